Background: an optimization exercise with open tools, aiming at small area and a short achievable clock period. Do not read the settings as production practice. At most, simulation tests tie the RTL to the original design; equivalence was not proved. Runs are listed by start time; runs that overlapped did not see each other's results, and the first one shown may already differ from the original design. Some runs may be left out. An edit can pass the tests and still lose a function that they never use. Only the layout flow was run in runs 2 to 7 and 20; the RTL was not checked for function there. Power figures rest on the tool's default switching activity, not on a simulated workload.

`flow/config.mk`:
```
export PLATFORM = sky130hd
export DESIGN_NAME = conv2d
export DESIGN_NICKNAME = conv2d
export VERILOG_FILES = /design/flow/design.v
export SDC_FILE = /design/flow/constraint.sdc
export NUM_CORES = 8
export LEC_CHECK = 0
export CAP_MARGIN = 20
export CORE_MARGIN = 2
export CORE_UTILIZATION = 35
export PLACE_DENSITY = 0.45
export SLEW_MARGIN = 20
```
`flow/constraint.sdc`:
```
create_clock -name core_clock -period 11.0 [get_ports {clk}]
set_input_delay 2.2000 -clock core_clock [delete_from_list [all_inputs] [get_ports {clk}]]
set_output_delay 2.2000 -clock core_clock [all_outputs]
set_load 0.01 [all_outputs]
```
`flow/design.v`:
```
module dff_define (Q, clk, D, rstn, en);
  parameter WIDTH=32;
   output reg [WIDTH-1:0] Q;
   input  clk;
   input [WIDTH-1:0]  D;
	input rstn;
	input en;
	always @(posedge clk) begin
	if(~rstn ==1'b1) begin
		Q<=0;
		end
	else if (en) Q<=D;
end
endmodule
module line	#(parameter size_buffer = 32)(clk,reset,en,datain,dataout);
input clk,reset,en;
input [31:0]datain;
output [31:0]dataout;
wire [31:0] Q1 [size_buffer-1:0];
dff_define d0(.Q(Q1[0]), .clk(clk), .D(datain),.rstn(reset),.en(en));
genvar g;
generate
	for (g = 1; g < size_buffer; g = g + 1) begin : stage
		dff_define d(.Q(Q1[g]), .clk(clk), .D(Q1[g-1]),.rstn(reset),.en(en));
	end
endgenerate
assign dataout = Q1[size_buffer-1];
endmodule
module counter #(parameter time_counter =10'd67)
						(clk,reset, lf_done,enable,fire);
input clk, enable, reset;
output reg lf_done;
output reg fire;
reg [9:0] i;
always @(posedge clk) begin
		if(~reset) begin
			i<=10'd0;
			lf_done<=0;
			fire<=0;
		end
		else begin
			fire <= enable & (i == (time_counter-1));
			if (i < (time_counter-1)& enable) begin
				i<=i+10'd1;
				lf_done<=0;
				end
			else if (i==(time_counter-1) & enable) begin
				lf_done<=1;
			end
		end
end
endmodule
module double_linebuffer (clk,enable, reset,in, w1,w2,w3,w4,w5,w6,w7,w8,w9,lf_done,win_valid);
parameter DATA_WIDTH = 32;
input clk, enable,reset;
input [DATA_WIDTH-1:0] in;
output [DATA_WIDTH-1:0] w1,w2,w3,w4,w5,w6,w7,w8,w9;
output lf_done;
output win_valid;
counter counter1(.clk(clk),.reset(reset), .lf_done(lf_done), .enable(enable), .fire(win_valid));
dff_define dff9(.Q(w9),
					 .clk(clk),
					 .D(in),
					 .rstn(reset),
					 .en(enable));
line lf1(	.clk(clk),
				.reset(reset),
				.en(enable),
				.datain(w9),
				.dataout(w6));
line lf2(	.clk(clk),
				.reset(reset),
				.en(enable),
				.datain(w6),
				.dataout(w3));
dff_define dff1(.Q(w8),
					 .clk(clk),
					 .D(w9),
					 .rstn(reset),
					 .en(enable)
					 );
dff_define dff2(.Q(w7),
					 .clk(clk),
					 .D(w8),
					 .rstn(reset),
					 .en(enable));
dff_define dff3(.Q(w5),
					 .clk(clk),
					 .D(w6),
					 .rstn(reset),
					 .en(enable));
dff_define dff4(.Q(w4),
					 .clk(clk),
					 .D(w5),
					 .rstn(reset),
					 .en(enable));
dff_define dff5(.Q(w2),
					 .clk(clk),
					 .D(w3),
					 .rstn(reset),
					 .en(enable));
dff_define dff6(.Q(w1),
					 .clk(clk),
					 .D(w2),
					 .rstn(reset),
					 .en(enable));
endmodule
module kernel (clk, kernel_in, load_kernel_done, reset,k1,k2,k3,k4,k5,k6,k7,k8,k9);
input clk, reset;
input [31:0] kernel_in;
output reg load_kernel_done;
output [31:0] k1,k2,k3,k4,k5,k6,k7,k8,k9;
reg [31:0] in [8:0];
reg [3:0] i;
always @(posedge clk) begin
	if(~reset) begin
		i<=0;
		load_kernel_done<=0;
	end
	else if (i<4'd9) begin
		in[i]<=kernel_in;
		load_kernel_done<=(i==4'd8);
		i<=i+4'd1;
	end
end
		assign k1=in[0];
		assign k2=in[1];
		assign k3=in[2];
		assign k4=in[3];
		assign k5=in[4];
		assign k6=in[5];
		assign k7=in[6];
		assign k8=in[7];
		assign k9=in[8];
endmodule
module fp_mul (A,B,C,enable,clk);
input [31:0] A,B;
input enable,clk;
output reg [31:0] C;
 reg [47:0] C1;
 reg [23:0] manA,manB;
 reg [31:0] R;
always @* begin
		R = 32'd0;
		C1 = 48'd0;
		manA = 24'd0;
		manB = 24'd0;
		if(A[30:0]==31'd0 || B[30:0]==31'd0) begin
		R=32'd0;
		end
		else begin
		R[31] = (A[31]-B[31]==0)?1'b0:1'b1;   
		R[30:23] = A[30:23] + B[30:23] - 8'd127;  
		manA= {1'd1,A[22:0]};				 
		manB={1'd1,B[22:0]};
		C1 = manA * manB;
					if (C1[47]==1'b1)begin		 
						R[30:23]=R[30:23]+8'd1;
						R[22:0] =C1[46:24];
						end
					else begin
					R[22:0] = C1[45:23];
						end
			end
end
always @(posedge clk) begin
	if (enable) C <= R;
end
endmodule
module fp_add (A,B,C,enable, clk);
input clk;
input [31:0] A,B;
input enable;
output reg [31:0] C;
reg [23:0] ManA, ManB;
reg[7:0] expTemp;
reg [24:0] ManC;
reg [7:0] ea, eb;
reg [31:0] R;
always @* begin
	R = 32'b0;
	ManA = 24'b0;
	ManB = 24'b0;
	ManC = 25'b0;
	ea = 8'b0;
	eb = 8'b0;
	expTemp = 8'b0;
if (A==32'b0 && B==32'b0) begin
	R=32'b0;
end
else begin
			ManA = {1'd1,A[22:0]};
			ManB= {1'd1,B[22:0]};
			ea= A[30:23];
			eb=B[30:23];
if (ea< eb) begin     		 
		expTemp = eb - ea;
		ea = eb;
		ManA = ManA >> expTemp;
end
else begin 											 
		expTemp= ea - eb;
		eb = ea;
		ManB = ManB >> expTemp;
end
if (A[31]==B[31]) begin
	ManC=ManB + ManA;
   R[31] = A[31];
end
else 	if(ManA > ManB) begin 			    
				ManC= ManA-ManB;
				R[31]=A[31];
			end
else if (ManA < ManB) begin			 
				ManC=ManB - ManA;
				R[31]=B[31];
				end
else begin			 
					ManC = ManA-ManB;
					R[31] = 1'd0;
				end
if (ManC[24]==1) begin
				R[22:0]=ManC[23:1];
				R[30:23]=ea+8'd1;
		end
		else if(ManC[23]==1) begin
				R[22:0]=ManC[22:0];
				R[30:23]=ea;
		end
		else if (ManC[22]==1) begin
					R[22:0]={ManC[21:0],1'd0};
					R[30:23]=ea-8'd1;
				end
		else if (ManC[21]==1) begin
					R[22:0]={ManC[20:0],2'd0};
					R[30:23]=ea-8'd2;
				end
		else if (ManC[20]==1) begin
					R[22:0]={ManC[19:0],3'd0};
					R[30:23]=ea-8'd3;
				end
		else if (ManC[19]==1) begin
					R[22:0]={ManC[18:0],4'd0};
					R[30:23]=ea-8'd4;
				end
		else if (ManC[18]==1) begin
					R[22:0]={ManC[17:0],5'd0};
					R[30:23]=ea-8'd5;
				end
		else if (ManC[17]==1) begin
					R[22:0]={ManC[16:0],6'd0};
					R[30:23]=ea-8'd6;
				end
		else if (ManC[16]==1) begin
					R[22:0]={ManC[15:0],7'd0};
					R[30:23]=ea-8'd7;
				end
		else if (ManC[15]==1) begin
					R[22:0]={ManC[14:0],8'd0};
					R[30:23]=ea-8'd8;
				end
		else if (ManC[14]==1) begin
					R[22:0]={ManC[13:0],9'd0};
					R[30:23]=ea-8'd9;
				end
		else if (ManC[13]==1) begin
					R[22:0]={ManC[12:0],10'd0};
					R[30:23]=ea-8'd10;
				end
		else if (ManC[12]==1) begin
					R[22:0]={ManC[11:0],11'd0};
					R[30:23]=ea-8'd11;
				end
		else if (ManC[11]==1) begin
					R[22:0]={ManC[10:0],12'd0};
					R[30:23]=ea-8'd12;
				end
		else if (ManC[10]==1) begin
					R[22:0]={ManC[9:0],13'd0};
					R[30:23]=ea-8'd13;
				end
		else if (ManC[9]==1) begin
					R[22:0]={ManC[8:0],14'd0};
					R[30:23]=ea-8'd14;
				end
		else if (ManC[8]==1) begin
					R[22:0]={ManC[7:0],15'd0};
					R[30:23]=ea-8'd15;
				end
		else if (ManC[7]==1) begin
					R[22:0]={ManC[6:0],16'd0};
					R[30:23]=ea-8'd16;
				end
		else if (ManC[6]==1) begin
					R[22:0]={ManC[5:0],17'd0};
					R[30:23]=ea-8'd17;
				end
		else if (ManC[5]==1) begin
					R[22:0]={ManC[4:0],18'd0};
					R[30:23]=ea-8'd18;
				end
		else if (ManC[4]==1) begin
					R[22:0]={ManC[3:0],19'd0};
					R[30:23]=ea-8'd19;
				end
		else if (ManC[3]==1) begin
					R[22:0]={ManC[2:0],20'd0};
					R[30:23]=ea-8'd20;
				end
		else if (ManC[2]==1) begin
					R[22:0]={ManC[1:0],21'd0};
					R[30:23]=ea-8'd21;
				end
		else if (ManC[1]==1) begin
					R[22:0]={ManC[0],22'd0};
					R[30:23]=ea-8'd22;
				end
		else if (ManC[0]==1) begin
					R[22:0]={23'd0};
					R[30:23]=ea-8'd23;
				end
		else R[30:0]=31'b0;
end
end
always @(posedge clk) begin
	if (!enable) C <= 32'b0;
	else C <= R;
end
endmodule
module alu (clk,reset,enable,w1,w2,w3,w4,w5,w6,w7,w8,w9,k1,k2,k3,k4,k5,k6,k7,k8,k9,out,valid_out);
input [31:0] w1,w2,w3,w4,w5,w6,w7,w8,w9,k1,k2,k3,k4,k5,k6,k7,k8,k9;
input clk, enable,reset;
output [31:0] out;
output valid_out;
wire [31:0] p1,p2,p3,p4,p5,p6,p7,p8,p9;
wire [31:0] a1,a2,a3,a4,a5,x1,x2,x3,x4,x5;
reg [4:0] v;
always @(posedge clk) begin
	if (~reset) v <= 5'b0;
	else v <= {v[3:0], enable};
end
assign valid_out = v[4];
fp_mul mul1(.A(k1),
				.B(w1),
				.C(p1),
				.enable(enable),
				.clk(clk)
				);
fp_mul mul2(.A(k2),
				.B(w2),
				.C(p2),
				.enable(enable),
				.clk(clk)
				);
fp_mul mul3(.A(k3),
				.B(w3),
				.C(p3),
				.enable(enable),
				.clk(clk)
				);
fp_mul mul4(.A(k4),
				.B(w4),
				.C(p4),
				.enable(enable),
				.clk(clk)
				);
fp_mul mul5(.A(k5),
				.B(w5),
				.C(p5),
				.enable(enable),
				.clk(clk)
				);
fp_mul mul6(.A(k6),
				.B(w6),
				.C(p6),
				.enable(enable),
				.clk(clk)
				);
fp_mul mul7(.A(k7),
				.B(w7),
				.C(p7),
				.enable(enable),
				.clk(clk)
				);
fp_mul mul8(.A(k8),
				.B(w8),
				.C(p8),
				.enable(enable),
				.clk(clk)
				);
fp_mul mul9(.A(k9),
				.B(w9),
				.C(p9),
				.enable(enable),
				.clk(clk)
				);
fp_add add1(.A(p1),.B(p2),.C(a1),.enable(v[0]), .clk(clk));
fp_add add2(.A(p3),.B(p4),.C(a2),.enable(v[0]), .clk(clk));
fp_add add3(.A(p5),.B(p6),.C(a3),.enable(v[0]), .clk(clk));
fp_add add4(.A(p7),.B(p8),.C(a4),.enable(v[0]), .clk(clk));
fp_add add5(.A(p9),.B(32'b0),.C(a5),.enable(v[0]), .clk(clk));
fp_add add6(.A(a1),.B(a2),.C(x1),.enable(v[1]), .clk(clk));
fp_add add7(.A(a3),.B(a4),.C(x2),.enable(v[1]), .clk(clk));
fp_add add8(.A(a5),.B(32'b0),.C(x3),.enable(v[1]), .clk(clk));
fp_add add9(.A(x1),.B(x2),.C(x4),.enable(v[2]), .clk(clk));
fp_add add10(.A(x3),.B(32'b0),.C(x5),.enable(v[2]), .clk(clk));
fp_add add11(.A(x4),.B(x5),.C(out),.enable(v[3]), .clk(clk));
endmodule
module relu (in, out );
input [31:0] in;
output reg [31:0] out;
always @* begin
	if(in[31]) out=32'b0;
	else out=in;
end
endmodule
module conv2d (clk,reset,valid_in,data_in,kernel_in,load_kernel_done,data_out,valid_out,lf_done);
input clk, reset, valid_in;
input [31:0] data_in,kernel_in;
output load_kernel_done,valid_out;
output [31:0] data_out;
output lf_done;
wire [31:0] w1,w2,w3,w4,w5,w6,w7,w8,w9,k1,k2,k3,k4,k5,k6,k7,k8,k9;
wire [31:0] alu_out;
wire win_valid;
double_linebuffer dblb(.clk(clk),
						 .enable(valid_in),
						 .reset(reset),
						 .in(data_in),
						 .w1(w1),
						 .w2(w2),
						 .w3(w3),
						 .w4(w4),
						 .w5(w5),
						 .w6(w6),
						 .w7(w7),
						 .w8(w8),
						 .w9(w9),
						 .lf_done(lf_done),
						 .win_valid(win_valid)
						 );
kernel ker1(.clk(clk),
				.kernel_in(kernel_in),
		  .load_kernel_done(load_kernel_done),
		  .reset(reset),
		  .k1(k1),
		  .k2(k2),
		  .k3(k3),
		  .k4(k4),
		  .k5(k5),
		  .k6(k6),
		  .k7(k7),
		  .k8(k8),
		  .k9(k9)
		  );
alu alu1(.clk(clk),
	  .reset(reset),
	  .enable(win_valid),
	  .w1(w1),
	  .w2(w2),
	  .w3(w3),
	  .w4(w4),
	  .w5(w5),
	  .w6(w6),
	  .w7(w7),
	  .w8(w8),
	  .w9(w9),
	  .k1(k1),
	  .k2(k2),
	  .k3(k3),
	  .k4(k4),
	  .k5(k5),
	  .k6(k6),
	  .k7(k7),
	  .k8(k8),
	  .k9(k9),
	  .out(alu_out),
	  .valid_out(valid_out)
	  );
relu rl(.in(alu_out), .out(data_out));
	  endmodule
```
`flow/run.sh`:
```
#!/bin/bash
# synth_recipe.tcl (not shown) runs the flow's synth.tcl, then flattens the netlist and writes it again
# the make line also repeats each setting of config.mk as NAME=value (left out here)
make -C /OpenROAD-flow-scripts/flow DESIGN_CONFIG=/design/flow/config.mk WORK_HOME=/design/flow/orfs CLKGATE_MAP_FILE= SYNTH_SCRIPT=/design/flow/synth_recipe.tcl finish
```
==> qor_table.md, run 1 <==
| Group | Parameter | Value |
| --- | --- | --- |
| global routing | Largest net degree at the start of global routing | 296 |
| detailed routing | Number of vias after detailed routing | 371k |
| cells and area | Register Area | 67700 um^2 |
| cells and area | Fillers | 121k |
| worst setup path | Worst path top cell family by delay | compound AO/OA/AOI/OAI gates |
| logic synthesis | Number of distinct standard cells referenced by the synthesized netlist | 122 |
| clock network | Post-cts sizing count | 0 |
| cells and area | Layout net count | 56.4k |
| clock network | CTS tree | built |
| timing | Final count of negative-setup-slack endpoints | 0 |
| pwr | Leak pwr | 198 nW |
| logic synthesis | Total standard cell area after synthesis | 414000 um^2 |
| cells and area | Count of placed standard cells in the final layout, fillers left out | 65.2k |
| placed design | Minimum setup slack after placement | 0.428 ns |
| run | Max-capacitance violation count | 0 |
| worst setup path | CP most frequent cell | fa_1 |
| global routing | Antenna violations before repair | 91 |
| hold path | Class of the tightest hold or removal check | reg2reg |
| placed design | Routability-driven placement congestion ratio | 0.949 |
| clock network | Total CTS buffers | 402 |
| pwr | Maximum vdd drop | 158 uV |
| cells and area | Top Registers | dblb.lf1.stage.d.Q (992), dblb.lf2.stage.d.Q (992), ker1.in (288) |
| logic synthesis | Async S/R FF share, synth | 0% |
| pwr | Power density of the placed cells | 68.7 nW/um^2 |
| worst setup path | Category of the most critical setup path | reg2reg |
| placed design | Half-perimeter wire length of the detailed placement result | 1280000 um |
| logic synthesis | Number of flip-flops and latches in the synthesized netlist | 3094 |
| cells and area | Multi-input logic area | 313000 um^2 |
| worst setup path | Data arrival time of the worst path | 11.47 ns |
| detailed routing | Initial drt markers | 35.6k |
| logic synthesis | Cell count after synthesis | 50.3k |
| logic synthesis | EDFF count, synth | 576 |
| pwr | Total Power | 0.0312 W |
| clock network | Count of H-tree levels built during CTS | 5 |
| cells and area | Share of cells above drive strength 1 | 7.37% |
| timing | RSZ-0062 raised after global routing | no |
| logic synthesis | Synth Flop Type | dfxtp_1 |
| floorplanning | Horiz. Die Dim | 1090 um |
| detailed routing | Residual antenna-violating net count after detailed routing | 0 |
| timing | Pins over their slew limit | 0 |
| floorplanning | Die ar. | 1190000 um^2 |
| timing | Setup TNS | 0 ns |
| cells and area | Final design instance area without fill | 454000 um^2 |
| timing | Transition at the pin with the smallest max-transition slack | 1.30 ns |
| hold path | Start point of the worst min-delay path | dblb.lf1.stage[17].d.Q[6] |
| worst setup path | Worst R2R Start | dblb.dff6.Q[2] |
| timing | Fin. Hold Viols | 0 |
| timing | Final Cycle Share | 95.2% |
| global routing | All-layer global routing usage | 27.5% |
| timing | Skew final | 0.149 ns |
| detailed routing | Routed wire length | 1700000 um |
| logic synthesis | Yosys warnings | 8 |
| global routing | Wire length of the first global-routing pass | 2520000 um |
| worst setup path | Type of element launching the critical path | flip-flop |
| timing | Relative slew slack | 13.3% |
| logic synthesis | Post-Syn Area per Cell | 8.24 um^2 |
| detailed routing | Number of iterations in the first detailed-routing pass | 9 |
| clock network | Number of clock sinks | 3094 |
| floorplanning | Overall die height | 1090 um |
| detailed routing | Remaining DRCs | 0 |
| clock network | Post-CTS Hold Buffers | 0 |
| worst setup path | Sum of buffers and inverters on the critical path | 5 |
| worst setup path | CP Max Fanout | 18 |
| timing | Post-layout minimum cycle time | 10.48 ns |
| run status | Status | no timing/DRC/antenna violations |
| floorplanning | Top-level I/O count | 102 |
| clock network | Maximum number of buffers from clock root to sink | 5 |
| clock network | Clk pin slew, worst setup/hold paths | 0.07 ns |
| worst setup path | Biggest cell delay along the critical path | 0.83 ns |
| logic synthesis | Share of synthesized area occupied by flip-flops and latches | 16.3% |
| global routing | Total gr overflow | 0 |
| clock network | CTS root buf | clkbuf_16 |
| global routing | Number of global-route vias before repair | 373k |
| placed design | Quantity of I/O buffers inserted on ports | 100 |
| timing | FMAX | 95.5 MHz |
| worst setup path | R2R Setup Slk | 0.52 ns |
| floorplanning | Area inside the core boundary | 1180000 um^2 |
| logic synthesis | Number of nets in the synthesized netlist | 57.6k |
| clock network | Setup bufs post-CTS | 0 |
| floorplanning | Initial standard-cell utilization of the core | 35.1% |
| clock network | Clock latency on the worst-skew pair | 1.20 ns |
| placed design | Placement Cell Area | 440000 um^2 |
| placed design | Number of cells in the design after placement | 64.3k |
| timing | Setup WS post-layout | 0.524 ns |
| cells and area | Area grow syn2layout | 9.62% |
| worst setup path | Critical Path Slowest Stage Cell | dfxtp_1 |
| worst setup path | Type of destination of the critical path | flip-flop |
| worst setup path | Worst endpoint required time | 12.00 ns |
| detailed routing | Vias/cell | 5.69 |
| floorplanning | Floorplan row count | 399 |
| worst setup path | Crit. Startpoint | dblb.dff6.Q[2] |
| detailed routing | Wirelength per Cell | 26.0 um |
[placed cells by master (no fill, tap or decap), types with 422 or more instances in the layout]
cell / synthesis / final
dfxtp_1: 2518 / 2504
ha_1: 2816 / 2808
and2_1: 2061 / 2061
nand2_1: 5501 / 5501
mux2i_1: 2617 / 2596
fa_1: 4387 / 4387
nor2_1: 2425 / 2410
xnor2_1: 939 / 811
o211ai_1: 469 / 469
a21oi_1: 2739 / 2711
nand3_1: 737 / 733
buf_4: 9 / 1989
nor2b_1: 2471 / 2470
a31oi_1: 487 / 484
nor4_1: 442 / 431
a211oi_1: 693 / 687
a21o_1: 422 / 422
inv_1: 5992 / 5992
edfxtp_1: 576 / 576
o21ai_0: 1976 / 1967
nor3_1: 885 / 853
[metal layers]
layer  GRT usage [%]  routed length [um]  up-vias
li1                -                   -   166949
met1            38.3              754000   185596
met2            43.5              759000    15600
met3            4.02              120000     3018
met4            9.52               61800       12
met5               0                  75        -
[cells in the mapped netlist, drive strengths merged, types with 281 or more instances]
cell type | n | area, um^2
dfxtp | 2518 | 50400
buf | 581 | 2500
xnor2 | 948 | 8370
o21ai | 2006 | 10000
a211oi | 697 | 5250
o22ai | 298 | 1870
nand3 | 738 | 3700
clkbuf | 3175 | 11900
mux2i | 2617 | 26200
nor4 | 447 | 2830
edfxtp | 576 | 17300
nor3 | 892 | 4500
a31oi | 487 | 3050
nor2b | 2471 | 15500
nand2 | 5501 | 20600
a21oi | 2750 | 13800
and2 | 2066 | 12900
ha | 2816 | 35200
nor2 | 2431 | 9150
o221ai | 306 | 2690
a21o | 422 | 3170
xor2 | 281 | 2480
o211ai | 472 | 3560
inv | 6002 | 22500
fa | 4387 | 87800
[worst register-to-register path: cells and delay by family (launching register included)]
family                   cells  cell delay, ns
AO/OA/AOI/OAI               12            4.24
adder cells (fa/ha/maj)      8            3.82
flip-flops                   1            0.83
buffers and inverters        5            0.79
AND/OR/NAND/NOR              2            0.40
XOR/XNOR                     1            0.25
[path summary, 6_finish.rpt]
| check | depth (start not counted) | endpoint |
|---|---|---|
| max | 28 | alu1.mul1.C[12] |
| min | 2 | dblb.lf1.stage[18].d.Q[6] |
| max reg2reg | 28 | alu1.mul1.C[12] |
| min reg2reg | 2 | dblb.lf1.stage[18].d.Q[6] |
[stage by stage]
step           utilization [%]  hold WS [ns]
3_3_place_gp              37.3         0.442
6_report                  38.5         0.437
3_5_place_dp              37.3         0.451
2_1_floorplan                -         0.431
5_1_grt                   38.5         0.456
4_1_cts                   38.4         0.426
[power by group]
part	leakage [nW]	switching [W]	internal, W
Sequential	25.4	0.000125	0.0117
Combinational	165	0.00321	0.00221
Clock	6.77	0.00591	0.00803
Total	198	0.00925	0.0219
[area by class of cell]
type / count / area share [%]
inverter: 6034 / 4.99
tap: 15639 / 4.31
antenna: 148 / 0.0816
timing repair buffer: 2163 / 3.81
clock buffer: 514 / 2.48
multi-input combinational: 37411 / 68.9
sequential: 3094 / 14.9
clock inverter: 225 / 0.566
[cells by family (layout without fill, tap and decap cells)]
group / after synthesis / after routing / share of synthesized area [%]
and+or+nand+nor: 15815 / 15815 / 18.7
AOI/OAI and AO/OA: 10347 / 10347 / 16.6
buffers and inverters: 9790 / 8936 / 8.95
adders and majority gates: 7203 / 7203 / 29.7
DFF: 3094 / 3094 / 16.3
muxes: 2816 / 2816 / 7.11
xor gates and xnor gates: 1229 / 1229 / 2.62
other: 1 / 149 / 0.000905
==> run 2, diff against run 1 <==
==> flow/design.v (replaced) <==
module dff_define (Q, clk, D, en);
parameter WIDTH = 32;
output reg [WIDTH-1:0] Q;
input clk;
input [WIDTH-1:0] D;
input en;
always @(posedge clk)
	if (en) Q <= D;
endmodule
module line #(parameter size_buffer = 32) (clk, en, datain, q);
input clk, en;
input [31:0] datain;
output [32*size_buffer-1:0] q;
dff_define d0(.Q(q[31:0]), .clk(clk), .D(datain), .en(en));
genvar g;
generate
	for (g = 1; g < size_buffer; g = g + 1) begin : stage
		dff_define d(.Q(q[32*g+31:32*g]), .clk(clk), .D(q[32*g-1:32*(g-1)]), .en(en));
	end
endgenerate
endmodule
module counter (clk, reset, acc, lf_done, win);
input clk, reset, acc;
output reg lf_done;
output win;
reg [6:0] i;
wire full = (i == 7'd66);
assign win = acc & full;
always @(posedge clk) begin
	if (~reset) begin
		i <= 7'd0;
		lf_done <= 1'b0;
	end else if (acc) begin
		if (!full) i <= i + 7'd1;
		if (full) lf_done <= 1'b1;
	end
end
endmodule
module double_linebuffer (clk, reset, valid_in, in, w1, w2, w3, w4, w5, w6, w7, w8, w9);
input clk, reset, valid_in;
input [31:0] in;
output [31:0] w1, w2, w3, w4, w5, w6, w7, w8, w9;
reg [31:0] in_q;
reg in_v;
always @(posedge clk) begin
	in_q <= in;
	in_v <= reset & valid_in;
end
wire [32*66-1:0] q;
line #(.size_buffer(66)) lb(.clk(clk), .en(in_v), .datain(in_q), .q(q));
assign w9 = in_q;              
assign w8 = q[32*0+31:32*0];   
assign w7 = q[32*1+31:32*1];   
assign w6 = q[32*31+31:32*31];   
assign w5 = q[32*32+31:32*32];   
assign w4 = q[32*33+31:32*33];   
assign w3 = q[32*63+31:32*63];   
assign w2 = q[32*64+31:32*64];   
assign w1 = q[32*65+31:32*65];   
endmodule
module kernel (clk, reset, kernel_in, load_kernel_done, k);
input clk, reset;
input [31:0] kernel_in;
output reg load_kernel_done;
output [32*9-1:0] k;
reg [3:0] i;
reg [31:0] kin;
reg kld;
always @(posedge clk) begin
	kin <= kernel_in;
	kld <= reset & (i != 4'd9);
	if (~reset) begin
		i <= 4'd0;
		load_kernel_done <= 1'b0;
	end else if (i != 4'd9) begin
		i <= i + 4'd1;
		load_kernel_done <= (i == 4'd8);
	end
end
dff_define kw8(.Q(k[32*8+31:32*8]), .clk(clk), .D(kin), .en(kld));
genvar g;
generate
	for (g = 0; g < 8; g = g + 1) begin : kw
		dff_define d(.Q(k[32*g+31:32*g]), .clk(clk), .D(k[32*g+63:32*g+32]), .en(kld));
	end
endgenerate
endmodule
module fp_mul (clk, k, w, p);
input clk;
input [31:0] k, w;
output reg [31:0] p;
wire z = ~|k[30:0] | ~|w[30:0];
wire sg = k[31] ^ w[31];
wire [7:0] e0 = k[30:23] + w[30:23] - 8'd127;
wire [25:0] y = {3'b001, k[22:0]};
wire [24:0] x = {2'b01, w[22:0]};
wire one0 = y[0] ^ 1'b0;
wire two0 = (y[1] & ~y[0] & ~1'b0) | (~y[1] & y[0] & 1'b0);
wire neg0 = y[1] & ~(y[0] & 1'b0);
wire pp0_0 = ((one0 & x[0]) | (two0 & 1'b0)) ^ neg0;
wire pp0_1 = ((one0 & x[1]) | (two0 & x[0])) ^ neg0;
wire pp0_2 = ((one0 & x[2]) | (two0 & x[1])) ^ neg0;
wire pp0_3 = ((one0 & x[3]) | (two0 & x[2])) ^ neg0;
wire pp0_4 = ((one0 & x[4]) | (two0 & x[3])) ^ neg0;
wire pp0_5 = ((one0 & x[5]) | (two0 & x[4])) ^ neg0;
wire pp0_6 = ((one0 & x[6]) | (two0 & x[5])) ^ neg0;
wire pp0_7 = ((one0 & x[7]) | (two0 & x[6])) ^ neg0;
wire pp0_8 = ((one0 & x[8]) | (two0 & x[7])) ^ neg0;
wire pp0_9 = ((one0 & x[9]) | (two0 & x[8])) ^ neg0;
wire pp0_10 = ((one0 & x[10]) | (two0 & x[9])) ^ neg0;
wire pp0_11 = ((one0 & x[11]) | (two0 & x[10])) ^ neg0;
wire pp0_12 = ((one0 & x[12]) | (two0 & x[11])) ^ neg0;
wire pp0_13 = ((one0 & x[13]) | (two0 & x[12])) ^ neg0;
wire pp0_14 = ((one0 & x[14]) | (two0 & x[13])) ^ neg0;
wire pp0_15 = ((one0 & x[15]) | (two0 & x[14])) ^ neg0;
wire pp0_16 = ((one0 & x[16]) | (two0 & x[15])) ^ neg0;
wire pp0_17 = ((one0 & x[17]) | (two0 & x[16])) ^ neg0;
wire pp0_18 = ((one0 & x[18]) | (two0 & x[17])) ^ neg0;
wire pp0_19 = ((one0 & x[19]) | (two0 & x[18])) ^ neg0;
wire pp0_20 = ((one0 & x[20]) | (two0 & x[19])) ^ neg0;
wire pp0_21 = ((one0 & x[21]) | (two0 & x[20])) ^ neg0;
wire pp0_22 = ((one0 & x[22]) | (two0 & x[21])) ^ neg0;
wire pp0_23 = ((one0 & x[23]) | (two0 & x[22])) ^ neg0;
wire pp0_24 = ((one0 & x[24]) | (two0 & x[23])) ^ neg0;
wire nn0 = ~neg0;
wire one1 = y[2] ^ y[1];
wire two1 = (y[3] & ~y[2] & ~y[1]) | (~y[3] & y[2] & y[1]);
wire neg1 = y[3] & ~(y[2] & y[1]);
wire pp1_0 = ((one1 & x[0]) | (two1 & 1'b0)) ^ neg1;
wire pp1_1 = ((one1 & x[1]) | (two1 & x[0])) ^ neg1;
wire pp1_2 = ((one1 & x[2]) | (two1 & x[1])) ^ neg1;
wire pp1_3 = ((one1 & x[3]) | (two1 & x[2])) ^ neg1;
wire pp1_4 = ((one1 & x[4]) | (two1 & x[3])) ^ neg1;
wire pp1_5 = ((one1 & x[5]) | (two1 & x[4])) ^ neg1;
wire pp1_6 = ((one1 & x[6]) | (two1 & x[5])) ^ neg1;
wire pp1_7 = ((one1 & x[7]) | (two1 & x[6])) ^ neg1;
wire pp1_8 = ((one1 & x[8]) | (two1 & x[7])) ^ neg1;
wire pp1_9 = ((one1 & x[9]) | (two1 & x[8])) ^ neg1;
wire pp1_10 = ((one1 & x[10]) | (two1 & x[9])) ^ neg1;
wire pp1_11 = ((one1 & x[11]) | (two1 & x[10])) ^ neg1;
wire pp1_12 = ((one1 & x[12]) | (two1 & x[11])) ^ neg1;
wire pp1_13 = ((one1 & x[13]) | (two1 & x[12])) ^ neg1;
wire pp1_14 = ((one1 & x[14]) | (two1 & x[13])) ^ neg1;
wire pp1_15 = ((one1 & x[15]) | (two1 & x[14])) ^ neg1;
wire pp1_16 = ((one1 & x[16]) | (two1 & x[15])) ^ neg1;
wire pp1_17 = ((one1 & x[17]) | (two1 & x[16])) ^ neg1;
wire pp1_18 = ((one1 & x[18]) | (two1 & x[17])) ^ neg1;
wire pp1_19 = ((one1 & x[19]) | (two1 & x[18])) ^ neg1;
wire pp1_20 = ((one1 & x[20]) | (two1 & x[19])) ^ neg1;
wire pp1_21 = ((one1 & x[21]) | (two1 & x[20])) ^ neg1;
wire pp1_22 = ((one1 & x[22]) | (two1 & x[21])) ^ neg1;
wire pp1_23 = ((one1 & x[23]) | (two1 & x[22])) ^ neg1;
wire pp1_24 = ((one1 & x[24]) | (two1 & x[23])) ^ neg1;
wire nn1 = ~neg1;
wire one2 = y[4] ^ y[3];
wire two2 = (y[5] & ~y[4] & ~y[3]) | (~y[5] & y[4] & y[3]);
wire neg2 = y[5] & ~(y[4] & y[3]);
wire pp2_0 = ((one2 & x[0]) | (two2 & 1'b0)) ^ neg2;
wire pp2_1 = ((one2 & x[1]) | (two2 & x[0])) ^ neg2;
wire pp2_2 = ((one2 & x[2]) | (two2 & x[1])) ^ neg2;
wire pp2_3 = ((one2 & x[3]) | (two2 & x[2])) ^ neg2;
wire pp2_4 = ((one2 & x[4]) | (two2 & x[3])) ^ neg2;
wire pp2_5 = ((one2 & x[5]) | (two2 & x[4])) ^ neg2;
wire pp2_6 = ((one2 & x[6]) | (two2 & x[5])) ^ neg2;
wire pp2_7 = ((one2 & x[7]) | (two2 & x[6])) ^ neg2;
wire pp2_8 = ((one2 & x[8]) | (two2 & x[7])) ^ neg2;
wire pp2_9 = ((one2 & x[9]) | (two2 & x[8])) ^ neg2;
wire pp2_10 = ((one2 & x[10]) | (two2 & x[9])) ^ neg2;
wire pp2_11 = ((one2 & x[11]) | (two2 & x[10])) ^ neg2;
wire pp2_12 = ((one2 & x[12]) | (two2 & x[11])) ^ neg2;
wire pp2_13 = ((one2 & x[13]) | (two2 & x[12])) ^ neg2;
wire pp2_14 = ((one2 & x[14]) | (two2 & x[13])) ^ neg2;
wire pp2_15 = ((one2 & x[15]) | (two2 & x[14])) ^ neg2;
wire pp2_16 = ((one2 & x[16]) | (two2 & x[15])) ^ neg2;
wire pp2_17 = ((one2 & x[17]) | (two2 & x[16])) ^ neg2;
wire pp2_18 = ((one2 & x[18]) | (two2 & x[17])) ^ neg2;
wire pp2_19 = ((one2 & x[19]) | (two2 & x[18])) ^ neg2;
wire pp2_20 = ((one2 & x[20]) | (two2 & x[19])) ^ neg2;
wire pp2_21 = ((one2 & x[21]) | (two2 & x[20])) ^ neg2;
wire pp2_22 = ((one2 & x[22]) | (two2 & x[21])) ^ neg2;
wire pp2_23 = ((one2 & x[23]) | (two2 & x[22])) ^ neg2;
wire pp2_24 = ((one2 & x[24]) | (two2 & x[23])) ^ neg2;
wire nn2 = ~neg2;
wire one3 = y[6] ^ y[5];
wire two3 = (y[7] & ~y[6] & ~y[5]) | (~y[7] & y[6] & y[5]);
wire neg3 = y[7] & ~(y[6] & y[5]);
wire pp3_0 = ((one3 & x[0]) | (two3 & 1'b0)) ^ neg3;
wire pp3_1 = ((one3 & x[1]) | (two3 & x[0])) ^ neg3;
wire pp3_2 = ((one3 & x[2]) | (two3 & x[1])) ^ neg3;
wire pp3_3 = ((one3 & x[3]) | (two3 & x[2])) ^ neg3;
wire pp3_4 = ((one3 & x[4]) | (two3 & x[3])) ^ neg3;
wire pp3_5 = ((one3 & x[5]) | (two3 & x[4])) ^ neg3;
wire pp3_6 = ((one3 & x[6]) | (two3 & x[5])) ^ neg3;
wire pp3_7 = ((one3 & x[7]) | (two3 & x[6])) ^ neg3;
wire pp3_8 = ((one3 & x[8]) | (two3 & x[7])) ^ neg3;
wire pp3_9 = ((one3 & x[9]) | (two3 & x[8])) ^ neg3;
wire pp3_10 = ((one3 & x[10]) | (two3 & x[9])) ^ neg3;
wire pp3_11 = ((one3 & x[11]) | (two3 & x[10])) ^ neg3;
wire pp3_12 = ((one3 & x[12]) | (two3 & x[11])) ^ neg3;
wire pp3_13 = ((one3 & x[13]) | (two3 & x[12])) ^ neg3;
wire pp3_14 = ((one3 & x[14]) | (two3 & x[13])) ^ neg3;
wire pp3_15 = ((one3 & x[15]) | (two3 & x[14])) ^ neg3;
wire pp3_16 = ((one3 & x[16]) | (two3 & x[15])) ^ neg3;
wire pp3_17 = ((one3 & x[17]) | (two3 & x[16])) ^ neg3;
wire pp3_18 = ((one3 & x[18]) | (two3 & x[17])) ^ neg3;
wire pp3_19 = ((one3 & x[19]) | (two3 & x[18])) ^ neg3;
wire pp3_20 = ((one3 & x[20]) | (two3 & x[19])) ^ neg3;
wire pp3_21 = ((one3 & x[21]) | (two3 & x[20])) ^ neg3;
wire pp3_22 = ((one3 & x[22]) | (two3 & x[21])) ^ neg3;
wire pp3_23 = ((one3 & x[23]) | (two3 & x[22])) ^ neg3;
wire pp3_24 = ((one3 & x[24]) | (two3 & x[23])) ^ neg3;
wire nn3 = ~neg3;
wire one4 = y[8] ^ y[7];
wire two4 = (y[9] & ~y[8] & ~y[7]) | (~y[9] & y[8] & y[7]);
wire neg4 = y[9] & ~(y[8] & y[7]);
wire pp4_0 = ((one4 & x[0]) | (two4 & 1'b0)) ^ neg4;
wire pp4_1 = ((one4 & x[1]) | (two4 & x[0])) ^ neg4;
wire pp4_2 = ((one4 & x[2]) | (two4 & x[1])) ^ neg4;
wire pp4_3 = ((one4 & x[3]) | (two4 & x[2])) ^ neg4;
wire pp4_4 = ((one4 & x[4]) | (two4 & x[3])) ^ neg4;
wire pp4_5 = ((one4 & x[5]) | (two4 & x[4])) ^ neg4;
wire pp4_6 = ((one4 & x[6]) | (two4 & x[5])) ^ neg4;
wire pp4_7 = ((one4 & x[7]) | (two4 & x[6])) ^ neg4;
wire pp4_8 = ((one4 & x[8]) | (two4 & x[7])) ^ neg4;
wire pp4_9 = ((one4 & x[9]) | (two4 & x[8])) ^ neg4;
wire pp4_10 = ((one4 & x[10]) | (two4 & x[9])) ^ neg4;
wire pp4_11 = ((one4 & x[11]) | (two4 & x[10])) ^ neg4;
wire pp4_12 = ((one4 & x[12]) | (two4 & x[11])) ^ neg4;
wire pp4_13 = ((one4 & x[13]) | (two4 & x[12])) ^ neg4;
wire pp4_14 = ((one4 & x[14]) | (two4 & x[13])) ^ neg4;
wire pp4_15 = ((one4 & x[15]) | (two4 & x[14])) ^ neg4;
wire pp4_16 = ((one4 & x[16]) | (two4 & x[15])) ^ neg4;
wire pp4_17 = ((one4 & x[17]) | (two4 & x[16])) ^ neg4;
wire pp4_18 = ((one4 & x[18]) | (two4 & x[17])) ^ neg4;
wire pp4_19 = ((one4 & x[19]) | (two4 & x[18])) ^ neg4;
wire pp4_20 = ((one4 & x[20]) | (two4 & x[19])) ^ neg4;
wire pp4_21 = ((one4 & x[21]) | (two4 & x[20])) ^ neg4;
wire pp4_22 = ((one4 & x[22]) | (two4 & x[21])) ^ neg4;
wire pp4_23 = ((one4 & x[23]) | (two4 & x[22])) ^ neg4;
wire pp4_24 = ((one4 & x[24]) | (two4 & x[23])) ^ neg4;
wire nn4 = ~neg4;
wire one5 = y[10] ^ y[9];
wire two5 = (y[11] & ~y[10] & ~y[9]) | (~y[11] & y[10] & y[9]);
wire neg5 = y[11] & ~(y[10] & y[9]);
wire pp5_0 = ((one5 & x[0]) | (two5 & 1'b0)) ^ neg5;
wire pp5_1 = ((one5 & x[1]) | (two5 & x[0])) ^ neg5;
wire pp5_2 = ((one5 & x[2]) | (two5 & x[1])) ^ neg5;
wire pp5_3 = ((one5 & x[3]) | (two5 & x[2])) ^ neg5;
wire pp5_4 = ((one5 & x[4]) | (two5 & x[3])) ^ neg5;
wire pp5_5 = ((one5 & x[5]) | (two5 & x[4])) ^ neg5;
wire pp5_6 = ((one5 & x[6]) | (two5 & x[5])) ^ neg5;
wire pp5_7 = ((one5 & x[7]) | (two5 & x[6])) ^ neg5;
wire pp5_8 = ((one5 & x[8]) | (two5 & x[7])) ^ neg5;
wire pp5_9 = ((one5 & x[9]) | (two5 & x[8])) ^ neg5;
wire pp5_10 = ((one5 & x[10]) | (two5 & x[9])) ^ neg5;
wire pp5_11 = ((one5 & x[11]) | (two5 & x[10])) ^ neg5;
wire pp5_12 = ((one5 & x[12]) | (two5 & x[11])) ^ neg5;
wire pp5_13 = ((one5 & x[13]) | (two5 & x[12])) ^ neg5;
wire pp5_14 = ((one5 & x[14]) | (two5 & x[13])) ^ neg5;
wire pp5_15 = ((one5 & x[15]) | (two5 & x[14])) ^ neg5;
wire pp5_16 = ((one5 & x[16]) | (two5 & x[15])) ^ neg5;
wire pp5_17 = ((one5 & x[17]) | (two5 & x[16])) ^ neg5;
wire pp5_18 = ((one5 & x[18]) | (two5 & x[17])) ^ neg5;
wire pp5_19 = ((one5 & x[19]) | (two5 & x[18])) ^ neg5;
wire pp5_20 = ((one5 & x[20]) | (two5 & x[19])) ^ neg5;
wire pp5_21 = ((one5 & x[21]) | (two5 & x[20])) ^ neg5;
wire pp5_22 = ((one5 & x[22]) | (two5 & x[21])) ^ neg5;
wire pp5_23 = ((one5 & x[23]) | (two5 & x[22])) ^ neg5;
wire pp5_24 = ((one5 & x[24]) | (two5 & x[23])) ^ neg5;
wire nn5 = ~neg5;
wire one6 = y[12] ^ y[11];
wire two6 = (y[13] & ~y[12] & ~y[11]) | (~y[13] & y[12] & y[11]);
wire neg6 = y[13] & ~(y[12] & y[11]);
wire pp6_0 = ((one6 & x[0]) | (two6 & 1'b0)) ^ neg6;
wire pp6_1 = ((one6 & x[1]) | (two6 & x[0])) ^ neg6;
wire pp6_2 = ((one6 & x[2]) | (two6 & x[1])) ^ neg6;
wire pp6_3 = ((one6 & x[3]) | (two6 & x[2])) ^ neg6;
wire pp6_4 = ((one6 & x[4]) | (two6 & x[3])) ^ neg6;
wire pp6_5 = ((one6 & x[5]) | (two6 & x[4])) ^ neg6;
wire pp6_6 = ((one6 & x[6]) | (two6 & x[5])) ^ neg6;
wire pp6_7 = ((one6 & x[7]) | (two6 & x[6])) ^ neg6;
wire pp6_8 = ((one6 & x[8]) | (two6 & x[7])) ^ neg6;
wire pp6_9 = ((one6 & x[9]) | (two6 & x[8])) ^ neg6;
wire pp6_10 = ((one6 & x[10]) | (two6 & x[9])) ^ neg6;
wire pp6_11 = ((one6 & x[11]) | (two6 & x[10])) ^ neg6;
wire pp6_12 = ((one6 & x[12]) | (two6 & x[11])) ^ neg6;
wire pp6_13 = ((one6 & x[13]) | (two6 & x[12])) ^ neg6;
wire pp6_14 = ((one6 & x[14]) | (two6 & x[13])) ^ neg6;
wire pp6_15 = ((one6 & x[15]) | (two6 & x[14])) ^ neg6;
wire pp6_16 = ((one6 & x[16]) | (two6 & x[15])) ^ neg6;
wire pp6_17 = ((one6 & x[17]) | (two6 & x[16])) ^ neg6;
wire pp6_18 = ((one6 & x[18]) | (two6 & x[17])) ^ neg6;
wire pp6_19 = ((one6 & x[19]) | (two6 & x[18])) ^ neg6;
wire pp6_20 = ((one6 & x[20]) | (two6 & x[19])) ^ neg6;
wire pp6_21 = ((one6 & x[21]) | (two6 & x[20])) ^ neg6;
wire pp6_22 = ((one6 & x[22]) | (two6 & x[21])) ^ neg6;
wire pp6_23 = ((one6 & x[23]) | (two6 & x[22])) ^ neg6;
wire pp6_24 = ((one6 & x[24]) | (two6 & x[23])) ^ neg6;
wire nn6 = ~neg6;
wire one7 = y[14] ^ y[13];
wire two7 = (y[15] & ~y[14] & ~y[13]) | (~y[15] & y[14] & y[13]);
wire neg7 = y[15] & ~(y[14] & y[13]);
wire pp7_0 = ((one7 & x[0]) | (two7 & 1'b0)) ^ neg7;
wire pp7_1 = ((one7 & x[1]) | (two7 & x[0])) ^ neg7;
wire pp7_2 = ((one7 & x[2]) | (two7 & x[1])) ^ neg7;
wire pp7_3 = ((one7 & x[3]) | (two7 & x[2])) ^ neg7;
wire pp7_4 = ((one7 & x[4]) | (two7 & x[3])) ^ neg7;
wire pp7_5 = ((one7 & x[5]) | (two7 & x[4])) ^ neg7;
wire pp7_6 = ((one7 & x[6]) | (two7 & x[5])) ^ neg7;
wire pp7_7 = ((one7 & x[7]) | (two7 & x[6])) ^ neg7;
wire pp7_8 = ((one7 & x[8]) | (two7 & x[7])) ^ neg7;
wire pp7_9 = ((one7 & x[9]) | (two7 & x[8])) ^ neg7;
wire pp7_10 = ((one7 & x[10]) | (two7 & x[9])) ^ neg7;
wire pp7_11 = ((one7 & x[11]) | (two7 & x[10])) ^ neg7;
wire pp7_12 = ((one7 & x[12]) | (two7 & x[11])) ^ neg7;
wire pp7_13 = ((one7 & x[13]) | (two7 & x[12])) ^ neg7;
wire pp7_14 = ((one7 & x[14]) | (two7 & x[13])) ^ neg7;
wire pp7_15 = ((one7 & x[15]) | (two7 & x[14])) ^ neg7;
wire pp7_16 = ((one7 & x[16]) | (two7 & x[15])) ^ neg7;
wire pp7_17 = ((one7 & x[17]) | (two7 & x[16])) ^ neg7;
wire pp7_18 = ((one7 & x[18]) | (two7 & x[17])) ^ neg7;
wire pp7_19 = ((one7 & x[19]) | (two7 & x[18])) ^ neg7;
wire pp7_20 = ((one7 & x[20]) | (two7 & x[19])) ^ neg7;
wire pp7_21 = ((one7 & x[21]) | (two7 & x[20])) ^ neg7;
wire pp7_22 = ((one7 & x[22]) | (two7 & x[21])) ^ neg7;
wire pp7_23 = ((one7 & x[23]) | (two7 & x[22])) ^ neg7;
wire pp7_24 = ((one7 & x[24]) | (two7 & x[23])) ^ neg7;
wire nn7 = ~neg7;
wire one8 = y[16] ^ y[15];
wire two8 = (y[17] & ~y[16] & ~y[15]) | (~y[17] & y[16] & y[15]);
wire neg8 = y[17] & ~(y[16] & y[15]);
wire pp8_0 = ((one8 & x[0]) | (two8 & 1'b0)) ^ neg8;
wire pp8_1 = ((one8 & x[1]) | (two8 & x[0])) ^ neg8;
wire pp8_2 = ((one8 & x[2]) | (two8 & x[1])) ^ neg8;
wire pp8_3 = ((one8 & x[3]) | (two8 & x[2])) ^ neg8;
wire pp8_4 = ((one8 & x[4]) | (two8 & x[3])) ^ neg8;
wire pp8_5 = ((one8 & x[5]) | (two8 & x[4])) ^ neg8;
wire pp8_6 = ((one8 & x[6]) | (two8 & x[5])) ^ neg8;
wire pp8_7 = ((one8 & x[7]) | (two8 & x[6])) ^ neg8;
wire pp8_8 = ((one8 & x[8]) | (two8 & x[7])) ^ neg8;
wire pp8_9 = ((one8 & x[9]) | (two8 & x[8])) ^ neg8;
wire pp8_10 = ((one8 & x[10]) | (two8 & x[9])) ^ neg8;
wire pp8_11 = ((one8 & x[11]) | (two8 & x[10])) ^ neg8;
wire pp8_12 = ((one8 & x[12]) | (two8 & x[11])) ^ neg8;
wire pp8_13 = ((one8 & x[13]) | (two8 & x[12])) ^ neg8;
wire pp8_14 = ((one8 & x[14]) | (two8 & x[13])) ^ neg8;
wire pp8_15 = ((one8 & x[15]) | (two8 & x[14])) ^ neg8;
wire pp8_16 = ((one8 & x[16]) | (two8 & x[15])) ^ neg8;
wire pp8_17 = ((one8 & x[17]) | (two8 & x[16])) ^ neg8;
wire pp8_18 = ((one8 & x[18]) | (two8 & x[17])) ^ neg8;
wire pp8_19 = ((one8 & x[19]) | (two8 & x[18])) ^ neg8;
wire pp8_20 = ((one8 & x[20]) | (two8 & x[19])) ^ neg8;
wire pp8_21 = ((one8 & x[21]) | (two8 & x[20])) ^ neg8;
wire pp8_22 = ((one8 & x[22]) | (two8 & x[21])) ^ neg8;
wire pp8_23 = ((one8 & x[23]) | (two8 & x[22])) ^ neg8;
wire pp8_24 = ((one8 & x[24]) | (two8 & x[23])) ^ neg8;
wire nn8 = ~neg8;
wire one9 = y[18] ^ y[17];
wire two9 = (y[19] & ~y[18] & ~y[17]) | (~y[19] & y[18] & y[17]);
wire neg9 = y[19] & ~(y[18] & y[17]);
wire pp9_0 = ((one9 & x[0]) | (two9 & 1'b0)) ^ neg9;
wire pp9_1 = ((one9 & x[1]) | (two9 & x[0])) ^ neg9;
wire pp9_2 = ((one9 & x[2]) | (two9 & x[1])) ^ neg9;
wire pp9_3 = ((one9 & x[3]) | (two9 & x[2])) ^ neg9;
wire pp9_4 = ((one9 & x[4]) | (two9 & x[3])) ^ neg9;
wire pp9_5 = ((one9 & x[5]) | (two9 & x[4])) ^ neg9;
wire pp9_6 = ((one9 & x[6]) | (two9 & x[5])) ^ neg9;
wire pp9_7 = ((one9 & x[7]) | (two9 & x[6])) ^ neg9;
wire pp9_8 = ((one9 & x[8]) | (two9 & x[7])) ^ neg9;
wire pp9_9 = ((one9 & x[9]) | (two9 & x[8])) ^ neg9;
wire pp9_10 = ((one9 & x[10]) | (two9 & x[9])) ^ neg9;
wire pp9_11 = ((one9 & x[11]) | (two9 & x[10])) ^ neg9;
wire pp9_12 = ((one9 & x[12]) | (two9 & x[11])) ^ neg9;
wire pp9_13 = ((one9 & x[13]) | (two9 & x[12])) ^ neg9;
wire pp9_14 = ((one9 & x[14]) | (two9 & x[13])) ^ neg9;
wire pp9_15 = ((one9 & x[15]) | (two9 & x[14])) ^ neg9;
wire pp9_16 = ((one9 & x[16]) | (two9 & x[15])) ^ neg9;
wire pp9_17 = ((one9 & x[17]) | (two9 & x[16])) ^ neg9;
wire pp9_18 = ((one9 & x[18]) | (two9 & x[17])) ^ neg9;
wire pp9_19 = ((one9 & x[19]) | (two9 & x[18])) ^ neg9;
wire pp9_20 = ((one9 & x[20]) | (two9 & x[19])) ^ neg9;
wire pp9_21 = ((one9 & x[21]) | (two9 & x[20])) ^ neg9;
wire pp9_22 = ((one9 & x[22]) | (two9 & x[21])) ^ neg9;
wire pp9_23 = ((one9 & x[23]) | (two9 & x[22])) ^ neg9;
wire pp9_24 = ((one9 & x[24]) | (two9 & x[23])) ^ neg9;
wire nn9 = ~neg9;
wire one10 = y[20] ^ y[19];
wire two10 = (y[21] & ~y[20] & ~y[19]) | (~y[21] & y[20] & y[19]);
wire neg10 = y[21] & ~(y[20] & y[19]);
wire pp10_0 = ((one10 & x[0]) | (two10 & 1'b0)) ^ neg10;
wire pp10_1 = ((one10 & x[1]) | (two10 & x[0])) ^ neg10;
wire pp10_2 = ((one10 & x[2]) | (two10 & x[1])) ^ neg10;
wire pp10_3 = ((one10 & x[3]) | (two10 & x[2])) ^ neg10;
wire pp10_4 = ((one10 & x[4]) | (two10 & x[3])) ^ neg10;
wire pp10_5 = ((one10 & x[5]) | (two10 & x[4])) ^ neg10;
wire pp10_6 = ((one10 & x[6]) | (two10 & x[5])) ^ neg10;
wire pp10_7 = ((one10 & x[7]) | (two10 & x[6])) ^ neg10;
wire pp10_8 = ((one10 & x[8]) | (two10 & x[7])) ^ neg10;
wire pp10_9 = ((one10 & x[9]) | (two10 & x[8])) ^ neg10;
wire pp10_10 = ((one10 & x[10]) | (two10 & x[9])) ^ neg10;
wire pp10_11 = ((one10 & x[11]) | (two10 & x[10])) ^ neg10;
wire pp10_12 = ((one10 & x[12]) | (two10 & x[11])) ^ neg10;
wire pp10_13 = ((one10 & x[13]) | (two10 & x[12])) ^ neg10;
wire pp10_14 = ((one10 & x[14]) | (two10 & x[13])) ^ neg10;
wire pp10_15 = ((one10 & x[15]) | (two10 & x[14])) ^ neg10;
wire pp10_16 = ((one10 & x[16]) | (two10 & x[15])) ^ neg10;
wire pp10_17 = ((one10 & x[17]) | (two10 & x[16])) ^ neg10;
wire pp10_18 = ((one10 & x[18]) | (two10 & x[17])) ^ neg10;
wire pp10_19 = ((one10 & x[19]) | (two10 & x[18])) ^ neg10;
wire pp10_20 = ((one10 & x[20]) | (two10 & x[19])) ^ neg10;
wire pp10_21 = ((one10 & x[21]) | (two10 & x[20])) ^ neg10;
wire pp10_22 = ((one10 & x[22]) | (two10 & x[21])) ^ neg10;
wire pp10_23 = ((one10 & x[23]) | (two10 & x[22])) ^ neg10;
wire pp10_24 = ((one10 & x[24]) | (two10 & x[23])) ^ neg10;
wire nn10 = ~neg10;
wire one11 = y[22] ^ y[21];
wire two11 = (y[23] & ~y[22] & ~y[21]) | (~y[23] & y[22] & y[21]);
wire neg11 = y[23] & ~(y[22] & y[21]);
wire pp11_0 = ((one11 & x[0]) | (two11 & 1'b0)) ^ neg11;
wire pp11_1 = ((one11 & x[1]) | (two11 & x[0])) ^ neg11;
wire pp11_2 = ((one11 & x[2]) | (two11 & x[1])) ^ neg11;
wire pp11_3 = ((one11 & x[3]) | (two11 & x[2])) ^ neg11;
wire pp11_4 = ((one11 & x[4]) | (two11 & x[3])) ^ neg11;
wire pp11_5 = ((one11 & x[5]) | (two11 & x[4])) ^ neg11;
wire pp11_6 = ((one11 & x[6]) | (two11 & x[5])) ^ neg11;
wire pp11_7 = ((one11 & x[7]) | (two11 & x[6])) ^ neg11;
wire pp11_8 = ((one11 & x[8]) | (two11 & x[7])) ^ neg11;
wire pp11_9 = ((one11 & x[9]) | (two11 & x[8])) ^ neg11;
wire pp11_10 = ((one11 & x[10]) | (two11 & x[9])) ^ neg11;
wire pp11_11 = ((one11 & x[11]) | (two11 & x[10])) ^ neg11;
wire pp11_12 = ((one11 & x[12]) | (two11 & x[11])) ^ neg11;
wire pp11_13 = ((one11 & x[13]) | (two11 & x[12])) ^ neg11;
wire pp11_14 = ((one11 & x[14]) | (two11 & x[13])) ^ neg11;
wire pp11_15 = ((one11 & x[15]) | (two11 & x[14])) ^ neg11;
wire pp11_16 = ((one11 & x[16]) | (two11 & x[15])) ^ neg11;
wire pp11_17 = ((one11 & x[17]) | (two11 & x[16])) ^ neg11;
wire pp11_18 = ((one11 & x[18]) | (two11 & x[17])) ^ neg11;
wire pp11_19 = ((one11 & x[19]) | (two11 & x[18])) ^ neg11;
wire pp11_20 = ((one11 & x[20]) | (two11 & x[19])) ^ neg11;
wire pp11_21 = ((one11 & x[21]) | (two11 & x[20])) ^ neg11;
wire pp11_22 = ((one11 & x[22]) | (two11 & x[21])) ^ neg11;
wire pp11_23 = ((one11 & x[23]) | (two11 & x[22])) ^ neg11;
wire pp11_24 = ((one11 & x[24]) | (two11 & x[23])) ^ neg11;
wire nn11 = ~neg11;
wire t_t1 = 1'b1 ^ x[1];
wire t_t2 = 1'b1 & x[1];
wire t_t3 = 1'b1 ^ x[2];
wire t_t4 = 1'b1 & x[2];
wire t_t5 = neg8 ^ pp0_16;
wire t_t6 = neg8 & pp0_16;
wire t_t7 = pp0_17 ^ pp1_15;
wire t_t8 = pp0_17 & pp1_15;
wire t_t9 = neg9 ^ pp0_18 ^ pp1_16;
wire t_t10 = (neg9 & pp0_18) | (neg9 & pp1_16) | (pp0_18 & pp1_16);
wire t_t11 = pp2_14 ^ pp3_12;
wire t_t12 = pp2_14 & pp3_12;
wire t_t13 = pp0_19 ^ pp1_17 ^ pp2_15;
wire t_t14 = (pp0_19 & pp1_17) | (pp0_19 & pp2_15) | (pp1_17 & pp2_15);
wire t_t15 = pp3_13 ^ pp4_11;
wire t_t16 = pp3_13 & pp4_11;
wire t_t17 = neg10 ^ pp0_20 ^ pp10_0;
wire t_t18 = (neg10 & pp0_20) | (neg10 & pp10_0) | (pp0_20 & pp10_0);
wire t_t19 = pp1_18 ^ pp2_16 ^ pp3_14;
wire t_t20 = (pp1_18 & pp2_16) | (pp1_18 & pp3_14) | (pp2_16 & pp3_14);
wire t_t21 = pp4_12 ^ pp5_10;
wire t_t22 = pp4_12 & pp5_10;
wire t_t23 = pp0_21 ^ pp10_1 ^ pp1_19;
wire t_t24 = (pp0_21 & pp10_1) | (pp0_21 & pp1_19) | (pp10_1 & pp1_19);
wire t_t25 = pp2_17 ^ pp3_15 ^ pp4_13;
wire t_t26 = (pp2_17 & pp3_15) | (pp2_17 & pp4_13) | (pp3_15 & pp4_13);
wire t_t27 = pp5_11 ^ pp6_9;
wire t_t28 = pp5_11 & pp6_9;
wire t_t29 = neg11 ^ pp0_22 ^ pp10_2;
wire t_t30 = (neg11 & pp0_22) | (neg11 & pp10_2) | (pp0_22 & pp10_2);
wire t_t31 = pp11_0 ^ pp1_20 ^ pp2_18;
wire t_t32 = (pp11_0 & pp1_20) | (pp11_0 & pp2_18) | (pp1_20 & pp2_18);
wire t_t33 = pp3_16 ^ pp4_14 ^ pp5_12;
wire t_t34 = (pp3_16 & pp4_14) | (pp3_16 & pp5_12) | (pp4_14 & pp5_12);
wire t_t35 = pp6_10 ^ pp7_8;
wire t_t36 = pp6_10 & pp7_8;
wire t_t37 = pp0_23 ^ pp10_3 ^ pp11_1;
wire t_t38 = (pp0_23 & pp10_3) | (pp0_23 & pp11_1) | (pp10_3 & pp11_1);
wire t_t39 = pp1_21 ^ pp2_19 ^ pp3_17;
wire t_t40 = (pp1_21 & pp2_19) | (pp1_21 & pp3_17) | (pp2_19 & pp3_17);
wire t_t41 = pp4_15 ^ pp5_13 ^ pp6_11;
wire t_t42 = (pp4_15 & pp5_13) | (pp4_15 & pp6_11) | (pp5_13 & pp6_11);
wire t_t43 = pp7_9 ^ pp8_7;
wire t_t44 = pp7_9 & pp8_7;
wire t_t45 = x[0] ^ pp0_24 ^ pp10_4;
wire t_t46 = (x[0] & pp0_24) | (x[0] & pp10_4) | (pp0_24 & pp10_4);
wire t_t47 = pp11_2 ^ pp1_22 ^ pp2_20;
wire t_t48 = (pp11_2 & pp1_22) | (pp11_2 & pp2_20) | (pp1_22 & pp2_20);
wire t_t49 = pp3_18 ^ pp4_16 ^ pp5_14;
wire t_t50 = (pp3_18 & pp4_16) | (pp3_18 & pp5_14) | (pp4_16 & pp5_14);
wire t_t51 = pp6_12 ^ pp7_10 ^ pp8_8;
wire t_t52 = (pp6_12 & pp7_10) | (pp6_12 & pp8_8) | (pp7_10 & pp8_8);
wire t_t53 = nn0 ^ pp10_5 ^ pp11_3;
wire t_t54 = (nn0 & pp10_5) | (nn0 & pp11_3) | (pp10_5 & pp11_3);
wire t_t55 = pp1_23 ^ pp2_21 ^ pp3_19;
wire t_t56 = (pp1_23 & pp2_21) | (pp1_23 & pp3_19) | (pp2_21 & pp3_19);
wire t_t57 = pp4_17 ^ pp5_15 ^ pp6_13;
wire t_t58 = (pp4_17 & pp5_15) | (pp4_17 & pp6_13) | (pp5_15 & pp6_13);
wire t_t59 = pp7_11 ^ pp8_9 ^ pp9_7;
wire t_t60 = (pp7_11 & pp8_9) | (pp7_11 & pp9_7) | (pp8_9 & pp9_7);
wire t_t61 = t_t2 ^ pp10_6 ^ pp11_4;
wire t_t62 = (t_t2 & pp10_6) | (t_t2 & pp11_4) | (pp10_6 & pp11_4);
wire t_t63 = pp1_24 ^ pp2_22 ^ pp3_20;
wire t_t64 = (pp1_24 & pp2_22) | (pp1_24 & pp3_20) | (pp2_22 & pp3_20);
wire t_t65 = pp4_18 ^ pp5_16 ^ pp6_14;
wire t_t66 = (pp4_18 & pp5_16) | (pp4_18 & pp6_14) | (pp5_16 & pp6_14);
wire t_t67 = pp7_12 ^ pp8_10 ^ pp9_8;
wire t_t68 = (pp7_12 & pp8_10) | (pp7_12 & pp9_8) | (pp8_10 & pp9_8);
wire t_t69 = x[3] ^ nn1 ^ t_t4;
wire t_t70 = (x[3] & nn1) | (x[3] & t_t4) | (nn1 & t_t4);
wire t_t71 = pp10_7 ^ pp11_5 ^ pp2_23;
wire t_t72 = (pp10_7 & pp11_5) | (pp10_7 & pp2_23) | (pp11_5 & pp2_23);
wire t_t73 = pp3_21 ^ pp4_19 ^ pp5_17;
wire t_t74 = (pp3_21 & pp4_19) | (pp3_21 & pp5_17) | (pp4_19 & pp5_17);
wire t_t75 = pp6_15 ^ pp7_13 ^ pp8_11;
wire t_t76 = (pp6_15 & pp7_13) | (pp6_15 & pp8_11) | (pp7_13 & pp8_11);
wire t_t77 = 1'b1 ^ x[4] ^ pp10_8;
wire t_t78 = (1'b1 & x[4]) | (1'b1 & pp10_8) | (x[4] & pp10_8);
wire t_t79 = pp11_6 ^ pp2_24 ^ pp3_22;
wire t_t80 = (pp11_6 & pp2_24) | (pp11_6 & pp3_22) | (pp2_24 & pp3_22);
wire t_t81 = pp4_20 ^ pp5_18 ^ pp6_16;
wire t_t82 = (pp4_20 & pp5_18) | (pp4_20 & pp6_16) | (pp5_18 & pp6_16);
wire t_t83 = pp7_14 ^ pp8_12;
wire t_t84 = pp7_14 & pp8_12;
wire t_t85 = x[5] ^ nn2 ^ pp10_9;
wire t_t86 = (x[5] & nn2) | (x[5] & pp10_9) | (nn2 & pp10_9);
wire t_t87 = pp11_7 ^ pp3_23 ^ pp4_21;
wire t_t88 = (pp11_7 & pp3_23) | (pp11_7 & pp4_21) | (pp3_23 & pp4_21);
wire t_t89 = pp5_19 ^ pp6_17 ^ pp7_15;
wire t_t90 = (pp5_19 & pp6_17) | (pp5_19 & pp7_15) | (pp6_17 & pp7_15);
wire t_t91 = 1'b1 ^ x[6] ^ pp10_10;
wire t_t92 = (1'b1 & x[6]) | (1'b1 & pp10_10) | (x[6] & pp10_10);
wire t_t93 = pp11_8 ^ pp3_24 ^ pp4_22;
wire t_t94 = (pp11_8 & pp3_24) | (pp11_8 & pp4_22) | (pp3_24 & pp4_22);
wire t_t95 = pp5_20 ^ pp6_18;
wire t_t96 = pp5_20 & pp6_18;
wire t_t97 = x[7] ^ nn3 ^ pp10_11;
wire t_t98 = (x[7] & nn3) | (x[7] & pp10_11) | (nn3 & pp10_11);
wire t_t99 = pp11_9 ^ pp4_23 ^ pp5_21;
wire t_t100 = (pp11_9 & pp4_23) | (pp11_9 & pp5_21) | (pp4_23 & pp5_21);
wire t_t101 = 1'b1 ^ x[8] ^ pp10_12;
wire t_t102 = (1'b1 & x[8]) | (1'b1 & pp10_12) | (x[8] & pp10_12);
wire t_t103 = pp11_10 ^ pp4_24;
wire t_t104 = pp11_10 & pp4_24;
wire t_t105 = x[9] ^ nn4 ^ pp10_13;
wire t_t106 = (x[9] & nn4) | (x[9] & pp10_13) | (nn4 & pp10_13);
wire t_t107 = 1'b1 ^ x[10];
wire t_t108 = 1'b1 & x[10];
wire t_t109 = neg5 ^ pp0_10;
wire t_t110 = neg5 & pp0_10;
wire t_t111 = pp0_11 ^ pp1_9;
wire t_t112 = pp0_11 & pp1_9;
wire t_t113 = neg6 ^ pp0_12 ^ pp1_10;
wire t_t114 = (neg6 & pp0_12) | (neg6 & pp1_10) | (pp0_12 & pp1_10);
wire t_t115 = pp2_8 ^ pp3_6;
wire t_t116 = pp2_8 & pp3_6;
wire t_t117 = pp0_13 ^ pp1_11 ^ pp2_9;
wire t_t118 = (pp0_13 & pp1_11) | (pp0_13 & pp2_9) | (pp1_11 & pp2_9);
wire t_t119 = pp3_7 ^ pp4_5;
wire t_t120 = pp3_7 & pp4_5;
wire t_t121 = neg7 ^ pp0_14 ^ pp1_12;
wire t_t122 = (neg7 & pp0_14) | (neg7 & pp1_12) | (pp0_14 & pp1_12);
wire t_t123 = pp2_10 ^ pp3_8 ^ pp4_6;
wire t_t124 = (pp2_10 & pp3_8) | (pp2_10 & pp4_6) | (pp3_8 & pp4_6);
wire t_t125 = pp5_4 ^ pp6_2;
wire t_t126 = pp5_4 & pp6_2;
wire t_t127 = pp0_15 ^ pp1_13 ^ pp2_11;
wire t_t128 = (pp0_15 & pp1_13) | (pp0_15 & pp2_11) | (pp1_13 & pp2_11);
wire t_t129 = pp3_9 ^ pp4_7 ^ pp5_5;
wire t_t130 = (pp3_9 & pp4_7) | (pp3_9 & pp5_5) | (pp4_7 & pp5_5);
wire t_t131 = pp6_3 ^ pp7_1;
wire t_t132 = pp6_3 & pp7_1;
wire t_t133 = pp1_14 ^ pp2_12 ^ pp3_10;
wire t_t134 = (pp1_14 & pp2_12) | (pp1_14 & pp3_10) | (pp2_12 & pp3_10);
wire t_t135 = pp4_8 ^ pp5_6 ^ pp6_4;
wire t_t136 = (pp4_8 & pp5_6) | (pp4_8 & pp6_4) | (pp5_6 & pp6_4);
wire t_t137 = pp7_2 ^ pp8_0 ^ t_t5;
wire t_t138 = (pp7_2 & pp8_0) | (pp7_2 & t_t5) | (pp8_0 & t_t5);
wire t_t139 = pp2_13 ^ pp3_11 ^ pp4_9;
wire t_t140 = (pp2_13 & pp3_11) | (pp2_13 & pp4_9) | (pp3_11 & pp4_9);
wire t_t141 = pp5_7 ^ pp6_5 ^ pp7_3;
wire t_t142 = (pp5_7 & pp6_5) | (pp5_7 & pp7_3) | (pp6_5 & pp7_3);
wire t_t143 = pp8_1 ^ t_t6 ^ t_t7;
wire t_t144 = (pp8_1 & t_t6) | (pp8_1 & t_t7) | (t_t6 & t_t7);
wire t_t145 = pp4_10 ^ pp5_8 ^ pp6_6;
wire t_t146 = (pp4_10 & pp5_8) | (pp4_10 & pp6_6) | (pp5_8 & pp6_6);
wire t_t147 = pp7_4 ^ pp8_2 ^ pp9_0;
wire t_t148 = (pp7_4 & pp8_2) | (pp7_4 & pp9_0) | (pp8_2 & pp9_0);
wire t_t149 = t_t8 ^ t_t11 ^ t_t9;
wire t_t150 = (t_t8 & t_t11) | (t_t8 & t_t9) | (t_t11 & t_t9);
wire t_t151 = pp5_9 ^ pp6_7 ^ pp7_5;
wire t_t152 = (pp5_9 & pp6_7) | (pp5_9 & pp7_5) | (pp6_7 & pp7_5);
wire t_t153 = pp8_3 ^ pp9_1 ^ t_t12;
wire t_t154 = (pp8_3 & pp9_1) | (pp8_3 & t_t12) | (pp9_1 & t_t12);
wire t_t155 = t_t15 ^ t_t10 ^ t_t13;
wire t_t156 = (t_t15 & t_t10) | (t_t15 & t_t13) | (t_t10 & t_t13);
wire t_t157 = pp6_8 ^ pp7_6 ^ pp8_4;
wire t_t158 = (pp6_8 & pp7_6) | (pp6_8 & pp8_4) | (pp7_6 & pp8_4);
wire t_t159 = pp9_2 ^ t_t16 ^ t_t21;
wire t_t160 = (pp9_2 & t_t16) | (pp9_2 & t_t21) | (t_t16 & t_t21);
wire t_t161 = t_t14 ^ t_t17 ^ t_t19;
wire t_t162 = (t_t14 & t_t17) | (t_t14 & t_t19) | (t_t17 & t_t19);
wire t_t163 = pp7_7 ^ pp8_5 ^ pp9_3;
wire t_t164 = (pp7_7 & pp8_5) | (pp7_7 & pp9_3) | (pp8_5 & pp9_3);
wire t_t165 = t_t22 ^ t_t27 ^ t_t18;
wire t_t166 = (t_t22 & t_t27) | (t_t22 & t_t18) | (t_t27 & t_t18);
wire t_t167 = t_t20 ^ t_t23 ^ t_t25;
wire t_t168 = (t_t20 & t_t23) | (t_t20 & t_t25) | (t_t23 & t_t25);
wire t_t169 = pp8_6 ^ pp9_4 ^ t_t28;
wire t_t170 = (pp8_6 & pp9_4) | (pp8_6 & t_t28) | (pp9_4 & t_t28);
wire t_t171 = t_t35 ^ t_t24 ^ t_t26;
wire t_t172 = (t_t35 & t_t24) | (t_t35 & t_t26) | (t_t24 & t_t26);
wire t_t173 = t_t29 ^ t_t31 ^ t_t33;
wire t_t174 = (t_t29 & t_t31) | (t_t29 & t_t33) | (t_t31 & t_t33);
wire t_t175 = pp9_5 ^ t_t36 ^ t_t43;
wire t_t176 = (pp9_5 & t_t36) | (pp9_5 & t_t43) | (t_t36 & t_t43);
wire t_t177 = t_t30 ^ t_t32 ^ t_t34;
wire t_t178 = (t_t30 & t_t32) | (t_t30 & t_t34) | (t_t32 & t_t34);
wire t_t179 = t_t37 ^ t_t39 ^ t_t41;
wire t_t180 = (t_t37 & t_t39) | (t_t37 & t_t41) | (t_t39 & t_t41);
wire t_t181 = pp9_6 ^ t_t44 ^ t_t38;
wire t_t182 = (pp9_6 & t_t44) | (pp9_6 & t_t38) | (t_t44 & t_t38);
wire t_t183 = t_t40 ^ t_t42 ^ t_t45;
wire t_t184 = (t_t40 & t_t42) | (t_t40 & t_t45) | (t_t42 & t_t45);
wire t_t185 = t_t47 ^ t_t49 ^ t_t51;
wire t_t186 = (t_t47 & t_t49) | (t_t47 & t_t51) | (t_t49 & t_t51);
wire t_t187 = t_t1 ^ t_t46 ^ t_t48;
wire t_t188 = (t_t1 & t_t46) | (t_t1 & t_t48) | (t_t46 & t_t48);
wire t_t189 = t_t50 ^ t_t52 ^ t_t53;
wire t_t190 = (t_t50 & t_t52) | (t_t50 & t_t53) | (t_t52 & t_t53);
wire t_t191 = t_t55 ^ t_t57 ^ t_t59;
wire t_t192 = (t_t55 & t_t57) | (t_t55 & t_t59) | (t_t57 & t_t59);
wire t_t193 = t_t3 ^ t_t54 ^ t_t56;
wire t_t194 = (t_t3 & t_t54) | (t_t3 & t_t56) | (t_t54 & t_t56);
wire t_t195 = t_t58 ^ t_t60 ^ t_t61;
wire t_t196 = (t_t58 & t_t60) | (t_t58 & t_t61) | (t_t60 & t_t61);
wire t_t197 = t_t63 ^ t_t65 ^ t_t67;
wire t_t198 = (t_t63 & t_t65) | (t_t63 & t_t67) | (t_t65 & t_t67);
wire t_t199 = pp9_9 ^ t_t62 ^ t_t64;
wire t_t200 = (pp9_9 & t_t62) | (pp9_9 & t_t64) | (t_t62 & t_t64);
wire t_t201 = t_t66 ^ t_t68 ^ t_t69;
wire t_t202 = (t_t66 & t_t68) | (t_t66 & t_t69) | (t_t68 & t_t69);
wire t_t203 = t_t71 ^ t_t73 ^ t_t75;
wire t_t204 = (t_t71 & t_t73) | (t_t71 & t_t75) | (t_t73 & t_t75);
wire t_t205 = pp9_10 ^ t_t83 ^ t_t70;
wire t_t206 = (pp9_10 & t_t83) | (pp9_10 & t_t70) | (t_t83 & t_t70);
wire t_t207 = t_t72 ^ t_t74 ^ t_t76;
wire t_t208 = (t_t72 & t_t74) | (t_t72 & t_t76) | (t_t74 & t_t76);
wire t_t209 = t_t77 ^ t_t79 ^ t_t81;
wire t_t210 = (t_t77 & t_t79) | (t_t77 & t_t81) | (t_t79 & t_t81);
wire t_t211 = pp8_13 ^ pp9_11 ^ t_t84;
wire t_t212 = (pp8_13 & pp9_11) | (pp8_13 & t_t84) | (pp9_11 & t_t84);
wire t_t213 = t_t78 ^ t_t80 ^ t_t82;
wire t_t214 = (t_t78 & t_t80) | (t_t78 & t_t82) | (t_t80 & t_t82);
wire t_t215 = t_t85 ^ t_t87 ^ t_t89;
wire t_t216 = (t_t85 & t_t87) | (t_t85 & t_t89) | (t_t87 & t_t89);
wire t_t217 = pp7_16 ^ pp8_14 ^ pp9_12;
wire t_t218 = (pp7_16 & pp8_14) | (pp7_16 & pp9_12) | (pp8_14 & pp9_12);
wire t_t219 = t_t95 ^ t_t86 ^ t_t88;
wire t_t220 = (t_t95 & t_t86) | (t_t95 & t_t88) | (t_t86 & t_t88);
wire t_t221 = t_t90 ^ t_t91 ^ t_t93;
wire t_t222 = (t_t90 & t_t91) | (t_t90 & t_t93) | (t_t91 & t_t93);
wire t_t223 = pp6_19 ^ pp7_17 ^ pp8_15;
wire t_t224 = (pp6_19 & pp7_17) | (pp6_19 & pp8_15) | (pp7_17 & pp8_15);
wire t_t225 = pp9_13 ^ t_t96 ^ t_t92;
wire t_t226 = (pp9_13 & t_t96) | (pp9_13 & t_t92) | (t_t96 & t_t92);
wire t_t227 = t_t94 ^ t_t97 ^ t_t99;
wire t_t228 = (t_t94 & t_t97) | (t_t94 & t_t99) | (t_t97 & t_t99);
wire t_t229 = pp5_22 ^ pp6_20 ^ pp7_18;
wire t_t230 = (pp5_22 & pp6_20) | (pp5_22 & pp7_18) | (pp6_20 & pp7_18);
wire t_t231 = pp8_16 ^ pp9_14 ^ t_t103;
wire t_t232 = (pp8_16 & pp9_14) | (pp8_16 & t_t103) | (pp9_14 & t_t103);
wire t_t233 = t_t100 ^ t_t98 ^ t_t101;
wire t_t234 = (t_t100 & t_t98) | (t_t100 & t_t101) | (t_t98 & t_t101);
wire t_t235 = pp11_11 ^ pp5_23 ^ pp6_21;
wire t_t236 = (pp11_11 & pp5_23) | (pp11_11 & pp6_21) | (pp5_23 & pp6_21);
wire t_t237 = pp7_19 ^ pp8_17 ^ pp9_15;
wire t_t238 = (pp7_19 & pp8_17) | (pp7_19 & pp9_15) | (pp8_17 & pp9_15);
wire t_t239 = t_t104 ^ t_t102 ^ t_t105;
wire t_t240 = (t_t104 & t_t102) | (t_t104 & t_t105) | (t_t102 & t_t105);
wire t_t241 = pp10_14 ^ pp11_12 ^ pp5_24;
wire t_t242 = (pp10_14 & pp11_12) | (pp10_14 & pp5_24) | (pp11_12 & pp5_24);
wire t_t243 = pp6_22 ^ pp7_20 ^ pp8_18;
wire t_t244 = (pp6_22 & pp7_20) | (pp6_22 & pp8_18) | (pp7_20 & pp8_18);
wire t_t245 = pp9_16 ^ t_t107 ^ t_t106;
wire t_t246 = (pp9_16 & t_t107) | (pp9_16 & t_t106) | (t_t107 & t_t106);
wire t_t247 = x[11] ^ nn5 ^ t_t108;
wire t_t248 = (x[11] & nn5) | (x[11] & t_t108) | (nn5 & t_t108);
wire t_t249 = pp10_15 ^ pp11_13 ^ pp6_23;
wire t_t250 = (pp10_15 & pp11_13) | (pp10_15 & pp6_23) | (pp11_13 & pp6_23);
wire t_t251 = pp7_21 ^ pp8_19 ^ pp9_17;
wire t_t252 = (pp7_21 & pp8_19) | (pp7_21 & pp9_17) | (pp8_19 & pp9_17);
wire t_t253 = 1'b1 ^ x[12] ^ pp10_16;
wire t_t254 = (1'b1 & x[12]) | (1'b1 & pp10_16) | (x[12] & pp10_16);
wire t_t255 = pp11_14 ^ pp6_24 ^ pp7_22;
wire t_t256 = (pp11_14 & pp6_24) | (pp11_14 & pp7_22) | (pp6_24 & pp7_22);
wire t_t257 = pp8_20 ^ pp9_18;
wire t_t258 = pp8_20 & pp9_18;
wire t_t259 = x[13] ^ nn6 ^ pp10_17;
wire t_t260 = (x[13] & nn6) | (x[13] & pp10_17) | (nn6 & pp10_17);
wire t_t261 = pp11_15 ^ pp7_23 ^ pp8_21;
wire t_t262 = (pp11_15 & pp7_23) | (pp11_15 & pp8_21) | (pp7_23 & pp8_21);
wire t_t263 = 1'b1 ^ x[14] ^ pp10_18;
wire t_t264 = (1'b1 & x[14]) | (1'b1 & pp10_18) | (x[14] & pp10_18);
wire t_t265 = pp11_16 ^ pp7_24;
wire t_t266 = pp11_16 & pp7_24;
wire t_t267 = x[15] ^ nn7 ^ pp10_19;
wire t_t268 = (x[15] & nn7) | (x[15] & pp10_19) | (nn7 & pp10_19);
wire t_t269 = 1'b1 ^ x[16];
wire t_t270 = 1'b1 & x[16];
wire t_t271 = neg3 ^ pp0_6;
wire t_t272 = neg3 & pp0_6;
wire t_t273 = pp0_7 ^ pp1_5;
wire t_t274 = pp0_7 & pp1_5;
wire t_t275 = neg4 ^ pp0_8 ^ pp1_6;
wire t_t276 = (neg4 & pp0_8) | (neg4 & pp1_6) | (pp0_8 & pp1_6);
wire t_t277 = pp2_4 ^ pp3_2;
wire t_t278 = pp2_4 & pp3_2;
wire t_t279 = pp0_9 ^ pp1_7 ^ pp2_5;
wire t_t280 = (pp0_9 & pp1_7) | (pp0_9 & pp2_5) | (pp1_7 & pp2_5);
wire t_t281 = pp3_3 ^ pp4_1;
wire t_t282 = pp3_3 & pp4_1;
wire t_t283 = pp1_8 ^ pp2_6 ^ pp3_4;
wire t_t284 = (pp1_8 & pp2_6) | (pp1_8 & pp3_4) | (pp2_6 & pp3_4);
wire t_t285 = pp4_2 ^ pp5_0 ^ t_t109;
wire t_t286 = (pp4_2 & pp5_0) | (pp4_2 & t_t109) | (pp5_0 & t_t109);
wire t_t287 = pp2_7 ^ pp3_5 ^ pp4_3;
wire t_t288 = (pp2_7 & pp3_5) | (pp2_7 & pp4_3) | (pp3_5 & pp4_3);
wire t_t289 = pp5_1 ^ t_t110 ^ t_t111;
wire t_t290 = (pp5_1 & t_t110) | (pp5_1 & t_t111) | (t_t110 & t_t111);
wire t_t291 = pp4_4 ^ pp5_2 ^ pp6_0;
wire t_t292 = (pp4_4 & pp5_2) | (pp4_4 & pp6_0) | (pp5_2 & pp6_0);
wire t_t293 = t_t112 ^ t_t115 ^ t_t113;
wire t_t294 = (t_t112 & t_t115) | (t_t112 & t_t113) | (t_t115 & t_t113);
wire t_t295 = pp5_3 ^ pp6_1 ^ t_t116;
wire t_t296 = (pp5_3 & pp6_1) | (pp5_3 & t_t116) | (pp6_1 & t_t116);
wire t_t297 = t_t119 ^ t_t114 ^ t_t117;
wire t_t298 = (t_t119 & t_t114) | (t_t119 & t_t117) | (t_t114 & t_t117);
wire t_t299 = pp7_0 ^ t_t120 ^ t_t125;
wire t_t300 = (pp7_0 & t_t120) | (pp7_0 & t_t125) | (t_t120 & t_t125);
wire t_t301 = t_t118 ^ t_t121 ^ t_t123;
wire t_t302 = (t_t118 & t_t121) | (t_t118 & t_t123) | (t_t121 & t_t123);
wire t_t303 = t_t126 ^ t_t131 ^ t_t122;
wire t_t304 = (t_t126 & t_t131) | (t_t126 & t_t122) | (t_t131 & t_t122);
wire t_t305 = t_t124 ^ t_t127 ^ t_t129;
wire t_t306 = (t_t124 & t_t127) | (t_t124 & t_t129) | (t_t127 & t_t129);
wire t_t307 = t_t132 ^ t_t128 ^ t_t130;
wire t_t308 = (t_t132 & t_t128) | (t_t132 & t_t130) | (t_t128 & t_t130);
wire t_t309 = t_t133 ^ t_t135 ^ t_t137;
wire t_t310 = (t_t133 & t_t135) | (t_t133 & t_t137) | (t_t135 & t_t137);
wire t_t311 = t_t134 ^ t_t136 ^ t_t139;
wire t_t312 = (t_t134 & t_t136) | (t_t134 & t_t139) | (t_t136 & t_t139);
wire t_t313 = t_t141 ^ t_t138 ^ t_t143;
wire t_t314 = (t_t141 & t_t138) | (t_t141 & t_t143) | (t_t138 & t_t143);
wire t_t315 = t_t140 ^ t_t142 ^ t_t145;
wire t_t316 = (t_t140 & t_t142) | (t_t140 & t_t145) | (t_t142 & t_t145);
wire t_t317 = t_t147 ^ t_t144 ^ t_t149;
wire t_t318 = (t_t147 & t_t144) | (t_t147 & t_t149) | (t_t144 & t_t149);
wire t_t319 = t_t146 ^ t_t148 ^ t_t151;
wire t_t320 = (t_t146 & t_t148) | (t_t146 & t_t151) | (t_t148 & t_t151);
wire t_t321 = t_t153 ^ t_t150 ^ t_t155;
wire t_t322 = (t_t153 & t_t150) | (t_t153 & t_t155) | (t_t150 & t_t155);
wire t_t323 = t_t152 ^ t_t157 ^ t_t154;
wire t_t324 = (t_t152 & t_t157) | (t_t152 & t_t154) | (t_t157 & t_t154);
wire t_t325 = t_t159 ^ t_t156 ^ t_t161;
wire t_t326 = (t_t159 & t_t156) | (t_t159 & t_t161) | (t_t156 & t_t161);
wire t_t327 = t_t158 ^ t_t163 ^ t_t160;
wire t_t328 = (t_t158 & t_t163) | (t_t158 & t_t160) | (t_t163 & t_t160);
wire t_t329 = t_t162 ^ t_t165 ^ t_t167;
wire t_t330 = (t_t162 & t_t165) | (t_t162 & t_t167) | (t_t165 & t_t167);
wire t_t331 = t_t164 ^ t_t169 ^ t_t166;
wire t_t332 = (t_t164 & t_t169) | (t_t164 & t_t166) | (t_t169 & t_t166);
wire t_t333 = t_t168 ^ t_t171 ^ t_t173;
wire t_t334 = (t_t168 & t_t171) | (t_t168 & t_t173) | (t_t171 & t_t173);
wire t_t335 = t_t170 ^ t_t175 ^ t_t172;
wire t_t336 = (t_t170 & t_t175) | (t_t170 & t_t172) | (t_t175 & t_t172);
wire t_t337 = t_t174 ^ t_t177 ^ t_t179;
wire t_t338 = (t_t174 & t_t177) | (t_t174 & t_t179) | (t_t177 & t_t179);
wire t_t339 = t_t176 ^ t_t178 ^ t_t180;
wire t_t340 = (t_t176 & t_t178) | (t_t176 & t_t180) | (t_t178 & t_t180);
wire t_t341 = t_t181 ^ t_t183 ^ t_t185;
wire t_t342 = (t_t181 & t_t183) | (t_t181 & t_t185) | (t_t183 & t_t185);
wire t_t343 = t_t182 ^ t_t184 ^ t_t186;
wire t_t344 = (t_t182 & t_t184) | (t_t182 & t_t186) | (t_t184 & t_t186);
wire t_t345 = t_t187 ^ t_t189 ^ t_t191;
wire t_t346 = (t_t187 & t_t189) | (t_t187 & t_t191) | (t_t189 & t_t191);
wire t_t347 = t_t188 ^ t_t190 ^ t_t192;
wire t_t348 = (t_t188 & t_t190) | (t_t188 & t_t192) | (t_t190 & t_t192);
wire t_t349 = t_t193 ^ t_t195 ^ t_t197;
wire t_t350 = (t_t193 & t_t195) | (t_t193 & t_t197) | (t_t195 & t_t197);
wire t_t351 = t_t194 ^ t_t196 ^ t_t198;
wire t_t352 = (t_t194 & t_t196) | (t_t194 & t_t198) | (t_t196 & t_t198);
wire t_t353 = t_t199 ^ t_t201 ^ t_t203;
wire t_t354 = (t_t199 & t_t201) | (t_t199 & t_t203) | (t_t201 & t_t203);
wire t_t355 = t_t200 ^ t_t202 ^ t_t205;
wire t_t356 = (t_t200 & t_t202) | (t_t200 & t_t205) | (t_t202 & t_t205);
wire t_t357 = t_t204 ^ t_t207 ^ t_t209;
wire t_t358 = (t_t204 & t_t207) | (t_t204 & t_t209) | (t_t207 & t_t209);
wire t_t359 = t_t211 ^ t_t206 ^ t_t208;
wire t_t360 = (t_t211 & t_t206) | (t_t211 & t_t208) | (t_t206 & t_t208);
wire t_t361 = t_t210 ^ t_t213 ^ t_t215;
wire t_t362 = (t_t210 & t_t213) | (t_t210 & t_t215) | (t_t213 & t_t215);
wire t_t363 = t_t217 ^ t_t212 ^ t_t214;
wire t_t364 = (t_t217 & t_t212) | (t_t217 & t_t214) | (t_t212 & t_t214);
wire t_t365 = t_t216 ^ t_t219 ^ t_t221;
wire t_t366 = (t_t216 & t_t219) | (t_t216 & t_t221) | (t_t219 & t_t221);
wire t_t367 = t_t218 ^ t_t223 ^ t_t220;
wire t_t368 = (t_t218 & t_t223) | (t_t218 & t_t220) | (t_t223 & t_t220);
wire t_t369 = t_t222 ^ t_t225 ^ t_t227;
wire t_t370 = (t_t222 & t_t225) | (t_t222 & t_t227) | (t_t225 & t_t227);
wire t_t371 = t_t224 ^ t_t229 ^ t_t231;
wire t_t372 = (t_t224 & t_t229) | (t_t224 & t_t231) | (t_t229 & t_t231);
wire t_t373 = t_t226 ^ t_t228 ^ t_t233;
wire t_t374 = (t_t226 & t_t228) | (t_t226 & t_t233) | (t_t228 & t_t233);
wire t_t375 = t_t230 ^ t_t235 ^ t_t237;
wire t_t376 = (t_t230 & t_t235) | (t_t230 & t_t237) | (t_t235 & t_t237);
wire t_t377 = t_t232 ^ t_t234 ^ t_t239;
wire t_t378 = (t_t232 & t_t234) | (t_t232 & t_t239) | (t_t234 & t_t239);
wire t_t379 = t_t236 ^ t_t238 ^ t_t241;
wire t_t380 = (t_t236 & t_t238) | (t_t236 & t_t241) | (t_t238 & t_t241);
wire t_t381 = t_t243 ^ t_t240 ^ t_t245;
wire t_t382 = (t_t243 & t_t240) | (t_t243 & t_t245) | (t_t240 & t_t245);
wire t_t383 = t_t242 ^ t_t244 ^ t_t247;
wire t_t384 = (t_t242 & t_t244) | (t_t242 & t_t247) | (t_t244 & t_t247);
wire t_t385 = t_t249 ^ t_t251 ^ t_t246;
wire t_t386 = (t_t249 & t_t251) | (t_t249 & t_t246) | (t_t251 & t_t246);
wire t_t387 = t_t257 ^ t_t248 ^ t_t250;
wire t_t388 = (t_t257 & t_t248) | (t_t257 & t_t250) | (t_t248 & t_t250);
wire t_t389 = t_t252 ^ t_t253 ^ t_t255;
wire t_t390 = (t_t252 & t_t253) | (t_t252 & t_t255) | (t_t253 & t_t255);
wire t_t391 = pp9_19 ^ t_t258 ^ t_t254;
wire t_t392 = (pp9_19 & t_t258) | (pp9_19 & t_t254) | (t_t258 & t_t254);
wire t_t393 = t_t256 ^ t_t259 ^ t_t261;
wire t_t394 = (t_t256 & t_t259) | (t_t256 & t_t261) | (t_t259 & t_t261);
wire t_t395 = pp8_22 ^ pp9_20 ^ t_t265;
wire t_t396 = (pp8_22 & pp9_20) | (pp8_22 & t_t265) | (pp9_20 & t_t265);
wire t_t397 = t_t260 ^ t_t262 ^ t_t263;
wire t_t398 = (t_t260 & t_t262) | (t_t260 & t_t263) | (t_t262 & t_t263);
wire t_t399 = pp11_17 ^ pp8_23 ^ pp9_21;
wire t_t400 = (pp11_17 & pp8_23) | (pp11_17 & pp9_21) | (pp8_23 & pp9_21);
wire t_t401 = t_t266 ^ t_t264 ^ t_t267;
wire t_t402 = (t_t266 & t_t264) | (t_t266 & t_t267) | (t_t264 & t_t267);
wire t_t403 = pp10_20 ^ pp11_18 ^ pp8_24;
wire t_t404 = (pp10_20 & pp11_18) | (pp10_20 & pp8_24) | (pp11_18 & pp8_24);
wire t_t405 = pp9_22 ^ t_t269 ^ t_t268;
wire t_t406 = (pp9_22 & t_t269) | (pp9_22 & t_t268) | (t_t269 & t_t268);
wire t_t407 = x[17] ^ nn8 ^ t_t270;
wire t_t408 = (x[17] & nn8) | (x[17] & t_t270) | (nn8 & t_t270);
wire t_t409 = pp10_21 ^ pp11_19 ^ pp9_23;
wire t_t410 = (pp10_21 & pp11_19) | (pp10_21 & pp9_23) | (pp11_19 & pp9_23);
wire t_t411 = 1'b1 ^ x[18] ^ pp10_22;
wire t_t412 = (1'b1 & x[18]) | (1'b1 & pp10_22) | (x[18] & pp10_22);
wire t_t413 = pp11_20 ^ pp9_24;
wire t_t414 = pp11_20 & pp9_24;
wire t_t415 = x[19] ^ nn9 ^ pp10_23;
wire t_t416 = (x[19] & nn9) | (x[19] & pp10_23) | (nn9 & pp10_23);
wire t_t417 = 1'b1 ^ x[20];
wire t_t418 = 1'b1 & x[20];
reg r_z, r_s;
reg [7:0] r_e0, r_e1;
reg c0_0;
reg c0_1;
reg c1_2;
reg c2_3;
reg c2_4;
reg c2_5;
reg c3_6;
reg c3_7;
reg c4_8;
reg c4_9;
reg c4_10;
reg c4_11;
reg c5_12;
reg c5_13;
reg c5_14;
reg c6_15;
reg c6_16;
reg c6_17;
reg c6_18;
reg c7_19;
reg c7_20;
reg c7_21;
reg c7_22;
reg c8_23;
reg c8_24;
reg c8_25;
reg c8_26;
reg c9_27;
reg c9_28;
reg c9_29;
reg c9_30;
reg c10_31;
reg c10_32;
reg c10_33;
reg c10_34;
reg c11_35;
reg c11_36;
reg c11_37;
reg c11_38;
reg c12_39;
reg c12_40;
reg c12_41;
reg c12_42;
reg c13_43;
reg c13_44;
reg c13_45;
reg c13_46;
reg c14_47;
reg c14_48;
reg c14_49;
reg c14_50;
reg c15_51;
reg c15_52;
reg c15_53;
reg c15_54;
reg c16_55;
reg c16_56;
reg c16_57;
reg c16_58;
reg c17_59;
reg c17_60;
reg c17_61;
reg c17_62;
reg c18_63;
reg c18_64;
reg c18_65;
reg c18_66;
reg c19_67;
reg c19_68;
reg c19_69;
reg c19_70;
reg c20_71;
reg c20_72;
reg c20_73;
reg c20_74;
reg c21_75;
reg c21_76;
reg c21_77;
reg c21_78;
reg c22_79;
reg c22_80;
reg c22_81;
reg c22_82;
reg c23_83;
reg c23_84;
reg c23_85;
reg c23_86;
reg c24_87;
reg c24_88;
reg c24_89;
reg c24_90;
reg c25_91;
reg c25_92;
reg c25_93;
reg c25_94;
reg c26_95;
reg c26_96;
reg c26_97;
reg c26_98;
reg c27_99;
reg c27_100;
reg c27_101;
reg c27_102;
reg c28_103;
reg c28_104;
reg c28_105;
reg c28_106;
reg c29_107;
reg c29_108;
reg c29_109;
reg c29_110;
reg c30_111;
reg c30_112;
reg c30_113;
reg c30_114;
reg c31_115;
reg c31_116;
reg c31_117;
reg c31_118;
reg c32_119;
reg c32_120;
reg c32_121;
reg c32_122;
reg c33_123;
reg c33_124;
reg c33_125;
reg c33_126;
reg c34_127;
reg c34_128;
reg c34_129;
reg c34_130;
reg c35_131;
reg c35_132;
reg c35_133;
reg c35_134;
reg c36_135;
reg c36_136;
reg c36_137;
reg c36_138;
reg c37_139;
reg c37_140;
reg c37_141;
reg c37_142;
reg c38_143;
reg c38_144;
reg c38_145;
reg c38_146;
reg c39_147;
reg c39_148;
reg c39_149;
reg c39_150;
reg c40_151;
reg c40_152;
reg c40_153;
reg c40_154;
reg c41_155;
reg c41_156;
reg c41_157;
reg c41_158;
reg c42_159;
reg c42_160;
reg c42_161;
reg c42_162;
reg c43_163;
reg c43_164;
reg c43_165;
reg c43_166;
reg c44_167;
reg c44_168;
reg c44_169;
reg c44_170;
reg c45_171;
reg c45_172;
reg c45_173;
reg c45_174;
reg c46_175;
reg c46_176;
reg c47_177;
always @(posedge clk) begin
	r_z <= z;
	r_s <= sg;
	r_e0 <= e0;
	r_e1 <= e0 + 8'd1;
	c0_0 <= neg0;
	c0_1 <= pp0_0;
	c1_2 <= pp0_1;
	c2_3 <= neg1;
	c2_4 <= pp0_2;
	c2_5 <= pp1_0;
	c3_6 <= pp0_3;
	c3_7 <= pp1_1;
	c4_8 <= neg2;
	c4_9 <= pp0_4;
	c4_10 <= pp1_2;
	c4_11 <= pp2_0;
	c5_12 <= pp0_5;
	c5_13 <= pp1_3;
	c5_14 <= pp2_1;
	c6_15 <= t_t271;
	c6_16 <= pp1_4;
	c6_17 <= pp2_2;
	c6_18 <= pp3_0;
	c7_19 <= t_t273;
	c7_20 <= pp2_3;
	c7_21 <= pp3_1;
	c7_22 <= t_t272;
	c8_23 <= t_t275;
	c8_24 <= t_t277;
	c8_25 <= pp4_0;
	c8_26 <= t_t274;
	c9_27 <= t_t279;
	c9_28 <= t_t281;
	c9_29 <= t_t276;
	c9_30 <= t_t278;
	c10_31 <= t_t283;
	c10_32 <= t_t285;
	c10_33 <= t_t280;
	c10_34 <= t_t282;
	c11_35 <= t_t287;
	c11_36 <= t_t289;
	c11_37 <= t_t284;
	c11_38 <= t_t286;
	c12_39 <= t_t291;
	c12_40 <= t_t293;
	c12_41 <= t_t288;
	c12_42 <= t_t290;
	c13_43 <= t_t295;
	c13_44 <= t_t297;
	c13_45 <= t_t292;
	c13_46 <= t_t294;
	c14_47 <= t_t299;
	c14_48 <= t_t301;
	c14_49 <= t_t296;
	c14_50 <= t_t298;
	c15_51 <= t_t303;
	c15_52 <= t_t305;
	c15_53 <= t_t300;
	c15_54 <= t_t302;
	c16_55 <= t_t307;
	c16_56 <= t_t309;
	c16_57 <= t_t304;
	c16_58 <= t_t306;
	c17_59 <= t_t311;
	c17_60 <= t_t313;
	c17_61 <= t_t308;
	c17_62 <= t_t310;
	c18_63 <= t_t315;
	c18_64 <= t_t317;
	c18_65 <= t_t312;
	c18_66 <= t_t314;
	c19_67 <= t_t319;
	c19_68 <= t_t321;
	c19_69 <= t_t316;
	c19_70 <= t_t318;
	c20_71 <= t_t323;
	c20_72 <= t_t325;
	c20_73 <= t_t320;
	c20_74 <= t_t322;
	c21_75 <= t_t327;
	c21_76 <= t_t329;
	c21_77 <= t_t324;
	c21_78 <= t_t326;
	c22_79 <= t_t331;
	c22_80 <= t_t333;
	c22_81 <= t_t328;
	c22_82 <= t_t330;
	c23_83 <= t_t335;
	c23_84 <= t_t337;
	c23_85 <= t_t332;
	c23_86 <= t_t334;
	c24_87 <= t_t339;
	c24_88 <= t_t341;
	c24_89 <= t_t336;
	c24_90 <= t_t338;
	c25_91 <= t_t343;
	c25_92 <= t_t345;
	c25_93 <= t_t340;
	c25_94 <= t_t342;
	c26_95 <= t_t347;
	c26_96 <= t_t349;
	c26_97 <= t_t344;
	c26_98 <= t_t346;
	c27_99 <= t_t351;
	c27_100 <= t_t353;
	c27_101 <= t_t348;
	c27_102 <= t_t350;
	c28_103 <= t_t355;
	c28_104 <= t_t357;
	c28_105 <= t_t352;
	c28_106 <= t_t354;
	c29_107 <= t_t359;
	c29_108 <= t_t361;
	c29_109 <= t_t356;
	c29_110 <= t_t358;
	c30_111 <= t_t363;
	c30_112 <= t_t365;
	c30_113 <= t_t360;
	c30_114 <= t_t362;
	c31_115 <= t_t367;
	c31_116 <= t_t369;
	c31_117 <= t_t364;
	c31_118 <= t_t366;
	c32_119 <= t_t371;
	c32_120 <= t_t373;
	c32_121 <= t_t368;
	c32_122 <= t_t370;
	c33_123 <= t_t375;
	c33_124 <= t_t377;
	c33_125 <= t_t372;
	c33_126 <= t_t374;
	c34_127 <= t_t379;
	c34_128 <= t_t381;
	c34_129 <= t_t376;
	c34_130 <= t_t378;
	c35_131 <= t_t383;
	c35_132 <= t_t385;
	c35_133 <= t_t380;
	c35_134 <= t_t382;
	c36_135 <= t_t387;
	c36_136 <= t_t389;
	c36_137 <= t_t384;
	c36_138 <= t_t386;
	c37_139 <= t_t391;
	c37_140 <= t_t393;
	c37_141 <= t_t388;
	c37_142 <= t_t390;
	c38_143 <= t_t395;
	c38_144 <= t_t397;
	c38_145 <= t_t392;
	c38_146 <= t_t394;
	c39_147 <= t_t399;
	c39_148 <= t_t401;
	c39_149 <= t_t396;
	c39_150 <= t_t398;
	c40_151 <= t_t403;
	c40_152 <= t_t405;
	c40_153 <= t_t400;
	c40_154 <= t_t402;
	c41_155 <= t_t407;
	c41_156 <= t_t409;
	c41_157 <= t_t404;
	c41_158 <= t_t406;
	c42_159 <= t_t411;
	c42_160 <= t_t413;
	c42_161 <= t_t408;
	c42_162 <= t_t410;
	c43_163 <= t_t415;
	c43_164 <= pp11_21;
	c43_165 <= t_t412;
	c43_166 <= t_t414;
	c44_167 <= t_t417;
	c44_168 <= pp10_24;
	c44_169 <= pp11_22;
	c44_170 <= t_t416;
	c45_171 <= x[21];
	c45_172 <= nn10;
	c45_173 <= pp11_23;
	c45_174 <= t_t418;
	c46_175 <= x[22];
	c46_176 <= pp11_24;
	c47_177 <= nn11;
end
wire u_t1 = c4_10 ^ c4_11;
wire u_t2 = c4_10 & c4_11;
wire u_t3 = c5_12 ^ c5_13;
wire u_t4 = c5_12 & c5_13;
wire u_t5 = c6_15 ^ c6_16 ^ c6_17;
wire u_t6 = (c6_15 & c6_16) | (c6_15 & c6_17) | (c6_16 & c6_17);
wire u_t7 = c7_19 ^ c7_20 ^ c7_21;
wire u_t8 = (c7_19 & c7_20) | (c7_19 & c7_21) | (c7_20 & c7_21);
wire u_t9 = c8_23 ^ c8_24 ^ c8_25;
wire u_t10 = (c8_23 & c8_24) | (c8_23 & c8_25) | (c8_24 & c8_25);
wire u_t11 = c9_27 ^ c9_28 ^ c9_29;
wire u_t12 = (c9_27 & c9_28) | (c9_27 & c9_29) | (c9_28 & c9_29);
wire u_t13 = c10_31 ^ c10_32 ^ c10_33;
wire u_t14 = (c10_31 & c10_32) | (c10_31 & c10_33) | (c10_32 & c10_33);
wire u_t15 = c11_35 ^ c11_36 ^ c11_37;
wire u_t16 = (c11_35 & c11_36) | (c11_35 & c11_37) | (c11_36 & c11_37);
wire u_t17 = c12_39 ^ c12_40 ^ c12_41;
wire u_t18 = (c12_39 & c12_40) | (c12_39 & c12_41) | (c12_40 & c12_41);
wire u_t19 = c13_43 ^ c13_44 ^ c13_45;
wire u_t20 = (c13_43 & c13_44) | (c13_43 & c13_45) | (c13_44 & c13_45);
wire u_t21 = c14_47 ^ c14_48 ^ c14_49;
wire u_t22 = (c14_47 & c14_48) | (c14_47 & c14_49) | (c14_48 & c14_49);
wire u_t23 = c15_51 ^ c15_52 ^ c15_53;
wire u_t24 = (c15_51 & c15_52) | (c15_51 & c15_53) | (c15_52 & c15_53);
wire u_t25 = c16_55 ^ c16_56 ^ c16_57;
wire u_t26 = (c16_55 & c16_56) | (c16_55 & c16_57) | (c16_56 & c16_57);
wire u_t27 = c17_59 ^ c17_60 ^ c17_61;
wire u_t28 = (c17_59 & c17_60) | (c17_59 & c17_61) | (c17_60 & c17_61);
wire u_t29 = c18_63 ^ c18_64 ^ c18_65;
wire u_t30 = (c18_63 & c18_64) | (c18_63 & c18_65) | (c18_64 & c18_65);
wire u_t31 = c19_67 ^ c19_68 ^ c19_69;
wire u_t32 = (c19_67 & c19_68) | (c19_67 & c19_69) | (c19_68 & c19_69);
wire u_t33 = c20_71 ^ c20_72 ^ c20_73;
wire u_t34 = (c20_71 & c20_72) | (c20_71 & c20_73) | (c20_72 & c20_73);
wire u_t35 = c21_75 ^ c21_76 ^ c21_77;
wire u_t36 = (c21_75 & c21_76) | (c21_75 & c21_77) | (c21_76 & c21_77);
wire u_t37 = c22_79 ^ c22_80 ^ c22_81;
wire u_t38 = (c22_79 & c22_80) | (c22_79 & c22_81) | (c22_80 & c22_81);
wire u_t39 = c23_83 ^ c23_84 ^ c23_85;
wire u_t40 = (c23_83 & c23_84) | (c23_83 & c23_85) | (c23_84 & c23_85);
wire u_t41 = c24_87 ^ c24_88 ^ c24_89;
wire u_t42 = (c24_87 & c24_88) | (c24_87 & c24_89) | (c24_88 & c24_89);
wire u_t43 = c25_91 ^ c25_92 ^ c25_93;
wire u_t44 = (c25_91 & c25_92) | (c25_91 & c25_93) | (c25_92 & c25_93);
wire u_t45 = c26_95 ^ c26_96 ^ c26_97;
wire u_t46 = (c26_95 & c26_96) | (c26_95 & c26_97) | (c26_96 & c26_97);
wire u_t47 = c27_100 ^ c27_101 ^ c27_102;
wire u_t48 = (c27_100 & c27_101) | (c27_100 & c27_102) | (c27_101 & c27_102);
wire u_t49 = c28_103 ^ c28_104 ^ c28_105;
wire u_t50 = (c28_103 & c28_104) | (c28_103 & c28_105) | (c28_104 & c28_105);
wire u_t51 = c29_107 ^ c29_108 ^ c29_109;
wire u_t52 = (c29_107 & c29_108) | (c29_107 & c29_109) | (c29_108 & c29_109);
wire u_t53 = c30_111 ^ c30_112 ^ c30_113;
wire u_t54 = (c30_111 & c30_112) | (c30_111 & c30_113) | (c30_112 & c30_113);
wire u_t55 = c31_115 ^ c31_116 ^ c31_117;
wire u_t56 = (c31_115 & c31_116) | (c31_115 & c31_117) | (c31_116 & c31_117);
wire u_t57 = c32_119 ^ c32_120 ^ c32_121;
wire u_t58 = (c32_119 & c32_120) | (c32_119 & c32_121) | (c32_120 & c32_121);
wire u_t59 = c33_123 ^ c33_124 ^ c33_125;
wire u_t60 = (c33_123 & c33_124) | (c33_123 & c33_125) | (c33_124 & c33_125);
wire u_t61 = c34_127 ^ c34_128 ^ c34_129;
wire u_t62 = (c34_127 & c34_128) | (c34_127 & c34_129) | (c34_128 & c34_129);
wire u_t63 = c35_131 ^ c35_132 ^ c35_133;
wire u_t64 = (c35_131 & c35_132) | (c35_131 & c35_133) | (c35_132 & c35_133);
wire u_t65 = c36_135 ^ c36_136 ^ c36_137;
wire u_t66 = (c36_135 & c36_136) | (c36_135 & c36_137) | (c36_136 & c36_137);
wire u_t67 = c37_139 ^ c37_140 ^ c37_141;
wire u_t68 = (c37_139 & c37_140) | (c37_139 & c37_141) | (c37_140 & c37_141);
wire u_t69 = c38_143 ^ c38_144 ^ c38_145;
wire u_t70 = (c38_143 & c38_144) | (c38_143 & c38_145) | (c38_144 & c38_145);
wire u_t71 = c39_147 ^ c39_148 ^ c39_149;
wire u_t72 = (c39_147 & c39_148) | (c39_147 & c39_149) | (c39_148 & c39_149);
wire u_t73 = c40_151 ^ c40_152 ^ c40_153;
wire u_t74 = (c40_151 & c40_152) | (c40_151 & c40_153) | (c40_152 & c40_153);
wire u_t75 = c41_155 ^ c41_156 ^ c41_157;
wire u_t76 = (c41_155 & c41_156) | (c41_155 & c41_157) | (c41_156 & c41_157);
wire u_t77 = c42_159 ^ c42_160 ^ c42_161;
wire u_t78 = (c42_159 & c42_160) | (c42_159 & c42_161) | (c42_160 & c42_161);
wire u_t79 = c43_163 ^ c43_164 ^ c43_165;
wire u_t80 = (c43_163 & c43_164) | (c43_163 & c43_165) | (c43_164 & c43_165);
wire u_t81 = c44_167 ^ c44_168 ^ c44_169;
wire u_t82 = (c44_167 & c44_168) | (c44_167 & c44_169) | (c44_168 & c44_169);
wire u_t83 = c45_171 ^ c45_172 ^ c45_173;
wire u_t84 = (c45_171 & c45_172) | (c45_171 & c45_173) | (c45_172 & c45_173);
wire u_t85 = 1'b1 ^ c46_175;
wire u_t86 = 1'b1 & c46_175;
wire u_t87 = c2_3 ^ c2_4;
wire u_t88 = c2_3 & c2_4;
wire u_t89 = c3_6 ^ c3_7;
wire u_t90 = c3_6 & c3_7;
wire u_t91 = c4_8 ^ c4_9 ^ u_t1;
wire u_t92 = (c4_8 & c4_9) | (c4_8 & u_t1) | (c4_9 & u_t1);
wire u_t93 = c5_14 ^ u_t2 ^ u_t3;
wire u_t94 = (c5_14 & u_t2) | (c5_14 & u_t3) | (u_t2 & u_t3);
wire u_t95 = c6_18 ^ u_t4 ^ u_t5;
wire u_t96 = (c6_18 & u_t4) | (c6_18 & u_t5) | (u_t4 & u_t5);
wire u_t97 = c7_22 ^ u_t6 ^ u_t7;
wire u_t98 = (c7_22 & u_t6) | (c7_22 & u_t7) | (u_t6 & u_t7);
wire u_t99 = c8_26 ^ u_t8 ^ u_t9;
wire u_t100 = (c8_26 & u_t8) | (c8_26 & u_t9) | (u_t8 & u_t9);
wire u_t101 = c9_30 ^ u_t10 ^ u_t11;
wire u_t102 = (c9_30 & u_t10) | (c9_30 & u_t11) | (u_t10 & u_t11);
wire u_t103 = c10_34 ^ u_t12 ^ u_t13;
wire u_t104 = (c10_34 & u_t12) | (c10_34 & u_t13) | (u_t12 & u_t13);
wire u_t105 = c11_38 ^ u_t14 ^ u_t15;
wire u_t106 = (c11_38 & u_t14) | (c11_38 & u_t15) | (u_t14 & u_t15);
wire u_t107 = c12_42 ^ u_t16 ^ u_t17;
wire u_t108 = (c12_42 & u_t16) | (c12_42 & u_t17) | (u_t16 & u_t17);
wire u_t109 = c13_46 ^ u_t18 ^ u_t19;
wire u_t110 = (c13_46 & u_t18) | (c13_46 & u_t19) | (u_t18 & u_t19);
wire u_t111 = c14_50 ^ u_t20 ^ u_t21;
wire u_t112 = (c14_50 & u_t20) | (c14_50 & u_t21) | (u_t20 & u_t21);
wire u_t113 = c15_54 ^ u_t22 ^ u_t23;
wire u_t114 = (c15_54 & u_t22) | (c15_54 & u_t23) | (u_t22 & u_t23);
wire u_t115 = c16_58 ^ u_t24 ^ u_t25;
wire u_t116 = (c16_58 & u_t24) | (c16_58 & u_t25) | (u_t24 & u_t25);
wire u_t117 = c17_62 ^ u_t26 ^ u_t27;
wire u_t118 = (c17_62 & u_t26) | (c17_62 & u_t27) | (u_t26 & u_t27);
wire u_t119 = c18_66 ^ u_t28 ^ u_t29;
wire u_t120 = (c18_66 & u_t28) | (c18_66 & u_t29) | (u_t28 & u_t29);
wire u_t121 = c19_70 ^ u_t30 ^ u_t31;
wire u_t122 = (c19_70 & u_t30) | (c19_70 & u_t31) | (u_t30 & u_t31);
wire u_t123 = c20_74 ^ u_t32 ^ u_t33;
wire u_t124 = (c20_74 & u_t32) | (c20_74 & u_t33) | (u_t32 & u_t33);
wire u_t125 = c21_78 ^ u_t34 ^ u_t35;
wire u_t126 = (c21_78 & u_t34) | (c21_78 & u_t35) | (u_t34 & u_t35);
wire u_t127 = c22_82 ^ u_t36 ^ u_t37;
wire u_t128 = (c22_82 & u_t36) | (c22_82 & u_t37) | (u_t36 & u_t37);
wire u_t129 = c23_86 ^ u_t38 ^ u_t39;
wire u_t130 = (c23_86 & u_t38) | (c23_86 & u_t39) | (u_t38 & u_t39);
wire u_t131 = c24_90 ^ u_t40 ^ u_t41;
wire u_t132 = (c24_90 & u_t40) | (c24_90 & u_t41) | (u_t40 & u_t41);
wire u_t133 = c25_94 ^ u_t42 ^ u_t43;
wire u_t134 = (c25_94 & u_t42) | (c25_94 & u_t43) | (u_t42 & u_t43);
wire u_t135 = c26_98 ^ u_t44 ^ u_t45;
wire u_t136 = (c26_98 & u_t44) | (c26_98 & u_t45) | (u_t44 & u_t45);
wire u_t137 = c27_99 ^ u_t46 ^ u_t47;
wire u_t138 = (c27_99 & u_t46) | (c27_99 & u_t47) | (u_t46 & u_t47);
wire u_t139 = c28_106 ^ u_t48 ^ u_t49;
wire u_t140 = (c28_106 & u_t48) | (c28_106 & u_t49) | (u_t48 & u_t49);
wire u_t141 = c29_110 ^ u_t50 ^ u_t51;
wire u_t142 = (c29_110 & u_t50) | (c29_110 & u_t51) | (u_t50 & u_t51);
wire u_t143 = c30_114 ^ u_t52 ^ u_t53;
wire u_t144 = (c30_114 & u_t52) | (c30_114 & u_t53) | (u_t52 & u_t53);
wire u_t145 = c31_118 ^ u_t54 ^ u_t55;
wire u_t146 = (c31_118 & u_t54) | (c31_118 & u_t55) | (u_t54 & u_t55);
wire u_t147 = c32_122 ^ u_t56 ^ u_t57;
wire u_t148 = (c32_122 & u_t56) | (c32_122 & u_t57) | (u_t56 & u_t57);
wire u_t149 = c33_126 ^ u_t58 ^ u_t59;
wire u_t150 = (c33_126 & u_t58) | (c33_126 & u_t59) | (u_t58 & u_t59);
wire u_t151 = c34_130 ^ u_t60 ^ u_t61;
wire u_t152 = (c34_130 & u_t60) | (c34_130 & u_t61) | (u_t60 & u_t61);
wire u_t153 = c35_134 ^ u_t62 ^ u_t63;
wire u_t154 = (c35_134 & u_t62) | (c35_134 & u_t63) | (u_t62 & u_t63);
wire u_t155 = c36_138 ^ u_t64 ^ u_t65;
wire u_t156 = (c36_138 & u_t64) | (c36_138 & u_t65) | (u_t64 & u_t65);
wire u_t157 = c37_142 ^ u_t66 ^ u_t67;
wire u_t158 = (c37_142 & u_t66) | (c37_142 & u_t67) | (u_t66 & u_t67);
wire u_t159 = c38_146 ^ u_t68 ^ u_t69;
wire u_t160 = (c38_146 & u_t68) | (c38_146 & u_t69) | (u_t68 & u_t69);
wire u_t161 = c39_150 ^ u_t70 ^ u_t71;
wire u_t162 = (c39_150 & u_t70) | (c39_150 & u_t71) | (u_t70 & u_t71);
wire u_t163 = c40_154 ^ u_t72 ^ u_t73;
wire u_t164 = (c40_154 & u_t72) | (c40_154 & u_t73) | (u_t72 & u_t73);
wire u_t165 = c41_158 ^ u_t74 ^ u_t75;
wire u_t166 = (c41_158 & u_t74) | (c41_158 & u_t75) | (u_t74 & u_t75);
wire u_t167 = c42_162 ^ u_t76 ^ u_t77;
wire u_t168 = (c42_162 & u_t76) | (c42_162 & u_t77) | (u_t76 & u_t77);
wire u_t169 = c43_166 ^ u_t78 ^ u_t79;
wire u_t170 = (c43_166 & u_t78) | (c43_166 & u_t79) | (u_t78 & u_t79);
wire u_t171 = c44_170 ^ u_t80 ^ u_t81;
wire u_t172 = (c44_170 & u_t80) | (c44_170 & u_t81) | (u_t80 & u_t81);
wire u_t173 = c45_174 ^ u_t82 ^ u_t83;
wire u_t174 = (c45_174 & u_t82) | (c45_174 & u_t83) | (u_t82 & u_t83);
wire u_t175 = c46_176 ^ u_t85 ^ u_t84;
wire u_t176 = (c46_176 & u_t85) | (c46_176 & u_t84) | (u_t85 & u_t84);
wire u_t177 = 1'b1 ^ c47_177 ^ u_t86;
wire u_t178 = (1'b1 & c47_177) | (1'b1 & u_t86) | (c47_177 & u_t86);
wire [47:0] ra = {u_t177, u_t175, u_t173, u_t171, u_t169, u_t167, u_t165, u_t163, u_t161, u_t159, u_t157, u_t155, u_t153, u_t151, u_t149, u_t147, u_t145, u_t143, u_t141, u_t139, u_t137, u_t135, u_t133, u_t131, u_t129, u_t127, u_t125, u_t123, u_t121, u_t119, u_t117, u_t115, u_t113, u_t111, u_t109, u_t107, u_t105, u_t103, u_t101, u_t99, u_t97, u_t95, u_t93, u_t91, u_t89, u_t87, c1_2, c0_0};
wire [47:0] rb = {u_t176, u_t174, u_t172, u_t170, u_t168, u_t166, u_t164, u_t162, u_t160, u_t158, u_t156, u_t154, u_t152, u_t150, u_t148, u_t146, u_t144, u_t142, u_t140, u_t138, u_t136, u_t134, u_t132, u_t130, u_t128, u_t126, u_t124, u_t122, u_t120, u_t118, u_t116, u_t114, u_t112, u_t110, u_t108, u_t106, u_t104, u_t102, u_t100, u_t98, u_t96, u_t94, u_t92, u_t90, u_t88, c2_5, 1'b0, c0_1};
wire [47:0] m = ra + rb;
always @(posedge clk)
	p <= r_z ? 32'd0 : {r_s, m[47] ? r_e1 : r_e0, m[47] ? m[46:24] : m[45:23]};
endmodule
module fp_add (clk, A, B, C);
input clk;
input [31:0] A, B;
output reg [31:0] C;
wire bz = ~|A & ~|B;
wire [7:0] ea = A[30:23], eb = B[30:23];
wire ege = ea >= eb;
wire eeq = ea == eb;
wire mge = A[22:0] >= B[22:0];
wire agb = eeq ? mge : ege;             
wire [7:0] dab = ea - eb;
wire [7:0] dba = eb - ea;
wire [7:0] d = ege ? dab : dba;
wire [22:0] mL = agb ? A[22:0] : B[22:0];
wire [22:0] mS = agb ? B[22:0] : A[22:0];
wire [7:0] eL = ege ? ea : eb;
wire sL = agb ? A[31] : B[31];
wire [23:0] al = (d > 8'd23) ? 24'd0 : ({1'b1, mS} >> d[4:0]);
reg [22:0] r_mL;
reg [23:0] r_al;
reg [7:0] r_e;
reg r_s, r_sub, r_bz;
always @(posedge clk) begin
	r_mL <= mL;
	r_al <= al;
	r_e <= eL;
	r_s <= sL;
	r_sub <= A[31] ^ B[31];
	r_bz <= bz;
end
wire [24:0] m = r_sub ? ({2'b01, r_mL} - {1'b0, r_al}) : ({2'b01, r_mL} + {1'b0, r_al});
reg [4:0] lz;
integer i;
always @* begin
	lz = 5'd0;
	for (i = 0; i < 24; i = i + 1)
		if (m[i]) lz = 5'd23 - i[4:0];
end
wire [23:0] ms = m[23:0] << lz;
wire [31:0] R = (r_bz || m == 25'd0) ? 32'd0 :
                m[24] ? {r_s, r_e + 8'd1, m[23:1]} :
                {r_s, r_e - {3'd0, lz}, ms[22:0]};
always @(posedge clk) C <= R;
endmodule
module alu (clk, reset, enable, w1, w2, w3, w4, w5, w6, w7, w8, w9, k, out, valid_out);
input clk, reset, enable;
input [31:0] w1, w2, w3, w4, w5, w6, w7, w8, w9;
input [32*9-1:0] k;
output [31:0] out;
output valid_out;
localparam LAT = 10;
reg [LAT-1:0] v;
always @(posedge clk) begin
	if (~reset) v <= {LAT{1'b0}};
	else v <= {v[LAT-2:0], enable};
end
assign valid_out = v[LAT-1];
wire [31:0] p1, p2, p3, p4, p5, p6, p7, p8, p9;
wire [31:0] a1, a2, a3, a4, a5, x1, x2, x3, x4, x5;
fp_mul mul1(.clk(clk), .k(k[32*0+31:32*0]), .w(w1), .p(p1));
fp_mul mul2(.clk(clk), .k(k[32*1+31:32*1]), .w(w2), .p(p2));
fp_mul mul3(.clk(clk), .k(k[32*2+31:32*2]), .w(w3), .p(p3));
fp_mul mul4(.clk(clk), .k(k[32*3+31:32*3]), .w(w4), .p(p4));
fp_mul mul5(.clk(clk), .k(k[32*4+31:32*4]), .w(w5), .p(p5));
fp_mul mul6(.clk(clk), .k(k[32*5+31:32*5]), .w(w6), .p(p6));
fp_mul mul7(.clk(clk), .k(k[32*6+31:32*6]), .w(w7), .p(p7));
fp_mul mul8(.clk(clk), .k(k[32*7+31:32*7]), .w(w8), .p(p8));
fp_mul mul9(.clk(clk), .k(k[32*8+31:32*8]), .w(w9), .p(p9));
fp_add add1(.clk(clk), .A(p1), .B(p2), .C(a1));
fp_add add2(.clk(clk), .A(p3), .B(p4), .C(a2));
fp_add add3(.clk(clk), .A(p5), .B(p6), .C(a3));
fp_add add4(.clk(clk), .A(p7), .B(p8), .C(a4));
fp_add add5(.clk(clk), .A(p9), .B(32'd0), .C(a5));
fp_add add6(.clk(clk), .A(a1), .B(a2), .C(x1));
fp_add add7(.clk(clk), .A(a3), .B(a4), .C(x2));
fp_add add8(.clk(clk), .A(a5), .B(32'd0), .C(x3));
fp_add add9(.clk(clk), .A(x1), .B(x2), .C(x4));
fp_add add10(.clk(clk), .A(x3), .B(32'd0), .C(x5));
fp_add add11(.clk(clk), .A(x4), .B(x5), .C(out));
endmodule
module relu (in, out);
input [31:0] in;
output [31:0] out;
assign out = in[31] ? 32'd0 : in;
endmodule
module conv2d (clk, reset, valid_in, data_in, kernel_in, load_kernel_done, data_out, valid_out, lf_done);
input clk, reset, valid_in;
input [31:0] data_in, kernel_in;
output load_kernel_done, valid_out;
output [31:0] data_out;
output lf_done;
wire [31:0] w1, w2, w3, w4, w5, w6, w7, w8, w9;
wire [32*9-1:0] k;
wire [31:0] alu_out, relu_out;
wire win;
reg win_q;
reg [31:0] out_q;
reg vout_q;
counter cnt(.clk(clk), .reset(reset), .acc(valid_in), .lf_done(lf_done), .win(win));
always @(posedge clk) win_q <= reset & win;
double_linebuffer dblb(.clk(clk), .reset(reset), .valid_in(valid_in), .in(data_in),
	.w1(w1), .w2(w2), .w3(w3), .w4(w4), .w5(w5), .w6(w6), .w7(w7), .w8(w8), .w9(w9));
kernel ker1(.clk(clk), .reset(reset), .kernel_in(kernel_in), .load_kernel_done(load_kernel_done), .k(k));
wire alu_valid;
alu alu1(.clk(clk), .reset(reset), .enable(win_q), .w1(w1), .w2(w2), .w3(w3), .w4(w4), .w5(w5),
	.w6(w6), .w7(w7), .w8(w8), .w9(w9), .k(k), .out(alu_out), .valid_out(alu_valid));
relu rl(.in(alu_out), .out(relu_out));
always @(posedge clk) begin
	out_q <= relu_out;
	vout_q <= reset & alu_valid;
end
assign data_out = out_q;
assign valid_out = vout_q;
endmodule
==> qor_table.md, run 2 <==
| Group | Parameter | Value | Change |
| --- | --- | --- | --- |
| clock network | Clock latency on the worst-skew pair | 1.11 ns | -0.09 ns |
| timing | Post-layout minimum cycle time | 8.41 ns | -2.06 ns |
| floorplanning | Top-level I/O count | 102 | unchanged |
| logic synthesis | Share of the synthesized area in the top cell type | 21.3% | +0.14 points |
| clock network | CTS tree | built |  |
| detailed routing | Vias/cell | 5.42 | -4.7% |
| worst setup path | Type of destination of the critical path | flip-flop |  |
| logic synthesis | Number of nets in the synthesized netlist | 35.2k | -39% |
| logic synthesis | Cell count after synthesis | 31.2k | -38% |
| detailed routing | Routed wire length | 1100000 um | -35% |
| timing | Setup TNS | 0 ns | unchanged |
| placed design | Minimum setup slack after placement | 2.58 ns | +2.16 ns |
| timing | RSZ-0062 raised after global routing | no |  |
| cells and area | Share of cells above drive strength 1 | 8.11% | +0.74 points |
| clock network | Post-CTS Hold Buffers | 0 | unchanged |
| cells and area | Most frequent cells in the layout | dfxtp_1 (3153), xnor2_1 (2986), edfxtp_1 (2400), fa_1 (2351), a22oi_1 (2298) |  |
| logic synthesis | Number of flip-flops and latches in the synthesized netlist | 5561 | +80% |
| worst setup path | Worst endpoint required time | 11.91 ns | -0.09 ns |
| floorplanning | Die ar. | 973000 um^2 | -18% |
| cells and area | Multi-input logic area | 187000 um^2 | -40% |
| logic synthesis | Top cells by area in the synthesized netlist | edfxtp_1 (21%), dfxtp_1 (19%), fa_1 (14%) |  |
| detailed routing | Number of iterations in the first detailed-routing pass | 9 | unchanged |
| logic synthesis | Number of distinct standard cells referenced by the synthesized netlist | 131 | +7.4% |
| clock network | Maximum number of buffers from clock root to sink | 5 | unchanged |
| timing | Relative slew slack | 20.6% | +7.4 points |
| floorplanning | Horiz. Die Dim | 986 um | -9.7% |
| placed design | Half-perimeter wire length of the detailed placement result | 755000 um | -41% |
| cells and area | Register Area | 135000 um^2 | +100% |
| logic synthesis | Async S/R FF share, synth | 0% | unchanged |
| cells and area | Max reg flops | 2080 |  |
| cells and area | Largest register by flop count | dblb.lb.stage.d.Q |  |
| timing | Fin. Hold Viols | 0 | unchanged |
| cells and area | Final design instance area without fill | 376000 um^2 | -17% |
| global routing | Largest net degree at the start of global routing | 202 | -32% |
| logic synthesis | Most numerous cell types in the synthesized netlist | dfxtp_1 (3161), xnor2_1 (3004), edfxtp_1 (2400) |  |
| placed design | Routability-driven placement congestion ratio | 0.867 | -8.6% |
| clock network | Post-cts sizing count | 0 | unchanged |
| detailed routing | Residual antenna-violating net count after detailed routing | 0 | unchanged |
| clock network | CTS root buf | clkbuf_16 |  |
| timing | Pins over their slew limit | 0 | unchanged |
| timing | Skew final | 0.102 ns | -0.0475 ns |
| logic synthesis | Post-Syn Area per Cell | 10.8 um^2 | +31% |
| cells and area | Top Registers | dblb.lb.stage.d.Q (2080), ker1.kw.d.Q (256) |  |
| clock network | Count of H-tree levels built during CTS | 6 | +1 |
| placed design | Quantity of I/O buffers inserted on ports | 100 | unchanged |
| logic synthesis | Library cell with the highest instance count after synthesis | dfxtp_1 |  |
| cells and area | Area grow syn2layout | 11.4% |  |
| worst setup path | Data arrival time of the worst path | 9.32 ns | -2.15 ns |
| global routing | Antenna violations before repair | 55 | -40% |
| hold path | Hold-critical path depth | 0 | -2 |
| clock network | Total CTS buffers | 655 | +63% |
| floorplanning | Initial standard-cell utilization of the core | 35.1% | about the same |
| detailed routing | Number of vias after detailed routing | 239k | -36% |
| hold path | Class of the tightest hold or removal check | reg2reg |  |
| worst setup path | Type of element launching the critical path | flip-flop |  |
| worst setup path | Category of the most critical setup path | reg2reg |  |
| run status | Status | no timing/DRC/antenna violations |  |
| detailed routing | Initial drt markers | 20.9k | -41% |
| cells and area | Share of the core filled with cells in the final layout | 39.1% | +0.64 points |
| cells and area | Fillers | 93.2k | -23% |
| global routing | Total gr overflow | 0 | unchanged |
| placed design | Placement Cell Area | 354000 um^2 | -20% |
| floorplanning | Area inside the core boundary | 962000 um^2 | -19% |
| floorplanning | Overall die height | 986 um | -9.7% |
| clock network | Setup bufs post-CTS | 0 | unchanged |
| logic synthesis | Cell taking the most area after synthesis | edfxtp_1 |  |
| worst setup path | FF-to-FF path depth | 27 | -3.6% |
| logic synthesis | Share of synthesized area occupied by flip-flops and latches | 40.1% | +24 points |
| timing | Setup WS post-layout | 2.59 ns | +2.06 ns |
| global routing | Wire length of the first global-routing pass | 1630000 um | -35% |
| logic synthesis | Synth Flop Type | dfxtp_1 |  |
| detailed routing | Wirelength per Cell | 24.8 um | -4.4% |
| clock network | Number of clock sinks | 5561 | +80% |
| cells and area | Layout net count | 34.7k | -38% |
| timing | Transition at the pin with the smallest max-transition slack | 1.19 ns | -0.106 ns |
| logic synthesis | EDFF count, synth | 2400 | +320% |
| detailed routing | Remaining DRCs | 0 | unchanged |
| logic synthesis | Total standard cell area after synthesis | 338000 um^2 | -18% |
| clock network | Clk pin slew, worst setup/hold paths | 0.06 ns | about the same |
| timing | FMAX | 119 MHz | +25% |
| global routing | All-layer global routing usage | 22.0% | -5.5 points |
| logic synthesis | Yosys warnings | 8 | unchanged |
| worst setup path | CP Max Fanout | 28 | +10 |
| timing | Final Cycle Share | 76.5% | -19 points |
| timing | Final count of negative-setup-slack endpoints | 0 | unchanged |
| floorplanning | Floorplan row count | 360 | -9.8% |
| worst setup path | R2R Setup Slk | 2.59 ns | +2.06 ns |
| global routing | Number of global-route vias before repair | 244k | -35% |
| cells and area | Commonest non-fill, non-tap cell in the layout | dfxtp_1 |  |
| run | Max-capacitance violation count | 0 | unchanged |
-- run 2: cells by family after synthesis --
family	synth area share, %
adder cells (fa/ha/maj)	19.9
buffers and inverters	4.82
other	0.00111
AO/OA/AOI/OAI	14.0
multiplexers	3.83
flip-flops	40.1
AND/OR/NAND/NOR	8.47
XOR/XNOR	8.89
-- run 2: routing by layer --
layer	global-route usage [%]	wire (um)	share of wire [%]	up-vias
li1	-	-	-	108860
met2	35.1	494000	45	8372
met5	0	55	0.0050	-
met3	3.34	70000	6.4	1907
met4	7.44	39600	3.6	8
met1	30.6	492000	45	119794
-- run 2: worst paths after layout --
path                                   startpoint                 end
worst max-delay path            alu1.add4.r_al[3]     alu1.add4.C[30]
worst min register to register     alu1.add8.C[0]  alu1.add10.r_mL[0]
worst max register to register  alu1.add4.r_al[3]     alu1.add4.C[30]
worst min-delay path               alu1.add8.C[0]  alu1.add10.r_mL[0]
-- run 2: worst max-delay path, stage by stage (launching register included) --
cell,delay (ns)
dfxtp_1,0.35
or4_1,0.66
or3_1,0.42
nor4_1,0.75
nor2_1,0.11
xnor2_1,0.17
ha_1,0.40
o21a_1,0.17
o21a_1,0.19
o21ai_1,0.27
o2bb2ai_1,0.32
nor2_1,0.15
xnor2_1,0.55
o311ai_0,0.43
a21boi_1,0.45
nand2_2,0.47
ha_1,0.44
and2_1,0.17
ha_1,0.30
a21o_1,0.18
a21o_1,0.21
a21o_1,0.19
a21oi_1,0.24
o21bai_1,0.09
a21oi_1,0.19
xnor2_1,0.15
xnor2_1,0.14
nor2_1,0.06
-- run 2: final cells by class --
cell class / instances / share of cell area, %
multi-input cells: 21342 / 49.8
flip-flops and latches: 5561 / 36.0
clock buffers: 844 / 4.78
well taps: 12851 / 4.27
inverters: 2304 / 2.30
repair buffers: 820 / 1.75
clock inverters: 331 / 1.07
diodes: 26 / 0.0173
-- run 2: metrics by stage --
stage	hold WS (ns)	instances
after floorplan	0.323	31189
final	0.343	44079
after CTS	0.347	44047
after global placement	0.336	42872
after detailed placement	0.343	42872
after global routing	0.349	44068
Power of run 2 is not shown: default switching activity piles up to over one toggle a cycle in this logic, so the estimate is an artifact.
==> run 3, diff against run 2 <==
--- a/flow/design.v
+++ b/flow/design.v
@@ -1415,9 +1415,7 @@
 wire bz = ~|A & ~|B;
 wire [7:0] ea = A[30:23], eb = B[30:23];
 wire ege = ea >= eb;
-wire eeq = ea == eb;
-wire mge = A[22:0] >= B[22:0];
-wire agb = eeq ? mge : ege;             
+wire agb = A[30:0] >= B[30:0];
 wire [7:0] dab = ea - eb;
 wire [7:0] dba = eb - ea;
 wire [7:0] d = ege ? dab : dba;
@@ -1425,31 +1423,312 @@
 wire [22:0] mS = agb ? B[22:0] : A[22:0];
 wire [7:0] eL = ege ? ea : eb;
 wire sL = agb ? A[31] : B[31];
-wire [23:0] al = (d > 8'd23) ? 24'd0 : ({1'b1, mS} >> d[4:0]);
+wire sub = A[31] ^ B[31];
+wire [23:0] al = ({1'b1, mS} >> d[4:0]) & {24{~(d[7] | d[6] | d[5] | (d[4] & d[3]))}};
 reg [22:0] r_mL;
-reg [23:0] r_al;
-reg [7:0] r_e;
+reg [24:0] r_al;
+reg [7:0] r_e1;
+reg [2:0] r_e1h;
 reg r_s, r_sub, r_bz;
 always @(posedge clk) begin
 	r_mL <= mL;
-	r_al <= al;
-	r_e <= eL;
+	r_al <= {1'b0, al} ^ {25{sub}};
+	r_e1 <= eL + 8'd1;
+	r_e1h <= eL[7:5] + {2'd0, eL[4:0] == 5'd31} - 3'd1;
 	r_s <= sL;
-	r_sub <= A[31] ^ B[31];
+	r_sub <= sub;
 	r_bz <= bz;
 end
-wire [24:0] m = r_sub ? ({2'b01, r_mL} - {1'b0, r_al}) : ({2'b01, r_mL} + {1'b0, r_al});
-reg [4:0] lz;
-integer i;
-always @* begin
-	lz = 5'd0;
-	for (i = 0; i < 24; i = i + 1)
-		if (m[i]) lz = 5'd23 - i[4:0];
+wire [25:0] mc = {2'b01, r_mL, 1'b1} + {r_al, r_sub};
+wire [24:0] m = mc[25:1];
+wire [7:0] e1 = r_e1;
+wire [2:0] e1h = r_e1h;
+wire s = r_s;
+wire z = r_bz;
+wire [31:0] n_lz_x = {m, 7'b1111111};
+wire n_lz_v0_0 = n_lz_x[31] | n_lz_x[30];
+wire n_lz_c0_0 = ~n_lz_x[31];
+wire n_lz_v0_1 = n_lz_x[29] | n_lz_x[28];
+wire n_lz_c0_1 = ~n_lz_x[29];
+wire n_lz_v0_2 = n_lz_x[27] | n_lz_x[26];
+wire n_lz_c0_2 = ~n_lz_x[27];
+wire n_lz_v0_3 = n_lz_x[25] | n_lz_x[24];
+wire n_lz_c0_3 = ~n_lz_x[25];
+wire n_lz_v0_4 = n_lz_x[23] | n_lz_x[22];
+wire n_lz_c0_4 = ~n_lz_x[23];
+wire n_lz_v0_5 = n_lz_x[21] | n_lz_x[20];
+wire n_lz_c0_5 = ~n_lz_x[21];
+wire n_lz_v0_6 = n_lz_x[19] | n_lz_x[18];
+wire n_lz_c0_6 = ~n_lz_x[19];
+wire n_lz_v0_7 = n_lz_x[17] | n_lz_x[16];
+wire n_lz_c0_7 = ~n_lz_x[17];
+wire n_lz_v0_8 = n_lz_x[15] | n_lz_x[14];
+wire n_lz_c0_8 = ~n_lz_x[15];
+wire n_lz_v0_9 = n_lz_x[13] | n_lz_x[12];
+wire n_lz_c0_9 = ~n_lz_x[13];
+wire n_lz_v0_10 = n_lz_x[11] | n_lz_x[10];
+wire n_lz_c0_10 = ~n_lz_x[11];
+wire n_lz_v0_11 = n_lz_x[9] | n_lz_x[8];
+wire n_lz_c0_11 = ~n_lz_x[9];
+wire n_lz_v0_12 = n_lz_x[7] | n_lz_x[6];
+wire n_lz_c0_12 = ~n_lz_x[7];
+wire n_lz_v0_13 = n_lz_x[5] | n_lz_x[4];
+wire n_lz_c0_13 = ~n_lz_x[5];
+wire n_lz_v0_14 = n_lz_x[3] | n_lz_x[2];
+wire n_lz_c0_14 = ~n_lz_x[3];
+wire n_lz_v0_15 = n_lz_x[1] | n_lz_x[0];
+wire n_lz_c0_15 = ~n_lz_x[1];
+wire n_lz_v1_0 = n_lz_v0_0 | n_lz_v0_1;
+wire [1:0] n_lz_c1_0 = n_lz_v0_0 ? {1'b0, n_lz_c0_0} : {1'b1, n_lz_c0_1};
+wire n_lz_v1_1 = n_lz_v0_2 | n_lz_v0_3;
+wire [1:0] n_lz_c1_1 = n_lz_v0_2 ? {1'b0, n_lz_c0_2} : {1'b1, n_lz_c0_3};
+wire n_lz_v1_2 = n_lz_v0_4 | n_lz_v0_5;
+wire [1:0] n_lz_c1_2 = n_lz_v0_4 ? {1'b0, n_lz_c0_4} : {1'b1, n_lz_c0_5};
+wire n_lz_v1_3 = n_lz_v0_6 | n_lz_v0_7;
+wire [1:0] n_lz_c1_3 = n_lz_v0_6 ? {1'b0, n_lz_c0_6} : {1'b1, n_lz_c0_7};
+wire n_lz_v1_4 = n_lz_v0_8 | n_lz_v0_9;
+wire [1:0] n_lz_c1_4 = n_lz_v0_8 ? {1'b0, n_lz_c0_8} : {1'b1, n_lz_c0_9};
+wire n_lz_v1_5 = n_lz_v0_10 | n_lz_v0_11;
+wire [1:0] n_lz_c1_5 = n_lz_v0_10 ? {1'b0, n_lz_c0_10} : {1'b1, n_lz_c0_11};
+wire n_lz_v1_6 = n_lz_v0_12 | n_lz_v0_13;
+wire [1:0] n_lz_c1_6 = n_lz_v0_12 ? {1'b0, n_lz_c0_12} : {1'b1, n_lz_c0_13};
+wire n_lz_v1_7 = n_lz_v0_14 | n_lz_v0_15;
+wire [1:0] n_lz_c1_7 = n_lz_v0_14 ? {1'b0, n_lz_c0_14} : {1'b1, n_lz_c0_15};
+wire n_lz_v2_0 = n_lz_v1_0 | n_lz_v1_1;
+wire [2:0] n_lz_c2_0 = n_lz_v1_0 ? {1'b0, n_lz_c1_0} : {1'b1, n_lz_c1_1};
+wire n_lz_v2_1 = n_lz_v1_2 | n_lz_v1_3;
+wire [2:0] n_lz_c2_1 = n_lz_v1_2 ? {1'b0, n_lz_c1_2} : {1'b1, n_lz_c1_3};
+wire n_lz_v2_2 = n_lz_v1_4 | n_lz_v1_5;
+wire [2:0] n_lz_c2_2 = n_lz_v1_4 ? {1'b0, n_lz_c1_4} : {1'b1, n_lz_c1_5};
+wire n_lz_v2_3 = n_lz_v1_6 | n_lz_v1_7;
+wire [2:0] n_lz_c2_3 = n_lz_v1_6 ? {1'b0, n_lz_c1_6} : {1'b1, n_lz_c1_7};
+wire n_lz_v3_0 = n_lz_v2_0 | n_lz_v2_1;
+wire [3:0] n_lz_c3_0 = n_lz_v2_0 ? {1'b0, n_lz_c2_0} : {1'b1, n_lz_c2_1};
+wire n_lz_v3_1 = n_lz_v2_2 | n_lz_v2_3;
+wire [3:0] n_lz_c3_1 = n_lz_v2_2 ? {1'b0, n_lz_c2_2} : {1'b1, n_lz_c2_3};
+wire n_lz_v4_0 = n_lz_v3_0 | n_lz_v3_1;
+wire [4:0] n_lz_c4_0 = n_lz_v3_0 ? {1'b0, n_lz_c3_0} : {1'b1, n_lz_c3_1};
+wire [4:0] n_lz = n_lz_c4_0;
+wire [24:0] n_sh4 = n_lz[4] ? {m[8:0], 16'd0} : m;
+wire [24:0] n_sh3 = n_lz[3] ? {n_sh4[16:0], 8'd0} : n_sh4;
+wire [24:0] n_sh2 = n_lz[2] ? {n_sh3[20:0], 4'd0} : n_sh3;
+wire [24:0] n_sh1 = n_lz[1] ? {n_sh2[22:0], 2'd0} : n_sh2;
+wire [24:0] n_sh0 = n_lz[0] ? {n_sh1[23:0], 1'd0} : n_sh1;
+wire [5:0] n_El = {1'b0, e1[4:0]} - {1'b0, n_lz};
+wire [7:0] n_E = {n_El[5] ? e1h : e1[7:5], n_El[4:0]};
+wire n_mz = ~|m;
+wire [31:0] R = (z | n_mz) ? 32'd0 : {s, n_E, n_sh0[23:1]};
+always @(posedge clk) C <= R;
+endmodule
+module fp_add_relu (clk, A, B, C);
+input clk;
+input [31:0] A, B;
+output reg [31:0] C;
+wire bz = ~|A & ~|B;
+wire [7:0] ea = A[30:23], eb = B[30:23];
+wire ege = ea >= eb;
+wire agb = A[30:0] >= B[30:0];
+wire [7:0] dab = ea - eb;
+wire [7:0] dba = eb - ea;
+wire [7:0] d = ege ? dab : dba;
+wire [22:0] mL = agb ? A[22:0] : B[22:0];
+wire [22:0] mS = agb ? B[22:0] : A[22:0];
+wire [7:0] eL = ege ? ea : eb;
+wire sL = agb ? A[31] : B[31];
+wire sub = A[31] ^ B[31];
+wire [23:0] al = ({1'b1, mS} >> d[4:0]) & {24{~(d[7] | d[6] | d[5] | (d[4] & d[3]))}};
+reg [22:0] r_mL;
+reg [24:0] r_al;
+reg [7:0] r_e1;
+reg [2:0] r_e1h;
+reg r_s, r_sub, r_bz;
+always @(posedge clk) begin
+	r_mL <= mL;
+	r_al <= {1'b0, al} ^ {25{sub}};
+	r_e1 <= eL + 8'd1;
+	r_e1h <= eL[7:5] + {2'd0, eL[4:0] == 5'd31} - 3'd1;
+	r_s <= sL;
+	r_sub <= sub;
+	r_bz <= bz;
+end
+wire [25:0] mc = {2'b01, r_mL, 1'b1} + {r_al, r_sub};
+wire [24:0] m = mc[25:1];
+wire [7:0] e1 = r_e1;
+wire [2:0] e1h = r_e1h;
+wire s = r_s;
+wire z = r_bz;
+wire [31:0] n_lz_x = {m, 7'b1111111};
+wire n_lz_v0_0 = n_lz_x[31] | n_lz_x[30];
+wire n_lz_c0_0 = ~n_lz_x[31];
+wire n_lz_v0_1 = n_lz_x[29] | n_lz_x[28];
+wire n_lz_c0_1 = ~n_lz_x[29];
+wire n_lz_v0_2 = n_lz_x[27] | n_lz_x[26];
+wire n_lz_c0_2 = ~n_lz_x[27];
+wire n_lz_v0_3 = n_lz_x[25] | n_lz_x[24];
+wire n_lz_c0_3 = ~n_lz_x[25];
+wire n_lz_v0_4 = n_lz_x[23] | n_lz_x[22];
+wire n_lz_c0_4 = ~n_lz_x[23];
+wire n_lz_v0_5 = n_lz_x[21] | n_lz_x[20];
+wire n_lz_c0_5 = ~n_lz_x[21];
+wire n_lz_v0_6 = n_lz_x[19] | n_lz_x[18];
+wire n_lz_c0_6 = ~n_lz_x[19];
+wire n_lz_v0_7 = n_lz_x[17] | n_lz_x[16];
+wire n_lz_c0_7 = ~n_lz_x[17];
+wire n_lz_v0_8 = n_lz_x[15] | n_lz_x[14];
+wire n_lz_c0_8 = ~n_lz_x[15];
+wire n_lz_v0_9 = n_lz_x[13] | n_lz_x[12];
+wire n_lz_c0_9 = ~n_lz_x[13];
+wire n_lz_v0_10 = n_lz_x[11] | n_lz_x[10];
+wire n_lz_c0_10 = ~n_lz_x[11];
+wire n_lz_v0_11 = n_lz_x[9] | n_lz_x[8];
+wire n_lz_c0_11 = ~n_lz_x[9];
+wire n_lz_v0_12 = n_lz_x[7] | n_lz_x[6];
+wire n_lz_c0_12 = ~n_lz_x[7];
+wire n_lz_v0_13 = n_lz_x[5] | n_lz_x[4];
+wire n_lz_c0_13 = ~n_lz_x[5];
+wire n_lz_v0_14 = n_lz_x[3] | n_lz_x[2];
+wire n_lz_c0_14 = ~n_lz_x[3];
+wire n_lz_v0_15 = n_lz_x[1] | n_lz_x[0];
+wire n_lz_c0_15 = ~n_lz_x[1];
+wire n_lz_v1_0 = n_lz_v0_0 | n_lz_v0_1;
+wire [1:0] n_lz_c1_0 = n_lz_v0_0 ? {1'b0, n_lz_c0_0} : {1'b1, n_lz_c0_1};
+wire n_lz_v1_1 = n_lz_v0_2 | n_lz_v0_3;
+wire [1:0] n_lz_c1_1 = n_lz_v0_2 ? {1'b0, n_lz_c0_2} : {1'b1, n_lz_c0_3};
+wire n_lz_v1_2 = n_lz_v0_4 | n_lz_v0_5;
+wire [1:0] n_lz_c1_2 = n_lz_v0_4 ? {1'b0, n_lz_c0_4} : {1'b1, n_lz_c0_5};
+wire n_lz_v1_3 = n_lz_v0_6 | n_lz_v0_7;
+wire [1:0] n_lz_c1_3 = n_lz_v0_6 ? {1'b0, n_lz_c0_6} : {1'b1, n_lz_c0_7};
+wire n_lz_v1_4 = n_lz_v0_8 | n_lz_v0_9;
+wire [1:0] n_lz_c1_4 = n_lz_v0_8 ? {1'b0, n_lz_c0_8} : {1'b1, n_lz_c0_9};
+wire n_lz_v1_5 = n_lz_v0_10 | n_lz_v0_11;
+wire [1:0] n_lz_c1_5 = n_lz_v0_10 ? {1'b0, n_lz_c0_10} : {1'b1, n_lz_c0_11};
+wire n_lz_v1_6 = n_lz_v0_12 | n_lz_v0_13;
+wire [1:0] n_lz_c1_6 = n_lz_v0_12 ? {1'b0, n_lz_c0_12} : {1'b1, n_lz_c0_13};
+wire n_lz_v1_7 = n_lz_v0_14 | n_lz_v0_15;
+wire [1:0] n_lz_c1_7 = n_lz_v0_14 ? {1'b0, n_lz_c0_14} : {1'b1, n_lz_c0_15};
+wire n_lz_v2_0 = n_lz_v1_0 | n_lz_v1_1;
+wire [2:0] n_lz_c2_0 = n_lz_v1_0 ? {1'b0, n_lz_c1_0} : {1'b1, n_lz_c1_1};
+wire n_lz_v2_1 = n_lz_v1_2 | n_lz_v1_3;
+wire [2:0] n_lz_c2_1 = n_lz_v1_2 ? {1'b0, n_lz_c1_2} : {1'b1, n_lz_c1_3};
+wire n_lz_v2_2 = n_lz_v1_4 | n_lz_v1_5;
+wire [2:0] n_lz_c2_2 = n_lz_v1_4 ? {1'b0, n_lz_c1_4} : {1'b1, n_lz_c1_5};
+wire n_lz_v2_3 = n_lz_v1_6 | n_lz_v1_7;
+wire [2:0] n_lz_c2_3 = n_lz_v1_6 ? {1'b0, n_lz_c1_6} : {1'b1, n_lz_c1_7};
+wire n_lz_v3_0 = n_lz_v2_0 | n_lz_v2_1;
+wire [3:0] n_lz_c3_0 = n_lz_v2_0 ? {1'b0, n_lz_c2_0} : {1'b1, n_lz_c2_1};
+wire n_lz_v3_1 = n_lz_v2_2 | n_lz_v2_3;
+wire [3:0] n_lz_c3_1 = n_lz_v2_2 ? {1'b0, n_lz_c2_2} : {1'b1, n_lz_c2_3};
+wire n_lz_v4_0 = n_lz_v3_0 | n_lz_v3_1;
+wire [4:0] n_lz_c4_0 = n_lz_v3_0 ? {1'b0, n_lz_c3_0} : {1'b1, n_lz_c3_1};
+wire [4:0] n_lz = n_lz_c4_0;
+wire [24:0] n_sh4 = n_lz[4] ? {m[8:0], 16'd0} : m;
+wire [24:0] n_sh3 = n_lz[3] ? {n_sh4[16:0], 8'd0} : n_sh4;
+wire [24:0] n_sh2 = n_lz[2] ? {n_sh3[20:0], 4'd0} : n_sh3;
+wire [24:0] n_sh1 = n_lz[1] ? {n_sh2[22:0], 2'd0} : n_sh2;
+wire [24:0] n_sh0 = n_lz[0] ? {n_sh1[23:0], 1'd0} : n_sh1;
+wire [5:0] n_El = {1'b0, e1[4:0]} - {1'b0, n_lz};
+wire [7:0] n_E = {n_El[5] ? e1h : e1[7:5], n_El[4:0]};
+wire n_mz = ~|m;
+wire [31:0] R = (z | n_mz) ? 32'd0 : {s, n_E, n_sh0[23:1]};
+always @(posedge clk) C <= R[31] ? 32'd0 : R;
+endmodule
+module fp_add0 (clk, A, C);
+input clk;
+input [31:0] A;
+output reg [31:0] C;
+wire [7:0] ea = A[30:23];
+wire [23:0] mb = (ea < 8'd24) ? (24'h800000 >> ea[4:0]) : 24'd0;
+wire [25:0] mmc = {2'b01, A[22:0], 1'b1} + {{1'b0, mb} ^ {25{A[31]}}, A[31]};
+wire [24:0] mm = mmc[25:1];
+reg [24:0] r_m;
+reg [7:0] r_e1;
+reg [2:0] r_e1h;
+reg r_s, r_z;
+always @(posedge clk) begin
+	r_m <= mm;
+	r_e1 <= ea + 8'd1;
+	r_e1h <= ea[7:5] + {2'd0, ea[4:0] == 5'd31} - 3'd1;
+	r_s <= A[31];
+	r_z <= ~|A;
 end
-wire [23:0] ms = m[23:0] << lz;
-wire [31:0] R = (r_bz || m == 25'd0) ? 32'd0 :
-                m[24] ? {r_s, r_e + 8'd1, m[23:1]} :
-                {r_s, r_e - {3'd0, lz}, ms[22:0]};
+wire [24:0] m = r_m;
+wire [7:0] e1 = r_e1;
+wire [2:0] e1h = r_e1h;
+wire s = r_s;
+wire z = r_z;
+wire [31:0] n_lz_x = {m, 7'b1111111};
+wire n_lz_v0_0 = n_lz_x[31] | n_lz_x[30];
+wire n_lz_c0_0 = ~n_lz_x[31];
+wire n_lz_v0_1 = n_lz_x[29] | n_lz_x[28];
+wire n_lz_c0_1 = ~n_lz_x[29];
+wire n_lz_v0_2 = n_lz_x[27] | n_lz_x[26];
+wire n_lz_c0_2 = ~n_lz_x[27];
+wire n_lz_v0_3 = n_lz_x[25] | n_lz_x[24];
+wire n_lz_c0_3 = ~n_lz_x[25];
+wire n_lz_v0_4 = n_lz_x[23] | n_lz_x[22];
+wire n_lz_c0_4 = ~n_lz_x[23];
+wire n_lz_v0_5 = n_lz_x[21] | n_lz_x[20];
+wire n_lz_c0_5 = ~n_lz_x[21];
+wire n_lz_v0_6 = n_lz_x[19] | n_lz_x[18];
+wire n_lz_c0_6 = ~n_lz_x[19];
+wire n_lz_v0_7 = n_lz_x[17] | n_lz_x[16];
+wire n_lz_c0_7 = ~n_lz_x[17];
+wire n_lz_v0_8 = n_lz_x[15] | n_lz_x[14];
+wire n_lz_c0_8 = ~n_lz_x[15];
+wire n_lz_v0_9 = n_lz_x[13] | n_lz_x[12];
+wire n_lz_c0_9 = ~n_lz_x[13];
+wire n_lz_v0_10 = n_lz_x[11] | n_lz_x[10];
+wire n_lz_c0_10 = ~n_lz_x[11];
+wire n_lz_v0_11 = n_lz_x[9] | n_lz_x[8];
+wire n_lz_c0_11 = ~n_lz_x[9];
+wire n_lz_v0_12 = n_lz_x[7] | n_lz_x[6];
+wire n_lz_c0_12 = ~n_lz_x[7];
+wire n_lz_v0_13 = n_lz_x[5] | n_lz_x[4];
+wire n_lz_c0_13 = ~n_lz_x[5];
+wire n_lz_v0_14 = n_lz_x[3] | n_lz_x[2];
+wire n_lz_c0_14 = ~n_lz_x[3];
+wire n_lz_v0_15 = n_lz_x[1] | n_lz_x[0];
+wire n_lz_c0_15 = ~n_lz_x[1];
+wire n_lz_v1_0 = n_lz_v0_0 | n_lz_v0_1;
+wire [1:0] n_lz_c1_0 = n_lz_v0_0 ? {1'b0, n_lz_c0_0} : {1'b1, n_lz_c0_1};
+wire n_lz_v1_1 = n_lz_v0_2 | n_lz_v0_3;
+wire [1:0] n_lz_c1_1 = n_lz_v0_2 ? {1'b0, n_lz_c0_2} : {1'b1, n_lz_c0_3};
+wire n_lz_v1_2 = n_lz_v0_4 | n_lz_v0_5;
+wire [1:0] n_lz_c1_2 = n_lz_v0_4 ? {1'b0, n_lz_c0_4} : {1'b1, n_lz_c0_5};
+wire n_lz_v1_3 = n_lz_v0_6 | n_lz_v0_7;
+wire [1:0] n_lz_c1_3 = n_lz_v0_6 ? {1'b0, n_lz_c0_6} : {1'b1, n_lz_c0_7};
+wire n_lz_v1_4 = n_lz_v0_8 | n_lz_v0_9;
+wire [1:0] n_lz_c1_4 = n_lz_v0_8 ? {1'b0, n_lz_c0_8} : {1'b1, n_lz_c0_9};
+wire n_lz_v1_5 = n_lz_v0_10 | n_lz_v0_11;
+wire [1:0] n_lz_c1_5 = n_lz_v0_10 ? {1'b0, n_lz_c0_10} : {1'b1, n_lz_c0_11};
+wire n_lz_v1_6 = n_lz_v0_12 | n_lz_v0_13;
+wire [1:0] n_lz_c1_6 = n_lz_v0_12 ? {1'b0, n_lz_c0_12} : {1'b1, n_lz_c0_13};
+wire n_lz_v1_7 = n_lz_v0_14 | n_lz_v0_15;
+wire [1:0] n_lz_c1_7 = n_lz_v0_14 ? {1'b0, n_lz_c0_14} : {1'b1, n_lz_c0_15};
+wire n_lz_v2_0 = n_lz_v1_0 | n_lz_v1_1;
+wire [2:0] n_lz_c2_0 = n_lz_v1_0 ? {1'b0, n_lz_c1_0} : {1'b1, n_lz_c1_1};
+wire n_lz_v2_1 = n_lz_v1_2 | n_lz_v1_3;
+wire [2:0] n_lz_c2_1 = n_lz_v1_2 ? {1'b0, n_lz_c1_2} : {1'b1, n_lz_c1_3};
+wire n_lz_v2_2 = n_lz_v1_4 | n_lz_v1_5;
+wire [2:0] n_lz_c2_2 = n_lz_v1_4 ? {1'b0, n_lz_c1_4} : {1'b1, n_lz_c1_5};
+wire n_lz_v2_3 = n_lz_v1_6 | n_lz_v1_7;
+wire [2:0] n_lz_c2_3 = n_lz_v1_6 ? {1'b0, n_lz_c1_6} : {1'b1, n_lz_c1_7};
+wire n_lz_v3_0 = n_lz_v2_0 | n_lz_v2_1;
+wire [3:0] n_lz_c3_0 = n_lz_v2_0 ? {1'b0, n_lz_c2_0} : {1'b1, n_lz_c2_1};
+wire n_lz_v3_1 = n_lz_v2_2 | n_lz_v2_3;
+wire [3:0] n_lz_c3_1 = n_lz_v2_2 ? {1'b0, n_lz_c2_2} : {1'b1, n_lz_c2_3};
+wire n_lz_v4_0 = n_lz_v3_0 | n_lz_v3_1;
+wire [4:0] n_lz_c4_0 = n_lz_v3_0 ? {1'b0, n_lz_c3_0} : {1'b1, n_lz_c3_1};
+wire [4:0] n_lz = n_lz_c4_0;
+wire [24:0] n_sh4 = n_lz[4] ? {m[8:0], 16'd0} : m;
+wire [24:0] n_sh3 = n_lz[3] ? {n_sh4[16:0], 8'd0} : n_sh4;
+wire [24:0] n_sh2 = n_lz[2] ? {n_sh3[20:0], 4'd0} : n_sh3;
+wire [24:0] n_sh1 = n_lz[1] ? {n_sh2[22:0], 2'd0} : n_sh2;
+wire [24:0] n_sh0 = n_lz[0] ? {n_sh1[23:0], 1'd0} : n_sh1;
+wire [5:0] n_El = {1'b0, e1[4:0]} - {1'b0, n_lz};
+wire [7:0] n_E = {n_El[5] ? e1h : e1[7:5], n_El[4:0]};
+wire n_mz = ~|m;
+wire [31:0] R = (z | n_mz) ? 32'd0 : {s, n_E, n_sh0[23:1]};
 always @(posedge clk) C <= R;
 endmodule
 module alu (clk, reset, enable, w1, w2, w3, w4, w5, w6, w7, w8, w9, k, out, valid_out);
@@ -1480,18 +1759,13 @@
 fp_add add2(.clk(clk), .A(p3), .B(p4), .C(a2));
 fp_add add3(.clk(clk), .A(p5), .B(p6), .C(a3));
 fp_add add4(.clk(clk), .A(p7), .B(p8), .C(a4));
-fp_add add5(.clk(clk), .A(p9), .B(32'd0), .C(a5));
+fp_add0 add5(.clk(clk), .A(p9), .C(a5));
 fp_add add6(.clk(clk), .A(a1), .B(a2), .C(x1));
 fp_add add7(.clk(clk), .A(a3), .B(a4), .C(x2));
-fp_add add8(.clk(clk), .A(a5), .B(32'd0), .C(x3));
+fp_add0 add8(.clk(clk), .A(a5), .C(x3));
 fp_add add9(.clk(clk), .A(x1), .B(x2), .C(x4));
-fp_add add10(.clk(clk), .A(x3), .B(32'd0), .C(x5));
-fp_add add11(.clk(clk), .A(x4), .B(x5), .C(out));
-endmodule
-module relu (in, out);
-input [31:0] in;
-output [31:0] out;
-assign out = in[31] ? 32'd0 : in;
+fp_add0 add10(.clk(clk), .A(x3), .C(x5));
+fp_add_relu add11(.clk(clk), .A(x4), .B(x5), .C(out));
 endmodule
 module conv2d (clk, reset, valid_in, data_in, kernel_in, load_kernel_done, data_out, valid_out, lf_done);
 input clk, reset, valid_in;
@@ -1501,24 +1775,14 @@
 output lf_done;
 wire [31:0] w1, w2, w3, w4, w5, w6, w7, w8, w9;
 wire [32*9-1:0] k;
-wire [31:0] alu_out, relu_out;
+wire [31:0] alu_out;
 wire win;
 reg win_q;
-reg [31:0] out_q;
-reg vout_q;
 counter cnt(.clk(clk), .reset(reset), .acc(valid_in), .lf_done(lf_done), .win(win));
 always @(posedge clk) win_q <= reset & win;
 double_linebuffer dblb(.clk(clk), .reset(reset), .valid_in(valid_in), .in(data_in),
 	.w1(w1), .w2(w2), .w3(w3), .w4(w4), .w5(w5), .w6(w6), .w7(w7), .w8(w8), .w9(w9));
 kernel ker1(.clk(clk), .reset(reset), .kernel_in(kernel_in), .load_kernel_done(load_kernel_done), .k(k));
-wire alu_valid;
 alu alu1(.clk(clk), .reset(reset), .enable(win_q), .w1(w1), .w2(w2), .w3(w3), .w4(w4), .w5(w5),
-	.w6(w6), .w7(w7), .w8(w8), .w9(w9), .k(k), .out(alu_out), .valid_out(alu_valid));
-relu rl(.in(alu_out), .out(relu_out));
-always @(posedge clk) begin
-	out_q <= relu_out;
-	vout_q <= reset & alu_valid;
-end
-assign data_out = out_q;
-assign valid_out = vout_q;
+	.w6(w6), .w7(w7), .w8(w8), .w9(w9), .k(k), .out(data_out), .valid_out(valid_out));
 endmodule
--- a/flow/config.mk
+++ b/flow/config.mk
@@ -5,8 +5,10 @@
 export SDC_FILE = /design/flow/constraint.sdc
 export NUM_CORES = 8
 export LEC_CHECK = 0
+export ABC_CLOCK_PERIOD_IN_PS = 3500
 export CAP_MARGIN = 20
 export CORE_MARGIN = 2
-export CORE_UTILIZATION = 35
-export PLACE_DENSITY = 0.45
+export CORE_UTILIZATION = 50
+export PLACE_DENSITY = 0.62
+export SETUP_SLACK_MARGIN = 5
 export SLEW_MARGIN = 20
==> qor_table.md, run 3 <==
| Group | Parameter | Value | Change |
| --- | --- | --- | --- |
| global routing | Met1 layer usage reported by global route | 38.9% | +8.3 points |
| floorplanning | Overall die height | 814 um | -17% |
| detailed routing | Residual antenna-violating net count after detailed routing | 0 | unchanged |
| logic synthesis | Post-Syn Area per Cell | 10.9 um^2 | +1.1% |
| logic synthesis | Library cell with the highest instance count after synthesis | dfxtp_1 |  |
| logic synthesis | Share of synthesized area occupied by flip-flops and latches | 40.8% | +0.78 points |
| detailed routing | Wirelength per Cell | 24.8 um | -0.36% |
| placed design | Routability-driven placement congestion ratio | 0.933 | +7.6% |
| timing | Fin. Hold Viols | 0 | unchanged |
| logic synthesis | Async S/R FF share, synth | 0% | unchanged |
| timing | FMAX | 173 MHz | +45% |
| timing | Post-layout minimum cycle time | 5.79 ns | -2.62 ns |
| run status | Status | no timing/DRC/antenna violations |  |
| global routing | All-layer global routing usage | 28.3% | +6.3 points |
| cells and area | Largest register by flop count | dblb.lb.stage.d.Q |  |
| worst setup path | R2R Setup Slk | 5.21 ns | +2.62 ns |
| floorplanning | Die ar. | 663000 um^2 | -32% |
| global routing | Wire length of the first global-routing pass | 1450000 um | -11% |
| floorplanning | Initial standard-cell utilization of the core | 50.2% | +15 points |
| run | Max-capacitance violation count | 0 | unchanged |
| timing | Final count of negative-setup-slack endpoints | 0 | unchanged |
| timing | Pins over their slew limit | 0 | unchanged |
| cells and area | Share of cells above drive strength 1 | 7.73% | -0.38 points |
| clock network | Total CTS buffers | 602 | -8.1% |
| logic synthesis | Number of nets in the synthesized netlist | 34.0k | -3.5% |
| detailed routing | Initial drt markers | 24.7k | +18% |
| clock network | Maximum number of buffers from clock root to sink | 4 | -1 |
| worst setup path | Type of element launching the critical path | flip-flop |  |
| worst setup path | Data arrival time of the worst path | 6.77 ns | -2.55 ns |
| cells and area | Area grow syn2layout | 9.63% |  |
| detailed routing | Remaining DRCs | 0 | unchanged |
| worst setup path | Category of the most critical setup path | reg2reg |  |
| floorplanning | Area inside the core boundary | 654000 um^2 | -32% |
| worst setup path | Worst endpoint required time | 11.98 ns | +0.07 ns |
| cells and area | Top Registers | dblb.lb.stage.d.Q (2080), ker1.kw.d.Q (256) |  |
| worst setup path | CP Max Fanout | 39 | +39% |
| logic synthesis | EDFF count, synth | 2400 | unchanged |
| floorplanning | Horiz. Die Dim | 814 um | -17% |
| timing | Final Cycle Share | 52.7% | -24 points |
| timing | Fin Hold WS | 0.379 ns | +0.0356 ns |
| clock network | Post-CTS Hold Buffers | 0 | unchanged |
| hold path | Class of the tightest hold or removal check | reg2reg |  |
| floorplanning | Top-level I/O count | 102 | unchanged |
| logic synthesis | Total standard cell area after synthesis | 328000 um^2 | -2.9% |
| placed design | Quantity of I/O buffers inserted on ports | 100 | unchanged |
| clock network | Count of H-tree levels built during CTS | 6 | unchanged |
| worst setup path | FF-to-FF path depth | 22 | -19% |
| logic synthesis | Multiplexer area fraction after synthesis | 3.41% | -0.42 points |
| detailed routing | Routed wire length | 957000 um | -13% |
| logic synthesis | Simple-Gate Fraction of Synth Area | 7.49% | -0.99 points |
| worst setup path | Capture instance of the worst register-to-register path | alu1.mul7.p[13] |  |
| clock network | Clock latency on the worst-skew pair | 1.15 ns | +0.04 ns |
| cells and area | Most frequent cells in the layout | dfxtp_1 (3087), xnor2_1 (3000), inv_1 (2659), edfxtp_1 (2400), fa_1 (2347) |  |
| detailed routing | Number of iterations in the first detailed-routing pass | 7 | -2 |
| logic synthesis | Number of distinct standard cells referenced by the synthesized netlist | 144 | +9.9% |
| logic synthesis | Top cells by area in the synthesized netlist | edfxtp_1 (22%), dfxtp_1 (19%), fa_1 (14%) |  |
| timing | RSZ-0062 raised after global routing | yes |  |
| logic synthesis | Cell count after synthesis | 30.0k | -3.9% |
| logic synthesis | Synth Area in Compound Gates | 13.0% | -1.0 points |
| global routing | GR Layer Usage met3 | 6.32% | +3.0 points |
| floorplanning | Floorplan row count | 297 | -18% |
| logic synthesis | Yosys warnings | 10 | +2 |
| logic synthesis | Synth Flop Type | dfxtp_1 |  |
| global routing | Largest net degree at the start of global routing | 206 | +2.0% |
| timing | Skew final | 0.0747 ns | -0.0269 ns |
| worst setup path | Critical Path Sink | alu1.mul7.p[13] |  |
| global routing | Met2 layer usage reported by global route | 43.3% | +8.2 points |
| clock network | Clk pin slew, worst setup/hold paths | 0.06 ns | about the same |
| cells and area | Commonest non-fill, non-tap cell in the layout | dfxtp_1 |  |
| logic synthesis | Cell taking the most area after synthesis | edfxtp_1 |  |
| cells and area | Max reg flops | 2080 | unchanged |
| clock network | CTS root buf | clkbuf_16 |  |
| placed design | Half-perimeter wire length of the detailed placement result | 651000 um | -14% |
| logic synthesis | Number of flip-flops and latches in the synthesized netlist | 5495 | -1.2% |
| clock network | Number of clock sinks | 5495 | -1.2% |
| cells and area | Layout net count | 33.5k | -3.5% |
| clock network | CTS tree | built |  |
| global routing | Total gr overflow | 0 | unchanged |
| worst setup path | Worst R2R Start | alu1.mul7.c14_47 |  |
| logic synthesis | Share of the synthesized netlist area taken by xor and xnor gates | 9.31% | +0.42 points |
| logic synthesis | Post-synthesis adder-cell area fraction | 20.5% | +0.64 points |
| logic synthesis | Share of the synthesized area in the top cell type | 22.0% | +0.63 points |
| worst setup path | Crit. Startpoint | alu1.mul7.c14_47 |  |
| logic synthesis | Dominant combinational cell family by area after synthesis | adder cells |  |
| logic synthesis | Most numerous cell types in the synthesized netlist | dfxtp_1 (3095), xnor2_1 (3018), inv_1 (2660) |  |
| timing | Relative slew slack | 14.0% | -6.6 points |
| worst setup path | Type of destination of the critical path | flip-flop |  |
| timing | Transition at the pin with the smallest max-transition slack | 1.28 ns | +0.0900 ns |
| detailed routing | Vias/cell | 5.95 | +9.8% |
| global routing | Antenna violations before repair | 27 | -51% |
| global routing | Most Crowded Layer GR | met2 |  |
| global routing | Number of global-route vias before repair | 232k | -4.9% |
| detailed routing | Number of vias after detailed routing | 230k | -3.7% |
[run 3: layer usage]
metal	vias to the layer above	part of all wire [%]
met1	112993	42
met3	2571	9.7
met5	-	0.011
li1	103042	-
met4	16	4.9
met2	11372	44
[run 3: metrics by stage]
stage	util (%)	instances	setup slack, ns	area [um^2]	TNS (ns)
2_1_floorplan	-	29965	-4.25	328000	-8967.95
3_3_place_gp	51.7	37495	4.53	338000	0
3_5_place_dp	51.7	37495	4.35	338000	0
4_1_cts	54.9	38595	4.81	359000	0
5_1_grt	55.0	38630	5.00	360000	0
6_report	55.0	38647	5.21	360000	0
[run 3: area by class of cell]
class / instances / area, um^2
fillers: 55921 / 294000
multi-input cells: 19810 / 177000
flip-flops and latches: 5495 / 134000
clock buffers: 804 / 16900
well taps: 8671 / 10800
inverters: 2771 / 10400
repair buffers: 781 / 6350
clock inverters: 295 / 3580
diodes: 20 / 50.0
[run 3: timing repair]
item                                    in CTS  in global routing
endpoints found under the setup margin     144                261
pin swaps                                    0                 13
gates resized for setup                     18                 85
setup buffers                                0                 28
cloned                                       1                  1
[run 3: worst max-delay path, cell delays in order (launching register included)]
cell and delay [ns]:
dfxtp_1 0.32, inv_1 0.05, fa_1 0.53, inv_1 0.06
fa_1 0.47, ha_1 0.32, a21o_1 0.19, a21o_1 0.18
a211o_1 0.34, a22o_1 0.23, nor3_1 0.27, buf_4 0.23
a211o_1 0.20, nand3_1 0.11, a31oi_1 0.29, o21ai_1 0.17
a21o_1 0.23, nand3_1 0.14, a21oi_4 0.08, xnor2_2 0.19
buf_6 0.28, o21a_1 0.21, a2111oi_1 0.50
[run 3: cell families after synthesis]
| kind of cell | after synthesis |
|---|---|
| compound gates | 6310 |
| xor+xnor | 3481 |
| fa+ha+maj | 3975 |
| buf+inv | 4662 |
| flops | 5495 |
| mux | 988 |
| other cells | 1 |
| simple gates | 5053 |
[run 3: worst min-delay path by stage]
stage | start | end | cells after the start
detailed placement | ker1.kin[17] | ker1.kw8.Q[17] | 0
global placement | ker1.kin[17] | ker1.kw8.Q[17] | 0
global route | dblb.lb.stage[39].d.Q[1] | dblb.lb.stage[40].d.Q[1] | 0
finish | dblb.lb.stage[9].d.Q[24] | dblb.lb.stage[10].d.Q[24] | 0
floorplan | dblb.in_q[21] | alu1.mul9.c45_171 | 0
CTS | dblb.lb.stage[40].d.Q[11] | dblb.lb.stage[41].d.Q[11] | 0
Power of run 3 is left out for the same reason.
==> run 4, diff against run 3 <==
==> flow/flow/run.sh (new file) <==
#!/bin/bash
# Own layout flow: the standard flow (standard.sh) on all steps, with timing
# repair allowed to resize cells across footprints and aimed at a tighter setup
# target than the 11 ns clock needs, so the achieved period is optimised.
# Each step's full log stays in orfs/logs/; make's own output goes to make.log.
set -euo pipefail
bash standard.sh MATCH_CELL_FOOTPRINT=0 SETUP_SLACK_MARGIN=7.4 finish > make.log 2>&1
==> flow/standard.sh (new file) <==
#!/bin/bash
# synth_recipe.tcl (not shown) runs the flow's synth.tcl, then flattens the netlist and writes it again
# the make line also repeats each setting of config.mk as NAME=value (left out here)
make -C /OpenROAD-flow-scripts/flow DESIGN_CONFIG=/design/flow/config.mk WORK_HOME=/design/flow/orfs CLKGATE_MAP_FILE= SYNTH_SCRIPT=/design/flow/synth_recipe.tcl "${@:-finish}"
removed: flow/run.sh
==> qor_table.md, run 4 <==
| Group | Parameter | Value | Change |
| --- | --- | --- | --- |
| cells and area | Share of cells above drive strength 1 | 21.8% | +14 points |
| logic synthesis | Synth Flop Type | dfxtp_1 |  |
| clock network | Number of clock sinks | 5495 | unchanged |
| floorplanning | Top-level I/O count | 102 | unchanged |
| clock network | Post-CTS Hold Buffers | 0 | unchanged |
| global routing | Number of global-route vias before repair | 244k | +5.2% |
| floorplanning | Die ar. | 663000 um^2 | unchanged |
| detailed routing | Routed wire length | 1020000 um | +7.0% |
| detailed routing | Vias/cell | 6.02 | +1.1% |
| detailed routing | Residual antenna-violating net count after detailed routing | 0 | unchanged |
| logic synthesis | Share of the synthesized area in the top cell type | 22.0% | unchanged |
| cells and area | Share of the core filled with cells in the final layout | 60.5% | +5.5 points |
| logic synthesis | Number of flip-flops and latches in the synthesized netlist | 5495 | unchanged |
| logic synthesis | Total standard cell area after synthesis | 328000 um^2 | unchanged |
| timing | Pins over their slew limit | 0 | unchanged |
| detailed routing | Uppermost layer routed | met5 |  |
| worst setup path | Crit-path cells | inv_2, fa_1, inv_2, fa_1, ha_4, nand4_1, nor2_2, o21ai_1, o31ai_2, buf_4, a31o_4, a41o_4, a221oi_4, o31ai_4, o2111ai_2, a311o_2, o2111a_2, buf_6, xor2_4, buf_6, nor2_2, o221ai_2, nor2_1 |  |
| logic synthesis | Post-Syn Area per Cell | 10.9 um^2 | unchanged |
| timing | Relative slew slack | 12.8% | -1.2 points |
| cells and area | Area grow syn2layout | 20.7% |  |
| detailed routing | Metal1 wirelength | 413000 um | +3.2% |
| timing | Final count of negative-setup-slack endpoints | 0 | unchanged |
| logic synthesis | Most numerous cell types in the synthesized netlist | dfxtp_1 (3095), xnor2_1 (3018), inv_1 (2660) |  |
| cells and area | Top Registers | dblb.lb.stage.d.Q (2080), ker1.kw.d.Q (256) |  |
| logic synthesis | Yosys warnings | 10 | unchanged |
| worst setup path | CP Max Fanout | 5 | -87% |
| run status | Status | no timing/DRC/antenna violations |  |
| detailed routing | Number of vias after detailed routing | 243k | +5.6% |
| timing | FMAX | 190 MHz | +9.9% |
| detailed routing | Remaining DRCs | 0 | unchanged |
| cells and area | Layout net count | 35.2k | +5.1% |
| global routing | Total gr overflow | 0 | unchanged |
| clock network | Total CTS buffers | 602 | unchanged |
| hold path | Class of the tightest hold or removal check | reg2reg |  |
| worst setup path | Data arrival time of the worst path | 6.27 ns | -0.50 ns |
| global routing | Antenna violations before repair | 31 | +15% |
| timing | Post-layout minimum cycle time | 5.27 ns | -0.523 ns |
| timing | Skew final | 0.0636 ns | -0.0111 ns |
| worst setup path | Critical Path Slowest Stage Cell | fa_1 |  |
| detailed routing | Wirelength per Cell | 25.4 um | +2.4% |
| logic synthesis | Number of nets in the synthesized netlist | 34.0k | unchanged |
| global routing | All-layer global routing usage | 29.8% | +1.5 points |
| worst setup path | R2R Setup Slk | 5.73 ns | +0.52 ns |
| clock network | Clock latency on the worst-skew pair | 1.16 ns | about the same |
| clock network | Clk pin slew, worst setup/hold paths | 0.06 ns | about the same |
| logic synthesis | Async S/R FF share, synth | 0% | unchanged |
| timing | Final Cycle Share | 47.9% | -4.8 points |
| worst setup path | Biggest cell delay along the critical path | 0.55 ns | +0.02 ns |
| worst setup path | Worst endpoint required time | 12.00 ns | +0.02 ns |
| detailed routing | Initial drt markers | 26.4k | +6.9% |
| logic synthesis | Cell count after synthesis | 30.0k | unchanged |
| cells and area | Most frequent cells in the layout | xnor2_1 (2883), dfxtp_1 (2788), inv_1 (2545), edfxtp_1 (2400), fa_1 (2308) |  |
| floorplanning | Floorplan row count | 297 | unchanged |
| detailed routing | Routed length on met3 | 104000 um | +12% |
| global routing | Largest net degree at the start of global routing | 206 | unchanged |
| detailed routing | Number of iterations in the first detailed-routing pass | 7 | unchanged |
| timing | Fin. Hold Viols | 0 | unchanged |
| logic synthesis | Share of synthesized area occupied by flip-flops and latches | 40.8% | unchanged |
| placed design | Routability-driven placement congestion ratio | 0.933 | unchanged |
| logic synthesis | Number of distinct standard cells referenced by the synthesized netlist | 144 | unchanged |
| logic synthesis | Top cells by area in the synthesized netlist | edfxtp_1 (22%), dfxtp_1 (19%), fa_1 (14%) |  |
| worst setup path | Category of the most critical setup path | reg2reg |  |
| run | Max-capacitance violation count | 0 | unchanged |
| detailed routing | Met2 wire len | 451000 um | +8.1% |
| clock network | CTS tree | built |  |
| logic synthesis | Library cell with the highest instance count after synthesis | dfxtp_1 |  |
| timing | Transition at the pin with the smallest max-transition slack | 1.30 ns | +0.0177 ns |
| clock network | Count of H-tree levels built during CTS | 6 | unchanged |
| floorplanning | Overall die height | 814 um | unchanged |
| cells and area | Largest register by flop count | dblb.lb.stage.d.Q |  |
| timing | RSZ-0062 raised after global routing | yes |  |
| placed design | Half-perimeter wire length of the detailed placement result | 651000 um | unchanged |
| cells and area | Fillers | 52.0k | -7.0% |
| cells and area | Commonest non-fill, non-tap cell in the layout | xnor2_1 |  |
| worst setup path | Type of destination of the critical path | flip-flop |  |
| worst setup path | Type of element launching the critical path | flip-flop |  |
| placed design | Quantity of I/O buffers inserted on ports | 100 | unchanged |
| floorplanning | Horiz. Die Dim | 814 um | unchanged |
| logic synthesis | EDFF count, synth | 2400 | unchanged |
| global routing | Wire length of the first global-routing pass | 1520000 um | +5.2% |
| placed design | Number of cells in the design after placement | 37.5k | unchanged |
| clock network | CTS root buf | clkbuf_16 |  |
| floorplanning | Area inside the core boundary | 654000 um^2 | unchanged |
| floorplanning | Initial standard-cell utilization of the core | 50.2% | unchanged |
| clock network | Maximum number of buffers from clock root to sink | 4 | unchanged |
| logic synthesis | Cell taking the most area after synthesis | edfxtp_1 |  |
| cells and area | Max reg flops | 2080 | unchanged |
| cells and area | Count of placed standard cells in the final layout, fillers left out | 40.4k | +4.4% |
## run 4: cell types whose count changed in the layout (fill, tap and decap cells not counted), sizes merged, moves of 5 or more
cell	previous run	this run
clkinv	193	181
clkbuf	804	889
clkinvlp	32	62
buf	681	2315
diode	20	13
o21ai	916	921
inv	2790	2772
clkdlybuf4s50	100	66
## run 4: final timing paths
path	start	end	cells past startpoint
setup reg to reg	alu1.mul8.c14_49	alu1.mul8.p[5]	23
hold reg to reg	dblb.lb.stage[47].d.Q[4]	dblb.lb.stage[48].d.Q[4]	0
hold / removal	dblb.lb.stage[47].d.Q[4]	dblb.lb.stage[48].d.Q[4]	0
setup / recovery	alu1.mul8.c14_49	alu1.mul8.p[5]	23
## run 4: timing repair
| action | 4_1_cts | 5_1_grt |
|---|---|---|
| gates cloned | 131 | 21 |
| pin swaps | 1330 | 1038 |
| hold endpoints to repair | 0 | 0 |
| endpoints found under the setup margin | 1831 | 1197 |
| setup buffers | 1026 | 572 |
| gates resized for setup | 3558 | 1741 |
## run 4: kinds of logic after synthesis
group | count (synthesis) | synth area share (%)
simple gates | 5053 | 7.49
fa+ha+maj | 3975 | 20.5
flops | 5495 | 40.8
compound gates | 6310 | 13.0
other cells | 1 | 0.00114
mux | 988 | 3.41
buf+inv | 4662 | 5.41
xor+xnor | 3481 | 9.31
## run 4: area by class of cell
class                           instances  area [um^2]  share of cell area, %
Antenna cell                           13         32.5                0.00822
Clock buffer                          804        16900                   4.28
Clock inverter                        295         3580                  0.903
Inverter                             2771        10800                   2.74
Multi-Input combinational cell      19846       195000                   49.3
Sequential cell                      5495       135000                   34.0
Tap cell                             8671        10800                   2.74
Timing Repair Buffer                 2466        23800                   6.00
## run 4: per-layer routing
metal | track usage, % | up-vias
met5 | 0 | -
met3 | 6.86 | 3218
met2 | 45.8 | 13037
met4 | 13.4 | 18
li1 | - | 106652
met1 | 40.3 | 119947
## run 4: critical path: cells and delay by family, from the launching register on
kind | cells | cell delay (ns)
DFF | 1 | 0.32
and+or+nand+nor | 4 | 0.44
adders and majority gates | 3 | 1.34
xor gates and xnor gates | 1 | 0.27
AOI/OAI and AO/OA | 10 | 2.16
buffers and inverters | 5 | 0.57
## run 4: through the flow
stage          TNS (ns)  hold WS, ns  setup WS [ns]  cell area [um^2]
6_report              0        0.379           5.73            396000
5_1_grt               0        0.389           5.59            396000
4_1_cts               0        0.375           5.79            383000
3_5_place_dp          0        0.389           4.35            338000
3_3_place_gp          0        0.389           4.53            338000
2_1_floorplan  -8967.95        0.345          -4.25            328000
Power of run 4 is left out for the same reason.
==> run 5, diff against run 4 <==
--- a/flow/design.v
+++ b/flow/design.v
@@ -88,7 +88,7 @@
 module fp_mul (clk, k, w, p);
 input clk;
 input [31:0] k, w;
-output reg [31:0] p;
+output reg [33:0] p;
 wire z = ~|k[30:0] | ~|w[30:0];
 wire sg = k[31] ^ w[31];
 wire [7:0] e0 = k[30:23] + w[30:23] - 8'd127;
@@ -861,7 +861,7 @@
 wire t_t417 = 1'b1 ^ x[20];
 wire t_t418 = 1'b1 & x[20];
 reg r_z, r_s;
-reg [7:0] r_e0, r_e1;
+reg [7:0] r_e0;
 reg c0_0;
 reg c0_1;
 reg c1_2;
@@ -1044,7 +1044,6 @@
 	r_z <= z;
 	r_s <= sg;
 	r_e0 <= e0;
-	r_e1 <= e0 + 8'd1;
 	c0_0 <= neg0;
 	c0_1 <= pp0_0;
 	c1_2 <= pp0_1;
@@ -1406,46 +1405,179 @@
 wire [47:0] rb = {u_t176, u_t174, u_t172, u_t170, u_t168, u_t166, u_t164, u_t162, u_t160, u_t158, u_t156, u_t154, u_t152, u_t150, u_t148, u_t146, u_t144, u_t142, u_t140, u_t138, u_t136, u_t134, u_t132, u_t130, u_t128, u_t126, u_t124, u_t122, u_t120, u_t118, u_t116, u_t114, u_t112, u_t110, u_t108, u_t106, u_t104, u_t102, u_t100, u_t98, u_t96, u_t94, u_t92, u_t90, u_t88, c2_5, 1'b0, c0_1};
 wire [47:0] m = ra + rb;
 always @(posedge clk)
-	p <= r_z ? 32'd0 : {r_s, m[47] ? r_e1 : r_e0, m[47] ? m[46:24] : m[45:23]};
+	p <= r_z ? 34'd0 : {r_s, r_e0, m[47:23]};
+endmodule
+module fp_add_p (clk, A, B, C);
+input clk;
+input [33:0] A, B;
+output reg [31:0] C;
+wire [7:0] a_e0 = A[32:25];
+wire [7:0] a_e1 = a_e0 + 8'd1;
+wire [31:0] a = {A[33], A[24] ? a_e1 : a_e0, A[24] ? A[23:1] : A[22:0]};
+wire [7:0] b_e0 = B[32:25];
+wire [7:0] b_e1 = b_e0 + 8'd1;
+wire [31:0] b = {B[33], B[24] ? b_e1 : b_e0, B[24] ? B[23:1] : B[22:0]};
+wire bz = ~|a & ~|b;
+wire [7:0] ea = a[30:23], eb = b[30:23];
+wire ege = ea >= eb;
+wire agb = a[30:0] >= b[30:0];
+wire [7:0] dab = ea - eb;
+wire [7:0] dba = eb - ea;
+wire [7:0] d = ege ? dab : dba;
+wire [22:0] mL = agb ? a[22:0] : b[22:0];
+wire [22:0] mS = agb ? b[22:0] : a[22:0];
+wire [7:0] eL = ege ? ea : eb;
+wire sL = agb ? a[31] : b[31];
+wire big = d[7] | d[6] | d[5] | (d[4] & d[3]);
+wire [23:0] s16 = d[4] ? {16'd0, 1'b1, mS[22:16]} : {1'b1, mS};
+wire [23:0] s8 = big ? 24'd0 : d[3] ? {8'd0, s16[23:8]} : s16;
+reg [22:0] r_mL;
+reg [23:0] r_s8;
+reg [2:0] r_d;
+reg [7:0] r_e;
+reg r_s, r_sub, r_bz;
+always @(posedge clk) begin
+	r_mL <= mL;
+	r_s8 <= s8;
+	r_d <= d[2:0];
+	r_e <= eL;
+	r_s <= sL;
+	r_sub <= a[31] ^ b[31];
+	r_bz <= bz;
+end
+wire [23:0] al = r_s8 >> r_d;
+wire [25:0] mc = {2'b01, r_mL, 1'b1} + {{1'b0, al} ^ {25{r_sub}}, r_sub};
+reg [24:0] r_m;
+reg [7:0] r_e1;
+reg r_s2, r_z2;
+always @(posedge clk) begin
+	r_m <= mc[25:1];
+	r_e1 <= r_e + 8'd1;
+	r_s2 <= r_s;
+	r_z2 <= r_bz;
+end
+wire [31:0] n_lz_x = {r_m, 7'b1111111};
+wire n_lz_v0_0 = n_lz_x[31] | n_lz_x[30];
+wire n_lz_c0_0 = ~n_lz_x[31];
+wire n_lz_v0_1 = n_lz_x[29] | n_lz_x[28];
+wire n_lz_c0_1 = ~n_lz_x[29];
+wire n_lz_v0_2 = n_lz_x[27] | n_lz_x[26];
+wire n_lz_c0_2 = ~n_lz_x[27];
+wire n_lz_v0_3 = n_lz_x[25] | n_lz_x[24];
+wire n_lz_c0_3 = ~n_lz_x[25];
+wire n_lz_v0_4 = n_lz_x[23] | n_lz_x[22];
+wire n_lz_c0_4 = ~n_lz_x[23];
+wire n_lz_v0_5 = n_lz_x[21] | n_lz_x[20];
+wire n_lz_c0_5 = ~n_lz_x[21];
+wire n_lz_v0_6 = n_lz_x[19] | n_lz_x[18];
+wire n_lz_c0_6 = ~n_lz_x[19];
+wire n_lz_v0_7 = n_lz_x[17] | n_lz_x[16];
+wire n_lz_c0_7 = ~n_lz_x[17];
+wire n_lz_v0_8 = n_lz_x[15] | n_lz_x[14];
+wire n_lz_c0_8 = ~n_lz_x[15];
+wire n_lz_v0_9 = n_lz_x[13] | n_lz_x[12];
+wire n_lz_c0_9 = ~n_lz_x[13];
+wire n_lz_v0_10 = n_lz_x[11] | n_lz_x[10];
+wire n_lz_c0_10 = ~n_lz_x[11];
+wire n_lz_v0_11 = n_lz_x[9] | n_lz_x[8];
+wire n_lz_c0_11 = ~n_lz_x[9];
+wire n_lz_v0_12 = n_lz_x[7] | n_lz_x[6];
+wire n_lz_c0_12 = ~n_lz_x[7];
+wire n_lz_v0_13 = n_lz_x[5] | n_lz_x[4];
+wire n_lz_c0_13 = ~n_lz_x[5];
+wire n_lz_v0_14 = n_lz_x[3] | n_lz_x[2];
+wire n_lz_c0_14 = ~n_lz_x[3];
+wire n_lz_v0_15 = n_lz_x[1] | n_lz_x[0];
+wire n_lz_c0_15 = ~n_lz_x[1];
+wire n_lz_v1_0 = n_lz_v0_0 | n_lz_v0_1;
+wire [1:0] n_lz_c1_0 = n_lz_v0_0 ? {1'b0, n_lz_c0_0} : {1'b1, n_lz_c0_1};
+wire n_lz_v1_1 = n_lz_v0_2 | n_lz_v0_3;
+wire [1:0] n_lz_c1_1 = n_lz_v0_2 ? {1'b0, n_lz_c0_2} : {1'b1, n_lz_c0_3};
+wire n_lz_v1_2 = n_lz_v0_4 | n_lz_v0_5;
+wire [1:0] n_lz_c1_2 = n_lz_v0_4 ? {1'b0, n_lz_c0_4} : {1'b1, n_lz_c0_5};
+wire n_lz_v1_3 = n_lz_v0_6 | n_lz_v0_7;
+wire [1:0] n_lz_c1_3 = n_lz_v0_6 ? {1'b0, n_lz_c0_6} : {1'b1, n_lz_c0_7};
+wire n_lz_v1_4 = n_lz_v0_8 | n_lz_v0_9;
+wire [1:0] n_lz_c1_4 = n_lz_v0_8 ? {1'b0, n_lz_c0_8} : {1'b1, n_lz_c0_9};
+wire n_lz_v1_5 = n_lz_v0_10 | n_lz_v0_11;
+wire [1:0] n_lz_c1_5 = n_lz_v0_10 ? {1'b0, n_lz_c0_10} : {1'b1, n_lz_c0_11};
+wire n_lz_v1_6 = n_lz_v0_12 | n_lz_v0_13;
+wire [1:0] n_lz_c1_6 = n_lz_v0_12 ? {1'b0, n_lz_c0_12} : {1'b1, n_lz_c0_13};
+wire n_lz_v1_7 = n_lz_v0_14 | n_lz_v0_15;
+wire [1:0] n_lz_c1_7 = n_lz_v0_14 ? {1'b0, n_lz_c0_14} : {1'b1, n_lz_c0_15};
+wire n_lz_v2_0 = n_lz_v1_0 | n_lz_v1_1;
+wire [2:0] n_lz_c2_0 = n_lz_v1_0 ? {1'b0, n_lz_c1_0} : {1'b1, n_lz_c1_1};
+wire n_lz_v2_1 = n_lz_v1_2 | n_lz_v1_3;
+wire [2:0] n_lz_c2_1 = n_lz_v1_2 ? {1'b0, n_lz_c1_2} : {1'b1, n_lz_c1_3};
+wire n_lz_v2_2 = n_lz_v1_4 | n_lz_v1_5;
+wire [2:0] n_lz_c2_2 = n_lz_v1_4 ? {1'b0, n_lz_c1_4} : {1'b1, n_lz_c1_5};
+wire n_lz_v2_3 = n_lz_v1_6 | n_lz_v1_7;
+wire [2:0] n_lz_c2_3 = n_lz_v1_6 ? {1'b0, n_lz_c1_6} : {1'b1, n_lz_c1_7};
+wire n_lz_v3_0 = n_lz_v2_0 | n_lz_v2_1;
+wire [3:0] n_lz_c3_0 = n_lz_v2_0 ? {1'b0, n_lz_c2_0} : {1'b1, n_lz_c2_1};
+wire n_lz_v3_1 = n_lz_v2_2 | n_lz_v2_3;
+wire [3:0] n_lz_c3_1 = n_lz_v2_2 ? {1'b0, n_lz_c2_2} : {1'b1, n_lz_c2_3};
+wire n_lz_v4_0 = n_lz_v3_0 | n_lz_v3_1;
+wire [4:0] n_lz_c4_0 = n_lz_v3_0 ? {1'b0, n_lz_c3_0} : {1'b1, n_lz_c3_1};
+wire [4:0] n_lz = n_lz_c4_0;
+wire [24:0] n_sh4 = n_lz[4] ? {r_m[8:0], 16'd0} : r_m;
+wire [24:0] n_sh3 = n_lz[3] ? {n_sh4[16:0], 8'd0} : n_sh4;
+wire [24:0] n_sh2 = n_lz[2] ? {n_sh3[20:0], 4'd0} : n_sh3;
+wire [24:0] n_sh1 = n_lz[1] ? {n_sh2[22:0], 2'd0} : n_sh2;
+wire [24:0] n_sh0 = n_lz[0] ? {n_sh1[23:0], 1'd0} : n_sh1;
+wire [5:0] n_El = {1'b0, r_e1[4:0]} - {1'b0, n_lz};
+wire [2:0] n_Eh = r_e1[7:5] - 3'd1;
+wire [7:0] n_E = {n_El[5] ? n_Eh : r_e1[7:5], n_El[4:0]};
+wire n_mz = ~|r_m;
+wire [31:0] R = (r_z2 | n_mz) ? 32'd0 : {r_s2, n_E, n_sh0[23:1]};
+always @(posedge clk) C <= R;
 endmodule
 module fp_add (clk, A, B, C);
 input clk;
 input [31:0] A, B;
 output reg [31:0] C;
-wire bz = ~|A & ~|B;
-wire [7:0] ea = A[30:23], eb = B[30:23];
+wire [31:0] a = A;
+wire [31:0] b = B;
+wire bz = ~|a & ~|b;
+wire [7:0] ea = a[30:23], eb = b[30:23];
 wire ege = ea >= eb;
-wire agb = A[30:0] >= B[30:0];
+wire agb = a[30:0] >= b[30:0];
 wire [7:0] dab = ea - eb;
 wire [7:0] dba = eb - ea;
 wire [7:0] d = ege ? dab : dba;
-wire [22:0] mL = agb ? A[22:0] : B[22:0];
-wire [22:0] mS = agb ? B[22:0] : A[22:0];
+wire [22:0] mL = agb ? a[22:0] : b[22:0];
+wire [22:0] mS = agb ? b[22:0] : a[22:0];
 wire [7:0] eL = ege ? ea : eb;
-wire sL = agb ? A[31] : B[31];
-wire sub = A[31] ^ B[31];
-wire [23:0] al = ({1'b1, mS} >> d[4:0]) & {24{~(d[7] | d[6] | d[5] | (d[4] & d[3]))}};
+wire sL = agb ? a[31] : b[31];
+wire big = d[7] | d[6] | d[5] | (d[4] & d[3]);
+wire [23:0] s16 = d[4] ? {16'd0, 1'b1, mS[22:16]} : {1'b1, mS};
+wire [23:0] s8 = big ? 24'd0 : d[3] ? {8'd0, s16[23:8]} : s16;
 reg [22:0] r_mL;
-reg [24:0] r_al;
-reg [7:0] r_e1;
-reg [2:0] r_e1h;
+reg [23:0] r_s8;
+reg [2:0] r_d;
+reg [7:0] r_e;
 reg r_s, r_sub, r_bz;
 always @(posedge clk) begin
 	r_mL <= mL;
-	r_al <= {1'b0, al} ^ {25{sub}};
-	r_e1 <= eL + 8'd1;
-	r_e1h <= eL[7:5] + {2'd0, eL[4:0] == 5'd31} - 3'd1;
+	r_s8 <= s8;
+	r_d <= d[2:0];
+	r_e <= eL;
 	r_s <= sL;
-	r_sub <= sub;
+	r_sub <= a[31] ^ b[31];
 	r_bz <= bz;
 end
-wire [25:0] mc = {2'b01, r_mL, 1'b1} + {r_al, r_sub};
-wire [24:0] m = mc[25:1];
-wire [7:0] e1 = r_e1;
-wire [2:0] e1h = r_e1h;
-wire s = r_s;
-wire z = r_bz;
-wire [31:0] n_lz_x = {m, 7'b1111111};
+wire [23:0] al = r_s8 >> r_d;
+wire [25:0] mc = {2'b01, r_mL, 1'b1} + {{1'b0, al} ^ {25{r_sub}}, r_sub};
+reg [24:0] r_m;
+reg [7:0] r_e1;
+reg r_s2, r_z2;
+always @(posedge clk) begin
+	r_m <= mc[25:1];
+	r_e1 <= r_e + 8'd1;
+	r_s2 <= r_s;
+	r_z2 <= r_bz;
+end
+wire [31:0] n_lz_x = {r_m, 7'b1111111};
 wire n_lz_v0_0 = n_lz_x[31] | n_lz_x[30];
 wire n_lz_c0_0 = ~n_lz_x[31];
 wire n_lz_v0_1 = n_lz_x[29] | n_lz_x[28];
@@ -1509,55 +1641,64 @@
 wire n_lz_v4_0 = n_lz_v3_0 | n_lz_v3_1;
 wire [4:0] n_lz_c4_0 = n_lz_v3_0 ? {1'b0, n_lz_c3_0} : {1'b1, n_lz_c3_1};
 wire [4:0] n_lz = n_lz_c4_0;
-wire [24:0] n_sh4 = n_lz[4] ? {m[8:0], 16'd0} : m;
+wire [24:0] n_sh4 = n_lz[4] ? {r_m[8:0], 16'd0} : r_m;
 wire [24:0] n_sh3 = n_lz[3] ? {n_sh4[16:0], 8'd0} : n_sh4;
 wire [24:0] n_sh2 = n_lz[2] ? {n_sh3[20:0], 4'd0} : n_sh3;
 wire [24:0] n_sh1 = n_lz[1] ? {n_sh2[22:0], 2'd0} : n_sh2;
 wire [24:0] n_sh0 = n_lz[0] ? {n_sh1[23:0], 1'd0} : n_sh1;
-wire [5:0] n_El = {1'b0, e1[4:0]} - {1'b0, n_lz};
-wire [7:0] n_E = {n_El[5] ? e1h : e1[7:5], n_El[4:0]};
-wire n_mz = ~|m;
-wire [31:0] R = (z | n_mz) ? 32'd0 : {s, n_E, n_sh0[23:1]};
+wire [5:0] n_El = {1'b0, r_e1[4:0]} - {1'b0, n_lz};
+wire [2:0] n_Eh = r_e1[7:5] - 3'd1;
+wire [7:0] n_E = {n_El[5] ? n_Eh : r_e1[7:5], n_El[4:0]};
+wire n_mz = ~|r_m;
+wire [31:0] R = (r_z2 | n_mz) ? 32'd0 : {r_s2, n_E, n_sh0[23:1]};
 always @(posedge clk) C <= R;
 endmodule
 module fp_add_relu (clk, A, B, C);
 input clk;
 input [31:0] A, B;
 output reg [31:0] C;
-wire bz = ~|A & ~|B;
-wire [7:0] ea = A[30:23], eb = B[30:23];
+wire [31:0] a = A;
+wire [31:0] b = B;
+wire bz = ~|a & ~|b;
+wire [7:0] ea = a[30:23], eb = b[30:23];
 wire ege = ea >= eb;
-wire agb = A[30:0] >= B[30:0];
+wire agb = a[30:0] >= b[30:0];
 wire [7:0] dab = ea - eb;
 wire [7:0] dba = eb - ea;
 wire [7:0] d = ege ? dab : dba;
-wire [22:0] mL = agb ? A[22:0] : B[22:0];
-wire [22:0] mS = agb ? B[22:0] : A[22:0];
+wire [22:0] mL = agb ? a[22:0] : b[22:0];
+wire [22:0] mS = agb ? b[22:0] : a[22:0];
 wire [7:0] eL = ege ? ea : eb;
-wire sL = agb ? A[31] : B[31];
-wire sub = A[31] ^ B[31];
-wire [23:0] al = ({1'b1, mS} >> d[4:0]) & {24{~(d[7] | d[6] | d[5] | (d[4] & d[3]))}};
+wire sL = agb ? a[31] : b[31];
+wire big = d[7] | d[6] | d[5] | (d[4] & d[3]);
+wire [23:0] s16 = d[4] ? {16'd0, 1'b1, mS[22:16]} : {1'b1, mS};
+wire [23:0] s8 = big ? 24'd0 : d[3] ? {8'd0, s16[23:8]} : s16;
 reg [22:0] r_mL;
-reg [24:0] r_al;
-reg [7:0] r_e1;
-reg [2:0] r_e1h;
+reg [23:0] r_s8;
+reg [2:0] r_d;
+reg [7:0] r_e;
 reg r_s, r_sub, r_bz;
 always @(posedge clk) begin
 	r_mL <= mL;
-	r_al <= {1'b0, al} ^ {25{sub}};
-	r_e1 <= eL + 8'd1;
-	r_e1h <= eL[7:5] + {2'd0, eL[4:0] == 5'd31} - 3'd1;
+	r_s8 <= s8;
+	r_d <= d[2:0];
+	r_e <= eL;
 	r_s <= sL;
-	r_sub <= sub;
+	r_sub <= a[31] ^ b[31];
 	r_bz <= bz;
 end
-wire [25:0] mc = {2'b01, r_mL, 1'b1} + {r_al, r_sub};
-wire [24:0] m = mc[25:1];
-wire [7:0] e1 = r_e1;
-wire [2:0] e1h = r_e1h;
-wire s = r_s;
-wire z = r_bz;
-wire [31:0] n_lz_x = {m, 7'b1111111};
+wire [23:0] al = r_s8 >> r_d;
+wire [25:0] mc = {2'b01, r_mL, 1'b1} + {{1'b0, al} ^ {25{r_sub}}, r_sub};
+reg [24:0] r_m;
+reg [7:0] r_e1;
+reg r_s2, r_z2;
+always @(posedge clk) begin
+	r_m <= mc[25:1];
+	r_e1 <= r_e + 8'd1;
+	r_s2 <= r_s;
+	r_z2 <= r_bz;
+end
+wire [31:0] n_lz_x = {r_m, 7'b1111111};
 wire n_lz_v0_0 = n_lz_x[31] | n_lz_x[30];
 wire n_lz_c0_0 = ~n_lz_x[31];
 wire n_lz_v0_1 = n_lz_x[29] | n_lz_x[28];
@@ -1621,42 +1762,133 @@
 wire n_lz_v4_0 = n_lz_v3_0 | n_lz_v3_1;
 wire [4:0] n_lz_c4_0 = n_lz_v3_0 ? {1'b0, n_lz_c3_0} : {1'b1, n_lz_c3_1};
 wire [4:0] n_lz = n_lz_c4_0;
-wire [24:0] n_sh4 = n_lz[4] ? {m[8:0], 16'd0} : m;
+wire [24:0] n_sh4 = n_lz[4] ? {r_m[8:0], 16'd0} : r_m;
 wire [24:0] n_sh3 = n_lz[3] ? {n_sh4[16:0], 8'd0} : n_sh4;
 wire [24:0] n_sh2 = n_lz[2] ? {n_sh3[20:0], 4'd0} : n_sh3;
 wire [24:0] n_sh1 = n_lz[1] ? {n_sh2[22:0], 2'd0} : n_sh2;
 wire [24:0] n_sh0 = n_lz[0] ? {n_sh1[23:0], 1'd0} : n_sh1;
-wire [5:0] n_El = {1'b0, e1[4:0]} - {1'b0, n_lz};
-wire [7:0] n_E = {n_El[5] ? e1h : e1[7:5], n_El[4:0]};
-wire n_mz = ~|m;
-wire [31:0] R = (z | n_mz) ? 32'd0 : {s, n_E, n_sh0[23:1]};
+wire [5:0] n_El = {1'b0, r_e1[4:0]} - {1'b0, n_lz};
+wire [2:0] n_Eh = r_e1[7:5] - 3'd1;
+wire [7:0] n_E = {n_El[5] ? n_Eh : r_e1[7:5], n_El[4:0]};
+wire n_mz = ~|r_m;
+wire [31:0] R = (r_z2 | n_mz) ? 32'd0 : {r_s2, n_E, n_sh0[23:1]};
 always @(posedge clk) C <= R[31] ? 32'd0 : R;
 endmodule
+module fp_add0_p (clk, A, C);
+input clk;
+input [33:0] A;
+output reg [31:0] C;
+wire [7:0] a_e0 = A[32:25];
+wire [7:0] a_e1 = a_e0 + 8'd1;
+wire [31:0] a = {A[33], A[24] ? a_e1 : a_e0, A[24] ? A[23:1] : A[22:0]};
+wire [7:0] ea = a[30:23];
+wire [23:0] mb = (ea < 8'd24) ? (24'h800000 >> ea[4:0]) : 24'd0;
+wire [25:0] mc = {2'b01, a[22:0], 1'b1} + {{1'b0, mb} ^ {25{a[31]}}, a[31]};
+reg [24:0] r_m;
+reg [7:0] r_e1;
+reg r_s, r_z;
+always @(posedge clk) begin
+	r_m <= mc[25:1];
+	r_e1 <= ea + 8'd1;
+	r_s <= a[31];
+	r_z <= ~|a;
+end
+wire [31:0] n_lz_x = {r_m, 7'b1111111};
+wire n_lz_v0_0 = n_lz_x[31] | n_lz_x[30];
+wire n_lz_c0_0 = ~n_lz_x[31];
+wire n_lz_v0_1 = n_lz_x[29] | n_lz_x[28];
+wire n_lz_c0_1 = ~n_lz_x[29];
+wire n_lz_v0_2 = n_lz_x[27] | n_lz_x[26];
+wire n_lz_c0_2 = ~n_lz_x[27];
+wire n_lz_v0_3 = n_lz_x[25] | n_lz_x[24];
+wire n_lz_c0_3 = ~n_lz_x[25];
+wire n_lz_v0_4 = n_lz_x[23] | n_lz_x[22];
+wire n_lz_c0_4 = ~n_lz_x[23];
+wire n_lz_v0_5 = n_lz_x[21] | n_lz_x[20];
+wire n_lz_c0_5 = ~n_lz_x[21];
+wire n_lz_v0_6 = n_lz_x[19] | n_lz_x[18];
+wire n_lz_c0_6 = ~n_lz_x[19];
+wire n_lz_v0_7 = n_lz_x[17] | n_lz_x[16];
+wire n_lz_c0_7 = ~n_lz_x[17];
+wire n_lz_v0_8 = n_lz_x[15] | n_lz_x[14];
+wire n_lz_c0_8 = ~n_lz_x[15];
+wire n_lz_v0_9 = n_lz_x[13] | n_lz_x[12];
+wire n_lz_c0_9 = ~n_lz_x[13];
+wire n_lz_v0_10 = n_lz_x[11] | n_lz_x[10];
+wire n_lz_c0_10 = ~n_lz_x[11];
+wire n_lz_v0_11 = n_lz_x[9] | n_lz_x[8];
+wire n_lz_c0_11 = ~n_lz_x[9];
+wire n_lz_v0_12 = n_lz_x[7] | n_lz_x[6];
+wire n_lz_c0_12 = ~n_lz_x[7];
+wire n_lz_v0_13 = n_lz_x[5] | n_lz_x[4];
+wire n_lz_c0_13 = ~n_lz_x[5];
+wire n_lz_v0_14 = n_lz_x[3] | n_lz_x[2];
+wire n_lz_c0_14 = ~n_lz_x[3];
+wire n_lz_v0_15 = n_lz_x[1] | n_lz_x[0];
+wire n_lz_c0_15 = ~n_lz_x[1];
+wire n_lz_v1_0 = n_lz_v0_0 | n_lz_v0_1;
+wire [1:0] n_lz_c1_0 = n_lz_v0_0 ? {1'b0, n_lz_c0_0} : {1'b1, n_lz_c0_1};
+wire n_lz_v1_1 = n_lz_v0_2 | n_lz_v0_3;
+wire [1:0] n_lz_c1_1 = n_lz_v0_2 ? {1'b0, n_lz_c0_2} : {1'b1, n_lz_c0_3};
+wire n_lz_v1_2 = n_lz_v0_4 | n_lz_v0_5;
+wire [1:0] n_lz_c1_2 = n_lz_v0_4 ? {1'b0, n_lz_c0_4} : {1'b1, n_lz_c0_5};
+wire n_lz_v1_3 = n_lz_v0_6 | n_lz_v0_7;
+wire [1:0] n_lz_c1_3 = n_lz_v0_6 ? {1'b0, n_lz_c0_6} : {1'b1, n_lz_c0_7};
+wire n_lz_v1_4 = n_lz_v0_8 | n_lz_v0_9;
+wire [1:0] n_lz_c1_4 = n_lz_v0_8 ? {1'b0, n_lz_c0_8} : {1'b1, n_lz_c0_9};
+wire n_lz_v1_5 = n_lz_v0_10 | n_lz_v0_11;
+wire [1:0] n_lz_c1_5 = n_lz_v0_10 ? {1'b0, n_lz_c0_10} : {1'b1, n_lz_c0_11};
+wire n_lz_v1_6 = n_lz_v0_12 | n_lz_v0_13;
+wire [1:0] n_lz_c1_6 = n_lz_v0_12 ? {1'b0, n_lz_c0_12} : {1'b1, n_lz_c0_13};
+wire n_lz_v1_7 = n_lz_v0_14 | n_lz_v0_15;
+wire [1:0] n_lz_c1_7 = n_lz_v0_14 ? {1'b0, n_lz_c0_14} : {1'b1, n_lz_c0_15};
+wire n_lz_v2_0 = n_lz_v1_0 | n_lz_v1_1;
+wire [2:0] n_lz_c2_0 = n_lz_v1_0 ? {1'b0, n_lz_c1_0} : {1'b1, n_lz_c1_1};
+wire n_lz_v2_1 = n_lz_v1_2 | n_lz_v1_3;
+wire [2:0] n_lz_c2_1 = n_lz_v1_2 ? {1'b0, n_lz_c1_2} : {1'b1, n_lz_c1_3};
+wire n_lz_v2_2 = n_lz_v1_4 | n_lz_v1_5;
+wire [2:0] n_lz_c2_2 = n_lz_v1_4 ? {1'b0, n_lz_c1_4} : {1'b1, n_lz_c1_5};
+wire n_lz_v2_3 = n_lz_v1_6 | n_lz_v1_7;
+wire [2:0] n_lz_c2_3 = n_lz_v1_6 ? {1'b0, n_lz_c1_6} : {1'b1, n_lz_c1_7};
+wire n_lz_v3_0 = n_lz_v2_0 | n_lz_v2_1;
+wire [3:0] n_lz_c3_0 = n_lz_v2_0 ? {1'b0, n_lz_c2_0} : {1'b1, n_lz_c2_1};
+wire n_lz_v3_1 = n_lz_v2_2 | n_lz_v2_3;
+wire [3:0] n_lz_c3_1 = n_lz_v2_2 ? {1'b0, n_lz_c2_2} : {1'b1, n_lz_c2_3};
+wire n_lz_v4_0 = n_lz_v3_0 | n_lz_v3_1;
+wire [4:0] n_lz_c4_0 = n_lz_v3_0 ? {1'b0, n_lz_c3_0} : {1'b1, n_lz_c3_1};
+wire [4:0] n_lz = n_lz_c4_0;
+wire [24:0] n_sh4 = n_lz[4] ? {r_m[8:0], 16'd0} : r_m;
+wire [24:0] n_sh3 = n_lz[3] ? {n_sh4[16:0], 8'd0} : n_sh4;
+wire [24:0] n_sh2 = n_lz[2] ? {n_sh3[20:0], 4'd0} : n_sh3;
+wire [24:0] n_sh1 = n_lz[1] ? {n_sh2[22:0], 2'd0} : n_sh2;
+wire [24:0] n_sh0 = n_lz[0] ? {n_sh1[23:0], 1'd0} : n_sh1;
+wire [5:0] n_El = {1'b0, r_e1[4:0]} - {1'b0, n_lz};
+wire [2:0] n_Eh = r_e1[7:5] - 3'd1;
+wire [7:0] n_E = {n_El[5] ? n_Eh : r_e1[7:5], n_El[4:0]};
+wire n_mz = ~|r_m;
+wire [31:0] R = (r_z | n_mz) ? 32'd0 : {r_s, n_E, n_sh0[23:1]};
+reg [31:0] r_c;
+always @(posedge clk) r_c <= R;
+always @(posedge clk) C <= r_c;
+endmodule
 module fp_add0 (clk, A, C);
 input clk;
 input [31:0] A;
 output reg [31:0] C;
-wire [7:0] ea = A[30:23];
+wire [31:0] a = A;
+wire [7:0] ea = a[30:23];
 wire [23:0] mb = (ea < 8'd24) ? (24'h800000 >> ea[4:0]) : 24'd0;
-wire [25:0] mmc = {2'b01, A[22:0], 1'b1} + {{1'b0, mb} ^ {25{A[31]}}, A[31]};
-wire [24:0] mm = mmc[25:1];
+wire [25:0] mc = {2'b01, a[22:0], 1'b1} + {{1'b0, mb} ^ {25{a[31]}}, a[31]};
 reg [24:0] r_m;
 reg [7:0] r_e1;
-reg [2:0] r_e1h;
 reg r_s, r_z;
 always @(posedge clk) begin
-	r_m <= mm;
+	r_m <= mc[25:1];
 	r_e1 <= ea + 8'd1;
-	r_e1h <= ea[7:5] + {2'd0, ea[4:0] == 5'd31} - 3'd1;
-	r_s <= A[31];
-	r_z <= ~|A;
+	r_s <= a[31];
+	r_z <= ~|a;
 end
-wire [24:0] m = r_m;
-wire [7:0] e1 = r_e1;
-wire [2:0] e1h = r_e1h;
-wire s = r_s;
-wire z = r_z;
-wire [31:0] n_lz_x = {m, 7'b1111111};
+wire [31:0] n_lz_x = {r_m, 7'b1111111};
 wire n_lz_v0_0 = n_lz_x[31] | n_lz_x[30];
 wire n_lz_c0_0 = ~n_lz_x[31];
 wire n_lz_v0_1 = n_lz_x[29] | n_lz_x[28];
@@ -1720,16 +1952,19 @@
 wire n_lz_v4_0 = n_lz_v3_0 | n_lz_v3_1;
 wire [4:0] n_lz_c4_0 = n_lz_v3_0 ? {1'b0, n_lz_c3_0} : {1'b1, n_lz_c3_1};
 wire [4:0] n_lz = n_lz_c4_0;
-wire [24:0] n_sh4 = n_lz[4] ? {m[8:0], 16'd0} : m;
+wire [24:0] n_sh4 = n_lz[4] ? {r_m[8:0], 16'd0} : r_m;
 wire [24:0] n_sh3 = n_lz[3] ? {n_sh4[16:0], 8'd0} : n_sh4;
 wire [24:0] n_sh2 = n_lz[2] ? {n_sh3[20:0], 4'd0} : n_sh3;
 wire [24:0] n_sh1 = n_lz[1] ? {n_sh2[22:0], 2'd0} : n_sh2;
 wire [24:0] n_sh0 = n_lz[0] ? {n_sh1[23:0], 1'd0} : n_sh1;
-wire [5:0] n_El = {1'b0, e1[4:0]} - {1'b0, n_lz};
-wire [7:0] n_E = {n_El[5] ? e1h : e1[7:5], n_El[4:0]};
-wire n_mz = ~|m;
-wire [31:0] R = (z | n_mz) ? 32'd0 : {s, n_E, n_sh0[23:1]};
-always @(posedge clk) C <= R;
+wire [5:0] n_El = {1'b0, r_e1[4:0]} - {1'b0, n_lz};
+wire [2:0] n_Eh = r_e1[7:5] - 3'd1;
+wire [7:0] n_E = {n_El[5] ? n_Eh : r_e1[7:5], n_El[4:0]};
+wire n_mz = ~|r_m;
+wire [31:0] R = (r_z | n_mz) ? 32'd0 : {r_s, n_E, n_sh0[23:1]};
+reg [31:0] r_c;
+always @(posedge clk) r_c <= R;
+always @(posedge clk) C <= r_c;
 endmodule
 module alu (clk, reset, enable, w1, w2, w3, w4, w5, w6, w7, w8, w9, k, out, valid_out);
 input clk, reset, enable;
@@ -1737,14 +1972,14 @@
 input [32*9-1:0] k;
 output [31:0] out;
 output valid_out;
-localparam LAT = 10;
+localparam LAT = 14;
 reg [LAT-1:0] v;
 always @(posedge clk) begin
 	if (~reset) v <= {LAT{1'b0}};
 	else v <= {v[LAT-2:0], enable};
 end
 assign valid_out = v[LAT-1];
-wire [31:0] p1, p2, p3, p4, p5, p6, p7, p8, p9;
+wire [33:0] p1, p2, p3, p4, p5, p6, p7, p8, p9;
 wire [31:0] a1, a2, a3, a4, a5, x1, x2, x3, x4, x5;
 fp_mul mul1(.clk(clk), .k(k[32*0+31:32*0]), .w(w1), .p(p1));
 fp_mul mul2(.clk(clk), .k(k[32*1+31:32*1]), .w(w2), .p(p2));
@@ -1755,11 +1990,11 @@
 fp_mul mul7(.clk(clk), .k(k[32*6+31:32*6]), .w(w7), .p(p7));
 fp_mul mul8(.clk(clk), .k(k[32*7+31:32*7]), .w(w8), .p(p8));
 fp_mul mul9(.clk(clk), .k(k[32*8+31:32*8]), .w(w9), .p(p9));
-fp_add add1(.clk(clk), .A(p1), .B(p2), .C(a1));
-fp_add add2(.clk(clk), .A(p3), .B(p4), .C(a2));
-fp_add add3(.clk(clk), .A(p5), .B(p6), .C(a3));
-fp_add add4(.clk(clk), .A(p7), .B(p8), .C(a4));
-fp_add0 add5(.clk(clk), .A(p9), .C(a5));
+fp_add_p add1(.clk(clk), .A(p1), .B(p2), .C(a1));
+fp_add_p add2(.clk(clk), .A(p3), .B(p4), .C(a2));
+fp_add_p add3(.clk(clk), .A(p5), .B(p6), .C(a3));
+fp_add_p add4(.clk(clk), .A(p7), .B(p8), .C(a4));
+fp_add0_p add5(.clk(clk), .A(p9), .C(a5));
 fp_add add6(.clk(clk), .A(a1), .B(a2), .C(x1));
 fp_add add7(.clk(clk), .A(a3), .B(a4), .C(x2));
 fp_add0 add8(.clk(clk), .A(a5), .C(x3));
==> flow/run.sh (new file) <==
#!/bin/bash
# synth_recipe.tcl (not shown) runs the flow's synth.tcl, then flattens the netlist and writes it again
# the make line also repeats each setting of config.mk as NAME=value (left out here)
make -C /OpenROAD-flow-scripts/flow DESIGN_CONFIG=/design/flow/config.mk WORK_HOME=/design/flow/orfs CLKGATE_MAP_FILE= SYNTH_SCRIPT=/design/flow/synth_recipe.tcl finish
--- a/flow/config.mk
+++ b/flow/config.mk
@@ -5,7 +5,7 @@
 export SDC_FILE = /design/flow/constraint.sdc
 export NUM_CORES = 8
 export LEC_CHECK = 0
-export ABC_CLOCK_PERIOD_IN_PS = 3500
+export ABC_AREA = 1
 export CAP_MARGIN = 20
 export CORE_MARGIN = 2
 export CORE_UTILIZATION = 50
removed: flow/flow/run.sh
removed: flow/standard.sh
==> qor_table.md, run 5 <==
| Group | Parameter | Value | Change |
| --- | --- | --- | --- |
| cells and area | Most frequent cells in the layout | nand2_1 (5275), inv_1 (4344), dfxtp_1 (3410), xor2_1 (3252), o22ai_1 (2460) |  |
| worst setup path | Worst path top cell family by delay | simple AND/OR/NAND/NOR gates |  |
| logic synthesis | Share of synthesized area occupied by flip-flops and latches | 41.0% | +0.12 points |
| worst setup path | CP Max Fanout | 51 | +46 |
| global routing | Wire length of the first global-routing pass | 1630000 um | +7.3% |
| run | Max-capacitance violation count | 0 | unchanged |
| placed design | Routability-driven placement congestion ratio | 0.967 | +3.6% |
| worst setup path | Type of element launching the critical path | flip-flop |  |
| placed design | Quantity of I/O buffers inserted on ports | 100 | unchanged |
| timing | Skew final | 0.111 ns | +0.0475 ns |
| clock network | Clock latency on the worst-skew pair | 1.18 ns | +0.02 ns |
| detailed routing | Residual antenna-violating net count after detailed routing | 0 | unchanged |
| placed design | Half-perimeter wire length of the detailed placement result | 797000 um | +22% |
| timing | Fin Hold WS | 0.319 ns | -0.0593 ns |
| detailed routing | Number of vias after detailed routing | 260k | +7.2% |
| run status | Status | no timing/DRC/antenna violations |  |
| timing | Final Cycle Share | 46.2% | -1.7 points |
| global routing | All-layer global routing usage | 30.8% | +0.98 points |
| cells and area | Max reg flops | 2080 | unchanged |
| clock network | Total CTS buffers | 637 | +5.8% |
| worst setup path | Data arrival time of the worst path | 6.08 ns | -0.19 ns |
| worst setup path | Biggest cell delay along the critical path | 0.74 ns | +0.19 ns |
| logic synthesis | Share of the synthesized area in the top cell type | 21.0% | -0.93 points |
| cells and area | Layout net count | 39.8k | +13% |
| cells and area | Largest register by flop count | dblb.lb.stage.d.Q |  |
| worst setup path | Worst R2R Start | alu1.mul6.p[24] |  |
| clock network | CTS root buf | clkbuf_16 |  |
| timing | Pins over their slew limit | 0 | unchanged |
| worst setup path | CP most frequent cell | nand2_1 |  |
| clock network | Count of H-tree levels built during CTS | 6 | unchanged |
| logic synthesis | Number of flip-flops and latches in the synthesized netlist | 5812 | +5.8% |
| clock network | CTS tree | built |  |
| detailed routing | Wirelength per Cell | 24.0 um | -5.4% |
| logic synthesis | Async S/R FF share, synth | 0% | unchanged |
| logic synthesis | Post-Syn Area per Cell | 9.50 um^2 | -13% |
| timing | RSZ-0062 raised after global routing | no |  |
| worst setup path | Sum of buffers and inverters on the critical path | 5 | unchanged |
| global routing | Total gr overflow | 0 | unchanged |
| worst setup path | Type of destination of the critical path | flip-flop |  |
| hold path | Class of the tightest hold or removal check | reg2reg |  |
| floorplanning | Overall die height | 832 um | +2.2% |
| clock network | Number of clock sinks | 5812 | +5.8% |
| timing | Fin. Hold Viols | 0 | unchanged |
| worst setup path | Critical Path Slowest Stage Cell | nand2_1 |  |
| worst setup path | Category of the most critical setup path | reg2reg |  |
| logic synthesis | Number of distinct standard cells referenced by the synthesized netlist | 74 | -49% |
| hold path | Start point of the worst min-delay path | alu1.add8.r_c[15] |  |
| detailed routing | Initial drt markers | 25.8k | -2.2% |
| global routing | Antenna violations before repair | 59 | +90% |
| logic synthesis | Cell taking the most area after synthesis | edfxtp_1 |  |
| detailed routing | Number of iterations in the first detailed-routing pass | 9 | +2 |
| clock network | Maximum number of buffers from clock root to sink | 4 | unchanged |
| floorplanning | Initial standard-cell utilization of the core | 50.1% | -0.065 points |
| worst setup path | Crit-path cells | buf_4, nand2_1, nor3_1, nand3_1, xor2_1, inv_1, ha_1, nand2_2, nor2_2, inv_1, nor2_1, nor2_1, nand2_2, nand2_1, nand2_1, inv_2, nand2_2, nand3_4, inv_2, nand2_1, nor2_1 |  |
| floorplanning | Horiz. Die Dim | 832 um | +2.2% |
| logic synthesis | Cell count after synthesis | 36.1k | +20% |
| clock network | Clk pin slew, worst setup/hold paths | 0.06 ns | about the same |
| worst setup path | Crit. Startpoint | alu1.mul6.p[24] |  |
| logic synthesis | EDFF count, synth | 2400 | unchanged |
| logic synthesis | Total standard cell area after synthesis | 343000 um^2 | +4.4% |
| cells and area | Area grow syn2layout | 9.39% |  |
| clock network | Post-cts sizing count | 0 | -100% |
| logic synthesis | Number of nets in the synthesized netlist | 40.1k | +18% |
| detailed routing | Remaining DRCs | 0 | unchanged |
| timing | Transition at the pin with the smallest max-transition slack | 1.25 ns | -0.0503 ns |
| logic synthesis | Yosys warnings | 12 | +2 |
| clock network | Post-CTS Hold Buffers | 0 | unchanged |
| floorplanning | Floorplan row count | 304 | +2.4% |
| cells and area | Commonest non-fill, non-tap cell in the layout | nand2_1 |  |
| global routing | Largest net degree at the start of global routing | 210 | +1.9% |
| global routing | Number of global-route vias before repair | 262k | +7.5% |
| timing | Post-layout minimum cycle time | 5.08 ns | -0.190 ns |
| worst setup path | Worst endpoint required time | 12.00 ns | about the same |
| logic synthesis | Top cells by area in the synthesized netlist | edfxtp_1 (21%), dfxtp_1 (20%), fa_1 (14%) |  |
| detailed routing | Vias/cell | 5.74 | -4.6% |
| floorplanning | Die ar. | 692000 um^2 | +4.4% |
| timing | FMAX | 197 MHz | +3.7% |
| cells and area | Top Registers | dblb.lb.stage.d.Q (2080), ker1.kw.d.Q (256) |  |
| detailed routing | Routed wire length | 1090000 um | +6.4% |
| timing | Relative slew slack | 16.0% | +3.2 points |
| timing | Final count of negative-setup-slack endpoints | 0 | unchanged |
| cells and area | Share of cells above drive strength 1 | 5.83% | -16 points |
| clock network | Setup bufs post-CTS | 0 | -100% |
| logic synthesis | Library cell with the highest instance count after synthesis | nand2_1 |  |
| logic synthesis | Synth Flop Type | dfxtp_1 |  |
| logic synthesis | Most numerous cell types in the synthesized netlist | nand2_1 (5279), inv_1 (4350), dfxtp_1 (3412) |  |
| floorplanning | Area inside the core boundary | 684000 um^2 | +4.6% |
| floorplanning | Top-level I/O count | 102 | unchanged |
==> run 5: changes by cell type after synthesis, sizes merged, moves of 649 or more <==
cell / delta
o21ai: +1257
o22ai: +2269
xnor2: -2806
inv: +1839
mux2i: -649
xor2: +2792
nor2: +1026
a22oi: -2239
nand3: +800
nand2: +3860
==> run 5: metal layers <==
| layer | track usage [%] | routed length (um) | up-vias |
|---|---|---|---|
| li1 | - | - | 119400 |
| met1 | 40.1 | 441000 | 125170 |
| met3 | 6.91 | 99900 | 3278 |
| met2 | 48.7 | 485000 | 12537 |
| met5 | 0 | 180 | - |
| met4 | 14.6 | 62600 | 28 |
==> run 5: through the flow <==
step	area (um^2)	cells	setup TNS (ns)	worst slack [ns]	utilization, %
after floorplan	343000	36058	-8967.95	-4.25	-
after global placement	353000	44138	0	5.99	51.6
after detailed placement	353000	44141	0	6.10	51.6
after CTS	375000	45311	0	5.95	54.8
after global routing	375000	45343	0	5.46	54.8
final	375000	45372	0	5.92	54.8
==> run 5: cell families after synthesis <==
family,after synthesis,share of synthesized area (%)
AO/OA/AOI/OAI,6787,11.4
XOR/XNOR,3467,8.86
adder cells (fa/ha/maj),3939,19.5
buffers and inverters,6131,6.86
flip-flops,5812,41.0
multiplexers,98,0.286
other,1,0.00109
AND/OR/NAND/NOR,9823,12.1
==> run 5: final timing paths <==
kind	to	slack, ns	depth (start not counted)
worst min register to register	alu1.add8.C[15]	0.32	0
worst max-delay path	alu1.add3.r_s8[0]	5.92	21
worst max register to register	alu1.add3.r_s8[0]	5.92	21
worst min-delay path	alu1.add8.C[15]	0.32	0
==> run 5: cell type report <==
cell class | instances | area [um^2]
timing repair buffer | 571 | 4670
clock inverter | 352 | 4240
multi-input combinational | 24115 | 179000
antenna | 60 | 150
fill | 61052 | 309000
clock buffer | 818 | 17600
sequential | 5812 | 140000
tap | 9027 | 11300
inverter | 4617 | 17300
Power of run 5 is left out for the same reason.
==> run 6, diff against run 5 <==
--- a/flow/config.mk
+++ b/flow/config.mk
@@ -6,9 +6,9 @@
 export NUM_CORES = 8
 export LEC_CHECK = 0
 export ABC_AREA = 1
-export CAP_MARGIN = 20
+export CAP_MARGIN = 50
 export CORE_MARGIN = 2
 export CORE_UTILIZATION = 50
 export PLACE_DENSITY = 0.62
 export SETUP_SLACK_MARGIN = 5
-export SLEW_MARGIN = 20
+export SLEW_MARGIN = 65
==> qor_table.md, run 6 <==
| Group | Parameter | Value | Change |
| --- | --- | --- | --- |
| floorplanning | Horiz. Die Dim | 832 um | unchanged |
| global routing | Wire length of the first global-routing pass | 1630000 um | about the same |
| clock network | Maximum number of buffers from clock root to sink | 4 | unchanged |
| timing | Pins over their slew limit | 0 | unchanged |
| clock network | Post-cts sizing count | 0 | unchanged |
| hold path | Start point of the worst min-delay path | alu1.add8.r_c[31] |  |
| timing | RSZ-0062 raised after global routing | no |  |
| worst setup path | Worst R2R Start | alu1.mul3.p[24] |  |
| hold path | Class of the tightest hold or removal check | reg2reg |  |
| clock network | Count of H-tree levels built during CTS | 6 | unchanged |
| floorplanning | Initial standard-cell utilization of the core | 50.1% | unchanged |
| detailed routing | Wirelength per Cell | 24.0 um | -0.11% |
| logic synthesis | Number of distinct standard cells referenced by the synthesized netlist | 74 | unchanged |
| logic synthesis | Share of the synthesized area in the top cell type | 21.0% | unchanged |
| timing | Skew final | 0.110 ns | -0.000732 ns |
| clock network | Clock latency on the worst-skew pair | 1.18 ns | about the same |
| logic synthesis | Cell count after synthesis | 36.1k | unchanged |
| detailed routing | Remaining DRCs | 0 | unchanged |
| placed design | Half-perimeter wire length of the detailed placement result | 805000 um | +0.97% |
| global routing | Largest net degree at the start of global routing | 84 | -60% |
| hold path | Hold endpoint | alu1.add8.C[31] |  |
| cells and area | Layout net count | 39.9k | +0.46% |
| worst setup path | CP Max Fanout | 40 | -22% |
| logic synthesis | Most numerous cell types in the synthesized netlist | nand2_1 (5279), inv_1 (4350), dfxtp_1 (3412) |  |
| logic synthesis | Number of flip-flops and latches in the synthesized netlist | 5812 | unchanged |
| cells and area | Most frequent cells in the layout | nand2_1 (5257), inv_1 (4167), dfxtp_1 (3378), xor2_1 (3242), o22ai_1 (2457) |  |
| timing | Fin Hold WS | 0.311 ns | -0.00781 ns |
| timing | Fin. Hold Viols | 0 | unchanged |
| worst setup path | Biggest cell delay along the critical path | 0.44 ns | -0.30 ns |
| cells and area | Share of cells above drive strength 1 | 7.40% | +1.6 points |
| worst setup path | Crit-path cells | buf_4, nand2_1, nor3_1, nand3_1, nor3_1, xor2_1, ha_1, nand4_1, inv_1, nand2_1, nor4_2, nand2_1, nand3_4, buf_4, inv_2, o21ai_0, nand3_1, nand2_1 |  |
| cells and area | Max reg flops | 2080 | unchanged |
| worst setup path | Type of element launching the critical path | flip-flop |  |
| worst setup path | Category of the most critical setup path | reg2reg |  |
| timing | Final count of negative-setup-slack endpoints | 0 | unchanged |
| cells and area | Fillers | 60.4k | -1.0% |
| cells and area | Area grow syn2layout | 10.5% |  |
| detailed routing | Initial drt markers | 26.0k | +0.58% |
| detailed routing | Number of vias after detailed routing | 261k | +0.31% |
| global routing | Total gr overflow | 0 | unchanged |
| clock network | CTS root buf | clkbuf_16 |  |
| logic synthesis | Number of nets in the synthesized netlist | 40.1k | unchanged |
| logic synthesis | Synth Flop Type | dfxtp_1 |  |
| detailed routing | Routed wire length | 1090000 um | +0.23% |
| placed design | Quantity of I/O buffers inserted on ports | 100 | unchanged |
| placed design | Routability-driven placement congestion ratio | 0.967 | unchanged |
| timing | Relative slew slack | 60.4% | +44 points |
| cells and area | Largest register by flop count | dblb.lb.stage.d.Q |  |
| logic synthesis | Total standard cell area after synthesis | 343000 um^2 | unchanged |
| timing | Transition at the pin with the smallest max-transition slack | 0.594 ns | -0.654 ns |
| detailed routing | Residual antenna-violating net count after detailed routing | 0 | unchanged |
| logic synthesis | Post-Syn Area per Cell | 9.50 um^2 | unchanged |
| clock network | Number of clock sinks | 5812 | unchanged |
| timing | Post-layout minimum cycle time | 4.76 ns | -0.324 ns |
| floorplanning | Floorplan row count | 304 | unchanged |
| worst setup path | CP most frequent cell | nand2_1 |  |
| logic synthesis | Library cell with the highest instance count after synthesis | nand2_1 |  |
| worst setup path | R2R Setup Slk | 6.24 ns | +0.32 ns |
| timing | FMAX | 210 MHz | +6.8% |
| placed design | Minimum setup slack after placement | 6.32 ns | +0.221 ns |
| clock network | Post-CTS Hold Buffers | 0 | unchanged |
| floorplanning | Area inside the core boundary | 684000 um^2 | unchanged |
| logic synthesis | Yosys warnings | 12 | unchanged |
| cells and area | Top Registers | dblb.lb.stage.d.Q (2080), ker1.kw.d.Q (256) |  |
| worst setup path | FF-to-FF path depth | 18 | -14% |
| clock network | Clk pin slew, worst setup/hold paths | 0.06 ns | about the same |
| floorplanning | Die ar. | 692000 um^2 | unchanged |
| floorplanning | Overall die height | 832 um | unchanged |
| placed design | Placement Cell Area | 356000 um^2 | +0.94% |
| global routing | Antenna violations before repair | 46 | -22% |
| logic synthesis | Cell taking the most area after synthesis | edfxtp_1 |  |
| global routing | Number of global-route vias before repair | 263k | +0.22% |
| detailed routing | Number of iterations in the first detailed-routing pass | 9 | unchanged |
| cells and area | Share of the core filled with cells in the final layout | 55.3% | +0.54 points |
| global routing | All-layer global routing usage | 30.8% | about the same |
| cells and area | Multi-input logic area | 180000 um^2 | +0.61% |
| detailed routing | Vias/cell | 5.74 | about the same |
| worst setup path | Number of stages on the worst setup path | 18 | -14% |
| run status | Status | no timing/DRC/antenna violations |  |
| cells and area | Register Area | 140000 um^2 | about the same |
| timing | Final Cycle Share | 43.2% | -2.9 points |
| worst setup path | Type of destination of the critical path | flip-flop |  |
| cells and area | Commonest non-fill, non-tap cell in the layout | nand2_1 |  |
| worst setup path | Capture instance of the worst register-to-register path | alu1.add2.r_s8[7] |  |
| worst setup path | Worst endpoint required time | 12.05 ns | +0.05 ns |
| cells and area | Final design instance area without fill | 379000 um^2 | +0.98% |
| clock network | Total CTS buffers | 633 | -0.63% |
| hold path | Hold-critical path depth | 0 | unchanged |
| clock network | Setup bufs post-CTS | 0 | unchanged |
| logic synthesis | Top cells by area in the synthesized netlist | edfxtp_1 (21%), dfxtp_1 (20%), fa_1 (14%) |  |
| floorplanning | Top-level I/O count | 102 | unchanged |
| logic synthesis | Async S/R FF share, synth | 0% | unchanged |
| worst setup path | Data arrival time of the worst path | 5.81 ns | -0.27 ns |
| worst setup path | Sum of buffers and inverters on the critical path | 4 | -1 |
| timing | Setup WS post-layout | 6.24 ns | +0.324 ns |
| worst setup path | Worst path top cell family by delay | simple AND/OR/NAND/NOR gates |  |
| logic synthesis | EDFF count, synth | 2400 | unchanged |
| run | Max-capacitance violation count | 0 | unchanged |
| worst setup path | Critical Path Slowest Stage Cell | buf_4 |  |
| logic synthesis | Share of synthesized area occupied by flip-flops and latches | 41.0% | unchanged |
| clock network | CTS tree | built |  |
run 6: cell counts after synthesis:
Identical to the previous run, type by type.
run 6: routing by layer:
layer	up-vias	share of wire, %	global-route usage [%]
met1	125726	41	40.2
met3	3246	9.1	6.90
met4	34	5.7	14.7
met5	-	0.030	0.158
met2	12471	45	48.7
li1	119737	-	-
run 6: worst max path at each step:
stage	from	to	slack (ns)
floorplan	dblb.in_v	dblb.lb.d0.Q[0]	-4.25
global placement	alu1.mul6.p[24]	alu1.add3.r_s8[0]	5.99
detailed placement	alu1.mul4.p[24]	alu1.add2.r_s8[7]	6.32
CTS	alu1.mul3.p[24]	alu1.add2.r_s8[7]	6.28
global route	alu1.mul1.p[24]	alu1.add1.r_s8[4]	5.82
finish	alu1.mul3.p[24]	alu1.add2.r_s8[7]	6.24
run 6: per-stage QoR:
step | instances | setup TNS, ns
floorplan | 36058 | -8967.95
global placement | 44138 | 0
detailed placement | 44301 | 0
CTS | 45467 | 0
global route | 45517 | 0
finish | 45526 | 0
run 6: final cells by class:
cell class,instances,share of cell area [%]
well taps,9027,2.98
clock buffers,802,4.58
diodes,33,0.0218
clock inverters,364,1.17
multi-input cells,24115,47.6
repair buffers,756,1.82
flip-flops and latches,5812,37.1
inverters,4617,4.70
run 6: logic make-up after synthesis:
family	synth area share, %
muxes	0.286
buffers and inverters	6.86
AOI/OAI and AO/OA	11.4
DFF	41.0
other	0.00109
and+or+nand+nor	12.1
xor gates and xnor gates	8.86
adders and majority gates	19.5
run 6: worst register-to-register path: stages, from the launching register on:
cell and delay [ns]:
dfxtp_1 0.30, buf_4 0.35, nand2_1 0.12, nor3_1 0.26, nand3_1 0.17, nor3_1 0.20, xor2_1 0.30, ha_1 0.34
nand4_1 0.14, inv_1 0.12, nand2_1 0.14, nor4_2 0.33, nand2_1 0.28, nand3_4 0.39, buf_4 0.45, inv_2 0.27
o21ai_0 0.33, nand3_1 0.12, nand2_1 0.09
Power of run 6 is left out for the same reason.
==> run 7, diff against run 6 <==
==> flow/flow/run.sh (new file) <==
#!/bin/bash
# Own layout flow: the standard flow (standard.sh) on all steps, with
# - port buffers of type buf_4 (the default picks a slow delay cell),
# - timing repair allowed to resize cells across footprints, aimed at a setup
#   target tighter than the 11 ns clock needs, so the achieved period improves.
# Each step's full log stays in orfs/logs/; make's own output goes to make.log.
set -euo pipefail
bash standard.sh MATCH_CELL_FOOTPRINT=0 SETUP_SLACK_MARGIN=6.6 \
  "BUFFER_PORTS_ARGS=-buffer_cell sky130_fd_sc_hd__buf_4" finish > make.log 2>&1
==> flow/standard.sh (new file) <==
#!/bin/bash
# synth_recipe.tcl (not shown) runs the flow's synth.tcl, then flattens the netlist and writes it again
# the make line also repeats each setting of config.mk as NAME=value (left out here)
make -C /OpenROAD-flow-scripts/flow DESIGN_CONFIG=/design/flow/config.mk WORK_HOME=/design/flow/orfs CLKGATE_MAP_FILE= SYNTH_SCRIPT=/design/flow/synth_recipe.tcl "${@:-finish}"
removed: flow/run.sh
==> qor_table.md, run 7 <==
| Group | Parameter | Value | Change |
| --- | --- | --- | --- |
| floorplanning | Initial standard-cell utilization of the core | 50.1% | unchanged |
| timing | Skew final | 0.111 ns | +0.000796 ns |
| floorplanning | Overall die height | 832 um | unchanged |
| timing | Pins over their slew limit | 0 | unchanged |
| worst setup path | CP Max Fanout | 28 | -30% |
| timing | Post-layout minimum cycle time | 4.17 ns | -0.587 ns |
| global routing | Antenna violations before repair | 45 | -2.2% |
| logic synthesis | Most numerous cell types in the synthesized netlist | nand2_1 (5279), inv_1 (4350), dfxtp_1 (3412) |  |
| logic synthesis | EDFF count, synth | 2400 | unchanged |
| logic synthesis | Number of nets in the synthesized netlist | 40.1k | unchanged |
| logic synthesis | Share of the synthesized area in the top cell type | 21.0% | unchanged |
| cells and area | Most frequent cells in the layout | nand2_1 (5252), inv_1 (4170), dfxtp_1 (3382), xor2_1 (3237), o22ai_1 (2457) |  |
| global routing | Number of global-route vias before repair | 263k | -0.013% |
| global routing | Largest net degree at the start of global routing | 84 | unchanged |
| detailed routing | Number of vias after detailed routing | 260k | -0.29% |
| clock network | Total CTS buffers | 628 | -0.79% |
| logic synthesis | Cell taking the most area after synthesis | edfxtp_1 |  |
| floorplanning | Die ar. | 692000 um^2 | unchanged |
| cells and area | Count of placed standard cells in the final layout, fillers left out | 45.5k | -0.053% |
| placed design | Quantity of I/O buffers inserted on ports | 100 | unchanged |
| placed design | Placement Cell Area | 356000 um^2 | about the same |
| cells and area | Share of cells above drive strength 1 | 7.81% | +0.40 points |
| clock network | Clock latency on the worst-skew pair | 1.16 ns | -0.02 ns |
| run | Max-capacitance violation count | 0 | unchanged |
| clock network | CTS tree | built |  |
| hold path | Start point of the worst min-delay path | alu1.add10.r_c[28] |  |
| timing | Setup TNS | 0 ns | unchanged |
| cells and area | Commonest non-fill, non-tap cell in the layout | nand2_1 |  |
| timing | FMAX | 240 MHz | +14% |
| detailed routing | Residual antenna-violating net count after detailed routing | 0 | unchanged |
| detailed routing | Number of iterations in the first detailed-routing pass | 10 | +1 |
| timing | Final Cycle Share | 37.9% | -5.3 points |
| logic synthesis | Synth Flop Type | dfxtp_1 |  |
| detailed routing | Routed wire length | 1100000 um | +0.32% |
| floorplanning | Top-level I/O count | 102 | unchanged |
| logic synthesis | Number of flip-flops and latches in the synthesized netlist | 5812 | unchanged |
| clock network | Maximum number of buffers from clock root to sink | 4 | unchanged |
| worst setup path | Category of the most critical setup path | reg2reg |  |
| worst setup path | Data arrival time of the worst path | 5.15 ns | -0.66 ns |
| timing | Final count of negative-setup-slack endpoints | 0 | unchanged |
| logic synthesis | Post-Syn Area per Cell | 9.50 um^2 | unchanged |
| global routing | Wire length of the first global-routing pass | 1640000 um | +0.45% |
| cells and area | Max reg flops | 2080 | unchanged |
| clock network | Number of clock sinks | 5812 | unchanged |
| run status | Status | no timing/DRC/antenna violations |  |
| global routing | Total gr overflow | 0 | unchanged |
| placed design | Half-perimeter wire length of the detailed placement result | 806000 um | +0.22% |
| placed design | Number of cells in the design after placement | 44.3k | +0.0023% |
| worst setup path | Worst endpoint required time | 11.98 ns | -0.07 ns |
| cells and area | Final design instance area without fill | 378000 um^2 | about the same |
| cells and area | Layout net count | 39.9k | +0.013% |
| detailed routing | Wirelength per Cell | 24.1 um | +0.37% |
| worst setup path | Type of element launching the critical path | flip-flop |  |
| hold path | Class of the tightest hold or removal check | reg2reg |  |
| floorplanning | Area inside the core boundary | 684000 um^2 | unchanged |
| logic synthesis | Share of synthesized area occupied by flip-flops and latches | 41.0% | unchanged |
| floorplanning | Horiz. Die Dim | 832 um | unchanged |
| logic synthesis | Cell count after synthesis | 36.1k | unchanged |
| logic synthesis | Number of distinct standard cells referenced by the synthesized netlist | 74 | unchanged |
| floorplanning | Floorplan row count | 304 | unchanged |
| worst setup path | Crit. Startpoint | ker1.kw[7].d.Q[1] |  |
| timing | Transition at the pin with the smallest max-transition slack | 0.581 ns | -0.0131 ns |
| detailed routing | Remaining DRCs | 0 | unchanged |
| detailed routing | Initial drt markers | 26.5k | +2.1% |
| clock network | CTS root buf | clkbuf_16 |  |
| logic synthesis | Async S/R FF share, synth | 0% | unchanged |
| worst setup path | Type of destination of the critical path | flip-flop |  |
| cells and area | Area grow syn2layout | 10.4% | about the same |
| logic synthesis | Top cells by area in the synthesized netlist | edfxtp_1 (21%), dfxtp_1 (20%), fa_1 (14%) |  |
| placed design | Routability-driven placement congestion ratio | 0.966 | about the same |
| detailed routing | Vias/cell | 5.72 | -0.23% |
| clock network | Post-CTS Hold Buffers | 0 | unchanged |
| timing | Fin Hold WS | 0.310 ns | -0.00136 ns |
| timing | Fin. Hold Viols | 0 | unchanged |
| cells and area | Largest register by flop count | dblb.lb.stage.d.Q |  |
| logic synthesis | Yosys warnings | 12 | unchanged |
| clock network | Clk pin slew, worst setup/hold paths | 0.06 ns | about the same |
| cells and area | Top Registers | dblb.lb.stage.d.Q (2080), ker1.kw.d.Q (256) |  |
| timing | RSZ-0062 raised after global routing | no |  |
| global routing | All-layer global routing usage | 30.9% | +0.17 points |
| clock network | Count of H-tree levels built during CTS | 6 | unchanged |
| logic synthesis | Total standard cell area after synthesis | 343000 um^2 | unchanged |
| logic synthesis | Library cell with the highest instance count after synthesis | nand2_1 |  |
| worst setup path | Worst R2R Start | ker1.kw[7].d.Q[1] |  |
| timing | Relative slew slack | 61.1% | +0.73 points |
-- run 7: cell counts after synthesis --
Identical to the previous run, type by type.
-- run 7: worst max-delay path, stage by stage (launching register included) --
cell,delay (ns)
edfxtp_1,0.35
buf_6,0.34
clkinv_1,0.56
o21ai_0,0.32
o21ai_1,0.10
buf_4,0.28
o21ai_0,0.24
xor2_1,0.24
fa_1,0.51
fa_1,0.56
inv_1,0.05
fa_1,0.44
-- run 7: routing by layer --
metal / global-route usage [%] / up-vias / part of all wire (%)
met1: 41.0 / 125345 / 41
met2: 48.3 / 12215 / 44
met4: 14.5 / 14 / 5.7
li1: - / 119743 / -
met5: 0 / - / 0.0098
met3: 7.13 / 3148 / 9.0
-- run 7: worst paths after layout --
path	to	depth (start not counted)	slack, ns
max	alu1.mul8.c25_92	11	6.83
min	alu1.add10.C[28]	0	0.31
max reg2reg	alu1.mul8.c25_92	11	6.83
min reg2reg	alu1.add10.C[28]	0	0.31
-- run 7: through the flow --
step | util [%] | setup slack (ns)
4_1_cts | 55.2 | 6.61
6_report | 55.3 | 6.83
5_1_grt | 55.3 | 6.59
3_3_place_gp | 51.5 | 5.85
3_5_place_dp | 52.0 | 6.28
2_1_floorplan | - | -4.25
-- run 7: kinds of logic after synthesis --
family / count (synthesis) / synth area share [%]
compound gates: 6787 / 11.4
xor+xnor: 3467 / 8.86
fa+ha+maj: 3939 / 19.5
buf+inv: 6131 / 6.86
flops: 5812 / 41.0
mux: 98 / 0.286
other cells: 1 / 0.00109
simple gates: 9823 / 12.1
-- run 7: final cells by class --
cell class | instances | area, um^2
multi-input combinational | 24120 | 181000
clock buffer | 808 | 17400
clock inverter | 344 | 3870
antenna | 13 | 32.5
tap | 9027 | 11300
sequential | 5812 | 140000
inverter | 4617 | 17700
fill | 60895 | 306000
timing repair buffer | 761 | 6760
-- run 7: timing repair --
item	in CTS	in global routing
gates resized for setup	14	53
buffers inserted	1	14
pin swaps	3	8
endpoints found under the setup margin	58	124
gates cloned	2	3
Power of run 7 is left out for the same reason.
==> run 8, diff against run 7 <==
--- a/flow/design.v
+++ b/flow/design.v
@@ -91,7 +91,8 @@
 output reg [33:0] p;
 wire z = ~|k[30:0] | ~|w[30:0];
 wire sg = k[31] ^ w[31];
-wire [7:0] e0 = k[30:23] + w[30:23] - 8'd127;
+wire [7:0] e0 = k[30:23] + w[30:23] + 8'd129;   
+wire [7:0] e1 = k[30:23] + w[30:23] + 8'd130;   
 wire [25:0] y = {3'b001, k[22:0]};
 wire [24:0] x = {2'b01, w[22:0]};
 wire one0 = y[0] ^ 1'b0;
@@ -861,7 +862,7 @@
 wire t_t417 = 1'b1 ^ x[20];
 wire t_t418 = 1'b1 & x[20];
 reg r_z, r_s;
-reg [7:0] r_e0;
+reg [7:0] r_e0, r_e1;
 reg c0_0;
 reg c0_1;
 reg c1_2;
@@ -1044,6 +1045,7 @@
 	r_z <= z;
 	r_s <= sg;
 	r_e0 <= e0;
+	r_e1 <= e1;
 	c0_0 <= neg0;
 	c0_1 <= pp0_0;
 	c1_2 <= pp0_1;
@@ -1405,48 +1407,50 @@
 wire [47:0] rb = {u_t176, u_t174, u_t172, u_t170, u_t168, u_t166, u_t164, u_t162, u_t160, u_t158, u_t156, u_t154, u_t152, u_t150, u_t148, u_t146, u_t144, u_t142, u_t140, u_t138, u_t136, u_t134, u_t132, u_t130, u_t128, u_t126, u_t124, u_t122, u_t120, u_t118, u_t116, u_t114, u_t112, u_t110, u_t108, u_t106, u_t104, u_t102, u_t100, u_t98, u_t96, u_t94, u_t92, u_t90, u_t88, c2_5, 1'b0, c0_1};
 wire [47:0] m = ra + rb;
 always @(posedge clk)
-	p <= r_z ? 34'd0 : {r_s, r_e0, m[47:23]};
+	p <= r_z ? 34'd0 : {r_s, m[47] ? r_e1 : r_e0, m[47:23]};
 endmodule
 module fp_add_p (clk, A, B, C);
 input clk;
 input [33:0] A, B;
 output reg [31:0] C;
-wire [7:0] a_e0 = A[32:25];
-wire [7:0] a_e1 = a_e0 + 8'd1;
-wire [31:0] a = {A[33], A[24] ? a_e1 : a_e0, A[24] ? A[23:1] : A[22:0]};
-wire [7:0] b_e0 = B[32:25];
-wire [7:0] b_e1 = b_e0 + 8'd1;
-wire [31:0] b = {B[33], B[24] ? b_e1 : b_e0, B[24] ? B[23:1] : B[22:0]};
+wire [31:0] a = {A[33:25], A[24] ? A[23:1] : A[22:0]};
+wire [31:0] b = {B[33:25], B[24] ? B[23:1] : B[22:0]};
 wire bz = ~|a & ~|b;
 wire [7:0] ea = a[30:23], eb = b[30:23];
 wire ege = ea >= eb;
-wire agb = a[30:0] >= b[30:0];
+wire eeq = ea == eb;
+wire mlt = a[22:0] < b[22:0];
+wire sub = a[31] ^ b[31];
+wire swp = sub & eeq & mlt;
 wire [7:0] dab = ea - eb;
 wire [7:0] dba = eb - ea;
 wire [7:0] d = ege ? dab : dba;
-wire [22:0] mL = agb ? a[22:0] : b[22:0];
-wire [22:0] mS = agb ? b[22:0] : a[22:0];
-wire [7:0] eL = ege ? ea : eb;
-wire sL = agb ? a[31] : b[31];
+wire [22:0] mX = ege ? a[22:0] : b[22:0];
+wire [22:0] mY = ege ? b[22:0] : a[22:0];
+wire [7:0] eX = ege ? ea : eb;
+wire sL = swp ? b[31] : ege ? a[31] : b[31];
 wire big = d[7] | d[6] | d[5] | (d[4] & d[3]);
-wire [23:0] s16 = d[4] ? {16'd0, 1'b1, mS[22:16]} : {1'b1, mS};
+wire [23:0] s16 = d[4] ? {16'd0, 1'b1, mY[22:16]} : {1'b1, mY};
 wire [23:0] s8 = big ? 24'd0 : d[3] ? {8'd0, s16[23:8]} : s16;
-reg [22:0] r_mL;
+reg [22:0] r_mX;
 reg [23:0] r_s8;
 reg [2:0] r_d;
 reg [7:0] r_e;
-reg r_s, r_sub, r_bz;
+reg r_s, r_sub, r_swp, r_bz;
 always @(posedge clk) begin
-	r_mL <= mL;
+	r_mX <= mX;
 	r_s8 <= s8;
 	r_d <= d[2:0];
-	r_e <= eL;
+	r_e <= eX;
 	r_s <= sL;
-	r_sub <= a[31] ^ b[31];
+	r_sub <= sub;
+	r_swp <= swp;
 	r_bz <= bz;
 end
 wire [23:0] al = r_s8 >> r_d;
-wire [25:0] mc = {2'b01, r_mL, 1'b1} + {{1'b0, al} ^ {25{r_sub}}, r_sub};
+wire [24:0] P = {2'b01, r_mX} ^ {25{r_swp}};
+wire [24:0] Q = {1'b0, al} ^ {25{r_sub & ~r_swp}};
+wire [25:0] mc = {P, 1'b1} + {Q, r_sub};
 reg [24:0] r_m;
 reg [7:0] r_e1;
 reg r_s2, r_z2;
@@ -1541,33 +1545,39 @@
 wire bz = ~|a & ~|b;
 wire [7:0] ea = a[30:23], eb = b[30:23];
 wire ege = ea >= eb;
-wire agb = a[30:0] >= b[30:0];
+wire eeq = ea == eb;
+wire mlt = a[22:0] < b[22:0];
+wire sub = a[31] ^ b[31];
+wire swp = sub & eeq & mlt;
 wire [7:0] dab = ea - eb;
 wire [7:0] dba = eb - ea;
 wire [7:0] d = ege ? dab : dba;
-wire [22:0] mL = agb ? a[22:0] : b[22:0];
-wire [22:0] mS = agb ? b[22:0] : a[22:0];
-wire [7:0] eL = ege ? ea : eb;
-wire sL = agb ? a[31] : b[31];
+wire [22:0] mX = ege ? a[22:0] : b[22:0];
+wire [22:0] mY = ege ? b[22:0] : a[22:0];
+wire [7:0] eX = ege ? ea : eb;
+wire sL = swp ? b[31] : ege ? a[31] : b[31];
 wire big = d[7] | d[6] | d[5] | (d[4] & d[3]);
-wire [23:0] s16 = d[4] ? {16'd0, 1'b1, mS[22:16]} : {1'b1, mS};
+wire [23:0] s16 = d[4] ? {16'd0, 1'b1, mY[22:16]} : {1'b1, mY};
 wire [23:0] s8 = big ? 24'd0 : d[3] ? {8'd0, s16[23:8]} : s16;
-reg [22:0] r_mL;
+reg [22:0] r_mX;
 reg [23:0] r_s8;
 reg [2:0] r_d;
 reg [7:0] r_e;
-reg r_s, r_sub, r_bz;
+reg r_s, r_sub, r_swp, r_bz;
 always @(posedge clk) begin
-	r_mL <= mL;
+	r_mX <= mX;
 	r_s8 <= s8;
 	r_d <= d[2:0];
-	r_e <= eL;
+	r_e <= eX;
 	r_s <= sL;
-	r_sub <= a[31] ^ b[31];
+	r_sub <= sub;
+	r_swp <= swp;
 	r_bz <= bz;
 end
 wire [23:0] al = r_s8 >> r_d;
-wire [25:0] mc = {2'b01, r_mL, 1'b1} + {{1'b0, al} ^ {25{r_sub}}, r_sub};
+wire [24:0] P = {2'b01, r_mX} ^ {25{r_swp}};
+wire [24:0] Q = {1'b0, al} ^ {25{r_sub & ~r_swp}};
+wire [25:0] mc = {P, 1'b1} + {Q, r_sub};
 reg [24:0] r_m;
 reg [7:0] r_e1;
 reg r_s2, r_z2;
@@ -1662,33 +1672,39 @@
 wire bz = ~|a & ~|b;
 wire [7:0] ea = a[30:23], eb = b[30:23];
 wire ege = ea >= eb;
-wire agb = a[30:0] >= b[30:0];
+wire eeq = ea == eb;
+wire mlt = a[22:0] < b[22:0];
+wire sub = a[31] ^ b[31];
+wire swp = sub & eeq & mlt;
 wire [7:0] dab = ea - eb;
 wire [7:0] dba = eb - ea;
 wire [7:0] d = ege ? dab : dba;
-wire [22:0] mL = agb ? a[22:0] : b[22:0];
-wire [22:0] mS = agb ? b[22:0] : a[22:0];
-wire [7:0] eL = ege ? ea : eb;
-wire sL = agb ? a[31] : b[31];
+wire [22:0] mX = ege ? a[22:0] : b[22:0];
+wire [22:0] mY = ege ? b[22:0] : a[22:0];
+wire [7:0] eX = ege ? ea : eb;
+wire sL = swp ? b[31] : ege ? a[31] : b[31];
 wire big = d[7] | d[6] | d[5] | (d[4] & d[3]);
-wire [23:0] s16 = d[4] ? {16'd0, 1'b1, mS[22:16]} : {1'b1, mS};
+wire [23:0] s16 = d[4] ? {16'd0, 1'b1, mY[22:16]} : {1'b1, mY};
 wire [23:0] s8 = big ? 24'd0 : d[3] ? {8'd0, s16[23:8]} : s16;
-reg [22:0] r_mL;
+reg [22:0] r_mX;
 reg [23:0] r_s8;
 reg [2:0] r_d;
 reg [7:0] r_e;
-reg r_s, r_sub, r_bz;
+reg r_s, r_sub, r_swp, r_bz;
 always @(posedge clk) begin
-	r_mL <= mL;
+	r_mX <= mX;
 	r_s8 <= s8;
 	r_d <= d[2:0];
-	r_e <= eL;
+	r_e <= eX;
 	r_s <= sL;
-	r_sub <= a[31] ^ b[31];
+	r_sub <= sub;
+	r_swp <= swp;
 	r_bz <= bz;
 end
 wire [23:0] al = r_s8 >> r_d;
-wire [25:0] mc = {2'b01, r_mL, 1'b1} + {{1'b0, al} ^ {25{r_sub}}, r_sub};
+wire [24:0] P = {2'b01, r_mX} ^ {25{r_swp}};
+wire [24:0] Q = {1'b0, al} ^ {25{r_sub & ~r_swp}};
+wire [25:0] mc = {P, 1'b1} + {Q, r_sub};
 reg [24:0] r_m;
 reg [7:0] r_e1;
 reg r_s2, r_z2;
@@ -1778,9 +1794,7 @@
 input clk;
 input [33:0] A;
 output reg [31:0] C;
-wire [7:0] a_e0 = A[32:25];
-wire [7:0] a_e1 = a_e0 + 8'd1;
-wire [31:0] a = {A[33], A[24] ? a_e1 : a_e0, A[24] ? A[23:1] : A[22:0]};
+wire [31:0] a = {A[33:25], A[24] ? A[23:1] : A[22:0]};
 wire [7:0] ea = a[30:23];
 wire [23:0] mb = (ea < 8'd24) ? (24'h800000 >> ea[4:0]) : 24'd0;
 wire [25:0] mc = {2'b01, a[22:0], 1'b1} + {{1'b0, mb} ^ {25{a[31]}}, a[31]};
--- a/flow/flow/run.sh
+++ b/flow/flow/run.sh
@@ -5,5 +5,5 @@
 #   target tighter than the 11 ns clock needs, so the achieved period improves.
 # Each step's full log stays in orfs/logs/; make's own output goes to make.log.
 set -euo pipefail
-bash standard.sh MATCH_CELL_FOOTPRINT=0 SETUP_SLACK_MARGIN=6.6 \
+bash standard.sh MATCH_CELL_FOOTPRINT=0 SETUP_SLACK_MARGIN=7.0 \
   "BUFFER_PORTS_ARGS=-buffer_cell sky130_fd_sc_hd__buf_4" finish > make.log 2>&1
==> qor_table.md, run 8 <==
| Group | Parameter | Value | Change |
| --- | --- | --- | --- |
| logic synthesis | Total standard cell area after synthesis | 357000 um^2 | +4.1% |
| logic synthesis | Dominant combinational cell family by area after synthesis | adder cells |  |
| logic synthesis | Async S/R FF share, synth | 0% | unchanged |
| logic synthesis | Post-synthesis adder-cell area fraction | 18.6% | -0.89 points |
| timing | Post-layout minimum cycle time | 3.92 ns | -0.247 ns |
| placed design | Routability-driven placement congestion ratio | 0.957 | -0.98% |
| run | Max-capacitance violation count | 0 | unchanged |
| logic synthesis | Most numerous cell types in the synthesized netlist | nand2_1 (6609), inv_1 (6039), dfxtp_1 (3492) |  |
| logic synthesis | Cell taking the most area after synthesis | edfxtp_1 |  |
| worst setup path | Data arrival time of the worst path | 4.91 ns | -0.24 ns |
| global routing | Most Crowded Layer GR | met2 |  |
| timing | Relative slew slack | 60.8% | -0.30 points |
| floorplanning | Initial standard-cell utilization of the core | 50.1% | about the same |
| detailed routing | Number of vias after detailed routing | 276k | +5.9% |
| logic synthesis | Top cells by area in the synthesized netlist | edfxtp_1 (20%), dfxtp_1 (20%), fa_1 (13%) |  |
| worst setup path | CP Max Fanout | 15 | -46% |
| cells and area | Top Registers | dblb.lb.stage.d.Q (2080), ker1.kw.d.Q (256) |  |
| cells and area | Multi-input logic area | 187000 um^2 | +3.4% |
| clock network | Number of clock sinks | 5892 | +1.4% |
| worst setup path | Type of destination of the critical path | flip-flop |  |
| worst setup path | Category of the most critical setup path | reg2reg |  |
| placed design | Half-perimeter wire length of the detailed placement result | 853000 um | +5.8% |
| run status | Status | no timing/DRC/antenna violations |  |
| timing | RSZ-0062 raised after global routing | yes |  |
| worst setup path | Worst path top cell family by delay | adder cells |  |
| cells and area | Largest register by flop count | dblb.lb.stage.d.Q |  |
| cells and area | Count of placed standard cells in the final layout, fillers left out | 49.5k | +8.7% |
| timing | Pins over their slew limit | 0 | unchanged |
| clock network | Clk pin slew, worst setup/hold paths | 0.07 ns | about the same |
| logic synthesis | Synth Area in Compound Gates | 10.3% | -1.1 points |
| floorplanning | Horiz. Die Dim | 849 um | +2.0% |
| clock network | Clock latency on the worst-skew pair | 1.19 ns | +0.03 ns |
| timing | FMAX | 255 MHz | +6.3% |
| cells and area | Share of cells above drive strength 1 | 7.26% | -0.54 points |
| logic synthesis | Simple-Gate Fraction of Synth Area | 13.7% | +1.6 points |
| timing | Transition at the pin with the smallest max-transition slack | 0.588 ns | +0.00672 ns |
| detailed routing | Initial drt markers | 28.4k | +7.1% |
| worst setup path | Biggest cell delay along the critical path | 0.59 ns | +0.03 ns |
| clock network | Post-CTS Hold Buffers | 0 | unchanged |
| cells and area | Most frequent cells in the layout | nand2_1 (6580), inv_1 (5863), dfxtp_1 (3457), xor2_1 (3393) |  |
| timing | Fin. Hold Viols | 0 | unchanged |
| timing | Skew final | 0.0949 ns | -0.0163 ns |
| logic synthesis | Share of the synthesized netlist area taken by xor and xnor gates | 8.93% | +0.068 points |
| global routing | All-layer global routing usage | 31.0% | about the same |
| logic synthesis | Share of the synthesized area in the top cell type | 20.2% | -0.83 points |
| detailed routing | Wirelength per Cell | 23.1 um | -4.2% |
| cells and area | Area grow syn2layout | 10.5% |  |
| worst setup path | Sum of buffers and inverters on the critical path | 5 | +1 |
| detailed routing | Number of iterations in the first detailed-routing pass | 11 | +1 |
| placed design | Number of cells in the design after placement | 48.2k | +8.9% |
| global routing | Met1 layer usage reported by global route | 42.1% | +1.1 points |
| cells and area | Fillers | 64.4k | +5.7% |
| logic synthesis | Multiplexer area fraction after synthesis | 0.227% | -0.059 points |
| timing | Fin Hold WS | 0.318 ns | +0.00771 ns |
| logic synthesis | Library cell with the highest instance count after synthesis | nand2_1 |  |
| global routing | Largest net degree at the start of global routing | 105 | +25% |
| cells and area | Commonest non-fill, non-tap cell in the layout | nand2_1 |  |
| logic synthesis | Number of nets in the synthesized netlist | 43.5k | +8.5% |
| clock network | Count of H-tree levels built during CTS | 6 | unchanged |
| clock network | Total CTS buffers | 641 | +2.1% |
| clock network | Maximum number of buffers from clock root to sink | 4 | unchanged |
| global routing | Antenna violations before repair | 59 | +31% |
| worst setup path | Type of element launching the critical path | flip-flop |  |
| floorplanning | Die ar. | 720000 um^2 | +4.1% |
| logic synthesis | Post-Syn Area per Cell | 9.03 um^2 | -4.9% |
| logic synthesis | Share of synthesized area occupied by flip-flops and latches | 39.8% | -1.2 points |
| detailed routing | Vias/cell | 5.57 | -2.6% |
| floorplanning | Top-level I/O count | 102 | unchanged |
| floorplanning | Floorplan row count | 310 | +2.0% |
| logic synthesis | Cell count after synthesis | 39.5k | +9.6% |
| worst setup path | Worst endpoint required time | 11.99 ns | about the same |
| cells and area | Register Area | 142000 um^2 | +1.2% |
| global routing | Total gr overflow | 0 | unchanged |
| global routing | Wire length of the first global-routing pass | 1720000 um | +4.7% |
| cells and area | Layout net count | 43.4k | +8.6% |
| timing | Final count of negative-setup-slack endpoints | 0 | unchanged |
| global routing | GR Layer Usage met3 | 7.09% | -0.044 points |
| floorplanning | Area inside the core boundary | 712000 um^2 | +4.1% |
| worst setup path | Crit-path cells | inv_1, nor2_1, buf_4, clkinvlp_4, buf_4, xor2_1, fa_1, inv_1, fa_1, fa_1 |  |
| floorplanning | Overall die height | 849 um | +2.0% |
| logic synthesis | Number of flip-flops and latches in the synthesized netlist | 5892 | +1.4% |
| logic synthesis | Number of distinct standard cells referenced by the synthesized netlist | 65 | -12% |
| placed design | Quantity of I/O buffers inserted on ports | 100 | unchanged |
| timing | Final Cycle Share | 35.7% | -2.2 points |
| logic synthesis | Synth Flop Type | dfxtp_1 |  |
| cells and area | Max reg flops | 2080 | unchanged |
| detailed routing | Residual antenna-violating net count after detailed routing | 0 | unchanged |
| detailed routing | Remaining DRCs | 0 | unchanged |
| logic synthesis | EDFF count, synth | 2400 | unchanged |
| worst setup path | Critical Path Slowest Stage Cell | edfxtp_1 |  |
| worst setup path | CP most frequent cell | fa_1 |  |
| global routing | Met2 layer usage reported by global route | 47.9% | -0.39 points |
| hold path | Class of the tightest hold or removal check | reg2reg |  |
| detailed routing | Routed wire length | 1140000 um | +4.2% |
| clock network | CTS tree | built |  |
| clock network | CTS root buf | clkbuf_16 |  |
| global routing | Number of global-route vias before repair | 276k | +4.8% |
| logic synthesis | Yosys warnings | 12 | unchanged |
-- run 8: cell count changes after synthesis, moves of 73 or more --
cell      delta
o21ai_0    -153
nand3_1    +449
nand4_1    +125
nor2_1     +277
dfxtp_1     +80
xor2_1     +161
inv_1     +1689
nand2_1   +1330
nand3b_1    -73
o21ai_1     -74
-- run 8: kinds of logic after synthesis --
| kind of cell | Yosys count |
|---|---|
| xor gates and xnor gates | 3639 |
| adders and majority gates | 3902 |
| and+or+nand+nor | 11748 |
| other | 1 |
| AOI/OAI and AO/OA | 6416 |
| buffers and inverters | 7823 |
| DFF | 5892 |
| muxes | 81 |
-- run 8: layout make-up --
class | count | area share [%]
antenna | 16 | 0.0102
clock buffer | 795 | 4.47
clock inverter | 387 | 1.15
inverter | 6270 | 6.06
multi-input combinational | 25787 | 47.4
sequential | 5892 | 36.0
tap | 9516 | 3.02
timing repair buffer | 809 | 1.88
timing repair inverter | 1 | 0.00127
-- run 8: metal layers --
layer | up-vias | routed length, um
li1 | 128196 | -
met1 | 132132 | 483000
met2 | 12479 | 496000
met3 | 2922 | 105000
met4 | 46 | 56500
met5 | - | 413
-- run 8: path summary, 6_finish.rpt --
path,startpoint,end,slack (ns),cells after the start
setup / recovery,ker1.kw8.Q[21],alu1.mul9.c22_80,7.08,10
hold / removal,alu1.add10.r_c[20],alu1.add10.C[20],0.32,0
setup reg to reg,ker1.kw8.Q[21],alu1.mul9.c22_80,7.08,10
hold reg to reg,alu1.add10.r_c[20],alu1.add10.C[20],0.32,0
-- run 8: per-stage QoR --
stage	TNS [ns]	setup WS, ns	util, %	area [um^2]
after CTS	0	7.01	55.2	393000
after detailed placement	0	6.93	52.1	371000
after floorplan	-8967.95	-4.25	-	357000
after global placement	0	6.52	51.6	367000
after global routing	0	6.97	55.4	394000
final	0	7.08	55.4	394000
-- run 8: timing repair --
item,in CTS,in global routing
pin swaps,0,1
resized for setup,1,54
buffers inserted,0,5
gates cloned,0,1
setup endpoints to repair,1,83
Power of run 8 is left out for the same reason.
==> run 9, diff against run 8 <==
--- a/flow/design.v
+++ b/flow/design.v
@@ -62,7 +62,7 @@
 input clk, reset;
 input [31:0] kernel_in;
 output reg load_kernel_done;
-output [32*9-1:0] k;
+output [46*9-1:0] k;
 reg [3:0] i;
 reg [31:0] kin;
 reg kld;
@@ -77,27 +77,39 @@
 		load_kernel_done <= (i == 4'd8);
 	end
 end
-dff_define kw8(.Q(k[32*8+31:32*8]), .clk(clk), .D(kin), .en(kld));
+wire [24:0] y = {1'b1, kin[22:0], 1'b0};    
+reg [11:0] one, two, neg;
+integer j;
+always @* begin
+	for (j = 0; j < 12; j = j + 1) begin
+		one[j] = y[2*j+1] ^ y[2*j];
+		two[j] = (y[2*j+2] & ~y[2*j+1] & ~y[2*j]) | (~y[2*j+2] & y[2*j+1] & y[2*j]);
+		neg[j] = y[2*j+2] & ~(y[2*j+1] & y[2*j]);
+	end
+end
+wire [45:0] enc = {kin[31], kin[30:23], ~|kin[30:0], neg, two, one};
+dff_define #(.WIDTH(46)) kw8(.Q(k[46*8+45:46*8]), .clk(clk), .D(enc), .en(kld));
 genvar g;
 generate
 	for (g = 0; g < 8; g = g + 1) begin : kw
-		dff_define d(.Q(k[32*g+31:32*g]), .clk(clk), .D(k[32*g+63:32*g+32]), .en(kld));
+		dff_define #(.WIDTH(46)) d(.Q(k[46*g+45:46*g]), .clk(clk), .D(k[46*g+91:46*g+46]), .en(kld));
 	end
 endgenerate
 endmodule
 module fp_mul (clk, k, w, p);
 input clk;
-input [31:0] k, w;
+input [45:0] k;    
+input [31:0] w;
 output reg [33:0] p;
-wire z = ~|k[30:0] | ~|w[30:0];
-wire sg = k[31] ^ w[31];
-wire [7:0] e0 = k[30:23] + w[30:23] + 8'd129;   
-wire [7:0] e1 = k[30:23] + w[30:23] + 8'd130;   
-wire [25:0] y = {3'b001, k[22:0]};
+wire z = k[36] | ~|w[30:0];
+wire sg = k[45] ^ w[31];
+wire [7:0] ke = k[44:37];
+wire [7:0] e0 = ke + w[30:23] + 8'd129;   
+wire [7:0] e1 = ke + w[30:23] + 8'd130;   
 wire [24:0] x = {2'b01, w[22:0]};
-wire one0 = y[0] ^ 1'b0;
-wire two0 = (y[1] & ~y[0] & ~1'b0) | (~y[1] & y[0] & 1'b0);
-wire neg0 = y[1] & ~(y[0] & 1'b0);
+wire one0 = k[0];
+wire two0 = k[12];
+wire neg0 = k[24];
 wire pp0_0 = ((one0 & x[0]) | (two0 & 1'b0)) ^ neg0;
 wire pp0_1 = ((one0 & x[1]) | (two0 & x[0])) ^ neg0;
 wire pp0_2 = ((one0 & x[2]) | (two0 & x[1])) ^ neg0;
@@ -124,9 +136,9 @@
 wire pp0_23 = ((one0 & x[23]) | (two0 & x[22])) ^ neg0;
 wire pp0_24 = ((one0 & x[24]) | (two0 & x[23])) ^ neg0;
 wire nn0 = ~neg0;
-wire one1 = y[2] ^ y[1];
-wire two1 = (y[3] & ~y[2] & ~y[1]) | (~y[3] & y[2] & y[1]);
-wire neg1 = y[3] & ~(y[2] & y[1]);
+wire one1 = k[1];
+wire two1 = k[13];
+wire neg1 = k[25];
 wire pp1_0 = ((one1 & x[0]) | (two1 & 1'b0)) ^ neg1;
 wire pp1_1 = ((one1 & x[1]) | (two1 & x[0])) ^ neg1;
 wire pp1_2 = ((one1 & x[2]) | (two1 & x[1])) ^ neg1;
@@ -153,9 +165,9 @@
 wire pp1_23 = ((one1 & x[23]) | (two1 & x[22])) ^ neg1;
 wire pp1_24 = ((one1 & x[24]) | (two1 & x[23])) ^ neg1;
 wire nn1 = ~neg1;
-wire one2 = y[4] ^ y[3];
-wire two2 = (y[5] & ~y[4] & ~y[3]) | (~y[5] & y[4] & y[3]);
-wire neg2 = y[5] & ~(y[4] & y[3]);
+wire one2 = k[2];
+wire two2 = k[14];
+wire neg2 = k[26];
 wire pp2_0 = ((one2 & x[0]) | (two2 & 1'b0)) ^ neg2;
 wire pp2_1 = ((one2 & x[1]) | (two2 & x[0])) ^ neg2;
 wire pp2_2 = ((one2 & x[2]) | (two2 & x[1])) ^ neg2;
@@ -182,9 +194,9 @@
 wire pp2_23 = ((one2 & x[23]) | (two2 & x[22])) ^ neg2;
 wire pp2_24 = ((one2 & x[24]) | (two2 & x[23])) ^ neg2;
 wire nn2 = ~neg2;
-wire one3 = y[6] ^ y[5];
-wire two3 = (y[7] & ~y[6] & ~y[5]) | (~y[7] & y[6] & y[5]);
-wire neg3 = y[7] & ~(y[6] & y[5]);
+wire one3 = k[3];
+wire two3 = k[15];
+wire neg3 = k[27];
 wire pp3_0 = ((one3 & x[0]) | (two3 & 1'b0)) ^ neg3;
 wire pp3_1 = ((one3 & x[1]) | (two3 & x[0])) ^ neg3;
 wire pp3_2 = ((one3 & x[2]) | (two3 & x[1])) ^ neg3;
@@ -211,9 +223,9 @@
 wire pp3_23 = ((one3 & x[23]) | (two3 & x[22])) ^ neg3;
 wire pp3_24 = ((one3 & x[24]) | (two3 & x[23])) ^ neg3;
 wire nn3 = ~neg3;
-wire one4 = y[8] ^ y[7];
-wire two4 = (y[9] & ~y[8] & ~y[7]) | (~y[9] & y[8] & y[7]);
-wire neg4 = y[9] & ~(y[8] & y[7]);
+wire one4 = k[4];
+wire two4 = k[16];
+wire neg4 = k[28];
 wire pp4_0 = ((one4 & x[0]) | (two4 & 1'b0)) ^ neg4;
 wire pp4_1 = ((one4 & x[1]) | (two4 & x[0])) ^ neg4;
 wire pp4_2 = ((one4 & x[2]) | (two4 & x[1])) ^ neg4;
@@ -240,9 +252,9 @@
 wire pp4_23 = ((one4 & x[23]) | (two4 & x[22])) ^ neg4;
 wire pp4_24 = ((one4 & x[24]) | (two4 & x[23])) ^ neg4;
 wire nn4 = ~neg4;
-wire one5 = y[10] ^ y[9];
-wire two5 = (y[11] & ~y[10] & ~y[9]) | (~y[11] & y[10] & y[9]);
-wire neg5 = y[11] & ~(y[10] & y[9]);
+wire one5 = k[5];
+wire two5 = k[17];
+wire neg5 = k[29];
 wire pp5_0 = ((one5 & x[0]) | (two5 & 1'b0)) ^ neg5;
 wire pp5_1 = ((one5 & x[1]) | (two5 & x[0])) ^ neg5;
 wire pp5_2 = ((one5 & x[2]) | (two5 & x[1])) ^ neg5;
@@ -269,9 +281,9 @@
 wire pp5_23 = ((one5 & x[23]) | (two5 & x[22])) ^ neg5;
 wire pp5_24 = ((one5 & x[24]) | (two5 & x[23])) ^ neg5;
 wire nn5 = ~neg5;
-wire one6 = y[12] ^ y[11];
-wire two6 = (y[13] & ~y[12] & ~y[11]) | (~y[13] & y[12] & y[11]);
-wire neg6 = y[13] & ~(y[12] & y[11]);
+wire one6 = k[6];
+wire two6 = k[18];
+wire neg6 = k[30];
 wire pp6_0 = ((one6 & x[0]) | (two6 & 1'b0)) ^ neg6;
 wire pp6_1 = ((one6 & x[1]) | (two6 & x[0])) ^ neg6;
 wire pp6_2 = ((one6 & x[2]) | (two6 & x[1])) ^ neg6;
@@ -298,9 +310,9 @@
 wire pp6_23 = ((one6 & x[23]) | (two6 & x[22])) ^ neg6;
 wire pp6_24 = ((one6 & x[24]) | (two6 & x[23])) ^ neg6;
 wire nn6 = ~neg6;
-wire one7 = y[14] ^ y[13];
-wire two7 = (y[15] & ~y[14] & ~y[13]) | (~y[15] & y[14] & y[13]);
-wire neg7 = y[15] & ~(y[14] & y[13]);
+wire one7 = k[7];
+wire two7 = k[19];
+wire neg7 = k[31];
 wire pp7_0 = ((one7 & x[0]) | (two7 & 1'b0)) ^ neg7;
 wire pp7_1 = ((one7 & x[1]) | (two7 & x[0])) ^ neg7;
 wire pp7_2 = ((one7 & x[2]) | (two7 & x[1])) ^ neg7;
@@ -327,9 +339,9 @@
 wire pp7_23 = ((one7 & x[23]) | (two7 & x[22])) ^ neg7;
 wire pp7_24 = ((one7 & x[24]) | (two7 & x[23])) ^ neg7;
 wire nn7 = ~neg7;
-wire one8 = y[16] ^ y[15];
-wire two8 = (y[17] & ~y[16] & ~y[15]) | (~y[17] & y[16] & y[15]);
-wire neg8 = y[17] & ~(y[16] & y[15]);
+wire one8 = k[8];
+wire two8 = k[20];
+wire neg8 = k[32];
 wire pp8_0 = ((one8 & x[0]) | (two8 & 1'b0)) ^ neg8;
 wire pp8_1 = ((one8 & x[1]) | (two8 & x[0])) ^ neg8;
 wire pp8_2 = ((one8 & x[2]) | (two8 & x[1])) ^ neg8;
@@ -356,9 +368,9 @@
 wire pp8_23 = ((one8 & x[23]) | (two8 & x[22])) ^ neg8;
 wire pp8_24 = ((one8 & x[24]) | (two8 & x[23])) ^ neg8;
 wire nn8 = ~neg8;
-wire one9 = y[18] ^ y[17];
-wire two9 = (y[19] & ~y[18] & ~y[17]) | (~y[19] & y[18] & y[17]);
-wire neg9 = y[19] & ~(y[18] & y[17]);
+wire one9 = k[9];
+wire two9 = k[21];
+wire neg9 = k[33];
 wire pp9_0 = ((one9 & x[0]) | (two9 & 1'b0)) ^ neg9;
 wire pp9_1 = ((one9 & x[1]) | (two9 & x[0])) ^ neg9;
 wire pp9_2 = ((one9 & x[2]) | (two9 & x[1])) ^ neg9;
@@ -385,9 +397,9 @@
 wire pp9_23 = ((one9 & x[23]) | (two9 & x[22])) ^ neg9;
 wire pp9_24 = ((one9 & x[24]) | (two9 & x[23])) ^ neg9;
 wire nn9 = ~neg9;
-wire one10 = y[20] ^ y[19];
-wire two10 = (y[21] & ~y[20] & ~y[19]) | (~y[21] & y[20] & y[19]);
-wire neg10 = y[21] & ~(y[20] & y[19]);
+wire one10 = k[10];
+wire two10 = k[22];
+wire neg10 = k[34];
 wire pp10_0 = ((one10 & x[0]) | (two10 & 1'b0)) ^ neg10;
 wire pp10_1 = ((one10 & x[1]) | (two10 & x[0])) ^ neg10;
 wire pp10_2 = ((one10 & x[2]) | (two10 & x[1])) ^ neg10;
@@ -414,9 +426,9 @@
 wire pp10_23 = ((one10 & x[23]) | (two10 & x[22])) ^ neg10;
 wire pp10_24 = ((one10 & x[24]) | (two10 & x[23])) ^ neg10;
 wire nn10 = ~neg10;
-wire one11 = y[22] ^ y[21];
-wire two11 = (y[23] & ~y[22] & ~y[21]) | (~y[23] & y[22] & y[21]);
-wire neg11 = y[23] & ~(y[22] & y[21]);
+wire one11 = k[11];
+wire two11 = k[23];
+wire neg11 = k[35];
 wire pp11_0 = ((one11 & x[0]) | (two11 & 1'b0)) ^ neg11;
 wire pp11_1 = ((one11 & x[1]) | (two11 & x[0])) ^ neg11;
 wire pp11_2 = ((one11 & x[2]) | (two11 & x[1])) ^ neg11;
@@ -861,6 +873,92 @@
 wire t_t416 = (x[19] & nn9) | (x[19] & pp10_23) | (nn9 & pp10_23);
 wire t_t417 = 1'b1 ^ x[20];
 wire t_t418 = 1'b1 & x[20];
+wire t_t419 = neg2 ^ pp0_4;
+wire t_t420 = neg2 & pp0_4;
+wire t_t421 = pp0_5 ^ pp1_3;
+wire t_t422 = pp0_5 & pp1_3;
+wire t_t423 = pp1_4 ^ pp2_2 ^ pp3_0;
+wire t_t424 = (pp1_4 & pp2_2) | (pp1_4 & pp3_0) | (pp2_2 & pp3_0);
+wire t_t425 = pp2_3 ^ pp3_1 ^ t_t272;
+wire t_t426 = (pp2_3 & pp3_1) | (pp2_3 & t_t272) | (pp3_1 & t_t272);
+wire t_t427 = pp4_0 ^ t_t274 ^ t_t277;
+wire t_t428 = (pp4_0 & t_t274) | (pp4_0 & t_t277) | (t_t274 & t_t277);
+wire t_t429 = t_t278 ^ t_t281 ^ t_t276;
+wire t_t430 = (t_t278 & t_t281) | (t_t278 & t_t276) | (t_t281 & t_t276);
+wire t_t431 = t_t282 ^ t_t280 ^ t_t283;
+wire t_t432 = (t_t282 & t_t280) | (t_t282 & t_t283) | (t_t280 & t_t283);
+wire t_t433 = t_t284 ^ t_t287 ^ t_t286;
+wire t_t434 = (t_t284 & t_t287) | (t_t284 & t_t286) | (t_t287 & t_t286);
+wire t_t435 = t_t288 ^ t_t291 ^ t_t290;
+wire t_t436 = (t_t288 & t_t291) | (t_t288 & t_t290) | (t_t291 & t_t290);
+wire t_t437 = t_t292 ^ t_t295 ^ t_t294;
+wire t_t438 = (t_t292 & t_t295) | (t_t292 & t_t294) | (t_t295 & t_t294);
+wire t_t439 = t_t296 ^ t_t299 ^ t_t298;
+wire t_t440 = (t_t296 & t_t299) | (t_t296 & t_t298) | (t_t299 & t_t298);
+wire t_t441 = t_t300 ^ t_t302 ^ t_t303;
+wire t_t442 = (t_t300 & t_t302) | (t_t300 & t_t303) | (t_t302 & t_t303);
+wire t_t443 = t_t304 ^ t_t306 ^ t_t307;
+wire t_t444 = (t_t304 & t_t306) | (t_t304 & t_t307) | (t_t306 & t_t307);
+wire t_t445 = t_t308 ^ t_t311 ^ t_t310;
+wire t_t446 = (t_t308 & t_t311) | (t_t308 & t_t310) | (t_t311 & t_t310);
+wire t_t447 = t_t312 ^ t_t315 ^ t_t314;
+wire t_t448 = (t_t312 & t_t315) | (t_t312 & t_t314) | (t_t315 & t_t314);
+wire t_t449 = t_t316 ^ t_t319 ^ t_t318;
+wire t_t450 = (t_t316 & t_t319) | (t_t316 & t_t318) | (t_t319 & t_t318);
+wire t_t451 = t_t320 ^ t_t323 ^ t_t322;
+wire t_t452 = (t_t320 & t_t323) | (t_t320 & t_t322) | (t_t323 & t_t322);
+wire t_t453 = t_t324 ^ t_t327 ^ t_t326;
+wire t_t454 = (t_t324 & t_t327) | (t_t324 & t_t326) | (t_t327 & t_t326);
+wire t_t455 = t_t328 ^ t_t331 ^ t_t330;
+wire t_t456 = (t_t328 & t_t331) | (t_t328 & t_t330) | (t_t331 & t_t330);
+wire t_t457 = t_t332 ^ t_t335 ^ t_t334;
+wire t_t458 = (t_t332 & t_t335) | (t_t332 & t_t334) | (t_t335 & t_t334);
+wire t_t459 = t_t336 ^ t_t338 ^ t_t339;
+wire t_t460 = (t_t336 & t_t338) | (t_t336 & t_t339) | (t_t338 & t_t339);
+wire t_t461 = t_t340 ^ t_t342 ^ t_t343;
+wire t_t462 = (t_t340 & t_t342) | (t_t340 & t_t343) | (t_t342 & t_t343);
+wire t_t463 = t_t344 ^ t_t346 ^ t_t347;
+wire t_t464 = (t_t344 & t_t346) | (t_t344 & t_t347) | (t_t346 & t_t347);
+wire t_t465 = t_t348 ^ t_t350 ^ t_t351;
+wire t_t466 = (t_t348 & t_t350) | (t_t348 & t_t351) | (t_t350 & t_t351);
+wire t_t467 = t_t352 ^ t_t355 ^ t_t354;
+wire t_t468 = (t_t352 & t_t355) | (t_t352 & t_t354) | (t_t355 & t_t354);
+wire t_t469 = t_t356 ^ t_t359 ^ t_t358;
+wire t_t470 = (t_t356 & t_t359) | (t_t356 & t_t358) | (t_t359 & t_t358);
+wire t_t471 = t_t360 ^ t_t363 ^ t_t362;
+wire t_t472 = (t_t360 & t_t363) | (t_t360 & t_t362) | (t_t363 & t_t362);
+wire t_t473 = t_t364 ^ t_t367 ^ t_t366;
+wire t_t474 = (t_t364 & t_t367) | (t_t364 & t_t366) | (t_t367 & t_t366);
+wire t_t475 = t_t368 ^ t_t371 ^ t_t370;
+wire t_t476 = (t_t368 & t_t371) | (t_t368 & t_t370) | (t_t371 & t_t370);
+wire t_t477 = t_t375 ^ t_t372 ^ t_t374;
+wire t_t478 = (t_t375 & t_t372) | (t_t375 & t_t374) | (t_t372 & t_t374);
+wire t_t479 = t_t376 ^ t_t379 ^ t_t378;
+wire t_t480 = (t_t376 & t_t379) | (t_t376 & t_t378) | (t_t379 & t_t378);
+wire t_t481 = t_t380 ^ t_t383 ^ t_t382;
+wire t_t482 = (t_t380 & t_t383) | (t_t380 & t_t382) | (t_t383 & t_t382);
+wire t_t483 = t_t384 ^ t_t387 ^ t_t389;
+wire t_t484 = (t_t384 & t_t387) | (t_t384 & t_t389) | (t_t387 & t_t389);
+wire t_t485 = t_t388 ^ t_t390 ^ t_t391;
+wire t_t486 = (t_t388 & t_t390) | (t_t388 & t_t391) | (t_t390 & t_t391);
+wire t_t487 = t_t395 ^ t_t392 ^ t_t394;
+wire t_t488 = (t_t395 & t_t392) | (t_t395 & t_t394) | (t_t392 & t_t394);
+wire t_t489 = t_t399 ^ t_t396 ^ t_t398;
+wire t_t490 = (t_t399 & t_t396) | (t_t399 & t_t398) | (t_t396 & t_t398);
+wire t_t491 = t_t400 ^ t_t403 ^ t_t402;
+wire t_t492 = (t_t400 & t_t403) | (t_t400 & t_t402) | (t_t403 & t_t402);
+wire t_t493 = t_t404 ^ t_t407 ^ t_t409;
+wire t_t494 = (t_t404 & t_t407) | (t_t404 & t_t409) | (t_t407 & t_t409);
+wire t_t495 = t_t413 ^ t_t408 ^ t_t410;
+wire t_t496 = (t_t413 & t_t408) | (t_t413 & t_t410) | (t_t408 & t_t410);
+wire t_t497 = pp11_21 ^ t_t414 ^ t_t412;
+wire t_t498 = (pp11_21 & t_t414) | (pp11_21 & t_t412) | (t_t414 & t_t412);
+wire t_t499 = pp10_24 ^ pp11_22 ^ t_t417;
+wire t_t500 = (pp10_24 & pp11_22) | (pp10_24 & t_t417) | (pp11_22 & t_t417);
+wire t_t501 = x[21] ^ nn10 ^ t_t418;
+wire t_t502 = (x[21] & nn10) | (x[21] & t_t418) | (nn10 & t_t418);
+wire t_t503 = 1'b1 ^ x[22];
+wire t_t504 = 1'b1 & x[22];
 reg r_z, r_s;
 reg [7:0] r_e0, r_e1;
 reg c0_0;
@@ -874,173 +972,134 @@
 reg c4_8;
 reg c4_9;
 reg c4_10;
-reg c4_11;
+reg c5_11;
 reg c5_12;
 reg c5_13;
-reg c5_14;
+reg c6_14;
 reg c6_15;
 reg c6_16;
-reg c6_17;
-reg c6_18;
+reg c7_17;
+reg c7_18;
 reg c7_19;
-reg c7_20;
-reg c7_21;
-reg c7_22;
-reg c8_23;
-reg c8_24;
-reg c8_25;
-reg c8_26;
-reg c9_27;
-reg c9_28;
-reg c9_29;
-reg c9_30;
-reg c10_31;
-reg c10_32;
-reg c10_33;
-reg c10_34;
-reg c11_35;
-reg c11_36;
-reg c11_37;
-reg c11_38;
-reg c12_39;
-reg c12_40;
-reg c12_41;
-reg c12_42;
-reg c13_43;
-reg c13_44;
-reg c13_45;
-reg c13_46;
-reg c14_47;
-reg c14_48;
-reg c14_49;
-reg c14_50;
-reg c15_51;
-reg c15_52;
-reg c15_53;
-reg c15_54;
-reg c16_55;
-reg c16_56;
-reg c16_57;
-reg c16_58;
-reg c17_59;
-reg c17_60;
-reg c17_61;
-reg c17_62;
-reg c18_63;
-reg c18_64;
-reg c18_65;
-reg c18_66;
-reg c19_67;
-reg c19_68;
-reg c19_69;
-reg c19_70;
-reg c20_71;
-reg c20_72;
-reg c20_73;
-reg c20_74;
-reg c21_75;
-reg c21_76;
-reg c21_77;
-reg c21_78;
-reg c22_79;
-reg c22_80;
-reg c22_81;
-reg c22_82;
-reg c23_83;
-reg c23_84;
-reg c23_85;
-reg c23_86;
-reg c24_87;
-reg c24_88;
-reg c24_89;
-reg c24_90;
-reg c25_91;
-reg c25_92;
-reg c25_93;
-reg c25_94;
-reg c26_95;
-reg c26_96;
-reg c26_97;
-reg c26_98;
-reg c27_99;
-reg c27_100;
-reg c27_101;
-reg c27_102;
-reg c28_103;
-reg c28_104;
-reg c28_105;
-reg c28_106;
-reg c29_107;
-reg c29_108;
-reg c29_109;
-reg c29_110;
-reg c30_111;
-reg c30_112;
-reg c30_113;
-reg c30_114;
-reg c31_115;
-reg c31_116;
-reg c31_117;
-reg c31_118;
-reg c32_119;
-reg c32_120;
-reg c32_121;
-reg c32_122;
-reg c33_123;
-reg c33_124;
-reg c33_125;
-reg c33_126;
-reg c34_127;
-reg c34_128;
-reg c34_129;
-reg c34_130;
-reg c35_131;
-reg c35_132;
-reg c35_133;
-reg c35_134;
-reg c36_135;
-reg c36_136;
-reg c36_137;
-reg c36_138;
-reg c37_139;
-reg c37_140;
-reg c37_141;
-reg c37_142;
-reg c38_143;
-reg c38_144;
-reg c38_145;
-reg c38_146;
-reg c39_147;
-reg c39_148;
-reg c39_149;
-reg c39_150;
-reg c40_151;
-reg c40_152;
-reg c40_153;
-reg c40_154;
-reg c41_155;
-reg c41_156;
-reg c41_157;
-reg c41_158;
-reg c42_159;
-reg c42_160;
-reg c42_161;
-reg c42_162;
-reg c43_163;
-reg c43_164;
-reg c43_165;
-reg c43_166;
-reg c44_167;
-reg c44_168;
-reg c44_169;
-reg c44_170;
-reg c45_171;
-reg c45_172;
-reg c45_173;
-reg c45_174;
-reg c46_175;
-reg c46_176;
-reg c47_177;
+reg c8_20;
+reg c8_21;
+reg c8_22;
+reg c9_23;
+reg c9_24;
+reg c9_25;
+reg c10_26;
+reg c10_27;
+reg c10_28;
+reg c11_29;
+reg c11_30;
+reg c11_31;
+reg c12_32;
+reg c12_33;
+reg c12_34;
+reg c13_35;
+reg c13_36;
+reg c13_37;
+reg c14_38;
+reg c14_39;
+reg c14_40;
+reg c15_41;
+reg c15_42;
+reg c15_43;
+reg c16_44;
+reg c16_45;
+reg c16_46;
+reg c17_47;
+reg c17_48;
+reg c17_49;
+reg c18_50;
+reg c18_51;
+reg c18_52;
+reg c19_53;
+reg c19_54;
+reg c19_55;
+reg c20_56;
+reg c20_57;
+reg c20_58;
+reg c21_59;
+reg c21_60;
+reg c21_61;
+reg c22_62;
+reg c22_63;
+reg c22_64;
+reg c23_65;
+reg c23_66;
+reg c23_67;
+reg c24_68;
+reg c24_69;
+reg c24_70;
+reg c25_71;
+reg c25_72;
+reg c25_73;
+reg c26_74;
+reg c26_75;
+reg c26_76;
+reg c27_77;
+reg c27_78;
+reg c27_79;
+reg c28_80;
+reg c28_81;
+reg c28_82;
+reg c29_83;
+reg c29_84;
+reg c29_85;
+reg c30_86;
+reg c30_87;
+reg c30_88;
+reg c31_89;
+reg c31_90;
+reg c31_91;
+reg c32_92;
+reg c32_93;
+reg c32_94;
+reg c33_95;
+reg c33_96;
+reg c33_97;
+reg c34_98;
+reg c34_99;
+reg c34_100;
+reg c35_101;
+reg c35_102;
+reg c35_103;
+reg c36_104;
+reg c36_105;
+reg c36_106;
+reg c37_107;
+reg c37_108;
+reg c37_109;
+reg c38_110;
+reg c38_111;
+reg c38_112;
+reg c39_113;
+reg c39_114;
+reg c39_115;
+reg c40_116;
+reg c40_117;
+reg c40_118;
+reg c41_119;
+reg c41_120;
+reg c41_121;
+reg c42_122;
+reg c42_123;
+reg c42_124;
+reg c43_125;
+reg c43_126;
+reg c43_127;
+reg c44_128;
+reg c44_129;
+reg c44_130;
+reg c45_131;
+reg c45_132;
+reg c45_133;
+reg c46_134;
+reg c46_135;
+reg c46_136;
+reg c47_137;
+reg c47_138;
 always @(posedge clk) begin
 	r_z <= z;
 	r_s <= sg;
@@ -1054,357 +1113,232 @@
 	c2_5 <= pp1_0;
 	c3_6 <= pp0_3;
 	c3_7 <= pp1_1;
-	c4_8 <= neg2;
-	c4_9 <= pp0_4;
-	c4_10 <= pp1_2;
-	c4_11 <= pp2_0;
-	c5_12 <= pp0_5;
-	c5_13 <= pp1_3;
-	c5_14 <= pp2_1;
+	c4_8 <= t_t419;
+	c4_9 <= pp1_2;
+	c4_10 <= pp2_0;
+	c5_11 <= t_t421;
+	c5_12 <= pp2_1;
+	c5_13 <= t_t420;
+	c6_14 <= t_t423;
 	c6_15 <= t_t271;
-	c6_16 <= pp1_4;
-	c6_17 <= pp2_2;
-	c6_18 <= pp3_0;
-	c7_19 <= t_t273;
-	c7_20 <= pp2_3;
-	c7_21 <= pp3_1;
-	c7_22 <= t_t272;
-	c8_23 <= t_t275;
-	c8_24 <= t_t277;
-	c8_25 <= pp4_0;
-	c8_26 <= t_t274;
-	c9_27 <= t_t279;
-	c9_28 <= t_t281;
-	c9_29 <= t_t276;
-	c9_30 <= t_t278;
-	c10_31 <= t_t283;
-	c10_32 <= t_t285;
-	c10_33 <= t_t280;
-	c10_34 <= t_t282;
-	c11_35 <= t_t287;
-	c11_36 <= t_t289;
-	c11_37 <= t_t284;
-	c11_38 <= t_t286;
-	c12_39 <= t_t291;
-	c12_40 <= t_t293;
-	c12_41 <= t_t288;
-	c12_42 <= t_t290;
-	c13_43 <= t_t295;
-	c13_44 <= t_t297;
-	c13_45 <= t_t292;
-	c13_46 <= t_t294;
-	c14_47 <= t_t299;
-	c14_48 <= t_t301;
-	c14_49 <= t_t296;
-	c14_50 <= t_t298;
-	c15_51 <= t_t303;
-	c15_52 <= t_t305;
-	c15_53 <= t_t300;
-	c15_54 <= t_t302;
-	c16_55 <= t_t307;
-	c16_56 <= t_t309;
-	c16_57 <= t_t304;
-	c16_58 <= t_t306;
-	c17_59 <= t_t311;
-	c17_60 <= t_t313;
-	c17_61 <= t_t308;
-	c17_62 <= t_t310;
-	c18_63 <= t_t315;
-	c18_64 <= t_t317;
-	c18_65 <= t_t312;
-	c18_66 <= t_t314;
-	c19_67 <= t_t319;
-	c19_68 <= t_t321;
-	c19_69 <= t_t316;
-	c19_70 <= t_t318;
-	c20_71 <= t_t323;
-	c20_72 <= t_t325;
-	c20_73 <= t_t320;
-	c20_74 <= t_t322;
-	c21_75 <= t_t327;
-	c21_76 <= t_t329;
-	c21_77 <= t_t324;
-	c21_78 <= t_t326;
-	c22_79 <= t_t331;
-	c22_80 <= t_t333;
-	c22_81 <= t_t328;
-	c22_82 <= t_t330;
-	c23_83 <= t_t335;
-	c23_84 <= t_t337;
-	c23_85 <= t_t332;
-	c23_86 <= t_t334;
-	c24_87 <= t_t339;
-	c24_88 <= t_t341;
-	c24_89 <= t_t336;
-	c24_90 <= t_t338;
-	c25_91 <= t_t343;
-	c25_92 <= t_t345;
-	c25_93 <= t_t340;
-	c25_94 <= t_t342;
-	c26_95 <= t_t347;
-	c26_96 <= t_t349;
-	c26_97 <= t_t344;
-	c26_98 <= t_t346;
-	c27_99 <= t_t351;
-	c27_100 <= t_t353;
-	c27_101 <= t_t348;
-	c27_102 <= t_t350;
-	c28_103 <= t_t355;
-	c28_104 <= t_t357;
-	c28_105 <= t_t352;
-	c28_106 <= t_t354;
-	c29_107 <= t_t359;
-	c29_108 <= t_t361;
-	c29_109 <= t_t356;
-	c29_110 <= t_t358;
-	c30_111 <= t_t363;
-	c30_112 <= t_t365;
-	c30_113 <= t_t360;
-	c30_114 <= t_t362;
-	c31_115 <= t_t367;
-	c31_116 <= t_t369;
-	c31_117 <= t_t364;
-	c31_118 <= t_t366;
-	c32_119 <= t_t371;
-	c32_120 <= t_t373;
-	c32_121 <= t_t368;
-	c32_122 <= t_t370;
-	c33_123 <= t_t375;
-	c33_124 <= t_t377;
-	c33_125 <= t_t372;
-	c33_126 <= t_t374;
-	c34_127 <= t_t379;
-	c34_128 <= t_t381;
-	c34_129 <= t_t376;
-	c34_130 <= t_t378;
-	c35_131 <= t_t383;
-	c35_132 <= t_t385;
-	c35_133 <= t_t380;
-	c35_134 <= t_t382;
-	c36_135 <= t_t387;
-	c36_136 <= t_t389;
-	c36_137 <= t_t384;
-	c36_138 <= t_t386;
-	c37_139 <= t_t391;
-	c37_140 <= t_t393;
-	c37_141 <= t_t388;
-	c37_142 <= t_t390;
-	c38_143 <= t_t395;
-	c38_144 <= t_t397;
-	c38_145 <= t_t392;
-	c38_146 <= t_t394;
-	c39_147 <= t_t399;
-	c39_148 <= t_t401;
-	c39_149 <= t_t396;
-	c39_150 <= t_t398;
-	c40_151 <= t_t403;
-	c40_152 <= t_t405;
-	c40_153 <= t_t400;
-	c40_154 <= t_t402;
-	c41_155 <= t_t407;
-	c41_156 <= t_t409;
-	c41_157 <= t_t404;
-	c41_158 <= t_t406;
-	c42_159 <= t_t411;
-	c42_160 <= t_t413;
-	c42_161 <= t_t408;
-	c42_162 <= t_t410;
-	c43_163 <= t_t415;
-	c43_164 <= pp11_21;
-	c43_165 <= t_t412;
-	c43_166 <= t_t414;
-	c44_167 <= t_t417;
-	c44_168 <= pp10_24;
-	c44_169 <= pp11_22;
-	c44_170 <= t_t416;
-	c45_171 <= x[21];
-	c45_172 <= nn10;
-	c45_173 <= pp11_23;
-	c45_174 <= t_t418;
-	c46_175 <= x[22];
-	c46_176 <= pp11_24;
-	c47_177 <= nn11;
+	c6_16 <= t_t422;
+	c7_17 <= t_t425;
+	c7_18 <= t_t273;
+	c7_19 <= t_t424;
+	c8_20 <= t_t427;
+	c8_21 <= t_t275;
+	c8_22 <= t_t426;
+	c9_23 <= t_t429;
+	c9_24 <= t_t279;
+	c9_25 <= t_t428;
+	c10_26 <= t_t431;
+	c10_27 <= t_t285;
+	c10_28 <= t_t430;
+	c11_29 <= t_t433;
+	c11_30 <= t_t289;
+	c11_31 <= t_t432;
+	c12_32 <= t_t435;
+	c12_33 <= t_t293;
+	c12_34 <= t_t434;
+	c13_35 <= t_t437;
+	c13_36 <= t_t297;
+	c13_37 <= t_t436;
+	c14_38 <= t_t439;
+	c14_39 <= t_t301;
+	c14_40 <= t_t438;
+	c15_41 <= t_t441;
+	c15_42 <= t_t305;
+	c15_43 <= t_t440;
+	c16_44 <= t_t443;
+	c16_45 <= t_t309;
+	c16_46 <= t_t442;
+	c17_47 <= t_t445;
+	c17_48 <= t_t313;
+	c17_49 <= t_t444;
+	c18_50 <= t_t447;
+	c18_51 <= t_t317;
+	c18_52 <= t_t446;
+	c19_53 <= t_t449;
+	c19_54 <= t_t321;
+	c19_55 <= t_t448;
+	c20_56 <= t_t451;
+	c20_57 <= t_t325;
+	c20_58 <= t_t450;
+	c21_59 <= t_t453;
+	c21_60 <= t_t329;
+	c21_61 <= t_t452;
+	c22_62 <= t_t455;
+	c22_63 <= t_t333;
+	c22_64 <= t_t454;
+	c23_65 <= t_t457;
+	c23_66 <= t_t337;
+	c23_67 <= t_t456;
+	c24_68 <= t_t459;
+	c24_69 <= t_t341;
+	c24_70 <= t_t458;
+	c25_71 <= t_t461;
+	c25_72 <= t_t345;
+	c25_73 <= t_t460;
+	c26_74 <= t_t463;
+	c26_75 <= t_t349;
+	c26_76 <= t_t462;
+	c27_77 <= t_t465;
+	c27_78 <= t_t353;
+	c27_79 <= t_t464;
+	c28_80 <= t_t467;
+	c28_81 <= t_t357;
+	c28_82 <= t_t466;
+	c29_83 <= t_t469;
+	c29_84 <= t_t361;
+	c29_85 <= t_t468;
+	c30_86 <= t_t471;
+	c30_87 <= t_t365;
+	c30_88 <= t_t470;
+	c31_89 <= t_t473;
+	c31_90 <= t_t369;
+	c31_91 <= t_t472;
+	c32_92 <= t_t475;
+	c32_93 <= t_t373;
+	c32_94 <= t_t474;
+	c33_95 <= t_t477;
+	c33_96 <= t_t377;
+	c33_97 <= t_t476;
+	c34_98 <= t_t479;
+	c34_99 <= t_t381;
+	c34_100 <= t_t478;
+	c35_101 <= t_t481;
+	c35_102 <= t_t385;
+	c35_103 <= t_t480;
+	c36_104 <= t_t483;
+	c36_105 <= t_t386;
+	c36_106 <= t_t482;
+	c37_107 <= t_t485;
+	c37_108 <= t_t393;
+	c37_109 <= t_t484;
+	c38_110 <= t_t487;
+	c38_111 <= t_t397;
+	c38_112 <= t_t486;
+	c39_113 <= t_t489;
+	c39_114 <= t_t401;
+	c39_115 <= t_t488;
+	c40_116 <= t_t491;
+	c40_117 <= t_t405;
+	c40_118 <= t_t490;
+	c41_119 <= t_t493;
+	c41_120 <= t_t406;
+	c41_121 <= t_t492;
+	c42_122 <= t_t495;
+	c42_123 <= t_t411;
+	c42_124 <= t_t494;
+	c43_125 <= t_t497;
+	c43_126 <= t_t415;
+	c43_127 <= t_t496;
+	c44_128 <= t_t499;
+	c44_129 <= t_t416;
+	c44_130 <= t_t498;
+	c45_131 <= t_t501;
+	c45_132 <= pp11_23;
+	c45_133 <= t_t500;
+	c46_134 <= t_t503;
+	c46_135 <= pp11_24;
+	c46_136 <= t_t502;
+	c47_137 <= nn11;
+	c47_138 <= t_t504;
 end
-wire u_t1 = c4_10 ^ c4_11;
-wire u_t2 = c4_10 & c4_11;
-wire u_t3 = c5_12 ^ c5_13;
-wire u_t4 = c5_12 & c5_13;
-wire u_t5 = c6_15 ^ c6_16 ^ c6_17;
-wire u_t6 = (c6_15 & c6_16) | (c6_15 & c6_17) | (c6_16 & c6_17);
-wire u_t7 = c7_19 ^ c7_20 ^ c7_21;
-wire u_t8 = (c7_19 & c7_20) | (c7_19 & c7_21) | (c7_20 & c7_21);
-wire u_t9 = c8_23 ^ c8_24 ^ c8_25;
-wire u_t10 = (c8_23 & c8_24) | (c8_23 & c8_25) | (c8_24 & c8_25);
-wire u_t11 = c9_27 ^ c9_28 ^ c9_29;
-wire u_t12 = (c9_27 & c9_28) | (c9_27 & c9_29) | (c9_28 & c9_29);
-wire u_t13 = c10_31 ^ c10_32 ^ c10_33;
-wire u_t14 = (c10_31 & c10_32) | (c10_31 & c10_33) | (c10_32 & c10_33);
-wire u_t15 = c11_35 ^ c11_36 ^ c11_37;
-wire u_t16 = (c11_35 & c11_36) | (c11_35 & c11_37) | (c11_36 & c11_37);
-wire u_t17 = c12_39 ^ c12_40 ^ c12_41;
-wire u_t18 = (c12_39 & c12_40) | (c12_39 & c12_41) | (c12_40 & c12_41);
-wire u_t19 = c13_43 ^ c13_44 ^ c13_45;
-wire u_t20 = (c13_43 & c13_44) | (c13_43 & c13_45) | (c13_44 & c13_45);
-wire u_t21 = c14_47 ^ c14_48 ^ c14_49;
-wire u_t22 = (c14_47 & c14_48) | (c14_47 & c14_49) | (c14_48 & c14_49);
-wire u_t23 = c15_51 ^ c15_52 ^ c15_53;
-wire u_t24 = (c15_51 & c15_52) | (c15_51 & c15_53) | (c15_52 & c15_53);
-wire u_t25 = c16_55 ^ c16_56 ^ c16_57;
-wire u_t26 = (c16_55 & c16_56) | (c16_55 & c16_57) | (c16_56 & c16_57);
-wire u_t27 = c17_59 ^ c17_60 ^ c17_61;
-wire u_t28 = (c17_59 & c17_60) | (c17_59 & c17_61) | (c17_60 & c17_61);
-wire u_t29 = c18_63 ^ c18_64 ^ c18_65;
-wire u_t30 = (c18_63 & c18_64) | (c18_63 & c18_65) | (c18_64 & c18_65);
-wire u_t31 = c19_67 ^ c19_68 ^ c19_69;
-wire u_t32 = (c19_67 & c19_68) | (c19_67 & c19_69) | (c19_68 & c19_69);
-wire u_t33 = c20_71 ^ c20_72 ^ c20_73;
-wire u_t34 = (c20_71 & c20_72) | (c20_71 & c20_73) | (c20_72 & c20_73);
-wire u_t35 = c21_75 ^ c21_76 ^ c21_77;
-wire u_t36 = (c21_75 & c21_76) | (c21_75 & c21_77) | (c21_76 & c21_77);
-wire u_t37 = c22_79 ^ c22_80 ^ c22_81;
-wire u_t38 = (c22_79 & c22_80) | (c22_79 & c22_81) | (c22_80 & c22_81);
-wire u_t39 = c23_83 ^ c23_84 ^ c23_85;
-wire u_t40 = (c23_83 & c23_84) | (c23_83 & c23_85) | (c23_84 & c23_85);
-wire u_t41 = c24_87 ^ c24_88 ^ c24_89;
-wire u_t42 = (c24_87 & c24_88) | (c24_87 & c24_89) | (c24_88 & c24_89);
-wire u_t43 = c25_91 ^ c25_92 ^ c25_93;
-wire u_t44 = (c25_91 & c25_92) | (c25_91 & c25_93) | (c25_92 & c25_93);
-wire u_t45 = c26_95 ^ c26_96 ^ c26_97;
-wire u_t46 = (c26_95 & c26_96) | (c26_95 & c26_97) | (c26_96 & c26_97);
-wire u_t47 = c27_100 ^ c27_101 ^ c27_102;
-wire u_t48 = (c27_100 & c27_101) | (c27_100 & c27_102) | (c27_101 & c27_102);
-wire u_t49 = c28_103 ^ c28_104 ^ c28_105;
-wire u_t50 = (c28_103 & c28_104) | (c28_103 & c28_105) | (c28_104 & c28_105);
-wire u_t51 = c29_107 ^ c29_108 ^ c29_109;
-wire u_t52 = (c29_107 & c29_108) | (c29_107 & c29_109) | (c29_108 & c29_109);
-wire u_t53 = c30_111 ^ c30_112 ^ c30_113;
-wire u_t54 = (c30_111 & c30_112) | (c30_111 & c30_113) | (c30_112 & c30_113);
-wire u_t55 = c31_115 ^ c31_116 ^ c31_117;
-wire u_t56 = (c31_115 & c31_116) | (c31_115 & c31_117) | (c31_116 & c31_117);
-wire u_t57 = c32_119 ^ c32_120 ^ c32_121;
-wire u_t58 = (c32_119 & c32_120) | (c32_119 & c32_121) | (c32_120 & c32_121);
-wire u_t59 = c33_123 ^ c33_124 ^ c33_125;
-wire u_t60 = (c33_123 & c33_124) | (c33_123 & c33_125) | (c33_124 & c33_125);
-wire u_t61 = c34_127 ^ c34_128 ^ c34_129;
-wire u_t62 = (c34_127 & c34_128) | (c34_127 & c34_129) | (c34_128 & c34_129);
-wire u_t63 = c35_131 ^ c35_132 ^ c35_133;
-wire u_t64 = (c35_131 & c35_132) | (c35_131 & c35_133) | (c35_132 & c35_133);
-wire u_t65 = c36_135 ^ c36_136 ^ c36_137;
-wire u_t66 = (c36_135 & c36_136) | (c36_135 & c36_137) | (c36_136 & c36_137);
-wire u_t67 = c37_139 ^ c37_140 ^ c37_141;
-wire u_t68 = (c37_139 & c37_140) | (c37_139 & c37_141) | (c37_140 & c37_141);
-wire u_t69 = c38_143 ^ c38_144 ^ c38_145;
-wire u_t70 = (c38_143 & c38_144) | (c38_143 & c38_145) | (c38_144 & c38_145);
-wire u_t71 = c39_147 ^ c39_148 ^ c39_149;
-wire u_t72 = (c39_147 & c39_148) | (c39_147 & c39_149) | (c39_148 & c39_149);
-wire u_t73 = c40_151 ^ c40_152 ^ c40_153;
-wire u_t74 = (c40_151 & c40_152) | (c40_151 & c40_153) | (c40_152 & c40_153);
-wire u_t75 = c41_155 ^ c41_156 ^ c41_157;
-wire u_t76 = (c41_155 & c41_156) | (c41_155 & c41_157) | (c41_156 & c41_157);
-wire u_t77 = c42_159 ^ c42_160 ^ c42_161;
-wire u_t78 = (c42_159 & c42_160) | (c42_159 & c42_161) | (c42_160 & c42_161);
-wire u_t79 = c43_163 ^ c43_164 ^ c43_165;
-wire u_t80 = (c43_163 & c43_164) | (c43_163 & c43_165) | (c43_164 & c43_165);
-wire u_t81 = c44_167 ^ c44_168 ^ c44_169;
-wire u_t82 = (c44_167 & c44_168) | (c44_167 & c44_169) | (c44_168 & c44_169);
-wire u_t83 = c45_171 ^ c45_172 ^ c45_173;
-wire u_t84 = (c45_171 & c45_172) | (c45_171 & c45_173) | (c45_172 & c45_173);
-wire u_t85 = 1'b1 ^ c46_175;
-wire u_t86 = 1'b1 & c46_175;
-wire u_t87 = c2_3 ^ c2_4;
-wire u_t88 = c2_3 & c2_4;
-wire u_t89 = c3_6 ^ c3_7;
-wire u_t90 = c3_6 & c3_7;
-wire u_t91 = c4_8 ^ c4_9 ^ u_t1;
-wire u_t92 = (c4_8 & c4_9) | (c4_8 & u_t1) | (c4_9 & u_t1);
-wire u_t93 = c5_14 ^ u_t2 ^ u_t3;
-wire u_t94 = (c5_14 & u_t2) | (c5_14 & u_t3) | (u_t2 & u_t3);
-wire u_t95 = c6_18 ^ u_t4 ^ u_t5;
-wire u_t96 = (c6_18 & u_t4) | (c6_18 & u_t5) | (u_t4 & u_t5);
-wire u_t97 = c7_22 ^ u_t6 ^ u_t7;
-wire u_t98 = (c7_22 & u_t6) | (c7_22 & u_t7) | (u_t6 & u_t7);
-wire u_t99 = c8_26 ^ u_t8 ^ u_t9;
-wire u_t100 = (c8_26 & u_t8) | (c8_26 & u_t9) | (u_t8 & u_t9);
-wire u_t101 = c9_30 ^ u_t10 ^ u_t11;
-wire u_t102 = (c9_30 & u_t10) | (c9_30 & u_t11) | (u_t10 & u_t11);
-wire u_t103 = c10_34 ^ u_t12 ^ u_t13;
-wire u_t104 = (c10_34 & u_t12) | (c10_34 & u_t13) | (u_t12 & u_t13);
-wire u_t105 = c11_38 ^ u_t14 ^ u_t15;
-wire u_t106 = (c11_38 & u_t14) | (c11_38 & u_t15) | (u_t14 & u_t15);
-wire u_t107 = c12_42 ^ u_t16 ^ u_t17;
-wire u_t108 = (c12_42 & u_t16) | (c12_42 & u_t17) | (u_t16 & u_t17);
-wire u_t109 = c13_46 ^ u_t18 ^ u_t19;
-wire u_t110 = (c13_46 & u_t18) | (c13_46 & u_t19) | (u_t18 & u_t19);
-wire u_t111 = c14_50 ^ u_t20 ^ u_t21;
-wire u_t112 = (c14_50 & u_t20) | (c14_50 & u_t21) | (u_t20 & u_t21);
-wire u_t113 = c15_54 ^ u_t22 ^ u_t23;
-wire u_t114 = (c15_54 & u_t22) | (c15_54 & u_t23) | (u_t22 & u_t23);
-wire u_t115 = c16_58 ^ u_t24 ^ u_t25;
-wire u_t116 = (c16_58 & u_t24) | (c16_58 & u_t25) | (u_t24 & u_t25);
-wire u_t117 = c17_62 ^ u_t26 ^ u_t27;
-wire u_t118 = (c17_62 & u_t26) | (c17_62 & u_t27) | (u_t26 & u_t27);
-wire u_t119 = c18_66 ^ u_t28 ^ u_t29;
-wire u_t120 = (c18_66 & u_t28) | (c18_66 & u_t29) | (u_t28 & u_t29);
-wire u_t121 = c19_70 ^ u_t30 ^ u_t31;
-wire u_t122 = (c19_70 & u_t30) | (c19_70 & u_t31) | (u_t30 & u_t31);
-wire u_t123 = c20_74 ^ u_t32 ^ u_t33;
-wire u_t124 = (c20_74 & u_t32) | (c20_74 & u_t33) | (u_t32 & u_t33);
-wire u_t125 = c21_78 ^ u_t34 ^ u_t35;
-wire u_t126 = (c21_78 & u_t34) | (c21_78 & u_t35) | (u_t34 & u_t35);
-wire u_t127 = c22_82 ^ u_t36 ^ u_t37;
-wire u_t128 = (c22_82 & u_t36) | (c22_82 & u_t37) | (u_t36 & u_t37);
-wire u_t129 = c23_86 ^ u_t38 ^ u_t39;
-wire u_t130 = (c23_86 & u_t38) | (c23_86 & u_t39) | (u_t38 & u_t39);
-wire u_t131 = c24_90 ^ u_t40 ^ u_t41;
-wire u_t132 = (c24_90 & u_t40) | (c24_90 & u_t41) | (u_t40 & u_t41);
-wire u_t133 = c25_94 ^ u_t42 ^ u_t43;
-wire u_t134 = (c25_94 & u_t42) | (c25_94 & u_t43) | (u_t42 & u_t43);
-wire u_t135 = c26_98 ^ u_t44 ^ u_t45;
-wire u_t136 = (c26_98 & u_t44) | (c26_98 & u_t45) | (u_t44 & u_t45);
-wire u_t137 = c27_99 ^ u_t46 ^ u_t47;
-wire u_t138 = (c27_99 & u_t46) | (c27_99 & u_t47) | (u_t46 & u_t47);
-wire u_t139 = c28_106 ^ u_t48 ^ u_t49;
-wire u_t140 = (c28_106 & u_t48) | (c28_106 & u_t49) | (u_t48 & u_t49);
-wire u_t141 = c29_110 ^ u_t50 ^ u_t51;
-wire u_t142 = (c29_110 & u_t50) | (c29_110 & u_t51) | (u_t50 & u_t51);
-wire u_t143 = c30_114 ^ u_t52 ^ u_t53;
-wire u_t144 = (c30_114 & u_t52) | (c30_114 & u_t53) | (u_t52 & u_t53);
-wire u_t145 = c31_118 ^ u_t54 ^ u_t55;
-wire u_t146 = (c31_118 & u_t54) | (c31_118 & u_t55) | (u_t54 & u_t55);
-wire u_t147 = c32_122 ^ u_t56 ^ u_t57;
-wire u_t148 = (c32_122 & u_t56) | (c32_122 & u_t57) | (u_t56 & u_t57);
-wire u_t149 = c33_126 ^ u_t58 ^ u_t59;
-wire u_t150 = (c33_126 & u_t58) | (c33_126 & u_t59) | (u_t58 & u_t59);
-wire u_t151 = c34_130 ^ u_t60 ^ u_t61;
-wire u_t152 = (c34_130 & u_t60) | (c34_130 & u_t61) | (u_t60 & u_t61);
-wire u_t153 = c35_134 ^ u_t62 ^ u_t63;
-wire u_t154 = (c35_134 & u_t62) | (c35_134 & u_t63) | (u_t62 & u_t63);
-wire u_t155 = c36_138 ^ u_t64 ^ u_t65;
-wire u_t156 = (c36_138 & u_t64) | (c36_138 & u_t65) | (u_t64 & u_t65);
-wire u_t157 = c37_142 ^ u_t66 ^ u_t67;
-wire u_t158 = (c37_142 & u_t66) | (c37_142 & u_t67) | (u_t66 & u_t67);
-wire u_t159 = c38_146 ^ u_t68 ^ u_t69;
-wire u_t160 = (c38_146 & u_t68) | (c38_146 & u_t69) | (u_t68 & u_t69);
-wire u_t161 = c39_150 ^ u_t70 ^ u_t71;
-wire u_t162 = (c39_150 & u_t70) | (c39_150 & u_t71) | (u_t70 & u_t71);
-wire u_t163 = c40_154 ^ u_t72 ^ u_t73;
-wire u_t164 = (c40_154 & u_t72) | (c40_154 & u_t73) | (u_t72 & u_t73);
-wire u_t165 = c41_158 ^ u_t74 ^ u_t75;
-wire u_t166 = (c41_158 & u_t74) | (c41_158 & u_t75) | (u_t74 & u_t75);
-wire u_t167 = c42_162 ^ u_t76 ^ u_t77;
-wire u_t168 = (c42_162 & u_t76) | (c42_162 & u_t77) | (u_t76 & u_t77);
-wire u_t169 = c43_166 ^ u_t78 ^ u_t79;
-wire u_t170 = (c43_166 & u_t78) | (c43_166 & u_t79) | (u_t78 & u_t79);
-wire u_t171 = c44_170 ^ u_t80 ^ u_t81;
-wire u_t172 = (c44_170 & u_t80) | (c44_170 & u_t81) | (u_t80 & u_t81);
-wire u_t173 = c45_174 ^ u_t82 ^ u_t83;
-wire u_t174 = (c45_174 & u_t82) | (c45_174 & u_t83) | (u_t82 & u_t83);
-wire u_t175 = c46_176 ^ u_t85 ^ u_t84;
-wire u_t176 = (c46_176 & u_t85) | (c46_176 & u_t84) | (u_t85 & u_t84);
-wire u_t177 = 1'b1 ^ c47_177 ^ u_t86;
-wire u_t178 = (1'b1 & c47_177) | (1'b1 & u_t86) | (c47_177 & u_t86);
-wire [47:0] ra = {u_t177, u_t175, u_t173, u_t171, u_t169, u_t167, u_t165, u_t163, u_t161, u_t159, u_t157, u_t155, u_t153, u_t151, u_t149, u_t147, u_t145, u_t143, u_t141, u_t139, u_t137, u_t135, u_t133, u_t131, u_t129, u_t127, u_t125, u_t123, u_t121, u_t119, u_t117, u_t115, u_t113, u_t111, u_t109, u_t107, u_t105, u_t103, u_t101, u_t99, u_t97, u_t95, u_t93, u_t91, u_t89, u_t87, c1_2, c0_0};
-wire [47:0] rb = {u_t176, u_t174, u_t172, u_t170, u_t168, u_t166, u_t164, u_t162, u_t160, u_t158, u_t156, u_t154, u_t152, u_t150, u_t148, u_t146, u_t144, u_t142, u_t140, u_t138, u_t136, u_t134, u_t132, u_t130, u_t128, u_t126, u_t124, u_t122, u_t120, u_t118, u_t116, u_t114, u_t112, u_t110, u_t108, u_t106, u_t104, u_t102, u_t100, u_t98, u_t96, u_t94, u_t92, u_t90, u_t88, c2_5, 1'b0, c0_1};
+wire u_t1 = c2_3 ^ c2_4;
+wire u_t2 = c2_3 & c2_4;
+wire u_t3 = c3_6 ^ c3_7;
+wire u_t4 = c3_6 & c3_7;
+wire u_t5 = c4_10 ^ c4_8 ^ c4_9;
+wire u_t6 = (c4_10 & c4_8) | (c4_10 & c4_9) | (c4_8 & c4_9);
+wire u_t7 = c5_11 ^ c5_12 ^ c5_13;
+wire u_t8 = (c5_11 & c5_12) | (c5_11 & c5_13) | (c5_12 & c5_13);
+wire u_t9 = c6_14 ^ c6_15 ^ c6_16;
+wire u_t10 = (c6_14 & c6_15) | (c6_14 & c6_16) | (c6_15 & c6_16);
+wire u_t11 = c7_17 ^ c7_18 ^ c7_19;
+wire u_t12 = (c7_17 & c7_18) | (c7_17 & c7_19) | (c7_18 & c7_19);
+wire u_t13 = c8_20 ^ c8_21 ^ c8_22;
+wire u_t14 = (c8_20 & c8_21) | (c8_20 & c8_22) | (c8_21 & c8_22);
+wire u_t15 = c9_23 ^ c9_24 ^ c9_25;
+wire u_t16 = (c9_23 & c9_24) | (c9_23 & c9_25) | (c9_24 & c9_25);
+wire u_t17 = c10_26 ^ c10_27 ^ c10_28;
+wire u_t18 = (c10_26 & c10_27) | (c10_26 & c10_28) | (c10_27 & c10_28);
+wire u_t19 = c11_29 ^ c11_30 ^ c11_31;
+wire u_t20 = (c11_29 & c11_30) | (c11_29 & c11_31) | (c11_30 & c11_31);
+wire u_t21 = c12_32 ^ c12_33 ^ c12_34;
+wire u_t22 = (c12_32 & c12_33) | (c12_32 & c12_34) | (c12_33 & c12_34);
+wire u_t23 = c13_35 ^ c13_36 ^ c13_37;
+wire u_t24 = (c13_35 & c13_36) | (c13_35 & c13_37) | (c13_36 & c13_37);
+wire u_t25 = c14_38 ^ c14_39 ^ c14_40;
+wire u_t26 = (c14_38 & c14_39) | (c14_38 & c14_40) | (c14_39 & c14_40);
+wire u_t27 = c15_41 ^ c15_42 ^ c15_43;
+wire u_t28 = (c15_41 & c15_42) | (c15_41 & c15_43) | (c15_42 & c15_43);
+wire u_t29 = c16_44 ^ c16_45 ^ c16_46;
+wire u_t30 = (c16_44 & c16_45) | (c16_44 & c16_46) | (c16_45 & c16_46);
+wire u_t31 = c17_47 ^ c17_48 ^ c17_49;
+wire u_t32 = (c17_47 & c17_48) | (c17_47 & c17_49) | (c17_48 & c17_49);
+wire u_t33 = c18_50 ^ c18_51 ^ c18_52;
+wire u_t34 = (c18_50 & c18_51) | (c18_50 & c18_52) | (c18_51 & c18_52);
+wire u_t35 = c19_53 ^ c19_54 ^ c19_55;
+wire u_t36 = (c19_53 & c19_54) | (c19_53 & c19_55) | (c19_54 & c19_55);
+wire u_t37 = c20_56 ^ c20_57 ^ c20_58;
+wire u_t38 = (c20_56 & c20_57) | (c20_56 & c20_58) | (c20_57 & c20_58);
+wire u_t39 = c21_59 ^ c21_60 ^ c21_61;
+wire u_t40 = (c21_59 & c21_60) | (c21_59 & c21_61) | (c21_60 & c21_61);
+wire u_t41 = c22_62 ^ c22_63 ^ c22_64;
+wire u_t42 = (c22_62 & c22_63) | (c22_62 & c22_64) | (c22_63 & c22_64);
+wire u_t43 = c23_65 ^ c23_66 ^ c23_67;
+wire u_t44 = (c23_65 & c23_66) | (c23_65 & c23_67) | (c23_66 & c23_67);
+wire u_t45 = c24_68 ^ c24_69 ^ c24_70;
+wire u_t46 = (c24_68 & c24_69) | (c24_68 & c24_70) | (c24_69 & c24_70);
+wire u_t47 = c25_71 ^ c25_72 ^ c25_73;
+wire u_t48 = (c25_71 & c25_72) | (c25_71 & c25_73) | (c25_72 & c25_73);
+wire u_t49 = c26_74 ^ c26_75 ^ c26_76;
+wire u_t50 = (c26_74 & c26_75) | (c26_74 & c26_76) | (c26_75 & c26_76);
+wire u_t51 = c27_77 ^ c27_78 ^ c27_79;
+wire u_t52 = (c27_77 & c27_78) | (c27_77 & c27_79) | (c27_78 & c27_79);
+wire u_t53 = c28_80 ^ c28_81 ^ c28_82;
+wire u_t54 = (c28_80 & c28_81) | (c28_80 & c28_82) | (c28_81 & c28_82);
+wire u_t55 = c29_83 ^ c29_84 ^ c29_85;
+wire u_t56 = (c29_83 & c29_84) | (c29_83 & c29_85) | (c29_84 & c29_85);
+wire u_t57 = c30_86 ^ c30_87 ^ c30_88;
+wire u_t58 = (c30_86 & c30_87) | (c30_86 & c30_88) | (c30_87 & c30_88);
+wire u_t59 = c31_89 ^ c31_90 ^ c31_91;
+wire u_t60 = (c31_89 & c31_90) | (c31_89 & c31_91) | (c31_90 & c31_91);
+wire u_t61 = c32_92 ^ c32_93 ^ c32_94;
+wire u_t62 = (c32_92 & c32_93) | (c32_92 & c32_94) | (c32_93 & c32_94);
+wire u_t63 = c33_95 ^ c33_96 ^ c33_97;
+wire u_t64 = (c33_95 & c33_96) | (c33_95 & c33_97) | (c33_96 & c33_97);
+wire u_t65 = c34_100 ^ c34_98 ^ c34_99;
+wire u_t66 = (c34_100 & c34_98) | (c34_100 & c34_99) | (c34_98 & c34_99);
+wire u_t67 = c35_101 ^ c35_102 ^ c35_103;
+wire u_t68 = (c35_101 & c35_102) | (c35_101 & c35_103) | (c35_102 & c35_103);
+wire u_t69 = c36_104 ^ c36_105 ^ c36_106;
+wire u_t70 = (c36_104 & c36_105) | (c36_104 & c36_106) | (c36_105 & c36_106);
+wire u_t71 = c37_107 ^ c37_108 ^ c37_109;
+wire u_t72 = (c37_107 & c37_108) | (c37_107 & c37_109) | (c37_108 & c37_109);
+wire u_t73 = c38_110 ^ c38_111 ^ c38_112;
+wire u_t74 = (c38_110 & c38_111) | (c38_110 & c38_112) | (c38_111 & c38_112);
+wire u_t75 = c39_113 ^ c39_114 ^ c39_115;
+wire u_t76 = (c39_113 & c39_114) | (c39_113 & c39_115) | (c39_114 & c39_115);
+wire u_t77 = c40_116 ^ c40_117 ^ c40_118;
+wire u_t78 = (c40_116 & c40_117) | (c40_116 & c40_118) | (c40_117 & c40_118);
+wire u_t79 = c41_119 ^ c41_120 ^ c41_121;
+wire u_t80 = (c41_119 & c41_120) | (c41_119 & c41_121) | (c41_120 & c41_121);
+wire u_t81 = c42_122 ^ c42_123 ^ c42_124;
+wire u_t82 = (c42_122 & c42_123) | (c42_122 & c42_124) | (c42_123 & c42_124);
+wire u_t83 = c43_125 ^ c43_126 ^ c43_127;
+wire u_t84 = (c43_125 & c43_126) | (c43_125 & c43_127) | (c43_126 & c43_127);
+wire u_t85 = c44_128 ^ c44_129 ^ c44_130;
+wire u_t86 = (c44_128 & c44_129) | (c44_128 & c44_130) | (c44_129 & c44_130);
+wire u_t87 = c45_131 ^ c45_132 ^ c45_133;
+wire u_t88 = (c45_131 & c45_132) | (c45_131 & c45_133) | (c45_132 & c45_133);
+wire u_t89 = c46_134 ^ c46_135 ^ c46_136;
+wire u_t90 = (c46_134 & c46_135) | (c46_134 & c46_136) | (c46_135 & c46_136);
+wire u_t91 = 1'b1 ^ c47_137 ^ c47_138;
+wire u_t92 = (1'b1 & c47_137) | (1'b1 & c47_138) | (c47_137 & c47_138);
+wire [47:0] ra = {u_t91, u_t89, u_t87, u_t85, u_t83, u_t81, u_t79, u_t77, u_t75, u_t73, u_t71, u_t69, u_t67, u_t65, u_t63, u_t61, u_t59, u_t57, u_t55, u_t53, u_t51, u_t49, u_t47, u_t45, u_t43, u_t41, u_t39, u_t37, u_t35, u_t33, u_t31, u_t29, u_t27, u_t25, u_t23, u_t21, u_t19, u_t17, u_t15, u_t13, u_t11, u_t9, u_t7, u_t5, u_t3, u_t1, c1_2, c0_0};
+wire [47:0] rb = {u_t90, u_t88, u_t86, u_t84, u_t82, u_t80, u_t78, u_t76, u_t74, u_t72, u_t70, u_t68, u_t66, u_t64, u_t62, u_t60, u_t58, u_t56, u_t54, u_t52, u_t50, u_t48, u_t46, u_t44, u_t42, u_t40, u_t38, u_t36, u_t34, u_t32, u_t30, u_t28, u_t26, u_t24, u_t22, u_t20, u_t18, u_t16, u_t14, u_t12, u_t10, u_t8, u_t6, u_t4, u_t2, c2_5, 1'b0, c0_1};
 wire [47:0] m = ra + rb;
 always @(posedge clk)
 	p <= r_z ? 34'd0 : {r_s, m[47] ? r_e1 : r_e0, m[47:23]};
@@ -1983,7 +1917,7 @@
 module alu (clk, reset, enable, w1, w2, w3, w4, w5, w6, w7, w8, w9, k, out, valid_out);
 input clk, reset, enable;
 input [31:0] w1, w2, w3, w4, w5, w6, w7, w8, w9;
-input [32*9-1:0] k;
+input [46*9-1:0] k;
 output [31:0] out;
 output valid_out;
 localparam LAT = 14;
@@ -1995,15 +1929,15 @@
 assign valid_out = v[LAT-1];
 wire [33:0] p1, p2, p3, p4, p5, p6, p7, p8, p9;
 wire [31:0] a1, a2, a3, a4, a5, x1, x2, x3, x4, x5;
-fp_mul mul1(.clk(clk), .k(k[32*0+31:32*0]), .w(w1), .p(p1));
-fp_mul mul2(.clk(clk), .k(k[32*1+31:32*1]), .w(w2), .p(p2));
-fp_mul mul3(.clk(clk), .k(k[32*2+31:32*2]), .w(w3), .p(p3));
-fp_mul mul4(.clk(clk), .k(k[32*3+31:32*3]), .w(w4), .p(p4));
-fp_mul mul5(.clk(clk), .k(k[32*4+31:32*4]), .w(w5), .p(p5));
-fp_mul mul6(.clk(clk), .k(k[32*5+31:32*5]), .w(w6), .p(p6));
-fp_mul mul7(.clk(clk), .k(k[32*6+31:32*6]), .w(w7), .p(p7));
-fp_mul mul8(.clk(clk), .k(k[32*7+31:32*7]), .w(w8), .p(p8));
-fp_mul mul9(.clk(clk), .k(k[32*8+31:32*8]), .w(w9), .p(p9));
+fp_mul mul1(.clk(clk), .k(k[46*0+45:46*0]), .w(w1), .p(p1));
+fp_mul mul2(.clk(clk), .k(k[46*1+45:46*1]), .w(w2), .p(p2));
+fp_mul mul3(.clk(clk), .k(k[46*2+45:46*2]), .w(w3), .p(p3));
+fp_mul mul4(.clk(clk), .k(k[46*3+45:46*3]), .w(w4), .p(p4));
+fp_mul mul5(.clk(clk), .k(k[46*4+45:46*4]), .w(w5), .p(p5));
+fp_mul mul6(.clk(clk), .k(k[46*5+45:46*5]), .w(w6), .p(p6));
+fp_mul mul7(.clk(clk), .k(k[46*6+45:46*6]), .w(w7), .p(p7));
+fp_mul mul8(.clk(clk), .k(k[46*7+45:46*7]), .w(w8), .p(p8));
+fp_mul mul9(.clk(clk), .k(k[46*8+45:46*8]), .w(w9), .p(p9));
 fp_add_p add1(.clk(clk), .A(p1), .B(p2), .C(a1));
 fp_add_p add2(.clk(clk), .A(p3), .B(p4), .C(a2));
 fp_add_p add3(.clk(clk), .A(p5), .B(p6), .C(a3));
@@ -2023,7 +1957,7 @@
 output [31:0] data_out;
 output lf_done;
 wire [31:0] w1, w2, w3, w4, w5, w6, w7, w8, w9;
-wire [32*9-1:0] k;
+wire [46*9-1:0] k;
 wire [31:0] alu_out;
 wire win;
 reg win_q;
==> flow/flow/run.sh (replaced) <==
#!/bin/bash
# Own layout flow: the standard flow (standard.sh) on all steps, with
# - a full-adder polarity pass at the start of floorplan (flow/pol.tcl) that
#   removes inverters Yosys's full-adder extraction leaves between adder cells,
# - port buffers of type buf_4 (the default picks a slow delay cell),
# - timing repair allowed to resize cells across footprints, aimed at a setup
#   target tighter than the 11 ns clock needs, so the achieved period improves.
# Each step's full log stays in orfs/logs/; make's own output goes to make.log.
set -euo pipefail
bash standard.sh MATCH_CELL_FOOTPRINT=0 SETUP_SLACK_MARGIN=7.0 \
  "PRE_FLOORPLAN_TCL=$PWD/flow/pol.tcl" \
  "BUFFER_PORTS_ARGS=-buffer_cell sky130_fd_sc_hd__buf_4" finish > make.log 2>&1
==> flow/flow/pol.tcl (new file) <==
# Full-adder polarity optimisation.
# Yosys's extract_fa leaves many inverters between full-adder cells. Since
# FA(~a, ~b, ~c) = (~sum, ~cout), a full adder can take the complements of its
# inputs and give the complements of its outputs. This pass flips full adders
# (greedily, while it saves inverters): inputs that came through an inverter are
# connected to the inverter's input instead; outputs that fed only inverters drive
# those inverters' loads directly. The logic function is unchanged.

proc pol_is_inv {inst} {
  set m [[$inst getMaster] getName]
  return [expr {[string match "sky130_fd_sc_hd__inv_*" $m] || [string match "sky130_fd_sc_hd__clkinv_*" $m]}]
}

proc pol_is_fa {inst} {
  return [string match "sky130_fd_sc_hd__fa_*" [[$inst getMaster] getName]]
}

# driver iterm of a net (or "")
proc pol_driver {net} {
  foreach it [$net getITerms] {
    if {[$it isOutputSignal]} { return $it }
  }
  return ""
}

# input (load) iterms of a net
proc pol_loads {net} {
  set l {}
  foreach it [$net getITerms] {
    if {[$it isInputSignal]} { lappend l $it }
  }
  return $l
}

proc pol_inv_in {inv} { return [[$inv findITerm A] getNet] }
proc pol_inv_out {inv} { return [[$inv findITerm Y] getNet] }

# a net that carries ~net: the input of the inverter driving net, or the output
# of an inverter loading net; "" if none
proc pol_complement {net} {
  set d [pol_driver $net]
  if {$d ne "" && [pol_is_inv [$d getInst]]} {
    set n [pol_inv_in [$d getInst]]
    if {$n ne "NULL"} { return $n }
  }
  foreach it [pol_loads $net] {
    set i [$it getInst]
    if {[pol_is_inv $i]} {
      set o [pol_inv_out $i]
      if {$o ne "NULL"} { return $o }
    }
  }
  return ""
}

proc pol_gain {fa} {
  set g 0
  foreach p {A B CIN} {
    set n [[$fa findITerm $p] getNet]
    set d [pol_driver $n]
    if {$d ne "" && [pol_is_inv [$d getInst]]} {
      # connect to the inverter's input; the inverter goes if this was its only load
      set others 0
      foreach it [pol_loads $n] { if {[$it getInst] ne $fa} { incr others } }
      if {$others == 0 && [llength [$n getBTerms]] == 0} { incr g }
    } elseif {[pol_complement $n] eq ""} {
      incr g -1
    }
  }
  foreach p {SUM COUT} {
    set s [[$fa findITerm $p] getNet]
    if {$s eq "NULL"} { continue }
    set rest 0
    foreach it [pol_loads $s] {
      set i [$it getInst]
      if {[pol_is_inv $i] && [llength [[pol_inv_out $i] getBTerms]] == 0} {
        incr g
      } else {
        set rest 1
      }
    }
    if {[llength [$s getBTerms]] > 0} { set rest 1 }
    if {$rest} { incr g -1 }
  }
  return $g
}

proc pol_new_inv {block master from to} {
  global pol_n
  incr pol_n
  set inv [odb::dbInst_create $block $master "pol_inv_$pol_n"]
  [$inv findITerm A] connect $from
  [$inv findITerm Y] connect $to
  return $inv
}

proc pol_new_net {block} {
  global pol_n
  incr pol_n
  return [odb::dbNet_create $block "pol_net_$pol_n"]
}

proc pol_flip {block master fa} {
  # inputs
  foreach p {A B CIN} {
    set it [$fa findITerm $p]
    set n [$it getNet]
    set c [pol_complement $n]
    if {$c eq ""} {
      set c [pol_new_net $block]
      pol_new_inv $block $master $n $c
    }
    $it disconnect
    $it connect $c
  }
  # outputs
  foreach p {SUM COUT} {
    set it [$fa findITerm $p]
    set s [$it getNet]
    if {$s eq "NULL"} { continue }
    set ns [pol_new_net $block]
    $it disconnect
    $it connect $ns
    set rest 0
    foreach lit [pol_loads $s] {
      set i [$lit getInst]
      if {[pol_is_inv $i] && [llength [[pol_inv_out $i] getBTerms]] == 0} {
        set t [pol_inv_out $i]
        foreach l2 [pol_loads $t] {
          $l2 disconnect
          $l2 connect $ns
        }
        odb::dbInst_destroy $i
        odb::dbNet_destroy $t
      } else {
        set rest 1
      }
    }
    if {[llength [$s getBTerms]] > 0} { set rest 1 }
    if {$rest} {
      pol_new_inv $block $master $ns $s
    } else {
      odb::dbNet_destroy $s
    }
  }
}

# remove inverters with no loads
proc pol_sweep {block} {
  set k 0
  set again 1
  while {$again} {
    set again 0
    foreach inst [$block getInsts] {
      if {![pol_is_inv $inst]} { continue }
      set o [pol_inv_out $inst]
      if {$o eq "NULL" || ([llength [pol_loads $o]] == 0 && [llength [$o getBTerms]] == 0)} {
        set a [pol_inv_in $inst]
        odb::dbInst_destroy $inst
        if {$o ne "NULL"} { odb::dbNet_destroy $o }
        incr k
        set again 1
      }
    }
  }
  return $k
}

proc pol_count_inv {block} {
  set k 0
  foreach inst [$block getInsts] { if {[pol_is_inv $inst]} { incr k } }
  return $k
}

proc pol_run {} {
  global pol_n
  set pol_n 0
  set block [ord::get_db_block]
  set master [[ord::get_db] findMaster sky130_fd_sc_hd__inv_1]
  set before [pol_count_inv $block]
  set fas {}
  foreach inst [$block getInsts] { if {[pol_is_fa $inst]} { lappend fas $inst } }
  set flips 0
  for {set pass 0} {$pass < 6} {incr pass} {
    set f 0
    foreach fa $fas {
      if {[pol_gain $fa] > 0} {
        pol_flip $block $master $fa
        incr f
      }
    }
    set swept [pol_sweep $block]
    puts "pol: pass $pass flipped $f full adders, swept $swept inverters, [pol_count_inv $block] inverters"
    incr flips $f
    if {$f == 0} { break }
  }
  puts "pol: inverters $before -> [pol_count_inv $block], $flips flips"
}

pol_run
--- a/flow/config.mk
+++ b/flow/config.mk
@@ -9,6 +9,8 @@
 export CAP_MARGIN = 50
 export CORE_MARGIN = 2
 export CORE_UTILIZATION = 50
+export CTS_CLUSTER_DIAMETER = 80
+export CTS_CLUSTER_SIZE = 20
 export PLACE_DENSITY = 0.62
 export SETUP_SLACK_MARGIN = 5
 export SLEW_MARGIN = 65
==> qor_table.md, run 9 <==
| Group | Parameter | Value | Change |
| --- | --- | --- | --- |
| run status | Status | no timing/DRC/antenna violations |  |
| clock network | Number of clock sinks | 5667 | -3.8% |
| cells and area | Max reg flops | 2080 | unchanged |
| clock network | Total CTS buffers | 403 | -37% |
| worst setup path | Category of the most critical setup path | reg2reg |  |
| global routing | All-layer global routing usage | 31.5% | +0.54 points |
| worst setup path | Crit. Startpoint | ker1.kw[3].d.Q[3] |  |
| detailed routing | Initial drt markers | 26.8k | -5.4% |
| detailed routing | Vias/cell | 5.75 | +3.2% |
| placed design | Half-perimeter wire length of the detailed placement result | 834000 um | -2.3% |
| cells and area | Area grow syn2layout | 7.58% |  |
| placed design | Quantity of I/O buffers inserted on ports | 100 | unchanged |
| timing | Fin. Hold Viols | 0 | unchanged |
| worst setup path | Critical Path Sink | alu1.mul4.c28_80 |  |
| floorplanning | Floorplan row count | 304 | -1.9% |
| worst setup path | Data arrival time of the worst path | 4.91 ns | about the same |
| cells and area | Final design instance area without fill | 369000 um^2 | -6.5% |
| timing | Pins over their slew limit | 0 | unchanged |
| clock network | CTS tree | built |  |
| worst setup path | Type of destination of the critical path | flip-flop |  |
| worst setup path | Worst R2R Start | ker1.kw[3].d.Q[3] |  |
| run | Max-capacitance violation count | 0 | unchanged |
| global routing | Largest net degree at the start of global routing | 102 | -2.9% |
| cells and area | Top Registers | dblb.lb.stage.d.Q (2080), ker1.kw.d.Q (368), ker1.kw8.Q (46) |  |
| clock network | CTS root buf | clkbuf_16 |  |
| floorplanning | Overall die height | 832 um | -2.0% |
| cells and area | Layout net count | 40.0k | -7.8% |
| timing | Post-layout minimum cycle time | 3.90 ns | -0.0191 ns |
| cells and area | Commonest non-fill, non-tap cell in the layout | nand2_1 |  |
| floorplanning | Area inside the core boundary | 684000 um^2 | -3.9% |
| cells and area | Share of cells above drive strength 1 | 6.05% | -1.2 points |
| logic synthesis | Yosys warnings | 13 | +1 |
| timing | RSZ-0062 raised after global routing | yes |  |
| timing | Skew final | 0.102 ns | +0.00661 ns |
| detailed routing | Wirelength per Cell | 24.6 um | +6.5% |
| timing | FMAX | 256 MHz | +0.49% |
| detailed routing | Routed wire length | 1120000 um | -2.1% |
| cells and area | Largest register by flop count | dblb.lb.stage.d.Q |  |
| timing | Relative slew slack | 61.0% | +0.17 points |
| clock network | Post-CTS Hold Buffers | 0 | unchanged |
| clock network | Clock latency on the worst-skew pair | 1.11 ns | -0.08 ns |
| hold path | Hold-critical path depth | 0 | unchanged |
| logic synthesis | Total standard cell area after synthesis | 343000 um^2 | -3.9% |
| detailed routing | Residual antenna-violating net count after detailed routing | 0 | unchanged |
| global routing | Number of global-route vias before repair | 259k | -5.9% |
| worst setup path | FF-to-FF path depth | 8 | -2 |
| detailed routing | Number of vias after detailed routing | 262k | -5.1% |
| logic synthesis | Cell count after synthesis | 36.7k | -7.1% |
| global routing | Wire length of the first global-routing pass | 1660000 um | -3.2% |
| floorplanning | Initial standard-cell utilization of the core | 50.1% | about the same |
| timing | Transition at the pin with the smallest max-transition slack | 0.582 ns | -0.00578 ns |
| placed design | Routability-driven placement congestion ratio | 0.980 | +2.4% |
| timing | Final count of negative-setup-slack endpoints | 0 | unchanged |
| timing | Final Cycle Share | 35.5% | -0.17 points |
| clock network | Clk pin slew, worst setup/hold paths | 0.10 ns | +0.03 ns |
| logic synthesis | Number of nets in the synthesized netlist | 40.6k | -6.7% |
| clock network | Maximum number of buffers from clock root to sink | 4 | unchanged |
| floorplanning | Die ar. | 692000 um^2 | -3.9% |
| detailed routing | Remaining DRCs | 0 | unchanged |
| floorplanning | Top-level I/O count | 102 | unchanged |
| floorplanning | Horiz. Die Dim | 832 um | -2.0% |
| cells and area | Most frequent cells in the layout | nand2_1 (6573), inv_1 (3468), xor2_1 (3452), dfxtp_1 (3109), edfxtp_1 (2526) |  |
| worst setup path | CP Max Fanout | 22 | +7 |
| logic synthesis | Post-Syn Area per Cell | 9.34 um^2 | +3.4% |
| placed design | Placement Cell Area | 354000 um^2 | -4.6% |
| worst setup path | Type of element launching the critical path | flip-flop |  |
| hold path | Class of the tightest hold or removal check | reg2reg |  |
| worst setup path | Worst endpoint required time | 12.00 ns | about the same |
| clock network | Setup bufs post-CTS | 0 | unchanged |
| global routing | Antenna violations before repair | 54 | -8.5% |
| worst setup path | R2R Setup Slk | 7.10 ns | +0.02 ns |
| detailed routing | Number of iterations in the first detailed-routing pass | 7 | -4 |
| worst setup path | Capture instance of the worst register-to-register path | alu1.mul4.c28_80 |  |
| global routing | Total gr overflow | 0 | unchanged |
| clock network | Count of H-tree levels built during CTS | 5 | -1 |
run 9: layer usage:
metal | vias up | global-route usage, % | share of wire [%]
li1 | 120430 | - | -
met1 | 126762 | 43.7 | 43
met2 | 11921 | 48.3 | 43
met3 | 2535 | 6.76 | 8.9
met4 | 20 | 12.5 | 4.8
met5 | - | 0 | 0.012
run 9: cell type report:
type                       instances  area (um^2)
fill                           61899       316000
multi-input combinational      25353       183000
sequential                      5667       139000
inverter                        4006        15400
tap                             9027        11300
clock buffer                     538        10900
timing repair buffer             674         6170
clock inverter                   192         2710
antenna                           15         37.5
run 9: worst max-delay path: stages (launching register included):
cell and delay (ns):
edfxtp_1 0.69, clkinv_2 0.57, o22ai_1 0.40, xor2_1 0.14, fa_1 0.57, inv_1 0.06, fa_1 0.50, fa_1 0.40
fa_1 0.44
run 9: timing repair:
| action | CTS | global route |
|---|---|---|
| resized for setup | 0 | 12 |
| endpoints found under the hold margin | 0 | 0 |
| endpoints found under the setup margin | 0 | 35 |
run 9: worst min path at each step:
stage	start	endpoint	slack, ns
6_report	alu1.add7.r_s	alu1.add7.r_s2	0.30
5_1_grt	alu1.add7.r_s	alu1.add7.r_s2	0.32
4_1_cts	alu1.add7.r_s	alu1.add7.r_s2	0.31
3_5_place_dp	alu1.add10.r_c[21]	alu1.add10.C[21]	0.31
3_3_place_gp	alu1.add5.r_c[11]	alu1.add5.C[11]	0.31
2_1_floorplan	alu1.add1.r_s	alu1.add1.r_s2	0.31
run 9: metrics by stage:
| step | std cells | hold WS [ns] | util [%] | worst slack (ns) | TNS (ns) |
|---|---|---|---|---|---|
| 3_3_place_gp | 44561 | 0.310 | 51.3 | 6.68 | 0 |
| 4_1_cts | 45420 | 0.305 | 53.7 | 7.09 | 0 |
| 5_1_grt | 45463 | 0.325 | 53.9 | 6.96 | 0 |
| 2_1_floorplan | 36689 | 0.310 | - | -4.25 | -8967.95 |
| 3_5_place_dp | 44690 | 0.312 | 51.8 | 7.17 | 0 |
| 6_report | 45472 | 0.304 | 53.9 | 7.10 | 0 |
Power of run 9 is not shown: the default activity estimate is doubtful for this run.
==> run 10, diff against run 9 <==
--- a/flow/config.mk
+++ b/flow/config.mk
@@ -8,9 +8,9 @@
 export ABC_AREA = 1
 export CAP_MARGIN = 50
 export CORE_MARGIN = 2
-export CORE_UTILIZATION = 50
+export CORE_UTILIZATION = 62
 export CTS_CLUSTER_DIAMETER = 80
 export CTS_CLUSTER_SIZE = 20
-export PLACE_DENSITY = 0.62
+export PLACE_DENSITY = 0.72
 export SETUP_SLACK_MARGIN = 5
 export SLEW_MARGIN = 65
==> qor_table.md, run 10 <==
| Group | Parameter | Value | Change |
| --- | --- | --- | --- |
| worst setup path | Crit. Startpoint | ker1.kw[5].d.Q[15] |  |
| floorplanning | Area inside the core boundary | 552000 um^2 | -19% |
| cells and area | Area grow syn2layout | 6.29% |  |
| worst setup path | Worst endpoint required time | 11.98 ns | -0.02 ns |
| worst setup path | Crit-path cells | clkinv_2, o22ai_1, xor2_1, fa_1, fa_1, inv_1, fa_1, fa_1 |  |
| timing | Relative slew slack | 60.8% | -0.15 points |
| detailed routing | Number of vias after detailed routing | 268k | +2.5% |
| worst setup path | Worst R2R Start | ker1.kw[5].d.Q[15] |  |
| timing | Final Cycle Share | 37.1% | +1.6 points |
| detailed routing | Wirelength per Cell | 24.8 um | +1.1% |
| worst setup path | Type of element launching the critical path | flip-flop |  |
| run status | Status | no timing/DRC/antenna violations |  |
| clock network | Total CTS buffers | 378 | -6.2% |
| global routing | Wire length of the first global-routing pass | 1620000 um | -2.7% |
| clock network | CTS tree | built |  |
| timing | Final count of negative-setup-slack endpoints | 0 | unchanged |
| placed design | Half-perimeter wire length of the detailed placement result | 788000 um | -5.6% |
| logic synthesis | Total standard cell area after synthesis | 343000 um^2 | unchanged |
| logic synthesis | Yosys warnings | 13 | unchanged |
| worst setup path | Data arrival time of the worst path | 5.07 ns | +0.16 ns |
| detailed routing | Number of iterations in the first detailed-routing pass | 19 | +12 |
| floorplanning | Horiz. Die Dim | 747 um | -10% |
| clock network | Clk pin slew, worst setup/hold paths | 0.08 ns | -0.02 ns |
| clock network | Number of clock sinks | 5667 | unchanged |
| global routing | Largest net degree at the start of global routing | 102 | unchanged |
| worst setup path | CP Max Fanout | 22 | unchanged |
| clock network | CTS root buf | clkbuf_16 |  |
| cells and area | Max reg flops | 2080 | unchanged |
| placed design | Routability-driven placement congestion ratio | 1.02 | +4.5% |
| floorplanning | Top-level I/O count | 102 | unchanged |
| timing | Fin. Hold Viols | 0 | unchanged |
| clock network | Maximum number of buffers from clock root to sink | 4 | unchanged |
| cells and area | Commonest non-fill, non-tap cell in the layout | nand2_1 |  |
| cells and area | Fillers | 44.5k | -28% |
| floorplanning | Floorplan row count | 273 | -10% |
| timing | Transition at the pin with the smallest max-transition slack | 0.581 ns | -0.000700 ns |
| floorplanning | Initial standard-cell utilization of the core | 62.1% | +12 points |
| run | Max-capacitance violation count | 0 | unchanged |
| cells and area | Share of cells above drive strength 1 | 5.69% | -0.36 points |
| global routing | Total gr overflow | 0 | unchanged |
| logic synthesis | Number of nets in the synthesized netlist | 40.6k | unchanged |
| clock network | Clock latency on the worst-skew pair | 1.12 ns | about the same |
| detailed routing | Residual antenna-violating net count after detailed routing | 0 | unchanged |
| floorplanning | Overall die height | 747 um | -10% |
| clock network | Count of H-tree levels built during CTS | 5 | unchanged |
| global routing | Number of global-route vias before repair | 264k | +1.8% |
| detailed routing | Routed wire length | 1080000 um | -3.1% |
| timing | Post-layout minimum cycle time | 4.08 ns | +0.179 ns |
| worst setup path | Critical Path Slowest Stage Cell | edfxtp_1 |  |
| worst setup path | Type of destination of the critical path | flip-flop |  |
| hold path | Start point of the worst min-delay path | alu1.add10.r_c[28] |  |
| detailed routing | Remaining DRCs | 0 | unchanged |
| floorplanning | Die ar. | 559000 um^2 | -19% |
| timing | RSZ-0062 raised after global routing | no |  |
| detailed routing | Initial drt markers | 32.9k | +23% |
| logic synthesis | Cell count after synthesis | 36.7k | unchanged |
| logic synthesis | Post-Syn Area per Cell | 9.34 um^2 | unchanged |
| worst setup path | CP most frequent cell | fa_1 |  |
| worst setup path | Category of the most critical setup path | reg2reg |  |
| cells and area | Layout net count | 39.9k | -0.30% |
| cells and area | Top Registers | dblb.lb.stage.d.Q (2080), ker1.kw.d.Q (368), ker1.kw8.Q (46) |  |
| global routing | Antenna violations before repair | 55 | +1.9% |
| hold path | Class of the tightest hold or removal check | reg2reg |  |
| global routing | All-layer global routing usage | 37.8% | +6.2 points |
| detailed routing | Vias/cell | 6.15 | +6.9% |
| timing | FMAX | 245 MHz | -4.4% |
| cells and area | Largest register by flop count | dblb.lb.stage.d.Q |  |
| placed design | Quantity of I/O buffers inserted on ports | 100 | unchanged |
| worst setup path | Biggest cell delay along the critical path | 0.68 ns | about the same |
| timing | Skew final | 0.0989 ns | -0.00261 ns |
| timing | Setup TNS | 0 ns | unchanged |
| timing | Pins over their slew limit | 0 | unchanged |
| cells and area | Most frequent cells in the layout | nand2_1 (6574), xor2_1 (3460), inv_1 (3425), dfxtp_1 (3104), edfxtp_1 (2526) |  |
run 10: what timing repair did:
action,in CTS,in global routing
cloned,0,1
endpoints found under the setup margin,1,45
resized for setup,1,8
pin swaps,0,1
buffers inserted,0,0
hold buffers,0,0
run 10: final timing paths:
kind / end / slack, ns / depth (start not counted)
min reg2reg: alu1.add10.C[28] / 0.31 / 0
max: alu1.mul6.c29_83 / 6.92 / 8
max reg2reg: alu1.mul6.c29_83 / 6.92 / 8
min: alu1.add10.C[28] / 0.31 / 0
run 10: through the flow:
stage / util, % / instance area (um^2) / cells / hold slack, ns / worst slack, ns
floorplan: - / 343000 / 36689 / 0.310 / -4.25
global placement: 63.2 / 349000 / 42755 / 0.310 / 6.73
detailed placement: 63.6 / 351000 / 42850 / 0.312 / 7.07
CTS: 65.9 / 363000 / 43526 / 0.312 / 7.02
global route: 66.0 / 364000 / 43573 / 0.326 / 7.00
finish: 66.0 / 364000 / 43591 / 0.312 / 6.92
run 10: metal layers:
metal  part of all wire (%)  vias up  routed length [um]  track usage, %
li1                       -   120220                   -               -
met1                     39   127739              426000            50.2
met2                     43    16320              463000            56.8
met3                     12     3958              127000            10.8
met4                    6.1       40               66400            18.9
met5                  0.034        -                 368          0.0425
run 10: critical path, delay by kind of cell (launching register included):
kind,cells,cell delay (ns)
adders and majority gates,4,2.00
DFF,1,0.68
buffers and inverters,2,0.63
AOI/OAI and AO/OA,1,0.35
xor gates and xnor gates,1,0.27
run 10: cell type report:
class	count	area [um^2]	area share, %
clock buffer	524	10200	2.81
antenna	23	57.6	0.0158
multi-input combinational	25352	183000	50.3
clock inverter	152	2110	0.580
sequential	5667	139000	38.1
inverter	4006	15400	4.24
tap	7287	9120	2.50
timing repair buffer	580	5280	1.45
Power of run 10 is not shown: the default activity estimate is doubtful for this run.
==> run 11, diff against run 10 <==
==> flow/design.v: back to that of run 8 <==
--- a/flow/config.mk
+++ b/flow/config.mk
@@ -8,9 +8,7 @@
 export ABC_AREA = 1
 export CAP_MARGIN = 50
 export CORE_MARGIN = 2
-export CORE_UTILIZATION = 62
-export CTS_CLUSTER_DIAMETER = 80
-export CTS_CLUSTER_SIZE = 20
-export PLACE_DENSITY = 0.72
+export CORE_UTILIZATION = 50
+export PLACE_DENSITY = 0.62
 export SETUP_SLACK_MARGIN = 5
 export SLEW_MARGIN = 65
==> qor_table.md, run 11 <==
| Group | Parameter | Value | Change |
| --- | --- | --- | --- |
| global routing | Total gr overflow | 0 | unchanged |
| worst setup path | R2R Setup Slk | 7.08 ns | +0.16 ns |
| placed design | Quantity of I/O buffers inserted on ports | 100 | unchanged |
| detailed routing | Residual antenna-violating net count after detailed routing | 0 | unchanged |
| run | Max-capacitance violation count | 0 | unchanged |
| worst setup path | Type of element launching the critical path | flip-flop |  |
| global routing | Wire length of the first global-routing pass | 1660000 um | +2.6% |
| detailed routing | Routed wire length | 1110000 um | +2.1% |
| detailed routing | Initial drt markers | 27.6k | -16% |
| detailed routing | Number of iterations in the first detailed-routing pass | 6 | -13 |
| cells and area | Largest register by flop count | dblb.lb.stage.d.Q |  |
| worst setup path | Critical Path Slowest Stage Cell | edfxtp_1 |  |
| timing | Skew final | 0.0880 ns | -0.0109 ns |
| worst setup path | Worst endpoint required time | 12.00 ns | +0.02 ns |
| clock network | Maximum number of buffers from clock root to sink | 4 | unchanged |
| timing | Setup TNS | 0 ns | unchanged |
| worst setup path | Type of destination of the critical path | flip-flop |  |
| clock network | Clock latency on the worst-skew pair | 1.17 ns | +0.05 ns |
| logic synthesis | Post-Syn Area per Cell | 9.37 um^2 | +0.33% |
| run status | Status | no timing/DRC/antenna violations |  |
| cells and area | Layout net count | 40.9k | +2.7% |
| cells and area | Most frequent cells in the layout | nand2_1 (6588), dfxtp_1 (3463), inv_1 (3454), xor2_1 (3397), edfxtp_1 (2400) |  |
| worst setup path | Crit-path cells | ha_1, nor2_4, buf_4, clkinv_2, xor2_1, fa_1, inv_1, fa_1, fa_1 |  |
| worst setup path | Biggest cell delay along the critical path | 0.63 ns | -0.05 ns |
| floorplanning | Overall die height | 838 um | +12% |
| logic synthesis | Number of nets in the synthesized netlist | 41.1k | +1.3% |
| timing | Post-layout minimum cycle time | 3.92 ns | -0.164 ns |
| detailed routing | Remaining DRCs | 0 | unchanged |
| clock network | Number of clock sinks | 5892 | +4.0% |
| global routing | Number of global-route vias before repair | 267k | +1.1% |
| cells and area | Commonest non-fill, non-tap cell in the layout | nand2_1 |  |
| timing | Final count of negative-setup-slack endpoints | 0 | unchanged |
| clock network | Clk pin slew, worst setup/hold paths | 0.06 ns | -0.02 ns |
| logic synthesis | Total standard cell area after synthesis | 348000 um^2 | +1.5% |
| cells and area | Final design instance area without fill | 384000 um^2 | +5.5% |
| clock network | Count of H-tree levels built during CTS | 6 | +1 |
| timing | FMAX | 255 MHz | +4.2% |
| floorplanning | Area inside the core boundary | 694000 um^2 | +26% |
| timing | Relative slew slack | 61.6% | +0.77 points |
| floorplanning | Initial standard-cell utilization of the core | 50.1% | -12 points |
| placed design | Half-perimeter wire length of the detailed placement result | 818000 um | +3.9% |
| timing | Fin. Hold Viols | 0 | unchanged |
| timing | Transition at the pin with the smallest max-transition slack | 0.572 ns | -0.00945 ns |
| cells and area | Area grow syn2layout | 10.4% |  |
| clock network | Total CTS buffers | 638 | +69% |
| floorplanning | Top-level I/O count | 102 | unchanged |
| cells and area | Max reg flops | 2080 | unchanged |
| worst setup path | Worst path top cell family by delay | adder cells |  |
| worst setup path | Data arrival time of the worst path | 4.91 ns | -0.16 ns |
| placed design | Placement Cell Area | 361000 um^2 | +3.0% |
| hold path | Class of the tightest hold or removal check | reg2reg |  |
| timing | Final Cycle Share | 35.6% | -1.5 points |
| floorplanning | Floorplan row count | 306 | +12% |
| detailed routing | Number of vias after detailed routing | 268k | -0.16% |
| worst setup path | Sum of buffers and inverters on the critical path | 3 | +1 |
| floorplanning | Die ar. | 702000 um^2 | +26% |
| timing | RSZ-0062 raised after global routing | yes |  |
| worst setup path | CP most frequent cell | fa_1 |  |
| detailed routing | Wirelength per Cell | 23.6 um | -4.8% |
| clock network | CTS tree | built |  |
| timing | Pins over their slew limit | 0 | unchanged |
| clock network | CTS root buf | clkbuf_16 |  |
| worst setup path | Category of the most critical setup path | reg2reg |  |
| global routing | All-layer global routing usage | 30.7% | -7.0 points |
| cells and area | Share of cells above drive strength 1 | 7.47% | +1.8 points |
| worst setup path | CP Max Fanout | 18 | -18% |
| logic synthesis | Cell count after synthesis | 37.1k | +1.2% |
| detailed routing | Vias/cell | 5.73 | -6.9% |
| global routing | Antenna violations before repair | 49 | -11% |
| floorplanning | Horiz. Die Dim | 838 um | +12% |
| logic synthesis | Yosys warnings | 12 | -1 |
| global routing | Largest net degree at the start of global routing | 104 | +2.0% |
| placed design | Routability-driven placement congestion ratio | 0.973 | -5.0% |
| cells and area | Top Registers | dblb.lb.stage.d.Q (2080), ker1.kw.d.Q (256) |  |
[run 11: repair_timing]
action,in CTS,in global routing
resized for setup,1,7
setup buffers,1,5
pin swaps,0,2
setup endpoints to repair,21,25
hold buffers,0,0
[run 11: worst paths after layout]
path                      startpoint                to  cells past startpoint
setup / recovery  ker1.kw[2].d.Q[15]  alu1.mul3.c24_88                      9
hold / removal        alu1.add4.r_bz    alu1.add4.r_z2                      0
setup reg to reg  ker1.kw[2].d.Q[15]  alu1.mul3.c24_88                      9
hold reg to reg       alu1.add4.r_bz    alu1.add4.r_z2                      0
[run 11: worst reg2reg max path: cells and delay by family (launching register included)]
| family | cells | cell delay, ns |
|---|---|---|
| fa+ha+maj | 4 | 1.80 |
| flops | 1 | 0.63 |
| xor+xnor | 1 | 0.31 |
| buf+inv | 3 | 0.95 |
| simple gates | 1 | 0.10 |
[run 11: final cells by class]
class	count	area [um^2]
well taps	9240	11600
multi-input cells	25787	187000
repair buffers	755	6830
clock inverters	332	4040
flip-flops and latches	5892	142000
diodes	21	52.6
fillers	61785	310000
clock buffers	841	18000
inverters	3882	15000
[run 11: layer usage]
layer	share of wire (%)	vias to the layer above	global-route usage [%]
met2	44	12660	47.6
li1	-	123336	-
met5	0.038	-	0.163
met4	5.7	40	14.4
met3	9.3	3116	7.04
met1	41	128692	41.0
[run 11: metrics by stage]
step	instances	util (%)	hold slack (ns)	setup WS, ns
2_1_floorplan	37114	-	0.310	-4.25
6_report	46750	55.4	0.306	7.08
3_5_place_dp	45521	52.1	0.312	6.76
3_3_place_gp	45308	51.5	0.310	6.63
5_1_grt	46734	55.4	0.318	6.97
4_1_cts	46695	55.3	0.311	7.02
Power of run 11 is left out: the tool's default activity adds up to more than one toggle a clock period on the data nets, which glitch-free logic cannot reach.
==> run 12, diff against run 11 <==
==> flow/design.v: back to that of run 9 <==
==> flow/flow/run.sh (replaced) <==
#!/bin/bash
# Own layout flow: the standard flow (standard.sh) on all steps, with
# - a full-adder polarity pass at the start of floorplan (flow/pol.tcl) that
#   removes inverters Yosys's full-adder extraction leaves between adder cells,
# - port buffers of type buf_4 (the default picks a slow delay cell),
# - clock tree synthesis without dummy loads, with 20-sink clusters,
# - timing repair allowed to resize cells across footprints, aimed at a setup
#   target tighter than the 11 ns clock needs, so the achieved period improves.
# Each step's full log stays in orfs/logs/; make's own output goes to make.log.
set -euo pipefail
bash standard.sh MATCH_CELL_FOOTPRINT=0 SETUP_SLACK_MARGIN=7.3 \
  "PRE_FLOORPLAN_TCL=$PWD/flow/pol.tcl" \
  "BUFFER_PORTS_ARGS=-buffer_cell sky130_fd_sc_hd__buf_4" \
  "CTS_ARGS=-sink_clustering_enable -repair_clock_nets -dont_use_dummy_load -sink_clustering_size 20 -sink_clustering_max_diameter 80" \
  finish > make.log 2>&1
--- a/flow/config.mk
+++ b/flow/config.mk
@@ -9,6 +9,8 @@
 export CAP_MARGIN = 50
 export CORE_MARGIN = 2
 export CORE_UTILIZATION = 50
+export CTS_CLUSTER_DIAMETER = 80
+export CTS_CLUSTER_SIZE = 20
 export PLACE_DENSITY = 0.62
 export SETUP_SLACK_MARGIN = 5
 export SLEW_MARGIN = 65
==> qor_table.md, run 12 <==
| Group | Parameter | Value | Change |
| --- | --- | --- | --- |
| run | Max-capacitance violation count | 0 | unchanged |
| cells and area | Top Registers | dblb.lb.stage.d.Q (2080), ker1.kw.d.Q (368), ker1.kw8.Q (46) |  |
| timing | Transition at the pin with the smallest max-transition slack | 0.566 ns | -0.00636 ns |
| clock network | Count of H-tree levels built during CTS | 5 | -1 |
| floorplanning | Initial standard-cell utilization of the core | 50.1% | -0.055 points |
| global routing | Wire length of the first global-routing pass | 1660000 um | about the same |
| clock network | Maximum number of buffers from clock root to sink | 4 | unchanged |
| global routing | Number of global-route vias before repair | 259k | -3.0% |
| logic synthesis | Yosys warnings | 13 | +1 |
| placed design | Number of cells in the design after placement | 44.7k | -1.8% |
| clock network | Clock latency on the worst-skew pair | 1.07 ns | -0.10 ns |
| hold path | Class of the tightest hold or removal check | reg2reg |  |
| global routing | Total gr overflow | 0 | unchanged |
| run status | Status | no timing/DRC/antenna violations |  |
| floorplanning | Floorplan row count | 304 | -0.65% |
| global routing | Largest net degree at the start of global routing | 102 | -1.9% |
| detailed routing | Routed wire length | 1120000 um | +1.1% |
| worst setup path | Crit-path cells | buf_6 |  |
| timing | Skew final | 0.129 ns | +0.0412 ns |
| detailed routing | Initial drt markers | 26.8k | -3.0% |
| cells and area | Max reg flops | 2080 | unchanged |
| worst setup path | Biggest cell delay along the critical path | 0.35 ns | -0.28 ns |
| logic synthesis | Cell count after synthesis | 36.7k | -1.1% |
| worst setup path | CP Max Fanout | 1 | -17 |
| timing | Final Cycle Share | 33.6% | -2.0 points |
| detailed routing | Wirelength per Cell | 24.7 um | +4.5% |
| clock network | Post-CTS Hold Buffers | 0 | unchanged |
| timing | RSZ-0062 raised after global routing | yes |  |
| cells and area | Layout net count | 40.1k | -2.1% |
| worst setup path | Type of destination of the critical path | output pin |  |
| cells and area | Most frequent cells in the layout | nand2_1 (6570), xor2_1 (3452), inv_1 (3438), dfxtp_1 (3077), edfxtp_1 (2526) |  |
| cells and area | Register Area | 139000 um^2 | -2.2% |
| cells and area | Final design instance area without fill | 367000 um^2 | -4.6% |
| timing | Fin. Hold Viols | 0 | unchanged |
| clock network | Total CTS buffers | 403 | -37% |
| timing | Relative slew slack | 62.2% | +0.64 points |
| cells and area | Share of cells above drive strength 1 | 5.98% | -1.5 points |
| floorplanning | Horiz. Die Dim | 832 um | -0.74% |
| global routing | All-layer global routing usage | 31.5% | +0.76 points |
| logic synthesis | Total standard cell area after synthesis | 343000 um^2 | -1.5% |
| detailed routing | Vias/cell | 5.78 | +0.88% |
| worst setup path | Category of the most critical setup path | reg2out |  |
| worst setup path | Worst endpoint required time | 8.80 ns | -3.20 ns |
| floorplanning | Die ar. | 692000 um^2 | -1.5% |
| worst setup path | Sum of buffers and inverters on the critical path | 1 | -2 |
| detailed routing | Number of vias after detailed routing | 261k | -2.4% |
| timing | Post-layout minimum cycle time | 3.70 ns | -0.218 ns |
| clock network | CTS tree | built |  |
| timing | Final count of negative-setup-slack endpoints | 0 | unchanged |
| detailed routing | Number of iterations in the first detailed-routing pass | 9 | +3 |
| cells and area | Share of the core filled with cells in the final layout | 53.6% | -1.8 points |
| cells and area | Fillers | 62.0k | +0.42% |
| placed design | Routability-driven placement congestion ratio | 0.980 | +0.74% |
| logic synthesis | Post-Syn Area per Cell | 9.34 um^2 | -0.33% |
| clock network | CTS root buf | clkbuf_16 |  |
| worst setup path | Worst path top cell family by delay | flip-flops |  |
| floorplanning | Area inside the core boundary | 684000 um^2 | -1.4% |
| floorplanning | Top-level I/O count | 102 | unchanged |
| clock network | Number of clock sinks | 5667 | -3.8% |
| logic synthesis | Number of nets in the synthesized netlist | 40.6k | -1.3% |
| cells and area | Commonest non-fill, non-tap cell in the layout | nand2_1 |  |
| cells and area | Multi-input logic area | 184000 um^2 | -1.7% |
| placed design | Quantity of I/O buffers inserted on ports | 100 | unchanged |
| worst setup path | R2R Setup Slk | 7.34 ns | +0.26 ns |
| timing | FMAX | 270 MHz | +5.9% |
| worst setup path | Data arrival time of the worst path | 1.50 ns | -3.41 ns |
| cells and area | Largest register by flop count | dblb.lb.stage.d.Q |  |
| detailed routing | Remaining DRCs | 0 | unchanged |
| clock network | Clk pin slew, worst setup/hold paths | 0.08 ns | +0.02 ns |
| placed design | Half-perimeter wire length of the detailed placement result | 834000 um | +1.9% |
| cells and area | Count of placed standard cells in the final layout, fillers left out | 45.2k | -3.2% |
| timing | Pins over their slew limit | 0 | unchanged |
| cells and area | Area grow syn2layout | 6.96% |  |
| detailed routing | Residual antenna-violating net count after detailed routing | 0 | unchanged |
| worst setup path | Critical Path Slowest Stage Cell | dfxtp_2 |  |
| placed design | Placement Cell Area | 354000 um^2 | -2.0% |
| global routing | Antenna violations before repair | 53 | +8.2% |
| worst setup path | Type of element launching the critical path | flip-flop |  |
| floorplanning | Overall die height | 832 um | -0.74% |
run 12: final cells by class:
cell class | count | share of cell area [%]
multi-input combinational | 25354 | 50.1
sequential | 5667 | 37.9
inverter | 4006 | 4.29
tap | 9027 | 3.08
clock buffer | 403 | 2.75
timing repair buffer | 757 | 1.92
antenna | 18 | 0.0123
run 12: path summary, 6_finish.rpt:
kind,startpoint,endpoint,cells past startpoint
worst max register to register,ker1.kw[7].d.Q[18],alu1.mul8.c25_71,9
worst min register to register,alu1.add7.r_s,alu1.add7.r_s2,0
worst min-delay path,alu1.add7.r_s,alu1.add7.r_s2,0
worst max-delay path,alu1.add11.C[28],data_out[28],1
run 12: repair_timing:
action	in CTS	in global routing
pin swaps	2	7
hold endpoints to repair	0	0
gates cloned	2	2
setup buffers	13	64
endpoints found under the setup margin	155	335
resized for setup	99	206
run 12: per-stage QoR:
step | hold WS (ns) | worst slack (ns) | setup TNS (ns)
after floorplan | 0.310 | -4.25 | -8967.95
after global placement | 0.310 | 6.68 | 0
after detailed placement | 0.312 | 7.17 | 0
after CTS | 0.287 | 7.18 | 0
after global routing | 0.303 | 7.22 | 0
final | 0.293 | 7.30 | 0
run 12: per-layer routing:
metal  routed length [um]  share of wire [%]  track usage [%]  vias to the layer above
li1                     -                  -                -                   120289
met1               479000                 43             43.7                   126683
met2               484000                 43             48.3                    11907
met3               100000                9.0             6.68                     2531
met4                53700                4.8             12.5                       18
met5                  115              0.010                0                        -
Power of run 12 is not shown: the default activity estimate is doubtful for this run.
==> run 13, diff against run 12 <==
--- a/flow/flow/run.sh
+++ b/flow/flow/run.sh
@@ -8,7 +8,7 @@
 #   target tighter than the 11 ns clock needs, so the achieved period improves.
 # Each step's full log stays in orfs/logs/; make's own output goes to make.log.
 set -euo pipefail
-bash standard.sh MATCH_CELL_FOOTPRINT=0 SETUP_SLACK_MARGIN=7.3 \
+bash standard.sh MATCH_CELL_FOOTPRINT=0 SETUP_SLACK_MARGIN=7.0 \
   "PRE_FLOORPLAN_TCL=$PWD/flow/pol.tcl" \
   "BUFFER_PORTS_ARGS=-buffer_cell sky130_fd_sc_hd__buf_4" \
   "CTS_ARGS=-sink_clustering_enable -repair_clock_nets -dont_use_dummy_load -sink_clustering_size 20 -sink_clustering_max_diameter 80" \
==> qor_table.md, run 13 <==
| Group | Parameter | Value | Change |
| --- | --- | --- | --- |
| timing | Final count of negative-setup-slack endpoints | 0 | unchanged |
| floorplanning | Horiz. Die Dim | 832 um | unchanged |
| worst setup path | Type of element launching the critical path | flip-flop |  |
| clock network | Maximum number of buffers from clock root to sink | 4 | unchanged |
| timing | Skew final | 0.127 ns | -0.00225 ns |
| worst setup path | Worst endpoint required time | 11.88 ns | +3.08 ns |
| logic synthesis | Post-Syn Area per Cell | 9.34 um^2 | unchanged |
| timing | RSZ-0062 raised after global routing | yes |  |
| floorplanning | Initial standard-cell utilization of the core | 50.1% | unchanged |
| worst setup path | CP most frequent cell | fa_1 |  |
| global routing | Total gr overflow | 0 | unchanged |
| run | Max-capacitance violation count | 0 | unchanged |
| clock network | Clock latency on the worst-skew pair | 1.11 ns | +0.04 ns |
| timing | Final Cycle Share | 35.8% | +2.1 points |
| global routing | Largest net degree at the start of global routing | 102 | unchanged |
| timing | Fin. Hold Viols | 0 | unchanged |
| clock network | Count of H-tree levels built during CTS | 5 | unchanged |
| timing | Setup TNS | 0 ns | unchanged |
| detailed routing | Number of iterations in the first detailed-routing pass | 8 | -1 |
| clock network | Clk pin slew, worst setup/hold paths | 0.09 ns | about the same |
| placed design | Number of cells in the design after placement | 44.7k | unchanged |
| worst setup path | Category of the most critical setup path | reg2reg |  |
| cells and area | Share of cells above drive strength 1 | 5.53% | -0.45 points |
| timing | Pins over their slew limit | 0 | unchanged |
| global routing | All-layer global routing usage | 31.5% | -0.037 points |
| cells and area | Top Registers | dblb.lb.stage.d.Q (2080), ker1.kw.d.Q (368), ker1.kw8.Q (46) |  |
| cells and area | Count of placed standard cells in the final layout, fillers left out | 45.2k | -0.18% |
| worst setup path | Sum of buffers and inverters on the critical path | 4 | +3 |
| cells and area | Max reg flops | 2080 | unchanged |
| placed design | Half-perimeter wire length of the detailed placement result | 834000 um | unchanged |
| worst setup path | Crit-path cells | buf_4, inv_1, buf_4, o22ai_1, xor2_1, fa_1, inv_1, fa_1, fa_1, fa_1 |  |
| floorplanning | Overall die height | 832 um | unchanged |
| clock network | CTS root buf | clkbuf_16 |  |
| worst setup path | Type of destination of the critical path | flip-flop |  |
| hold path | Class of the tightest hold or removal check | reg2reg |  |
| run status | Status | no timing/DRC/antenna violations |  |
| cells and area | Most frequent cells in the layout | nand2_1 (6571), inv_1 (3467), xor2_1 (3452), dfxtp_1 (3109), edfxtp_1 (2526) |  |
| detailed routing | Initial drt markers | 26.6k | -0.52% |
| cells and area | Area grow syn2layout | 6.57% |  |
| detailed routing | Remaining DRCs | 0 | unchanged |
| timing | FMAX | 254 MHz | -6.0% |
| detailed routing | Number of vias after detailed routing | 261k | -0.16% |
| floorplanning | Die ar. | 692000 um^2 | unchanged |
| cells and area | Layout net count | 40.0k | -0.20% |
| placed design | Routability-driven placement congestion ratio | 0.980 | unchanged |
| worst setup path | Worst path top cell family by delay | adder cells |  |
| timing | Post-layout minimum cycle time | 3.94 ns | +0.236 ns |
| logic synthesis | Yosys warnings | 13 | unchanged |
| clock network | Setup bufs post-CTS | 0 | -13 |
| logic synthesis | Total standard cell area after synthesis | 343000 um^2 | unchanged |
| floorplanning | Area inside the core boundary | 684000 um^2 | unchanged |
| floorplanning | Top-level I/O count | 102 | unchanged |
| clock network | CTS tree | built |  |
| global routing | Wire length of the first global-routing pass | 1660000 um | about the same |
| detailed routing | Wirelength per Cell | 24.7 um | about the same |
| clock network | Number of clock sinks | 5667 | unchanged |
| logic synthesis | Cell count after synthesis | 36.7k | unchanged |
| placed design | Quantity of I/O buffers inserted on ports | 100 | unchanged |
| detailed routing | Vias/cell | 5.78 | about the same |
| clock network | Total CTS buffers | 403 | unchanged |
| cells and area | Commonest non-fill, non-tap cell in the layout | nand2_1 |  |
| detailed routing | Routed wire length | 1120000 um | -0.20% |
| timing | Relative slew slack | 62.1% | -0.15 points |
| global routing | Antenna violations before repair | 54 | +1.9% |
| global routing | Number of global-route vias before repair | 259k | -0.061% |
| worst setup path | Critical Path Slowest Stage Cell | fa_1 |  |
| timing | Transition at the pin with the smallest max-transition slack | 0.563 ns | -0.00283 ns |
| worst setup path | CP Max Fanout | 15 | +14 |
| worst setup path | Data arrival time of the worst path | 4.81 ns | +3.31 ns |
| worst setup path | Biggest cell delay along the critical path | 0.54 ns | +0.19 ns |
| cells and area | Largest register by flop count | dblb.lb.stage.d.Q |  |
| floorplanning | Floorplan row count | 304 | unchanged |
| logic synthesis | Number of nets in the synthesized netlist | 40.6k | unchanged |
| detailed routing | Residual antenna-violating net count after detailed routing | 0 | unchanged |
==> run 13: worst register-to-register path: stages (launching register included) <==
cell,delay [ns]
edfxtp_1,0.49
buf_4,0.23
inv_1,0.37
buf_4,0.38
o22ai_1,0.17
xor2_1,0.19
fa_1,0.54
inv_1,0.05
fa_1,0.48
fa_1,0.40
fa_1,0.44
==> run 13: worst paths after layout <==
kind                      end  depth (start not counted)        startpoint  slack (ns)
max          alu1.mul8.c23_65                         10  dblb.lb.d0.Q[13]        7.06
min            alu1.add7.r_s2                          0     alu1.add7.r_s        0.29
min reg2reg    alu1.add7.r_s2                          0     alu1.add7.r_s        0.29
max reg2reg  alu1.mul8.c23_65                         10  dblb.lb.d0.Q[13]        7.06
==> run 13: layout make-up <==
cell class | count | area, um^2
Inverter | 4006 | 15400
Sequential cell | 5667 | 139000
Timing Repair Buffer | 678 | 6210
Tap cell | 9027 | 11300
Fill cell | 62122 | 319000
Clock buffer | 403 | 10100
Multi-Input combinational cell | 25353 | 183000
Antenna cell | 16 | 40.0
==> run 13: layer usage <==
layer,global-route usage [%],share of wire [%],up-vias
met4,12.6,4.9,20
met5,0,0.011,-
li1,-,-,120096
met1,43.7,43,126501
met2,48.2,43,11835
met3,6.65,8.9,2557
==> run 13: per-stage QoR <==
stage	area [um^2]	hold slack (ns)	utilization (%)	setup slack (ns)
after floorplan	343000	0.310	-	-4.25
after global placement	351000	0.310	51.3	6.68
after detailed placement	354000	0.312	51.8	7.17
after CTS	364000	0.287	53.2	7.12
after global routing	365000	0.303	53.4	6.94
final	365000	0.293	53.4	7.06
==> run 13: what timing repair did <==
item | 4_1_cts | 5_1_grt
resized for setup | 0 | 14
endpoints found under the setup margin | 0 | 38
endpoints found under the hold margin | 0 | 0
hold buffers | 0 | 0
Power of run 13 is not shown: the default activity estimate is doubtful for this run.
==> run 14, diff against run 13 <==
--- a/flow/flow/run.sh
+++ b/flow/flow/run.sh
@@ -8,7 +8,7 @@
 #   target tighter than the 11 ns clock needs, so the achieved period improves.
 # Each step's full log stays in orfs/logs/; make's own output goes to make.log.
 set -euo pipefail
-bash standard.sh MATCH_CELL_FOOTPRINT=0 SETUP_SLACK_MARGIN=7.0 \
+bash standard.sh MATCH_CELL_FOOTPRINT=0 SETUP_SLACK_MARGIN=7.5 \
   "PRE_FLOORPLAN_TCL=$PWD/flow/pol.tcl" \
   "BUFFER_PORTS_ARGS=-buffer_cell sky130_fd_sc_hd__buf_4" \
   "CTS_ARGS=-sink_clustering_enable -repair_clock_nets -dont_use_dummy_load -sink_clustering_size 20 -sink_clustering_max_diameter 80" \
==> qor_table.md, run 14 <==
| Group | Parameter | Value | Change |
| --- | --- | --- | --- |
| run status | Status | no timing/DRC/antenna violations |  |
| cells and area | Most frequent cells in the layout | nand2_1 (6566), xor2_1 (3446), inv_1 (3428), dfxtp_1 (3071), edfxtp_1 (2526) |  |
| timing | Setup TNS | 0 ns | unchanged |
| cells and area | Multi-input logic area | 184000 um^2 | +0.35% |
| worst setup path | Critical Path Slowest Stage Cell | dfxtp_2 |  |
| cells and area | Top Registers | dblb.lb.stage.d.Q (2080), ker1.kw.d.Q (368), ker1.kw8.Q (46) |  |
| detailed routing | Remaining DRCs | 0 | unchanged |
| timing | Pins over their slew limit | 0 | unchanged |
| timing | Skew final | 0.126 ns | -0.000586 ns |
| floorplanning | Area inside the core boundary | 684000 um^2 | unchanged |
| clock network | Total CTS buffers | 403 | unchanged |
| floorplanning | Top-level I/O count | 102 | unchanged |
| cells and area | Largest register by flop count | dblb.lb.stage.d.Q |  |
| timing | Fin. Hold Viols | 0 | unchanged |
| worst setup path | Type of element launching the critical path | flip-flop |  |
| worst setup path | Data arrival time of the worst path | 1.50 ns | -3.31 ns |
| detailed routing | Initial drt markers | 26.7k | +0.068% |
| run | Max-capacitance violation count | 0 | unchanged |
| worst setup path | Type of destination of the critical path | output pin |  |
| hold path | Class of the tightest hold or removal check | reg2reg |  |
| placed design | Quantity of I/O buffers inserted on ports | 100 | unchanged |
| global routing | All-layer global routing usage | 31.6% | +0.13 points |
| timing | Fin Hold WS | 0.294 ns | +0.00127 ns |
| detailed routing | Number of iterations in the first detailed-routing pass | 8 | unchanged |
| clock network | CTS tree | built |  |
| global routing | Wire length of the first global-routing pass | 1670000 um | +0.36% |
| timing | RSZ-0062 raised after global routing | yes |  |
| floorplanning | Floorplan row count | 304 | unchanged |
| floorplanning | Horiz. Die Dim | 832 um | unchanged |
| cells and area | Share of cells above drive strength 1 | 6.79% | +1.3 points |
| timing | FMAX | 270 MHz | +6.3% |
| timing | Post-layout minimum cycle time | 3.70 ns | -0.234 ns |
| clock network | CTS root buf | clkbuf_16 |  |
| detailed routing | Vias/cell | 5.78 | about the same |
| clock network | Clk pin slew, worst setup/hold paths | 0.08 ns | about the same |
| detailed routing | Routed wire length | 1120000 um | +0.75% |
| clock network | Clock latency on the worst-skew pair | 1.09 ns | -0.02 ns |
| logic synthesis | Cell count after synthesis | 36.7k | unchanged |
| global routing | Total gr overflow | 0 | unchanged |
| detailed routing | Number of vias after detailed routing | 263k | +0.64% |
| detailed routing | Wirelength per Cell | 24.7 um | +0.13% |
| clock network | Count of H-tree levels built during CTS | 5 | unchanged |
| timing | Final Cycle Share | 33.7% | -2.1 points |
| cells and area | Fillers | 61.8k | -0.51% |
| logic synthesis | Post-Syn Area per Cell | 9.34 um^2 | unchanged |
| global routing | Antenna violations before repair | 62 | +15% |
| logic synthesis | Total standard cell area after synthesis | 343000 um^2 | unchanged |
| detailed routing | Residual antenna-violating net count after detailed routing | 0 | unchanged |
| worst setup path | Worst path top cell family by delay | flip-flops |  |
| worst setup path | Category of the most critical setup path | reg2out |  |
| worst setup path | Worst endpoint required time | 8.80 ns | -3.08 ns |
| worst setup path | Sum of buffers and inverters on the critical path | 1 | -3 |
| floorplanning | Initial standard-cell utilization of the core | 50.1% | unchanged |
| cells and area | Area grow syn2layout | 7.85% |  |
| global routing | Largest net degree at the start of global routing | 102 | unchanged |
| global routing | Number of global-route vias before repair | 259k | +0.17% |
| logic synthesis | Yosys warnings | 13 | unchanged |
| cells and area | Max reg flops | 2080 | unchanged |
| logic synthesis | Number of nets in the synthesized netlist | 40.6k | unchanged |
| clock network | Maximum number of buffers from clock root to sink | 4 | unchanged |
| cells and area | Commonest non-fill, non-tap cell in the layout | nand2_1 |  |
| cells and area | Share of the core filled with cells in the final layout | 54.0% | +0.64 points |
| floorplanning | Overall die height | 832 um | unchanged |
| cells and area | Layout net count | 40.3k | +0.69% |
| worst setup path | Biggest cell delay along the critical path | 0.35 ns | -0.19 ns |
| worst setup path | CP Max Fanout | 1 | -14 |
| timing | Relative slew slack | 60.9% | -1.2 points |
| placed design | Half-perimeter wire length of the detailed placement result | 834000 um | unchanged |
| cells and area | Register Area | 139000 um^2 | about the same |
| timing | Transition at the pin with the smallest max-transition slack | 0.583 ns | +0.0205 ns |
| worst setup path | Crit-path cells | buf_6 |  |
| floorplanning | Die ar. | 692000 um^2 | unchanged |
| timing | Final count of negative-setup-slack endpoints | 0 | unchanged |
| placed design | Routability-driven placement congestion ratio | 0.980 | unchanged |
| clock network | Number of clock sinks | 5667 | unchanged |
-- run 14: changes by cell type in the layout (fill, tap and decap cells not counted), moves of 38 or more --
cell / previous run / this run
inv_4: 85 / 222
inv_1: 3467 / 3428
buf_4: 519 / 603
dfxtp_1: 3109 / 3071
clkinvlp_4: 2 / 59
inv_2: 243 / 178
buf_6: 28 / 171
clkinv_2: 142 / 6
inv_6: 0 / 53
-- run 14: what timing repair did --
action,in CTS,in global routing
gates cloned,10,18
setup buffers,74,179
endpoints found under the setup margin,393,604
hold buffers,0,0
pin swaps,3,26
resized for setup,337,536
-- run 14: metal layers --
metal / part of all wire (%) / track usage, %
met1: 43 / 43.7
met3: 9.1 / 6.97
met4: 4.8 / 12.6
met5: 0.016 / 0
met2: 43 / 48.4
-- run 14: cell type report --
cell class	instances	area share, %
timing repair buffer	938	2.46
sequential	5667	37.6
inverter	4006	4.38
timing repair inverter	10	0.0190
multi-input combinational	25360	49.8
clock buffer	403	2.73
antenna	20	0.0135
tap	9027	3.06
-- run 14: final timing paths --
kind | start | depth (start not counted) | end | slack (ns)
worst max-delay path | alu1.add11.C[28] | 1 | data_out[28] | 7.30
worst min-delay path | alu1.add7.r_s | 0 | alu1.add7.r_s2 | 0.29
worst max register to register | dblb.lb.d0.Q[14] | 8 | alu1.mul8.c23_65 | 7.50
worst min register to register | alu1.add7.r_s | 0 | alu1.add7.r_s2 | 0.29
-- run 14: per-stage QoR --
| stage | instance area (um^2) | worst slack (ns) | instances |
|---|---|---|---|
| after CTS | 366000 | 7.18 | 45177 |
| after detailed placement | 354000 | 7.17 | 44690 |
| after floorplan | 343000 | -4.25 | 36689 |
| final | 370000 | 7.30 | 45431 |
| after global routing | 370000 | 7.22 | 45417 |
| after global placement | 351000 | 6.68 | 44561 |
Power of run 14 is not shown: the default activity estimate is doubtful for this run.
==> run 15, diff against run 14 <==
--- a/flow/flow/run.sh
+++ b/flow/flow/run.sh
@@ -8,7 +8,7 @@
 #   target tighter than the 11 ns clock needs, so the achieved period improves.
 # Each step's full log stays in orfs/logs/; make's own output goes to make.log.
 set -euo pipefail
-bash standard.sh MATCH_CELL_FOOTPRINT=0 SETUP_SLACK_MARGIN=7.5 \
+bash standard.sh MATCH_CELL_FOOTPRINT=0 SETUP_SLACK_MARGIN=7.7 \
   "PRE_FLOORPLAN_TCL=$PWD/flow/pol.tcl" \
   "BUFFER_PORTS_ARGS=-buffer_cell sky130_fd_sc_hd__buf_4" \
   "CTS_ARGS=-sink_clustering_enable -repair_clock_nets -dont_use_dummy_load -sink_clustering_size 20 -sink_clustering_max_diameter 80" \
==> qor_table.md, run 15 <==
| Group | Parameter | Value | Change |
| --- | --- | --- | --- |
| clock network | Total CTS buffers | 403 | unchanged |
| worst setup path | Biggest cell delay along the critical path | 0.35 ns | about the same |
| timing | Setup TNS | 0 ns | unchanged |
| detailed routing | Routed wire length | 1160000 um | +3.0% |
| floorplanning | Initial standard-cell utilization of the core | 50.1% | unchanged |
| clock network | CTS root buf | clkbuf_16 |  |
| timing | Fin. Hold Viols | 0 | unchanged |
| clock network | CTS tree | built |  |
| worst setup path | Worst path top cell family by delay | flip-flops |  |
| timing | Transition at the pin with the smallest max-transition slack | 0.591 ns | +0.00719 ns |
| timing | Post-layout minimum cycle time | 3.71 ns | +0.00473 ns |
| clock network | Maximum number of buffers from clock root to sink | 4 | unchanged |
| detailed routing | Vias/cell | 5.80 | +0.33% |
| placed design | Minimum setup slack after placement | 7.17 ns | unchanged |
| run status | Status | no timing/DRC/antenna violations |  |
| cells and area | Top Registers | dblb.lb.stage.d.Q (2080), ker1.kw.d.Q (368), ker1.kw8.Q (46) |  |
| timing | Setup WS post-layout | 7.29 ns | -0.00473 ns |
| worst setup path | Type of element launching the critical path | flip-flop |  |
| timing | Skew final | 0.123 ns | -0.00326 ns |
| logic synthesis | Number of nets in the synthesized netlist | 40.6k | unchanged |
| detailed routing | Residual antenna-violating net count after detailed routing | 0 | unchanged |
| timing | RSZ-0062 raised after global routing | yes |  |
| detailed routing | Wirelength per Cell | 25.2 um | +1.7% |
| placed design | Routability-driven placement congestion ratio | 0.980 | unchanged |
| worst setup path | CP Max Fanout | 1 | unchanged |
| clock network | Clock latency on the worst-skew pair | 1.09 ns | about the same |
| cells and area | Fillers | 60.8k | -1.6% |
| floorplanning | Floorplan row count | 304 | unchanged |
| global routing | All-layer global routing usage | 32.0% | +0.43 points |
| worst setup path | Critical Path Slowest Stage Cell | dfxtp_2 |  |
| logic synthesis | Cell count after synthesis | 36.7k | unchanged |
| timing | Relative slew slack | 60.5% | -0.35 points |
| cells and area | Most frequent cells in the layout | nand2_1 (6549), xor2_1 (3380), inv_1 (3371), dfxtp_1 (3062), edfxtp_1 (2526) |  |
| cells and area | Share of cells above drive strength 1 | 9.95% | +3.2 points |
| placed design | Half-perimeter wire length of the detailed placement result | 834000 um | unchanged |
| floorplanning | Overall die height | 832 um | unchanged |
| floorplanning | Top-level I/O count | 102 | unchanged |
| detailed routing | Number of vias after detailed routing | 267k | +1.6% |
| worst setup path | Crit-path cells | buf_6 |  |
| cells and area | Commonest non-fill, non-tap cell in the layout | nand2_1 |  |
| global routing | Antenna violations before repair | 58 | -6.5% |
| global routing | Largest net degree at the start of global routing | 90 | -12% |
| worst setup path | Worst endpoint required time | 8.80 ns | about the same |
| clock network | Clk pin slew, worst setup/hold paths | 0.08 ns | about the same |
| floorplanning | Horiz. Die Dim | 832 um | unchanged |
| global routing | Wire length of the first global-routing pass | 1690000 um | +1.1% |
| cells and area | Count of placed standard cells in the final layout, fillers left out | 46.0k | +1.2% |
| cells and area | Layout net count | 40.8k | +1.4% |
| cells and area | Max reg flops | 2080 | unchanged |
| detailed routing | Number of iterations in the first detailed-routing pass | 7 | -1 |
| detailed routing | Initial drt markers | 27.7k | +3.8% |
| placed design | Quantity of I/O buffers inserted on ports | 100 | unchanged |
| timing | Final Cycle Share | 33.7% | +0.043 points |
| hold path | Class of the tightest hold or removal check | reg2reg |  |
| floorplanning | Die ar. | 692000 um^2 | unchanged |
| cells and area | Area grow syn2layout | 11.1% |  |
| worst setup path | Type of destination of the critical path | output pin |  |
| timing | Pins over their slew limit | 0 | unchanged |
| run | Max-capacitance violation count | 0 | unchanged |
| timing | FMAX | 270 MHz | -0.13% |
| detailed routing | Remaining DRCs | 0 | unchanged |
| clock network | Count of H-tree levels built during CTS | 5 | unchanged |
| timing | Final count of negative-setup-slack endpoints | 0 | unchanged |
| global routing | Number of global-route vias before repair | 261k | +0.63% |
| worst setup path | Data arrival time of the worst path | 1.51 ns | about the same |
| worst setup path | Category of the most critical setup path | reg2out |  |
| worst setup path | Sum of buffers and inverters on the critical path | 1 | unchanged |
| cells and area | Largest register by flop count | dblb.lb.stage.d.Q |  |
| logic synthesis | Post-Syn Area per Cell | 9.34 um^2 | unchanged |
| global routing | Total gr overflow | 0 | unchanged |
| logic synthesis | Yosys warnings | 13 | unchanged |
| logic synthesis | Total standard cell area after synthesis | 343000 um^2 | unchanged |
| placed design | Number of cells in the design after placement | 44.7k | unchanged |
| floorplanning | Area inside the core boundary | 684000 um^2 | unchanged |
| clock network | Number of clock sinks | 5667 | unchanged |
[run 15: final timing paths]
check             slack (ns)                       from  cells past startpoint                to
setup / recovery        7.29           alu1.add11.C[28]                      1      data_out[28]
hold / removal          0.29              alu1.add7.r_s                      0    alu1.add7.r_s2
setup reg to reg        7.40  dblb.lb.stage[64].d.Q[13]                      9  alu1.mul2.c27_77
hold reg to reg         0.29              alu1.add7.r_s                      0    alu1.add7.r_s2
[run 15: repair_timing]
action	CTS	global route
setup endpoints to repair	746	722
gates cloned	45	97
buffers inserted	320	387
pin swaps	71	252
hold buffers	0	0
gates resized for setup	1213	1364
[run 15: final cells by class]
| type | instances | area (um^2) | area share, % |
|---|---|---|---|
| repair buffers | 1412 | 14800 | 3.90 |
| clock buffers | 403 | 10100 | 2.65 |
| flip-flops and latches | 5667 | 139000 | 36.5 |
| well taps | 9027 | 11300 | 2.97 |
| repair inverters | 80 | 543 | 0.143 |
| inverters | 4006 | 17600 | 4.63 |
| multi-input cells | 25365 | 187000 | 49.2 |
| diodes | 27 | 67.6 | 0.0177 |
[run 15: per-layer routing]
layer | share of wire, % | GRT usage, % | vias up | wire (um)
met1 | 42 | 44.0 | 128969 | 484000
met5 | 0.019 | 0 | - | 215
li1 | - | - | 121854 | -
met3 | 9.9 | 7.34 | 2900 | 114000
met2 | 43 | 48.9 | 13004 | 498000
met4 | 5.2 | 13.2 | 24 | 60600
[run 15: through the flow]
| step | cell area (um^2) | hold WS [ns] | utilization (%) |
|---|---|---|---|
| floorplan | 343000 | 0.310 | - |
| global placement | 351000 | 0.310 | 51.3 |
| detailed placement | 354000 | 0.312 | 51.8 |
| CTS | 371000 | 0.287 | 54.2 |
| global route | 381000 | 0.303 | 55.6 |
| finish | 381000 | 0.292 | 55.6 |
Power of run 15 is not shown: the default activity estimate is doubtful for this run.
==> run 16, diff against run 15 <==
--- a/flow/flow/run.sh
+++ b/flow/flow/run.sh
@@ -8,7 +8,7 @@
 #   target tighter than the 11 ns clock needs, so the achieved period improves.
 # Each step's full log stays in orfs/logs/; make's own output goes to make.log.
 set -euo pipefail
-bash standard.sh MATCH_CELL_FOOTPRINT=0 SETUP_SLACK_MARGIN=7.7 \
+bash standard.sh MATCH_CELL_FOOTPRINT=0 SETUP_SLACK_MARGIN=7.4 \
   "PRE_FLOORPLAN_TCL=$PWD/flow/pol.tcl" \
   "BUFFER_PORTS_ARGS=-buffer_cell sky130_fd_sc_hd__buf_4" \
   "CTS_ARGS=-sink_clustering_enable -repair_clock_nets -dont_use_dummy_load -sink_clustering_size 20 -sink_clustering_max_diameter 80" \
--- a/flow/config.mk
+++ b/flow/config.mk
@@ -8,9 +8,9 @@
 export ABC_AREA = 1
 export CAP_MARGIN = 50
 export CORE_MARGIN = 2
-export CORE_UTILIZATION = 50
+export CORE_UTILIZATION = 55
 export CTS_CLUSTER_DIAMETER = 80
 export CTS_CLUSTER_SIZE = 20
-export PLACE_DENSITY = 0.62
+export PLACE_DENSITY = 0.66
 export SETUP_SLACK_MARGIN = 5
 export SLEW_MARGIN = 65
==> qor_table.md, run 16 <==
| Group | Parameter | Value | Change |
| --- | --- | --- | --- |
| logic synthesis | Post-Syn Area per Cell | 9.34 um^2 | unchanged |
| cells and area | Final design instance area without fill | 367000 um^2 | -3.7% |
| floorplanning | Horiz. Die Dim | 793 um | -4.6% |
| timing | Final Cycle Share | 33.5% | -0.20 points |
| detailed routing | Wirelength per Cell | 25.1 um | -0.43% |
| floorplanning | Floorplan row count | 289 | -4.9% |
| timing | Fin. Hold Viols | 0 | unchanged |
| hold path | Class of the tightest hold or removal check | reg2reg |  |
| clock network | CTS tree | built |  |
| cells and area | Share of the core filled with cells in the final layout | 59.1% | +3.5 points |
| cells and area | Max reg flops | 2080 | unchanged |
| detailed routing | Vias/cell | 5.94 | +2.4% |
| detailed routing | Number of iterations in the first detailed-routing pass | 9 | +2 |
| worst setup path | Type of element launching the critical path | flip-flop |  |
| cells and area | Layout net count | 40.1k | -1.7% |
| logic synthesis | Number of nets in the synthesized netlist | 40.6k | unchanged |
| worst setup path | FF-to-FF path depth | 9 | unchanged |
| placed design | Half-perimeter wire length of the detailed placement result | 822000 um | -1.4% |
| timing | Pins over their slew limit | 0 | unchanged |
| global routing | Number of global-route vias before repair | 260k | -0.49% |
| worst setup path | R2R Setup Slk | 7.40 ns | about the same |
| timing | Final count of negative-setup-slack endpoints | 0 | unchanged |
| timing | Relative slew slack | 61.4% | +0.94 points |
| placed design | Placement Cell Area | 353000 um^2 | -0.30% |
| run | Max-capacitance violation count | 0 | unchanged |
| clock network | Post-CTS Hold Buffers | 0 | unchanged |
| detailed routing | Initial drt markers | 29.4k | +6.2% |
| detailed routing | Residual antenna-violating net count after detailed routing | 0 | unchanged |
| detailed routing | Number of vias after detailed routing | 265k | -0.82% |
| timing | Skew final | 0.147 ns | +0.0239 ns |
| placed design | Quantity of I/O buffers inserted on ports | 100 | unchanged |
| timing | Post-layout minimum cycle time | 3.68 ns | -0.0223 ns |
| worst setup path | Data arrival time of the worst path | 1.48 ns | -0.03 ns |
| worst setup path | CP Max Fanout | 1 | unchanged |
| global routing | All-layer global routing usage | 34.6% | +2.5 points |
| logic synthesis | Total standard cell area after synthesis | 343000 um^2 | unchanged |
| worst setup path | Sum of buffers and inverters on the critical path | 1 | unchanged |
| detailed routing | Remaining DRCs | 0 | unchanged |
| global routing | Wire length of the first global-routing pass | 1650000 um | -2.1% |
| timing | FMAX | 271 MHz | +0.61% |
| cells and area | Most frequent cells in the layout | nand2_1 (6569), xor2_1 (3457), inv_1 (3436), dfxtp_1 (3067), edfxtp_1 (2526) |  |
| detailed routing | Uppermost layer routed | met5 |  |
| worst setup path | Category of the most critical setup path | reg2out |  |
| worst setup path | Biggest cell delay along the critical path | 0.32 ns | -0.03 ns |
| floorplanning | Top-level I/O count | 102 | unchanged |
| floorplanning | Die ar. | 629000 um^2 | -9.0% |
| worst setup path | Worst path top cell family by delay | flip-flops |  |
| floorplanning | Initial standard-cell utilization of the core | 55.3% | +5.2 points |
| global routing | Antenna violations before repair | 51 | -12% |
| cells and area | Largest register by flop count | dblb.lb.stage.d.Q |  |
| floorplanning | Overall die height | 793 um | -4.6% |
| clock network | Count of H-tree levels built during CTS | 5 | unchanged |
| clock network | CTS root buf | clkbuf_16 |  |
| logic synthesis | Cell count after synthesis | 36.7k | unchanged |
| global routing | Largest net degree at the start of global routing | 103 | +14% |
| placed design | Number of cells in the design after placement | 43.9k | -1.7% |
| detailed routing | Routed wire length | 1120000 um | -3.5% |
| placed design | Routability-driven placement congestion ratio | 0.995 | +1.6% |
| cells and area | Top Registers | dblb.lb.stage.d.Q (2080), ker1.kw.d.Q (368), ker1.kw8.Q (46) |  |
| logic synthesis | Yosys warnings | 13 | unchanged |
| clock network | Total CTS buffers | 401 | -0.50% |
| cells and area | Share of cells above drive strength 1 | 6.18% | -3.8 points |
| run status | Status | no timing/DRC/antenna violations |  |
| floorplanning | Area inside the core boundary | 620000 um^2 | -9.4% |
| worst setup path | Critical Path Slowest Stage Cell | dfxtp_2 |  |
| cells and area | Area grow syn2layout | 6.96% |  |
| clock network | Clock latency on the worst-skew pair | 1.12 ns | +0.03 ns |
| cells and area | Commonest non-fill, non-tap cell in the layout | nand2_1 |  |
| worst setup path | Crit-path cells | buf_6 |  |
| worst setup path | Number of stages on the worst setup path | 1 | unchanged |
| clock network | Clk pin slew, worst setup/hold paths | 0.07 ns | about the same |
| worst setup path | Type of destination of the critical path | output pin |  |
| worst setup path | Worst endpoint required time | 8.80 ns | about the same |
| hold path | Hold-critical path depth | 0 | unchanged |
| detailed routing | Metal1 wirelength | 458000 um | -5.2% |
| detailed routing | Routed length on met3 | 110000 um | -4.1% |
| timing | Transition at the pin with the smallest max-transition slack | 0.572 ns | -0.0182 ns |
| clock network | Maximum number of buffers from clock root to sink | 4 | unchanged |
| detailed routing | Met2 wire len | 485000 um | -2.7% |
| global routing | Total gr overflow | 0 | unchanged |
| cells and area | Count of placed standard cells in the final layout, fillers left out | 44.6k | -3.1% |
| timing | RSZ-0062 raised after global routing | yes |  |
| clock network | Number of clock sinks | 5667 | unchanged |
-- run 16: path summary, 6_finish.rpt --
check / start / endpoint
worst max-delay path: alu1.v[13] / valid_out
worst min-delay path: alu1.add5.r_c[25] / alu1.add5.C[25]
worst max register to register: ker1.kw[2].d.Q[4] / alu1.mul3.c26_74
worst min register to register: alu1.add5.r_c[25] / alu1.add5.C[25]
-- run 16: metal layers --
layer / up-vias / GRT usage, %
met3: 3130 / 7.84
li1: 120393 / -
met2: 13621 / 53.0
met1: 127386 / 46.9
met5: - / 0.0681
met4: 46 / 16.0
-- run 16: per-stage QoR --
stage	hold WS, ns	TNS, ns	setup WS [ns]
global placement	0.310	0	6.61
floorplan	0.310	-8967.95	-4.25
CTS	0.290	0	7.21
detailed placement	0.312	0	7.04
global route	0.302	0	7.24
finish	0.292	0	7.32
-- run 16: cell type report --
type	count	area, um^2
antenna	15	37.5
clock buffer	401	10000
fill	53920	254000
inverter	4006	15900
multi-input combinational	25361	184000
sequential	5667	139000
tap	8293	10400
timing repair buffer	810	7720
timing repair inverter	3	22.5
-- run 16: what timing repair did --
| action | 4_1_cts | 5_1_grt |
|---|---|---|
| endpoints found under the hold margin | 0 | 0 |
| pin swaps | 2 | 18 |
| cloned | 5 | 12 |
| setup buffers | 49 | 103 |
| resized for setup | 202 | 332 |
| endpoints found under the setup margin | 334 | 524 |
Power of run 16 is not shown: the default activity estimate is doubtful for this run.
==> run 17, diff against run 16 <==
--- a/flow/flow/run.sh
+++ b/flow/flow/run.sh
@@ -8,7 +8,7 @@
 #   target tighter than the 11 ns clock needs, so the achieved period improves.
 # Each step's full log stays in orfs/logs/; make's own output goes to make.log.
 set -euo pipefail
-bash standard.sh MATCH_CELL_FOOTPRINT=0 SETUP_SLACK_MARGIN=7.4 \
+bash standard.sh MATCH_CELL_FOOTPRINT=0 SETUP_SLACK_MARGIN=7.5 \
   "PRE_FLOORPLAN_TCL=$PWD/flow/pol.tcl" \
   "BUFFER_PORTS_ARGS=-buffer_cell sky130_fd_sc_hd__buf_4" \
   "CTS_ARGS=-sink_clustering_enable -repair_clock_nets -dont_use_dummy_load -sink_clustering_size 20 -sink_clustering_max_diameter 80" \
--- a/flow/config.mk
+++ b/flow/config.mk
@@ -8,9 +8,9 @@
 export ABC_AREA = 1
 export CAP_MARGIN = 50
 export CORE_MARGIN = 2
-export CORE_UTILIZATION = 55
+export CORE_UTILIZATION = 58
 export CTS_CLUSTER_DIAMETER = 80
 export CTS_CLUSTER_SIZE = 20
-export PLACE_DENSITY = 0.66
+export PLACE_DENSITY = 0.69
 export SETUP_SLACK_MARGIN = 5
 export SLEW_MARGIN = 65
==> qor_table.md, run 17 <==
| Group | Parameter | Value | Change |
| --- | --- | --- | --- |
| global routing | Total gr overflow | 0 | unchanged |
| cells and area | Share of the core filled with cells in the final layout | 62.2% | +3.1 points |
| timing | Final Cycle Share | 33.8% | +0.27 points |
| clock network | Number of clock sinks | 5667 | unchanged |
| detailed routing | Residual antenna-violating net count after detailed routing | 0 | unchanged |
| detailed routing | Vias/cell | 6.03 | +1.6% |
| floorplanning | Floorplan row count | 282 | -2.4% |
| floorplanning | Die ar. | 597000 um^2 | -5.1% |
| worst setup path | R2R Setup Slk | 7.50 ns | +0.10 ns |
| hold path | Class of the tightest hold or removal check | reg2reg |  |
| timing | Pins over their slew limit | 0 | unchanged |
| global routing | Antenna violations before repair | 62 | +22% |
| worst setup path | Type of element launching the critical path | flip-flop |  |
| cells and area | Largest register by flop count | dblb.lb.stage.d.Q |  |
| clock network | Clk pin slew, worst setup/hold paths | 0.08 ns | about the same |
| worst setup path | Worst path top cell family by delay | flip-flops |  |
| timing | Post-layout minimum cycle time | 3.71 ns | +0.0298 ns |
| timing | Final count of negative-setup-slack endpoints | 0 | unchanged |
| logic synthesis | Yosys warnings | 13 | unchanged |
| worst setup path | Critical Path Slowest Stage Cell | dfxtp_2 |  |
| cells and area | Layout net count | 40.2k | +0.077% |
| hold path | Hold endpoint | alu1.add11.r_z2 |  |
| placed design | Number of cells in the design after placement | 43.4k | -1.2% |
| global routing | Wire length of the first global-routing pass | 1630000 um | -1.3% |
| worst setup path | Sum of buffers and inverters on the critical path | 1 | unchanged |
| detailed routing | Number of vias after detailed routing | 266k | +0.59% |
| timing | Transition at the pin with the smallest max-transition slack | 0.589 ns | +0.0162 ns |
| logic synthesis | Cell count after synthesis | 36.7k | unchanged |
| cells and area | Count of placed standard cells in the final layout, fillers left out | 44.1k | -0.99% |
| placed design | Quantity of I/O buffers inserted on ports | 100 | unchanged |
| global routing | All-layer global routing usage | 36.0% | +1.4 points |
| global routing | Most Crowded Layer GR | met2 |  |
| detailed routing | Routed wire length | 1100000 um | -1.4% |
| cells and area | Area grow syn2layout | 6.94% | about the same |
| hold path | Hold-critical path depth | 0 | unchanged |
| clock network | Total CTS buffers | 385 | -4.0% |
| floorplanning | Overall die height | 773 um | -2.6% |
| clock network | Count of H-tree levels built during CTS | 5 | unchanged |
| timing | Fin. Hold Viols | 0 | unchanged |
| run | Max-capacitance violation count | 0 | unchanged |
| worst setup path | Worst endpoint required time | 8.80 ns | about the same |
| detailed routing | Remaining DRCs | 0 | unchanged |
| global routing | Met2 layer usage reported by global route | 53.7% | +0.71 points |
| timing | FMAX | 269 MHz | -0.80% |
| placed design | Half-perimeter wire length of the detailed placement result | 810000 um | -1.5% |
| cells and area | Top Registers | dblb.lb.stage.d.Q (2080), ker1.kw.d.Q (368), ker1.kw8.Q (46) |  |
| worst setup path | Data arrival time of the worst path | 1.51 ns | +0.03 ns |
| timing | RSZ-0062 raised after global routing | yes |  |
| hold path | Start point of the worst min-delay path | alu1.add11.r_bz |  |
| worst setup path | Biggest cell delay along the critical path | 0.34 ns | +0.02 ns |
| cells and area | Commonest non-fill, non-tap cell in the layout | nand2_1 |  |
| detailed routing | Initial drt markers | 30.3k | +3.0% |
| clock network | Clock latency on the worst-skew pair | 1.14 ns | +0.02 ns |
| cells and area | Share of cells above drive strength 1 | 6.46% | +0.28 points |
| worst setup path | Worst R2R Start | dblb.lb.stage[63].d.Q[5] |  |
| worst setup path | Category of the most critical setup path | reg2out |  |
| detailed routing | Wirelength per Cell | 25.0 um | -0.38% |
| clock network | Maximum number of buffers from clock root to sink | 4 | unchanged |
| floorplanning | Top-level I/O count | 102 | unchanged |
| placed design | Routability-driven placement congestion ratio | 0.999 | +0.31% |
| worst setup path | CP Max Fanout | 2 | +1 |
| cells and area | Most frequent cells in the layout | nand2_1 (6569), xor2_1 (3452), inv_1 (3408), dfxtp_1 (3067), edfxtp_1 (2526) |  |
| detailed routing | Number of iterations in the first detailed-routing pass | 10 | +1 |
| worst setup path | Crit-path cells | buf_6 |  |
| timing | Skew final | 0.165 ns | +0.0177 ns |
| logic synthesis | Post-Syn Area per Cell | 9.34 um^2 | unchanged |
| floorplanning | Horiz. Die Dim | 773 um | -2.6% |
| global routing | Number of global-route vias before repair | 260k | +0.038% |
| logic synthesis | Number of nets in the synthesized netlist | 40.6k | unchanged |
| clock network | CTS root buf | clkbuf_16 |  |
| clock network | CTS tree | built |  |
| timing | Fin Hold WS | 0.282 ns | -0.0101 ns |
| run status | Status | no timing/DRC/antenna violations |  |
| logic synthesis | Total standard cell area after synthesis | 343000 um^2 | unchanged |
| worst setup path | FF-to-FF path depth | 8 | -1 |
| global routing | GR Layer Usage met3 | 9.76% | +1.9 points |
| global routing | Met1 layer usage reported by global route | 48.8% | +2.0 points |
| worst setup path | Capture instance of the worst register-to-register path | alu1.mul3.c28_80 |  |
| floorplanning | Area inside the core boundary | 589000 um^2 | -5.0% |
| timing | Relative slew slack | 60.6% | -0.81 points |
| cells and area | Max reg flops | 2080 | unchanged |
| floorplanning | Initial standard-cell utilization of the core | 58.2% | +2.9 points |
| global routing | Largest net degree at the start of global routing | 105 | +1.9% |
| worst setup path | Type of destination of the critical path | output pin |  |
## run 17: layout make-up
| cell class | count | area (um^2) |
|---|---|---|
| fillers | 49698 | 223000 |
| multi-input cells | 25360 | 184000 |
| flip-flops and latches | 5667 | 139000 |
| inverters | 4006 | 16200 |
| well taps | 7810 | 9770 |
| clock buffers | 385 | 9630 |
| repair buffers | 857 | 8320 |
| diodes | 27 | 67.6 |
| repair inverters | 4 | 31.3 |
## run 17: timing repair
item,CTS,global route
endpoints found under the setup margin,373,635
buffers inserted,69,166
endpoints found under the hold margin,0,0
cloned,7,14
pin swaps,7,10
hold buffers,0,0
resized for setup,316,449
## run 17: how the worst max path moves through the flow
stage                           from                end  slack [ns]  cells past startpoint
6_report       ker1.load_kernel_done   load_kernel_done        7.29                      1
5_1_grt        ker1.load_kernel_done   load_kernel_done        7.22                      1
4_1_cts        ker1.load_kernel_done   load_kernel_done        7.18                      1
2_1_floorplan              dblb.in_v    dblb.lb.d0.Q[0]       -4.25                      0
3_3_place_gp        alu1.add1.r_d[0]  alu1.add1.r_m[17]        6.58                     15
3_5_place_dp      alu1.add11.r_m[23]   alu1.add11.C[30]        7.13                     18
## run 17: stage by stage
stage	setup TNS (ns)	worst slack (ns)	area, um^2
2_1_floorplan	-8967.95	-4.25	343000
3_3_place_gp	0	6.58	349000
3_5_place_dp	0	7.13	352000
4_1_cts	0	7.18	363000
5_1_grt	0	7.22	366000
6_report	0	7.29	367000
## run 17: metal layers
metal  vias to the layer above  routed length [um]  share of wire (%)
li1                     120476                   -                  -
met1                    127457              448000                 41
met2                     14800              467000                 42
met3                      3350              122000                 11
met4                        46               64300                5.8
met5                         -                 345              0.031
Power of run 17 is not shown: the default activity estimate is doubtful for this run.
==> run 18, diff against run 17 <==
--- a/flow/config.mk
+++ b/flow/config.mk
@@ -8,9 +8,9 @@
 export ABC_AREA = 1
 export CAP_MARGIN = 50
 export CORE_MARGIN = 2
-export CORE_UTILIZATION = 58
+export CORE_UTILIZATION = 55
 export CTS_CLUSTER_DIAMETER = 80
 export CTS_CLUSTER_SIZE = 20
-export PLACE_DENSITY = 0.69
+export PLACE_DENSITY = 0.66
 export SETUP_SLACK_MARGIN = 5
 export SLEW_MARGIN = 65
==> qor_table.md, run 18 <==
| Group | Parameter | Value | Change |
| --- | --- | --- | --- |
| timing | Fin Hold WS | 0.294 ns | +0.0116 ns |
| worst setup path | Sum of buffers and inverters on the critical path | 1 | unchanged |
| placed design | Quantity of I/O buffers inserted on ports | 100 | unchanged |
| worst setup path | R2R Setup Slk | 7.46 ns | -0.04 ns |
| cells and area | Largest register by flop count | dblb.lb.stage.d.Q |  |
| logic synthesis | Number of nets in the synthesized netlist | 40.6k | unchanged |
| clock network | Clock latency on the worst-skew pair | 1.13 ns | about the same |
| floorplanning | Area inside the core boundary | 620000 um^2 | +5.2% |
| logic synthesis | Yosys warnings | 13 | unchanged |
| floorplanning | Horiz. Die Dim | 793 um | +2.7% |
| clock network | Maximum number of buffers from clock root to sink | 4 | unchanged |
| logic synthesis | Total standard cell area after synthesis | 343000 um^2 | unchanged |
| worst setup path | Biggest cell delay along the critical path | 0.32 ns | -0.02 ns |
| run | Max-capacitance violation count | 0 | unchanged |
| timing | Relative slew slack | 59.3% | -1.3 points |
| cells and area | Max reg flops | 2080 | unchanged |
| timing | Setup TNS | 0 ns | unchanged |
| worst setup path | Worst endpoint required time | 8.80 ns | about the same |
| cells and area | Most frequent cells in the layout | nand2_1 (6564), xor2_1 (3454), inv_1 (3425), dfxtp_1 (3066), edfxtp_1 (2526) |  |
| worst setup path | Data arrival time of the worst path | 1.49 ns | -0.02 ns |
| timing | RSZ-0062 raised after global routing | yes |  |
| floorplanning | Die ar. | 629000 um^2 | +5.4% |
| hold path | Hold endpoint | alu1.add5.C[25] |  |
| worst setup path | Type of destination of the critical path | output pin |  |
| worst setup path | FF-to-FF path depth | 8 | unchanged |
| cells and area | Share of cells above drive strength 1 | 6.70% | +0.23 points |
| cells and area | Share of the core filled with cells in the final layout | 59.4% | -2.8 points |
| floorplanning | Floorplan row count | 289 | +2.5% |
| detailed routing | Initial drt markers | 29.2k | -3.7% |
| run status | Status | no timing/DRC/antenna violations |  |
| detailed routing | Residual antenna-violating net count after detailed routing | 0 | unchanged |
| clock network | CTS root buf | clkbuf_16 |  |
| floorplanning | Top-level I/O count | 102 | unchanged |
| cells and area | Layout net count | 40.2k | +0.21% |
| worst setup path | CP Max Fanout | 1 | -1 |
| detailed routing | Routed wire length | 1120000 um | +1.8% |
| detailed routing | Remaining DRCs | 0 | unchanged |
| placed design | Routability-driven placement congestion ratio | 0.995 | -0.31% |
| timing | Skew final | 0.147 ns | -0.0178 ns |
| hold path | Class of the tightest hold or removal check | reg2reg |  |
| timing | Fin. Hold Viols | 0 | unchanged |
| cells and area | Register Area | 139000 um^2 | about the same |
| cells and area | Count of placed standard cells in the final layout, fillers left out | 44.7k | +1.3% |
| timing | Pins over their slew limit | 0 | unchanged |
| placed design | Half-perimeter wire length of the detailed placement result | 822000 um | +1.6% |
| global routing | Antenna violations before repair | 46 | -26% |
| clock network | Clk pin slew, worst setup/hold paths | 0.07 ns | about the same |
| worst setup path | Crit-path cells | buf_6 |  |
| worst setup path | Worst R2R Start | ker1.kw[1].d.Q[9] |  |
| clock network | Count of H-tree levels built during CTS | 5 | unchanged |
| global routing | Wire length of the first global-routing pass | 1660000 um | +1.5% |
| timing | Transition at the pin with the smallest max-transition slack | 0.611 ns | +0.0222 ns |
| global routing | Number of global-route vias before repair | 260k | +0.074% |
| hold path | Hold-critical path depth | 0 | unchanged |
| cells and area | Commonest non-fill, non-tap cell in the layout | nand2_1 |  |
| worst setup path | Critical Path Slowest Stage Cell | dfxtp_2 |  |
| global routing | Largest net degree at the start of global routing | 103 | -1.9% |
| worst setup path | Capture instance of the worst register-to-register path | alu1.mul2.c26_74 |  |
| floorplanning | Overall die height | 793 um | +2.7% |
| clock network | Total CTS buffers | 401 | +4.2% |
| global routing | Total gr overflow | 0 | unchanged |
| worst setup path | Type of element launching the critical path | flip-flop |  |
| cells and area | Multi-input logic area | 184000 um^2 | +0.15% |
| worst setup path | Category of the most critical setup path | reg2out |  |
| cells and area | Fillers | 53.8k | +8.2% |
| clock network | CTS tree | built |  |
| cells and area | Top Registers | dblb.lb.stage.d.Q (2080), ker1.kw.d.Q (368), ker1.kw8.Q (46) |  |
| timing | Final count of negative-setup-slack endpoints | 0 | unchanged |
| detailed routing | Number of iterations in the first detailed-routing pass | 10 | unchanged |
| worst setup path | Worst path top cell family by delay | flip-flops |  |
| cells and area | Area grow syn2layout | 7.53% |  |
| logic synthesis | Cell count after synthesis | 36.7k | unchanged |
| floorplanning | Initial standard-cell utilization of the core | 55.3% | -2.9 points |
| hold path | Start point of the worst min-delay path | alu1.add5.r_c[25] |  |
| detailed routing | Vias/cell | 5.95 | -1.4% |
| timing | Final Cycle Share | 33.5% | -0.24 points |
| timing | FMAX | 271 MHz | +0.70% |
| clock network | Number of clock sinks | 5667 | unchanged |
| detailed routing | Number of vias after detailed routing | 266k | -0.18% |
| detailed routing | Wirelength per Cell | 25.1 um | +0.52% |
| logic synthesis | Post-Syn Area per Cell | 9.34 um^2 | unchanged |
| placed design | Number of cells in the design after placement | 43.9k | +1.2% |
| timing | Post-layout minimum cycle time | 3.69 ns | -0.0259 ns |
| global routing | All-layer global routing usage | 34.7% | -1.3 points |
-- run 18: changes by cell type in the layout (fill, tap and decap cells not counted), sizes merged, moves of 2 or more --
cell	delta
buf	+67
clkinvlp	+13
clkbuf	+10
diode	-10
inv	-9
nand3	+3
clkinv	+2
-- run 18: repair_timing --
item	in CTS	in global routing
resized for setup	370	571
hold buffers	0	0
pin swaps	6	41
gates cloned	12	17
endpoints found under the hold margin	0	0
buffers inserted	99	161
endpoints found under the setup margin	531	696
-- run 18: through the flow --
stage	area (um^2)	setup WS, ns
floorplan	343000	-4.25
global placement	350000	6.61
detailed placement	353000	7.04
CTS	365000	7.21
global route	368000	7.24
finish	369000	7.31
-- run 18: metal layers --
metal | wire [um] | track usage [%] | vias up
met5 | 398 | 0 | -
met4 | 63200 | 16.2 | 36
met3 | 110000 | 7.91 | 3087
met2 | 486000 | 53.1 | 13725
met1 | 461000 | 47.0 | 128120
li1 | - | - | 120672
-- run 18: cell type report --
class	count	area share, %
Clock buffer	401	2.72
Antenna cell	17	0.0115
Timing Repair Buffer	917	2.45
Sequential cell	5667	37.7
Inverter	4006	4.38
Tap cell	8293	2.82
Multi-Input combinational cell	25363	49.9
Timing Repair inverter	9	0.0163
-- run 18: worst max path at each step --
stage	cells after the start	to	slack, ns	startpoint
3_3_place_gp	7	alu1.mul5.c25_71	6.61	ker1.kw[4].d.Q[35]
3_5_place_dp	9	alu1.mul1.c26_74	7.04	dblb.lb.stage[65].d.Q[20]
6_report	1	valid_out	7.31	alu1.v[13]
2_1_floorplan	0	dblb.lb.d0.Q[0]	-4.25	dblb.in_v
4_1_cts	1	valid_out	7.21	alu1.v[13]
5_1_grt	1	valid_out	7.24	alu1.v[13]
Power of run 18 is not shown: the default activity estimate is doubtful for this run.
==> run 19, diff against run 18 <==
--- a/flow/flow/run.sh
+++ b/flow/flow/run.sh
@@ -8,7 +8,7 @@
 #   target tighter than the 11 ns clock needs, so the achieved period improves.
 # Each step's full log stays in orfs/logs/; make's own output goes to make.log.
 set -euo pipefail
-bash standard.sh MATCH_CELL_FOOTPRINT=0 SETUP_SLACK_MARGIN=7.5 \
+bash standard.sh MATCH_CELL_FOOTPRINT=0 SETUP_SLACK_MARGIN=7.4 \
   "PRE_FLOORPLAN_TCL=$PWD/flow/pol.tcl" \
   "BUFFER_PORTS_ARGS=-buffer_cell sky130_fd_sc_hd__buf_4" \
   "CTS_ARGS=-sink_clustering_enable -repair_clock_nets -dont_use_dummy_load -sink_clustering_size 20 -sink_clustering_max_diameter 80" \
--- a/flow/config.mk
+++ b/flow/config.mk
@@ -6,11 +6,11 @@
 export NUM_CORES = 8
 export LEC_CHECK = 0
 export ABC_AREA = 1
-export CAP_MARGIN = 50
+export CAP_MARGIN = 20
 export CORE_MARGIN = 2
 export CORE_UTILIZATION = 55
 export CTS_CLUSTER_DIAMETER = 80
 export CTS_CLUSTER_SIZE = 20
 export PLACE_DENSITY = 0.66
 export SETUP_SLACK_MARGIN = 5
-export SLEW_MARGIN = 65
+export SLEW_MARGIN = 30
==> qor_table.md, run 19 <==
| Group | Parameter | Value | Change |
| --- | --- | --- | --- |
| clock network | Post-CTS Hold Buffers | 0 | unchanged |
| timing | Final Cycle Share | 33.4% | -0.12 points |
| clock network | CTS tree | built |  |
| detailed routing | Initial drt markers | 31.1k | +6.7% |
| clock network | Total CTS buffers | 404 | +0.75% |
| timing | Relative slew slack | 30.0% | -29 points |
| timing | Transition at the pin with the smallest max-transition slack | 1.05 ns | +0.439 ns |
| timing | RSZ-0062 raised after global routing | yes |  |
| global routing | All-layer global routing usage | 35.3% | +0.63 points |
| cells and area | Largest register by flop count | dblb.lb.stage.d.Q |  |
| detailed routing | Residual antenna-violating net count after detailed routing | 0 | unchanged |
| clock network | Number of clock sinks | 5667 | unchanged |
| clock network | Clk pin slew, worst setup/hold paths | 0.08 ns | about the same |
| global routing | Antenna violations before repair | 50 | +8.7% |
| cells and area | Final design instance area without fill | 371000 um^2 | +0.66% |
| floorplanning | Initial standard-cell utilization of the core | 55.3% | unchanged |
| worst setup path | Worst endpoint required time | 8.80 ns | about the same |
| floorplanning | Area inside the core boundary | 620000 um^2 | unchanged |
| logic synthesis | Post-Syn Area per Cell | 9.34 um^2 | unchanged |
| timing | Skew final | 0.143 ns | -0.00365 ns |
| floorplanning | Top-level I/O count | 102 | unchanged |
| worst setup path | Sum of buffers and inverters on the critical path | 1 | unchanged |
| cells and area | Layout net count | 40.8k | +1.4% |
| placed design | Routability-driven placement congestion ratio | 0.995 | unchanged |
| worst setup path | Crit-path cells | buf_6 |  |
| cells and area | Area grow syn2layout | 8.24% |  |
| run | Max-capacitance violation count | 0 | unchanged |
| timing | Post-layout minimum cycle time | 3.67 ns | -0.0130 ns |
| detailed routing | Remaining DRCs | 0 | unchanged |
| timing | FMAX | 272 MHz | +0.35% |
| detailed routing | Routed wire length | 1140000 um | +2.0% |
| hold path | Class of the tightest hold or removal check | reg2reg |  |
| global routing | Largest net degree at the start of global routing | 193 | +87% |
| clock network | Maximum number of buffers from clock root to sink | 4 | unchanged |
| worst setup path | Worst path top cell family by delay | flip-flops |  |
| worst setup path | Type of destination of the critical path | output pin |  |
| detailed routing | Number of vias after detailed routing | 269k | +1.3% |
| placed design | Placement Cell Area | 350000 um^2 | -0.77% |
| worst setup path | Critical Path Slowest Stage Cell | dfxtp_2 |  |
| floorplanning | Die ar. | 629000 um^2 | unchanged |
| cells and area | Share of cells above drive strength 1 | 7.58% | +0.89 points |
| logic synthesis | Number of nets in the synthesized netlist | 40.6k | unchanged |
| timing | Fin. Hold Viols | 0 | unchanged |
| placed design | Quantity of I/O buffers inserted on ports | 100 | unchanged |
| worst setup path | Data arrival time of the worst path | 1.47 ns | -0.02 ns |
| logic synthesis | Yosys warnings | 13 | unchanged |
| clock network | CTS root buf | clkbuf_16 |  |
| logic synthesis | Cell count after synthesis | 36.7k | unchanged |
| floorplanning | Horiz. Die Dim | 793 um | unchanged |
| run status | Status | no timing/DRC/antenna violations |  |
| timing | Final count of negative-setup-slack endpoints | 0 | unchanged |
| cells and area | Max reg flops | 2080 | unchanged |
| global routing | Number of global-route vias before repair | 262k | +0.81% |
| detailed routing | Number of iterations in the first detailed-routing pass | 7 | -3 |
| detailed routing | Wirelength per Cell | 25.3 um | +0.68% |
| clock network | Count of H-tree levels built during CTS | 5 | unchanged |
| floorplanning | Overall die height | 793 um | unchanged |
| detailed routing | Vias/cell | 5.95 | about the same |
| worst setup path | Biggest cell delay along the critical path | 0.33 ns | about the same |
| timing | Pins over their slew limit | 0 | unchanged |
| placed design | Half-perimeter wire length of the detailed placement result | 816000 um | -0.77% |
| floorplanning | Floorplan row count | 289 | unchanged |
| cells and area | Commonest non-fill, non-tap cell in the layout | nand2_1 |  |
| global routing | Wire length of the first global-routing pass | 1680000 um | +1.3% |
| worst setup path | Category of the most critical setup path | reg2out |  |
| global routing | Total gr overflow | 0 | unchanged |
| logic synthesis | Total standard cell area after synthesis | 343000 um^2 | unchanged |
| cells and area | Top Registers | dblb.lb.stage.d.Q (2080), ker1.kw.d.Q (368), ker1.kw8.Q (46) |  |
| worst setup path | Type of element launching the critical path | flip-flop |  |
| clock network | Clock latency on the worst-skew pair | 1.10 ns | -0.03 ns |
| worst setup path | CP Max Fanout | 1 | unchanged |
| cells and area | Most frequent cells in the layout | nand2_1 (6574), xor2_1 (3473), inv_1 (3453), dfxtp_1 (3069), edfxtp_1 (2526) |  |
## run 19: routing by layer
| layer | vias up | track usage (%) | routed length, um | share of wire (%) |
|---|---|---|---|---|
| met3 | 3618 | 9.71 | 124000 | 11 |
| li1 | 121809 | - | - | - |
| met5 | - | 0.174 | 461 | 0.040 |
| met1 | 128961 | 47.1 | 461000 | 40 |
| met4 | 36 | 17.1 | 70200 | 6.1 |
| met2 | 14674 | 53.3 | 487000 | 43 |
## run 19: path summary, 6_finish.rpt
kind                                         from          endpoint  slack, ns  depth (start not counted)
worst max-delay path             alu1.add11.C[25]      data_out[25]       7.33                          1
worst min-delay path            alu1.add8.r_c[20]   alu1.add8.C[20]       0.29                          0
worst max register to register  ker1.kw[7].d.Q[4]  alu1.mul8.c19_55       7.33                          6
worst min register to register  alu1.add8.r_c[20]   alu1.add8.C[20]       0.29                          0
## run 19: repair_timing
| action | in CTS | in global routing |
|---|---|---|
| buffers inserted | 505 | 331 |
| pin swaps | 4 | 12 |
| cloned | 150 | 36 |
| endpoints found under the setup margin | 904 | 1065 |
| gates resized for setup | 503 | 326 |
## run 19: cell type report
| type | instances | area (um^2) |
|---|---|---|
| fillers | 53718 | 249000 |
| multi-input cells | 25361 | 183000 |
| flip-flops and latches | 5667 | 139000 |
| inverters | 4006 | 16400 |
| repair buffers | 1333 | 11300 |
| well taps | 8293 | 10400 |
| clock buffers | 404 | 10100 |
| repair inverters | 174 | 1050 |
| diodes | 22 | 55.1 |
## run 19: through the flow
| stage | utilization, % | hold WS (ns) | worst slack [ns] | cells | setup TNS, ns |
|---|---|---|---|---|---|
| after global placement | 56.5 | 0.310 | 6.61 | 43810 | 0 |
| after detailed placement | 56.5 | 0.312 | 6.54 | 43811 | 0 |
| final | 59.8 | 0.288 | 7.33 | 45260 | 0 |
| after global routing | 59.8 | 0.288 | 7.26 | 45246 | 0 |
| after floorplan | - | 0.310 | -4.25 | 36689 | -8967.95 |
| after CTS | 59.2 | 0.281 | 7.22 | 44870 | 0 |
Power of run 19 is not shown: the default activity estimate is doubtful for this run.
==> run 20, diff against run 19 <==
--- a/flow/design.v
+++ b/flow/design.v
@@ -62,7 +62,7 @@
 input clk, reset;
 input [31:0] kernel_in;
 output reg load_kernel_done;
-output [46*9-1:0] k;
+output [32*9-1:0] k;
 reg [3:0] i;
 reg [31:0] kin;
 reg kld;
@@ -77,39 +77,28 @@
 		load_kernel_done <= (i == 4'd8);
 	end
 end
-wire [24:0] y = {1'b1, kin[22:0], 1'b0};    
-reg [11:0] one, two, neg;
-integer j;
-always @* begin
-	for (j = 0; j < 12; j = j + 1) begin
-		one[j] = y[2*j+1] ^ y[2*j];
-		two[j] = (y[2*j+2] & ~y[2*j+1] & ~y[2*j]) | (~y[2*j+2] & y[2*j+1] & y[2*j]);
-		neg[j] = y[2*j+2] & ~(y[2*j+1] & y[2*j]);
-	end
-end
-wire [45:0] enc = {kin[31], kin[30:23], ~|kin[30:0], neg, two, one};
-dff_define #(.WIDTH(46)) kw8(.Q(k[46*8+45:46*8]), .clk(clk), .D(enc), .en(kld));
+dff_define kw8(.Q(k[32*8+31:32*8]), .clk(clk), .D(kin), .en(kld));
 genvar g;
 generate
 	for (g = 0; g < 8; g = g + 1) begin : kw
-		dff_define #(.WIDTH(46)) d(.Q(k[46*g+45:46*g]), .clk(clk), .D(k[46*g+91:46*g+46]), .en(kld));
+		dff_define d(.Q(k[32*g+31:32*g]), .clk(clk), .D(k[32*g+63:32*g+32]), .en(kld));
 	end
 endgenerate
 endmodule
 module fp_mul (clk, k, w, p);
 input clk;
-input [45:0] k;    
-input [31:0] w;
+input [31:0] k, w;
 output reg [33:0] p;
-wire z = k[36] | ~|w[30:0];
-wire sg = k[45] ^ w[31];
-wire [7:0] ke = k[44:37];
+wire z = ~|k[30:0] | ~|w[30:0];
+wire sg = k[31] ^ w[31];
+wire [7:0] ke = k[30:23];
 wire [7:0] e0 = ke + w[30:23] + 8'd129;   
 wire [7:0] e1 = ke + w[30:23] + 8'd130;   
+wire [25:0] y = {3'b001, k[22:0]};
 wire [24:0] x = {2'b01, w[22:0]};
-wire one0 = k[0];
-wire two0 = k[12];
-wire neg0 = k[24];
+wire one0 = y[0] ^ 1'b0;
+wire two0 = (y[1] & ~y[0] & ~1'b0) | (~y[1] & y[0] & 1'b0);
+wire neg0 = y[1] & ~(y[0] & 1'b0);
 wire pp0_0 = ((one0 & x[0]) | (two0 & 1'b0)) ^ neg0;
 wire pp0_1 = ((one0 & x[1]) | (two0 & x[0])) ^ neg0;
 wire pp0_2 = ((one0 & x[2]) | (two0 & x[1])) ^ neg0;
@@ -136,9 +125,9 @@
 wire pp0_23 = ((one0 & x[23]) | (two0 & x[22])) ^ neg0;
 wire pp0_24 = ((one0 & x[24]) | (two0 & x[23])) ^ neg0;
 wire nn0 = ~neg0;
-wire one1 = k[1];
-wire two1 = k[13];
-wire neg1 = k[25];
+wire one1 = y[2] ^ y[1];
+wire two1 = (y[3] & ~y[2] & ~y[1]) | (~y[3] & y[2] & y[1]);
+wire neg1 = y[3] & ~(y[2] & y[1]);
 wire pp1_0 = ((one1 & x[0]) | (two1 & 1'b0)) ^ neg1;
 wire pp1_1 = ((one1 & x[1]) | (two1 & x[0])) ^ neg1;
 wire pp1_2 = ((one1 & x[2]) | (two1 & x[1])) ^ neg1;
@@ -165,9 +154,9 @@
 wire pp1_23 = ((one1 & x[23]) | (two1 & x[22])) ^ neg1;
 wire pp1_24 = ((one1 & x[24]) | (two1 & x[23])) ^ neg1;
 wire nn1 = ~neg1;
-wire one2 = k[2];
-wire two2 = k[14];
-wire neg2 = k[26];
+wire one2 = y[4] ^ y[3];
+wire two2 = (y[5] & ~y[4] & ~y[3]) | (~y[5] & y[4] & y[3]);
+wire neg2 = y[5] & ~(y[4] & y[3]);
 wire pp2_0 = ((one2 & x[0]) | (two2 & 1'b0)) ^ neg2;
 wire pp2_1 = ((one2 & x[1]) | (two2 & x[0])) ^ neg2;
 wire pp2_2 = ((one2 & x[2]) | (two2 & x[1])) ^ neg2;
@@ -194,9 +183,9 @@
 wire pp2_23 = ((one2 & x[23]) | (two2 & x[22])) ^ neg2;
 wire pp2_24 = ((one2 & x[24]) | (two2 & x[23])) ^ neg2;
 wire nn2 = ~neg2;
-wire one3 = k[3];
-wire two3 = k[15];
-wire neg3 = k[27];
+wire one3 = y[6] ^ y[5];
+wire two3 = (y[7] & ~y[6] & ~y[5]) | (~y[7] & y[6] & y[5]);
+wire neg3 = y[7] & ~(y[6] & y[5]);
 wire pp3_0 = ((one3 & x[0]) | (two3 & 1'b0)) ^ neg3;
 wire pp3_1 = ((one3 & x[1]) | (two3 & x[0])) ^ neg3;
 wire pp3_2 = ((one3 & x[2]) | (two3 & x[1])) ^ neg3;
@@ -223,9 +212,9 @@
 wire pp3_23 = ((one3 & x[23]) | (two3 & x[22])) ^ neg3;
 wire pp3_24 = ((one3 & x[24]) | (two3 & x[23])) ^ neg3;
 wire nn3 = ~neg3;
-wire one4 = k[4];
-wire two4 = k[16];
-wire neg4 = k[28];
+wire one4 = y[8] ^ y[7];
+wire two4 = (y[9] & ~y[8] & ~y[7]) | (~y[9] & y[8] & y[7]);
+wire neg4 = y[9] & ~(y[8] & y[7]);
 wire pp4_0 = ((one4 & x[0]) | (two4 & 1'b0)) ^ neg4;
 wire pp4_1 = ((one4 & x[1]) | (two4 & x[0])) ^ neg4;
 wire pp4_2 = ((one4 & x[2]) | (two4 & x[1])) ^ neg4;
@@ -252,9 +241,9 @@
 wire pp4_23 = ((one4 & x[23]) | (two4 & x[22])) ^ neg4;
 wire pp4_24 = ((one4 & x[24]) | (two4 & x[23])) ^ neg4;
 wire nn4 = ~neg4;
-wire one5 = k[5];
-wire two5 = k[17];
-wire neg5 = k[29];
+wire one5 = y[10] ^ y[9];
+wire two5 = (y[11] & ~y[10] & ~y[9]) | (~y[11] & y[10] & y[9]);
+wire neg5 = y[11] & ~(y[10] & y[9]);
 wire pp5_0 = ((one5 & x[0]) | (two5 & 1'b0)) ^ neg5;
 wire pp5_1 = ((one5 & x[1]) | (two5 & x[0])) ^ neg5;
 wire pp5_2 = ((one5 & x[2]) | (two5 & x[1])) ^ neg5;
@@ -281,9 +270,9 @@
 wire pp5_23 = ((one5 & x[23]) | (two5 & x[22])) ^ neg5;
 wire pp5_24 = ((one5 & x[24]) | (two5 & x[23])) ^ neg5;
 wire nn5 = ~neg5;
-wire one6 = k[6];
-wire two6 = k[18];
-wire neg6 = k[30];
+wire one6 = y[12] ^ y[11];
+wire two6 = (y[13] & ~y[12] & ~y[11]) | (~y[13] & y[12] & y[11]);
+wire neg6 = y[13] & ~(y[12] & y[11]);
 wire pp6_0 = ((one6 & x[0]) | (two6 & 1'b0)) ^ neg6;
 wire pp6_1 = ((one6 & x[1]) | (two6 & x[0])) ^ neg6;
 wire pp6_2 = ((one6 & x[2]) | (two6 & x[1])) ^ neg6;
@@ -310,9 +299,9 @@
 wire pp6_23 = ((one6 & x[23]) | (two6 & x[22])) ^ neg6;
 wire pp6_24 = ((one6 & x[24]) | (two6 & x[23])) ^ neg6;
 wire nn6 = ~neg6;
-wire one7 = k[7];
-wire two7 = k[19];
-wire neg7 = k[31];
+wire one7 = y[14] ^ y[13];
+wire two7 = (y[15] & ~y[14] & ~y[13]) | (~y[15] & y[14] & y[13]);
+wire neg7 = y[15] & ~(y[14] & y[13]);
 wire pp7_0 = ((one7 & x[0]) | (two7 & 1'b0)) ^ neg7;
 wire pp7_1 = ((one7 & x[1]) | (two7 & x[0])) ^ neg7;
 wire pp7_2 = ((one7 & x[2]) | (two7 & x[1])) ^ neg7;
@@ -339,9 +328,9 @@
 wire pp7_23 = ((one7 & x[23]) | (two7 & x[22])) ^ neg7;
 wire pp7_24 = ((one7 & x[24]) | (two7 & x[23])) ^ neg7;
 wire nn7 = ~neg7;
-wire one8 = k[8];
-wire two8 = k[20];
-wire neg8 = k[32];
+wire one8 = y[16] ^ y[15];
+wire two8 = (y[17] & ~y[16] & ~y[15]) | (~y[17] & y[16] & y[15]);
+wire neg8 = y[17] & ~(y[16] & y[15]);
 wire pp8_0 = ((one8 & x[0]) | (two8 & 1'b0)) ^ neg8;
 wire pp8_1 = ((one8 & x[1]) | (two8 & x[0])) ^ neg8;
 wire pp8_2 = ((one8 & x[2]) | (two8 & x[1])) ^ neg8;
@@ -368,9 +357,9 @@
 wire pp8_23 = ((one8 & x[23]) | (two8 & x[22])) ^ neg8;
 wire pp8_24 = ((one8 & x[24]) | (two8 & x[23])) ^ neg8;
 wire nn8 = ~neg8;
-wire one9 = k[9];
-wire two9 = k[21];
-wire neg9 = k[33];
+wire one9 = y[18] ^ y[17];
+wire two9 = (y[19] & ~y[18] & ~y[17]) | (~y[19] & y[18] & y[17]);
+wire neg9 = y[19] & ~(y[18] & y[17]);
 wire pp9_0 = ((one9 & x[0]) | (two9 & 1'b0)) ^ neg9;
 wire pp9_1 = ((one9 & x[1]) | (two9 & x[0])) ^ neg9;
 wire pp9_2 = ((one9 & x[2]) | (two9 & x[1])) ^ neg9;
@@ -397,9 +386,9 @@
 wire pp9_23 = ((one9 & x[23]) | (two9 & x[22])) ^ neg9;
 wire pp9_24 = ((one9 & x[24]) | (two9 & x[23])) ^ neg9;
 wire nn9 = ~neg9;
-wire one10 = k[10];
-wire two10 = k[22];
-wire neg10 = k[34];
+wire one10 = y[20] ^ y[19];
+wire two10 = (y[21] & ~y[20] & ~y[19]) | (~y[21] & y[20] & y[19]);
+wire neg10 = y[21] & ~(y[20] & y[19]);
 wire pp10_0 = ((one10 & x[0]) | (two10 & 1'b0)) ^ neg10;
 wire pp10_1 = ((one10 & x[1]) | (two10 & x[0])) ^ neg10;
 wire pp10_2 = ((one10 & x[2]) | (two10 & x[1])) ^ neg10;
@@ -426,9 +415,9 @@
 wire pp10_23 = ((one10 & x[23]) | (two10 & x[22])) ^ neg10;
 wire pp10_24 = ((one10 & x[24]) | (two10 & x[23])) ^ neg10;
 wire nn10 = ~neg10;
-wire one11 = k[11];
-wire two11 = k[23];
-wire neg11 = k[35];
+wire one11 = y[22] ^ y[21];
+wire two11 = (y[23] & ~y[22] & ~y[21]) | (~y[23] & y[22] & y[21]);
+wire neg11 = y[23] & ~(y[22] & y[21]);
 wire pp11_0 = ((one11 & x[0]) | (two11 & 1'b0)) ^ neg11;
 wire pp11_1 = ((one11 & x[1]) | (two11 & x[0])) ^ neg11;
 wire pp11_2 = ((one11 & x[2]) | (two11 & x[1])) ^ neg11;
@@ -1917,7 +1906,7 @@
 module alu (clk, reset, enable, w1, w2, w3, w4, w5, w6, w7, w8, w9, k, out, valid_out);
 input clk, reset, enable;
 input [31:0] w1, w2, w3, w4, w5, w6, w7, w8, w9;
-input [46*9-1:0] k;
+input [32*9-1:0] k;
 output [31:0] out;
 output valid_out;
 localparam LAT = 14;
@@ -1929,15 +1918,15 @@
 assign valid_out = v[LAT-1];
 wire [33:0] p1, p2, p3, p4, p5, p6, p7, p8, p9;
 wire [31:0] a1, a2, a3, a4, a5, x1, x2, x3, x4, x5;
-fp_mul mul1(.clk(clk), .k(k[46*0+45:46*0]), .w(w1), .p(p1));
-fp_mul mul2(.clk(clk), .k(k[46*1+45:46*1]), .w(w2), .p(p2));
-fp_mul mul3(.clk(clk), .k(k[46*2+45:46*2]), .w(w3), .p(p3));
-fp_mul mul4(.clk(clk), .k(k[46*3+45:46*3]), .w(w4), .p(p4));
-fp_mul mul5(.clk(clk), .k(k[46*4+45:46*4]), .w(w5), .p(p5));
-fp_mul mul6(.clk(clk), .k(k[46*5+45:46*5]), .w(w6), .p(p6));
-fp_mul mul7(.clk(clk), .k(k[46*6+45:46*6]), .w(w7), .p(p7));
-fp_mul mul8(.clk(clk), .k(k[46*7+45:46*7]), .w(w8), .p(p8));
-fp_mul mul9(.clk(clk), .k(k[46*8+45:46*8]), .w(w9), .p(p9));
+fp_mul mul1(.clk(clk), .k(k[32*0+31:32*0]), .w(w1), .p(p1));
+fp_mul mul2(.clk(clk), .k(k[32*1+31:32*1]), .w(w2), .p(p2));
+fp_mul mul3(.clk(clk), .k(k[32*2+31:32*2]), .w(w3), .p(p3));
+fp_mul mul4(.clk(clk), .k(k[32*3+31:32*3]), .w(w4), .p(p4));
+fp_mul mul5(.clk(clk), .k(k[32*4+31:32*4]), .w(w5), .p(p5));
+fp_mul mul6(.clk(clk), .k(k[32*5+31:32*5]), .w(w6), .p(p6));
+fp_mul mul7(.clk(clk), .k(k[32*6+31:32*6]), .w(w7), .p(p7));
+fp_mul mul8(.clk(clk), .k(k[32*7+31:32*7]), .w(w8), .p(p8));
+fp_mul mul9(.clk(clk), .k(k[32*8+31:32*8]), .w(w9), .p(p9));
 fp_add_p add1(.clk(clk), .A(p1), .B(p2), .C(a1));
 fp_add_p add2(.clk(clk), .A(p3), .B(p4), .C(a2));
 fp_add_p add3(.clk(clk), .A(p5), .B(p6), .C(a3));
@@ -1957,7 +1946,7 @@
 output [31:0] data_out;
 output lf_done;
 wire [31:0] w1, w2, w3, w4, w5, w6, w7, w8, w9;
-wire [46*9-1:0] k;
+wire [32*9-1:0] k;
 wire [31:0] alu_out;
 wire win;
 reg win_q;
--- a/flow/config.mk
+++ b/flow/config.mk
@@ -6,11 +6,11 @@
 export NUM_CORES = 8
 export LEC_CHECK = 0
 export ABC_AREA = 1
-export CAP_MARGIN = 20
+export CAP_MARGIN = 50
 export CORE_MARGIN = 2
 export CORE_UTILIZATION = 55
 export CTS_CLUSTER_DIAMETER = 80
 export CTS_CLUSTER_SIZE = 20
 export PLACE_DENSITY = 0.66
 export SETUP_SLACK_MARGIN = 5
-export SLEW_MARGIN = 30
+export SLEW_MARGIN = 65
==> qor_table.md, run 20 <==
| Group | Parameter | Value | Change |
| --- | --- | --- | --- |
| run status | Status | no timing/DRC/antenna violations |  |
| worst setup path | Type of destination of the critical path | flip-flop |  |
| worst setup path | Worst path top cell family by delay | adder cells |  |
| placed design | Placement Cell Area | 353000 um^2 | +0.76% |
| clock network | Clk pin slew, worst setup/hold paths | 0.09 ns | about the same |
| detailed routing | Initial drt markers | 31.8k | +2.3% |
| timing | RSZ-0062 raised after global routing | yes |  |
| clock network | Number of clock sinks | 5541 | -2.2% |
| logic synthesis | Total standard cell area after synthesis | 342000 um^2 | -0.34% |
| timing | Relative slew slack | 51.1% | +21 points |
| logic synthesis | Post-Syn Area per Cell | 9.24 um^2 | -1.1% |
| worst setup path | Type of element launching the critical path | flip-flop |  |
| run | Max-capacitance violation count | 0 | unchanged |
| hold path | Hold-critical path depth | 0 | unchanged |
| worst setup path | Category of the most critical setup path | reg2reg |  |
| detailed routing | Remaining DRCs | 0 | unchanged |
| worst setup path | Data arrival time of the worst path | 4.73 ns | +3.26 ns |
| cells and area | Area grow syn2layout | 12.6% |  |
| logic synthesis | Cell count after synthesis | 37.0k | +0.78% |
| timing | Transition at the pin with the smallest max-transition slack | 0.733 ns | -0.317 ns |
| global routing | Wire length of the first global-routing pass | 1650000 um | -1.5% |
| timing | Fin Hold WS | 0.286 ns | -0.00209 ns |
| worst setup path | Worst endpoint required time | 11.94 ns | +3.14 ns |
| detailed routing | Routed wire length | 1130000 um | -0.93% |
| cells and area | Top Registers | dblb.lb.stage.d.Q (2080), ker1.kw.d.Q (256) |  |
| timing | Fin. Hold Viols | 0 | unchanged |
| floorplanning | Overall die height | 792 um | -0.17% |
| placed design | Number of cells in the design after placement | 44.3k | +1.2% |
| worst setup path | Capture instance of the worst register-to-register path | alu1.mul4.c23_65 |  |
| detailed routing | Number of vias after detailed routing | 273k | +1.5% |
| worst setup path | CP most frequent cell | fa_2 |  |
| global routing | Antenna violations before repair | 54 | +8.0% |
| cells and area | Commonest non-fill, non-tap cell in the layout | nand2_1 |  |
| timing | Skew final | 0.135 ns | -0.00805 ns |
| hold path | Start point of the worst min-delay path | alu1.add10.r_c[25] |  |
| placed design | Routability-driven placement congestion ratio | 0.966 | -3.0% |
| clock network | Maximum number of buffers from clock root to sink | 4 | unchanged |
| cells and area | Most frequent cells in the layout | nand2_1 (6623), inv_1 (3371), xor2_1 (3254), dfxtp_1 (3075), edfxtp_1 (2400) |  |
| floorplanning | Floorplan row count | 289 | unchanged |
| floorplanning | Top-level I/O count | 102 | unchanged |
| worst setup path | CP Max Fanout | 12 | +11 |
| worst setup path | Sum of buffers and inverters on the critical path | 4 | +3 |
| clock network | Clock latency on the worst-skew pair | 1.09 ns | about the same |
| cells and area | Share of the core filled with cells in the final layout | 62.1% | +2.3 points |
| worst setup path | FF-to-FF path depth | 11 | +5 |
| floorplanning | Horiz. Die Dim | 792 um | -0.17% |
| cells and area | Share of cells above drive strength 1 | 11.6% | +4.0 points |
| detailed routing | Number of iterations in the first detailed-routing pass | 13 | +6 |
| worst setup path | Biggest cell delay along the critical path | 0.58 ns | +0.25 ns |
| clock network | CTS tree | built |  |
| logic synthesis | Number of nets in the synthesized netlist | 40.9k | +0.94% |
| timing | Final Cycle Share | 34.4% | +0.98 points |
| cells and area | Final design instance area without fill | 385000 um^2 | +3.7% |
| worst setup path | Worst R2R Start | ker1.kw[3].d.Q[7] |  |
| global routing | Largest net degree at the start of global routing | 106 | -45% |
| clock network | Total CTS buffers | 387 | -4.2% |
| floorplanning | Die ar. | 627000 um^2 | -0.34% |
| placed design | Half-perimeter wire length of the detailed placement result | 797000 um | -2.4% |
| cells and area | Largest register by flop count | dblb.lb.stage.d.Q |  |
| hold path | Class of the tightest hold or removal check | reg2reg |  |
| timing | Pins over their slew limit | 0 | unchanged |
| cells and area | Max reg flops | 2080 | unchanged |
| global routing | Number of global-route vias before repair | 266k | +1.3% |
| worst setup path | Crit-path cells | buf_6, ha_4, clkinvlp_4, buf_12, o22ai_2, xor2_1, fa_1, fa_2, inv_1, fa_2, fa_2 |  |
| logic synthesis | Yosys warnings | 12 | -1 |
| floorplanning | Initial standard-cell utilization of the core | 55.2% | -0.090 points |
| clock network | CTS root buf | clkbuf_16 |  |
| timing | Final count of negative-setup-slack endpoints | 0 | unchanged |
| timing | FMAX | 264 MHz | -2.9% |
| detailed routing | Wirelength per Cell | 24.6 um | -2.4% |
| detailed routing | Vias/cell | 5.94 | about the same |
| floorplanning | Area inside the core boundary | 619000 um^2 | -0.17% |
| worst setup path | R2R Setup Slk | 7.22 ns | -0.11 ns |
| detailed routing | Residual antenna-violating net count after detailed routing | 0 | unchanged |
| placed design | Quantity of I/O buffers inserted on ports | 100 | unchanged |
| worst setup path | Critical Path Slowest Stage Cell | fa_2 |  |
| global routing | All-layer global routing usage | 34.4% | -0.88 points |
| global routing | Total gr overflow | 0 | unchanged |
| hold path | Hold endpoint | alu1.add10.C[25] |  |
| cells and area | Count of placed standard cells in the final layout, fillers left out | 46.0k | +1.5% |
| timing | Post-layout minimum cycle time | 3.78 ns | +0.108 ns |
| clock network | Count of H-tree levels built during CTS | 5 | unchanged |
| cells and area | Layout net count | 41.6k | +1.9% |
## run 20: repair_timing
item,in CTS,in global routing
cloned,126,71
pin swaps,188,527
setup endpoints to repair,598,623
hold buffers,0,0
resized for setup,1449,1405
buffers inserted,480,498
## run 20: worst max-delay path by stage
| stage | from | to | depth (start not counted) |
|---|---|---|---|
| floorplan | dblb.in_v | dblb.lb.d0.Q[0] | 0 |
| detailed placement | ker1.kw[2].d.Q[1] | alu1.mul3.c26_74 | 11 |
| global placement | ker1.kw[6].d.Q[21] | alu1.mul7.c26_74 | 10 |
| finish | ker1.kw[3].d.Q[7] | alu1.mul4.c23_65 | 11 |
| CTS | cnt.lf_done | lf_done | 1 |
| global route | ker1.kw[3].d.Q[7] | alu1.mul4.c23_65 | 12 |
## run 20: per-stage QoR
step	setup TNS [ns]	worst slack [ns]
finish	0	7.22
global route	0	7.17
CTS	0	7.21
detailed placement	0	6.65
global placement	0	6.44
floorplan	-8967.95	-4.25
## run 20: layout make-up
class / instances / area, um^2
Fill cell: 51743 / 234000
Inverter: 3943 / 16200
Sequential cell: 5541 / 135000
Tap cell: 8293 / 10400
Multi-Input combinational cell: 25923 / 194000
Clock buffer: 387 / 9680
Timing Repair Buffer: 1799 / 19300
Antenna cell: 31 / 77.6
Timing Repair inverter: 34 / 185
## run 20: layer usage
| metal | vias to the layer above | wire, um | track usage, % |
|---|---|---|---|
| met5 | - | 423 | 0.318 |
| met4 | 56 | 77600 | 17.8 |
| met3 | 4130 | 117000 | 8.01 |
| met2 | 15064 | 491000 | 53.4 |
| met1 | 130019 | 446000 | 45.2 |
| li1 | 123816 | - | - |
Power of run 20 is not shown: the default activity estimate is doubtful for this run.
==> run 21, diff against run 20 <==
--- a/flow/design.v
+++ b/flow/design.v
@@ -62,7 +62,7 @@
 input clk, reset;
 input [31:0] kernel_in;
 output reg load_kernel_done;
-output [32*9-1:0] k;
+output [46*9-1:0] k;
 reg [3:0] i;
 reg [31:0] kin;
 reg kld;
@@ -77,28 +77,38 @@
 		load_kernel_done <= (i == 4'd8);
 	end
 end
-dff_define kw8(.Q(k[32*8+31:32*8]), .clk(clk), .D(kin), .en(kld));
+wire [24:0] y = {1'b1, kin[22:0], 1'b0};    
+reg [11:0] one, two, neg;
+integer j;
+always @* begin
+	for (j = 0; j < 12; j = j + 1) begin
+		one[j] = y[2*j+1] ^ y[2*j];
+		two[j] = (y[2*j+2] & ~y[2*j+1] & ~y[2*j]) | (~y[2*j+2] & y[2*j+1] & y[2*j]);
+		neg[j] = y[2*j+2] & ~(y[2*j+1] & y[2*j]);
+	end
+end
+wire [45:0] enc = {kin[31], kin[30:23], ~|kin[30:0], neg, two, one};
+dff_define #(.WIDTH(46)) kw8(.Q(k[46*8+45:46*8]), .clk(clk), .D(enc), .en(kld));
 genvar g;
 generate
 	for (g = 0; g < 8; g = g + 1) begin : kw
-		dff_define d(.Q(k[32*g+31:32*g]), .clk(clk), .D(k[32*g+63:32*g+32]), .en(kld));
+		dff_define #(.WIDTH(46)) d(.Q(k[46*g+45:46*g]), .clk(clk), .D(k[46*g+91:46*g+46]), .en(kld));
 	end
 endgenerate
 endmodule
 module fp_mul (clk, k, w, p);
 input clk;
-input [31:0] k, w;
+input [45:0] k;    
+input [31:0] w;
 output reg [33:0] p;
-wire z = ~|k[30:0] | ~|w[30:0];
-wire sg = k[31] ^ w[31];
-wire [7:0] ke = k[30:23];
+wire z = k[36] | ~|w[30:0];
+wire sg = k[45] ^ w[31];
+wire [7:0] ke = k[44:37];
 wire [7:0] e0 = ke + w[30:23] + 8'd129;   
-wire [7:0] e1 = ke + w[30:23] + 8'd130;   
-wire [25:0] y = {3'b001, k[22:0]};
 wire [24:0] x = {2'b01, w[22:0]};
-wire one0 = y[0] ^ 1'b0;
-wire two0 = (y[1] & ~y[0] & ~1'b0) | (~y[1] & y[0] & 1'b0);
-wire neg0 = y[1] & ~(y[0] & 1'b0);
+wire one0 = k[0];
+wire two0 = k[12];
+wire neg0 = k[24];
 wire pp0_0 = ((one0 & x[0]) | (two0 & 1'b0)) ^ neg0;
 wire pp0_1 = ((one0 & x[1]) | (two0 & x[0])) ^ neg0;
 wire pp0_2 = ((one0 & x[2]) | (two0 & x[1])) ^ neg0;
@@ -125,9 +135,9 @@
 wire pp0_23 = ((one0 & x[23]) | (two0 & x[22])) ^ neg0;
 wire pp0_24 = ((one0 & x[24]) | (two0 & x[23])) ^ neg0;
 wire nn0 = ~neg0;
-wire one1 = y[2] ^ y[1];
-wire two1 = (y[3] & ~y[2] & ~y[1]) | (~y[3] & y[2] & y[1]);
-wire neg1 = y[3] & ~(y[2] & y[1]);
+wire one1 = k[1];
+wire two1 = k[13];
+wire neg1 = k[25];
 wire pp1_0 = ((one1 & x[0]) | (two1 & 1'b0)) ^ neg1;
 wire pp1_1 = ((one1 & x[1]) | (two1 & x[0])) ^ neg1;
 wire pp1_2 = ((one1 & x[2]) | (two1 & x[1])) ^ neg1;
@@ -154,9 +164,9 @@
 wire pp1_23 = ((one1 & x[23]) | (two1 & x[22])) ^ neg1;
 wire pp1_24 = ((one1 & x[24]) | (two1 & x[23])) ^ neg1;
 wire nn1 = ~neg1;
-wire one2 = y[4] ^ y[3];
-wire two2 = (y[5] & ~y[4] & ~y[3]) | (~y[5] & y[4] & y[3]);
-wire neg2 = y[5] & ~(y[4] & y[3]);
+wire one2 = k[2];
+wire two2 = k[14];
+wire neg2 = k[26];
 wire pp2_0 = ((one2 & x[0]) | (two2 & 1'b0)) ^ neg2;
 wire pp2_1 = ((one2 & x[1]) | (two2 & x[0])) ^ neg2;
 wire pp2_2 = ((one2 & x[2]) | (two2 & x[1])) ^ neg2;
@@ -183,9 +193,9 @@
 wire pp2_23 = ((one2 & x[23]) | (two2 & x[22])) ^ neg2;
 wire pp2_24 = ((one2 & x[24]) | (two2 & x[23])) ^ neg2;
 wire nn2 = ~neg2;
-wire one3 = y[6] ^ y[5];
-wire two3 = (y[7] & ~y[6] & ~y[5]) | (~y[7] & y[6] & y[5]);
-wire neg3 = y[7] & ~(y[6] & y[5]);
+wire one3 = k[3];
+wire two3 = k[15];
+wire neg3 = k[27];
 wire pp3_0 = ((one3 & x[0]) | (two3 & 1'b0)) ^ neg3;
 wire pp3_1 = ((one3 & x[1]) | (two3 & x[0])) ^ neg3;
 wire pp3_2 = ((one3 & x[2]) | (two3 & x[1])) ^ neg3;
@@ -212,9 +222,9 @@
 wire pp3_23 = ((one3 & x[23]) | (two3 & x[22])) ^ neg3;
 wire pp3_24 = ((one3 & x[24]) | (two3 & x[23])) ^ neg3;
 wire nn3 = ~neg3;
-wire one4 = y[8] ^ y[7];
-wire two4 = (y[9] & ~y[8] & ~y[7]) | (~y[9] & y[8] & y[7]);
-wire neg4 = y[9] & ~(y[8] & y[7]);
+wire one4 = k[4];
+wire two4 = k[16];
+wire neg4 = k[28];
 wire pp4_0 = ((one4 & x[0]) | (two4 & 1'b0)) ^ neg4;
 wire pp4_1 = ((one4 & x[1]) | (two4 & x[0])) ^ neg4;
 wire pp4_2 = ((one4 & x[2]) | (two4 & x[1])) ^ neg4;
@@ -241,9 +251,9 @@
 wire pp4_23 = ((one4 & x[23]) | (two4 & x[22])) ^ neg4;
 wire pp4_24 = ((one4 & x[24]) | (two4 & x[23])) ^ neg4;
 wire nn4 = ~neg4;
-wire one5 = y[10] ^ y[9];
-wire two5 = (y[11] & ~y[10] & ~y[9]) | (~y[11] & y[10] & y[9]);
-wire neg5 = y[11] & ~(y[10] & y[9]);
+wire one5 = k[5];
+wire two5 = k[17];
+wire neg5 = k[29];
 wire pp5_0 = ((one5 & x[0]) | (two5 & 1'b0)) ^ neg5;
 wire pp5_1 = ((one5 & x[1]) | (two5 & x[0])) ^ neg5;
 wire pp5_2 = ((one5 & x[2]) | (two5 & x[1])) ^ neg5;
@@ -270,9 +280,9 @@
 wire pp5_23 = ((one5 & x[23]) | (two5 & x[22])) ^ neg5;
 wire pp5_24 = ((one5 & x[24]) | (two5 & x[23])) ^ neg5;
 wire nn5 = ~neg5;
-wire one6 = y[12] ^ y[11];
-wire two6 = (y[13] & ~y[12] & ~y[11]) | (~y[13] & y[12] & y[11]);
-wire neg6 = y[13] & ~(y[12] & y[11]);
+wire one6 = k[6];
+wire two6 = k[18];
+wire neg6 = k[30];
 wire pp6_0 = ((one6 & x[0]) | (two6 & 1'b0)) ^ neg6;
 wire pp6_1 = ((one6 & x[1]) | (two6 & x[0])) ^ neg6;
 wire pp6_2 = ((one6 & x[2]) | (two6 & x[1])) ^ neg6;
@@ -299,9 +309,9 @@
 wire pp6_23 = ((one6 & x[23]) | (two6 & x[22])) ^ neg6;
 wire pp6_24 = ((one6 & x[24]) | (two6 & x[23])) ^ neg6;
 wire nn6 = ~neg6;
-wire one7 = y[14] ^ y[13];
-wire two7 = (y[15] & ~y[14] & ~y[13]) | (~y[15] & y[14] & y[13]);
-wire neg7 = y[15] & ~(y[14] & y[13]);
+wire one7 = k[7];
+wire two7 = k[19];
+wire neg7 = k[31];
 wire pp7_0 = ((one7 & x[0]) | (two7 & 1'b0)) ^ neg7;
 wire pp7_1 = ((one7 & x[1]) | (two7 & x[0])) ^ neg7;
 wire pp7_2 = ((one7 & x[2]) | (two7 & x[1])) ^ neg7;
@@ -328,9 +338,9 @@
 wire pp7_23 = ((one7 & x[23]) | (two7 & x[22])) ^ neg7;
 wire pp7_24 = ((one7 & x[24]) | (two7 & x[23])) ^ neg7;
 wire nn7 = ~neg7;
-wire one8 = y[16] ^ y[15];
-wire two8 = (y[17] & ~y[16] & ~y[15]) | (~y[17] & y[16] & y[15]);
-wire neg8 = y[17] & ~(y[16] & y[15]);
+wire one8 = k[8];
+wire two8 = k[20];
+wire neg8 = k[32];
 wire pp8_0 = ((one8 & x[0]) | (two8 & 1'b0)) ^ neg8;
 wire pp8_1 = ((one8 & x[1]) | (two8 & x[0])) ^ neg8;
 wire pp8_2 = ((one8 & x[2]) | (two8 & x[1])) ^ neg8;
@@ -357,9 +367,9 @@
 wire pp8_23 = ((one8 & x[23]) | (two8 & x[22])) ^ neg8;
 wire pp8_24 = ((one8 & x[24]) | (two8 & x[23])) ^ neg8;
 wire nn8 = ~neg8;
-wire one9 = y[18] ^ y[17];
-wire two9 = (y[19] & ~y[18] & ~y[17]) | (~y[19] & y[18] & y[17]);
-wire neg9 = y[19] & ~(y[18] & y[17]);
+wire one9 = k[9];
+wire two9 = k[21];
+wire neg9 = k[33];
 wire pp9_0 = ((one9 & x[0]) | (two9 & 1'b0)) ^ neg9;
 wire pp9_1 = ((one9 & x[1]) | (two9 & x[0])) ^ neg9;
 wire pp9_2 = ((one9 & x[2]) | (two9 & x[1])) ^ neg9;
@@ -386,9 +396,9 @@
 wire pp9_23 = ((one9 & x[23]) | (two9 & x[22])) ^ neg9;
 wire pp9_24 = ((one9 & x[24]) | (two9 & x[23])) ^ neg9;
 wire nn9 = ~neg9;
-wire one10 = y[20] ^ y[19];
-wire two10 = (y[21] & ~y[20] & ~y[19]) | (~y[21] & y[20] & y[19]);
-wire neg10 = y[21] & ~(y[20] & y[19]);
+wire one10 = k[10];
+wire two10 = k[22];
+wire neg10 = k[34];
 wire pp10_0 = ((one10 & x[0]) | (two10 & 1'b0)) ^ neg10;
 wire pp10_1 = ((one10 & x[1]) | (two10 & x[0])) ^ neg10;
 wire pp10_2 = ((one10 & x[2]) | (two10 & x[1])) ^ neg10;
@@ -415,9 +425,9 @@
 wire pp10_23 = ((one10 & x[23]) | (two10 & x[22])) ^ neg10;
 wire pp10_24 = ((one10 & x[24]) | (two10 & x[23])) ^ neg10;
 wire nn10 = ~neg10;
-wire one11 = y[22] ^ y[21];
-wire two11 = (y[23] & ~y[22] & ~y[21]) | (~y[23] & y[22] & y[21]);
-wire neg11 = y[23] & ~(y[22] & y[21]);
+wire one11 = k[11];
+wire two11 = k[23];
+wire neg11 = k[35];
 wire pp11_0 = ((one11 & x[0]) | (two11 & 1'b0)) ^ neg11;
 wire pp11_1 = ((one11 & x[1]) | (two11 & x[0])) ^ neg11;
 wire pp11_2 = ((one11 & x[2]) | (two11 & x[1])) ^ neg11;
@@ -949,7 +959,7 @@
 wire t_t503 = 1'b1 ^ x[22];
 wire t_t504 = 1'b1 & x[22];
 reg r_z, r_s;
-reg [7:0] r_e0, r_e1;
+reg [7:0] r_e0;
 reg c0_0;
 reg c0_1;
 reg c1_2;
@@ -1093,7 +1103,6 @@
 	r_z <= z;
 	r_s <= sg;
 	r_e0 <= e0;
-	r_e1 <= e1;
 	c0_0 <= neg0;
 	c0_1 <= pp0_0;
 	c1_2 <= pp0_1;
@@ -1329,8 +1338,9 @@
 wire [47:0] ra = {u_t91, u_t89, u_t87, u_t85, u_t83, u_t81, u_t79, u_t77, u_t75, u_t73, u_t71, u_t69, u_t67, u_t65, u_t63, u_t61, u_t59, u_t57, u_t55, u_t53, u_t51, u_t49, u_t47, u_t45, u_t43, u_t41, u_t39, u_t37, u_t35, u_t33, u_t31, u_t29, u_t27, u_t25, u_t23, u_t21, u_t19, u_t17, u_t15, u_t13, u_t11, u_t9, u_t7, u_t5, u_t3, u_t1, c1_2, c0_0};
 wire [47:0] rb = {u_t90, u_t88, u_t86, u_t84, u_t82, u_t80, u_t78, u_t76, u_t74, u_t72, u_t70, u_t68, u_t66, u_t64, u_t62, u_t60, u_t58, u_t56, u_t54, u_t52, u_t50, u_t48, u_t46, u_t44, u_t42, u_t40, u_t38, u_t36, u_t34, u_t32, u_t30, u_t28, u_t26, u_t24, u_t22, u_t20, u_t18, u_t16, u_t14, u_t12, u_t10, u_t8, u_t6, u_t4, u_t2, c2_5, 1'b0, c0_1};
 wire [47:0] m = ra + rb;
+wire [7:0] e1s = r_e0 + 8'd1;
 always @(posedge clk)
-	p <= r_z ? 34'd0 : {r_s, m[47] ? r_e1 : r_e0, m[47:23]};
+	p <= r_z ? 34'd0 : {r_s, m[47] ? e1s : r_e0, m[47:23]};
 endmodule
 module fp_add_p (clk, A, B, C);
 input clk;
@@ -1906,7 +1916,7 @@
 module alu (clk, reset, enable, w1, w2, w3, w4, w5, w6, w7, w8, w9, k, out, valid_out);
 input clk, reset, enable;
 input [31:0] w1, w2, w3, w4, w5, w6, w7, w8, w9;
-input [32*9-1:0] k;
+input [46*9-1:0] k;
 output [31:0] out;
 output valid_out;
 localparam LAT = 14;
@@ -1918,15 +1928,15 @@
 assign valid_out = v[LAT-1];
 wire [33:0] p1, p2, p3, p4, p5, p6, p7, p8, p9;
 wire [31:0] a1, a2, a3, a4, a5, x1, x2, x3, x4, x5;
-fp_mul mul1(.clk(clk), .k(k[32*0+31:32*0]), .w(w1), .p(p1));
-fp_mul mul2(.clk(clk), .k(k[32*1+31:32*1]), .w(w2), .p(p2));
-fp_mul mul3(.clk(clk), .k(k[32*2+31:32*2]), .w(w3), .p(p3));
-fp_mul mul4(.clk(clk), .k(k[32*3+31:32*3]), .w(w4), .p(p4));
-fp_mul mul5(.clk(clk), .k(k[32*4+31:32*4]), .w(w5), .p(p5));
-fp_mul mul6(.clk(clk), .k(k[32*5+31:32*5]), .w(w6), .p(p6));
-fp_mul mul7(.clk(clk), .k(k[32*6+31:32*6]), .w(w7), .p(p7));
-fp_mul mul8(.clk(clk), .k(k[32*7+31:32*7]), .w(w8), .p(p8));
-fp_mul mul9(.clk(clk), .k(k[32*8+31:32*8]), .w(w9), .p(p9));
+fp_mul mul1(.clk(clk), .k(k[46*0+45:46*0]), .w(w1), .p(p1));
+fp_mul mul2(.clk(clk), .k(k[46*1+45:46*1]), .w(w2), .p(p2));
+fp_mul mul3(.clk(clk), .k(k[46*2+45:46*2]), .w(w3), .p(p3));
+fp_mul mul4(.clk(clk), .k(k[46*3+45:46*3]), .w(w4), .p(p4));
+fp_mul mul5(.clk(clk), .k(k[46*4+45:46*4]), .w(w5), .p(p5));
+fp_mul mul6(.clk(clk), .k(k[46*5+45:46*5]), .w(w6), .p(p6));
+fp_mul mul7(.clk(clk), .k(k[46*6+45:46*6]), .w(w7), .p(p7));
+fp_mul mul8(.clk(clk), .k(k[46*7+45:46*7]), .w(w8), .p(p8));
+fp_mul mul9(.clk(clk), .k(k[46*8+45:46*8]), .w(w9), .p(p9));
 fp_add_p add1(.clk(clk), .A(p1), .B(p2), .C(a1));
 fp_add_p add2(.clk(clk), .A(p3), .B(p4), .C(a2));
 fp_add_p add3(.clk(clk), .A(p5), .B(p6), .C(a3));
@@ -1946,8 +1956,7 @@
 output [31:0] data_out;
 output lf_done;
 wire [31:0] w1, w2, w3, w4, w5, w6, w7, w8, w9;
-wire [32*9-1:0] k;
-wire [31:0] alu_out;
+wire [46*9-1:0] k;
 wire win;
 reg win_q;
 counter cnt(.clk(clk), .reset(reset), .acc(valid_in), .lf_done(lf_done), .win(win));
--- a/flow/flow/run.sh
+++ b/flow/flow/run.sh
@@ -8,7 +8,7 @@
 #   target tighter than the 11 ns clock needs, so the achieved period improves.
 # Each step's full log stays in orfs/logs/; make's own output goes to make.log.
 set -euo pipefail
-bash standard.sh MATCH_CELL_FOOTPRINT=0 SETUP_SLACK_MARGIN=7.4 \
+bash standard.sh MATCH_CELL_FOOTPRINT=0 SETUP_SLACK_MARGIN=7.5 \
   "PRE_FLOORPLAN_TCL=$PWD/flow/pol.tcl" \
   "BUFFER_PORTS_ARGS=-buffer_cell sky130_fd_sc_hd__buf_4" \
   "CTS_ARGS=-sink_clustering_enable -repair_clock_nets -dont_use_dummy_load -sink_clustering_size 20 -sink_clustering_max_diameter 80" \
==> qor_table.md, run 21 <==
| Group | Parameter | Value | Change |
| --- | --- | --- | --- |
| hold path | Hold-critical path depth | 0 | unchanged |
| logic synthesis | Cell count after synthesis | 36.3k | -1.8% |
| worst setup path | Category of the most critical setup path | reg2out |  |
| worst setup path | Type of destination of the critical path | output pin |  |
| clock network | Clock latency on the worst-skew pair | 1.14 ns | +0.05 ns |
| cells and area | Share of cells above drive strength 1 | 6.48% | -5.1 points |
| global routing | Antenna violations before repair | 51 | -5.6% |
| placed design | Number of cells in the design after placement | 43.4k | -2.1% |
| placed design | Half-perimeter wire length of the detailed placement result | 815000 um | +2.4% |
| cells and area | Layout net count | 39.9k | -4.1% |
| worst setup path | Biggest cell delay along the critical path | 0.33 ns | -0.25 ns |
| timing | FMAX | 272 MHz | +2.8% |
| timing | Fin Hold WS | 0.286 ns | -0.000616 ns |
| timing | Relative slew slack | 55.1% | +4.1 points |
| cells and area | Max reg flops | 2080 | unchanged |
| clock network | Post-CTS Hold Buffers | 0 | unchanged |
| logic synthesis | Number of nets in the synthesized netlist | 40.2k | -1.7% |
| detailed routing | Remaining DRCs | 0 | unchanged |
| clock network | Number of clock sinks | 5595 | +0.97% |
| global routing | Largest net degree at the start of global routing | 102 | -3.8% |
| timing | Setup WS post-layout | 7.32 ns | +0.103 ns |
| cells and area | Most frequent cells in the layout | nand2_1 (6441), xor2_1 (3409), inv_1 (3368), dfxtp_1 (3006), edfxtp_1 (2526) |  |
| timing | RSZ-0062 raised after global routing | yes |  |
| worst setup path | Worst path top cell family by delay | flip-flops |  |
| logic synthesis | Yosys warnings | 13 | +1 |
| cells and area | Area grow syn2layout | 7.17% |  |
| worst setup path | CP Max Fanout | 2 | -10 |
| cells and area | Final design instance area without fill | 365000 um^2 | -5.2% |
| detailed routing | Initial drt markers | 29.7k | -6.9% |
| detailed routing | Routed wire length | 1100000 um | -2.7% |
| worst setup path | Number of stages on the worst setup path | 1 | -10 |
| floorplanning | Floorplan row count | 288 | -0.35% |
| timing | Final Cycle Share | 33.5% | -0.93 points |
| global routing | Wire length of the first global-routing pass | 1640000 um | -0.97% |
| clock network | CTS tree | built |  |
| worst setup path | Worst endpoint required time | 8.80 ns | -3.14 ns |
| worst setup path | Sum of buffers and inverters on the critical path | 1 | -3 |
| placed design | Routability-driven placement congestion ratio | 0.982 | +1.7% |
| clock network | Total CTS buffers | 386 | -0.26% |
| floorplanning | Initial standard-cell utilization of the core | 55.3% | +0.094 points |
| timing | Fin. Hold Viols | 0 | unchanged |
| worst setup path | Crit-path cells | buf_6 |  |
| cells and area | Largest register by flop count | dblb.lb.stage.d.Q |  |
| cells and area | Count of placed standard cells in the final layout, fillers left out | 44.1k | -4.0% |
| detailed routing | Wirelength per Cell | 25.0 um | +1.4% |
| run | Max-capacitance violation count | 0 | unchanged |
| floorplanning | Horiz. Die Dim | 791 um | -0.17% |
| timing | Skew final | 0.161 ns | +0.0259 ns |
| timing | Pins over their slew limit | 0 | unchanged |
| worst setup path | Crit. Startpoint | ker1.load_kernel_done |  |
| hold path | Class of the tightest hold or removal check | reg2reg |  |
| floorplanning | Top-level I/O count | 102 | unchanged |
| worst setup path | Critical Path Slowest Stage Cell | dfxtp_2 |  |
| cells and area | Commonest non-fill, non-tap cell in the layout | nand2_1 |  |
| detailed routing | Number of iterations in the first detailed-routing pass | 9 | -4 |
| clock network | Clk pin slew, worst setup/hold paths | 0.06 ns | -0.03 ns |
| worst setup path | Worst R2R Start | ker1.kw[2].d.Q[3] |  |
| global routing | All-layer global routing usage | 34.3% | -0.064 points |
| cells and area | Top Registers | dblb.lb.stage.d.Q (2080), ker1.kw.d.Q (368), ker1.kw8.Q (46) |  |
| detailed routing | Vias/cell | 5.94 | about the same |
| hold path | Hold endpoint | alu1.add3.r_s2 |  |
| placed design | Minimum setup slack after placement | 7.14 ns | +0.495 ns |
| clock network | CTS root buf | clkbuf_16 |  |
| worst setup path | Capture instance of the worst register-to-register path | alu1.mul3.c28_80 |  |
| floorplanning | Area inside the core boundary | 616000 um^2 | -0.52% |
| timing | Final count of negative-setup-slack endpoints | 0 | unchanged |
| placed design | Quantity of I/O buffers inserted on ports | 100 | unchanged |
| logic synthesis | Post-Syn Area per Cell | 9.37 um^2 | +1.4% |
| detailed routing | Number of vias after detailed routing | 262k | -4.1% |
| hold path | Start point of the worst min-delay path | alu1.add3.r_s |  |
| logic synthesis | Total standard cell area after synthesis | 340000 um^2 | -0.35% |
| floorplanning | Die ar. | 625000 um^2 | -0.35% |
| global routing | Total gr overflow | 0 | unchanged |
| worst setup path | Type of element launching the critical path | flip-flop |  |
| worst setup path | Data arrival time of the worst path | 1.48 ns | -3.25 ns |
| worst setup path | R2R Setup Slk | 7.41 ns | +0.19 ns |
| detailed routing | Residual antenna-violating net count after detailed routing | 0 | unchanged |
| clock network | Count of H-tree levels built during CTS | 5 | unchanged |
| floorplanning | Overall die height | 791 um | -0.17% |
| clock network | Maximum number of buffers from clock root to sink | 4 | unchanged |
| placed design | Placement Cell Area | 350000 um^2 | -0.73% |
| worst setup path | FF-to-FF path depth | 11 | unchanged |
| timing | Transition at the pin with the smallest max-transition slack | 0.667 ns | -0.0663 ns |
| timing | Post-layout minimum cycle time | 3.68 ns | -0.103 ns |
| run status | Status | no timing/DRC/antenna violations |  |
| global routing | Number of global-route vias before repair | 258k | -3.0% |
## run 21: cell types whose count changed in the layout (fill, tap and decap cells not counted), moves of 157 or more
| cell | before | now |
|---|---|---|
| fa_2 | 233 | 25 |
| buf_4 | 1137 | 591 |
| buf_12 | 196 | 39 |
| o22ai_1 | 2085 | 2405 |
| fa_1 | 2115 | 2323 |
| nand2_1 | 6623 | 6441 |
| o22ai_2 | 261 | 5 |
## run 21: what timing repair did
action | CTS | global route
setup buffers | 80 | 156
setup endpoints to repair | 439 | 577
resized for setup | 264 | 465
endpoints found under the hold margin | 0 | 0
pin swaps | 2 | 34
gates cloned | 4 | 23
## run 21: metal layers
metal  GRT usage, %  vias to the layer above  part of all wire (%)
li1               -                   119537                     -
met1           47.1                   126142                    41
met2           52.4                    13272                    43
met3           7.82                     2934                   9.9
met4           15.2                       28                   5.4
met5         0.0153                        -                 0.030
## run 21: layout make-up
class | count | area [um^2]
repair inverters | 10 | 65.1
well taps | 8120 | 10200
multi-input cells | 25151 | 183000
inverters | 3921 | 15700
repair buffers | 895 | 8560
clock buffers | 386 | 9660
fillers | 53238 | 251000
flip-flops and latches | 5595 | 137000
diodes | 16 | 40.0
## run 21: how the worst max path moves through the flow
| stage | end | slack (ns) |
|---|---|---|
| floorplan | dblb.lb.d0.Q[0] | -4.25 |
| global placement | alu1.add3.C[30] | 6.74 |
| detailed placement | alu1.mul9.c26_74 | 7.14 |
| CTS | load_kernel_done | 7.24 |
| global route | load_kernel_done | 7.25 |
| finish | load_kernel_done | 7.32 |
## run 21: per-stage QoR
stage               setup TNS (ns)  util (%)
finish                           0      59.2
global route                     0      59.2
CTS                              0      58.7
detailed placement               0      56.9
global placement                 0      56.5
floorplan                 -8967.95         -
Power of run 21 is not shown: the default activity estimate is doubtful for this run.
==> run 22, diff against run 21 <==
==> flow/flow/run.sh (replaced) <==
#!/bin/bash
# Own layout flow: the standard flow (standard.sh) on all steps, with
# - a full-adder polarity pass at the start of floorplan (flow/pol.tcl) that
#   removes inverters Yosys's full-adder extraction leaves between adder cells,
# - port buffers of type buf_4 (the default picks a slow delay cell),
# - clock tree synthesis without dummy loads, with 24-sink clusters,
# - timing repair allowed to resize cells across footprints, aimed at a setup
#   target tighter than the 11 ns clock needs, so the achieved period improves.
# Each step's full log stays in orfs/logs/; make's own output goes to make.log.
set -euo pipefail
bash standard.sh MATCH_CELL_FOOTPRINT=0 SETUP_SLACK_MARGIN=7.5 \
  "PRE_FLOORPLAN_TCL=$PWD/flow/pol.tcl" \
  "BUFFER_PORTS_ARGS=-buffer_cell sky130_fd_sc_hd__buf_4" \
  "CTS_ARGS=-sink_clustering_enable -repair_clock_nets -dont_use_dummy_load -sink_clustering_size 24 -sink_clustering_max_diameter 80" \
  finish > make.log 2>&1
==> qor_table.md, run 22 <==
| Group | Parameter | Value | Change |
| --- | --- | --- | --- |
| cells and area | Layout net count | 39.9k | -0.030% |
| clock network | Clk pin slew, worst setup/hold paths | 0.09 ns | +0.03 ns |
| clock network | Post-CTS Hold Buffers | 0 | unchanged |
| worst setup path | CP Max Fanout | 1 | -1 |
| worst setup path | Biggest cell delay along the critical path | 0.33 ns | about the same |
| run | Max-capacitance violation count | 0 | unchanged |
| detailed routing | Number of vias after detailed routing | 262k | +0.082% |
| worst setup path | Sum of buffers and inverters on the critical path | 1 | unchanged |
| floorplanning | Top-level I/O count | 102 | unchanged |
| cells and area | Commonest non-fill, non-tap cell in the layout | nand2_1 |  |
| clock network | Count of H-tree levels built during CTS | 5 | unchanged |
| floorplanning | Initial standard-cell utilization of the core | 55.3% | unchanged |
| worst setup path | Crit-path cells | buf_6 |  |
| timing | RSZ-0062 raised after global routing | yes |  |
| timing | Post-layout minimum cycle time | 3.67 ns | -0.00773 ns |
| hold path | Class of the tightest hold or removal check | reg2reg |  |
| detailed routing | Number of iterations in the first detailed-routing pass | 7 | -2 |
| global routing | Total gr overflow | 0 | unchanged |
| run status | Status | no timing/DRC/antenna violations |  |
| timing | Final count of negative-setup-slack endpoints | 0 | unchanged |
| clock network | CTS tree | built |  |
| clock network | Number of clock sinks | 5595 | unchanged |
| global routing | Largest net degree at the start of global routing | 102 | unchanged |
| detailed routing | Vias/cell | 5.95 | about the same |
| worst setup path | Category of the most critical setup path | reg2out |  |
| global routing | Antenna violations before repair | 44 | -14% |
| timing | Setup TNS | 0 ns | unchanged |
| timing | Transition at the pin with the smallest max-transition slack | 0.600 ns | -0.0672 ns |
| timing | Pins over their slew limit | 0 | unchanged |
| placed design | Quantity of I/O buffers inserted on ports | 100 | unchanged |
| cells and area | Top Registers | dblb.lb.stage.d.Q (2080), ker1.kw.d.Q (368), ker1.kw8.Q (46) |  |
| detailed routing | Initial drt markers | 30.0k | +1.1% |
| cells and area | Area grow syn2layout | 6.97% |  |
| clock network | Total CTS buffers | 359 | -7.0% |
| worst setup path | Type of destination of the critical path | output pin |  |
| clock network | Maximum number of buffers from clock root to sink | 4 | unchanged |
| floorplanning | Floorplan row count | 288 | unchanged |
| cells and area | Share of the core filled with cells in the final layout | 59.1% | -0.11 points |
| cells and area | Share of cells above drive strength 1 | 6.41% | -0.067 points |
| logic synthesis | Number of nets in the synthesized netlist | 40.2k | unchanged |
| cells and area | Max reg flops | 2080 | unchanged |
| worst setup path | Worst path top cell family by delay | flip-flops |  |
| placed design | Half-perimeter wire length of the detailed placement result | 815000 um | unchanged |
| global routing | Number of global-route vias before repair | 258k | -0.11% |
| worst setup path | R2R Setup Slk | 7.46 ns | +0.05 ns |
| floorplanning | Overall die height | 791 um | unchanged |
| logic synthesis | Yosys warnings | 13 | unchanged |
| worst setup path | Type of element launching the critical path | flip-flop |  |
| global routing | All-layer global routing usage | 34.3% | about the same |
| cells and area | Most frequent cells in the layout | nand2_1 (6439), xor2_1 (3410), inv_1 (3369), dfxtp_1 (3007), edfxtp_1 (2526) |  |
| detailed routing | Routed wire length | 1100000 um | about the same |
| timing | FMAX | 272 MHz | +0.21% |
| clock network | Clock latency on the worst-skew pair | 1.13 ns | about the same |
| floorplanning | Horiz. Die Dim | 791 um | unchanged |
| cells and area | Largest register by flop count | dblb.lb.stage.d.Q |  |
| floorplanning | Area inside the core boundary | 616000 um^2 | unchanged |
| global routing | Wire length of the first global-routing pass | 1630000 um | about the same |
| detailed routing | Remaining DRCs | 0 | unchanged |
| timing | Final Cycle Share | 33.4% | -0.070 points |
| clock network | CTS root buf | clkbuf_16 |  |
| logic synthesis | Post-Syn Area per Cell | 9.37 um^2 | unchanged |
| timing | Relative slew slack | 60.0% | +4.9 points |
| worst setup path | Data arrival time of the worst path | 1.47 ns | about the same |
| floorplanning | Die ar. | 625000 um^2 | unchanged |
| detailed routing | Residual antenna-violating net count after detailed routing | 0 | unchanged |
| placed design | Routability-driven placement congestion ratio | 0.982 | unchanged |
| detailed routing | Wirelength per Cell | 25.0 um | about the same |
| logic synthesis | Cell count after synthesis | 36.3k | unchanged |
| worst setup path | Worst endpoint required time | 8.80 ns | about the same |
| worst setup path | Critical Path Slowest Stage Cell | dfxtp_2 |  |
| logic synthesis | Total standard cell area after synthesis | 340000 um^2 | unchanged |
| timing | Skew final | 0.162 ns | +0.000533 ns |
| timing | Fin. Hold Viols | 0 | unchanged |
[run 22: worst paths after layout]
check | startpoint | end | depth (start not counted)
worst max-delay path | alu1.add11.C[28] | data_out[28] | 1
worst min-delay path | alu1.add10.r_c[24] | alu1.add10.C[24] | 0
worst max register to register | ker1.kw[2].d.Q[3] | alu1.mul3.c26_74 | 10
worst min register to register | alu1.add10.r_c[24] | alu1.add10.C[24] | 0
[run 22: what timing repair did]
action / 4_1_cts / 5_1_grt
setup endpoints to repair: 430 / 560
gates cloned: 7 / 18
resized for setup: 262 / 443
hold endpoints to repair: 0 / 0
pin swaps: 2 / 23
buffers inserted: 79 / 177
[run 22: layout make-up]
| cell class | count | area (um^2) |
|---|---|---|
| well taps | 8120 | 10200 |
| multi-input cells | 25152 | 183000 |
| repair buffers | 911 | 8620 |
| inverters | 3921 | 15700 |
| clock buffers | 359 | 8980 |
| diodes | 21 | 52.6 |
| flip-flops and latches | 5595 | 137000 |
| fillers | 53313 | 252000 |
| repair inverters | 8 | 55.1 |
[run 22: stage by stage]
stage          worst slack [ns]  area (um^2)  hold WS (ns)  instances
6_report                   7.33       364000         0.295      44087
5_1_grt                    7.27       364000         0.298      44070
4_1_cts                    7.23       361000         0.292      43847
3_5_place_dp               7.14       350000         0.312      43402
3_3_place_gp               6.74       348000         0.310      43279
2_1_floorplan             -4.25       340000         0.310      36326
[run 22: layer usage]
| layer | vias up | global-route usage [%] | routed length (um) |
|---|---|---|---|
| li1 | 119536 | - | - |
| met1 | 126379 | 47.0 | 458000 |
| met2 | 13298 | 52.4 | 478000 |
| met3 | 2895 | 7.82 | 107000 |
| met5 | - | 0.0153 | 147 |
| met4 | 20 | 14.9 | 57700 |
Power of run 22 is not shown: the default activity estimate is doubtful for this run.

## separate check: timing with driven ports
How much do the figures lean on ideal ports? The routed layouts below were timed once more, with nothing changed but the port constraints.
Step 1 sets driving cells, clkbuf_16 on the clock port and buf_2 on the other inputs (assumed; they add their load-dependent delay and slew).
Step 2 also shifts input and output timing later by t, the mid clock arrival at the registers, as if the neighbouring blocks saw the same clock.
Three values: ideal, step 1, step 2; two values: the first two.
| run | shift t [ns] | slack for setup (ns) | cell pins on the clock port's net |
|---|---|---|---|
| run 1 | 1.270 | 0.524 / 0.524 / 0.524 | 1 |
| run 2 | 1.210 | 2.588 / 2.588 / 2.588 | 1 |
| run 3 | 1.249 | 5.207 / 5.207 / 5.207 | 1 |
| run 4 | 1.263 | 5.730 / 5.730 / 5.730 | 1 |
| run 5 | 1.269 | 5.920 / 5.920 / 5.920 | 1 |
| run 6 | 1.265 | 6.244 / 6.244 / 6.244 | 1 |
| run 7 | 1.247 | 6.831 / 6.831 / 6.831 | 1 |
| run 8 | 1.294 | 7.078 / 7.072 / 7.078 | 1 |
| run 9 | 1.212 | 7.097 / 7.058 / 7.097 | 1 |
| run 10 | 1.204 | 6.918 / 6.918 / 6.918 | 1 |
| run 11 | 1.274 | 7.082 / 6.986 / 7.082 | 1 |
| run 12 | 1.175 | 7.300 / 7.157 / 7.338 | 1 |
| run 13 | 1.179 | 7.064 / 7.064 / 7.064 | 1 |
| run 14 | 1.180 | 7.298 / 7.153 / 7.502 | 1 |
| run 15 | 1.183 | 7.294 / 7.150 / 7.403 | 1 |
| run 16 | 1.177 | 7.316 / 7.178 / 7.402 | 1 |
| run 17 | 1.191 | 7.286 / 7.151 / 7.500 | 1 |
| run 18 | 1.183 | 7.312 / 7.172 / 7.464 | 1 |
| run 19 | 1.182 | 7.325 / 7.186 / 7.334 | 1 |
| run 20 | 1.163 | 7.217 / 7.152 / 7.217 | 1 |
| run 21 | 1.200 | 7.320 / 7.184 / 7.415 | 1 |
| run 22 | 1.174 | 7.328 / 7.192 / 7.462 | 1 |
After both steps setup and hold are still met in every run listed.
